From an optimization exercise on the open Yosys and OpenROAD flow, aimed at small area and a short achievable clock period; shortcuts taken in it are not production practice. At most, simulation tests tie the RTL to the original design; equivalence was not proved. Runs are listed by start time; runs that overlapped did not see each other's results, and the first one shown may already differ from the original design. The series may have gaps, and a smaller design here may also do less where the tests do not look. Function not checked in runs 11, 12, 17 to 20, 27, 29 and 30: the RTL went through the layout flow alone. Power figures rest on the tool's default switching activity, not on a simulated workload.

$ cat flow/config.mk
export PLATFORM = sky130hd
export DESIGN_NAME = ALU_TOP
export DESIGN_NICKNAME = ALU_TOP
export VERILOG_FILES = /design/flow/design.v
export SDC_FILE = /design/flow/constraint.sdc
export NUM_CORES = 4
export LEC_CHECK = 0
export CAP_MARGIN = 20
export CORE_MARGIN = 2
export CORE_UTILIZATION = 40
export SLEW_MARGIN = 20
$ cat flow/design.v
module Decoder_Unit (
input wire [1:0] ALU_FUN,
output reg Arith_Enable, Logic_Enable, CMP_Enable, Shift_Enable
	);
always @(*) begin
Arith_Enable = 0;
Logic_Enable = 0;
CMP_Enable = 0;
Shift_Enable = 0;
	case (ALU_FUN)
		2'b00:begin
			Arith_Enable = 1;
		end
		2'b01:begin
			Logic_Enable = 1;
		end
		2'b10:begin
			CMP_Enable = 1;
		end
		2'b11:begin
			Shift_Enable = 1;
		end
	endcase
end
endmodule
module ARITHMETIC_UNIT #(parameter Arith_In_WIDTH = 16, Arith_Out_WIDTH = 32)(
input wire signed [Arith_In_WIDTH-1 : 0] A,
input wire signed [Arith_In_WIDTH-1 : 0] B,
input wire [1:0] ALU_FUN,
input wire CLK,
input wire RST,
input wire Arith_Enable,
output reg signed [Arith_Out_WIDTH-1 : 0] Arith_OUT,
output reg Arith_Flag
 	);
always @(posedge CLK or negedge RST) begin
if (!RST) begin
	Arith_OUT <= 32'b0;
	Arith_Flag <= 0;
end
else if (Arith_Enable) begin
		case (ALU_FUN)
			2'b00:begin
				Arith_OUT <= A+B;
				Arith_Flag <= 1;			
			end
			2'b01:begin
				Arith_OUT <= A-B;
				Arith_Flag <= 1;			
			end
			2'b10:begin
				Arith_OUT <= A*B;
				Arith_Flag <= 1;			
			end
			2'b11:begin
				if (B == 0) begin
					Arith_OUT <= 32'b0;
				end else begin
					Arith_OUT <= A/B;
				end
				Arith_Flag <= 1;			
			end
		endcase
end 
else begin
	Arith_OUT <= 32'b0;
	Arith_Flag <= 0;
end
end
endmodule
module LOGIC_UNIT #(parameter Logic_In_WIDTH = 16, Logic_Out_WIDTH = 16) (
input wire signed [Logic_In_WIDTH-1 : 0] A,
input wire signed [Logic_In_WIDTH-1 : 0] B,
input wire [1:0] ALU_FUN,
input wire CLK,
input wire RST,
input wire Logic_Enable,
output reg [Logic_Out_WIDTH-1 : 0] Logic_OUT,
output reg Logic_Flag
	);
always @(posedge CLK or negedge RST) begin
if (!RST) begin
	Logic_OUT <= 0;
	Logic_Flag <= 0;
end
else if (Logic_Enable) begin
		case (ALU_FUN)
			2'b00:begin
				Logic_OUT <= A&B;
				Logic_Flag <= 1;			
			end
			2'b01:begin
				Logic_OUT <= A|B;
				Logic_Flag <= 1;			
			end
			2'b10:begin
				Logic_OUT <= ~(A&B);
				Logic_Flag <= 1;			
			end
			2'b11:begin
				Logic_OUT <= ~(A|B);
				Logic_Flag <= 1;			
			end
		endcase
end 
else begin
	Logic_OUT <= 0;
	Logic_Flag <= 0;
end
end
endmodule
module CMP_UNIT #(parameter CMP_In_WIDTH = 16, CMP_Out_WIDTH = 2) (
input wire signed [CMP_In_WIDTH-1:0] A,
input wire signed [CMP_In_WIDTH-1:0] B,
input wire [1:0] ALU_FUN,
input wire CLK,
input wire RST,
input wire CMP_Enable,
output reg [CMP_Out_WIDTH-1:0] CMP_OUT,
output reg CMP_Flag
	);
always @(posedge CLK or negedge RST) begin
if (!RST) begin
	CMP_OUT <= 0;
	CMP_Flag <= 0;
end
else if (CMP_Enable) begin
		case (ALU_FUN)
			2'b00:begin
				CMP_Flag <= 1;
				CMP_OUT <= 0;	
			end
			2'b01:begin
				CMP_Flag <= 1;
				if (A == B) begin
					CMP_OUT <= 1;					
				end	else begin
					CMP_OUT <= 0;
				end			
			end
			2'b10:begin
				CMP_Flag <= 1;	
				if (A > B) begin
					CMP_OUT <= 2;					
				end	else begin
					CMP_OUT <= 0;
				end			
			end
			2'b11:begin
				CMP_Flag <= 1;
				if (A < B) begin
					CMP_OUT <= 3;					
				end	else begin
					CMP_OUT <= 0;
				end			
			end
		endcase
end 
else begin
	CMP_OUT <= 0;
	CMP_Flag <= 0;
end
end
endmodule 
module SHIFT_UNIT #(parameter Shift_In_WIDTH = 16, Shift_Out_WIDTH = 17)(
input wire signed [Shift_In_WIDTH-1:0] A,
input wire signed [Shift_In_WIDTH-1:0] B,
input wire [1:0] ALU_FUN,
input wire CLK,
input wire RST,
input wire Shift_Enable,
output reg [Shift_Out_WIDTH-1:0] Shift_OUT,
output reg Shift_Flag
 	);
always @(posedge CLK or negedge RST) begin
if (!RST) begin
	Shift_OUT <= 0;
	Shift_Flag <= 0;
end
else if (Shift_Enable) begin
		case (ALU_FUN)
			2'b00:begin
				Shift_OUT <= A >> 1;
				Shift_Flag <= 1;			
			end
			2'b01:begin
				Shift_OUT <= A << 1;
				Shift_Flag <= 1;			
			end
			2'b10:begin
				Shift_OUT <= B >> 1;
				Shift_Flag <= 1;			
			end
			2'b11:begin
				Shift_OUT <= B << 1;
				Shift_Flag <= 1;			
			end
		endcase
end 
else begin
	Shift_OUT <= 0;
	Shift_Flag <= 0;
end
end
endmodule
module ALU_TOP #(parameter Data_In_WIDTH = 16, Arith_Out_WIDTH = 32, Logic_Out_WIDTH = 16, CMP_Out_WIDTH = 2, Shift_Out_WIDTH = 17) (
input wire signed [Data_In_WIDTH-1 : 0] A,
input wire signed [Data_In_WIDTH-1 : 0] B,
input wire [3:0] ALU_FUNC,
input wire CLK,
input wire RST,
output wire signed [Arith_Out_WIDTH-1 : 0] Arith_OUT, 
output wire [Logic_Out_WIDTH-1 : 0] Logic_OUT,
output wire [CMP_Out_WIDTH-1 : 0] CMP_OUT,
output wire [Shift_Out_WIDTH-1 : 0] SHIFT_OUT,
output wire Arith_Flag, Logic_Flag, CMP_Flag, SHIFT_Flag 
	);
wire Arith_Enable, Logic_Enable, CMP_Enable, Shift_Enable;
Decoder_Unit Decoder(
.ALU_FUN(ALU_FUNC[3:2]),
.Arith_Enable(Arith_Enable),
.Logic_Enable(Logic_Enable),
.CMP_Enable(CMP_Enable),
.Shift_Enable(Shift_Enable)
	);
ARITHMETIC_UNIT #(.Arith_In_WIDTH(Data_In_WIDTH),.Arith_Out_WIDTH(Arith_Out_WIDTH)) Arith_unit(
.A(A),
.B(B),
.ALU_FUN(ALU_FUNC[1:0]),
.CLK(CLK),
.RST(RST),
.Arith_Enable(Arith_Enable),
.Arith_OUT(Arith_OUT),
.Arith_Flag(Arith_Flag)
	);
LOGIC_UNIT #(.Logic_In_WIDTH(Data_In_WIDTH),.Logic_Out_WIDTH(Logic_Out_WIDTH)) Logic_unit(
.A(A),
.B(B),
.ALU_FUN(ALU_FUNC[1:0]),
.CLK(CLK),
.RST(RST),
.Logic_Enable(Logic_Enable),
.Logic_OUT(Logic_OUT),
.Logic_Flag(Logic_Flag)
	);
CMP_UNIT #(.CMP_In_WIDTH(Data_In_WIDTH),.CMP_Out_WIDTH(CMP_Out_WIDTH)) CMP_unit(
.A(A),
.B(B),
.ALU_FUN(ALU_FUNC[1:0]),
.CLK(CLK),
.RST(RST),
.CMP_Enable(CMP_Enable),
.CMP_OUT(CMP_OUT),
.CMP_Flag(CMP_Flag)
	);
SHIFT_UNIT #(.Shift_In_WIDTH(Data_In_WIDTH),.Shift_Out_WIDTH(Shift_Out_WIDTH)) Shift_unit(
.A(A),
.B(B),
.ALU_FUN(ALU_FUNC[1:0]),
.CLK(CLK),
.RST(RST),
.Shift_Enable(Shift_Enable),
.Shift_OUT(SHIFT_OUT),
.Shift_Flag(SHIFT_Flag)
	);
endmodule
$ cat flow/constraint.sdc
create_clock -name core_clock -period 95.0 [get_ports {CLK}]
set_input_delay 19.0000 -clock core_clock [delete_from_list [all_inputs] [get_ports {CLK}]]
set_output_delay 19.0000 -clock core_clock [all_outputs]
set_load 0.01 [all_outputs]
$ cat flow/run.sh
#!/bin/bash
# synth_recipe.tcl (not shown) runs the flow's synth.tcl, then flattens the netlist and writes it again
# the make line also repeats each setting of config.mk as NAME=value (left out here)
make -C /OpenROAD-flow-scripts/flow DESIGN_CONFIG=/design/flow/config.mk WORK_HOME=/design/flow/orfs CLKGATE_MAP_FILE= SYNTH_SCRIPT=/design/flow/synth_recipe.tcl finish
==> flow_metrics.env, run 1 <==
export IMPL_antenna_found_initial=8
export IMPL_seq_area_frac_synth_pct=4.10
export IMPL_cts_hold_fix_buffers=0
export IMPL_hpwl_microns=142000
export IMPL_critPathMaxStageDelay_ns=1.01
export IMPL_dr_total_vias=46000
export IMPL_maxSlewViolCount=0
export IMPL_finish_utilization_pct=45.6
export IMPL_grt_pass1_wl_microns=267000
export IMPL_num_nets_final=7159
export IMPL_post_synth_num_cell_types=118
export IMPL_dr_pass1_iters=8
export IMPL_ios=109
export IMPL_synth_seq_cells=71
export IMPL_crit_fanout=27
export IMPL_area_growth_syn_to_layout_pct=12.7
export IMPL_cp_slowest_cell="clkdlybuf4s50_1"
export IMPL_hold_viol_final=0
export IMPL_hp_class="input port to async pin"
export IMPL_coreArea_sq_mm=0.107
export IMPL_drc=0
export IMPL_worstSetupStartpointType="input port"
export IMPL_period_minus_slack_ns=91.03
export IMPL_max_freq_mhz=11.0
export IMPL_cts_inserted_buffers=9
export IMPL_die_area_sq_mm=0.111
export IMPL_fillCellCount=11100
export IMPL_start_util_pct=40.4
export IMPL_synthFlopType="dfrtp_1"
export IMPL_drtIter0Drc=4583
export IMPL_layout_commonest_cell="ha_1"
export IMPL_worstPathArrival_ns=91.27
export IMPL_synth_async_reset_ratio_pct=100
export IMPL_clkTransAtPathRegs_ns=0.07
export IMPL_grt_max_degree=72
export IMPL_die_width_microns=333
export IMPL_track_usage_pct=31.0
export IMPL_drv_cap=0
export IMPL_layout_common_cells="ha_1, nand2_1, nor2_1, inv_1, a21oi_1"
export IMPL_status="finished clean"
export IMPL_post_drt_via_cell_ratio=6.05
export IMPL_cts_num_sinks=71
export IMPL_syn_instance_count=5864
export IMPL_synth_edf_count=0
export IMPL_die_y_microns=333
export IMPL_grt_pass1_vias=43100
export IMPL_netlist_area_sq_mm=0.0433
export IMPL_holdWs_ns=18.69
export IMPL_path_class="input port to register"
export IMPL_postRouteAntennaNets=0
export IMPL_port_buffers=108
export IMPL_finalInstanceArea_sq_mm=0.0488
export IMPL_critical_path_most_common_cell="ha_1"
export IMPL_drive_above_1_share_pct=8.77
export IMPL_multi_input_area_sq_mm=0.0401
export IMPL_fin_crit_sh_pct=95.8
export IMPL_endpoint_kind="register"
export IMPL_htree_num_levels=3
export IMPL_critPathLaunch="B[10]"
export IMPL_seq_area_sq_mm=0.00178
export IMPL_wl_per_cell_microns=23.3
export IMPL_yosysWarnings=5
export IMPL_row_count=120
export IMPL_worst_endpoint_required_ns=95.23
export IMPL_drt_total_wl_microns=178000
export IMPL_cts_buffer_depth=2
export IMPL_max_slew_margin_pct=15.1
export IMPL_gp_congestion=1.00
export IMPL_cts_tree="built"
export IMPL_setup_viol=0
export IMPL_syn_area_per_cell_sq_um=7.39
export IMPL_grt_overflow=0
export IMPL_tightestPinTransition_ns=1.26
export IMPL_placed_cell_area_sq_mm=0.0480
export IMPL_cts_root_buf="clkbuf_16"
## cells by family after synthesis
kind of cell / after synthesis / share of synthesized area [%]
simple gates: 2011 / 21.7
compound gates: 1637 / 25.2
fa+ha+maj: 926 / 31.3
buf+inv: 683 / 6.04
xor+xnor: 428 / 8.65
mux: 106 / 3.00
flops: 71 / 4.10
other cells: 2 / 0.0173
## metal layers
| layer | wire length [microns] | vias up | GRT usage [%] |
|---|---|---|---|
| met1 | 81600 | 22200 | 44.9 |
| met5 | 13 | - | 0 |
| li1 | - | 21500 | - |
| met4 | 6200 | 2 | 9.22 |
| met3 | 16400 | 303 | 5.51 |
| met2 | 73300 | 2015 | 46.4 |
## final timing paths
path	end
worst max-delay path	Arith_unit.Arith_OUT[24]
worst min-delay path	Shift_unit.Shift_OUT[13]
max in group asynchronous	Arith_unit.Arith_OUT[2]
min in group core_clock	Shift_unit.Shift_OUT[16]
## through the flow
step / worst slack [ns] / setup TNS (ns) / std cells
after floorplan: 4.93 / 0 / 6014
after global placement: -0.171 / -0.171 / 7569
after detailed placement: -0.911 / -3.64 / 7569
after CTS: 0.0176 / 0 / 7585
after global routing: -0.161 / -0.555 / 7604
final: 3.97 / 0 / 7604
## state kept, by name, summed over array words and instances, names as in the netlist
| signal | cells |
|---|---|
| Arith_unit.Arith_Flag | 1 |
| Arith_unit.Arith_OUT | 32 |
| CMP_unit.CMP_Flag | 1 |
| CMP_unit.CMP_OUT | 2 |
| Logic_unit.Logic_Flag | 1 |
| Logic_unit.Logic_OUT | 16 |
| Shift_unit.Shift_Flag | 1 |
| Shift_unit.Shift_OUT | 17 |
## Yosys cell counts (41+ instances only)
master    count  area, sq um
a211oi_1     63          473
a21o_1      179         1340
a21oi_1     416         2080
a31oi_1      74          463
and2_1       42          263
and3_1       52          325
clkbuf_1    139          522
dfrtp_1      71         1780
fa_1        264         5290
ha_1        662         8280
inv_1       471         1770
mux2_2       56          631
nand2_1     602         2260
nand2b_1     64          400
nand3_1     143          716
nand4_1      58          363
nor2_1      594         2230
nor2b_1      66          413
nor3_1      158          791
o211ai_1     55          413
o21a_1      122          916
o21ai_0     299         1500
o21bai_1     41          308
o31ai_1      58          435
or3_1        82          513
xnor2_1     298         2610
xor2_1      130         1140
## layout make-up
class                   count  share of cell area [%]
multi-input cells        5262                    82.1
repair buffers            367                    6.27
inverters                 484                    3.74
flip-flops and latches     71                    3.64
well taps                1403                    3.59
clock buffers               9                   0.461
clock inverters             7                   0.161
diodes                      1                 0.00512
## worst max-delay path: cells and delay by family
kind	cells	cell delay, ns
AOI/OAI and AO/OA	145	33.87
xor gates and xnor gates	2	0.40
adders and majority gates	31	9.49
buffers and inverters	27	6.68
muxes	8	2.38
and+or+nand+nor	88	19.29
## timing repair
item | in CTS | in global routing
setup endpoints to repair | 10 | 32
pin swaps | 0 | 16
setup buffers | 0 | 16
gates cloned | 0 | 2
gates resized for setup | 5 | 96
Power of run 1 is not shown: the default activity estimate is doubtful for this run.
==> run 2, diff against run 1 <==
==> flow/design.v (replaced) <==
module Decoder_Unit (
input wire [1:0] ALU_FUN,
output wire Arith_Enable, Logic_Enable, CMP_Enable, Shift_Enable
	);
assign Arith_Enable = (ALU_FUN == 2'b00);
assign Logic_Enable = (ALU_FUN == 2'b01);
assign CMP_Enable   = (ALU_FUN == 2'b10);
assign Shift_Enable = (ALU_FUN == 2'b11);
endmodule
module ALU_MUL (
  input  wire [15:0] A,
  input  wire [15:0] B,
  output wire [31:0] P
);
wire pp1;
wire pp2;
wire pp3;
wire pp4;
wire pp5;
wire pp6;
wire pp7;
wire pp8;
wire pp9;
wire pp10;
wire pp11;
wire pp12;
wire pp13;
wire pp14;
wire pp15;
wire pp16;
wire pp17;
wire pp18;
wire pp19;
wire pp20;
wire pp21;
wire pp22;
wire pp23;
wire pp24;
wire pp25;
wire pp26;
wire pp27;
wire pp28;
wire pp29;
wire pp30;
wire pp31;
wire pp32;
wire pp33;
wire pp34;
wire pp35;
wire pp36;
wire pp37;
wire pp38;
wire pp39;
wire pp40;
wire pp41;
wire pp42;
wire pp43;
wire pp44;
wire pp45;
wire pp46;
wire pp47;
wire pp48;
wire pp49;
wire pp50;
wire pp51;
wire pp52;
wire pp53;
wire pp54;
wire pp55;
wire pp56;
wire pp57;
wire pp58;
wire pp59;
wire pp60;
wire pp61;
wire pp62;
wire pp63;
wire pp64;
wire pp65;
wire pp66;
wire pp67;
wire pp68;
wire pp69;
wire pp70;
wire pp71;
wire pp72;
wire pp73;
wire pp74;
wire pp75;
wire pp76;
wire pp77;
wire pp78;
wire pp79;
wire pp80;
wire pp81;
wire pp82;
wire pp83;
wire pp84;
wire pp85;
wire pp86;
wire pp87;
wire pp88;
wire pp89;
wire pp90;
wire pp91;
wire pp92;
wire pp93;
wire pp94;
wire pp95;
wire pp96;
wire pp97;
wire pp98;
wire pp99;
wire pp100;
wire pp101;
wire pp102;
wire pp103;
wire pp104;
wire pp105;
wire pp106;
wire pp107;
wire pp108;
wire pp109;
wire pp110;
wire pp111;
wire pp112;
wire pp113;
wire pp114;
wire pp115;
wire pp116;
wire pp117;
wire pp118;
wire pp119;
wire pp120;
wire pp121;
wire pp122;
wire pp123;
wire pp124;
wire pp125;
wire pp126;
wire pp127;
wire pp128;
wire pp129;
wire pp130;
wire pp131;
wire pp132;
wire pp133;
wire pp134;
wire pp135;
wire pp136;
wire pp137;
wire pp138;
wire pp139;
wire pp140;
wire pp141;
wire pp142;
wire pp143;
wire pp144;
wire pp145;
wire pp146;
wire pp147;
wire pp148;
wire pp149;
wire pp150;
wire pp151;
wire pp152;
wire pp153;
wire pp154;
wire pp155;
wire pp156;
wire pp157;
wire pp158;
wire pp159;
wire pp160;
wire pp161;
wire pp162;
wire pp163;
wire pp164;
wire pp165;
wire pp166;
wire pp167;
wire pp168;
wire pp169;
wire pp170;
wire pp171;
wire pp172;
wire pp173;
wire pp174;
wire pp175;
wire pp176;
wire pp177;
wire pp178;
wire pp179;
wire pp180;
wire pp181;
wire pp182;
wire pp183;
wire pp184;
wire pp185;
wire pp186;
wire pp187;
wire pp188;
wire pp189;
wire pp190;
wire pp191;
wire pp192;
wire pp193;
wire pp194;
wire pp195;
wire pp196;
wire pp197;
wire pp198;
wire pp199;
wire pp200;
wire pp201;
wire pp202;
wire pp203;
wire pp204;
wire pp205;
wire pp206;
wire pp207;
wire pp208;
wire pp209;
wire pp210;
wire pp211;
wire pp212;
wire pp213;
wire pp214;
wire pp215;
wire pp216;
wire pp217;
wire pp218;
wire pp219;
wire pp220;
wire pp221;
wire pp222;
wire pp223;
wire pp224;
wire pp225;
wire pp226;
wire pp227;
wire pp228;
wire pp229;
wire pp230;
wire pp231;
wire pp232;
wire pp233;
wire pp234;
wire pp235;
wire pp236;
wire pp237;
wire pp238;
wire pp239;
wire pp240;
wire pp241;
wire pp242;
wire pp243;
wire pp244;
wire pp245;
wire pp246;
wire pp247;
wire pp248;
wire pp249;
wire pp250;
wire pp251;
wire pp252;
wire pp253;
wire pp254;
wire pp255;
wire pp256;
wire s257;
wire c258;
wire s259;
wire c260;
wire s261;
wire c262;
wire s263;
wire c264;
wire s265;
wire c266;
wire s267;
wire c268;
wire s269;
wire c270;
wire s271;
wire c272;
wire s273;
wire c274;
wire s275;
wire c276;
wire s277;
wire c278;
wire s279;
wire c280;
wire s281;
wire c282;
wire s283;
wire c284;
wire s285;
wire c286;
wire s287;
wire c288;
wire s289;
wire c290;
wire s291;
wire c292;
wire s293;
wire c294;
wire s295;
wire c296;
wire s297;
wire c298;
wire s299;
wire c300;
wire s301;
wire c302;
wire s303;
wire c304;
wire s305;
wire c306;
wire s307;
wire c308;
wire s309;
wire c310;
wire s311;
wire c312;
wire s313;
wire c314;
wire s315;
wire c316;
wire s317;
wire c318;
wire s319;
wire c320;
wire s321;
wire c322;
wire s323;
wire c324;
wire s325;
wire c326;
wire s327;
wire c328;
wire s329;
wire c330;
wire s331;
wire c332;
wire s333;
wire c334;
wire s335;
wire c336;
wire s337;
wire c338;
wire s339;
wire c340;
wire s341;
wire c342;
wire s343;
wire c344;
wire s345;
wire c346;
wire s347;
wire c348;
wire s349;
wire c350;
wire s351;
wire c352;
wire s353;
wire c354;
wire s355;
wire c356;
wire s357;
wire c358;
wire s359;
wire c360;
wire s361;
wire c362;
wire s363;
wire c364;
wire s365;
wire c366;
wire s367;
wire c368;
wire s369;
wire c370;
wire s371;
wire c372;
wire s373;
wire c374;
wire s375;
wire c376;
wire s377;
wire c378;
wire s379;
wire c380;
wire s381;
wire c382;
wire s383;
wire c384;
wire s385;
wire c386;
wire s387;
wire c388;
wire s389;
wire c390;
wire s391;
wire c392;
wire s393;
wire c394;
wire s395;
wire c396;
wire s397;
wire c398;
wire s399;
wire c400;
wire s401;
wire c402;
wire s403;
wire c404;
wire s405;
wire c406;
wire s407;
wire c408;
wire s409;
wire c410;
wire s411;
wire c412;
wire s413;
wire c414;
wire s415;
wire c416;
wire s417;
wire c418;
wire s419;
wire c420;
wire s421;
wire c422;
wire s423;
wire c424;
wire s425;
wire c426;
wire s427;
wire c428;
wire s429;
wire c430;
wire s431;
wire c432;
wire s433;
wire c434;
wire s435;
wire c436;
wire s437;
wire c438;
wire s439;
wire c440;
wire s441;
wire c442;
wire s443;
wire c444;
wire s445;
wire c446;
wire s447;
wire c448;
wire s449;
wire c450;
wire s451;
wire c452;
wire s453;
wire c454;
wire s455;
wire c456;
wire s457;
wire c458;
wire s459;
wire c460;
wire s461;
wire c462;
wire s463;
wire c464;
wire s465;
wire c466;
wire s467;
wire c468;
wire s469;
wire c470;
wire s471;
wire c472;
wire s473;
wire c474;
wire s475;
wire c476;
wire s477;
wire c478;
wire s479;
wire c480;
wire s481;
wire c482;
wire s483;
wire c484;
wire s485;
wire c486;
wire s487;
wire c488;
wire s489;
wire c490;
wire s491;
wire c492;
wire s493;
wire c494;
wire s495;
wire c496;
wire s497;
wire c498;
wire s499;
wire c500;
wire s501;
wire c502;
wire s503;
wire c504;
wire s505;
wire c506;
wire s507;
wire c508;
wire s509;
wire c510;
wire s511;
wire c512;
wire s513;
wire c514;
wire s515;
wire c516;
wire s517;
wire c518;
wire s519;
wire c520;
wire s521;
wire c522;
wire s523;
wire c524;
wire s525;
wire c526;
wire s527;
wire c528;
wire s529;
wire c530;
wire s531;
wire c532;
wire s533;
wire c534;
wire s535;
wire c536;
wire s537;
wire c538;
wire s539;
wire c540;
wire s541;
wire c542;
wire s543;
wire c544;
wire s545;
wire c546;
wire s547;
wire c548;
wire s549;
wire c550;
wire s551;
wire c552;
wire s553;
wire c554;
wire s555;
wire c556;
wire s557;
wire c558;
wire s559;
wire c560;
wire s561;
wire c562;
wire s563;
wire c564;
wire s565;
wire c566;
wire s567;
wire c568;
wire s569;
wire c570;
wire s571;
wire c572;
wire s573;
wire c574;
wire s575;
wire c576;
wire s577;
wire c578;
wire s579;
wire c580;
wire s581;
wire c582;
wire s583;
wire c584;
wire s585;
wire c586;
wire s587;
wire c588;
wire s589;
wire c590;
wire s591;
wire c592;
wire s593;
wire c594;
wire s595;
wire c596;
wire s597;
wire c598;
wire s599;
wire c600;
wire s601;
wire c602;
wire s603;
wire c604;
wire s605;
wire c606;
wire s607;
wire c608;
wire s609;
wire c610;
wire s611;
wire c612;
wire s613;
wire c614;
wire s615;
wire c616;
wire s617;
wire c618;
wire s619;
wire c620;
wire s621;
wire c622;
wire s623;
wire c624;
wire s625;
wire c626;
wire s627;
wire c628;
wire s629;
wire c630;
wire s631;
wire c632;
wire s633;
wire c634;
wire s635;
wire c636;
wire s637;
wire c638;
wire s639;
wire c640;
wire s641;
wire c642;
wire s643;
wire c644;
wire s645;
wire c646;
wire s647;
wire c648;
wire s649;
wire c650;
wire s651;
wire c652;
wire s653;
wire c654;
wire s655;
wire c656;
wire s657;
wire c658;
wire s659;
wire c660;
wire s661;
wire c662;
wire s663;
wire c664;
wire s665;
wire c666;
wire s667;
wire c668;
wire s669;
wire c670;
wire s671;
wire c672;
wire s673;
wire c674;
wire s675;
wire c676;
wire s677;
wire c678;
wire s679;
wire c680;
wire s681;
wire c682;
wire s683;
wire c684;
wire s685;
wire c686;
wire s687;
wire c688;
wire s689;
wire c690;
wire s691;
wire c692;
wire s693;
wire c694;
wire s695;
wire c696;
wire s697;
wire c698;
wire s699;
wire c700;
wire s701;
wire c702;
wire s703;
wire c704;
wire s705;
wire c706;
wire s707;
wire c708;
wire s709;
wire c710;
wire s711;
wire c712;
wire s713;
wire c714;
wire s715;
wire c716;
wire s717;
wire c718;
wire s719;
wire c720;
wire s721;
wire c722;
wire s723;
wire c724;
wire s725;
wire c726;
wire s727;
wire c728;
wire s729;
wire c730;
wire s731;
wire c732;
wire s733;
wire c734;
wire s735;
wire c736;
wire s737;
assign pp1 = A[0] & B[0];
assign pp2 = A[1] & B[0];
assign pp3 = A[2] & B[0];
assign pp4 = A[3] & B[0];
assign pp5 = A[4] & B[0];
assign pp6 = A[5] & B[0];
assign pp7 = A[6] & B[0];
assign pp8 = A[7] & B[0];
assign pp9 = A[8] & B[0];
assign pp10 = A[9] & B[0];
assign pp11 = A[10] & B[0];
assign pp12 = A[11] & B[0];
assign pp13 = A[12] & B[0];
assign pp14 = A[13] & B[0];
assign pp15 = A[14] & B[0];
assign pp16 = ~(A[15] & B[0]);
assign pp17 = A[0] & B[1];
assign pp18 = A[1] & B[1];
assign pp19 = A[2] & B[1];
assign pp20 = A[3] & B[1];
assign pp21 = A[4] & B[1];
assign pp22 = A[5] & B[1];
assign pp23 = A[6] & B[1];
assign pp24 = A[7] & B[1];
assign pp25 = A[8] & B[1];
assign pp26 = A[9] & B[1];
assign pp27 = A[10] & B[1];
assign pp28 = A[11] & B[1];
assign pp29 = A[12] & B[1];
assign pp30 = A[13] & B[1];
assign pp31 = A[14] & B[1];
assign pp32 = ~(A[15] & B[1]);
assign pp33 = A[0] & B[2];
assign pp34 = A[1] & B[2];
assign pp35 = A[2] & B[2];
assign pp36 = A[3] & B[2];
assign pp37 = A[4] & B[2];
assign pp38 = A[5] & B[2];
assign pp39 = A[6] & B[2];
assign pp40 = A[7] & B[2];
assign pp41 = A[8] & B[2];
assign pp42 = A[9] & B[2];
assign pp43 = A[10] & B[2];
assign pp44 = A[11] & B[2];
assign pp45 = A[12] & B[2];
assign pp46 = A[13] & B[2];
assign pp47 = A[14] & B[2];
assign pp48 = ~(A[15] & B[2]);
assign pp49 = A[0] & B[3];
assign pp50 = A[1] & B[3];
assign pp51 = A[2] & B[3];
assign pp52 = A[3] & B[3];
assign pp53 = A[4] & B[3];
assign pp54 = A[5] & B[3];
assign pp55 = A[6] & B[3];
assign pp56 = A[7] & B[3];
assign pp57 = A[8] & B[3];
assign pp58 = A[9] & B[3];
assign pp59 = A[10] & B[3];
assign pp60 = A[11] & B[3];
assign pp61 = A[12] & B[3];
assign pp62 = A[13] & B[3];
assign pp63 = A[14] & B[3];
assign pp64 = ~(A[15] & B[3]);
assign pp65 = A[0] & B[4];
assign pp66 = A[1] & B[4];
assign pp67 = A[2] & B[4];
assign pp68 = A[3] & B[4];
assign pp69 = A[4] & B[4];
assign pp70 = A[5] & B[4];
assign pp71 = A[6] & B[4];
assign pp72 = A[7] & B[4];
assign pp73 = A[8] & B[4];
assign pp74 = A[9] & B[4];
assign pp75 = A[10] & B[4];
assign pp76 = A[11] & B[4];
assign pp77 = A[12] & B[4];
assign pp78 = A[13] & B[4];
assign pp79 = A[14] & B[4];
assign pp80 = ~(A[15] & B[4]);
assign pp81 = A[0] & B[5];
assign pp82 = A[1] & B[5];
assign pp83 = A[2] & B[5];
assign pp84 = A[3] & B[5];
assign pp85 = A[4] & B[5];
assign pp86 = A[5] & B[5];
assign pp87 = A[6] & B[5];
assign pp88 = A[7] & B[5];
assign pp89 = A[8] & B[5];
assign pp90 = A[9] & B[5];
assign pp91 = A[10] & B[5];
assign pp92 = A[11] & B[5];
assign pp93 = A[12] & B[5];
assign pp94 = A[13] & B[5];
assign pp95 = A[14] & B[5];
assign pp96 = ~(A[15] & B[5]);
assign pp97 = A[0] & B[6];
assign pp98 = A[1] & B[6];
assign pp99 = A[2] & B[6];
assign pp100 = A[3] & B[6];
assign pp101 = A[4] & B[6];
assign pp102 = A[5] & B[6];
assign pp103 = A[6] & B[6];
assign pp104 = A[7] & B[6];
assign pp105 = A[8] & B[6];
assign pp106 = A[9] & B[6];
assign pp107 = A[10] & B[6];
assign pp108 = A[11] & B[6];
assign pp109 = A[12] & B[6];
assign pp110 = A[13] & B[6];
assign pp111 = A[14] & B[6];
assign pp112 = ~(A[15] & B[6]);
assign pp113 = A[0] & B[7];
assign pp114 = A[1] & B[7];
assign pp115 = A[2] & B[7];
assign pp116 = A[3] & B[7];
assign pp117 = A[4] & B[7];
assign pp118 = A[5] & B[7];
assign pp119 = A[6] & B[7];
assign pp120 = A[7] & B[7];
assign pp121 = A[8] & B[7];
assign pp122 = A[9] & B[7];
assign pp123 = A[10] & B[7];
assign pp124 = A[11] & B[7];
assign pp125 = A[12] & B[7];
assign pp126 = A[13] & B[7];
assign pp127 = A[14] & B[7];
assign pp128 = ~(A[15] & B[7]);
assign pp129 = A[0] & B[8];
assign pp130 = A[1] & B[8];
assign pp131 = A[2] & B[8];
assign pp132 = A[3] & B[8];
assign pp133 = A[4] & B[8];
assign pp134 = A[5] & B[8];
assign pp135 = A[6] & B[8];
assign pp136 = A[7] & B[8];
assign pp137 = A[8] & B[8];
assign pp138 = A[9] & B[8];
assign pp139 = A[10] & B[8];
assign pp140 = A[11] & B[8];
assign pp141 = A[12] & B[8];
assign pp142 = A[13] & B[8];
assign pp143 = A[14] & B[8];
assign pp144 = ~(A[15] & B[8]);
assign pp145 = A[0] & B[9];
assign pp146 = A[1] & B[9];
assign pp147 = A[2] & B[9];
assign pp148 = A[3] & B[9];
assign pp149 = A[4] & B[9];
assign pp150 = A[5] & B[9];
assign pp151 = A[6] & B[9];
assign pp152 = A[7] & B[9];
assign pp153 = A[8] & B[9];
assign pp154 = A[9] & B[9];
assign pp155 = A[10] & B[9];
assign pp156 = A[11] & B[9];
assign pp157 = A[12] & B[9];
assign pp158 = A[13] & B[9];
assign pp159 = A[14] & B[9];
assign pp160 = ~(A[15] & B[9]);
assign pp161 = A[0] & B[10];
assign pp162 = A[1] & B[10];
assign pp163 = A[2] & B[10];
assign pp164 = A[3] & B[10];
assign pp165 = A[4] & B[10];
assign pp166 = A[5] & B[10];
assign pp167 = A[6] & B[10];
assign pp168 = A[7] & B[10];
assign pp169 = A[8] & B[10];
assign pp170 = A[9] & B[10];
assign pp171 = A[10] & B[10];
assign pp172 = A[11] & B[10];
assign pp173 = A[12] & B[10];
assign pp174 = A[13] & B[10];
assign pp175 = A[14] & B[10];
assign pp176 = ~(A[15] & B[10]);
assign pp177 = A[0] & B[11];
assign pp178 = A[1] & B[11];
assign pp179 = A[2] & B[11];
assign pp180 = A[3] & B[11];
assign pp181 = A[4] & B[11];
assign pp182 = A[5] & B[11];
assign pp183 = A[6] & B[11];
assign pp184 = A[7] & B[11];
assign pp185 = A[8] & B[11];
assign pp186 = A[9] & B[11];
assign pp187 = A[10] & B[11];
assign pp188 = A[11] & B[11];
assign pp189 = A[12] & B[11];
assign pp190 = A[13] & B[11];
assign pp191 = A[14] & B[11];
assign pp192 = ~(A[15] & B[11]);
assign pp193 = A[0] & B[12];
assign pp194 = A[1] & B[12];
assign pp195 = A[2] & B[12];
assign pp196 = A[3] & B[12];
assign pp197 = A[4] & B[12];
assign pp198 = A[5] & B[12];
assign pp199 = A[6] & B[12];
assign pp200 = A[7] & B[12];
assign pp201 = A[8] & B[12];
assign pp202 = A[9] & B[12];
assign pp203 = A[10] & B[12];
assign pp204 = A[11] & B[12];
assign pp205 = A[12] & B[12];
assign pp206 = A[13] & B[12];
assign pp207 = A[14] & B[12];
assign pp208 = ~(A[15] & B[12]);
assign pp209 = A[0] & B[13];
assign pp210 = A[1] & B[13];
assign pp211 = A[2] & B[13];
assign pp212 = A[3] & B[13];
assign pp213 = A[4] & B[13];
assign pp214 = A[5] & B[13];
assign pp215 = A[6] & B[13];
assign pp216 = A[7] & B[13];
assign pp217 = A[8] & B[13];
assign pp218 = A[9] & B[13];
assign pp219 = A[10] & B[13];
assign pp220 = A[11] & B[13];
assign pp221 = A[12] & B[13];
assign pp222 = A[13] & B[13];
assign pp223 = A[14] & B[13];
assign pp224 = ~(A[15] & B[13]);
assign pp225 = A[0] & B[14];
assign pp226 = A[1] & B[14];
assign pp227 = A[2] & B[14];
assign pp228 = A[3] & B[14];
assign pp229 = A[4] & B[14];
assign pp230 = A[5] & B[14];
assign pp231 = A[6] & B[14];
assign pp232 = A[7] & B[14];
assign pp233 = A[8] & B[14];
assign pp234 = A[9] & B[14];
assign pp235 = A[10] & B[14];
assign pp236 = A[11] & B[14];
assign pp237 = A[12] & B[14];
assign pp238 = A[13] & B[14];
assign pp239 = A[14] & B[14];
assign pp240 = ~(A[15] & B[14]);
assign pp241 = ~(A[0] & B[15]);
assign pp242 = ~(A[1] & B[15]);
assign pp243 = ~(A[2] & B[15]);
assign pp244 = ~(A[3] & B[15]);
assign pp245 = ~(A[4] & B[15]);
assign pp246 = ~(A[5] & B[15]);
assign pp247 = ~(A[6] & B[15]);
assign pp248 = ~(A[7] & B[15]);
assign pp249 = ~(A[8] & B[15]);
assign pp250 = ~(A[9] & B[15]);
assign pp251 = ~(A[10] & B[15]);
assign pp252 = ~(A[11] & B[15]);
assign pp253 = ~(A[12] & B[15]);
assign pp254 = ~(A[13] & B[15]);
assign pp255 = ~(A[14] & B[15]);
assign pp256 = A[15] & B[15];
assign s257 = pp14 ^ pp29;
assign c258 = pp14 & pp29;
assign s259 = pp15 ^ pp30 ^ pp45;
assign c260 = (pp15 & pp30) | (pp45 & (pp15 ^ pp30));
assign s261 = pp60 ^ pp75;
assign c262 = pp60 & pp75;
assign s263 = pp16 ^ pp31 ^ pp46;
assign c264 = (pp16 & pp31) | (pp46 & (pp16 ^ pp31));
assign s265 = pp61 ^ pp76 ^ pp91;
assign c266 = (pp61 & pp76) | (pp91 & (pp61 ^ pp76));
assign s267 = pp106 ^ pp121;
assign c268 = pp106 & pp121;
assign s269 = pp32 ^ pp47 ^ pp62;
assign c270 = (pp32 & pp47) | (pp62 & (pp32 ^ pp47));
assign s271 = pp77 ^ pp92 ^ pp107;
assign c272 = (pp77 & pp92) | (pp107 & (pp77 ^ pp92));
assign s273 = pp122 ^ pp137 ^ pp152;
assign c274 = (pp122 & pp137) | (pp152 & (pp122 ^ pp137));
assign s275 = pp48 ^ pp63 ^ pp78;
assign c276 = (pp48 & pp63) | (pp78 & (pp48 ^ pp63));
assign s277 = pp93 ^ pp108 ^ pp123;
assign c278 = (pp93 & pp108) | (pp123 & (pp93 ^ pp108));
assign s279 = pp64 ^ pp79 ^ pp94;
assign c280 = (pp64 & pp79) | (pp94 & (pp64 ^ pp79));
assign s281 = pp10 ^ pp25;
assign c282 = pp10 & pp25;
assign s283 = pp11 ^ pp26 ^ pp41;
assign c284 = (pp11 & pp26) | (pp41 & (pp11 ^ pp26));
assign s285 = pp56 ^ pp71;
assign c286 = pp56 & pp71;
assign s287 = pp12 ^ pp27 ^ pp42;
assign c288 = (pp12 & pp27) | (pp42 & (pp12 ^ pp27));
assign s289 = pp57 ^ pp72 ^ pp87;
assign c290 = (pp57 & pp72) | (pp87 & (pp57 ^ pp72));
assign s291 = pp102 ^ pp117;
assign c292 = pp102 & pp117;
assign s293 = pp13 ^ pp28 ^ pp43;
assign c294 = (pp13 & pp28) | (pp43 & (pp13 ^ pp28));
assign s295 = pp58 ^ pp73 ^ pp88;
assign c296 = (pp58 & pp73) | (pp88 & (pp58 ^ pp73));
assign s297 = pp103 ^ pp118 ^ pp133;
assign c298 = (pp103 & pp118) | (pp133 & (pp103 ^ pp118));
assign s299 = pp148 ^ pp163;
assign c300 = pp148 & pp163;
assign s301 = s257 ^ pp44 ^ pp59;
assign c302 = (s257 & pp44) | (pp59 & (s257 ^ pp44));
assign s303 = pp74 ^ pp89 ^ pp104;
assign c304 = (pp74 & pp89) | (pp104 & (pp74 ^ pp89));
assign s305 = pp119 ^ pp134 ^ pp149;
assign c306 = (pp119 & pp134) | (pp149 & (pp119 ^ pp134));
assign s307 = pp164 ^ pp179 ^ pp194;
assign c308 = (pp164 & pp179) | (pp194 & (pp164 ^ pp179));
assign s309 = c258 ^ s259 ^ s261;
assign c310 = (c258 & s259) | (s261 & (c258 ^ s259));
assign s311 = pp90 ^ pp105 ^ pp120;
assign c312 = (pp90 & pp105) | (pp120 & (pp90 ^ pp105));
assign s313 = pp135 ^ pp150 ^ pp165;
assign c314 = (pp135 & pp150) | (pp165 & (pp135 ^ pp150));
assign s315 = pp180 ^ pp195 ^ pp210;
assign c316 = (pp180 & pp195) | (pp210 & (pp180 ^ pp195));
assign s317 = c260 ^ c262 ^ s263;
assign c318 = (c260 & c262) | (s263 & (c260 ^ c262));
assign s319 = s265 ^ s267 ^ pp136;
assign c320 = (s265 & s267) | (pp136 & (s265 ^ s267));
assign s321 = pp151 ^ pp166 ^ pp181;
assign c322 = (pp151 & pp166) | (pp181 & (pp151 ^ pp166));
assign s323 = pp196 ^ pp211 ^ pp226;
assign c324 = (pp196 & pp211) | (pp226 & (pp196 ^ pp211));
assign s325 = c264 ^ c266 ^ c268;
assign c326 = (c264 & c266) | (c268 & (c264 ^ c266));
assign s327 = s269 ^ s271 ^ s273;
assign c328 = (s269 & s271) | (s273 & (s269 ^ s271));
assign s329 = pp167 ^ pp182 ^ pp197;
assign c330 = (pp167 & pp182) | (pp197 & (pp167 ^ pp182));
assign s331 = pp212 ^ pp227 ^ pp242;
assign c332 = (pp212 & pp227) | (pp242 & (pp212 ^ pp227));
assign s333 = c270 ^ c272 ^ c274;
assign c334 = (c270 & c272) | (c274 & (c270 ^ c272));
assign s335 = s275 ^ s277 ^ pp138;
assign c336 = (s275 & s277) | (pp138 & (s275 ^ s277));
assign s337 = pp153 ^ pp168 ^ pp183;
assign c338 = (pp153 & pp168) | (pp183 & (pp153 ^ pp168));
assign s339 = pp198 ^ pp213 ^ pp228;
assign c340 = (pp198 & pp213) | (pp228 & (pp198 ^ pp213));
assign s341 = c276 ^ c278 ^ s279;
assign c342 = (c276 & c278) | (s279 & (c276 ^ c278));
assign s343 = pp109 ^ pp124 ^ pp139;
assign c344 = (pp109 & pp124) | (pp139 & (pp109 ^ pp124));
assign s345 = pp154 ^ pp169 ^ pp184;
assign c346 = (pp154 & pp169) | (pp184 & (pp154 ^ pp169));
assign s347 = pp199 ^ pp214 ^ pp229;
assign c348 = (pp199 & pp214) | (pp229 & (pp199 ^ pp214));
assign s349 = c280 ^ pp80 ^ pp95;
assign c350 = (c280 & pp80) | (pp95 & (c280 ^ pp80));
assign s351 = pp110 ^ pp125 ^ pp140;
assign c352 = (pp110 & pp125) | (pp140 & (pp110 ^ pp125));
assign s353 = pp155 ^ pp170 ^ pp185;
assign c354 = (pp155 & pp170) | (pp185 & (pp155 ^ pp170));
assign s355 = pp200 ^ pp215 ^ pp230;
assign c356 = (pp200 & pp215) | (pp230 & (pp200 ^ pp215));
assign s357 = pp96 ^ pp111 ^ pp126;
assign c358 = (pp96 & pp111) | (pp126 & (pp96 ^ pp111));
assign s359 = pp141 ^ pp156 ^ pp171;
assign c360 = (pp141 & pp156) | (pp171 & (pp141 ^ pp156));
assign s361 = pp186 ^ pp201 ^ pp216;
assign c362 = (pp186 & pp201) | (pp216 & (pp186 ^ pp201));
assign s363 = pp112 ^ pp127 ^ pp142;
assign c364 = (pp112 & pp127) | (pp142 & (pp112 ^ pp127));
assign s365 = pp157 ^ pp172 ^ pp187;
assign c366 = (pp157 & pp172) | (pp187 & (pp157 ^ pp172));
assign s367 = pp128 ^ pp143 ^ pp158;
assign c368 = (pp128 & pp143) | (pp158 & (pp128 ^ pp143));
assign s369 = pp7 ^ pp22;
assign c370 = pp7 & pp22;
assign s371 = pp8 ^ pp23 ^ pp38;
assign c372 = (pp8 & pp23) | (pp38 & (pp8 ^ pp23));
assign s373 = pp53 ^ pp68;
assign c374 = pp53 & pp68;
assign s375 = pp9 ^ pp24 ^ pp39;
assign c376 = (pp9 & pp24) | (pp39 & (pp9 ^ pp24));
assign s377 = pp54 ^ pp69 ^ pp84;
assign c378 = (pp54 & pp69) | (pp84 & (pp54 ^ pp69));
assign s379 = pp99 ^ pp114;
assign c380 = pp99 & pp114;
assign s381 = s281 ^ pp40 ^ pp55;
assign c382 = (s281 & pp40) | (pp55 & (s281 ^ pp40));
assign s383 = pp70 ^ pp85 ^ pp100;
assign c384 = (pp70 & pp85) | (pp100 & (pp70 ^ pp85));
assign s385 = pp115 ^ pp130 ^ pp145;
assign c386 = (pp115 & pp130) | (pp145 & (pp115 ^ pp130));
assign s387 = c282 ^ s283 ^ s285;
assign c388 = (c282 & s283) | (s285 & (c282 ^ s283));
assign s389 = pp86 ^ pp101 ^ pp116;
assign c390 = (pp86 & pp101) | (pp116 & (pp86 ^ pp101));
assign s391 = pp131 ^ pp146 ^ pp161;
assign c392 = (pp131 & pp146) | (pp161 & (pp131 ^ pp146));
assign s393 = c284 ^ c286 ^ s287;
assign c394 = (c284 & c286) | (s287 & (c284 ^ c286));
assign s395 = s289 ^ s291 ^ pp132;
assign c396 = (s289 & s291) | (pp132 & (s289 ^ s291));
assign s397 = pp147 ^ pp162 ^ pp177;
assign c398 = (pp147 & pp162) | (pp177 & (pp147 ^ pp162));
assign s399 = c288 ^ c290 ^ c292;
assign c400 = (c288 & c290) | (c292 & (c288 ^ c290));
assign s401 = s293 ^ s295 ^ s297;
assign c402 = (s293 & s295) | (s297 & (s293 ^ s295));
assign s403 = s299 ^ pp178 ^ pp193;
assign c404 = (s299 & pp178) | (pp193 & (s299 ^ pp178));
assign s405 = c294 ^ c296 ^ c298;
assign c406 = (c294 & c296) | (c298 & (c294 ^ c296));
assign s407 = c300 ^ s301 ^ s303;
assign c408 = (c300 & s301) | (s303 & (c300 ^ s301));
assign s409 = s305 ^ s307 ^ pp209;
assign c410 = (s305 & s307) | (pp209 & (s305 ^ s307));
assign s411 = c302 ^ c304 ^ c306;
assign c412 = (c302 & c304) | (c306 & (c302 ^ c304));
assign s413 = c308 ^ s309 ^ s311;
assign c414 = (c308 & s309) | (s311 & (c308 ^ s309));
assign s415 = s313 ^ s315 ^ pp225;
assign c416 = (s313 & s315) | (pp225 & (s313 ^ s315));
assign s417 = c310 ^ c312 ^ c314;
assign c418 = (c310 & c312) | (c314 & (c310 ^ c312));
assign s419 = c316 ^ s317 ^ s319;
assign c420 = (c316 & s317) | (s319 & (c316 ^ s317));
assign s421 = s321 ^ s323 ^ pp241;
assign c422 = (s321 & s323) | (pp241 & (s321 ^ s323));
assign s423 = c318 ^ c320 ^ c322;
assign c424 = (c318 & c320) | (c322 & (c318 ^ c320));
assign s425 = c324 ^ s325 ^ s327;
assign c426 = (c324 & s325) | (s327 & (c324 ^ s325));
assign s427 = ~(s329 ^ s331);
assign c428 = s329 | s331;
assign s429 = c326 ^ c328 ^ c330;
assign c430 = (c326 & c328) | (c330 & (c326 ^ c328));
assign s431 = c332 ^ s333 ^ s335;
assign c432 = (c332 & s333) | (s335 & (c332 ^ s333));
assign s433 = s337 ^ s339 ^ pp243;
assign c434 = (s337 & s339) | (pp243 & (s337 ^ s339));
assign s435 = c334 ^ c336 ^ c338;
assign c436 = (c334 & c336) | (c338 & (c334 ^ c336));
assign s437 = c340 ^ s341 ^ s343;
assign c438 = (c340 & s341) | (s343 & (c340 ^ s341));
assign s439 = s345 ^ s347 ^ pp244;
assign c440 = (s345 & s347) | (pp244 & (s345 ^ s347));
assign s441 = c342 ^ c344 ^ c346;
assign c442 = (c342 & c344) | (c346 & (c342 ^ c344));
assign s443 = c348 ^ s349 ^ s351;
assign c444 = (c348 & s349) | (s351 & (c348 ^ s349));
assign s445 = s353 ^ s355 ^ pp245;
assign c446 = (s353 & s355) | (pp245 & (s353 ^ s355));
assign s447 = c350 ^ c352 ^ c354;
assign c448 = (c350 & c352) | (c354 & (c350 ^ c352));
assign s449 = c356 ^ s357 ^ s359;
assign c450 = (c356 & s357) | (s359 & (c356 ^ s357));
assign s451 = s361 ^ pp231 ^ pp246;
assign c452 = (s361 & pp231) | (pp246 & (s361 ^ pp231));
assign s453 = c358 ^ c360 ^ c362;
assign c454 = (c358 & c360) | (c362 & (c358 ^ c360));
assign s455 = s363 ^ s365 ^ pp202;
assign c456 = (s363 & s365) | (pp202 & (s363 ^ s365));
assign s457 = pp217 ^ pp232 ^ pp247;
assign c458 = (pp217 & pp232) | (pp247 & (pp217 ^ pp232));
assign s459 = c364 ^ c366 ^ s367;
assign c460 = (c364 & c366) | (s367 & (c364 ^ c366));
assign s461 = pp173 ^ pp188 ^ pp203;
assign c462 = (pp173 & pp188) | (pp203 & (pp173 ^ pp188));
assign s463 = pp218 ^ pp233 ^ pp248;
assign c464 = (pp218 & pp233) | (pp248 & (pp218 ^ pp233));
assign s465 = c368 ^ pp144 ^ pp159;
assign c466 = (c368 & pp144) | (pp159 & (c368 ^ pp144));
assign s467 = pp174 ^ pp189 ^ pp204;
assign c468 = (pp174 & pp189) | (pp204 & (pp174 ^ pp189));
assign s469 = pp219 ^ pp234 ^ pp249;
assign c470 = (pp219 & pp234) | (pp249 & (pp219 ^ pp234));
assign s471 = pp160 ^ pp175 ^ pp190;
assign c472 = (pp160 & pp175) | (pp190 & (pp160 ^ pp175));
assign s473 = pp205 ^ pp220 ^ pp235;
assign c474 = (pp205 & pp220) | (pp235 & (pp205 ^ pp220));
assign s475 = pp176 ^ pp191 ^ pp206;
assign c476 = (pp176 & pp191) | (pp206 & (pp176 ^ pp191));
assign s477 = pp5 ^ pp20;
assign c478 = pp5 & pp20;
assign s479 = pp6 ^ pp21 ^ pp36;
assign c480 = (pp6 & pp21) | (pp36 & (pp6 ^ pp21));
assign s481 = pp51 ^ pp66;
assign c482 = pp51 & pp66;
assign s483 = s369 ^ pp37 ^ pp52;
assign c484 = (s369 & pp37) | (pp52 & (s369 ^ pp37));
assign s485 = pp67 ^ pp82 ^ pp97;
assign c486 = (pp67 & pp82) | (pp97 & (pp67 ^ pp82));
assign s487 = c370 ^ s371 ^ s373;
assign c488 = (c370 & s371) | (s373 & (c370 ^ s371));
assign s489 = pp83 ^ pp98 ^ pp113;
assign c490 = (pp83 & pp98) | (pp113 & (pp83 ^ pp98));
assign s491 = c372 ^ c374 ^ s375;
assign c492 = (c372 & c374) | (s375 & (c372 ^ c374));
assign s493 = s377 ^ s379 ^ pp129;
assign c494 = (s377 & s379) | (pp129 & (s377 ^ s379));
assign s495 = c376 ^ c378 ^ c380;
assign c496 = (c376 & c378) | (c380 & (c376 ^ c378));
assign s497 = s381 ^ s383 ^ s385;
assign c498 = (s381 & s383) | (s385 & (s381 ^ s383));
assign s499 = c382 ^ c384 ^ c386;
assign c500 = (c382 & c384) | (c386 & (c382 ^ c384));
assign s501 = s387 ^ s389 ^ s391;
assign c502 = (s387 & s389) | (s391 & (s387 ^ s389));
assign s503 = c388 ^ c390 ^ c392;
assign c504 = (c388 & c390) | (c392 & (c388 ^ c390));
assign s505 = s393 ^ s395 ^ s397;
assign c506 = (s393 & s395) | (s397 & (s393 ^ s395));
assign s507 = c394 ^ c396 ^ c398;
assign c508 = (c394 & c396) | (c398 & (c394 ^ c396));
assign s509 = s399 ^ s401 ^ s403;
assign c510 = (s399 & s401) | (s403 & (s399 ^ s401));
assign s511 = c400 ^ c402 ^ c404;
assign c512 = (c400 & c402) | (c404 & (c400 ^ c402));
assign s513 = s405 ^ s407 ^ s409;
assign c514 = (s405 & s407) | (s409 & (s405 ^ s407));
assign s515 = c406 ^ c408 ^ c410;
assign c516 = (c406 & c408) | (c410 & (c406 ^ c408));
assign s517 = s411 ^ s413 ^ s415;
assign c518 = (s411 & s413) | (s415 & (s411 ^ s413));
assign s519 = c412 ^ c414 ^ c416;
assign c520 = (c412 & c414) | (c416 & (c412 ^ c414));
assign s521 = s417 ^ s419 ^ s421;
assign c522 = (s417 & s419) | (s421 & (s417 ^ s419));
assign s523 = c418 ^ c420 ^ c422;
assign c524 = (c418 & c420) | (c422 & (c418 ^ c420));
assign s525 = s423 ^ s425 ^ s427;
assign c526 = (s423 & s425) | (s427 & (s423 ^ s425));
assign s527 = c424 ^ c426 ^ c428;
assign c528 = (c424 & c426) | (c428 & (c424 ^ c426));
assign s529 = s429 ^ s431 ^ s433;
assign c530 = (s429 & s431) | (s433 & (s429 ^ s431));
assign s531 = c430 ^ c432 ^ c434;
assign c532 = (c430 & c432) | (c434 & (c430 ^ c432));
assign s533 = s435 ^ s437 ^ s439;
assign c534 = (s435 & s437) | (s439 & (s435 ^ s437));
assign s535 = c436 ^ c438 ^ c440;
assign c536 = (c436 & c438) | (c440 & (c436 ^ c438));
assign s537 = s441 ^ s443 ^ s445;
assign c538 = (s441 & s443) | (s445 & (s441 ^ s443));
assign s539 = c442 ^ c444 ^ c446;
assign c540 = (c442 & c444) | (c446 & (c442 ^ c444));
assign s541 = s447 ^ s449 ^ s451;
assign c542 = (s447 & s449) | (s451 & (s447 ^ s449));
assign s543 = c448 ^ c450 ^ c452;
assign c544 = (c448 & c450) | (c452 & (c448 ^ c450));
assign s545 = s453 ^ s455 ^ s457;
assign c546 = (s453 & s455) | (s457 & (s453 ^ s455));
assign s547 = c454 ^ c456 ^ c458;
assign c548 = (c454 & c456) | (c458 & (c454 ^ c456));
assign s549 = s459 ^ s461 ^ s463;
assign c550 = (s459 & s461) | (s463 & (s459 ^ s461));
assign s551 = c460 ^ c462 ^ c464;
assign c552 = (c460 & c462) | (c464 & (c460 ^ c462));
assign s553 = s465 ^ s467 ^ s469;
assign c554 = (s465 & s467) | (s469 & (s465 ^ s467));
assign s555 = c466 ^ c468 ^ c470;
assign c556 = (c466 & c468) | (c470 & (c466 ^ c468));
assign s557 = s471 ^ s473 ^ pp250;
assign c558 = (s471 & s473) | (pp250 & (s471 ^ s473));
assign s559 = c472 ^ c474 ^ s475;
assign c560 = (c472 & c474) | (s475 & (c472 ^ c474));
assign s561 = pp221 ^ pp236 ^ pp251;
assign c562 = (pp221 & pp236) | (pp251 & (pp221 ^ pp236));
assign s563 = c476 ^ pp192 ^ pp207;
assign c564 = (c476 & pp192) | (pp207 & (c476 ^ pp192));
assign s565 = pp222 ^ pp237 ^ pp252;
assign c566 = (pp222 & pp237) | (pp252 & (pp222 ^ pp237));
assign s567 = pp208 ^ pp223 ^ pp238;
assign c568 = (pp208 & pp223) | (pp238 & (pp208 ^ pp223));
assign s569 = pp4 ^ pp19;
assign c570 = pp4 & pp19;
assign s571 = s477 ^ pp35 ^ pp50;
assign c572 = (s477 & pp35) | (pp50 & (s477 ^ pp35));
assign s573 = c478 ^ s479 ^ s481;
assign c574 = (c478 & s479) | (s481 & (c478 ^ s479));
assign s575 = c480 ^ c482 ^ s483;
assign c576 = (c480 & c482) | (s483 & (c480 ^ c482));
assign s577 = c484 ^ c486 ^ s487;
assign c578 = (c484 & c486) | (s487 & (c484 ^ c486));
assign s579 = c488 ^ c490 ^ s491;
assign c580 = (c488 & c490) | (s491 & (c488 ^ c490));
assign s581 = c492 ^ c494 ^ s495;
assign c582 = (c492 & c494) | (s495 & (c492 ^ c494));
assign s583 = c496 ^ c498 ^ s499;
assign c584 = (c496 & c498) | (s499 & (c496 ^ c498));
assign s585 = c500 ^ c502 ^ s503;
assign c586 = (c500 & c502) | (s503 & (c500 ^ c502));
assign s587 = c504 ^ c506 ^ s507;
assign c588 = (c504 & c506) | (s507 & (c504 ^ c506));
assign s589 = c508 ^ c510 ^ s511;
assign c590 = (c508 & c510) | (s511 & (c508 ^ c510));
assign s591 = c512 ^ c514 ^ s515;
assign c592 = (c512 & c514) | (s515 & (c512 ^ c514));
assign s593 = c516 ^ c518 ^ s519;
assign c594 = (c516 & c518) | (s519 & (c516 ^ c518));
assign s595 = c520 ^ c522 ^ s523;
assign c596 = (c520 & c522) | (s523 & (c520 ^ c522));
assign s597 = c524 ^ c526 ^ s527;
assign c598 = (c524 & c526) | (s527 & (c524 ^ c526));
assign s599 = c528 ^ c530 ^ s531;
assign c600 = (c528 & c530) | (s531 & (c528 ^ c530));
assign s601 = c532 ^ c534 ^ s535;
assign c602 = (c532 & c534) | (s535 & (c532 ^ c534));
assign s603 = c536 ^ c538 ^ s539;
assign c604 = (c536 & c538) | (s539 & (c536 ^ c538));
assign s605 = c540 ^ c542 ^ s543;
assign c606 = (c540 & c542) | (s543 & (c540 ^ c542));
assign s607 = c544 ^ c546 ^ s547;
assign c608 = (c544 & c546) | (s547 & (c544 ^ c546));
assign s609 = c548 ^ c550 ^ s551;
assign c610 = (c548 & c550) | (s551 & (c548 ^ c550));
assign s611 = c552 ^ c554 ^ s555;
assign c612 = (c552 & c554) | (s555 & (c552 ^ c554));
assign s613 = c556 ^ c558 ^ s559;
assign c614 = (c556 & c558) | (s559 & (c556 ^ c558));
assign s615 = c560 ^ c562 ^ s563;
assign c616 = (c560 & c562) | (s563 & (c560 ^ c562));
assign s617 = c564 ^ c566 ^ s567;
assign c618 = (c564 & c566) | (s567 & (c564 ^ c566));
assign s619 = c568 ^ pp224 ^ pp239;
assign c620 = (c568 & pp224) | (pp239 & (c568 ^ pp224));
assign s621 = pp3 ^ pp18;
assign c622 = pp3 & pp18;
assign s623 = s569 ^ pp34 ^ pp49;
assign c624 = (s569 & pp34) | (pp49 & (s569 ^ pp34));
assign s625 = c570 ^ s571 ^ pp65;
assign c626 = (c570 & s571) | (pp65 & (c570 ^ s571));
assign s627 = c572 ^ s573 ^ pp81;
assign c628 = (c572 & s573) | (pp81 & (c572 ^ s573));
assign s629 = c574 ^ s575 ^ s485;
assign c630 = (c574 & s575) | (s485 & (c574 ^ s575));
assign s631 = c576 ^ s577 ^ s489;
assign c632 = (c576 & s577) | (s489 & (c576 ^ s577));
assign s633 = c578 ^ s579 ^ s493;
assign c634 = (c578 & s579) | (s493 & (c578 ^ s579));
assign s635 = c580 ^ s581 ^ s497;
assign c636 = (c580 & s581) | (s497 & (c580 ^ s581));
assign s637 = c582 ^ s583 ^ s501;
assign c638 = (c582 & s583) | (s501 & (c582 ^ s583));
assign s639 = c584 ^ s585 ^ s505;
assign c640 = (c584 & s585) | (s505 & (c584 ^ s585));
assign s641 = c586 ^ s587 ^ s509;
assign c642 = (c586 & s587) | (s509 & (c586 ^ s587));
assign s643 = c588 ^ s589 ^ s513;
assign c644 = (c588 & s589) | (s513 & (c588 ^ s589));
assign s645 = c590 ^ s591 ^ s517;
assign c646 = (c590 & s591) | (s517 & (c590 ^ s591));
assign s647 = c592 ^ s593 ^ s521;
assign c648 = (c592 & s593) | (s521 & (c592 ^ s593));
assign s649 = c594 ^ s595 ^ s525;
assign c650 = (c594 & s595) | (s525 & (c594 ^ s595));
assign s651 = c596 ^ s597 ^ s529;
assign c652 = (c596 & s597) | (s529 & (c596 ^ s597));
assign s653 = c598 ^ s599 ^ s533;
assign c654 = (c598 & s599) | (s533 & (c598 ^ s599));
assign s655 = c600 ^ s601 ^ s537;
assign c656 = (c600 & s601) | (s537 & (c600 ^ s601));
assign s657 = c602 ^ s603 ^ s541;
assign c658 = (c602 & s603) | (s541 & (c602 ^ s603));
assign s659 = c604 ^ s605 ^ s545;
assign c660 = (c604 & s605) | (s545 & (c604 ^ s605));
assign s661 = c606 ^ s607 ^ s549;
assign c662 = (c606 & s607) | (s549 & (c606 ^ s607));
assign s663 = c608 ^ s609 ^ s553;
assign c664 = (c608 & s609) | (s553 & (c608 ^ s609));
assign s665 = c610 ^ s611 ^ s557;
assign c666 = (c610 & s611) | (s557 & (c610 ^ s611));
assign s667 = c612 ^ s613 ^ s561;
assign c668 = (c612 & s613) | (s561 & (c612 ^ s613));
assign s669 = c614 ^ s615 ^ s565;
assign c670 = (c614 & s615) | (s565 & (c614 ^ s615));
assign s671 = c616 ^ s617 ^ pp253;
assign c672 = (c616 & s617) | (pp253 & (c616 ^ s617));
assign s673 = c618 ^ s619 ^ pp254;
assign c674 = (c618 & s619) | (pp254 & (c618 ^ s619));
assign s675 = c620 ^ pp240 ^ pp255;
assign c676 = (c620 & pp240) | (pp255 & (c620 ^ pp240));
assign s677 = pp2 ^ pp17;
assign c678 = pp2 & pp17;
assign s679 = s621 ^ pp33 ^ c678;
assign c680 = (s621 & pp33) | (c678 & (s621 ^ pp33));
assign s681 = c622 ^ s623 ^ c680;
assign c682 = (c622 & s623) | (c680 & (c622 ^ s623));
assign s683 = c624 ^ s625 ^ c682;
assign c684 = (c624 & s625) | (c682 & (c624 ^ s625));
assign s685 = c626 ^ s627 ^ c684;
assign c686 = (c626 & s627) | (c684 & (c626 ^ s627));
assign s687 = c628 ^ s629 ^ c686;
assign c688 = (c628 & s629) | (c686 & (c628 ^ s629));
assign s689 = c630 ^ s631 ^ c688;
assign c690 = (c630 & s631) | (c688 & (c630 ^ s631));
assign s691 = c632 ^ s633 ^ c690;
assign c692 = (c632 & s633) | (c690 & (c632 ^ s633));
assign s693 = c634 ^ s635 ^ c692;
assign c694 = (c634 & s635) | (c692 & (c634 ^ s635));
assign s695 = c636 ^ s637 ^ c694;
assign c696 = (c636 & s637) | (c694 & (c636 ^ s637));
assign s697 = c638 ^ s639 ^ c696;
assign c698 = (c638 & s639) | (c696 & (c638 ^ s639));
assign s699 = c640 ^ s641 ^ c698;
assign c700 = (c640 & s641) | (c698 & (c640 ^ s641));
assign s701 = c642 ^ s643 ^ c700;
assign c702 = (c642 & s643) | (c700 & (c642 ^ s643));
assign s703 = c644 ^ s645 ^ c702;
assign c704 = (c644 & s645) | (c702 & (c644 ^ s645));
assign s705 = c646 ^ s647 ^ c704;
assign c706 = (c646 & s647) | (c704 & (c646 ^ s647));
assign s707 = c648 ^ s649 ^ c706;
assign c708 = (c648 & s649) | (c706 & (c648 ^ s649));
assign s709 = c650 ^ s651 ^ c708;
assign c710 = (c650 & s651) | (c708 & (c650 ^ s651));
assign s711 = c652 ^ s653 ^ c710;
assign c712 = (c652 & s653) | (c710 & (c652 ^ s653));
assign s713 = c654 ^ s655 ^ c712;
assign c714 = (c654 & s655) | (c712 & (c654 ^ s655));
assign s715 = c656 ^ s657 ^ c714;
assign c716 = (c656 & s657) | (c714 & (c656 ^ s657));
assign s717 = c658 ^ s659 ^ c716;
assign c718 = (c658 & s659) | (c716 & (c658 ^ s659));
assign s719 = c660 ^ s661 ^ c718;
assign c720 = (c660 & s661) | (c718 & (c660 ^ s661));
assign s721 = c662 ^ s663 ^ c720;
assign c722 = (c662 & s663) | (c720 & (c662 ^ s663));
assign s723 = c664 ^ s665 ^ c722;
assign c724 = (c664 & s665) | (c722 & (c664 ^ s665));
assign s725 = c666 ^ s667 ^ c724;
assign c726 = (c666 & s667) | (c724 & (c666 ^ s667));
assign s727 = c668 ^ s669 ^ c726;
assign c728 = (c668 & s669) | (c726 & (c668 ^ s669));
assign s729 = c670 ^ s671 ^ c728;
assign c730 = (c670 & s671) | (c728 & (c670 ^ s671));
assign s731 = c672 ^ s673 ^ c730;
assign c732 = (c672 & s673) | (c730 & (c672 ^ s673));
assign s733 = c674 ^ s675 ^ c732;
assign c734 = (c674 & s675) | (c732 & (c674 ^ s675));
assign s735 = c676 ^ pp256 ^ c734;
assign c736 = (c676 & pp256) | (c734 & (c676 ^ pp256));
assign s737 = 1'b1 ^ c736;
assign P = {s737, s735, s733, s731, s729, s727, s725, s723, s721, s719, s717, s715, s713, s711, s709, s707, s705, s703, s701, s699, s697, s695, s693, s691, s689, s687, s685, s683, s681, s679, s677, pp1};
endmodule
module ALU_DIV (
  input  wire [15:0] A,
  input  wire [15:0] B,
  output wire [16:0] Q    
);
wire sa = A[15];
wire sb = B[15];
wire [15:0] N;
assign N[0] = A[0];
assign N[1] = A[1] ^ (sa & (|A[0:0]));
assign N[2] = A[2] ^ (sa & (|A[1:0]));
assign N[3] = A[3] ^ (sa & (|A[2:0]));
assign N[4] = A[4] ^ (sa & (|A[3:0]));
assign N[5] = A[5] ^ (sa & (|A[4:0]));
assign N[6] = A[6] ^ (sa & (|A[5:0]));
assign N[7] = A[7] ^ (sa & (|A[6:0]));
assign N[8] = A[8] ^ (sa & (|A[7:0]));
assign N[9] = A[9] ^ (sa & (|A[8:0]));
assign N[10] = A[10] ^ (sa & (|A[9:0]));
assign N[11] = A[11] ^ (sa & (|A[10:0]));
assign N[12] = A[12] ^ (sa & (|A[11:0]));
assign N[13] = A[13] ^ (sa & (|A[12:0]));
assign N[14] = A[14] ^ (sa & (|A[13:0]));
assign N[15] = A[15] ^ (sa & (|A[14:0]));
wire ci = ~sb;
wire [15:0] Bx = B ^ {16{ci}};
wire [15:0] q;
wire [0:0] x15;
assign x15 = N[15];
wire [0:0] d15;
wire [1:0] c15;
assign c15[0] = ci;
assign d15[0] = x15[0] ^ Bx[0] ^ c15[0];
assign c15[1] = (x15[0] & Bx[0]) | (c15[0] & (x15[0] ^ Bx[0]));
assign q[15] = c15[1] & (&Bx[15:1]);
wire [0:0] r15 = q[15] ? d15 : x15;
wire [1:0] x14;
assign x14 = {r15, N[14]};
wire [1:0] d14;
wire [2:0] c14;
assign c14[0] = ci;
assign d14[0] = x14[0] ^ Bx[0] ^ c14[0];
assign c14[1] = (x14[0] & Bx[0]) | (c14[0] & (x14[0] ^ Bx[0]));
assign d14[1] = x14[1] ^ Bx[1] ^ c14[1];
assign c14[2] = (x14[1] & Bx[1]) | (c14[1] & (x14[1] ^ Bx[1]));
assign q[14] = c14[2] & (&Bx[15:2]);
wire [1:0] r14 = q[14] ? d14 : x14;
wire [2:0] x13;
assign x13 = {r14, N[13]};
wire [2:0] d13;
wire [3:0] c13;
assign c13[0] = ci;
assign d13[0] = x13[0] ^ Bx[0] ^ c13[0];
assign c13[1] = (x13[0] & Bx[0]) | (c13[0] & (x13[0] ^ Bx[0]));
assign d13[1] = x13[1] ^ Bx[1] ^ c13[1];
assign c13[2] = (x13[1] & Bx[1]) | (c13[1] & (x13[1] ^ Bx[1]));
assign d13[2] = x13[2] ^ Bx[2] ^ c13[2];
assign c13[3] = (x13[2] & Bx[2]) | (c13[2] & (x13[2] ^ Bx[2]));
assign q[13] = c13[3] & (&Bx[15:3]);
wire [2:0] r13 = q[13] ? d13 : x13;
wire [3:0] x12;
assign x12 = {r13, N[12]};
wire [3:0] d12;
wire [4:0] c12;
assign c12[0] = ci;
assign d12[0] = x12[0] ^ Bx[0] ^ c12[0];
assign c12[1] = (x12[0] & Bx[0]) | (c12[0] & (x12[0] ^ Bx[0]));
assign d12[1] = x12[1] ^ Bx[1] ^ c12[1];
assign c12[2] = (x12[1] & Bx[1]) | (c12[1] & (x12[1] ^ Bx[1]));
assign d12[2] = x12[2] ^ Bx[2] ^ c12[2];
assign c12[3] = (x12[2] & Bx[2]) | (c12[2] & (x12[2] ^ Bx[2]));
assign d12[3] = x12[3] ^ Bx[3] ^ c12[3];
assign c12[4] = (x12[3] & Bx[3]) | (c12[3] & (x12[3] ^ Bx[3]));
assign q[12] = c12[4] & (&Bx[15:4]);
wire [3:0] r12 = q[12] ? d12 : x12;
wire [4:0] x11;
assign x11 = {r12, N[11]};
wire [4:0] d11;
wire [5:0] c11;
assign c11[0] = ci;
assign d11[0] = x11[0] ^ Bx[0] ^ c11[0];
assign c11[1] = (x11[0] & Bx[0]) | (c11[0] & (x11[0] ^ Bx[0]));
assign d11[1] = x11[1] ^ Bx[1] ^ c11[1];
assign c11[2] = (x11[1] & Bx[1]) | (c11[1] & (x11[1] ^ Bx[1]));
assign d11[2] = x11[2] ^ Bx[2] ^ c11[2];
assign c11[3] = (x11[2] & Bx[2]) | (c11[2] & (x11[2] ^ Bx[2]));
assign d11[3] = x11[3] ^ Bx[3] ^ c11[3];
assign c11[4] = (x11[3] & Bx[3]) | (c11[3] & (x11[3] ^ Bx[3]));
assign d11[4] = x11[4] ^ Bx[4] ^ c11[4];
assign c11[5] = (x11[4] & Bx[4]) | (c11[4] & (x11[4] ^ Bx[4]));
assign q[11] = c11[5] & (&Bx[15:5]);
wire [4:0] r11 = q[11] ? d11 : x11;
wire [5:0] x10;
assign x10 = {r11, N[10]};
wire [5:0] d10;
wire [6:0] c10;
assign c10[0] = ci;
assign d10[0] = x10[0] ^ Bx[0] ^ c10[0];
assign c10[1] = (x10[0] & Bx[0]) | (c10[0] & (x10[0] ^ Bx[0]));
assign d10[1] = x10[1] ^ Bx[1] ^ c10[1];
assign c10[2] = (x10[1] & Bx[1]) | (c10[1] & (x10[1] ^ Bx[1]));
assign d10[2] = x10[2] ^ Bx[2] ^ c10[2];
assign c10[3] = (x10[2] & Bx[2]) | (c10[2] & (x10[2] ^ Bx[2]));
assign d10[3] = x10[3] ^ Bx[3] ^ c10[3];
assign c10[4] = (x10[3] & Bx[3]) | (c10[3] & (x10[3] ^ Bx[3]));
assign d10[4] = x10[4] ^ Bx[4] ^ c10[4];
assign c10[5] = (x10[4] & Bx[4]) | (c10[4] & (x10[4] ^ Bx[4]));
assign d10[5] = x10[5] ^ Bx[5] ^ c10[5];
assign c10[6] = (x10[5] & Bx[5]) | (c10[5] & (x10[5] ^ Bx[5]));
assign q[10] = c10[6] & (&Bx[15:6]);
wire [5:0] r10 = q[10] ? d10 : x10;
wire [6:0] x9;
assign x9 = {r10, N[9]};
wire [6:0] d9;
wire [7:0] c9;
assign c9[0] = ci;
assign d9[0] = x9[0] ^ Bx[0] ^ c9[0];
assign c9[1] = (x9[0] & Bx[0]) | (c9[0] & (x9[0] ^ Bx[0]));
assign d9[1] = x9[1] ^ Bx[1] ^ c9[1];
assign c9[2] = (x9[1] & Bx[1]) | (c9[1] & (x9[1] ^ Bx[1]));
assign d9[2] = x9[2] ^ Bx[2] ^ c9[2];
assign c9[3] = (x9[2] & Bx[2]) | (c9[2] & (x9[2] ^ Bx[2]));
assign d9[3] = x9[3] ^ Bx[3] ^ c9[3];
assign c9[4] = (x9[3] & Bx[3]) | (c9[3] & (x9[3] ^ Bx[3]));
assign d9[4] = x9[4] ^ Bx[4] ^ c9[4];
assign c9[5] = (x9[4] & Bx[4]) | (c9[4] & (x9[4] ^ Bx[4]));
assign d9[5] = x9[5] ^ Bx[5] ^ c9[5];
assign c9[6] = (x9[5] & Bx[5]) | (c9[5] & (x9[5] ^ Bx[5]));
assign d9[6] = x9[6] ^ Bx[6] ^ c9[6];
assign c9[7] = (x9[6] & Bx[6]) | (c9[6] & (x9[6] ^ Bx[6]));
assign q[9] = c9[7] & (&Bx[15:7]);
wire [6:0] r9 = q[9] ? d9 : x9;
wire [7:0] x8;
assign x8 = {r9, N[8]};
wire [7:0] d8;
wire [8:0] c8;
assign c8[0] = ci;
assign d8[0] = x8[0] ^ Bx[0] ^ c8[0];
assign c8[1] = (x8[0] & Bx[0]) | (c8[0] & (x8[0] ^ Bx[0]));
assign d8[1] = x8[1] ^ Bx[1] ^ c8[1];
assign c8[2] = (x8[1] & Bx[1]) | (c8[1] & (x8[1] ^ Bx[1]));
assign d8[2] = x8[2] ^ Bx[2] ^ c8[2];
assign c8[3] = (x8[2] & Bx[2]) | (c8[2] & (x8[2] ^ Bx[2]));
assign d8[3] = x8[3] ^ Bx[3] ^ c8[3];
assign c8[4] = (x8[3] & Bx[3]) | (c8[3] & (x8[3] ^ Bx[3]));
assign d8[4] = x8[4] ^ Bx[4] ^ c8[4];
assign c8[5] = (x8[4] & Bx[4]) | (c8[4] & (x8[4] ^ Bx[4]));
assign d8[5] = x8[5] ^ Bx[5] ^ c8[5];
assign c8[6] = (x8[5] & Bx[5]) | (c8[5] & (x8[5] ^ Bx[5]));
assign d8[6] = x8[6] ^ Bx[6] ^ c8[6];
assign c8[7] = (x8[6] & Bx[6]) | (c8[6] & (x8[6] ^ Bx[6]));
assign d8[7] = x8[7] ^ Bx[7] ^ c8[7];
assign c8[8] = (x8[7] & Bx[7]) | (c8[7] & (x8[7] ^ Bx[7]));
assign q[8] = c8[8] & (&Bx[15:8]);
wire [7:0] r8 = q[8] ? d8 : x8;
wire [8:0] x7;
assign x7 = {r8, N[7]};
wire [8:0] d7;
wire [9:0] c7;
assign c7[0] = ci;
assign d7[0] = x7[0] ^ Bx[0] ^ c7[0];
assign c7[1] = (x7[0] & Bx[0]) | (c7[0] & (x7[0] ^ Bx[0]));
assign d7[1] = x7[1] ^ Bx[1] ^ c7[1];
assign c7[2] = (x7[1] & Bx[1]) | (c7[1] & (x7[1] ^ Bx[1]));
assign d7[2] = x7[2] ^ Bx[2] ^ c7[2];
assign c7[3] = (x7[2] & Bx[2]) | (c7[2] & (x7[2] ^ Bx[2]));
assign d7[3] = x7[3] ^ Bx[3] ^ c7[3];
assign c7[4] = (x7[3] & Bx[3]) | (c7[3] & (x7[3] ^ Bx[3]));
assign d7[4] = x7[4] ^ Bx[4] ^ c7[4];
assign c7[5] = (x7[4] & Bx[4]) | (c7[4] & (x7[4] ^ Bx[4]));
assign d7[5] = x7[5] ^ Bx[5] ^ c7[5];
assign c7[6] = (x7[5] & Bx[5]) | (c7[5] & (x7[5] ^ Bx[5]));
assign d7[6] = x7[6] ^ Bx[6] ^ c7[6];
assign c7[7] = (x7[6] & Bx[6]) | (c7[6] & (x7[6] ^ Bx[6]));
assign d7[7] = x7[7] ^ Bx[7] ^ c7[7];
assign c7[8] = (x7[7] & Bx[7]) | (c7[7] & (x7[7] ^ Bx[7]));
assign d7[8] = x7[8] ^ Bx[8] ^ c7[8];
assign c7[9] = (x7[8] & Bx[8]) | (c7[8] & (x7[8] ^ Bx[8]));
assign q[7] = c7[9] & (&Bx[15:9]);
wire [8:0] r7 = q[7] ? d7 : x7;
wire [9:0] x6;
assign x6 = {r7, N[6]};
wire [9:0] d6;
wire [10:0] c6;
assign c6[0] = ci;
assign d6[0] = x6[0] ^ Bx[0] ^ c6[0];
assign c6[1] = (x6[0] & Bx[0]) | (c6[0] & (x6[0] ^ Bx[0]));
assign d6[1] = x6[1] ^ Bx[1] ^ c6[1];
assign c6[2] = (x6[1] & Bx[1]) | (c6[1] & (x6[1] ^ Bx[1]));
assign d6[2] = x6[2] ^ Bx[2] ^ c6[2];
assign c6[3] = (x6[2] & Bx[2]) | (c6[2] & (x6[2] ^ Bx[2]));
assign d6[3] = x6[3] ^ Bx[3] ^ c6[3];
assign c6[4] = (x6[3] & Bx[3]) | (c6[3] & (x6[3] ^ Bx[3]));
assign d6[4] = x6[4] ^ Bx[4] ^ c6[4];
assign c6[5] = (x6[4] & Bx[4]) | (c6[4] & (x6[4] ^ Bx[4]));
assign d6[5] = x6[5] ^ Bx[5] ^ c6[5];
assign c6[6] = (x6[5] & Bx[5]) | (c6[5] & (x6[5] ^ Bx[5]));
assign d6[6] = x6[6] ^ Bx[6] ^ c6[6];
assign c6[7] = (x6[6] & Bx[6]) | (c6[6] & (x6[6] ^ Bx[6]));
assign d6[7] = x6[7] ^ Bx[7] ^ c6[7];
assign c6[8] = (x6[7] & Bx[7]) | (c6[7] & (x6[7] ^ Bx[7]));
assign d6[8] = x6[8] ^ Bx[8] ^ c6[8];
assign c6[9] = (x6[8] & Bx[8]) | (c6[8] & (x6[8] ^ Bx[8]));
assign d6[9] = x6[9] ^ Bx[9] ^ c6[9];
assign c6[10] = (x6[9] & Bx[9]) | (c6[9] & (x6[9] ^ Bx[9]));
assign q[6] = c6[10] & (&Bx[15:10]);
wire [9:0] r6 = q[6] ? d6 : x6;
wire [10:0] x5;
assign x5 = {r6, N[5]};
wire [10:0] d5;
wire [11:0] c5;
assign c5[0] = ci;
assign d5[0] = x5[0] ^ Bx[0] ^ c5[0];
assign c5[1] = (x5[0] & Bx[0]) | (c5[0] & (x5[0] ^ Bx[0]));
assign d5[1] = x5[1] ^ Bx[1] ^ c5[1];
assign c5[2] = (x5[1] & Bx[1]) | (c5[1] & (x5[1] ^ Bx[1]));
assign d5[2] = x5[2] ^ Bx[2] ^ c5[2];
assign c5[3] = (x5[2] & Bx[2]) | (c5[2] & (x5[2] ^ Bx[2]));
assign d5[3] = x5[3] ^ Bx[3] ^ c5[3];
assign c5[4] = (x5[3] & Bx[3]) | (c5[3] & (x5[3] ^ Bx[3]));
assign d5[4] = x5[4] ^ Bx[4] ^ c5[4];
assign c5[5] = (x5[4] & Bx[4]) | (c5[4] & (x5[4] ^ Bx[4]));
assign d5[5] = x5[5] ^ Bx[5] ^ c5[5];
assign c5[6] = (x5[5] & Bx[5]) | (c5[5] & (x5[5] ^ Bx[5]));
assign d5[6] = x5[6] ^ Bx[6] ^ c5[6];
assign c5[7] = (x5[6] & Bx[6]) | (c5[6] & (x5[6] ^ Bx[6]));
assign d5[7] = x5[7] ^ Bx[7] ^ c5[7];
assign c5[8] = (x5[7] & Bx[7]) | (c5[7] & (x5[7] ^ Bx[7]));
assign d5[8] = x5[8] ^ Bx[8] ^ c5[8];
assign c5[9] = (x5[8] & Bx[8]) | (c5[8] & (x5[8] ^ Bx[8]));
assign d5[9] = x5[9] ^ Bx[9] ^ c5[9];
assign c5[10] = (x5[9] & Bx[9]) | (c5[9] & (x5[9] ^ Bx[9]));
assign d5[10] = x5[10] ^ Bx[10] ^ c5[10];
assign c5[11] = (x5[10] & Bx[10]) | (c5[10] & (x5[10] ^ Bx[10]));
assign q[5] = c5[11] & (&Bx[15:11]);
wire [10:0] r5 = q[5] ? d5 : x5;
wire [11:0] x4;
assign x4 = {r5, N[4]};
wire [11:0] d4;
wire [12:0] c4;
assign c4[0] = ci;
assign d4[0] = x4[0] ^ Bx[0] ^ c4[0];
assign c4[1] = (x4[0] & Bx[0]) | (c4[0] & (x4[0] ^ Bx[0]));
assign d4[1] = x4[1] ^ Bx[1] ^ c4[1];
assign c4[2] = (x4[1] & Bx[1]) | (c4[1] & (x4[1] ^ Bx[1]));
assign d4[2] = x4[2] ^ Bx[2] ^ c4[2];
assign c4[3] = (x4[2] & Bx[2]) | (c4[2] & (x4[2] ^ Bx[2]));
assign d4[3] = x4[3] ^ Bx[3] ^ c4[3];
assign c4[4] = (x4[3] & Bx[3]) | (c4[3] & (x4[3] ^ Bx[3]));
assign d4[4] = x4[4] ^ Bx[4] ^ c4[4];
assign c4[5] = (x4[4] & Bx[4]) | (c4[4] & (x4[4] ^ Bx[4]));
assign d4[5] = x4[5] ^ Bx[5] ^ c4[5];
assign c4[6] = (x4[5] & Bx[5]) | (c4[5] & (x4[5] ^ Bx[5]));
assign d4[6] = x4[6] ^ Bx[6] ^ c4[6];
assign c4[7] = (x4[6] & Bx[6]) | (c4[6] & (x4[6] ^ Bx[6]));
assign d4[7] = x4[7] ^ Bx[7] ^ c4[7];
assign c4[8] = (x4[7] & Bx[7]) | (c4[7] & (x4[7] ^ Bx[7]));
assign d4[8] = x4[8] ^ Bx[8] ^ c4[8];
assign c4[9] = (x4[8] & Bx[8]) | (c4[8] & (x4[8] ^ Bx[8]));
assign d4[9] = x4[9] ^ Bx[9] ^ c4[9];
assign c4[10] = (x4[9] & Bx[9]) | (c4[9] & (x4[9] ^ Bx[9]));
assign d4[10] = x4[10] ^ Bx[10] ^ c4[10];
assign c4[11] = (x4[10] & Bx[10]) | (c4[10] & (x4[10] ^ Bx[10]));
assign d4[11] = x4[11] ^ Bx[11] ^ c4[11];
assign c4[12] = (x4[11] & Bx[11]) | (c4[11] & (x4[11] ^ Bx[11]));
assign q[4] = c4[12] & (&Bx[15:12]);
wire [11:0] r4 = q[4] ? d4 : x4;
wire [12:0] x3;
assign x3 = {r4, N[3]};
wire [12:0] d3;
wire [13:0] c3;
assign c3[0] = ci;
assign d3[0] = x3[0] ^ Bx[0] ^ c3[0];
assign c3[1] = (x3[0] & Bx[0]) | (c3[0] & (x3[0] ^ Bx[0]));
assign d3[1] = x3[1] ^ Bx[1] ^ c3[1];
assign c3[2] = (x3[1] & Bx[1]) | (c3[1] & (x3[1] ^ Bx[1]));
assign d3[2] = x3[2] ^ Bx[2] ^ c3[2];
assign c3[3] = (x3[2] & Bx[2]) | (c3[2] & (x3[2] ^ Bx[2]));
assign d3[3] = x3[3] ^ Bx[3] ^ c3[3];
assign c3[4] = (x3[3] & Bx[3]) | (c3[3] & (x3[3] ^ Bx[3]));
assign d3[4] = x3[4] ^ Bx[4] ^ c3[4];
assign c3[5] = (x3[4] & Bx[4]) | (c3[4] & (x3[4] ^ Bx[4]));
assign d3[5] = x3[5] ^ Bx[5] ^ c3[5];
assign c3[6] = (x3[5] & Bx[5]) | (c3[5] & (x3[5] ^ Bx[5]));
assign d3[6] = x3[6] ^ Bx[6] ^ c3[6];
assign c3[7] = (x3[6] & Bx[6]) | (c3[6] & (x3[6] ^ Bx[6]));
assign d3[7] = x3[7] ^ Bx[7] ^ c3[7];
assign c3[8] = (x3[7] & Bx[7]) | (c3[7] & (x3[7] ^ Bx[7]));
assign d3[8] = x3[8] ^ Bx[8] ^ c3[8];
assign c3[9] = (x3[8] & Bx[8]) | (c3[8] & (x3[8] ^ Bx[8]));
assign d3[9] = x3[9] ^ Bx[9] ^ c3[9];
assign c3[10] = (x3[9] & Bx[9]) | (c3[9] & (x3[9] ^ Bx[9]));
assign d3[10] = x3[10] ^ Bx[10] ^ c3[10];
assign c3[11] = (x3[10] & Bx[10]) | (c3[10] & (x3[10] ^ Bx[10]));
assign d3[11] = x3[11] ^ Bx[11] ^ c3[11];
assign c3[12] = (x3[11] & Bx[11]) | (c3[11] & (x3[11] ^ Bx[11]));
assign d3[12] = x3[12] ^ Bx[12] ^ c3[12];
assign c3[13] = (x3[12] & Bx[12]) | (c3[12] & (x3[12] ^ Bx[12]));
assign q[3] = c3[13] & (&Bx[15:13]);
wire [12:0] r3 = q[3] ? d3 : x3;
wire [13:0] x2;
assign x2 = {r3, N[2]};
wire [13:0] d2;
wire [14:0] c2;
assign c2[0] = ci;
assign d2[0] = x2[0] ^ Bx[0] ^ c2[0];
assign c2[1] = (x2[0] & Bx[0]) | (c2[0] & (x2[0] ^ Bx[0]));
assign d2[1] = x2[1] ^ Bx[1] ^ c2[1];
assign c2[2] = (x2[1] & Bx[1]) | (c2[1] & (x2[1] ^ Bx[1]));
assign d2[2] = x2[2] ^ Bx[2] ^ c2[2];
assign c2[3] = (x2[2] & Bx[2]) | (c2[2] & (x2[2] ^ Bx[2]));
assign d2[3] = x2[3] ^ Bx[3] ^ c2[3];
assign c2[4] = (x2[3] & Bx[3]) | (c2[3] & (x2[3] ^ Bx[3]));
assign d2[4] = x2[4] ^ Bx[4] ^ c2[4];
assign c2[5] = (x2[4] & Bx[4]) | (c2[4] & (x2[4] ^ Bx[4]));
assign d2[5] = x2[5] ^ Bx[5] ^ c2[5];
assign c2[6] = (x2[5] & Bx[5]) | (c2[5] & (x2[5] ^ Bx[5]));
assign d2[6] = x2[6] ^ Bx[6] ^ c2[6];
assign c2[7] = (x2[6] & Bx[6]) | (c2[6] & (x2[6] ^ Bx[6]));
assign d2[7] = x2[7] ^ Bx[7] ^ c2[7];
assign c2[8] = (x2[7] & Bx[7]) | (c2[7] & (x2[7] ^ Bx[7]));
assign d2[8] = x2[8] ^ Bx[8] ^ c2[8];
assign c2[9] = (x2[8] & Bx[8]) | (c2[8] & (x2[8] ^ Bx[8]));
assign d2[9] = x2[9] ^ Bx[9] ^ c2[9];
assign c2[10] = (x2[9] & Bx[9]) | (c2[9] & (x2[9] ^ Bx[9]));
assign d2[10] = x2[10] ^ Bx[10] ^ c2[10];
assign c2[11] = (x2[10] & Bx[10]) | (c2[10] & (x2[10] ^ Bx[10]));
assign d2[11] = x2[11] ^ Bx[11] ^ c2[11];
assign c2[12] = (x2[11] & Bx[11]) | (c2[11] & (x2[11] ^ Bx[11]));
assign d2[12] = x2[12] ^ Bx[12] ^ c2[12];
assign c2[13] = (x2[12] & Bx[12]) | (c2[12] & (x2[12] ^ Bx[12]));
assign d2[13] = x2[13] ^ Bx[13] ^ c2[13];
assign c2[14] = (x2[13] & Bx[13]) | (c2[13] & (x2[13] ^ Bx[13]));
assign q[2] = c2[14] & (&Bx[15:14]);
wire [13:0] r2 = q[2] ? d2 : x2;
wire [14:0] x1;
assign x1 = {r2, N[1]};
wire [14:0] d1;
wire [15:0] c1;
assign c1[0] = ci;
assign d1[0] = x1[0] ^ Bx[0] ^ c1[0];
assign c1[1] = (x1[0] & Bx[0]) | (c1[0] & (x1[0] ^ Bx[0]));
assign d1[1] = x1[1] ^ Bx[1] ^ c1[1];
assign c1[2] = (x1[1] & Bx[1]) | (c1[1] & (x1[1] ^ Bx[1]));
assign d1[2] = x1[2] ^ Bx[2] ^ c1[2];
assign c1[3] = (x1[2] & Bx[2]) | (c1[2] & (x1[2] ^ Bx[2]));
assign d1[3] = x1[3] ^ Bx[3] ^ c1[3];
assign c1[4] = (x1[3] & Bx[3]) | (c1[3] & (x1[3] ^ Bx[3]));
assign d1[4] = x1[4] ^ Bx[4] ^ c1[4];
assign c1[5] = (x1[4] & Bx[4]) | (c1[4] & (x1[4] ^ Bx[4]));
assign d1[5] = x1[5] ^ Bx[5] ^ c1[5];
assign c1[6] = (x1[5] & Bx[5]) | (c1[5] & (x1[5] ^ Bx[5]));
assign d1[6] = x1[6] ^ Bx[6] ^ c1[6];
assign c1[7] = (x1[6] & Bx[6]) | (c1[6] & (x1[6] ^ Bx[6]));
assign d1[7] = x1[7] ^ Bx[7] ^ c1[7];
assign c1[8] = (x1[7] & Bx[7]) | (c1[7] & (x1[7] ^ Bx[7]));
assign d1[8] = x1[8] ^ Bx[8] ^ c1[8];
assign c1[9] = (x1[8] & Bx[8]) | (c1[8] & (x1[8] ^ Bx[8]));
assign d1[9] = x1[9] ^ Bx[9] ^ c1[9];
assign c1[10] = (x1[9] & Bx[9]) | (c1[9] & (x1[9] ^ Bx[9]));
assign d1[10] = x1[10] ^ Bx[10] ^ c1[10];
assign c1[11] = (x1[10] & Bx[10]) | (c1[10] & (x1[10] ^ Bx[10]));
assign d1[11] = x1[11] ^ Bx[11] ^ c1[11];
assign c1[12] = (x1[11] & Bx[11]) | (c1[11] & (x1[11] ^ Bx[11]));
assign d1[12] = x1[12] ^ Bx[12] ^ c1[12];
assign c1[13] = (x1[12] & Bx[12]) | (c1[12] & (x1[12] ^ Bx[12]));
assign d1[13] = x1[13] ^ Bx[13] ^ c1[13];
assign c1[14] = (x1[13] & Bx[13]) | (c1[13] & (x1[13] ^ Bx[13]));
assign d1[14] = x1[14] ^ Bx[14] ^ c1[14];
assign c1[15] = (x1[14] & Bx[14]) | (c1[14] & (x1[14] ^ Bx[14]));
assign q[1] = c1[15] & (&Bx[15:15]);
wire [14:0] r1 = q[1] ? d1 : x1;
wire [15:0] x0;
assign x0 = {r1, N[0]};
wire [15:0] d0;
wire [16:0] c0;
assign c0[0] = ci;
assign d0[0] = x0[0] ^ Bx[0] ^ c0[0];
assign c0[1] = (x0[0] & Bx[0]) | (c0[0] & (x0[0] ^ Bx[0]));
assign d0[1] = x0[1] ^ Bx[1] ^ c0[1];
assign c0[2] = (x0[1] & Bx[1]) | (c0[1] & (x0[1] ^ Bx[1]));
assign d0[2] = x0[2] ^ Bx[2] ^ c0[2];
assign c0[3] = (x0[2] & Bx[2]) | (c0[2] & (x0[2] ^ Bx[2]));
assign d0[3] = x0[3] ^ Bx[3] ^ c0[3];
assign c0[4] = (x0[3] & Bx[3]) | (c0[3] & (x0[3] ^ Bx[3]));
assign d0[4] = x0[4] ^ Bx[4] ^ c0[4];
assign c0[5] = (x0[4] & Bx[4]) | (c0[4] & (x0[4] ^ Bx[4]));
assign d0[5] = x0[5] ^ Bx[5] ^ c0[5];
assign c0[6] = (x0[5] & Bx[5]) | (c0[5] & (x0[5] ^ Bx[5]));
assign d0[6] = x0[6] ^ Bx[6] ^ c0[6];
assign c0[7] = (x0[6] & Bx[6]) | (c0[6] & (x0[6] ^ Bx[6]));
assign d0[7] = x0[7] ^ Bx[7] ^ c0[7];
assign c0[8] = (x0[7] & Bx[7]) | (c0[7] & (x0[7] ^ Bx[7]));
assign d0[8] = x0[8] ^ Bx[8] ^ c0[8];
assign c0[9] = (x0[8] & Bx[8]) | (c0[8] & (x0[8] ^ Bx[8]));
assign d0[9] = x0[9] ^ Bx[9] ^ c0[9];
assign c0[10] = (x0[9] & Bx[9]) | (c0[9] & (x0[9] ^ Bx[9]));
assign d0[10] = x0[10] ^ Bx[10] ^ c0[10];
assign c0[11] = (x0[10] & Bx[10]) | (c0[10] & (x0[10] ^ Bx[10]));
assign d0[11] = x0[11] ^ Bx[11] ^ c0[11];
assign c0[12] = (x0[11] & Bx[11]) | (c0[11] & (x0[11] ^ Bx[11]));
assign d0[12] = x0[12] ^ Bx[12] ^ c0[12];
assign c0[13] = (x0[12] & Bx[12]) | (c0[12] & (x0[12] ^ Bx[12]));
assign d0[13] = x0[13] ^ Bx[13] ^ c0[13];
assign c0[14] = (x0[13] & Bx[13]) | (c0[13] & (x0[13] ^ Bx[13]));
assign d0[14] = x0[14] ^ Bx[14] ^ c0[14];
assign c0[15] = (x0[14] & Bx[14]) | (c0[14] & (x0[14] ^ Bx[14]));
assign d0[15] = x0[15] ^ Bx[15] ^ c0[15];
assign c0[16] = (x0[15] & Bx[15]) | (c0[15] & (x0[15] ^ Bx[15]));
assign q[0] = c0[16];
wire sq = sa ^ sb;
wire bz = ~|B;
wire [16:0] qn;
assign qn[0] = q[0];
assign qn[1] = q[1] ^ (sq & (|q[0:0]));
assign qn[2] = q[2] ^ (sq & (|q[1:0]));
assign qn[3] = q[3] ^ (sq & (|q[2:0]));
assign qn[4] = q[4] ^ (sq & (|q[3:0]));
assign qn[5] = q[5] ^ (sq & (|q[4:0]));
assign qn[6] = q[6] ^ (sq & (|q[5:0]));
assign qn[7] = q[7] ^ (sq & (|q[6:0]));
assign qn[8] = q[8] ^ (sq & (|q[7:0]));
assign qn[9] = q[9] ^ (sq & (|q[8:0]));
assign qn[10] = q[10] ^ (sq & (|q[9:0]));
assign qn[11] = q[11] ^ (sq & (|q[10:0]));
assign qn[12] = q[12] ^ (sq & (|q[11:0]));
assign qn[13] = q[13] ^ (sq & (|q[12:0]));
assign qn[14] = q[14] ^ (sq & (|q[13:0]));
assign qn[15] = q[15] ^ (sq & (|q[14:0]));
assign qn[16] = sq & (|q);
assign Q = bz ? 17'd0 : qn;
endmodule
module ALU_ADDSUB (
  input  wire [15:0] A,
  input  wire [15:0] B,
  input  wire SUB,
  output wire [16:0] S    
);
wire [16:0] a = {A[15], A};
wire [16:0] b = {B[15], B} ^ {17{SUB}};
wire [17:0] c;
assign c[0] = SUB;
assign S[0] = a[0] ^ b[0] ^ c[0];
assign c[1] = (a[0] & b[0]) | (c[0] & (a[0] ^ b[0]));
assign S[1] = a[1] ^ b[1] ^ c[1];
assign c[2] = (a[1] & b[1]) | (c[1] & (a[1] ^ b[1]));
assign S[2] = a[2] ^ b[2] ^ c[2];
assign c[3] = (a[2] & b[2]) | (c[2] & (a[2] ^ b[2]));
assign S[3] = a[3] ^ b[3] ^ c[3];
assign c[4] = (a[3] & b[3]) | (c[3] & (a[3] ^ b[3]));
assign S[4] = a[4] ^ b[4] ^ c[4];
assign c[5] = (a[4] & b[4]) | (c[4] & (a[4] ^ b[4]));
assign S[5] = a[5] ^ b[5] ^ c[5];
assign c[6] = (a[5] & b[5]) | (c[5] & (a[5] ^ b[5]));
assign S[6] = a[6] ^ b[6] ^ c[6];
assign c[7] = (a[6] & b[6]) | (c[6] & (a[6] ^ b[6]));
assign S[7] = a[7] ^ b[7] ^ c[7];
assign c[8] = (a[7] & b[7]) | (c[7] & (a[7] ^ b[7]));
assign S[8] = a[8] ^ b[8] ^ c[8];
assign c[9] = (a[8] & b[8]) | (c[8] & (a[8] ^ b[8]));
assign S[9] = a[9] ^ b[9] ^ c[9];
assign c[10] = (a[9] & b[9]) | (c[9] & (a[9] ^ b[9]));
assign S[10] = a[10] ^ b[10] ^ c[10];
assign c[11] = (a[10] & b[10]) | (c[10] & (a[10] ^ b[10]));
assign S[11] = a[11] ^ b[11] ^ c[11];
assign c[12] = (a[11] & b[11]) | (c[11] & (a[11] ^ b[11]));
assign S[12] = a[12] ^ b[12] ^ c[12];
assign c[13] = (a[12] & b[12]) | (c[12] & (a[12] ^ b[12]));
assign S[13] = a[13] ^ b[13] ^ c[13];
assign c[14] = (a[13] & b[13]) | (c[13] & (a[13] ^ b[13]));
assign S[14] = a[14] ^ b[14] ^ c[14];
assign c[15] = (a[14] & b[14]) | (c[14] & (a[14] ^ b[14]));
assign S[15] = a[15] ^ b[15] ^ c[15];
assign c[16] = (a[15] & b[15]) | (c[15] & (a[15] ^ b[15]));
assign S[16] = a[16] ^ b[16] ^ c[16];
endmodule
module LOGIC_UNIT (
input wire [15:0] A,
input wire [15:0] B,
input wire [1:0] ALU_FUN,
output wire [15:0] Y
	);
assign Y = (ALU_FUN[0] ? (A | B) : (A & B)) ^ {16{ALU_FUN[1]}};
endmodule
module CMP_UNIT (
input wire [16:0] D,       
input wire [1:0] ALU_FUN,
output wire [1:0] Y
	);
wire eq = ~|D[15:0];
wire lt = D[16];
wire gt = ~lt & ~eq;
assign Y[1] = ALU_FUN[1] & (ALU_FUN[0] ? lt : gt);
assign Y[0] = ALU_FUN[0] & (ALU_FUN[1] ? lt : eq);
endmodule
module SHIFT_UNIT (
input wire [15:0] A,
input wire [15:0] B,
input wire [1:0] ALU_FUN,
output wire [16:0] Y
	);
wire [15:0] X = ALU_FUN[1] ? B : A;
assign Y = ALU_FUN[0] ? {X, 1'b0} : {1'b0, X[15], X[15:1]};
endmodule
module ALU_TOP (
input wire signed [15:0] A,
input wire signed [15:0] B,
input wire [3:0] ALU_FUNC,
input wire CLK,
input wire RST,
output reg signed [31:0] Arith_OUT,
output reg [15:0] Logic_OUT,
output reg [1:0] CMP_OUT,
output reg [16:0] SHIFT_OUT,
output reg Arith_Flag, Logic_Flag, CMP_Flag, SHIFT_Flag
	);
wire Arith_Enable, Logic_Enable, CMP_Enable, Shift_Enable;
Decoder_Unit Decoder (
.ALU_FUN(ALU_FUNC[3:2]),
.Arith_Enable(Arith_Enable),
.Logic_Enable(Logic_Enable),
.CMP_Enable(CMP_Enable),
.Shift_Enable(Shift_Enable)
	);
wire sub = ALU_FUNC[0] | ALU_FUNC[3];
wire [16:0] sum;
ALU_ADDSUB AddSub (.A(A), .B(B), .SUB(sub), .S(sum));
wire [31:0] prod;
ALU_MUL Mul (.A(A), .B(B), .P(prod));
wire [16:0] quo;
ALU_DIV Div (.A(A), .B(B), .Q(quo));
wire [31:0] arith = ALU_FUNC[1] ? (ALU_FUNC[0] ? {{15{quo[16]}}, quo} : prod)
                                : {{15{sum[16]}}, sum};
wire [15:0] logic_res;
LOGIC_UNIT Logic (.A(A), .B(B), .ALU_FUN(ALU_FUNC[1:0]), .Y(logic_res));
wire [1:0] cmp_res;
CMP_UNIT Cmp (.D(sum), .ALU_FUN(ALU_FUNC[1:0]), .Y(cmp_res));
wire [16:0] shift_res;
SHIFT_UNIT Shift (.A(A), .B(B), .ALU_FUN(ALU_FUNC[1:0]), .Y(shift_res));
always @(posedge CLK or negedge RST) begin
if (!RST) begin
	Arith_OUT <= 32'b0;
	Logic_OUT <= 16'b0;
	CMP_OUT <= 2'b0;
	SHIFT_OUT <= 17'b0;
	Arith_Flag <= 1'b0;
	Logic_Flag <= 1'b0;
	CMP_Flag <= 1'b0;
	SHIFT_Flag <= 1'b0;
end else begin
	Arith_OUT <= Arith_Enable ? arith : 32'b0;
	Logic_OUT <= Logic_Enable ? logic_res : 16'b0;
	CMP_OUT <= CMP_Enable ? cmp_res : 2'b0;
	SHIFT_OUT <= Shift_Enable ? shift_res : 17'b0;
	Arith_Flag <= Arith_Enable;
	Logic_Flag <= Logic_Enable;
	CMP_Flag <= CMP_Enable;
	SHIFT_Flag <= Shift_Enable;
end
end
endmodule
==> flow_metrics.env, run 2 <==
export IMPL_grt_pass1_wl_microns=88500
export IMPL_ios=109
export IMPL_worst_endpoint_required_ns=95.18
export IMPL_wl_per_cell_microns=23.9
export IMPL_post_synth_num_cell_types=85
export IMPL_setup_viol=0
export IMPL_synth_simple_gate_area_share_pct=19.4
export IMPL_synth_async_reset_ratio_pct=100
export IMPL_num_nets_final=2222
export IMPL_top_regs="Arith_OUT: 32 flops, SHIFT_OUT: 17 flops, Logic_OUT: 16 flops"
export IMPL_post_drt_via_cell_ratio=5.83
export IMPL_holdWs_ns=18.53
export IMPL_placed_cell_area_sq_mm=0.0182
export IMPL_setup_tns_ns=0
export IMPL_hp_class="input port to async pin"
export IMPL_synthTopCellsByArea="fa_1, dfrtp_1, and2_1"
export IMPL_coreArea_sq_mm=0.0409
export IMPL_cp_slowest_cell="or4b_2"
export IMPL_drc=0
export IMPL_antenna_found_initial=1
export IMPL_cts_root_buf="clkbuf_16"
export IMPL_synthFlopType="dfrtp_1"
export IMPL_seq_area_frac_synth_pct=10.7
export IMPL_grt_overflow=0
export IMPL_worst_ir_drop_vdd_uv=19.9
export IMPL_endpoint_kind="register"
export IMPL_synth_top_family_by_area="adder cells"
export IMPL_path_class="input port to register"
export IMPL_critPathLaunch="A[3]"
export IMPL_fillCellCount=3955
export IMPL_critPathMaxStageDelay_ns=0.84
export IMPL_max_freq_mhz=13.3
export IMPL_cts_tree="built"
export IMPL_fin_crit_sh_pct=79.0
export IMPL_synth_adder_area_share_pct=45.0
export IMPL_power_mw=0.353
export IMPL_n_antenna_cell=0
export IMPL_crit_fanout=25
export IMPL_cts_buffer_depth=2
export IMPL_cp_num_buf_inv=34
export IMPL_dr_total_vias=13600
export IMPL_period_minus_slack_ns=75.08
export IMPL_status="finished clean"
export IMPL_dp_cells=2326
export IMPL_critical_path_most_common_cell="fa_1"
export IMPL_post_cts_buffers=0
export IMPL_synth_edf_count=0
export IMPL_grt_pass1_vias=14600
export IMPL_drtIter0Drc=1317
export IMPL_yosys_top_cells_count="fa_1, nand2_1, inv_1"
export IMPL_largest_reg_flops=32
export IMPL_clkTransAtPathRegs_ns=0.07
export IMPL_htree_num_levels=3
export IMPL_p_leak_nw=8.03
export IMPL_drv_cap=0
export IMPL_synthMuxAreaShare_pct=4.19
export IMPL_dr_pass1_iters=6
export IMPL_p_per_area_mw_per_mm2=19.1
export IMPL_port_buffers=108
export IMPL_finalInstanceArea_sq_mm=0.0185
export IMPL_gp_congestion=0.969
export IMPL_track_usage_pct=26.6
export IMPL_worstPathArrival_ns=75.26
export IMPL_cts_num_sinks=71
export IMPL_synth_xor_area_share_pct=4.16
export IMPL_crit_family="adder cells"
export IMPL_synth_compound_area_share_pct=9.67
export IMPL_cts_hold_fix_buffers=0
export IMPL_die_y_microns=208
export IMPL_die_area_sq_mm=0.0432
export IMPL_drive_above_1_share_pct=7.68
export IMPL_place_ws_ns=20.14
export IMPL_syn_area_per_cell_sq_um=9.39
export IMPL_drt_total_wl_microns=55900
export IMPL_maxSlewViolCount=0
export IMPL_hpwl_microns=40400
export IMPL_syn_instance_count=1768
export IMPL_cts_resized=0
export IMPL_max_slew_margin_pct=30.6
export IMPL_synth_top_cell_area_share_pct=41.5
export IMPL_worstSetupStartpointType="input port"
export IMPL_layout_common_cells="fa_1, nand2_1, inv_1, and2_1"
export IMPL_synth_top_cell_by_area="fa_1"
export IMPL_rsz0062_at_grt="no"
export IMPL_final_cells=2342
export IMPL_top_register="Arith_OUT"
export IMPL_start_util_pct=40.6
export IMPL_hold_viol_final=0
export IMPL_die_width_microns=208
export IMPL_yosysMostFrequentCell="fa_1"
export IMPL_netlist_area_sq_mm=0.0166
export IMPL_layout_commonest_cell="fa_1"
export IMPL_finalWorstSetupSlack_ns=19.92
export IMPL_yosysWarnings=1
export IMPL_grt_max_degree=67
export IMPL_row_count=74
export IMPL_area_growth_syn_to_layout_pct=11.4
export IMPL_finish_utilization_pct=45.2
export IMPL_synth_seq_cells=71
export IMPL_postRouteAntennaNets=0
export IMPL_cts_inserted_buffers=9
export IMPL_tightestPinTransition_ns=1.04
[run 2: changes by cell type after synthesis, sizes merged, moves of 267 or more]
cell   previous run  this run
ha              662        35
o21ai           319        52
inv             472       160
nand2           604       231
a21oi           417        48
nor2            596       103
[run 2: how the worst max path moves through the flow]
stage | end | slack (ns) | depth (start not counted)
6_report | Arith_OUT[29] | 19.92 | 192
5_1_grt | Arith_OUT[23] | 17.14 | 192
4_1_cts | Arith_OUT[23] | 20.34 | 192
3_5_place_dp | Arith_OUT[23] | 20.14 | 192
3_3_place_gp | Arith_OUT[29] | 21.13 | 192
2_1_floorplan | Arith_OUT[21] | 23.38 | 197
[run 2: area by class of cell]
type                       count  area, sq um  share of cell area (%)
multi-input combinational   1402        13700                    74.1
sequential                    71         1780                    9.61
timing repair buffer         161         1450                    7.86
tap                          532          666                    3.60
inverter                     160          601                    3.25
clock buffer                   9          225                    1.22
clock inverter                 7         70.1                   0.379
[run 2: report_power, final]
group	switching [mW]	internal [mW]
Combinational	0.155	0.126
Sequential	0.00167	0.0343
Clock	0.0151	0.0204
Total	0.172	0.181
[run 2: metal layers]
| layer | wire, microns | vias up | share of wire [%] | track usage [%] |
|---|---|---|---|---|
| li1 | - | 5786 | - | - |
| met4 | 1710 | 0 | 3.1 | 7.80 |
| met2 | 26200 | 711 | 47 | 42.9 |
| met5 | 0 | - | 0 | 0 |
| met1 | 22900 | 7051 | 41 | 37.1 |
| met3 | 5090 | 98 | 9.1 | 4.46 |
[run 2: cells by family after synthesis]
logic type,after synthesis
adder cells (fa/ha/maj),393
flip-flops,71
AND/OR/NAND/NOR,646
buffers and inverters,295
AO/OA/AOI/OAI,235
XOR/XNOR,78
multiplexers,50
## Run 3: large edit since run 2, in outline
flow/design.v: 2051 -> 2893 lines; modules unchanged: 7
  ALU_DIV: edited, 432 -> 1274 lines, shown in part
==> module ALU_DIV, changes in run 3, first 57 of 1514 lines <==
@@ -29,8 +29,11 @@
 assign x15 = N[15];
 wire [0:0] d15;
+wire r15_s1;
+wire r15_c2;
+assign r15_s1 = x15[0] ^ Bx[0] ^ ci;
+assign r15_c2 = (x15[0] & Bx[0]) | (ci & (x15[0] ^ Bx[0]));
+assign d15[0] = r15_s1;
 wire [1:0] c15;
-assign c15[0] = ci;
-assign d15[0] = x15[0] ^ Bx[0] ^ c15[0];
-assign c15[1] = (x15[0] & Bx[0]) | (c15[0] & (x15[0] ^ Bx[0]));
+assign c15[1] = r15_c2;
 assign q[15] = c15[1] & (&Bx[15:1]);
 wire [0:0] r15 = q[15] ? d15 : x15;
@@ -38,10 +41,16 @@
 assign x14 = {r15, N[14]};
 wire [1:0] d14;
+wire r14_s1;
+wire r14_c2;
+wire r14_s3;
+wire r14_c4;
+assign r14_s1 = x14[0] ^ Bx[0] ^ ci;
+assign r14_c2 = (x14[0] & Bx[0]) | (ci & (x14[0] ^ Bx[0]));
+assign d14[0] = r14_s1;
+assign r14_s3 = x14[1] ^ Bx[1] ^ r14_c2;
+assign r14_c4 = (x14[1] & Bx[1]) | (r14_c2 & (x14[1] ^ Bx[1]));
+assign d14[1] = r14_s3;
 wire [2:0] c14;
-assign c14[0] = ci;
-assign d14[0] = x14[0] ^ Bx[0] ^ c14[0];
-assign c14[1] = (x14[0] & Bx[0]) | (c14[0] & (x14[0] ^ Bx[0]));
-assign d14[1] = x14[1] ^ Bx[1] ^ c14[1];
-assign c14[2] = (x14[1] & Bx[1]) | (c14[1] & (x14[1] ^ Bx[1]));
+assign c14[2] = r14_c4;
 assign q[14] = c14[2] & (&Bx[15:2]);
 wire [1:0] r14 = q[14] ? d14 : x14;
@@ -49,12 +58,21 @@
 assign x13 = {r14, N[13]};
 wire [2:0] d13;
+wire r13_s1;
+wire r13_c2;
+wire r13_s3;
+wire r13_c4;
+wire r13_s5;
+wire r13_c6;
+assign r13_s1 = x13[0] ^ Bx[0] ^ ci;
+assign r13_c2 = (x13[0] & Bx[0]) | (ci & (x13[0] ^ Bx[0]));
+assign d13[0] = r13_s1;
+assign r13_s3 = x13[1] ^ Bx[1] ^ r13_c2;
+assign r13_c4 = (x13[1] & Bx[1]) | (r13_c2 & (x13[1] ^ Bx[1]));
+assign d13[1] = r13_s3;
+assign r13_s5 = x13[2] ^ Bx[2] ^ r13_c4;
+assign r13_c6 = (x13[2] & Bx[2]) | (r13_c4 & (x13[2] ^ Bx[2]));
+assign d13[2] = r13_s5;
 wire [3:0] c13;
-assign c13[0] = ci;
--- a/flow/config.mk
+++ b/flow/config.mk
@@ -6,4 +6,5 @@
 export NUM_CORES = 4
 export LEC_CHECK = 0
+export ABC_AREA = 1
 export CAP_MARGIN = 20
 export CORE_MARGIN = 2
==> flow_metrics.env, run 3 <==
export IMPL_track_usage_pct=26.4
export IMPL_yosys_top_cells_count="nand2_1, inv_1, fa_1"
export IMPL_seq_area_sq_mm=0.00178
export IMPL_max_freq_mhz=18.6
export IMPL_grt_pass1_wl_microns=94300
export IMPL_synth_edf_count=0
export IMPL_area_growth_syn_to_layout_pct=11.1
export IMPL_post_cts_buffers=0
export IMPL_coreArea_sq_mm=0.0441
export IMPL_p_leak_nw=10.9
export IMPL_cts_hold_fix_buffers=0
export IMPL_dr_pass1_iters=5
export IMPL_die_y_microns=215
export IMPL_cts_inserted_buffers=9
export IMPL_max_slew_margin_pct=43.4
export IMPL_gp_congestion=0.912
export IMPL_clkTransAtPathRegs_ns=0.07
export IMPL_largest_reg_flops=32
export IMPL_synthMuxAreaShare_pct=0.336
export IMPL_die_area_sq_mm=0.0464
export IMPL_synthFlopType="dfrtp_1"
export IMPL_cp_slowest_cell="a21boi_2"
export IMPL_intPower_mw=0.196
export IMPL_htree_num_levels=3
export IMPL_pwr_share_clk_pct=8.7
export IMPL_drive_above_1_share_pct=7.31
export IMPL_critPathMaxStageDelay_ns=0.71
export IMPL_synth_compound_area_share_pct=9.33
export IMPL_p_per_area_mw_per_mm2=20.2
export IMPL_crit_fanout=20
export IMPL_syn_instance_count=2403
export IMPL_top_register="Arith_OUT"
export IMPL_wl_per_cell_microns=19.6
export IMPL_tightestPinTransition_ns=0.843
export IMPL_seq_area_frac_synth_pct=9.94
export IMPL_synth_simple_gate_area_share_pct=23.1
export IMPL_yosysMostFrequentCell="nand2_1"
export IMPL_hp_class="input port to async pin"
export IMPL_critical_path_most_common_cell="nand2_1"
export IMPL_drtIter0Drc=1171
export IMPL_synthTopCellsByArea="fa_1, nand2_1, dfrtp_1"
export IMPL_period_minus_slack_ns=53.66
export IMPL_post_synth_num_cell_types=56
export IMPL_fillCellCount=4530
export IMPL_synth_xor_area_share_pct=5.82
export IMPL_worst_ir_drop_vdd_uv=16.6
export IMPL_synth_top_family_by_area="adder cells"
export IMPL_netlist_area_sq_mm=0.0179
export IMPL_yosysWarnings=1
export IMPL_hpwl_microns=44900
export IMPL_cts_num_sinks=71
export IMPL_maxSlewViolCount=0
export IMPL_worstPathArrival_ns=53.86
export IMPL_grt_pass1_vias=16800
export IMPL_num_nets_final=2897
export IMPL_p_switching_mw=0.205
export IMPL_worst_endpoint_required_ns=95.20
export IMPL_swShare_pct=51.0
export IMPL_power_frac_comb_pct=82.3
export IMPL_synth_adder_area_share_pct=39.4
export IMPL_cts_tree="built"
export IMPL_cts_resized=0
export IMPL_status="finished clean"
export IMPL_top_regs="Arith_OUT: 32 flops, SHIFT_OUT: 17 flops, Logic_OUT: 16 flops"
export IMPL_layout_common_cells="nand2_1, inv_1, fa_1, a21oi_1, ha_1"
export IMPL_p_seq_share_pct=9.0
export IMPL_syn_area_per_cell_sq_um=7.44
export IMPL_rsz0062_at_grt="no"
export IMPL_ios=109
export IMPL_setup_tns_ns=0
export IMPL_port_buffers=108
export IMPL_start_util_pct=40.5
export IMPL_synth_async_reset_ratio_pct=100
export IMPL_crit_family="simple AND/OR/NAND/NOR gates"
export IMPL_endpoint_kind="register"
export IMPL_synth_seq_cells=71
export IMPL_multi_input_area_sq_mm=0.0140
export IMPL_drc=0
export IMPL_fin_crit_sh_pct=56.5
export IMPL_grt_overflow=0
export IMPL_drv_cap=0
export IMPL_setup_viol=0
export IMPL_postRouteAntennaNets=0
export IMPL_cts_buffer_depth=2
export IMPL_antenna_found_initial=1
export IMPL_die_width_microns=215
export IMPL_cp_num_buf_inv=34
export IMPL_grt_max_degree=72
export IMPL_layout_commonest_cell="nand2_1"
export IMPL_row_count=77
export IMPL_hold_viol_final=0
export IMPL_dp_cells=3038
export IMPL_cts_root_buf="clkbuf_16"
export IMPL_path_class="input port to register"
export IMPL_final_cells=3056
export IMPL_dr_total_vias=16000
export IMPL_synth_top_cell_by_area="fa_1"
export IMPL_synth_top_cell_area_share_pct=30.2
export IMPL_drt_total_wl_microns=59900
export IMPL_post_drt_via_cell_ratio=5.25
export IMPL_worstSetupStartpointType="input port"
-- run 3: changes by cell type in the layout (fill, tap and decap cells not counted), sizes merged, moves of 28 or more --
cell   previous run  this run
o21ai            52       123
a31oi            34         2
nand3            18        95
xor2             19        88
a21oi            48       133
ha               35       131
inv             162       424
fa              344       270
or2               7        35
and2            154         4
nand2           231       679
xnor2            59        29
-- run 3: kinds of logic after synthesis --
| logic type | Yosys count |
|---|---|
| AO/OA/AOI/OAI | 304 |
| XOR/XNOR | 117 |
| adder cells (fa/ha/maj) | 401 |
| buffers and inverters | 544 |
| flip-flops | 71 |
| multiplexers | 6 |
| AND/OR/NAND/NOR | 960 |
-- run 3: path summary, 6_finish.rpt --
check	from	to	slack, ns	cells after the start
worst max-delay path	B[9]	Arith_OUT[19]	41.34	219
worst min-delay path	RST	Arith_OUT[1]	18.63	1
max in group asynchronous	RST	CMP_OUT[1]	75.76	2
min in group core_clock	ALU_FUNC[1]	Logic_OUT[15]	19.24	3
-- run 3: metrics by stage --
stage,util [%],instance area [sq um],hold slack [ns],total power [mW],setup slack [ns]
2_1_floorplan,-,17900,18.70,0.270,46.86
3_3_place_gp,44.3,19500,19.22,0.360,42.29
3_5_place_dp,44.3,19500,19.22,0.367,41.24
4_1_cts,44.9,19800,18.85,0.404,41.48
5_1_grt,45.0,19900,18.66,0.448,37.60
6_report,45.0,19900,18.63,0.401,41.34
-- run 3: final cells by class --
class                      instances  area share [%]
multi-input combinational       1788            70.3
sequential                        71            8.95
inverter                         428            8.15
timing repair buffer             160            7.41
tap                              592            3.73
clock buffer                      11            1.27
clock inverter                     5           0.195
antenna                            1          0.0126
-- run 3: metal layers --
layer	part of all wire (%)	vias up	GRT usage, %	routed length, microns
met5	0	-	0	0
met4	5.2	0	12.4	3130
met3	6.2	180	3.14	3740
met2	49	636	46.2	29200
met1	40	7824	32.4	23800
li1	-	7406	-	-
-- run 3: power by group through the flow --
stage | Combinational (mW) | Sequential (mW) | Clock [mW]
after CTS | 0.332 | 0.0363 | 0.0355
final | 0.330 | 0.0361 | 0.0350
after global placement | 0.323 | 0.0369 | 0
after detailed placement | 0.330 | 0.0368 | 0
after floorplan | 0.233 | 0.0377 | 0
after global routing | 0.375 | 0.0364 | 0.0370
## Run 4: large edit since run 3, in outline
flow/design.v: 2893 -> 1811 lines; modules unchanged: 6
  ALU_MUL: edited, 1481 -> 1481 lines, shown in part
  ALU_DIV: edited, 1274 -> 192 lines
==> module ALU_MUL, changes in run 4, first 64 of 649 lines <==
@@ -741,272 +741,272 @@
 wire c736;
 wire s737;
-assign pp1 = A[0] & B[0];
-assign pp2 = A[1] & B[0];
-assign pp3 = A[2] & B[0];
-assign pp4 = A[3] & B[0];
-assign pp5 = A[4] & B[0];
-assign pp6 = A[5] & B[0];
-assign pp7 = A[6] & B[0];
-assign pp8 = A[7] & B[0];
-assign pp9 = A[8] & B[0];
-assign pp10 = A[9] & B[0];
-assign pp11 = A[10] & B[0];
-assign pp12 = A[11] & B[0];
-assign pp13 = A[12] & B[0];
-assign pp14 = A[13] & B[0];
-assign pp15 = A[14] & B[0];
-assign pp16 = ~(A[15] & B[0]);
-assign pp17 = A[0] & B[1];
-assign pp18 = A[1] & B[1];
-assign pp19 = A[2] & B[1];
-assign pp20 = A[3] & B[1];
-assign pp21 = A[4] & B[1];
-assign pp22 = A[5] & B[1];
-assign pp23 = A[6] & B[1];
-assign pp24 = A[7] & B[1];
-assign pp25 = A[8] & B[1];
-assign pp26 = A[9] & B[1];
-assign pp27 = A[10] & B[1];
-assign pp28 = A[11] & B[1];
-assign pp29 = A[12] & B[1];
-assign pp30 = A[13] & B[1];
-assign pp31 = A[14] & B[1];
-assign pp32 = ~(A[15] & B[1]);
-assign pp33 = A[0] & B[2];
-assign pp34 = A[1] & B[2];
-assign pp35 = A[2] & B[2];
-assign pp36 = A[3] & B[2];
-assign pp37 = A[4] & B[2];
-assign pp38 = A[5] & B[2];
-assign pp39 = A[6] & B[2];
-assign pp40 = A[7] & B[2];
-assign pp41 = A[8] & B[2];
-assign pp42 = A[9] & B[2];
-assign pp43 = A[10] & B[2];
-assign pp44 = A[11] & B[2];
-assign pp45 = A[12] & B[2];
-assign pp46 = A[13] & B[2];
-assign pp47 = A[14] & B[2];
-assign pp48 = ~(A[15] & B[2]);
-assign pp49 = A[0] & B[3];
-assign pp50 = A[1] & B[3];
-assign pp51 = A[2] & B[3];
-assign pp52 = A[3] & B[3];
-assign pp53 = A[4] & B[3];
-assign pp54 = A[5] & B[3];
-assign pp55 = A[6] & B[3];
-assign pp56 = A[7] & B[3];
-assign pp57 = A[8] & B[3];
-assign pp58 = A[9] & B[3];
-assign pp59 = A[10] & B[3];
-assign pp60 = A[11] & B[3];
-assign pp61 = A[12] & B[3];
==> module ALU_DIV as of run 4 <==
module ALU_DIV (
  input  wire [15:0] A,
  input  wire [15:0] B,
  output wire [16:0] Q    
);
wire sa = A[15];
wire sb = B[15];
wire [15:0] N;
assign N[0] = A[0];
assign N[1] = A[1] ^ (sa & (|A[0:0]));
assign N[2] = A[2] ^ (sa & (|A[1:0]));
assign N[3] = A[3] ^ (sa & (|A[2:0]));
assign N[4] = A[4] ^ (sa & (|A[3:0]));
assign N[5] = A[5] ^ (sa & (|A[4:0]));
assign N[6] = A[6] ^ (sa & (|A[5:0]));
assign N[7] = A[7] ^ (sa & (|A[6:0]));
assign N[8] = A[8] ^ (sa & (|A[7:0]));
assign N[9] = A[9] ^ (sa & (|A[8:0]));
assign N[10] = A[10] ^ (sa & (|A[9:0]));
assign N[11] = A[11] ^ (sa & (|A[10:0]));
assign N[12] = A[12] ^ (sa & (|A[11:0]));
assign N[13] = A[13] ^ (sa & (|A[12:0]));
assign N[14] = A[14] ^ (sa & (|A[13:0]));
assign N[15] = A[15] ^ (sa & (|A[14:0]));
wire ci = ~sb;
wire [15:0] Bx = B ^ {16{ci}};
wire [15:0] q;
wire [0:0] x15;
assign x15 = N[15];
wire [0:0] d15;
wire [1:0] c15;
wire [1:0] t15 = {1'b0, x15} + {1'b0, Bx[0:0]} + ci;
assign d15 = t15[0:0];
assign c15[1] = t15[1];
assign q[15] = c15[1] & (&Bx[15:1]);
wire [0:0] r15 = q[15] ? d15 : x15;
wire [1:0] x14;
assign x14 = {r15, N[14]};
wire [1:0] d14;
wire [2:0] c14;
wire [2:0] t14 = {1'b0, x14} + {1'b0, Bx[1:0]} + ci;
assign d14 = t14[1:0];
assign c14[2] = t14[2];
assign q[14] = c14[2] & (&Bx[15:2]);
wire [1:0] r14 = q[14] ? d14 : x14;
wire [2:0] x13;
assign x13 = {r14, N[13]};
wire [2:0] d13;
wire [3:0] c13;
wire [3:0] t13 = {1'b0, x13} + {1'b0, Bx[2:0]} + ci;
assign d13 = t13[2:0];
assign c13[3] = t13[3];
assign q[13] = c13[3] & (&Bx[15:3]);
wire [2:0] r13 = q[13] ? d13 : x13;
wire [3:0] x12;
assign x12 = {r13, N[12]};
wire [3:0] d12;
wire [4:0] c12;
wire [4:0] t12 = {1'b0, x12} + {1'b0, Bx[3:0]} + ci;
assign d12 = t12[3:0];
assign c12[4] = t12[4];
assign q[12] = c12[4] & (&Bx[15:4]);
wire [3:0] r12 = q[12] ? d12 : x12;
wire [4:0] x11;
assign x11 = {r12, N[11]};
wire [4:0] d11;
wire [5:0] c11;
wire [5:0] t11 = {1'b0, x11} + {1'b0, Bx[4:0]} + ci;
assign d11 = t11[4:0];
assign c11[5] = t11[5];
assign q[11] = c11[5] & (&Bx[15:5]);
wire [4:0] r11 = q[11] ? d11 : x11;
wire [5:0] x10;
assign x10 = {r11, N[10]};
wire [5:0] d10;
wire [6:0] c10;
wire [6:0] t10 = {1'b0, x10} + {1'b0, Bx[5:0]} + ci;
assign d10 = t10[5:0];
assign c10[6] = t10[6];
assign q[10] = c10[6] & (&Bx[15:6]);
wire [5:0] r10 = q[10] ? d10 : x10;
wire [6:0] x9;
assign x9 = {r10, N[9]};
wire [6:0] d9;
wire [7:0] c9;
wire [7:0] t9 = {1'b0, x9} + {1'b0, Bx[6:0]} + ci;
assign d9 = t9[6:0];
assign c9[7] = t9[7];
assign q[9] = c9[7] & (&Bx[15:7]);
wire [6:0] r9 = q[9] ? d9 : x9;
wire [7:0] x8;
assign x8 = {r9, N[8]};
wire [7:0] d8;
wire [8:0] c8;
wire [8:0] t8 = {1'b0, x8} + {1'b0, Bx[7:0]} + ci;
assign d8 = t8[7:0];
assign c8[8] = t8[8];
assign q[8] = c8[8] & (&Bx[15:8]);
wire [7:0] r8 = q[8] ? d8 : x8;
wire [8:0] x7;
assign x7 = {r8, N[7]};
wire [8:0] d7;
wire [9:0] c7;
wire [9:0] t7 = {1'b0, x7} + {1'b0, Bx[8:0]} + ci;
assign d7 = t7[8:0];
assign c7[9] = t7[9];
assign q[7] = c7[9] & (&Bx[15:9]);
wire [8:0] r7 = q[7] ? d7 : x7;
wire [9:0] x6;
assign x6 = {r7, N[6]};
wire [9:0] d6;
wire [10:0] c6;
wire [10:0] t6 = {1'b0, x6} + {1'b0, Bx[9:0]} + ci;
assign d6 = t6[9:0];
assign c6[10] = t6[10];
assign q[6] = c6[10] & (&Bx[15:10]);
wire [9:0] r6 = q[6] ? d6 : x6;
wire [10:0] x5;
assign x5 = {r6, N[5]};
wire [10:0] d5;
wire [11:0] c5;
wire [11:0] t5 = {1'b0, x5} + {1'b0, Bx[10:0]} + ci;
assign d5 = t5[10:0];
assign c5[11] = t5[11];
assign q[5] = c5[11] & (&Bx[15:11]);
wire [10:0] r5 = q[5] ? d5 : x5;
wire [11:0] x4;
assign x4 = {r5, N[4]};
wire [11:0] d4;
wire [12:0] c4;
wire [12:0] t4 = {1'b0, x4} + {1'b0, Bx[11:0]} + ci;
assign d4 = t4[11:0];
assign c4[12] = t4[12];
assign q[4] = c4[12] & (&Bx[15:12]);
wire [11:0] r4 = q[4] ? d4 : x4;
wire [12:0] x3;
assign x3 = {r4, N[3]};
wire [12:0] d3;
wire [13:0] c3;
wire [13:0] t3 = {1'b0, x3} + {1'b0, Bx[12:0]} + ci;
assign d3 = t3[12:0];
assign c3[13] = t3[13];
assign q[3] = c3[13] & (&Bx[15:13]);
wire [12:0] r3 = q[3] ? d3 : x3;
wire [13:0] x2;
assign x2 = {r3, N[2]};
wire [13:0] d2;
wire [14:0] c2;
wire [14:0] t2 = {1'b0, x2} + {1'b0, Bx[13:0]} + ci;
assign d2 = t2[13:0];
assign c2[14] = t2[14];
assign q[2] = c2[14] & (&Bx[15:14]);
wire [13:0] r2 = q[2] ? d2 : x2;
wire [14:0] x1;
assign x1 = {r2, N[1]};
wire [14:0] d1;
wire [15:0] c1;
wire [15:0] t1 = {1'b0, x1} + {1'b0, Bx[14:0]} + ci;
assign d1 = t1[14:0];
assign c1[15] = t1[15];
assign q[1] = c1[15] & (&Bx[15:15]);
wire [14:0] r1 = q[1] ? d1 : x1;
wire [15:0] x0;
assign x0 = {r1, N[0]};
wire [15:0] d0;
wire [16:0] c0;
wire [16:0] t0 = {1'b0, x0} + {1'b0, Bx[15:0]} + ci;
assign d0 = t0[15:0];
assign c0[16] = t0[16];
assign q[0] = c0[16];
wire sq = sa ^ sb;
wire bz = ~|B;
wire [16:0] qn;
assign qn[0] = q[0];
assign qn[1] = q[1] ^ (sq & (|q[0:0]));
assign qn[2] = q[2] ^ (sq & (|q[1:0]));
assign qn[3] = q[3] ^ (sq & (|q[2:0]));
assign qn[4] = q[4] ^ (sq & (|q[3:0]));
assign qn[5] = q[5] ^ (sq & (|q[4:0]));
assign qn[6] = q[6] ^ (sq & (|q[5:0]));
assign qn[7] = q[7] ^ (sq & (|q[6:0]));
assign qn[8] = q[8] ^ (sq & (|q[7:0]));
assign qn[9] = q[9] ^ (sq & (|q[8:0]));
assign qn[10] = q[10] ^ (sq & (|q[9:0]));
assign qn[11] = q[11] ^ (sq & (|q[10:0]));
assign qn[12] = q[12] ^ (sq & (|q[11:0]));
assign qn[13] = q[13] ^ (sq & (|q[12:0]));
assign qn[14] = q[14] ^ (sq & (|q[13:0]));
assign qn[15] = q[15] ^ (sq & (|q[14:0]));
assign qn[16] = sq & (|q);
assign Q = bz ? 17'd0 : qn;
endmodule
==> flow_metrics.env, run 4 <==
export IMPL_cts_resized=0
export IMPL_grt_pass1_wl_microns=92900
export IMPL_post_cts_buffers=0
export IMPL_cts_tree="built"
export IMPL_row_count=76
export IMPL_max_freq_mhz=19.5
export IMPL_endpoint_kind="register"
export IMPL_seq_area_frac_synth_pct=10.1
export IMPL_fillCellCount=4352
export IMPL_die_area_sq_mm=0.0457
export IMPL_p_leak_nw=10.0
export IMPL_synth_top_cell_area_share_pct=28.7
export IMPL_hp_class="input port to async pin"
export IMPL_finalWorstSetupSlack_ns=43.70
export IMPL_synth_seq_cells=71
export IMPL_wl_per_cell_microns=20.0
export IMPL_worst_ir_drop_vdd_uv=14.3
export IMPL_worstPathArrival_ns=51.51
export IMPL_yosysMostFrequentCell="nand2_1"
export IMPL_path_class="input port to register"
export IMPL_maxSlewViolCount=0
export IMPL_synthTopCellsByArea="fa_1, nand2_1, dfrtp_1"
export IMPL_p_switching_mw=0.210
export IMPL_die_width_microns=214
export IMPL_post_synth_num_cell_types=55
export IMPL_place_ws_ns=43.88
export IMPL_htree_num_levels=3
export IMPL_drive_above_1_share_pct=7.03
export IMPL_post_drt_via_cell_ratio=5.41
export IMPL_intPower_mw=0.190
export IMPL_crit_fanout=28
export IMPL_drc=0
export IMPL_grt_pass1_vias=16600
export IMPL_grt_max_degree=86
export IMPL_cp_slowest_cell="clkdlybuf4s50_1"
export IMPL_cts_root_buf="clkbuf_16"
export IMPL_top_layer="met5"
export IMPL_met1Wirelength_microns=24000
export IMPL_top_regs="Arith_OUT: 32 flops, SHIFT_OUT: 17 flops, Logic_OUT: 16 flops"
export IMPL_netlist_area_sq_mm=0.0176
export IMPL_critPathMaxStageDelay_ns=1.16
export IMPL_holdWs_ns=18.67
export IMPL_worstSetupStartpointType="input port"
export IMPL_synth_edf_count=0
export IMPL_fin_crit_sh_pct=54.0
export IMPL_grt_overflow=0
export IMPL_gp_congestion=0.957
export IMPL_critical_path_most_common_cell="nand2_1"
export IMPL_clkTransAtPathRegs_ns=0.08
export IMPL_coreArea_sq_mm=0.0433
export IMPL_dr_pass1_iters=6
export IMPL_cts_hold_fix_buffers=0
export IMPL_cts_buffer_depth=2
export IMPL_n_antenna_cell=0
export IMPL_postRouteAntennaNets=0
export IMPL_synthFlopType="dfrtp_1"
export IMPL_synth_async_reset_ratio_pct=100
export IMPL_status="finished clean"
export IMPL_die_y_microns=214
export IMPL_hpwl_microns=43900
export IMPL_start_util_pct=40.7
export IMPL_period_minus_slack_ns=51.30
export IMPL_cts_inserted_buffers=9
export IMPL_area_growth_syn_to_layout_pct=11.1
export IMPL_num_nets_final=2828
export IMPL_ios=109
export IMPL_cts_num_sinks=71
export IMPL_met3_length_microns=4440
export IMPL_drtIter0Drc=1088
export IMPL_drt_total_wl_microns=59700
export IMPL_setup_tns_ns=0
export IMPL_setup_viol=0
export IMPL_tightestPinTransition_ns=1.05
export IMPL_dr_total_vias=16200
export IMPL_swShare_pct=52.5
export IMPL_port_buffers=108
export IMPL_layout_commonest_cell="nand2_1"
export IMPL_p_per_area_mw_per_mm2=20.5
export IMPL_top_register="Arith_OUT"
export IMPL_power_frac_comb_pct=82.1
export IMPL_worst_endpoint_required_ns=95.21
export IMPL_yosys_top_cells_count="nand2_1, inv_1, fa_1"
export IMPL_hold_viol_final=0
export IMPL_layout_common_cells="nand2_1, inv_1, fa_1, a21oi_1, ha_1"
export IMPL_yosysWarnings=1
export IMPL_track_usage_pct=26.9
export IMPL_syn_area_per_cell_sq_um=7.52
export IMPL_antenna_found_initial=1
export IMPL_synth_top_cell_by_area="fa_1"
export IMPL_largest_reg_flops=32
export IMPL_rsz0062_at_grt="no"
export IMPL_p_seq_share_pct=8.9
export IMPL_wl_met2_microns=28600
export IMPL_drv_cap=0
export IMPL_max_slew_margin_pct=29.7
export IMPL_syn_instance_count=2343
export IMPL_pwr_share_clk_pct=9.0
==> run 4: cell count changes in the layout (fill, tap and decap cells not counted), sizes merged, moves of 17 or more <==
cell	change
a21oi	+22
or2	-25
nand2	-65
inv	-49
fa	-17
o21ai	+32
==> run 4: final cells by class <==
cell class	instances	area, sq um	area share (%)
Multi-Input combinational cell	1782	13900	71.2
Sequential cell	71	1780	9.08
Inverter	379	1420	7.27
Timing Repair Buffer	155	1420	7.23
Tap cell	585	732	3.74
Clock buffer	11	243	1.24
Clock inverter	5	40.0	0.205
==> run 4: metrics by stage <==
step / cell area [sq um] / std cells / utilization, % / total power [mW]
floorplan: 17600 / 2343 / - / 0.271
global placement: 19300 / 2972 / 44.6 / 0.360
detailed placement: 19300 / 2972 / 44.6 / 0.364
CTS: 19600 / 2988 / 45.2 / 0.402
global route: 19600 / 2988 / 45.2 / 0.449
finish: 19600 / 2988 / 45.2 / 0.401
==> run 4: final timing paths <==
| path | startpoint | end | slack (ns) | depth (start not counted) |
|---|---|---|---|---|
| max | B[1] | Arith_OUT[17] | 43.70 | 186 |
| min | RST | Arith_OUT[5] | 18.67 | 1 |
| max in group asynchronous | RST | Arith_OUT[11] | 75.83 | 1 |
| min in group core_clock | ALU_FUNC[2] | SHIFT_Flag | 19.33 | 3 |
==> run 4: layer usage <==
| layer | vias to the layer above | GRT usage, % |
|---|---|---|
| met5 | - | 0 |
| met4 | 2 | 11.0 |
| met3 | 174 | 3.78 |
| met2 | 729 | 46.1 |
| met1 | 7846 | 34.2 |
| li1 | 7421 | - |
==> run 4: cell families after synthesis <==
family	Yosys count	synth area share [%]
xor gates and xnor gates	133	6.91
DFF	71	10.1
AOI/OAI and AO/OA	377	12.3
muxes	1	0.0568
and+or+nand+nor	879	21.2
buffers and inverters	490	10.8
adders and majority gates	392	38.6
==> run 4: critical path, delay by kind of cell <==
kind / cells / cell delay [ns]
xor+xnor: 11 / 2.08
compound gates: 66 / 10.55
buf+inv: 21 / 4.30
simple gates: 73 / 10.04
fa+ha+maj: 15 / 5.39
==> run 4: power groups by stage <==
| stage | registers [mW] | clock network [mW] | logic, mW |
|---|---|---|---|
| 4_1_cts | 0.0358 | 0.0371 | 0.329 |
| 6_report | 0.0357 | 0.0361 | 0.329 |
| 3_3_place_gp | 0.0364 | 0 | 0.323 |
| 5_1_grt | 0.0360 | 0.0382 | 0.375 |
| 3_5_place_dp | 0.0363 | 0 | 0.328 |
| 2_1_floorplan | 0.0376 | 0 | 0.233 |
==> run 5, diff against run 4 <==
==> flow/flow/run.sh (new file) <==
#!/bin/bash
# The standard layout (standard.sh), with every port buffered by the smallest buffer cell
# instead of the one buffer_ports picks by default. Each tool's output lands in the ORFS logs
# under orfs/logs/; make's own output goes to standard_flow.log in this folder.
set -euo pipefail
bash standard.sh "BUFFER_PORTS_ARGS=-buffer_cell sky130_fd_sc_hd__buf_1" finish > standard_flow.log 2>&1
==> flow/standard.sh (new file) <==
#!/bin/bash
# synth_recipe.tcl (not shown) runs the flow's synth.tcl, then flattens the netlist and writes it again
# the make line also repeats each setting of config.mk as NAME=value (left out here)
make -C /OpenROAD-flow-scripts/flow DESIGN_CONFIG=/design/flow/config.mk WORK_HOME=/design/flow/orfs CLKGATE_MAP_FILE= SYNTH_SCRIPT=/design/flow/synth_recipe.tcl "${@:-finish}"
removed: flow/run.sh
==> flow_metrics.env, run 5 <==
export IMPL_status="finished clean"
export IMPL_synthFlopType="dfrtp_1"
export IMPL_port_buffers=108
export IMPL_worstSetupStartpointType="input port"
export IMPL_cp_num_buf_inv=24
export IMPL_intPower_mw=0.186
export IMPL_post_cts_buffers=0
export IMPL_largest_reg_flops=32
export IMPL_dr_total_vias=16100
export IMPL_swShare_pct=52.8
export IMPL_cts_hold_fix_buffers=0
export IMPL_setup_viol=0
export IMPL_max_freq_mhz=19.7
export IMPL_row_count=76
export IMPL_post_synth_num_cell_types=55
export IMPL_netlist_area_sq_mm=0.0176
export IMPL_cts_root_buf="clkbuf_16"
export IMPL_postRouteAntennaNets=0
export IMPL_holdWs_ns=18.92
export IMPL_ios=109
export IMPL_hp_class="input port to async pin"
export IMPL_num_nets_final=2833
export IMPL_yosysWarnings=1
export IMPL_worst_ir_drop_vdd_uv=15.0
export IMPL_cts_inserted_buffers=9
export IMPL_p_per_area_mw_per_mm2=20.8
export IMPL_track_usage_pct=26.9
export IMPL_synth_top_cell_by_area="fa_1"
export IMPL_p_seq_share_pct=9.2
export IMPL_critical_path_most_common_cell="nand2_1"
export IMPL_start_util_pct=40.7
export IMPL_layout_commonest_cell="nand2_1"
export IMPL_p_switching_mw=0.208
export IMPL_n_antenna_cell=0
export IMPL_yosysMostFrequentCell="nand2_1"
export IMPL_cts_resized=0
export IMPL_htree_num_levels=3
export IMPL_max_slew_margin_pct=31.0
export IMPL_drtIter0Drc=1144
export IMPL_layout_common_cells="nand2_1, inv_1, fa_1, a21oi_1, ha_1"
export IMPL_endpoint_kind="register"
export IMPL_grt_pass1_vias=16600
export IMPL_path_class="input port to register"
export IMPL_syn_instance_count=2343
export IMPL_drt_total_wl_microns=59600
export IMPL_synth_seq_cells=71
export IMPL_drc=0
export IMPL_period_minus_slack_ns=50.75
export IMPL_gp_congestion=0.963
export IMPL_top_regs="Arith_OUT: 32 flops, SHIFT_OUT: 17 flops, Logic_OUT: 16 flops"
export IMPL_drive_above_1_share_pct=7.27
export IMPL_top_register="Arith_OUT"
export IMPL_final_cells=2993
export IMPL_dr_pass1_iters=5
export IMPL_synth_top_cell_area_share_pct=28.7
export IMPL_coreArea_sq_mm=0.0433
export IMPL_cp_slowest_cell="clkinv_1"
export IMPL_dp_cells=2976
export IMPL_grt_pass1_wl_microns=93000
export IMPL_die_width_microns=214
export IMPL_wl_per_cell_microns=19.9
export IMPL_hpwl_microns=44000
export IMPL_antenna_found_initial=1
export IMPL_critPathMaxStageDelay_ns=0.56
export IMPL_worstPathArrival_ns=50.94
export IMPL_drv_cap=0
export IMPL_synth_edf_count=0
export IMPL_syn_area_per_cell_sq_um=7.52
export IMPL_seq_area_frac_synth_pct=10.1
export IMPL_yosys_top_cells_count="nand2_1, inv_1, fa_1"
export IMPL_grt_max_degree=72
export IMPL_synth_async_reset_ratio_pct=100
export IMPL_placed_cell_area_sq_mm=0.0187
export IMPL_synthTopCellsByArea="fa_1, nand2_1, dfrtp_1"
export IMPL_worst_endpoint_required_ns=95.20
export IMPL_area_growth_syn_to_layout_pct=7.78
export IMPL_die_y_microns=214
export IMPL_setup_tns_ns=0
export IMPL_fin_crit_sh_pct=53.4
export IMPL_finalInstanceArea_sq_mm=0.0190
export IMPL_crit_family="simple AND/OR/NAND/NOR gates"
export IMPL_die_area_sq_mm=0.0457
export IMPL_cts_tree="built"
export IMPL_cts_num_sinks=71
export IMPL_cts_buffer_depth=2
export IMPL_crit_fanout=30
export IMPL_fillCellCount=4415
export IMPL_hold_viol_final=0
export IMPL_power_frac_comb_pct=81.6
export IMPL_rsz0062_at_grt="no"
export IMPL_p_leak_nw=9.79
export IMPL_maxSlewViolCount=0
export IMPL_clkTransAtPathRegs_ns=0.07
export IMPL_post_drt_via_cell_ratio=5.37
export IMPL_pwr_share_clk_pct=9.2
export IMPL_grt_overflow=0
export IMPL_tightestPinTransition_ns=1.03
==> run 5: cell counts after synthesis <==
Identical to the previous run, type by type.
==> run 5: per-stage QoR <==
stage / worst slack [ns] / total power, mW / util (%)
after floorplan: 49.56 / 0.271 / -
after global placement: 45.35 / 0.352 / 43.2
after detailed placement: 44.19 / 0.359 / 43.2
after CTS: 44.48 / 0.397 / 43.9
after global routing: 40.47 / 0.441 / 43.9
final: 44.25 / 0.395 / 43.9
==> run 5: path summary, 6_finish.rpt <==
path                                  to  slack (ns)  cells past startpoint        start
setup / recovery           Arith_OUT[18]       44.25                    189        B[15]
hold / removal              Logic_OUT[7]       18.92                      2          RST
max in group asynchronous  Arith_OUT[19]       75.44                      2          RST
min in group core_clock       SHIFT_Flag       18.98                      3  ALU_FUNC[2]
==> run 5: power groups by stage <==
stage / sequential, mW / combinational [mW] / clock (mW)
final: 0.0363 / 0.322 / 0.0364
after global routing: 0.0364 / 0.366 / 0.0383
after CTS: 0.0364 / 0.324 / 0.0369
after detailed placement: 0.0369 / 0.322 / 0
after global placement: 0.0370 / 0.315 / 0
after floorplan: 0.0376 / 0.233 / 0
==> run 5: area by class of cell <==
class                      instances  area (sq um)  area share (%)
multi-input combinational       1782         13900            73.4
sequential                        71          1780            9.36
inverter                         379          1420            7.49
timing repair buffer             160           813            4.28
tap                              585           732            3.85
clock buffer                       9           225            1.19
clock inverter                     7          78.8           0.415
==> run 5: cell families (layout without fill, tap and decap cells) <==
logic type | after synthesis | count (layout) | share of synthesized area, %
AOI/OAI and AO/OA | 377 | 377 | 12.3
and+or+nand+nor | 879 | 879 | 21.2
adders and majority gates | 392 | 392 | 38.6
muxes | 1 | 1 | 0.0568
DFF | 71 | 71 | 10.1
buffers and inverters | 490 | 555 | 10.8
xor gates and xnor gates | 133 | 133 | 6.91
==> run 5: metal layers <==
metal | wire length, microns | GRT usage [%] | vias up
li1 | - | - | 7410
met1 | 24500 | 34.2 | 7893
met2 | 28800 | 46.4 | 621
met3 | 3800 | 3.25 | 158
met4 | 2490 | 11.4 | 2
met5 | 13 | 0 | -
==> run 6, diff against run 5 <==
--- a/flow/config.mk
+++ b/flow/config.mk
@@ -9,4 +9,4 @@
 export CAP_MARGIN = 20
 export CORE_MARGIN = 2
-export CORE_UTILIZATION = 40
+export CORE_UTILIZATION = 65
 export SLEW_MARGIN = 20
==> flow_metrics.env, run 6 <==
export IMPL_syn_area_per_cell_sq_um=7.52
export IMPL_area_growth_syn_to_layout_pct=5.79
export IMPL_postRouteAntennaNets=0
export IMPL_hp_class="input port to async pin"
export IMPL_finish_utilization_pct=69.5
export IMPL_dr_pass1_iters=5
export IMPL_antenna_found_initial=0
export IMPL_grt_max_degree=86
export IMPL_post_synth_num_cell_types=55
export IMPL_synth_compound_area_share_pct=12.3
export IMPL_tightestPinTransition_ns=0.987
export IMPL_synth_top_family_by_area="adder cells"
export IMPL_dr_total_vias=16300
export IMPL_cts_root_buf="clkbuf_16"
export IMPL_die_width_microns=169
export IMPL_grt_pass1_wl_microns=87500
export IMPL_synthTopCellsByArea="fa_1, nand2_1, dfrtp_1"
export IMPL_cts_inserted_buffers=9
export IMPL_path_class="input port to register"
export IMPL_final_cells=2746
export IMPL_rsz0062_at_grt="no"
export IMPL_power_mw=0.397
export IMPL_top_register="Arith_OUT"
export IMPL_num_nets_final=2830
export IMPL_synth_seq_cells=71
export IMPL_synth_top_cell_area_share_pct=28.7
export IMPL_seq_area_frac_synth_pct=10.1
export IMPL_worst_endpoint_required_ns=95.20
export IMPL_max_freq_mhz=19.7
export IMPL_cts_tree="built"
export IMPL_drv_cap=0
export IMPL_netlist_area_sq_mm=0.0176
export IMPL_cp_num_buf_inv=24
export IMPL_post_cts_buffers=0
export IMPL_die_y_microns=169
export IMPL_row_count=60
export IMPL_cts_hold_fix_buffers=0
export IMPL_drive_above_1_share_pct=7.15
export IMPL_cts_buffer_depth=2
export IMPL_top_regs="Arith_OUT: 32 flops, SHIFT_OUT: 17 flops, Logic_OUT: 16 flops"
export IMPL_syn_instance_count=2343
export IMPL_endpoint_kind="register"
export IMPL_crit_family="compound AO/OA/AOI/OAI gates"
export IMPL_coreArea_sq_mm=0.0268
export IMPL_status="finished clean"
export IMPL_worstPathArrival_ns=50.87
export IMPL_layout_commonest_cell="nand2_1"
export IMPL_synth_xor_area_share_pct=6.91
export IMPL_synth_adder_area_share_pct=38.6
export IMPL_critical_path_most_common_cell="nand2_1"
export IMPL_p_per_area_mw_per_mm2=21.3
export IMPL_worst_ir_drop_vdd_uv=47.2
export IMPL_wl_per_cell_microns=19.7
export IMPL_clkTransAtPathRegs_ns=0.07
export IMPL_htree_num_levels=3
export IMPL_setup_tns_ns=0
export IMPL_synth_top_cell_by_area="fa_1"
export IMPL_track_usage_pct=39.8
export IMPL_start_util_pct=65.7
export IMPL_port_buffers=108
export IMPL_n_antenna_cell=0
export IMPL_hpwl_microns=39700
export IMPL_synth_edf_count=0
export IMPL_cts_num_sinks=71
export IMPL_cp_slowest_cell="clkinv_1"
export IMPL_synthFlopType="dfrtp_1"
export IMPL_max_slew_margin_pct=34.2
export IMPL_crit_fanout=30
export IMPL_p_leak_nw=9.77
export IMPL_yosys_top_cells_count="nand2_1, inv_1, fa_1"
export IMPL_largest_reg_flops=32
export IMPL_hold_viol_final=0
export IMPL_layout_common_cells="nand2_1, inv_1, fa_1, a21oi_1, ha_1"
export IMPL_ios=109
export IMPL_setup_viol=0
export IMPL_dp_cells=2730
export IMPL_period_minus_slack_ns=50.67
export IMPL_yosysWarnings=1
export IMPL_fin_crit_sh_pct=53.3
export IMPL_synth_async_reset_ratio_pct=100
export IMPL_synthMuxAreaShare_pct=0.0568
export IMPL_cts_resized=0
export IMPL_synth_simple_gate_area_share_pct=21.2
export IMPL_holdWs_ns=18.80
export IMPL_grt_overflow=0
export IMPL_drtIter0Drc=1396
export IMPL_drt_total_wl_microns=54000
export IMPL_post_drt_via_cell_ratio=5.94
export IMPL_worstSetupStartpointType="input port"
export IMPL_grt_pass1_vias=16800
export IMPL_die_area_sq_mm=0.0284
export IMPL_drc=0
export IMPL_maxSlewViolCount=0
export IMPL_gp_congestion=0.940
export IMPL_critPathMaxStageDelay_ns=0.57
export IMPL_yosysMostFrequentCell="nand2_1"
-- run 6: area by class of cell --
cell class	count	area (sq um)
Multi-Input combinational cell	1782	13900
Timing Repair Buffer	157	782
Clock inverter	7	62.6
Sequential cell	71	1780
Inverter	379	1420
Tap cell	341	427
Clock buffer	9	225
Fill cell	2345	8160
-- run 6: worst max path at each step --
stage / from / cells past startpoint / slack [ns] / end
after floorplan: B[15] / 196 / 49.56 / Arith_OUT[29]
after global placement: B[15] / 189 / 45.81 / Arith_OUT[31]
after detailed placement: B[15] / 188 / 44.51 / Arith_OUT[19]
after CTS: B[15] / 188 / 44.76 / Arith_OUT[19]
after global routing: B[15] / 189 / 40.62 / Arith_OUT[16]
final: B[15] / 188 / 44.33 / Arith_OUT[17]
-- run 6: through the flow --
stage,instance area [sq um],setup slack [ns]
4_1_cts,18600,44.76
6_report,18600,44.33
2_1_floorplan,17600,49.56
3_3_place_gp,18300,45.81
3_5_place_dp,18300,44.51
5_1_grt,18600,40.62
-- run 6: cells by family (layout without fill, tap and decap cells) --
group / after synthesis / after routing
compound gates: 377 / 377
xor+xnor: 133 / 133
fa+ha+maj: 392 / 392
buf+inv: 490 / 552
flops: 71 / 71
mux: 1 / 1
simple gates: 879 / 879
-- run 6: metal layers --
| metal | vias up | global-route usage, % | part of all wire (%) |
|---|---|---|---|
| li1 | 7416 | - | - |
| met1 | 7845 | 51.1 | 39 |
| met2 | 844 | 65.4 | 47 |
| met3 | 216 | 6.97 | 9.2 |
| met4 | 0 | 20.3 | 5.2 |
| met5 | - | 0 | 0 |
-- run 6: power by group --
group / internal, mW / leakage, nW / total, mW / switching (mW)
clock network: 0.0183 / 0.139 / 0.0340 / 0.0158
logic: 0.134 / 8.68 / 0.328 / 0.194
registers: 0.0339 / 0.951 / 0.0355 / 0.00150
total: 0.186 / 9.77 / 0.397 / 0.212
==> run 7, diff against run 6 <==
==> flow/design.v (replaced) <==
module Decoder_Unit (
input wire [1:0] ALU_FUN,
output wire Arith_Enable, Logic_Enable, CMP_Enable, Shift_Enable
	);
assign Arith_Enable = (ALU_FUN == 2'b00);
assign Logic_Enable = (ALU_FUN == 2'b01);
assign CMP_Enable   = (ALU_FUN == 2'b10);
assign Shift_Enable = (ALU_FUN == 2'b11);
endmodule
module ALU_MUL (
  input  wire [15:0] A,
  input  wire [15:0] B,
  output wire [31:0] P
);
wire one1;
wire two2;
wire neg3;
wire pp4;
wire pp5;
wire pp6;
wire pp7;
wire pp8;
wire pp9;
wire pp10;
wire pp11;
wire pp12;
wire pp13;
wire pp14;
wire pp15;
wire pp16;
wire pp17;
wire pp18;
wire pp19;
wire pp20;
wire one21;
wire two22;
wire neg23;
wire pp24;
wire pp25;
wire pp26;
wire pp27;
wire pp28;
wire pp29;
wire pp30;
wire pp31;
wire pp32;
wire pp33;
wire pp34;
wire pp35;
wire pp36;
wire pp37;
wire pp38;
wire pp39;
wire pp40;
wire one41;
wire two42;
wire neg43;
wire pp44;
wire pp45;
wire pp46;
wire pp47;
wire pp48;
wire pp49;
wire pp50;
wire pp51;
wire pp52;
wire pp53;
wire pp54;
wire pp55;
wire pp56;
wire pp57;
wire pp58;
wire pp59;
wire pp60;
wire one61;
wire two62;
wire neg63;
wire pp64;
wire pp65;
wire pp66;
wire pp67;
wire pp68;
wire pp69;
wire pp70;
wire pp71;
wire pp72;
wire pp73;
wire pp74;
wire pp75;
wire pp76;
wire pp77;
wire pp78;
wire pp79;
wire pp80;
wire one81;
wire two82;
wire neg83;
wire pp84;
wire pp85;
wire pp86;
wire pp87;
wire pp88;
wire pp89;
wire pp90;
wire pp91;
wire pp92;
wire pp93;
wire pp94;
wire pp95;
wire pp96;
wire pp97;
wire pp98;
wire pp99;
wire pp100;
wire one101;
wire two102;
wire neg103;
wire pp104;
wire pp105;
wire pp106;
wire pp107;
wire pp108;
wire pp109;
wire pp110;
wire pp111;
wire pp112;
wire pp113;
wire pp114;
wire pp115;
wire pp116;
wire pp117;
wire pp118;
wire pp119;
wire pp120;
wire one121;
wire two122;
wire neg123;
wire pp124;
wire pp125;
wire pp126;
wire pp127;
wire pp128;
wire pp129;
wire pp130;
wire pp131;
wire pp132;
wire pp133;
wire pp134;
wire pp135;
wire pp136;
wire pp137;
wire pp138;
wire pp139;
wire pp140;
wire one141;
wire two142;
wire neg143;
wire pp144;
wire pp145;
wire pp146;
wire pp147;
wire pp148;
wire pp149;
wire pp150;
wire pp151;
wire pp152;
wire pp153;
wire pp154;
wire pp155;
wire pp156;
wire pp157;
wire pp158;
wire pp159;
wire pp160;
wire s161;
wire c162;
wire s163;
wire c164;
wire s165;
wire c166;
wire s167;
wire c168;
wire s169;
wire c170;
wire s171;
wire c172;
wire s173;
wire c174;
wire s175;
wire c176;
wire s177;
wire c178;
wire s179;
wire c180;
wire s181;
wire c182;
wire s183;
wire c184;
wire s185;
wire c186;
wire s187;
wire c188;
wire s189;
wire c190;
wire s191;
wire c192;
wire s193;
wire c194;
wire s195;
wire c196;
wire s197;
wire c198;
wire s199;
wire c200;
wire s201;
wire c202;
wire s203;
wire c204;
wire s205;
wire c206;
wire s207;
wire c208;
wire s209;
wire c210;
wire s211;
wire c212;
wire s213;
wire c214;
wire s215;
wire c216;
wire s217;
wire c218;
wire s219;
wire c220;
wire s221;
wire c222;
wire s223;
wire c224;
wire s225;
wire c226;
wire s227;
wire c228;
wire s229;
wire c230;
wire s231;
wire c232;
wire s233;
wire c234;
wire s235;
wire c236;
wire s237;
wire c238;
wire s239;
wire c240;
wire s241;
wire c242;
wire s243;
wire c244;
wire s245;
wire c246;
wire s247;
wire c248;
wire s249;
wire c250;
wire s251;
wire c252;
wire s253;
wire c254;
wire s255;
wire c256;
wire s257;
wire c258;
wire s259;
wire c260;
wire s261;
wire c262;
wire s263;
wire c264;
wire s265;
wire c266;
wire s267;
wire c268;
wire s269;
wire c270;
wire s271;
wire c272;
wire s273;
wire c274;
wire s275;
wire c276;
wire s277;
wire c278;
wire s279;
wire c280;
wire s281;
wire c282;
wire s283;
wire c284;
wire s285;
wire c286;
wire s287;
wire c288;
wire s289;
wire c290;
wire s291;
wire c292;
wire s293;
wire c294;
wire s295;
wire c296;
wire s297;
wire c298;
wire s299;
wire c300;
wire s301;
wire c302;
wire s303;
wire c304;
wire s305;
wire c306;
wire s307;
wire c308;
wire s309;
wire c310;
wire s311;
wire c312;
wire s313;
wire c314;
wire s315;
wire c316;
wire s317;
wire c318;
wire s319;
wire c320;
wire s321;
wire c322;
wire s323;
wire c324;
wire s325;
wire c326;
wire s327;
wire c328;
wire s329;
wire c330;
wire s331;
wire c332;
wire s333;
wire c334;
wire s335;
wire c336;
wire s337;
wire c338;
wire s339;
wire c340;
wire s341;
wire c342;
wire s343;
wire c344;
wire s345;
wire c346;
wire s347;
wire c348;
wire s349;
wire c350;
wire s351;
wire c352;
wire s353;
wire c354;
wire s355;
wire c356;
wire s357;
wire c358;
wire s359;
wire c360;
wire s361;
wire c362;
wire s363;
wire c364;
wire s365;
wire c366;
wire s367;
wire c368;
wire s369;
wire c370;
wire s371;
wire c372;
wire s373;
wire c374;
wire s375;
wire c376;
wire s377;
wire c378;
wire s379;
wire c380;
wire s381;
wire c382;
wire s383;
wire c384;
wire s385;
wire c386;
wire s387;
wire c388;
wire s389;
wire c390;
wire s391;
wire c392;
wire s393;
wire c394;
wire s395;
wire c396;
wire s397;
wire c398;
wire s399;
wire c400;
wire s401;
wire c402;
wire s403;
wire c404;
wire s405;
wire c406;
wire s407;
wire c408;
wire s409;
wire c410;
wire s411;
wire c412;
wire s413;
wire c414;
wire s415;
wire c416;
wire s417;
wire c418;
wire s419;
wire c420;
wire s421;
wire c422;
wire s423;
wire c424;
wire s425;
wire c426;
wire s427;
wire c428;
wire s429;
wire c430;
wire s431;
wire c432;
wire s433;
wire c434;
wire s435;
wire c436;
wire s437;
wire c438;
wire s439;
wire c440;
wire s441;
wire c442;
wire s443;
wire c444;
wire s445;
wire c446;
wire s447;
assign one1 = B[0] ^ 1'b0;
assign two2 = (B[1] & ~B[0] & ~1'b0) | (~B[1] & B[0] & 1'b0);
assign neg3 = B[1];
assign pp4 = ((one1 & A[0]) | (two2 & 1'b0)) ^ neg3;
assign pp5 = ((one1 & A[1]) | (two2 & A[0])) ^ neg3;
assign pp6 = ((one1 & A[2]) | (two2 & A[1])) ^ neg3;
assign pp7 = ((one1 & A[3]) | (two2 & A[2])) ^ neg3;
assign pp8 = ((one1 & A[4]) | (two2 & A[3])) ^ neg3;
assign pp9 = ((one1 & A[5]) | (two2 & A[4])) ^ neg3;
assign pp10 = ((one1 & A[6]) | (two2 & A[5])) ^ neg3;
assign pp11 = ((one1 & A[7]) | (two2 & A[6])) ^ neg3;
assign pp12 = ((one1 & A[8]) | (two2 & A[7])) ^ neg3;
assign pp13 = ((one1 & A[9]) | (two2 & A[8])) ^ neg3;
assign pp14 = ((one1 & A[10]) | (two2 & A[9])) ^ neg3;
assign pp15 = ((one1 & A[11]) | (two2 & A[10])) ^ neg3;
assign pp16 = ((one1 & A[12]) | (two2 & A[11])) ^ neg3;
assign pp17 = ((one1 & A[13]) | (two2 & A[12])) ^ neg3;
assign pp18 = ((one1 & A[14]) | (two2 & A[13])) ^ neg3;
assign pp19 = ((one1 & A[15]) | (two2 & A[14])) ^ neg3;
assign pp20 = ~(((one1 & A[15]) | (two2 & A[15])) ^ neg3);
assign one21 = B[2] ^ B[1];
assign two22 = (B[3] & ~B[2] & ~B[1]) | (~B[3] & B[2] & B[1]);
assign neg23 = B[3];
assign pp24 = ((one21 & A[0]) | (two22 & 1'b0)) ^ neg23;
assign pp25 = ((one21 & A[1]) | (two22 & A[0])) ^ neg23;
assign pp26 = ((one21 & A[2]) | (two22 & A[1])) ^ neg23;
assign pp27 = ((one21 & A[3]) | (two22 & A[2])) ^ neg23;
assign pp28 = ((one21 & A[4]) | (two22 & A[3])) ^ neg23;
assign pp29 = ((one21 & A[5]) | (two22 & A[4])) ^ neg23;
assign pp30 = ((one21 & A[6]) | (two22 & A[5])) ^ neg23;
assign pp31 = ((one21 & A[7]) | (two22 & A[6])) ^ neg23;
assign pp32 = ((one21 & A[8]) | (two22 & A[7])) ^ neg23;
assign pp33 = ((one21 & A[9]) | (two22 & A[8])) ^ neg23;
assign pp34 = ((one21 & A[10]) | (two22 & A[9])) ^ neg23;
assign pp35 = ((one21 & A[11]) | (two22 & A[10])) ^ neg23;
assign pp36 = ((one21 & A[12]) | (two22 & A[11])) ^ neg23;
assign pp37 = ((one21 & A[13]) | (two22 & A[12])) ^ neg23;
assign pp38 = ((one21 & A[14]) | (two22 & A[13])) ^ neg23;
assign pp39 = ((one21 & A[15]) | (two22 & A[14])) ^ neg23;
assign pp40 = ~(((one21 & A[15]) | (two22 & A[15])) ^ neg23);
assign one41 = B[4] ^ B[3];
assign two42 = (B[5] & ~B[4] & ~B[3]) | (~B[5] & B[4] & B[3]);
assign neg43 = B[5];
assign pp44 = ((one41 & A[0]) | (two42 & 1'b0)) ^ neg43;
assign pp45 = ((one41 & A[1]) | (two42 & A[0])) ^ neg43;
assign pp46 = ((one41 & A[2]) | (two42 & A[1])) ^ neg43;
assign pp47 = ((one41 & A[3]) | (two42 & A[2])) ^ neg43;
assign pp48 = ((one41 & A[4]) | (two42 & A[3])) ^ neg43;
assign pp49 = ((one41 & A[5]) | (two42 & A[4])) ^ neg43;
assign pp50 = ((one41 & A[6]) | (two42 & A[5])) ^ neg43;
assign pp51 = ((one41 & A[7]) | (two42 & A[6])) ^ neg43;
assign pp52 = ((one41 & A[8]) | (two42 & A[7])) ^ neg43;
assign pp53 = ((one41 & A[9]) | (two42 & A[8])) ^ neg43;
assign pp54 = ((one41 & A[10]) | (two42 & A[9])) ^ neg43;
assign pp55 = ((one41 & A[11]) | (two42 & A[10])) ^ neg43;
assign pp56 = ((one41 & A[12]) | (two42 & A[11])) ^ neg43;
assign pp57 = ((one41 & A[13]) | (two42 & A[12])) ^ neg43;
assign pp58 = ((one41 & A[14]) | (two42 & A[13])) ^ neg43;
assign pp59 = ((one41 & A[15]) | (two42 & A[14])) ^ neg43;
assign pp60 = ~(((one41 & A[15]) | (two42 & A[15])) ^ neg43);
assign one61 = B[6] ^ B[5];
assign two62 = (B[7] & ~B[6] & ~B[5]) | (~B[7] & B[6] & B[5]);
assign neg63 = B[7];
assign pp64 = ((one61 & A[0]) | (two62 & 1'b0)) ^ neg63;
assign pp65 = ((one61 & A[1]) | (two62 & A[0])) ^ neg63;
assign pp66 = ((one61 & A[2]) | (two62 & A[1])) ^ neg63;
assign pp67 = ((one61 & A[3]) | (two62 & A[2])) ^ neg63;
assign pp68 = ((one61 & A[4]) | (two62 & A[3])) ^ neg63;
assign pp69 = ((one61 & A[5]) | (two62 & A[4])) ^ neg63;
assign pp70 = ((one61 & A[6]) | (two62 & A[5])) ^ neg63;
assign pp71 = ((one61 & A[7]) | (two62 & A[6])) ^ neg63;
assign pp72 = ((one61 & A[8]) | (two62 & A[7])) ^ neg63;
assign pp73 = ((one61 & A[9]) | (two62 & A[8])) ^ neg63;
assign pp74 = ((one61 & A[10]) | (two62 & A[9])) ^ neg63;
assign pp75 = ((one61 & A[11]) | (two62 & A[10])) ^ neg63;
assign pp76 = ((one61 & A[12]) | (two62 & A[11])) ^ neg63;
assign pp77 = ((one61 & A[13]) | (two62 & A[12])) ^ neg63;
assign pp78 = ((one61 & A[14]) | (two62 & A[13])) ^ neg63;
assign pp79 = ((one61 & A[15]) | (two62 & A[14])) ^ neg63;
assign pp80 = ~(((one61 & A[15]) | (two62 & A[15])) ^ neg63);
assign one81 = B[8] ^ B[7];
assign two82 = (B[9] & ~B[8] & ~B[7]) | (~B[9] & B[8] & B[7]);
assign neg83 = B[9];
assign pp84 = ((one81 & A[0]) | (two82 & 1'b0)) ^ neg83;
assign pp85 = ((one81 & A[1]) | (two82 & A[0])) ^ neg83;
assign pp86 = ((one81 & A[2]) | (two82 & A[1])) ^ neg83;
assign pp87 = ((one81 & A[3]) | (two82 & A[2])) ^ neg83;
assign pp88 = ((one81 & A[4]) | (two82 & A[3])) ^ neg83;
assign pp89 = ((one81 & A[5]) | (two82 & A[4])) ^ neg83;
assign pp90 = ((one81 & A[6]) | (two82 & A[5])) ^ neg83;
assign pp91 = ((one81 & A[7]) | (two82 & A[6])) ^ neg83;
assign pp92 = ((one81 & A[8]) | (two82 & A[7])) ^ neg83;
assign pp93 = ((one81 & A[9]) | (two82 & A[8])) ^ neg83;
assign pp94 = ((one81 & A[10]) | (two82 & A[9])) ^ neg83;
assign pp95 = ((one81 & A[11]) | (two82 & A[10])) ^ neg83;
assign pp96 = ((one81 & A[12]) | (two82 & A[11])) ^ neg83;
assign pp97 = ((one81 & A[13]) | (two82 & A[12])) ^ neg83;
assign pp98 = ((one81 & A[14]) | (two82 & A[13])) ^ neg83;
assign pp99 = ((one81 & A[15]) | (two82 & A[14])) ^ neg83;
assign pp100 = ~(((one81 & A[15]) | (two82 & A[15])) ^ neg83);
assign one101 = B[10] ^ B[9];
assign two102 = (B[11] & ~B[10] & ~B[9]) | (~B[11] & B[10] & B[9]);
assign neg103 = B[11];
assign pp104 = ((one101 & A[0]) | (two102 & 1'b0)) ^ neg103;
assign pp105 = ((one101 & A[1]) | (two102 & A[0])) ^ neg103;
assign pp106 = ((one101 & A[2]) | (two102 & A[1])) ^ neg103;
assign pp107 = ((one101 & A[3]) | (two102 & A[2])) ^ neg103;
assign pp108 = ((one101 & A[4]) | (two102 & A[3])) ^ neg103;
assign pp109 = ((one101 & A[5]) | (two102 & A[4])) ^ neg103;
assign pp110 = ((one101 & A[6]) | (two102 & A[5])) ^ neg103;
assign pp111 = ((one101 & A[7]) | (two102 & A[6])) ^ neg103;
assign pp112 = ((one101 & A[8]) | (two102 & A[7])) ^ neg103;
assign pp113 = ((one101 & A[9]) | (two102 & A[8])) ^ neg103;
assign pp114 = ((one101 & A[10]) | (two102 & A[9])) ^ neg103;
assign pp115 = ((one101 & A[11]) | (two102 & A[10])) ^ neg103;
assign pp116 = ((one101 & A[12]) | (two102 & A[11])) ^ neg103;
assign pp117 = ((one101 & A[13]) | (two102 & A[12])) ^ neg103;
assign pp118 = ((one101 & A[14]) | (two102 & A[13])) ^ neg103;
assign pp119 = ((one101 & A[15]) | (two102 & A[14])) ^ neg103;
assign pp120 = ~(((one101 & A[15]) | (two102 & A[15])) ^ neg103);
assign one121 = B[12] ^ B[11];
assign two122 = (B[13] & ~B[12] & ~B[11]) | (~B[13] & B[12] & B[11]);
assign neg123 = B[13];
assign pp124 = ((one121 & A[0]) | (two122 & 1'b0)) ^ neg123;
assign pp125 = ((one121 & A[1]) | (two122 & A[0])) ^ neg123;
assign pp126 = ((one121 & A[2]) | (two122 & A[1])) ^ neg123;
assign pp127 = ((one121 & A[3]) | (two122 & A[2])) ^ neg123;
assign pp128 = ((one121 & A[4]) | (two122 & A[3])) ^ neg123;
assign pp129 = ((one121 & A[5]) | (two122 & A[4])) ^ neg123;
assign pp130 = ((one121 & A[6]) | (two122 & A[5])) ^ neg123;
assign pp131 = ((one121 & A[7]) | (two122 & A[6])) ^ neg123;
assign pp132 = ((one121 & A[8]) | (two122 & A[7])) ^ neg123;
assign pp133 = ((one121 & A[9]) | (two122 & A[8])) ^ neg123;
assign pp134 = ((one121 & A[10]) | (two122 & A[9])) ^ neg123;
assign pp135 = ((one121 & A[11]) | (two122 & A[10])) ^ neg123;
assign pp136 = ((one121 & A[12]) | (two122 & A[11])) ^ neg123;
assign pp137 = ((one121 & A[13]) | (two122 & A[12])) ^ neg123;
assign pp138 = ((one121 & A[14]) | (two122 & A[13])) ^ neg123;
assign pp139 = ((one121 & A[15]) | (two122 & A[14])) ^ neg123;
assign pp140 = ~(((one121 & A[15]) | (two122 & A[15])) ^ neg123);
assign one141 = B[14] ^ B[13];
assign two142 = (B[15] & ~B[14] & ~B[13]) | (~B[15] & B[14] & B[13]);
assign neg143 = B[15];
assign pp144 = ((one141 & A[0]) | (two142 & 1'b0)) ^ neg143;
assign pp145 = ((one141 & A[1]) | (two142 & A[0])) ^ neg143;
assign pp146 = ((one141 & A[2]) | (two142 & A[1])) ^ neg143;
assign pp147 = ((one141 & A[3]) | (two142 & A[2])) ^ neg143;
assign pp148 = ((one141 & A[4]) | (two142 & A[3])) ^ neg143;
assign pp149 = ((one141 & A[5]) | (two142 & A[4])) ^ neg143;
assign pp150 = ((one141 & A[6]) | (two142 & A[5])) ^ neg143;
assign pp151 = ((one141 & A[7]) | (two142 & A[6])) ^ neg143;
assign pp152 = ((one141 & A[8]) | (two142 & A[7])) ^ neg143;
assign pp153 = ((one141 & A[9]) | (two142 & A[8])) ^ neg143;
assign pp154 = ((one141 & A[10]) | (two142 & A[9])) ^ neg143;
assign pp155 = ((one141 & A[11]) | (two142 & A[10])) ^ neg143;
assign pp156 = ((one141 & A[12]) | (two142 & A[11])) ^ neg143;
assign pp157 = ((one141 & A[13]) | (two142 & A[12])) ^ neg143;
assign pp158 = ((one141 & A[14]) | (two142 & A[13])) ^ neg143;
assign pp159 = ((one141 & A[15]) | (two142 & A[14])) ^ neg143;
assign pp160 = ~(((one141 & A[15]) | (two142 & A[15])) ^ neg143);
assign s161 = pp14 ^ pp32;
assign c162 = pp14 & pp32;
assign s163 = pp15 ^ pp33;
assign c164 = pp15 & pp33;
assign s165 = pp16 ^ pp34 ^ pp52;
assign c166 = (pp16 & pp34) | (pp52 & (pp16 ^ pp34));
assign s167 = pp70 ^ pp88;
assign c168 = pp70 & pp88;
assign s169 = pp17 ^ pp35 ^ pp53;
assign c170 = (pp17 & pp35) | (pp53 & (pp17 ^ pp35));
assign s171 = pp71 ^ pp89;
assign c172 = pp71 & pp89;
assign s173 = pp18 ^ pp36 ^ pp54;
assign c174 = (pp18 & pp36) | (pp54 & (pp18 ^ pp36));
assign s175 = pp72 ^ pp90 ^ pp108;
assign c176 = (pp72 & pp90) | (pp108 & (pp72 ^ pp90));
assign s177 = pp126 ^ pp144;
assign c178 = pp126 & pp144;
assign s179 = pp19 ^ pp37 ^ pp55;
assign c180 = (pp19 & pp37) | (pp55 & (pp19 ^ pp37));
assign s181 = pp73 ^ pp91 ^ pp109;
assign c182 = (pp73 & pp91) | (pp109 & (pp73 ^ pp91));
assign s183 = pp127 ^ pp145;
assign c184 = pp127 & pp145;
assign s185 = pp20 ^ pp38 ^ pp56;
assign c186 = (pp20 & pp38) | (pp56 & (pp20 ^ pp38));
assign s187 = pp74 ^ pp92 ^ pp110;
assign c188 = (pp74 & pp92) | (pp110 & (pp74 ^ pp92));
assign s189 = ~(pp128 ^ pp146);
assign c190 = pp128 | pp146;
assign s191 = pp39 ^ pp57 ^ pp75;
assign c192 = (pp39 & pp57) | (pp75 & (pp39 ^ pp57));
assign s193 = pp93 ^ pp111 ^ pp129;
assign c194 = (pp93 & pp111) | (pp129 & (pp93 ^ pp111));
assign s195 = ~pp147;
assign c196 = pp147;
assign s197 = pp40 ^ pp58 ^ pp76;
assign c198 = (pp40 & pp58) | (pp76 & (pp40 ^ pp58));
assign s199 = pp94 ^ pp112 ^ pp130;
assign c200 = (pp94 & pp112) | (pp130 & (pp94 ^ pp112));
assign s201 = pp59 ^ pp77 ^ pp95;
assign c202 = (pp59 & pp77) | (pp95 & (pp59 ^ pp77));
assign s203 = pp113 ^ pp131;
assign c204 = pp113 & pp131;
assign s205 = pp60 ^ pp78 ^ pp96;
assign c206 = (pp60 & pp78) | (pp96 & (pp60 ^ pp78));
assign s207 = pp79 ^ pp97;
assign c208 = pp79 & pp97;
assign s209 = pp10 ^ pp28;
assign c210 = pp10 & pp28;
assign s211 = pp11 ^ pp29;
assign c212 = pp11 & pp29;
assign s213 = pp12 ^ pp30 ^ pp48;
assign c214 = (pp12 & pp30) | (pp48 & (pp12 ^ pp30));
assign s215 = pp66 ^ pp84;
assign c216 = pp66 & pp84;
assign s217 = pp13 ^ pp31 ^ pp49;
assign c218 = (pp13 & pp31) | (pp49 & (pp13 ^ pp31));
assign s219 = pp67 ^ pp85;
assign c220 = pp67 & pp85;
assign s221 = s161 ^ pp50 ^ pp68;
assign c222 = (s161 & pp50) | (pp68 & (s161 ^ pp50));
assign s223 = pp86 ^ pp104 ^ neg103;
assign c224 = (pp86 & pp104) | (neg103 & (pp86 ^ pp104));
assign s225 = c162 ^ s163 ^ pp51;
assign c226 = (c162 & s163) | (pp51 & (c162 ^ s163));
assign s227 = pp69 ^ pp87 ^ pp105;
assign c228 = (pp69 & pp87) | (pp105 & (pp69 ^ pp87));
assign s229 = c164 ^ s165 ^ s167;
assign c230 = (c164 & s165) | (s167 & (c164 ^ s165));
assign s231 = pp106 ^ pp124 ^ neg123;
assign c232 = (pp106 & pp124) | (neg123 & (pp106 ^ pp124));
assign s233 = c166 ^ c168 ^ s169;
assign c234 = (c166 & c168) | (s169 & (c166 ^ c168));
assign s235 = s171 ^ pp107 ^ pp125;
assign c236 = (s171 & pp107) | (pp125 & (s171 ^ pp107));
assign s237 = c170 ^ c172 ^ s173;
assign c238 = (c170 & c172) | (s173 & (c170 ^ c172));
assign s239 = s175 ^ s177 ^ neg143;
assign c240 = (s175 & s177) | (neg143 & (s175 ^ s177));
assign s241 = c174 ^ c176 ^ c178;
assign c242 = (c174 & c176) | (c178 & (c174 ^ c176));
assign s243 = s179 ^ s181 ^ s183;
assign c244 = (s179 & s181) | (s183 & (s179 ^ s181));
assign s245 = c180 ^ c182 ^ c184;
assign c246 = (c180 & c182) | (c184 & (c180 ^ c182));
assign s247 = s185 ^ s187 ^ s189;
assign c248 = (s185 & s187) | (s189 & (s185 ^ s187));
assign s249 = c186 ^ c188 ^ c190;
assign c250 = (c186 & c188) | (c190 & (c186 ^ c188));
assign s251 = s191 ^ s193 ^ s195;
assign c252 = (s191 & s193) | (s195 & (s191 ^ s193));
assign s253 = c192 ^ c194 ^ c196;
assign c254 = (c192 & c194) | (c196 & (c192 ^ c194));
assign s255 = s197 ^ s199 ^ pp148;
assign c256 = (s197 & s199) | (pp148 & (s197 ^ s199));
assign s257 = c198 ^ c200 ^ s201;
assign c258 = (c198 & c200) | (s201 & (c198 ^ c200));
assign s259 = ~(s203 ^ pp149);
assign c260 = s203 | pp149;
assign s261 = c202 ^ c204 ^ s205;
assign c262 = (c202 & c204) | (s205 & (c202 ^ c204));
assign s263 = pp114 ^ pp132 ^ pp150;
assign c264 = (pp114 & pp132) | (pp150 & (pp114 ^ pp132));
assign s265 = c206 ^ s207 ^ pp115;
assign c266 = (c206 & s207) | (pp115 & (c206 ^ s207));
assign s267 = ~(pp133 ^ pp151);
assign c268 = pp133 | pp151;
assign s269 = c208 ^ pp80 ^ pp98;
assign c270 = (c208 & pp80) | (pp98 & (c208 ^ pp80));
assign s271 = pp116 ^ pp134 ^ pp152;
assign c272 = (pp116 & pp134) | (pp152 & (pp116 ^ pp134));
assign s273 = pp99 ^ pp117 ^ pp135;
assign c274 = (pp99 & pp117) | (pp135 & (pp99 ^ pp117));
assign s275 = ~pp153;
assign c276 = pp153;
assign s277 = pp100 ^ pp118 ^ pp136;
assign c278 = (pp100 & pp118) | (pp136 & (pp100 ^ pp118));
assign s279 = pp119 ^ pp137;
assign c280 = pp119 & pp137;
assign s281 = pp8 ^ pp26;
assign c282 = pp8 & pp26;
assign s283 = pp9 ^ pp27;
assign c284 = pp9 & pp27;
assign s285 = s209 ^ pp46 ^ pp64;
assign c286 = (s209 & pp46) | (pp64 & (s209 ^ pp46));
assign s287 = c210 ^ s211 ^ pp47;
assign c288 = (c210 & s211) | (pp47 & (c210 ^ s211));
assign s289 = c212 ^ s213 ^ s215;
assign c290 = (c212 & s213) | (s215 & (c212 ^ s213));
assign s291 = c214 ^ c216 ^ s217;
assign c292 = (c214 & c216) | (s217 & (c214 ^ c216));
assign s293 = c218 ^ c220 ^ s221;
assign c294 = (c218 & c220) | (s221 & (c218 ^ c220));
assign s295 = c222 ^ c224 ^ s225;
assign c296 = (c222 & c224) | (s225 & (c222 ^ c224));
assign s297 = c226 ^ c228 ^ s229;
assign c298 = (c226 & c228) | (s229 & (c226 ^ c228));
assign s299 = c230 ^ c232 ^ s233;
assign c300 = (c230 & c232) | (s233 & (c230 ^ c232));
assign s301 = c234 ^ c236 ^ s237;
assign c302 = (c234 & c236) | (s237 & (c234 ^ c236));
assign s303 = c238 ^ c240 ^ s241;
assign c304 = (c238 & c240) | (s241 & (c238 ^ c240));
assign s305 = c242 ^ c244 ^ s245;
assign c306 = (c242 & c244) | (s245 & (c242 ^ c244));
assign s307 = c246 ^ c248 ^ s249;
assign c308 = (c246 & c248) | (s249 & (c246 ^ c248));
assign s309 = c250 ^ c252 ^ s253;
assign c310 = (c250 & c252) | (s253 & (c250 ^ c252));
assign s311 = c254 ^ c256 ^ s257;
assign c312 = (c254 & c256) | (s257 & (c254 ^ c256));
assign s313 = c258 ^ c260 ^ s261;
assign c314 = (c258 & c260) | (s261 & (c258 ^ c260));
assign s315 = c262 ^ c264 ^ s265;
assign c316 = (c262 & c264) | (s265 & (c262 ^ c264));
assign s317 = c266 ^ c268 ^ s269;
assign c318 = (c266 & c268) | (s269 & (c266 ^ c268));
assign s319 = c270 ^ c272 ^ s273;
assign c320 = (c270 & c272) | (s273 & (c270 ^ c272));
assign s321 = c274 ^ c276 ^ s277;
assign c322 = (c274 & c276) | (s277 & (c274 ^ c276));
assign s323 = c278 ^ s279 ^ pp155;
assign c324 = (c278 & s279) | (pp155 & (c278 ^ s279));
assign s325 = c280 ^ pp120 ^ pp138;
assign c326 = (c280 & pp120) | (pp138 & (c280 ^ pp120));
assign s327 = pp139 ^ pp157;
assign c328 = pp139 & pp157;
assign s329 = pp6 ^ pp24;
assign c330 = pp6 & pp24;
assign s331 = pp7 ^ pp25;
assign c332 = pp7 & pp25;
assign s333 = s281 ^ pp44 ^ neg43;
assign c334 = (s281 & pp44) | (neg43 & (s281 ^ pp44));
assign s335 = c282 ^ s283 ^ pp45;
assign c336 = (c282 & s283) | (pp45 & (c282 ^ s283));
assign s337 = c284 ^ s285 ^ neg63;
assign c338 = (c284 & s285) | (neg63 & (c284 ^ s285));
assign s339 = c286 ^ s287 ^ pp65;
assign c340 = (c286 & s287) | (pp65 & (c286 ^ s287));
assign s341 = c288 ^ s289 ^ neg83;
assign c342 = (c288 & s289) | (neg83 & (c288 ^ s289));
assign s343 = c290 ^ s291 ^ s219;
assign c344 = (c290 & s291) | (s219 & (c290 ^ s291));
assign s345 = c292 ^ s293 ^ s223;
assign c346 = (c292 & s293) | (s223 & (c292 ^ s293));
assign s347 = c294 ^ s295 ^ s227;
assign c348 = (c294 & s295) | (s227 & (c294 ^ s295));
assign s349 = c296 ^ s297 ^ s231;
assign c350 = (c296 & s297) | (s231 & (c296 ^ s297));
assign s351 = c298 ^ s299 ^ s235;
assign c352 = (c298 & s299) | (s235 & (c298 ^ s299));
assign s353 = c300 ^ s301 ^ s239;
assign c354 = (c300 & s301) | (s239 & (c300 ^ s301));
assign s355 = c302 ^ s303 ^ s243;
assign c356 = (c302 & s303) | (s243 & (c302 ^ s303));
assign s357 = c304 ^ s305 ^ s247;
assign c358 = (c304 & s305) | (s247 & (c304 ^ s305));
assign s359 = c306 ^ s307 ^ s251;
assign c360 = (c306 & s307) | (s251 & (c306 ^ s307));
assign s361 = c308 ^ s309 ^ s255;
assign c362 = (c308 & s309) | (s255 & (c308 ^ s309));
assign s363 = c310 ^ s311 ^ s259;
assign c364 = (c310 & s311) | (s259 & (c310 ^ s311));
assign s365 = c312 ^ s313 ^ s263;
assign c366 = (c312 & s313) | (s263 & (c312 ^ s313));
assign s367 = c314 ^ s315 ^ s267;
assign c368 = (c314 & s315) | (s267 & (c314 ^ s315));
assign s369 = c316 ^ s317 ^ s271;
assign c370 = (c316 & s317) | (s271 & (c316 ^ s317));
assign s371 = c318 ^ s319 ^ s275;
assign c372 = (c318 & s319) | (s275 & (c318 ^ s319));
assign s373 = c320 ^ s321 ^ pp154;
assign c374 = (c320 & s321) | (pp154 & (c320 ^ s321));
assign s375 = ~(c322 ^ s323);
assign c376 = c322 | s323;
assign s377 = c324 ^ s325 ^ pp156;
assign c378 = (c324 & s325) | (pp156 & (c324 ^ s325));
assign s379 = ~(c326 ^ s327);
assign c380 = c326 | s327;
assign s381 = c328 ^ pp140 ^ pp158;
assign c382 = (c328 & pp140) | (pp158 & (c328 ^ pp140));
assign s383 = ~pp159;
assign c384 = pp159;
assign s385 = pp4 ^ neg3;
assign c386 = pp4 & neg3;
assign s387 = pp5 ^ c386;
assign c388 = pp5 & c386;
assign s389 = s329 ^ neg23 ^ c388;
assign c390 = (s329 & neg23) | (c388 & (s329 ^ neg23));
assign s391 = c330 ^ s331 ^ c390;
assign c392 = (c330 & s331) | (c390 & (c330 ^ s331));
assign s393 = c332 ^ s333 ^ c392;
assign c394 = (c332 & s333) | (c392 & (c332 ^ s333));
assign s395 = c334 ^ s335 ^ c394;
assign c396 = (c334 & s335) | (c394 & (c334 ^ s335));
assign s397 = c336 ^ s337 ^ c396;
assign c398 = (c336 & s337) | (c396 & (c336 ^ s337));
assign s399 = c338 ^ s339 ^ c398;
assign c400 = (c338 & s339) | (c398 & (c338 ^ s339));
assign s401 = c340 ^ s341 ^ c400;
assign c402 = (c340 & s341) | (c400 & (c340 ^ s341));
assign s403 = c342 ^ s343 ^ c402;
assign c404 = (c342 & s343) | (c402 & (c342 ^ s343));
assign s405 = c344 ^ s345 ^ c404;
assign c406 = (c344 & s345) | (c404 & (c344 ^ s345));
assign s407 = c346 ^ s347 ^ c406;
assign c408 = (c346 & s347) | (c406 & (c346 ^ s347));
assign s409 = c348 ^ s349 ^ c408;
assign c410 = (c348 & s349) | (c408 & (c348 ^ s349));
assign s411 = c350 ^ s351 ^ c410;
assign c412 = (c350 & s351) | (c410 & (c350 ^ s351));
assign s413 = c352 ^ s353 ^ c412;
assign c414 = (c352 & s353) | (c412 & (c352 ^ s353));
assign s415 = c354 ^ s355 ^ c414;
assign c416 = (c354 & s355) | (c414 & (c354 ^ s355));
assign s417 = c356 ^ s357 ^ c416;
assign c418 = (c356 & s357) | (c416 & (c356 ^ s357));
assign s419 = c358 ^ s359 ^ c418;
assign c420 = (c358 & s359) | (c418 & (c358 ^ s359));
assign s421 = c360 ^ s361 ^ c420;
assign c422 = (c360 & s361) | (c420 & (c360 ^ s361));
assign s423 = c362 ^ s363 ^ c422;
assign c424 = (c362 & s363) | (c422 & (c362 ^ s363));
assign s425 = c364 ^ s365 ^ c424;
assign c426 = (c364 & s365) | (c424 & (c364 ^ s365));
assign s427 = c366 ^ s367 ^ c426;
assign c428 = (c366 & s367) | (c426 & (c366 ^ s367));
assign s429 = c368 ^ s369 ^ c428;
assign c430 = (c368 & s369) | (c428 & (c368 ^ s369));
assign s431 = c370 ^ s371 ^ c430;
assign c432 = (c370 & s371) | (c430 & (c370 ^ s371));
assign s433 = c372 ^ s373 ^ c432;
assign c434 = (c372 & s373) | (c432 & (c372 ^ s373));
assign s435 = c374 ^ s375 ^ c434;
assign c436 = (c374 & s375) | (c434 & (c374 ^ s375));
assign s437 = c376 ^ s377 ^ c436;
assign c438 = (c376 & s377) | (c436 & (c376 ^ s377));
assign s439 = c378 ^ s379 ^ c438;
assign c440 = (c378 & s379) | (c438 & (c378 ^ s379));
assign s441 = c380 ^ s381 ^ c440;
assign c442 = (c380 & s381) | (c440 & (c380 ^ s381));
assign s443 = c382 ^ s383 ^ c442;
assign c444 = (c382 & s383) | (c442 & (c382 ^ s383));
assign s445 = c384 ^ pp160 ^ c444;
assign c446 = (c384 & pp160) | (c444 & (c384 ^ pp160));
assign s447 = 1'b1 ^ c446;
assign P = {s447, s445, s443, s441, s439, s437, s435, s433, s431, s429, s427, s425, s423, s421, s419, s417, s415, s413, s411, s409, s407, s405, s403, s401, s399, s397, s395, s393, s391, s389, s387, s385};
endmodule
module ALU_DIV (
  input  wire [15:0] A,
  input  wire [15:0] B,
  output wire [16:0] Q    
);
wire sa = A[15];
wire sb = B[15];
wire [15:0] N;
assign N[0] = A[0];
assign N[1] = A[1] ^ (sa & (|A[0:0]));
assign N[2] = A[2] ^ (sa & (|A[1:0]));
assign N[3] = A[3] ^ (sa & (|A[2:0]));
assign N[4] = A[4] ^ (sa & (|A[3:0]));
assign N[5] = A[5] ^ (sa & (|A[4:0]));
assign N[6] = A[6] ^ (sa & (|A[5:0]));
assign N[7] = A[7] ^ (sa & (|A[6:0]));
assign N[8] = A[8] ^ (sa & (|A[7:0]));
assign N[9] = A[9] ^ (sa & (|A[8:0]));
assign N[10] = A[10] ^ (sa & (|A[9:0]));
assign N[11] = A[11] ^ (sa & (|A[10:0]));
assign N[12] = A[12] ^ (sa & (|A[11:0]));
assign N[13] = A[13] ^ (sa & (|A[12:0]));
assign N[14] = A[14] ^ (sa & (|A[13:0]));
assign N[15] = A[15] ^ (sa & (|A[14:0]));
wire ci = ~sb;
wire [15:0] Bx = B ^ {16{ci}};
wire [15:0] q;
wire [0:0] x15;
assign x15 = N[15];
wire [0:0] d15;
wire [1:0] c15;
wire [1:0] t15 = {1'b0, x15} + {1'b0, Bx[0:0]} + ci;
assign d15 = t15[0:0];
assign c15[1] = t15[1];
assign q[15] = c15[1] & (&Bx[15:1]);
wire [0:0] r15 = q[15] ? d15 : x15;
wire [1:0] x14;
assign x14 = {r15, N[14]};
wire [1:0] d14;
wire [2:0] c14;
wire [2:0] t14 = {1'b0, x14} + {1'b0, Bx[1:0]} + ci;
assign d14 = t14[1:0];
assign c14[2] = t14[2];
assign q[14] = c14[2] & (&Bx[15:2]);
wire [1:0] r14 = q[14] ? d14 : x14;
wire [2:0] x13;
assign x13 = {r14, N[13]};
wire [2:0] d13;
wire [3:0] c13;
wire [3:0] t13 = {1'b0, x13} + {1'b0, Bx[2:0]} + ci;
assign d13 = t13[2:0];
assign c13[3] = t13[3];
assign q[13] = c13[3] & (&Bx[15:3]);
wire [2:0] r13 = q[13] ? d13 : x13;
wire [3:0] x12;
assign x12 = {r13, N[12]};
wire [3:0] d12;
wire [4:0] c12;
wire [4:0] t12 = {1'b0, x12} + {1'b0, Bx[3:0]} + ci;
assign d12 = t12[3:0];
assign c12[4] = t12[4];
assign q[12] = c12[4] & (&Bx[15:4]);
wire [3:0] r12 = q[12] ? d12 : x12;
wire [4:0] x11;
assign x11 = {r12, N[11]};
wire [4:0] d11;
wire [5:0] c11;
wire [5:0] t11 = {1'b0, x11} + {1'b0, Bx[4:0]} + ci;
assign d11 = t11[4:0];
assign c11[5] = t11[5];
assign q[11] = c11[5] & (&Bx[15:5]);
wire [4:0] r11 = q[11] ? d11 : x11;
wire [5:0] x10;
assign x10 = {r11, N[10]};
wire [5:0] d10;
wire [6:0] c10;
wire [6:0] t10 = {1'b0, x10} + {1'b0, Bx[5:0]} + ci;
assign d10 = t10[5:0];
assign c10[6] = t10[6];
assign q[10] = c10[6] & (&Bx[15:6]);
wire [5:0] r10 = q[10] ? d10 : x10;
wire [6:0] x9;
assign x9 = {r10, N[9]};
wire [6:0] d9;
wire [7:0] c9;
wire [7:0] t9 = {1'b0, x9} + {1'b0, Bx[6:0]} + ci;
assign d9 = t9[6:0];
assign c9[7] = t9[7];
assign q[9] = c9[7] & (&Bx[15:7]);
wire [6:0] r9 = q[9] ? d9 : x9;
wire [7:0] x8;
assign x8 = {r9, N[8]};
wire [7:0] d8;
wire [8:0] c8;
wire [8:0] t8 = {1'b0, x8} + {1'b0, Bx[7:0]} + ci;
assign d8 = t8[7:0];
assign c8[8] = t8[8];
assign q[8] = c8[8] & (&Bx[15:8]);
wire [7:0] r8 = q[8] ? d8 : x8;
wire [8:0] x7;
assign x7 = {r8, N[7]};
wire [8:0] d7;
wire [9:0] c7;
wire [9:0] t7 = {1'b0, x7} + {1'b0, Bx[8:0]} + ci;
assign d7 = t7[8:0];
assign c7[9] = t7[9];
assign q[7] = c7[9] & (&Bx[15:9]);
wire [8:0] r7 = q[7] ? d7 : x7;
wire [9:0] x6;
assign x6 = {r7, N[6]};
wire [9:0] d6;
wire [10:0] c6;
wire [10:0] t6 = {1'b0, x6} + {1'b0, Bx[9:0]} + ci;
assign d6 = t6[9:0];
assign c6[10] = t6[10];
assign q[6] = c6[10] & (&Bx[15:10]);
wire [9:0] r6 = q[6] ? d6 : x6;
wire [10:0] x5;
assign x5 = {r6, N[5]};
wire [10:0] d5;
wire [11:0] c5;
wire [11:0] t5 = {1'b0, x5} + {1'b0, Bx[10:0]} + ci;
assign d5 = t5[10:0];
assign c5[11] = t5[11];
assign q[5] = c5[11] & (&Bx[15:11]);
wire [10:0] r5 = q[5] ? d5 : x5;
wire [11:0] x4;
assign x4 = {r5, N[4]};
wire [11:0] d4;
wire [12:0] c4;
wire [12:0] t4 = {1'b0, x4} + {1'b0, Bx[11:0]} + ci;
assign d4 = t4[11:0];
assign c4[12] = t4[12];
assign q[4] = c4[12] & (&Bx[15:12]);
wire [11:0] r4 = q[4] ? d4 : x4;
wire [12:0] x3;
assign x3 = {r4, N[3]};
wire [12:0] d3;
wire [13:0] c3;
wire [13:0] t3 = {1'b0, x3} + {1'b0, Bx[12:0]} + ci;
assign d3 = t3[12:0];
assign c3[13] = t3[13];
assign q[3] = c3[13] & (&Bx[15:13]);
wire [12:0] r3 = q[3] ? d3 : x3;
wire [13:0] x2;
assign x2 = {r3, N[2]};
wire [13:0] d2;
wire [14:0] c2;
wire [14:0] t2 = {1'b0, x2} + {1'b0, Bx[13:0]} + ci;
assign d2 = t2[13:0];
assign c2[14] = t2[14];
assign q[2] = c2[14] & (&Bx[15:14]);
wire [13:0] r2 = q[2] ? d2 : x2;
wire [14:0] x1;
assign x1 = {r2, N[1]};
wire [14:0] d1;
wire [15:0] c1;
wire [15:0] t1 = {1'b0, x1} + {1'b0, Bx[14:0]} + ci;
assign d1 = t1[14:0];
assign c1[15] = t1[15];
assign q[1] = c1[15] & (&Bx[15:15]);
wire [14:0] r1 = q[1] ? d1 : x1;
wire [15:0] x0;
assign x0 = {r1, N[0]};
wire [15:0] d0;
wire [16:0] c0;
wire [16:0] t0 = {1'b0, x0} + {1'b0, Bx[15:0]} + ci;
assign d0 = t0[15:0];
assign c0[16] = t0[16];
assign q[0] = c0[16];
wire sq = sa ^ sb;
wire [16:0] qn;
assign qn[0] = q[0];
assign qn[1] = q[1] ^ (sq & (|q[0:0]));
assign qn[2] = q[2] ^ (sq & (|q[1:0]));
assign qn[3] = q[3] ^ (sq & (|q[2:0]));
assign qn[4] = q[4] ^ (sq & (|q[3:0]));
assign qn[5] = q[5] ^ (sq & (|q[4:0]));
assign qn[6] = q[6] ^ (sq & (|q[5:0]));
assign qn[7] = q[7] ^ (sq & (|q[6:0]));
assign qn[8] = q[8] ^ (sq & (|q[7:0]));
assign qn[9] = q[9] ^ (sq & (|q[8:0]));
assign qn[10] = q[10] ^ (sq & (|q[9:0]));
assign qn[11] = q[11] ^ (sq & (|q[10:0]));
assign qn[12] = q[12] ^ (sq & (|q[11:0]));
assign qn[13] = q[13] ^ (sq & (|q[12:0]));
assign qn[14] = q[14] ^ (sq & (|q[13:0]));
assign qn[15] = q[15] ^ (sq & (|q[14:0]));
assign qn[16] = sq & (|q);
assign Q = qn;
endmodule
module ALU_ADDSUB (
  input  wire [15:0] A,
  input  wire [15:0] B,
  input  wire SUB,
  output wire [16:0] S    
);
wire [16:0] a = {A[15], A};
wire [16:0] b = {B[15], B} ^ {17{SUB}};
wire [17:0] c;
assign c[0] = SUB;
assign S[0] = a[0] ^ b[0] ^ c[0];
assign c[1] = (a[0] & b[0]) | (c[0] & (a[0] ^ b[0]));
assign S[1] = a[1] ^ b[1] ^ c[1];
assign c[2] = (a[1] & b[1]) | (c[1] & (a[1] ^ b[1]));
assign S[2] = a[2] ^ b[2] ^ c[2];
assign c[3] = (a[2] & b[2]) | (c[2] & (a[2] ^ b[2]));
assign S[3] = a[3] ^ b[3] ^ c[3];
assign c[4] = (a[3] & b[3]) | (c[3] & (a[3] ^ b[3]));
assign S[4] = a[4] ^ b[4] ^ c[4];
assign c[5] = (a[4] & b[4]) | (c[4] & (a[4] ^ b[4]));
assign S[5] = a[5] ^ b[5] ^ c[5];
assign c[6] = (a[5] & b[5]) | (c[5] & (a[5] ^ b[5]));
assign S[6] = a[6] ^ b[6] ^ c[6];
assign c[7] = (a[6] & b[6]) | (c[6] & (a[6] ^ b[6]));
assign S[7] = a[7] ^ b[7] ^ c[7];
assign c[8] = (a[7] & b[7]) | (c[7] & (a[7] ^ b[7]));
assign S[8] = a[8] ^ b[8] ^ c[8];
assign c[9] = (a[8] & b[8]) | (c[8] & (a[8] ^ b[8]));
assign S[9] = a[9] ^ b[9] ^ c[9];
assign c[10] = (a[9] & b[9]) | (c[9] & (a[9] ^ b[9]));
assign S[10] = a[10] ^ b[10] ^ c[10];
assign c[11] = (a[10] & b[10]) | (c[10] & (a[10] ^ b[10]));
assign S[11] = a[11] ^ b[11] ^ c[11];
assign c[12] = (a[11] & b[11]) | (c[11] & (a[11] ^ b[11]));
assign S[12] = a[12] ^ b[12] ^ c[12];
assign c[13] = (a[12] & b[12]) | (c[12] & (a[12] ^ b[12]));
assign S[13] = a[13] ^ b[13] ^ c[13];
assign c[14] = (a[13] & b[13]) | (c[13] & (a[13] ^ b[13]));
assign S[14] = a[14] ^ b[14] ^ c[14];
assign c[15] = (a[14] & b[14]) | (c[14] & (a[14] ^ b[14]));
assign S[15] = a[15] ^ b[15] ^ c[15];
assign c[16] = (a[15] & b[15]) | (c[15] & (a[15] ^ b[15]));
assign S[16] = a[16] ^ b[16] ^ c[16];
endmodule
module LOGIC_UNIT (
input wire [15:0] A,
input wire [15:0] B,
input wire [1:0] ALU_FUN,
output wire [15:0] Y
	);
assign Y = (ALU_FUN[0] ? (A | B) : (A & B)) ^ {16{ALU_FUN[1]}};
endmodule
module CMP_UNIT (
input wire [16:0] D,       
input wire [1:0] ALU_FUN,
output wire [1:0] Y
	);
wire eq = ~|D[15:0];
wire lt = D[16];
wire gt = ~lt & ~eq;
assign Y[1] = ALU_FUN[1] & (ALU_FUN[0] ? lt : gt);
assign Y[0] = ALU_FUN[0] & (ALU_FUN[1] ? lt : eq);
endmodule
module SHIFT_UNIT (
input wire [15:0] A,
input wire [15:0] B,
input wire [1:0] ALU_FUN,
output wire [16:0] Y
	);
wire [15:0] X = ALU_FUN[1] ? B : A;
assign Y = ALU_FUN[0] ? {X, 1'b0} : {1'b0, X[15], X[15:1]};
endmodule
module ALU_TOP (
input wire signed [15:0] A,
input wire signed [15:0] B,
input wire [3:0] ALU_FUNC,
input wire CLK,
input wire RST,
output reg signed [31:0] Arith_OUT,
output reg [15:0] Logic_OUT,
output reg [1:0] CMP_OUT,
output reg [16:0] SHIFT_OUT,
output reg Arith_Flag, Logic_Flag, CMP_Flag, SHIFT_Flag
	);
wire Arith_Enable, Logic_Enable, CMP_Enable, Shift_Enable;
Decoder_Unit Decoder (
.ALU_FUN(ALU_FUNC[3:2]),
.Arith_Enable(Arith_Enable),
.Logic_Enable(Logic_Enable),
.CMP_Enable(CMP_Enable),
.Shift_Enable(Shift_Enable)
	);
wire sub = ALU_FUNC[0] | ALU_FUNC[3];
wire [16:0] sum;
ALU_ADDSUB AddSub (.A(A), .B(B), .SUB(sub), .S(sum));
wire [31:0] prod;
ALU_MUL Mul (.A(A), .B(B), .P(prod));
wire [16:0] quo;
ALU_DIV Div (.A(A), .B(B), .Q(quo));
wire div_ok = |B;
wire sel_add = Arith_Enable & ~ALU_FUNC[1];
wire sel_mul = Arith_Enable & ALU_FUNC[1] & ~ALU_FUNC[0];
wire sel_div = Arith_Enable & ALU_FUNC[1] & ALU_FUNC[0] & div_ok;
wire [31:0] arith = ({32{sel_add}} & {{15{sum[16]}}, sum})
                  | ({32{sel_mul}} & prod)
                  | ({32{sel_div}} & {{15{quo[16]}}, quo});
wire [15:0] logic_res;
LOGIC_UNIT Logic (.A(A), .B(B), .ALU_FUN(ALU_FUNC[1:0]), .Y(logic_res));
wire [1:0] cmp_res;
CMP_UNIT Cmp (.D(sum), .ALU_FUN(ALU_FUNC[1:0]), .Y(cmp_res));
wire [16:0] shift_res;
SHIFT_UNIT Shift (.A(A), .B(B), .ALU_FUN(ALU_FUNC[1:0]), .Y(shift_res));
always @(posedge CLK or negedge RST) begin
if (!RST) begin
	Arith_OUT <= 32'b0;
	Logic_OUT <= 16'b0;
	CMP_OUT <= 2'b0;
	SHIFT_OUT <= 17'b0;
	Arith_Flag <= 1'b0;
	Logic_Flag <= 1'b0;
	CMP_Flag <= 1'b0;
	SHIFT_Flag <= 1'b0;
end else begin
	Arith_OUT <= arith;
	Logic_OUT <= Logic_Enable ? logic_res : 16'b0;
	CMP_OUT <= CMP_Enable ? cmp_res : 2'b0;
	SHIFT_OUT <= Shift_Enable ? shift_res : 17'b0;
	Arith_Flag <= Arith_Enable;
	Logic_Flag <= Logic_Enable;
	CMP_Flag <= CMP_Enable;
	SHIFT_Flag <= Shift_Enable;
end
end
endmodule
--- a/flow/config.mk
+++ b/flow/config.mk
@@ -9,4 +9,4 @@
 export CAP_MARGIN = 20
 export CORE_MARGIN = 2
-export CORE_UTILIZATION = 65
+export CORE_UTILIZATION = 40
 export SLEW_MARGIN = 20
==> flow_metrics.env, run 7 <==
export IMPL_layout_commonest_cell="nand2_1"
export IMPL_cp_slowest_cell="buf_4"
export IMPL_area_growth_syn_to_layout_pct=7.24
export IMPL_die_y_microns=206
export IMPL_ios=109
export IMPL_cts_resized=0
export IMPL_worst_ir_drop_vdd_uv=31.8
export IMPL_tightestPinTransition_ns=1.13
export IMPL_critPathLaunch="B[15]"
export IMPL_synthFlopType="dfrtp_1"
export IMPL_cts_num_sinks=71
export IMPL_coreArea_sq_mm=0.0400
export IMPL_top_regs="Arith_OUT: 32 flops, SHIFT_OUT: 17 flops, Logic_OUT: 16 flops"
export IMPL_netlist_area_sq_mm=0.0163
export IMPL_dr_pass1_iters=8
export IMPL_period_minus_slack_ns=50.88
export IMPL_synthTopCellsByArea="fa_1, xor2_1, ha_1"
export IMPL_synthMuxAreaShare_pct=0.0614
export IMPL_die_width_microns=206
export IMPL_track_usage_pct=26.5
export IMPL_synth_top_cell_by_area="fa_1"
export IMPL_synth_async_reset_ratio_pct=100
export IMPL_wl_per_cell_microns=20.4
export IMPL_antenna_found_initial=0
export IMPL_worst_endpoint_required_ns=95.20
export IMPL_hpwl_microns=41700
export IMPL_largest_reg_flops=32
export IMPL_status="finished clean"
export IMPL_max_freq_mhz=19.7
export IMPL_fin_crit_sh_pct=53.6
export IMPL_num_nets_final=2511
export IMPL_drc=0
export IMPL_finalInstanceArea_sq_mm=0.0175
export IMPL_synth_seq_cells=71
export IMPL_cts_inserted_buffers=9
export IMPL_worstSetupStartpointType="input port"
export IMPL_critical_path_most_common_cell="nand2_1"
export IMPL_cts_hold_fix_buffers=0
export IMPL_port_buffers=108
export IMPL_holdWs_ns=18.91
export IMPL_synth_adder_area_share_pct=28.8
export IMPL_syn_area_per_cell_sq_um=7.64
export IMPL_grt_pass1_wl_microns=85900
export IMPL_post_cts_buffers=0
export IMPL_clkTransAtPathRegs_ns=0.08
export IMPL_yosysMostFrequentCell="nand2_1"
export IMPL_start_util_pct=40.8
export IMPL_dp_cells=2696
export IMPL_p_leak_nw=8.67
export IMPL_synth_xor_area_share_pct=15.0
export IMPL_synth_simple_gate_area_share_pct=18.4
export IMPL_p_per_area_mw_per_mm2=22.0
export IMPL_synth_edf_count=0
export IMPL_grt_overflow=0
export IMPL_setup_tns_ns=0
export IMPL_drv_cap=0
export IMPL_dr_total_vias=15200
export IMPL_final_cells=2711
export IMPL_hp_class="input port to async pin"
export IMPL_synth_top_family_by_area="adder cells"
export IMPL_syn_instance_count=2134
export IMPL_gp_congestion=0.924
export IMPL_top_register="Arith_OUT"
export IMPL_crit_fanout=29
export IMPL_n_antenna_cell=0
export IMPL_yosysWarnings=1
export IMPL_seq_area_frac_synth_pct=10.9
export IMPL_post_drt_via_cell_ratio=5.61
export IMPL_drive_above_1_share_pct=8.46
export IMPL_rsz0062_at_grt="no"
export IMPL_htree_num_levels=3
export IMPL_drt_total_wl_microns=55400
export IMPL_drtIter0Drc=1449
export IMPL_maxSlewViolCount=0
export IMPL_synth_top_cell_area_share_pct=17.3
export IMPL_cp_endpoint="Arith_OUT[16]"
export IMPL_row_count=73
export IMPL_die_area_sq_mm=0.0424
export IMPL_fillCellCount=4082
export IMPL_hold_viol_final=0
export IMPL_setup_viol=0
export IMPL_max_slew_margin_pct=24.8
export IMPL_placed_cell_area_sq_mm=0.0172
export IMPL_postRouteAntennaNets=0
export IMPL_post_synth_num_cell_types=60
export IMPL_path_class="input port to register"
export IMPL_layout_common_cells="nand2_1, inv_1, xor2_1, ha_1, fa_1"
export IMPL_cts_tree="built"
export IMPL_grt_max_degree=72
export IMPL_endpoint_kind="register"
export IMPL_grt_pass1_vias=15500
export IMPL_worstPathArrival_ns=51.08
export IMPL_cts_buffer_depth=2
export IMPL_synth_compound_area_share_pct=18.3
export IMPL_place_ws_ns=44.14
export IMPL_critPathMaxStageDelay_ns=0.47
export IMPL_finalWorstSetupSlack_ns=44.12
export IMPL_yosys_top_cells_count="nand2_1, inv_1, xor2_1"
export IMPL_cts_root_buf="clkbuf_16"
==> run 7: cell count changes after synthesis, moves of 11 or more <==
| cell | delta |
|---|---|
| o21ai_1 | +15 |
| xor2_1 | +128 |
| o22ai_1 | +119 |
| fa_1 | -112 |
| a21oi_1 | -14 |
| nor2_1 | -28 |
| o21ai_2 | +11 |
| nand3_2 | +11 |
| o21ai_0 | -14 |
| inv_1 | -142 |
| nand2_1 | -212 |
| ha_1 | +11 |
==> run 7: how the worst min path moves through the flow <==
stage / startpoint / to / slack, ns / cells after the start
after floorplan: RST / Arith_Flag / 18.70 / 0
after CTS: RST / SHIFT_OUT[11] / 18.92 / 2
after detailed placement: ALU_FUNC[2] / Arith_Flag / 19.32 / 2
after global placement: RST / SHIFT_OUT[13] / 19.31 / 2
final: RST / SHIFT_OUT[11] / 18.91 / 2
after global routing: ALU_FUNC[2] / Arith_Flag / 18.97 / 2
==> run 7: layer usage <==
layer	routed length [microns]	GRT usage, %	share of wire [%]	vias to the layer above
li1	-	-	-	7184
met5	0	0	0	-
met3	3750	4.13	6.8	159
met2	26200	44.1	47	583
met1	22900	33.7	41	7295
met4	2460	12.1	4.4	0
==> run 7: critical path: cells and delay by family <==
family	cells	cell delay (ns)
and+or+nand+nor	63	8.95
buffers and inverters	24	3.79
adders and majority gates	16	5.75
xor gates and xnor gates	7	1.39
AOI/OAI and AO/OA	72	12.08
==> run 7: cell families after synthesis <==
kind of cell               after synthesis
and+or+nand+nor                        652
AOI/OAI and AO/OA                      497
xor gates and xnor gates               270
DFF                                     71
adders and majority gates              291
buffers and inverters                  352
muxes                                    1
==> run 7: power breakdown <==
part	total (mW)	switching, mW	internal (mW)	leakage [nW]
Sequential	0.0360	0.00151	0.0345	0.954
Clock	0.0370	0.0168	0.0202	0.141
Combinational	0.312	0.183	0.129	7.57
==> run 7: layout make-up <==
| type | count | area (sq um) | share of cell area [%] |
|---|---|---|---|
| inverter | 244 | 916 | 5.24 |
| clock buffer | 9 | 225 | 1.29 |
| clock inverter | 6 | 61.3 | 0.351 |
| tap | 525 | 657 | 3.76 |
| multi-input combinational | 1711 | 13200 | 75.2 |
| timing repair buffer | 145 | 693 | 3.96 |
| sequential | 71 | 1780 | 10.2 |
==> run 7: through the flow <==
stage	total power [mW]	utilization, %
detailed placement	0.350	43.0
CTS	0.389	43.7
finish	0.385	43.7
global route	0.431	43.7
global placement	0.344	43.0
floorplan	0.263	-
==> run 8, diff against run 7 <==
==> flow/flow/run.sh (replaced) <==
#!/bin/bash
# The standard layout (standard.sh) with two changes:
#  - synthesis is the standard synthesis with ABC's mapping script replaced by
#    flow/abc.script (flow/synth.tcl); the registers are the standard synthesis's;
#  - every port is buffered by the smallest buffer cell instead of the one buffer_ports
#    picks by default.
# Each tool's output lands in the ORFS logs under orfs/logs/; make's own output goes to
# standard_flow.log in this folder.
set -euo pipefail
bash standard.sh "SYNTH_SCRIPT=$PWD/flow/synth.tcl" \
  "BUFFER_PORTS_ARGS=-buffer_cell sky130_fd_sc_hd__buf_1" finish > standard_flow.log 2>&1
==> flow/flow/abc.script (new file) <==
strash
dch
map -B 0.9
topo
stime -c
==> flow/flow/synth.tcl (new file) <==
# The standard synthesis (synth_recipe.tcl in the work folder), with ABC's mapping script
# replaced by flow/abc.script. Only the combinational mapping changes; the registers are the
# standard synthesis's.
set my_flow_dir [file dirname [file normalize [info script]]]
proc abc {args} {
  set i [lsearch -exact $args -script]
  if {$i >= 0} { lset args [expr {$i + 1}] [file join $::my_flow_dir abc.script] }
  yosys abc {*}$args
}
source [file join [file dirname $my_flow_dir] synth_recipe.tcl]
==> flow_metrics.env, run 8 <==
export IMPL_critical_path_most_common_cell="nand2_1"
export IMPL_max_slew_margin_pct=31.7
export IMPL_grt_max_degree=72
export IMPL_layout_common_cells="nand2_1, clkinv_1, xor2_1, o21ai_0, ha_1"
export IMPL_clkTransAtPathRegs_ns=0.07
export IMPL_path_class="input port to register"
export IMPL_grt_pass1_wl_microns=83900
export IMPL_max_freq_mhz=18.5
export IMPL_synth_async_reset_ratio_pct=100
export IMPL_synthFlopType="dfrtp_1"
export IMPL_grt_pass1_vias=15400
export IMPL_htree_num_levels=3
export IMPL_finish_utilization_pct=45.1
export IMPL_top_regs="Arith_OUT: 32 flops, SHIFT_OUT: 17 flops, Logic_OUT: 16 flops"
export IMPL_tightestPinTransition_ns=1.02
export IMPL_yosysMostFrequentCell="nand2_1"
export IMPL_critPathMaxStageDelay_ns=0.63
export IMPL_die_y_microns=200
export IMPL_maxSlewViolCount=0
export IMPL_p_per_area_mw_per_mm2=22.1
export IMPL_cts_hold_fix_buffers=0
export IMPL_placed_cell_area_sq_mm=0.0166
export IMPL_setup_tns_ns=0
export IMPL_die_width_microns=200
export IMPL_place_ws_ns=41.09
export IMPL_endpoint_kind="register"
export IMPL_cts_resized=0
export IMPL_netlist_area_sq_mm=0.0153
export IMPL_postRouteAntennaNets=0
export IMPL_gp_congestion=0.915
export IMPL_post_drt_via_cell_ratio=5.64
export IMPL_synth_seq_cells=71
export IMPL_status="finished clean"
export IMPL_coreArea_sq_mm=0.0377
export IMPL_start_util_pct=40.7
export IMPL_ios=109
export IMPL_worst_endpoint_required_ns=95.19
export IMPL_synthTopCellsByArea="fa_1, xor2_1, ha_1"
export IMPL_track_usage_pct=27.3
export IMPL_row_count=71
export IMPL_drv_cap=0
export IMPL_hpwl_microns=39600
export IMPL_n_antenna_cell=0
export IMPL_yosysWarnings=1
export IMPL_p_leak_nw=7.48
export IMPL_cts_num_sinks=71
export IMPL_setup_viol=0
export IMPL_layout_commonest_cell="nand2_1"
export IMPL_seq_area_frac_synth_pct=11.6
export IMPL_post_cts_buffers=0
export IMPL_fillCellCount=3827
export IMPL_crit_fanout=29
export IMPL_dr_pass1_iters=5
export IMPL_dr_total_vias=15200
export IMPL_area_growth_syn_to_layout_pct=10.8
export IMPL_worst_ir_drop_vdd_uv=35.7
export IMPL_syn_area_per_cell_sq_um=7.56
export IMPL_finalWorstSetupSlack_ns=40.91
export IMPL_cp_slowest_cell="nand3_1"
export IMPL_hp_class="input port to async pin"
export IMPL_num_nets_final=2508
export IMPL_antenna_found_initial=0
export IMPL_drt_total_wl_microns=53000
export IMPL_synth_edf_count=0
export IMPL_cts_tree="built"
export IMPL_rsz0062_at_grt="no"
export IMPL_synth_top_cell_area_share_pct=18.4
export IMPL_period_minus_slack_ns=54.09
export IMPL_yosys_top_cells_count="nand2_1, clkinv_1, xor2_1"
export IMPL_port_buffers=108
export IMPL_cts_inserted_buffers=9
export IMPL_fin_crit_sh_pct=56.9
export IMPL_largest_reg_flops=32
export IMPL_syn_instance_count=2026
export IMPL_grt_overflow=0
export IMPL_post_synth_num_cell_types=32
export IMPL_drive_above_1_share_pct=4.08
export IMPL_drc=0
export IMPL_worstSetupStartpointType="input port"
export IMPL_worstPathArrival_ns=54.28
export IMPL_die_area_sq_mm=0.0399
export IMPL_synth_top_cell_by_area="fa_1"
export IMPL_cts_buffer_depth=2
export IMPL_top_register="Arith_OUT"
export IMPL_hold_viol_final=0
export IMPL_cts_root_buf="clkbuf_16"
export IMPL_finalInstanceArea_sq_mm=0.0170
export IMPL_drtIter0Drc=1166
export IMPL_wl_per_cell_microns=19.7
run 8: cell count changes after synthesis, moves of 45 or more:
cell,delta
clkinv_1,+237
clkbuf_1,-55
o21ai_1,-45
inv_1,-225
o21ai_0,+74
run 8: critical path: cells and delay by family:
family                   cells  cell delay [ns]
AO/OA/AOI/OAI               73            13.63
AND/OR/NAND/NOR             61             9.83
adder cells (fa/ha/maj)     15             5.61
buffers and inverters       23             4.51
XOR/XNOR                     7             1.56
run 8: how the worst max path moves through the flow:
stage                     startpoint             to  cells past startpoint
after floorplan                B[15]  Arith_OUT[10]                    180
after global placement         B[15]  Arith_OUT[27]                    179
after detailed placement       B[15]  Arith_OUT[31]                    179
after CTS                      B[15]  Arith_OUT[31]                    179
after global routing           B[13]  Arith_OUT[31]                    179
final                          B[13]  Arith_OUT[31]                    179
run 8: through the flow:
step / total power, mW / cells / hold WS (ns)
final: 0.376 / 2695 / 18.90
after global routing: 0.426 / 2695 / 18.95
after CTS: 0.380 / 2695 / 18.95
after detailed placement: 0.336 / 2679 / 19.31
after global placement: 0.334 / 2679 / 19.31
after floorplan: 0.251 / 2026 / 18.70
run 8: area by class of cell:
| class | count | area (sq um) | area share [%] |
|---|---|---|---|
| Inverter | 244 | 916 | 5.40 |
| Timing Repair Buffer | 142 | 669 | 3.94 |
| Tap cell | 511 | 639 | 3.77 |
| Sequential cell | 71 | 1780 | 10.5 |
| Clock buffer | 10 | 239 | 1.41 |
| Multi-Input combinational cell | 1711 | 12600 | 74.5 |
| Clock inverter | 6 | 92.6 | 0.545 |
run 8: kinds of logic (layout without fill, tap and decap cells):
| logic type | Yosys count | after routing | share of synthesized area [%] |
|---|---|---|---|
| DFF | 71 | 71 | 11.6 |
| buffers and inverters | 244 | 402 | 5.98 |
| and+or+nand+nor | 652 | 652 | 17.7 |
| adders and majority gates | 291 | 291 | 30.7 |
| muxes | 1 | 1 | 0.0653 |
| xor gates and xnor gates | 270 | 270 | 15.4 |
| AOI/OAI and AO/OA | 497 | 497 | 18.5 |
run 8: routing by layer:
layer / global-route usage, % / vias to the layer above / wire [microns]
met3: 3.16 / 138 / 3440
met2: 47.6 / 613 / 25800
li1: - / 7187 / -
met1: 34.1 / 7269 / 21600
met4: 11.0 / 0 / 2120
met5: 0 / - / 0
run 8: power breakdown:
group	internal (mW)	switching, mW
clock	0.0239	0.0165
combinational	0.125	0.174
sequential	0.0345	0.00186
==> run 9, diff against run 8 <==
==> flow/flow/abc.script (replaced) <==
strash
dch
map -a
topo
stime -c
==> flow_metrics.env, run 9 <==
export IMPL_cts_tree="built"
export IMPL_rsz0062_at_grt="no"
export IMPL_synth_async_reset_ratio_pct=100
export IMPL_top_register="Arith_OUT"
export IMPL_maxSlewViolCount=0
export IMPL_clkTransAtPathRegs_ns=0.06
export IMPL_hp_class="input port to async pin"
export IMPL_seq_area_frac_synth_pct=12.0
export IMPL_grt_max_degree=72
export IMPL_drv_cap=0
export IMPL_layout_commonest_cell="nand2_1"
export IMPL_worst_endpoint_required_ns=95.22
export IMPL_grt_overflow=0
export IMPL_largest_reg_flops=32
export IMPL_synth_top_cell_area_share_pct=19.1
export IMPL_top_regs="Arith_OUT: 32 flops, SHIFT_OUT: 17 flops, Logic_OUT: 16 flops"
export IMPL_p_per_area_mw_per_mm2=22.9
export IMPL_cts_root_buf="clkbuf_16"
export IMPL_coreArea_sq_mm=0.0365
export IMPL_track_usage_pct=26.8
export IMPL_synth_simple_gate_area_share_pct=13.1
export IMPL_htree_num_levels=3
export IMPL_syn_area_per_cell_sq_um=7.81
export IMPL_yosys_top_cells_count="nand2_1, xor2_1, clkinv_1"
export IMPL_drive_above_1_share_pct=4.65
export IMPL_die_area_sq_mm=0.0385
export IMPL_wl_per_cell_microns=20.1
export IMPL_place_ws_ns=39.39
export IMPL_max_freq_mhz=17.9
export IMPL_die_y_microns=196
export IMPL_gp_congestion=0.908
export IMPL_post_drt_via_cell_ratio=5.77
export IMPL_postRouteAntennaNets=0
export IMPL_num_nets_final=2388
export IMPL_grt_pass1_wl_microns=80500
export IMPL_cts_num_sinks=71
export IMPL_cts_inserted_buffers=9
export IMPL_hpwl_microns=38100
export IMPL_synthMuxAreaShare_pct=0.144
export IMPL_port_buffers=108
export IMPL_status="finished clean"
export IMPL_syn_instance_count=1893
export IMPL_post_cts_buffers=0
export IMPL_synthTopCellsByArea="fa_1, xor2_1, ha_1"
export IMPL_die_width_microns=196
export IMPL_drc=0
export IMPL_ios=109
export IMPL_dr_pass1_iters=6
export IMPL_netlist_area_sq_mm=0.0148
export IMPL_synthFlopType="dfrtp_1"
export IMPL_path_class="input port to register"
export IMPL_period_minus_slack_ns=55.91
export IMPL_cp_slowest_cell="clkinv_1"
export IMPL_fin_crit_sh_pct=58.9
export IMPL_setup_tns_ns=0
export IMPL_setup_viol=0
export IMPL_endpoint_kind="register"
export IMPL_hold_viol_final=0
export IMPL_synth_top_family_by_area="adder cells"
export IMPL_tightestPinTransition_ns=1.02
export IMPL_cts_hold_fix_buffers=0
export IMPL_post_synth_num_cell_types=35
export IMPL_synth_edf_count=0
export IMPL_yosysWarnings=1
export IMPL_antenna_found_initial=1
export IMPL_start_util_pct=40.5
export IMPL_worstSetupStartpointType="input port"
export IMPL_drtIter0Drc=1081
export IMPL_synth_adder_area_share_pct=31.8
export IMPL_cts_buffer_depth=2
export IMPL_row_count=70
export IMPL_synth_xor_area_share_pct=15.7
export IMPL_yosysMostFrequentCell="nand2_1"
export IMPL_max_slew_margin_pct=32.0
export IMPL_p_leak_nw=7.11
export IMPL_worstPathArrival_ns=56.13
export IMPL_drt_total_wl_microns=51000
export IMPL_critical_path_most_common_cell="nand2_1"
export IMPL_synth_seq_cells=71
export IMPL_crit_fanout=28
export IMPL_worst_ir_drop_vdd_uv=34.3
export IMPL_synth_compound_area_share_pct=21.7
export IMPL_layout_common_cells="nand2_1, xor2_1, clkinv_1, a21oi_1, o21ai_0"
export IMPL_finalWorstSetupSlack_ns=39.09
export IMPL_cts_resized=0
export IMPL_critPathMaxStageDelay_ns=1.01
export IMPL_synth_top_cell_by_area="fa_1"
export IMPL_area_growth_syn_to_layout_pct=11.2
export IMPL_grt_pass1_vias=14700
export IMPL_dr_total_vias=14600
[run 9: critical path: cells and delay by family]
family	cells	cell delay (ns)
fa+ha+maj	16	6.08
compound gates	72	12.13
xor+xnor	11	2.21
buf+inv	22	5.74
simple gates	71	10.85
[run 9: where the power goes]
part / switching, mW / total, mW / internal (mW)
sequential: 0.00224 / 0.0368 / 0.0346
combinational: 0.178 / 0.305 / 0.127
clock: 0.0159 / 0.0342 / 0.0183
[run 9: metrics by stage]
stage                     instance area, sq um  util, %  cells  total power [mW]  hold slack [ns]
after CTS                                16400     45.0   2532             0.379            18.91
after global routing                     16400     45.0   2532             0.420            18.97
after global placement                   16100     44.2   2516             0.338            19.26
after floorplan                          14800        -   1893             0.252            18.70
after detailed placement                 16100     44.2   2516             0.343            19.27
final                                    16400     45.0   2533             0.376            18.88
[run 9: area by class of cell]
type / instances / area (sq um)
Inverter: 218 / 818
Sequential cell: 71 / 1780
Antenna cell: 1 / 2.50
Tap cell: 468 / 586
Multi-Input combinational cell: 1604 / 12200
Clock inverter: 7 / 62.6
Fill cell: 3713 / 20100
Timing Repair Buffer: 155 / 771
Clock buffer: 9 / 225
[run 9: cells by family (layout without fill, tap and decap cells)]
kind of cell / count (synthesis) / after routing
AO/OA/AOI/OAI: 563 / 563
XOR/XNOR: 265 / 265
adder cells (fa/ha/maj): 291 / 291
buffers and inverters: 218 / 389
flip-flops: 71 / 71
multiplexers: 2 / 2
other: 0 / 1
AND/OR/NAND/NOR: 483 / 483
[run 9: routing by layer]
layer	vias to the layer above	routed length (microns)	GRT usage (%)	share of wire, %
met3	147	3350	3.80	6.6
li1	6865	-	-	-
met1	7030	21400	34.8	42
met4	0	2350	11.5	4.6
met2	580	23800	44.5	47
met5	-	0	0	0
[run 9: final timing paths]
check                       startpoint             to  slack, ns
setup / recovery                 B[15]  Arith_OUT[30]      39.09
hold / removal                     RST  Arith_OUT[22]      18.88
max in group asynchronous          RST  Arith_OUT[12]      75.48
min in group core_clock    ALU_FUNC[2]     SHIFT_Flag      18.92
==> run 10, diff against run 9 <==
==> flow/flow/run.sh (replaced) <==
#!/bin/bash
# The standard layout (standard.sh), with every port buffered by the smallest buffer cell
# instead of the one buffer_ports picks by default. Each tool's output lands in the ORFS logs
# under orfs/logs/; make's own output goes to standard_flow.log in this folder.
set -euo pipefail
bash standard.sh "BUFFER_PORTS_ARGS=-buffer_cell sky130_fd_sc_hd__buf_1" finish > standard_flow.log 2>&1
--- a/flow/config.mk
+++ b/flow/config.mk
@@ -6,5 +6,4 @@
 export NUM_CORES = 4
 export LEC_CHECK = 0
-export ABC_AREA = 1
 export CAP_MARGIN = 20
 export CORE_MARGIN = 2
removed: flow/flow/abc.script
removed: flow/flow/synth.tcl
==> flow_metrics.env, run 10 <==
export IMPL_cts_hold_fix_buffers=0
export IMPL_yosysMostFrequentCell="nor2_1"
export IMPL_hold_viol_final=0
export IMPL_area_growth_syn_to_layout_pct=6.82
export IMPL_seq_area_frac_synth_pct=9.54
export IMPL_finalWorstSetupSlack_ns=42.20
export IMPL_hp_class="input port to async pin"
export IMPL_p_per_area_mw_per_mm2=21.2
export IMPL_worstPathArrival_ns=53.01
export IMPL_num_nets_final=2721
export IMPL_finalInstanceArea_sq_mm=0.0199
export IMPL_p_leak_nw=8.41
export IMPL_ios=109
export IMPL_cts_inserted_buffers=9
export IMPL_post_drt_via_cell_ratio=6.27
export IMPL_status="finished clean"
export IMPL_grt_overflow=0
export IMPL_worstSetupStartpointType="input port"
export IMPL_wl_met2_microns=32700
export IMPL_wl_per_cell_microns=23.8
export IMPL_maxSlewViolCount=0
export IMPL_largest_reg_flops=32
export IMPL_pwr_share_clk_pct=8.8
export IMPL_dp_cells=2988
export IMPL_met1Wirelength_microns=28600
export IMPL_syn_area_per_cell_sq_um=7.72
export IMPL_post_cts_buffers=0
export IMPL_drtIter0Drc=1867
export IMPL_tightestPinTransition_ns=1.13
export IMPL_layout_common_cells="nor2_1, nand2_1, a21oi_1, ha_1, fa_1"
export IMPL_drt_total_wl_microns=71500
export IMPL_grt_pass1_wl_microns=111000
export IMPL_synth_top_cell_by_area="fa_1"
export IMPL_cts_num_sinks=71
export IMPL_grt_pass1_vias=18900
export IMPL_port_buffers=108
export IMPL_n_antenna_cell=0
export IMPL_drc=0
export IMPL_synth_async_reset_ratio_pct=100
export IMPL_synth_seq_cells=71
export IMPL_place_ws_ns=42.27
export IMPL_met3_length_microns=6360
export IMPL_antenna_found_initial=1
export IMPL_drv_cap=0
export IMPL_postRouteAntennaNets=0
export IMPL_cts_tree="built"
export IMPL_gp_congestion=0.933
export IMPL_max_slew_margin_pct=24.3
export IMPL_critPathMaxStageDelay_ns=0.74
export IMPL_cts_root_buf="clkbuf_16"
export IMPL_worst_endpoint_required_ns=95.21
export IMPL_crit_fanout=43
export IMPL_die_area_sq_mm=0.0483
export IMPL_yosys_top_cells_count="nor2_1, nand2_1, clkbuf_1"
export IMPL_critical_path_most_common_cell="ha_1"
export IMPL_power_mw=0.421
export IMPL_top_register="Arith_OUT"
export IMPL_die_y_microns=220
export IMPL_hpwl_microns=51000
export IMPL_endpoint_kind="register"
export IMPL_final_cells=3004
export IMPL_dr_pass1_iters=6
export IMPL_holdWs_ns=18.87
export IMPL_synth_edf_count=0
export IMPL_drive_above_1_share_pct=8.76
export IMPL_track_usage_pct=29.9
export IMPL_swShare_pct=52.7
export IMPL_p_seq_share_pct=8.8
export IMPL_top_layer="met4"
export IMPL_netlist_area_sq_mm=0.0186
export IMPL_coreArea_sq_mm=0.0463
export IMPL_max_freq_mhz=18.9
export IMPL_worst_ir_drop_vdd_uv=19.6
export IMPL_syn_instance_count=2413
export IMPL_power_frac_comb_pct=82.4
export IMPL_top_regs="Arith_OUT: 32 flops, SHIFT_OUT: 17 flops, Logic_OUT: 16 flops"
export IMPL_synth_top_cell_area_share_pct=15.2
export IMPL_placed_cell_area_sq_mm=0.0196
export IMPL_dr_total_vias=18800
export IMPL_finish_utilization_pct=43.0
export IMPL_clkTransAtPathRegs_ns=0.08
export IMPL_setup_viol=0
export IMPL_cts_buffer_depth=2
export IMPL_p_switching_mw=0.222
export IMPL_intPower_mw=0.199
export IMPL_post_synth_num_cell_types=89
export IMPL_fin_crit_sh_pct=55.6
export IMPL_row_count=79
export IMPL_start_util_pct=40.3
export IMPL_grt_max_degree=72
export IMPL_htree_num_levels=3
export IMPL_period_minus_slack_ns=52.80
export IMPL_path_class="input port to register"
export IMPL_setup_tns_ns=0
export IMPL_die_width_microns=220
export IMPL_cp_slowest_cell="ha_1"
export IMPL_synthTopCellsByArea="fa_1, ha_1, dfrtp_1"
export IMPL_yosysWarnings=1
export IMPL_rsz0062_at_grt="no"
export IMPL_layout_commonest_cell="nor2_1"
export IMPL_cts_resized=0
export IMPL_synthFlopType="dfrtp_1"
==> run 10: cell count changes in the layout (fill, tap and decap cells not counted), sizes merged, moves of 32 or more <==
cell and change:
mux2 +37, clkinv -207, o21ai -41, nor2 +152
o22ai -63, xnor2 +92, nor3 +39, maj3 +32
xor2 -170, a221oi +73, a211oi +33, nand2 -68
inv +111
==> run 10: cells by family after synthesis <==
| group | after synthesis | share of synthesized area [%] |
|---|---|---|
| mux | 66 | 4.56 |
| flops | 71 | 9.54 |
| fa+ha+maj | 323 | 26.9 |
| compound gates | 712 | 25.7 |
| buf+inv | 333 | 6.85 |
| simple gates | 721 | 17.6 |
| xor+xnor | 187 | 8.79 |
==> run 10: path summary, 6_finish.rpt <==
kind | start | end | slack, ns | cells after the start
max in group asynchronous | RST | SHIFT_OUT[8] | 75.49 | 2
setup / recovery | B[15] | Arith_OUT[29] | 42.20 | 126
hold / removal | RST | CMP_Flag | 18.87 | 2
min in group core_clock | ALU_FUNC[3] | CMP_Flag | 19.04 | 3
==> run 10: per-layer routing <==
metal  track usage [%]  up-vias
met5                 0        -
met4              16.4        0
met3              4.57      205
met2              48.7      972
met1              37.9     9085
li1                  -     8575
==> run 10: power groups by stage <==
stage / registers, mW / clock network [mW] / logic [mW]
after floorplan: 0.0393 / 0 / 0.219
after global placement: 0.0380 / 0 / 0.335
after detailed placement: 0.0377 / 0 / 0.340
after CTS: 0.0373 / 0.0370 / 0.343
after global routing: 0.0376 / 0.0384 / 0.376
final: 0.0372 / 0.0370 / 0.347
==> run 10: layout make-up <==
class	instances	area [sq um]
fillers	4744	26400
multi-input cells	2009	15600
flip-flops and latches	71	1780
repair buffers	179	972
well taps	607	759
inverters	122	458
clock buffers	11	243
clock inverters	5	57.6
==> run 10: worst max-delay path: cells and delay by family <==
family	cells	cell delay (ns)
AOI/OAI and AO/OA	64	17.03
and+or+nand+nor	30	6.53
adders and majority gates	16	5.84
muxes	5	2.00
buffers and inverters	7	1.58
xor gates and xnor gates	4	0.87
--- run 11: outline of the changes from run 10 ---
flow/design.v: 1235 -> 2317 lines; modules unchanged: 7
  ALU_DIV: edited, 191 -> 1273 lines, shown in part
==> module ALU_DIV, changes in run 11, first 60 of 1274 lines <==
@@ -29,8 +29,11 @@
 assign x15 = N[15];
 wire [0:0] d15;
+wire r15_s1;
+wire r15_c2;
+assign r15_s1 = x15[0] ^ Bx[0] ^ ci;
+assign r15_c2 = (x15[0] & Bx[0]) | (ci & (x15[0] ^ Bx[0]));
+assign d15[0] = r15_s1;
 wire [1:0] c15;
-wire [1:0] t15 = {1'b0, x15} + {1'b0, Bx[0:0]} + ci;
-assign d15 = t15[0:0];
-assign c15[1] = t15[1];
+assign c15[1] = r15_c2;
 assign q[15] = c15[1] & (&Bx[15:1]);
 wire [0:0] r15 = q[15] ? d15 : x15;
@@ -38,8 +41,16 @@
 assign x14 = {r15, N[14]};
 wire [1:0] d14;
+wire r14_s1;
+wire r14_c2;
+wire r14_s3;
+wire r14_c4;
+assign r14_s1 = x14[0] ^ Bx[0] ^ ci;
+assign r14_c2 = (x14[0] & Bx[0]) | (ci & (x14[0] ^ Bx[0]));
+assign d14[0] = r14_s1;
+assign r14_s3 = x14[1] ^ Bx[1] ^ r14_c2;
+assign r14_c4 = (x14[1] & Bx[1]) | (r14_c2 & (x14[1] ^ Bx[1]));
+assign d14[1] = r14_s3;
 wire [2:0] c14;
-wire [2:0] t14 = {1'b0, x14} + {1'b0, Bx[1:0]} + ci;
-assign d14 = t14[1:0];
-assign c14[2] = t14[2];
+assign c14[2] = r14_c4;
 assign q[14] = c14[2] & (&Bx[15:2]);
 wire [1:0] r14 = q[14] ? d14 : x14;
@@ -47,8 +58,21 @@
 assign x13 = {r14, N[13]};
 wire [2:0] d13;
+wire r13_s1;
+wire r13_c2;
+wire r13_s3;
+wire r13_c4;
+wire r13_s5;
+wire r13_c6;
+assign r13_s1 = x13[0] ^ Bx[0] ^ ci;
+assign r13_c2 = (x13[0] & Bx[0]) | (ci & (x13[0] ^ Bx[0]));
+assign d13[0] = r13_s1;
+assign r13_s3 = x13[1] ^ Bx[1] ^ r13_c2;
+assign r13_c4 = (x13[1] & Bx[1]) | (r13_c2 & (x13[1] ^ Bx[1]));
+assign d13[1] = r13_s3;
+assign r13_s5 = x13[2] ^ Bx[2] ^ r13_c4;
+assign r13_c6 = (x13[2] & Bx[2]) | (r13_c4 & (x13[2] ^ Bx[2]));
+assign d13[2] = r13_s5;
 wire [3:0] c13;
-wire [3:0] t13 = {1'b0, x13} + {1'b0, Bx[2:0]} + ci;
-assign d13 = t13[2:0];
-assign c13[3] = t13[3];
+assign c13[3] = r13_c6;
 assign q[13] = c13[3] & (&Bx[15:3]);
 wire [2:0] r13 = q[13] ? d13 : x13;
--- a/flow/config.mk
+++ b/flow/config.mk
@@ -6,4 +6,5 @@
 export NUM_CORES = 4
 export LEC_CHECK = 0
+export ABC_AREA = 1
 export CAP_MARGIN = 20
 export CORE_MARGIN = 2
==> flow_metrics.env, run 11 <==
export IMPL_status="finished clean"
export IMPL_fin_crit_sh_pct=56.8
export IMPL_netlist_area_sq_mm=0.0167
export IMPL_crit_family="simple AND/OR/NAND/NOR gates"
export IMPL_yosysWarnings=1
export IMPL_setup_tns_ns=0
export IMPL_dp_cells=2761
export IMPL_grt_pass1_wl_microns=86300
export IMPL_synthFlopType="dfrtp_1"
export IMPL_yosys_top_cells_count="nand2_1, inv_1, xor2_1"
export IMPL_hpwl_microns=41200
export IMPL_dr_pass1_iters=7
export IMPL_cp_slowest_cell="nand2_1"
export IMPL_crit_fanout=33
export IMPL_max_freq_mhz=18.5
export IMPL_start_util_pct=40.7
export IMPL_hold_viol_final=0
export IMPL_critPathMaxStageDelay_ns=0.56
export IMPL_grt_overflow=0
export IMPL_swShare_pct=52.4
export IMPL_track_usage_pct=25.5
export IMPL_p_per_area_mw_per_mm2=21.6
export IMPL_die_y_microns=208
export IMPL_cp_depth=211
export IMPL_die_width_microns=208
export IMPL_seq_area_frac_synth_pct=10.6
export IMPL_coreArea_sq_mm=0.0410
export IMPL_largest_reg_flops=32
export IMPL_num_nets_final=2578
export IMPL_post_synth_num_cell_types=66
export IMPL_drc=0
export IMPL_critical_path_most_common_cell="nand2_1"
export IMPL_finalInstanceArea_sq_mm=0.0178
export IMPL_grt_pass1_vias=15500
export IMPL_final_cells=2778
export IMPL_intPower_mw=0.183
export IMPL_p_seq_share_pct=9.5
export IMPL_yosysMostFrequentCell="nand2_1"
export IMPL_port_buffers=108
export IMPL_worstPathArrival_ns=54.20
export IMPL_gp_congestion=0.888
export IMPL_p_leak_nw=8.89
export IMPL_cts_buffer_depth=2
export IMPL_cts_root_buf="clkbuf_16"
export IMPL_die_area_sq_mm=0.0434
export IMPL_synth_seq_cells=71
export IMPL_drtIter0Drc=1347
export IMPL_cts_resized=0
export IMPL_area_growth_syn_to_layout_pct=6.59
export IMPL_postRouteAntennaNets=0
export IMPL_worst_ir_drop_vdd_uv=26.6
export IMPL_worstSetupStartpointType="input port"
export IMPL_syn_area_per_cell_sq_um=7.62
export IMPL_syn_instance_count=2192
export IMPL_layout_common_cells="nand2_1, inv_1, xor2_1, fa_1, ha_1"
export IMPL_row_count=74
export IMPL_pwr_share_clk_pct=9.2
export IMPL_worst_endpoint_required_ns=95.20
export IMPL_placed_cell_area_sq_mm=0.0175
export IMPL_rsz0062_at_grt="no"
export IMPL_clkTransAtPathRegs_ns=0.06
export IMPL_post_cts_buffers=0
export IMPL_fillCellCount=4252
export IMPL_dr_total_vias=15300
export IMPL_synth_edf_count=0
export IMPL_grt_max_degree=72
export IMPL_tightestPinTransition_ns=1.13
export IMPL_layout_commonest_cell="nand2_1"
export IMPL_hp_class="input port to async pin"
export IMPL_top_register="Arith_OUT"
export IMPL_ios=109
export IMPL_cts_num_sinks=71
export IMPL_synthTopCellsByArea="fa_1, xor2_1, dfrtp_1"
export IMPL_finalWorstSetupSlack_ns=41.00
export IMPL_p_switching_mw=0.201
export IMPL_htree_num_levels=3
export IMPL_power_frac_comb_pct=81.3
export IMPL_synth_async_reset_ratio_pct=100
export IMPL_wl_per_cell_microns=19.8
export IMPL_max_slew_margin_pct=24.2
export IMPL_endpoint_kind="register"
export IMPL_synth_top_cell_by_area="fa_1"
export IMPL_drive_above_1_share_pct=9.49
export IMPL_cp_num_buf_inv=33
export IMPL_place_ws_ns=40.85
export IMPL_antenna_found_initial=1
export IMPL_synth_top_cell_area_share_pct=18.9
export IMPL_setup_viol=0
export IMPL_post_drt_via_cell_ratio=5.50
export IMPL_top_regs="Arith_OUT: 32 flops, SHIFT_OUT: 17 flops, Logic_OUT: 16 flops"
export IMPL_drv_cap=0
export IMPL_maxSlewViolCount=0
export IMPL_period_minus_slack_ns=54.00
export IMPL_cts_inserted_buffers=9
export IMPL_path_class="input port to register"
export IMPL_cts_tree="built"
export IMPL_drt_total_wl_microns=55000
export IMPL_cts_hold_fix_buffers=0
[run 11: changes by cell type in the layout (fill, tap and decap cells not counted), moves of 32 or more]
cell      change
a211oi_1     -32
a21oi_1      -83
a221oi_1     -73
inv_1       +158
mux2_2       -37
nand2_1     +203
nand3_1      +50
nor2_1      -177
nor3_1       -39
o22ai_1      +64
xnor2_1     -101
xor2_1      +165
[run 11: power by group through the flow]
stage	logic, mW	registers [mW]	clock network (mW)
floorplan	0.231	0.0387	0
global placement	0.305	0.0371	0
detailed placement	0.310	0.0371	0
CTS	0.313	0.0365	0.0358
global route	0.359	0.0369	0.0370
finish	0.312	0.0365	0.0353
[run 11: how the worst max path moves through the flow]
stage | start | endpoint | slack [ns]
after floorplan | B[15] | Arith_OUT[21] | 45.95
after global placement | B[15] | Arith_OUT[18] | 42.00
after detailed placement | B[15] | Arith_OUT[19] | 40.85
after CTS | B[15] | Arith_OUT[19] | 41.10
after global routing | B[15] | Arith_OUT[17] | 37.39
final | B[15] | Arith_OUT[19] | 41.00
[run 11: kinds of logic after synthesis]
| group | Yosys count | synth area share, % |
|---|---|---|
| AND/OR/NAND/NOR | 744 | 21.2 |
| AO/OA/AOI/OAI | 413 | 14.4 |
| buffers and inverters | 403 | 10.2 |
| adder cells (fa/ha/maj) | 303 | 29.8 |
| XOR/XNOR | 253 | 13.5 |
| flip-flops | 71 | 10.6 |
| multiplexers | 5 | 0.300 |
[run 11: metrics by stage]
step           power [mW]  utilization, %  hold slack, ns
6_report            0.383            43.4           18.89
5_1_grt             0.433            43.4           18.96
4_1_cts             0.386            43.4           18.92
3_5_place_dp        0.347            42.6           19.30
3_3_place_gp        0.342            42.6           19.28
2_1_floorplan       0.270               -           18.70
[run 11: metal layers]
metal	track usage, %	share of wire [%]
met1	32.7	42
met3	3.56	6.6
met4	9.45	3.2
met2	43.5	48
met5	0	0
[run 11: area by class of cell]
type                       count  area (sq um)  area share (%)
timing repair buffer         149           724            4.07
sequential                    71          1780            9.99
tap                          532           666            3.74
inverter                     291          1100            6.17
clock buffer                   9           225            1.27
clock inverter                 6          70.1           0.394
antenna                        2          5.00          0.0281
multi-input combinational   1718         13200            74.3
## Run 12: large edit since run 11, in outline
flow/design.v: 2317 -> 1692 lines; modules unchanged: 7
  ALU_DIV: edited, 1273 -> 648 lines, shown in part
==> module ALU_DIV, changes in run 12, first 60 of 1713 lines <==
@@ -41,16 +41,12 @@
 assign x14 = {r15, N[14]};
 wire [1:0] d14;
-wire r14_s1;
-wire r14_c2;
-wire r14_s3;
-wire r14_c4;
-assign r14_s1 = x14[0] ^ Bx[0] ^ ci;
-assign r14_c2 = (x14[0] & Bx[0]) | (ci & (x14[0] ^ Bx[0]));
-assign d14[0] = r14_s1;
-assign r14_s3 = x14[1] ^ Bx[1] ^ r14_c2;
-assign r14_c4 = (x14[1] & Bx[1]) | (r14_c2 & (x14[1] ^ Bx[1]));
-assign d14[1] = r14_s3;
 wire [2:0] c14;
-assign c14[2] = r14_c4;
+wire [1:0] p14 = x14 ^ Bx[1:0];
+wire [1:0] g14 = x14 & Bx[1:0];
+wire k14_g0 = g14[0] | (p14[0] & ci);
+wire k14_1G = g14[1] | (p14[1] & k14_g0);
+assign d14[0] = p14[0] ^ ci;
+assign d14[1] = p14[1] ^ k14_g0;
+assign c14[2] = k14_1G;
 assign q[14] = c14[2] & (&Bx[15:2]);
 wire [1:0] r14 = q[14] ? d14 : x14;
@@ -58,21 +54,14 @@
 assign x13 = {r14, N[13]};
 wire [2:0] d13;
-wire r13_s1;
-wire r13_c2;
-wire r13_s3;
-wire r13_c4;
-wire r13_s5;
-wire r13_c6;
-assign r13_s1 = x13[0] ^ Bx[0] ^ ci;
-assign r13_c2 = (x13[0] & Bx[0]) | (ci & (x13[0] ^ Bx[0]));
-assign d13[0] = r13_s1;
-assign r13_s3 = x13[1] ^ Bx[1] ^ r13_c2;
-assign r13_c4 = (x13[1] & Bx[1]) | (r13_c2 & (x13[1] ^ Bx[1]));
-assign d13[1] = r13_s3;
-assign r13_s5 = x13[2] ^ Bx[2] ^ r13_c4;
-assign r13_c6 = (x13[2] & Bx[2]) | (r13_c4 & (x13[2] ^ Bx[2]));
-assign d13[2] = r13_s5;
 wire [3:0] c13;
-assign c13[3] = r13_c6;
+wire [2:0] p13 = x13 ^ Bx[2:0];
+wire [2:0] g13 = x13 & Bx[2:0];
+wire k13_g0 = g13[0] | (p13[0] & ci);
+wire k13_1G = g13[1] | (p13[1] & k13_g0);
+wire k13_2G = g13[2] | (p13[2] & k13_1G);
+assign d13[0] = p13[0] ^ ci;
+assign d13[1] = p13[1] ^ k13_g0;
+assign d13[2] = p13[2] ^ k13_1G;
+assign c13[3] = k13_2G;
 assign q[13] = c13[3] & (&Bx[15:3]);
 wire [2:0] r13 = q[13] ? d13 : x13;
@@ -80,32 +69,18 @@
 assign x12 = {r13, N[12]};
 wire [3:0] d12;
-wire r12_s1;
-wire r12_c2;
==> flow_metrics.env, run 12 <==
export IMPL_seq_area_frac_synth_pct=11.4
export IMPL_holdWs_ns=18.81
export IMPL_max_freq_mhz=18.7
export IMPL_seq_area_sq_mm=0.00178
export IMPL_period_minus_slack_ns=53.58
export IMPL_synth_edf_count=0
export IMPL_die_y_microns=201
export IMPL_final_cells=2583
export IMPL_setup_viol=0
export IMPL_cts_num_sinks=71
export IMPL_postRouteAntennaNets=0
export IMPL_fin_crit_sh_pct=56.4
export IMPL_cts_resized=0
export IMPL_start_util_pct=40.4
export IMPL_p_per_area_mw_per_mm2=21.9
export IMPL_cts_inserted_buffers=9
export IMPL_drtIter0Drc=1023
export IMPL_critical_path_most_common_cell="nand2_1"
export IMPL_num_nets_final=2404
export IMPL_intPower_mw=0.179
export IMPL_dp_cells=2566
export IMPL_grt_busiest_layer="met2"
export IMPL_gp_congestion=0.925
export IMPL_worst_endpoint_required_ns=95.25
export IMPL_p_switching_mw=0.190
export IMPL_wl_per_cell_microns=20.3
export IMPL_clkTransAtPathRegs_ns=0.07
export IMPL_setup_tns_ns=0
export IMPL_syn_area_per_cell_sq_um=7.78
export IMPL_maxSlewViolCount=0
export IMPL_track_usage_pct=26.1
export IMPL_row_count=72
export IMPL_layout_commonest_cell="nand2_1"
export IMPL_critPathMaxStageDelay_ns=0.77
export IMPL_yosys_top_cells_count="nand2_1, inv_1, xor2_1"
export IMPL_port_buffers=108
export IMPL_grt_pass1_vias=14600
export IMPL_die_area_sq_mm=0.0405
export IMPL_coreArea_sq_mm=0.0386
export IMPL_drt_total_wl_microns=52400
export IMPL_synth_top_cell_by_area="fa_1"
export IMPL_cts_buffer_depth=2
export IMPL_status="finished clean"
export IMPL_yosysMostFrequentCell="nand2_1"
export IMPL_antenna_found_initial=0
export IMPL_drive_above_1_share_pct=8.43
export IMPL_path_class="input port to register"
export IMPL_multi_input_area_sq_mm=0.0125
export IMPL_cts_root_buf="clkbuf_16"
export IMPL_hpwl_microns=39300
export IMPL_die_width_microns=201
export IMPL_p_leak_nw=8.26
export IMPL_syn_instance_count=2003
export IMPL_area_growth_syn_to_layout_pct=7.97
export IMPL_worstPathArrival_ns=53.83
export IMPL_synth_async_reset_ratio_pct=100
export IMPL_synth_seq_cells=71
export IMPL_power_frac_comb_pct=80.1
export IMPL_post_cts_buffers=0
export IMPL_fillCellCount=3925
export IMPL_grt_overflow=0
export IMPL_grt_use_met1_pct=33.3
export IMPL_worstSetupStartpointType="input port"
export IMPL_cts_hold_fix_buffers=0
export IMPL_p_seq_share_pct=9.9
export IMPL_rsz0062_at_grt="no"
export IMPL_yosysWarnings=1
export IMPL_htree_num_levels=3
export IMPL_largest_reg_flops=32
export IMPL_endpoint_kind="register"
export IMPL_grt_use_met3_pct=3.30
export IMPL_drv_cap=0
export IMPL_swShare_pct=51.5
export IMPL_cp_slowest_cell="nor2_2"
export IMPL_hp_class="input port to async pin"
export IMPL_dr_total_vias=14500
export IMPL_dr_pass1_iters=5
export IMPL_synthTopCellsByArea="fa_1, dfrtp_1, ha_1"
export IMPL_ios=109
export IMPL_grtUsageMet2_pct=44.4
export IMPL_max_slew_margin_pct=31.3
export IMPL_tightestPinTransition_ns=1.03
export IMPL_synth_top_cell_area_share_pct=22.1
export IMPL_post_synth_num_cell_types=55
export IMPL_crit_fanout=29
export IMPL_pwr_share_clk_pct=10.0
export IMPL_layout_common_cells="nand2_1, inv_1, xor2_1, fa_1, ha_1"
export IMPL_grt_max_degree=72
export IMPL_cts_tree="built"
export IMPL_hold_viol_final=0
export IMPL_top_register="Arith_OUT"
export IMPL_netlist_area_sq_mm=0.0156
export IMPL_synthFlopType="dfrtp_1"
export IMPL_grt_pass1_wl_microns=82300
export IMPL_top_regs="Arith_OUT: 32 flops, SHIFT_OUT: 17 flops, Logic_OUT: 16 flops"
export IMPL_drc=0
export IMPL_power_mw=0.368
export IMPL_post_drt_via_cell_ratio=5.59
export IMPL_worst_ir_drop_vdd_uv=41.1
==> run 12: cell families after synthesis <==
family | Yosys count | synth area share, %
compound gates | 403 | 15.5
flops | 71 | 11.4
fa+ha+maj | 306 | 32.9
xor+xnor | 226 | 12.7
mux | 2 | 0.129
simple gates | 657 | 18.8
buf+inv | 338 | 8.58
==> run 12: final timing paths <==
check | to | slack, ns | cells past startpoint | from
max in group asynchronous | Logic_OUT[3] | 75.54 | 1 | RST
setup / recovery | Arith_OUT[17] | 41.42 | 193 | B[15]
min in group core_clock | CMP_Flag | 18.93 | 2 | ALU_FUNC[2]
hold / removal | SHIFT_OUT[12] | 18.81 | 1 | RST
==> run 12: final cells by class <==
| type | instances | area share [%] |
|---|---|---|
| multi-input cells | 1594 | 74.2 |
| flip-flops and latches | 71 | 10.6 |
| inverters | 235 | 5.27 |
| repair buffers | 149 | 4.41 |
| well taps | 518 | 3.85 |
| clock buffers | 9 | 1.34 |
| clock inverters | 6 | 0.372 |
| diodes | 1 | 0.0149 |
==> run 12: routing by layer <==
metal  wire length [microns]  up-vias
li1                        -     6677
met1                   21400     7020
met2                   25600      621
met3                    3310      133
met4                    2100        0
met5                       0        -
==> run 12: critical path: cells and delay by family <==
| kind | cells | cell delay (ns) |
|---|---|---|
| AOI/OAI and AO/OA | 52 | 9.74 |
| and+or+nand+nor | 94 | 12.77 |
| buffers and inverters | 19 | 3.23 |
| xor gates and xnor gates | 9 | 1.71 |
| adders and majority gates | 19 | 7.28 |
==> run 12: power by group through the flow <==
stage	combinational [mW]	clock (mW)	sequential, mW
detailed placement	0.298	0	0.0369
floorplan	0.216	0	0.0386
global route	0.340	0.0384	0.0367
finish	0.295	0.0369	0.0364
global placement	0.294	0	0.0370
CTS	0.299	0.0372	0.0365
==> run 12: stage by stage <==
| step | instance area, sq um | util (%) | worst slack (ns) |
|---|---|---|---|
| after floorplan | 15600 | - | 47.87 |
| after global placement | 16500 | 42.8 | 42.57 |
| after detailed placement | 16500 | 42.8 | 41.36 |
| after CTS | 16800 | 43.5 | 41.68 |
| after global routing | 16800 | 43.6 | 37.93 |
| final | 16800 | 43.6 | 41.42 |
==> run 13, diff against run 12 <==
==> flow/design.v: back to that of run 7 <==
==> flow/flow/run.sh (replaced) <==
#!/bin/bash
# The standard layout (standard.sh) with three changes:
#  - synthesis is the standard synthesis with ABC's mapping script replaced by
#    flow/abc.script (flow/synth.tcl); the registers are the standard synthesis's;
#  - every port is buffered by the smallest buffer cell instead of the one buffer_ports
#    picks by default;
#  - repair_timing aims for 49 ns of setup slack (SETUP_SLACK_MARGIN) instead of 0, so the
#    resizer upsizes the critical path; the clock and constraints stay the design's.
# Each tool's output lands in the ORFS logs under orfs/logs/; make's own output goes to
# standard_flow.log in this folder.
set -euo pipefail
bash standard.sh "SYNTH_SCRIPT=$PWD/flow/synth.tcl" \
  "BUFFER_PORTS_ARGS=-buffer_cell sky130_fd_sc_hd__buf_1" \
  SETUP_SLACK_MARGIN=49 finish > standard_flow.log 2>&1
==> flow/flow/abc.script (new file) <==
strash
dch
map -a
topo
stime -c
==> flow/flow/synth.tcl (new file) <==
# The standard synthesis (synth_recipe.tcl in the work folder), with ABC's mapping script
# replaced by flow/abc.script. Only the combinational mapping changes; the registers are the
# standard synthesis's.
set my_flow_dir [file dirname [file normalize [info script]]]
proc abc {args} {
  set i [lsearch -exact $args -script]
  if {$i >= 0} { lset args [expr {$i + 1}] [file join $::my_flow_dir abc.script] }
  yosys abc {*}$args
}
source [file join [file dirname $my_flow_dir] synth_recipe.tcl]
==> flow_metrics.env, run 13 <==
export IMPL_post_synth_num_cell_types=35
export IMPL_top_register="Arith_OUT"
export IMPL_layout_commonest_cell="nand2_1"
export IMPL_row_count=70
export IMPL_track_usage_pct=28.6
export IMPL_die_y_microns=196
export IMPL_finalWorstSetupSlack_ns=49.76
export IMPL_max_freq_mhz=22.1
export IMPL_crit_fanout=10
export IMPL_status="finished clean"
export IMPL_place_ws_ns=44.16
export IMPL_cts_root_buf="clkbuf_16"
export IMPL_dr_pass1_iters=7
export IMPL_cts_hold_fix_buffers=0
export IMPL_grt_pass1_wl_microns=85400
export IMPL_worst_endpoint_required_ns=95.21
export IMPL_drt_total_wl_microns=56700
export IMPL_synth_async_reset_ratio_pct=100
export IMPL_holdWs_ns=18.89
export IMPL_area_growth_syn_to_layout_pct=32.5
export IMPL_fillCellCount=3394
export IMPL_hpwl_microns=38600
export IMPL_critPathLaunch="B[8]"
export IMPL_setup_viol=0
export IMPL_drtIter0Drc=981
export IMPL_hp_class="input port to async pin"
export IMPL_wl_per_cell_microns=20.8
export IMPL_p_per_area_mw_per_mm2=22.2
export IMPL_die_area_sq_mm=0.0385
export IMPL_synth_top_cell_by_area="fa_1"
export IMPL_gp_congestion=0.912
export IMPL_cp_num_buf_inv=22
export IMPL_critical_path_most_common_cell="a21oi_2"
export IMPL_crit_family="compound AO/OA/AOI/OAI gates"
export IMPL_grt_max_degree=72
export IMPL_cts_num_sinks=71
export IMPL_coreArea_sq_mm=0.0365
export IMPL_seq_area_frac_synth_pct=12.0
export IMPL_clkTransAtPathRegs_ns=0.07
export IMPL_yosysMostFrequentCell="nand2_1"
export IMPL_final_cells=2728
export IMPL_cp_slowest_cell="buf_1"
export IMPL_dr_total_vias=15800
export IMPL_endpoint_kind="register"
export IMPL_path_class="input port to register"
export IMPL_layout_common_cells="nand2_1, xor2_1, buf_4, clkinv_1, a21oi_1"
export IMPL_synth_edf_count=0
export IMPL_num_nets_final=2584
export IMPL_htree_num_levels=3
export IMPL_port_buffers=108
export IMPL_syn_area_per_cell_sq_um=7.81
export IMPL_drv_cap=0
export IMPL_start_util_pct=40.5
export IMPL_synthFlopType="dfrtp_1"
export IMPL_postRouteAntennaNets=0
export IMPL_worstSetupStartpointType="input port"
export IMPL_synth_seq_cells=71
export IMPL_max_slew_margin_pct=35.6
export IMPL_antenna_found_initial=0
export IMPL_syn_instance_count=1893
export IMPL_dp_cells=2515
export IMPL_synth_top_cell_area_share_pct=19.1
export IMPL_yosys_top_cells_count="nand2_1, xor2_1, clkinv_1"
export IMPL_drive_above_1_share_pct=23.9
export IMPL_grt_overflow=0
export IMPL_largest_reg_flops=32
export IMPL_period_minus_slack_ns=45.24
export IMPL_maxSlewViolCount=0
export IMPL_critPathMaxStageDelay_ns=0.48
export IMPL_cts_tree="built"
export IMPL_drc=0
export IMPL_synthTopCellsByArea="fa_1, xor2_1, ha_1"
export IMPL_yosysWarnings=1
export IMPL_worstPathArrival_ns=45.45
export IMPL_worst_ir_drop_vdd_uv=32.2
export IMPL_top_regs="Arith_OUT: 32 flops, SHIFT_OUT: 17 flops, Logic_OUT: 16 flops"
export IMPL_hold_viol_final=0
export IMPL_netlist_area_sq_mm=0.0148
export IMPL_p_leak_nw=8.60
export IMPL_grt_pass1_vias=15600
export IMPL_n_antenna_cell=0
export IMPL_post_drt_via_cell_ratio=5.78
export IMPL_die_width_microns=196
export IMPL_ios=109
export IMPL_tightestPinTransition_ns=0.965
export IMPL_cts_inserted_buffers=9
export IMPL_fin_crit_sh_pct=47.6
export IMPL_rsz0062_at_grt="yes"
export IMPL_cts_buffer_depth=2
export IMPL_setup_tns_ns=0
-- run 13: cell types whose count changed in the layout (fill, tap and decap cells not counted), sizes merged, moves of 65 or more --
cell and delta:
nand2 -142, buf +186, clkinv +181, a21oi +109, nand3 -65, inv -198
-- run 13: layout make-up --
| type | instances | area, sq um | area share, % |
|---|---|---|---|
| Inverter | 218 | 911 | 4.65 |
| Timing Repair Buffer | 344 | 2370 | 12.1 |
| Multi-Input combinational cell | 1609 | 13600 | 69.5 |
| Clock buffer | 9 | 225 | 1.15 |
| Tap cell | 468 | 586 | 2.99 |
| Clock inverter | 7 | 103 | 0.524 |
| Timing Repair inverter | 2 | 10.0 | 0.0511 |
| Sequential cell | 71 | 1780 | 9.07 |
-- run 13: cell families (layout without fill, tap and decap cells) --
group,after synthesis,count (layout),share of synthesized area [%]
buf+inv,218,580,5.53
fa+ha+maj,291,291,31.8
mux,2,2,0.144
xor+xnor,265,265,15.7
simple gates,483,488,13.1
flops,71,71,12.0
compound gates,563,563,21.7
-- run 13: path summary, 6_finish.rpt --
check / end / slack [ns] / depth (start not counted)
worst max-delay path: Arith_OUT[10] / 49.76 / 189
worst min-delay path: Arith_OUT[22] / 18.89 / 2
max in group asynchronous: Arith_OUT[2] / 75.47 / 2
min in group core_clock: SHIFT_Flag / 18.92 / 3
-- run 13: metal layers --
metal | global-route usage [%] | vias to the layer above | routed length (microns)
li1 | - | 7262 | -
met1 | 35.1 | 7591 | 22000
met2 | 48.8 | 718 | 27400
met3 | 5.19 | 208 | 4250
met4 | 12.7 | 0 | 3080
met5 | 0 | - | 0
-- run 13: through the flow --
| step | power (mW) | instance area (sq um) | util, % |
|---|---|---|---|
| 3_3_place_gp | 0.335 | 16300 | 44.7 |
| 2_1_floorplan | 0.255 | 15000 | - |
| 4_1_cts | 0.403 | 18000 | 49.3 |
| 5_1_grt | 0.481 | 19600 | 53.6 |
| 6_report | 0.436 | 19600 | 53.6 |
| 3_5_place_dp | 0.341 | 16300 | 44.7 |
-- run 13: repair_timing --
| item | in CTS | in global routing |
|---|---|---|
| gates cloned | 7 | 2 |
| setup buffers | 112 | 76 |
| pin swaps | 56 | 146 |
| gates resized for setup | 103 | 255 |
| setup endpoints to repair | 32 | 32 |
-- run 13: report_power, final --
group	switching, mW	internal [mW]
logic	0.201	0.159
registers	0.00228	0.0346
clock network	0.0156	0.0234
total	0.219	0.217
==> run 14, diff against run 13 <==
==> flow/flow/run.sh (replaced) <==
#!/bin/bash
# The standard layout (standard.sh) with two changes:
#  - every port is buffered by the smallest buffer cell instead of the one buffer_ports
#    picks by default;
#  - repair_timing aims for 47 ns of setup slack (SETUP_SLACK_MARGIN) instead of 0, so the
#    resizer upsizes the critical path; the clock and constraints stay the design's.
# Each tool's output lands in the ORFS logs under orfs/logs/; make's own output goes to
# standard_flow.log in this folder.
set -euo pipefail
bash standard.sh "BUFFER_PORTS_ARGS=-buffer_cell sky130_fd_sc_hd__buf_1" \
  SETUP_SLACK_MARGIN=47 finish > standard_flow.log 2>&1
removed: flow/flow/abc.script
removed: flow/flow/synth.tcl
==> flow_metrics.env, run 14 <==
export IMPL_hold_viol_final=0
export IMPL_setup_tns_ns=0
export IMPL_syn_area_per_cell_sq_um=7.64
export IMPL_synth_top_cell_by_area="fa_1"
export IMPL_top_register="Arith_OUT"
export IMPL_hpwl_microns=41700
export IMPL_cts_tree="built"
export IMPL_synthFlopType="dfrtp_1"
export IMPL_coreArea_sq_mm=0.0400
export IMPL_hp_class="input port to async pin"
export IMPL_ios=109
export IMPL_largest_reg_flops=32
export IMPL_synth_top_cell_area_share_pct=17.3
export IMPL_tightestPinTransition_ns=1.04
export IMPL_htree_num_levels=3
export IMPL_cts_hold_fix_buffers=0
export IMPL_cts_root_buf="clkbuf_16"
export IMPL_post_drt_via_cell_ratio=5.63
export IMPL_p_seq_share_pct=9.0
export IMPL_clkTransAtPathRegs_ns=0.08
export IMPL_drt_total_wl_microns=57200
export IMPL_die_y_microns=206
export IMPL_status="finished clean"
export IMPL_synth_async_reset_ratio_pct=100
export IMPL_critical_path_most_common_cell="nand2_1"
export IMPL_p_switching_mw=0.210
export IMPL_intPower_mw=0.191
export IMPL_p_per_area_mw_per_mm2=21.8
export IMPL_gp_congestion=0.924
export IMPL_grtUsageMet2_pct=44.5
export IMPL_worst_endpoint_required_ns=95.24
export IMPL_grt_use_met3_pct=4.12
export IMPL_swShare_pct=52.4
export IMPL_area_growth_syn_to_layout_pct=12.8
export IMPL_start_util_pct=40.8
export IMPL_rsz0062_at_grt="no"
export IMPL_holdWs_ns=18.91
export IMPL_fin_crit_sh_pct=48.6
export IMPL_grt_pass1_wl_microns=86900
export IMPL_synthTopCellsByArea="fa_1, xor2_1, ha_1"
export IMPL_synth_seq_cells=71
export IMPL_num_nets_final=2569
export IMPL_track_usage_pct=26.8
export IMPL_grt_max_degree=72
export IMPL_row_count=73
export IMPL_yosysMostFrequentCell="nand2_1"
export IMPL_grt_use_met1_pct=34.2
export IMPL_drv_cap=0
export IMPL_cts_num_sinks=71
export IMPL_finish_utilization_pct=46.0
export IMPL_seq_area_frac_synth_pct=10.9
export IMPL_max_slew_margin_pct=30.3
export IMPL_syn_instance_count=2134
export IMPL_layout_commonest_cell="nand2_1"
export IMPL_port_buffers=108
export IMPL_period_minus_slack_ns=46.13
export IMPL_cts_buffer_depth=2
export IMPL_drive_above_1_share_pct=13.8
export IMPL_post_synth_num_cell_types=60
export IMPL_worst_ir_drop_vdd_uv=31.8
export IMPL_layout_common_cells="nand2_1, inv_1, xor2_1, ha_1, fa_1"
export IMPL_drtIter0Drc=1531
export IMPL_drc=0
export IMPL_n_antenna_cell=0
export IMPL_cp_slowest_cell="fa_1"
export IMPL_crit_fanout=15
export IMPL_critPathMaxStageDelay_ns=0.44
export IMPL_worstPathArrival_ns=46.37
export IMPL_pwr_share_clk_pct=9.3
export IMPL_max_freq_mhz=21.7
export IMPL_dr_total_vias=15600
export IMPL_power_mw=0.401
export IMPL_power_frac_comb_pct=81.7
export IMPL_cts_inserted_buffers=9
export IMPL_p_leak_nw=9.08
export IMPL_endpoint_kind="register"
export IMPL_wl_per_cell_microns=20.6
export IMPL_worstSetupStartpointType="input port"
export IMPL_maxSlewViolCount=0
export IMPL_top_regs="Arith_OUT: 32 flops, SHIFT_OUT: 17 flops, Logic_OUT: 16 flops"
export IMPL_grt_pass1_vias=15700
export IMPL_postRouteAntennaNets=0
export IMPL_yosys_top_cells_count="nand2_1, inv_1, xor2_1"
export IMPL_grt_busiest_layer="met2"
export IMPL_grt_overflow=0
export IMPL_dr_pass1_iters=6
export IMPL_die_area_sq_mm=0.0424
export IMPL_cp_num_buf_inv=30
export IMPL_die_width_microns=206
export IMPL_netlist_area_sq_mm=0.0163
export IMPL_setup_viol=0
export IMPL_synth_edf_count=0
export IMPL_cp_depth=186
export IMPL_antenna_found_initial=0
export IMPL_crit_family="compound AO/OA/AOI/OAI gates"
export IMPL_path_class="input port to register"
export IMPL_yosysWarnings=1
==> run 14: worst paths after layout <==
| check | slack, ns | to | start |
|---|---|---|---|
| max in group asynchronous | 75.42 | Arith_OUT[14] | RST |
| hold / removal | 18.91 | SHIFT_OUT[11] | RST |
| setup / recovery | 48.87 | Arith_OUT[14] | B[15] |
| min in group core_clock | 18.94 | Arith_Flag | ALU_FUNC[2] |
==> run 14: cell families (layout without fill, tap and decap cells) <==
family	count (synthesis)	in the layout	share of synthesized area, %
multiplexers	1	1	0.0614
flip-flops	71	71	10.9
adder cells (fa/ha/maj)	291	291	28.8
AND/OR/NAND/NOR	652	659	18.4
buffers and inverters	352	455	8.52
XOR/XNOR	270	270	15.0
AO/OA/AOI/OAI	497	497	18.3
==> run 14: metrics by stage <==
step	cell area (sq um)	instances	worst slack [ns]
final	18400	2769	48.87
after global routing	18400	2769	46.78
after CTS	17600	2717	47.01
after detailed placement	17200	2696	44.14
after global placement	17200	2696	45.33
after floorplan	16300	2134	49.81
==> run 14: layout make-up <==
| type | count | area (sq um) |
|---|---|---|
| Clock buffer | 9 | 225 |
| Fill cell | 4000 | 21600 |
| Sequential cell | 71 | 1780 |
| Multi-Input combinational cell | 1718 | 13600 |
| Tap cell | 525 | 657 |
| Timing Repair Buffer | 195 | 1130 |
| Timing Repair inverter | 1 | 7.51 |
| Clock inverter | 6 | 61.3 |
| Inverter | 244 | 931 |
==> run 14: repair_timing <==
| item | 4_1_cts | 5_1_grt |
|---|---|---|
| cloned | 3 | 6 |
| pin swaps | 2 | 30 |
| setup endpoints to repair | 32 | 32 |
| resized for setup | 25 | 81 |
| buffers inserted | 3 | 46 |
| hold endpoints to repair | 0 | 0 |
==> run 14: routing by layer <==
| metal | part of all wire [%] | vias to the layer above |
|---|---|---|
| li1 | - | 7306 |
| met1 | 41 | 7499 |
| met2 | 48 | 628 |
| met3 | 7.1 | 147 |
| met4 | 4.4 | 0 |
| met5 | 0 | - |
==> run 14: power by group through the flow <==
stage | sequential (mW) | clock, mW | combinational, mW
2_1_floorplan | 0.0385 | 0 | 0.224
4_1_cts | 0.0361 | 0.0376 | 0.319
3_3_place_gp | 0.0366 | 0 | 0.308
3_5_place_dp | 0.0366 | 0 | 0.314
6_report | 0.0361 | 0.0371 | 0.327
5_1_grt | 0.0364 | 0.0384 | 0.371
==> run 15, diff against run 14 <==
==> flow/flow/run.sh (replaced) <==
#!/bin/bash
# The standard layout (standard.sh) with two changes:
#  - every port is buffered by the smallest buffer cell instead of the one buffer_ports
#    picks by default;
#  - repair_timing aims for 42 ns of setup slack (SETUP_SLACK_MARGIN) instead of 0, so the
#    resizer upsizes the critical path; the clock and constraints stay the design's.
# Each tool's output lands in the ORFS logs under orfs/logs/; make's own output goes to
# standard_flow.log in this folder.
set -euo pipefail
bash standard.sh "BUFFER_PORTS_ARGS=-buffer_cell sky130_fd_sc_hd__buf_1" \
  SETUP_SLACK_MARGIN=42 finish > standard_flow.log 2>&1
==> flow_metrics.env, run 15 <==
export IMPL_status="finished clean"
export IMPL_endpoint_kind="register"
export IMPL_max_slew_margin_pct=21.3
export IMPL_critPathLaunch="B[15]"
export IMPL_crit_fanout=27
export IMPL_worst_endpoint_required_ns=95.20
export IMPL_cts_hold_fix_buffers=0
export IMPL_grt_pass1_vias=15500
export IMPL_yosys_top_cells_count="nand2_1, inv_1, xor2_1"
export IMPL_grt_overflow=0
export IMPL_layout_common_cells="nand2_1, inv_1, xor2_1, ha_1, fa_1"
export IMPL_setup_viol=0
export IMPL_worst_ir_drop_vdd_uv=31.8
export IMPL_drive_above_1_share_pct=8.73
export IMPL_postRouteAntennaNets=0
export IMPL_rsz0062_at_grt="no"
export IMPL_syn_area_per_cell_sq_um=7.64
export IMPL_area_growth_syn_to_layout_pct=7.45
export IMPL_cts_root_buf="clkbuf_16"
export IMPL_cts_buffer_depth=2
export IMPL_top_register="Arith_OUT"
export IMPL_grt_pass1_wl_microns=85900
export IMPL_gp_congestion=0.924
export IMPL_synth_xor_area_share_pct=15.0
export IMPL_hold_viol_final=0
export IMPL_drv_cap=0
export IMPL_synthTopCellsByArea="fa_1, xor2_1, ha_1"
export IMPL_htree_num_levels=3
export IMPL_post_cts_buffers=0
export IMPL_post_synth_num_cell_types=60
export IMPL_start_util_pct=40.8
export IMPL_n_antenna_cell=0
export IMPL_worstSetupStartpointType="input port"
export IMPL_cts_inserted_buffers=9
export IMPL_synth_top_family_by_area="adder cells"
export IMPL_drtIter0Drc=1387
export IMPL_critical_path_most_common_cell="nand2_1"
export IMPL_multi_input_area_sq_mm=0.0132
export IMPL_synth_adder_area_share_pct=28.8
export IMPL_synthFlopType="dfrtp_1"
export IMPL_port_buffers=108
export IMPL_dr_total_vias=15200
export IMPL_hp_class="input port to async pin"
export IMPL_netlist_area_sq_mm=0.0163
export IMPL_post_drt_via_cell_ratio=5.61
export IMPL_synth_simple_gate_area_share_pct=18.4
export IMPL_fillCellCount=4083
export IMPL_synth_top_cell_by_area="fa_1"
export IMPL_worstPathArrival_ns=50.03
export IMPL_die_y_microns=206
export IMPL_fin_crit_sh_pct=52.5
export IMPL_holdWs_ns=18.91
export IMPL_wl_per_cell_microns=20.5
export IMPL_clkTransAtPathRegs_ns=0.08
export IMPL_place_ws_ns=44.14
export IMPL_row_count=73
export IMPL_drc=0
export IMPL_synth_top_cell_area_share_pct=17.3
export IMPL_path_class="input port to register"
export IMPL_p_leak_nw=8.67
export IMPL_p_per_area_mw_per_mm2=21.9
export IMPL_yosysMostFrequentCell="nand2_1"
export IMPL_syn_instance_count=2134
export IMPL_cts_num_sinks=71
export IMPL_max_freq_mhz=20.1
export IMPL_die_width_microns=206
export IMPL_tightestPinTransition_ns=1.18
export IMPL_critPathMaxStageDelay_ns=0.47
export IMPL_cts_tree="built"
export IMPL_cp_slowest_cell="fa_1"
export IMPL_largest_reg_flops=32
export IMPL_coreArea_sq_mm=0.0400
export IMPL_top_regs="Arith_OUT: 32 flops, SHIFT_OUT: 17 flops, Logic_OUT: 16 flops"
export IMPL_grt_max_degree=72
export IMPL_setup_tns_ns=0
export IMPL_seq_area_sq_mm=0.00178
export IMPL_die_area_sq_mm=0.0424
export IMPL_dr_pass1_iters=8
export IMPL_num_nets_final=2512
export IMPL_ios=109
export IMPL_synth_edf_count=0
export IMPL_antenna_found_initial=0
export IMPL_period_minus_slack_ns=49.83
export IMPL_maxSlewViolCount=0
export IMPL_synth_compound_area_share_pct=18.3
export IMPL_yosysWarnings=1
export IMPL_drt_total_wl_microns=55500
export IMPL_synth_seq_cells=71
export IMPL_layout_commonest_cell="nand2_1"
export IMPL_finish_utilization_pct=43.8
export IMPL_synth_async_reset_ratio_pct=100
export IMPL_hpwl_microns=41700
export IMPL_track_usage_pct=26.5
export IMPL_synthMuxAreaShare_pct=0.0614
export IMPL_finalWorstSetupSlack_ns=45.17
export IMPL_seq_area_frac_synth_pct=10.9
export IMPL_cp_endpoint="Arith_OUT[16]"
[run 15: cell counts after synthesis]
Identical to the previous run, type by type.
[run 15: metal layers]
| metal | GRT usage (%) | wire length (microns) | vias up | share of wire [%] |
|---|---|---|---|---|
| met5 | 0 | 0 | - | 0 |
| met4 | 12.1 | 2460 | 0 | 4.4 |
| met3 | 4.13 | 3820 | 149 | 6.9 |
| met2 | 44.1 | 26300 | 580 | 47 |
| met1 | 33.7 | 23000 | 7295 | 41 |
| li1 | - | - | 7186 | - |
[run 15: final cells by class]
type / instances / share of cell area (%)
Multi-Input combinational cell: 1711 / 75.2
Sequential cell: 71 / 10.1
Inverter: 244 / 5.27
Timing Repair Buffer: 145 / 3.98
Tap cell: 525 / 3.75
Clock buffer: 9 / 1.29
Clock inverter: 6 / 0.350
Timing Repair inverter: 1 / 0.0286
[run 15: repair_timing]
action / CTS / global route
gates resized for setup: 0 / 7
setup endpoints to repair: 0 / 32
hold endpoints to repair: 0 / 0
[run 15: critical path: cells and delay by family]
kind	cells	cell delay, ns
and+or+nand+nor	64	8.44
adders and majority gates	16	5.77
xor gates and xnor gates	8	1.56
AOI/OAI and AO/OA	70	11.77
buffers and inverters	24	3.36
[run 15: worst min-delay path by stage]
stage               cells after the start        start       endpoint
floorplan                               0          RST     Arith_Flag
global placement                        2          RST  SHIFT_OUT[13]
detailed placement                      2  ALU_FUNC[2]     Arith_Flag
CTS                                     2          RST  SHIFT_OUT[11]
global route                            2  ALU_FUNC[2]     Arith_Flag
finish                                  2          RST  SHIFT_OUT[11]
[run 15: cells by family after synthesis]
kind of cell | Yosys count
XOR/XNOR | 270
adder cells (fa/ha/maj) | 291
multiplexers | 1
AO/OA/AOI/OAI | 497
flip-flops | 71
AND/OR/NAND/NOR | 652
buffers and inverters | 352
[run 15: report_power, final]
group	switching (mW)	internal, mW
registers	0.00151	0.0345
clock network	0.0167	0.0202
logic	0.183	0.129
total	0.201	0.184
[run 15: stage by stage]
stage | std cells | area [sq um] | power [mW]
after floorplan | 2134 | 16300 | 0.263
after global placement | 2696 | 17200 | 0.344
after detailed placement | 2696 | 17200 | 0.350
after CTS | 2711 | 17500 | 0.389
after global routing | 2712 | 17500 | 0.432
final | 2712 | 17500 | 0.385
==> run 16, diff against run 15 <==
==> flow/flow/run.sh (replaced) <==
#!/bin/bash
# The standard layout (standard.sh) with two changes:
#  - every port is buffered by the smallest buffer cell instead of the one buffer_ports
#    picks by default;
#  - repair_timing aims for 45 ns of setup slack (SETUP_SLACK_MARGIN) instead of 0, so the
#    resizer upsizes the critical path; the clock and constraints stay the design's.
# Each tool's output lands in the ORFS logs under orfs/logs/; make's own output goes to
# standard_flow.log in this folder.
set -euo pipefail
bash standard.sh "BUFFER_PORTS_ARGS=-buffer_cell sky130_fd_sc_hd__buf_1" \
  SETUP_SLACK_MARGIN=45 finish > standard_flow.log 2>&1
==> flow_metrics.env, run 16 <==
export IMPL_cts_tree="built"
export IMPL_layout_commonest_cell="nand2_1"
export IMPL_maxSlewViolCount=0
export IMPL_place_ws_ns=44.14
export IMPL_max_slew_margin_pct=8.52
export IMPL_port_buffers=108
export IMPL_synth_top_cell_area_share_pct=17.3
export IMPL_postRouteAntennaNets=0
export IMPL_top_register="Arith_OUT"
export IMPL_cts_buffer_depth=2
export IMPL_placed_cell_area_sq_mm=0.0172
export IMPL_die_area_sq_mm=0.0424
export IMPL_wl_per_cell_microns=20.6
export IMPL_setup_viol=0
export IMPL_coreArea_sq_mm=0.0400
export IMPL_worstSetupStartpointType="input port"
export IMPL_ios=109
export IMPL_path_class="input port to register"
export IMPL_yosysMostFrequentCell="nand2_1"
export IMPL_cp_slowest_cell="clkinvlp_2"
export IMPL_drive_above_1_share_pct=10.2
export IMPL_area_growth_syn_to_layout_pct=9.14
export IMPL_power_mw=0.391
export IMPL_dr_total_vias=15300
export IMPL_p_per_area_mw_per_mm2=22.0
export IMPL_htree_num_levels=3
export IMPL_critPathMaxStageDelay_ns=0.53
export IMPL_synth_async_reset_ratio_pct=100
export IMPL_drc=0
export IMPL_track_usage_pct=26.5
export IMPL_hpwl_microns=41700
export IMPL_netlist_area_sq_mm=0.0163
export IMPL_synth_edf_count=0
export IMPL_grt_overflow=0
export IMPL_yosys_top_cells_count="nand2_1, inv_1, xor2_1"
export IMPL_drt_total_wl_microns=56200
export IMPL_drv_cap=0
export IMPL_dr_pass1_iters=6
export IMPL_syn_instance_count=2134
export IMPL_grt_pass1_wl_microns=86100
export IMPL_grt_max_degree=72
export IMPL_finalWorstSetupSlack_ns=47.56
export IMPL_synthTopCellsByArea="fa_1, xor2_1, ha_1"
export IMPL_synth_top_cell_by_area="fa_1"
export IMPL_die_y_microns=206
export IMPL_max_freq_mhz=21.1
export IMPL_critical_path_most_common_cell="nand2_1"
export IMPL_cp_num_buf_inv=24
export IMPL_row_count=73
export IMPL_num_nets_final=2525
export IMPL_post_synth_num_cell_types=60
export IMPL_antenna_found_initial=0
export IMPL_final_cells=2726
export IMPL_finish_utilization_pct=44.5
export IMPL_layout_common_cells="nand2_1, inv_1, xor2_1, ha_1, fa_1"
export IMPL_hold_viol_final=0
export IMPL_synth_seq_cells=71
export IMPL_tightestPinTransition_ns=1.37
export IMPL_top_regs="Arith_OUT: 32 flops, SHIFT_OUT: 17 flops, Logic_OUT: 16 flops"
export IMPL_worst_ir_drop_vdd_uv=31.8
export IMPL_period_minus_slack_ns=47.44
export IMPL_rsz0062_at_grt="no"
export IMPL_hp_class="input port to async pin"
export IMPL_cts_root_buf="clkbuf_16"
export IMPL_holdWs_ns=18.91
export IMPL_post_drt_via_cell_ratio=5.63
export IMPL_worst_endpoint_required_ns=95.20
export IMPL_status="finished clean"
export IMPL_worstPathArrival_ns=47.64
export IMPL_dp_cells=2696
export IMPL_seq_area_frac_synth_pct=10.9
export IMPL_endpoint_kind="register"
export IMPL_grt_pass1_vias=15500
export IMPL_setup_tns_ns=0
export IMPL_crit_family="compound AO/OA/AOI/OAI gates"
export IMPL_finalInstanceArea_sq_mm=0.0178
export IMPL_start_util_pct=40.8
export IMPL_drtIter0Drc=1451
export IMPL_fin_crit_sh_pct=49.9
export IMPL_largest_reg_flops=32
export IMPL_synthFlopType="dfrtp_1"
export IMPL_p_leak_nw=8.84
export IMPL_yosysWarnings=1
export IMPL_clkTransAtPathRegs_ns=0.08
export IMPL_gp_congestion=0.924
export IMPL_crit_fanout=19
export IMPL_cts_num_sinks=71
export IMPL_syn_area_per_cell_sq_um=7.64
export IMPL_cts_inserted_buffers=9
export IMPL_die_width_microns=206
==> run 16: cell counts after synthesis <==
Identical to the previous run, type by type.
==> run 16: power breakdown <==
group          internal, mW  switching [mW]
Clock                0.0202          0.0168
Sequential           0.0345         0.00152
Combinational         0.131           0.186
==> run 16: final timing paths <==
path	from	to	slack, ns	depth (start not counted)
worst min-delay path	RST	SHIFT_OUT[11]	18.91	2
worst max-delay path	B[15]	Arith_OUT[16]	47.56	179
max in group asynchronous	RST	Arith_OUT[14]	75.42	2
min in group core_clock	ALU_FUNC[2]	Arith_Flag	18.94	2
==> run 16: per-layer routing <==
layer	global-route usage (%)	vias up	wire (microns)
li1	-	7215	-
met1	33.8	7351	23000
met2	44.1	635	26700
met3	4.15	147	4030
met4	12.1	0	2420
met5	0	-	0
==> run 16: cells by family (layout without fill, tap and decap cells) <==
logic type,after synthesis,count (layout),share of synthesized area [%]
flip-flops,71,71,10.9
other,0,1,0
adder cells (fa/ha/maj),291,291,28.8
AO/OA/AOI/OAI,497,497,18.3
XOR/XNOR,270,270,15.0
buffers and inverters,352,415,8.52
multiplexers,1,1,0.0614
AND/OR/NAND/NOR,652,655,18.4
==> run 16: area by class of cell <==
| cell class | instances | area, sq um |
|---|---|---|
| fillers | 4061 | 22200 |
| multi-input cells | 1714 | 13300 |
| flip-flops and latches | 71 | 1780 |
| inverters | 244 | 928 |
| repair buffers | 155 | 811 |
| well taps | 525 | 657 |
| clock buffers | 9 | 225 |
| clock inverters | 6 | 61.3 |
| repair inverters | 1 | 5.00 |
| diodes | 1 | 2.50 |
==> run 16: repair_timing <==
action,4_1_cts,5_1_grt
buffers inserted,0,9
pin swaps,0,5
cloned,1,4
hold buffers,0,0
gates resized for setup,5,41
setup endpoints to repair,32,32
==> run 17, diff against run 16 <==
==> flow/design.v: back to that of run 12 <==
==> flow_metrics.env, run 17 <==
export IMPL_max_slew_margin_pct=32.7
export IMPL_port_buffers=108
export IMPL_finalInstanceArea_sq_mm=0.0174
export IMPL_ios=109
export IMPL_synth_async_reset_ratio_pct=100
export IMPL_area_growth_syn_to_layout_pct=11.4
export IMPL_postRouteAntennaNets=0
export IMPL_syn_area_per_cell_sq_um=7.78
export IMPL_drt_total_wl_microns=53500
export IMPL_post_synth_num_cell_types=55
export IMPL_synth_seq_cells=71
export IMPL_setup_viol=0
export IMPL_dr_total_vias=14700
export IMPL_path_class="input port to register"
export IMPL_post_drt_via_cell_ratio=5.62
export IMPL_top_regs="Arith_OUT: 32 flops, SHIFT_OUT: 17 flops, Logic_OUT: 16 flops"
export IMPL_cts_hold_fix_buffers=0
export IMPL_drc=0
export IMPL_syn_instance_count=2003
export IMPL_maxSlewViolCount=0
export IMPL_grt_pass1_vias=14700
export IMPL_cts_tree="built"
export IMPL_rsz0062_at_grt="no"
export IMPL_finalWorstSetupSlack_ns=47.07
export IMPL_holdWs_ns=18.81
export IMPL_endpoint_kind="register"
export IMPL_yosys_top_cells_count="nand2_1, inv_1, xor2_1"
export IMPL_setup_tns_ns=0
export IMPL_hp_class="input port to async pin"
export IMPL_dp_cells=2566
export IMPL_cp_slowest_cell="fa_1"
export IMPL_drive_above_1_share_pct=12.1
export IMPL_p_leak_nw=8.46
export IMPL_crit_fanout=19
export IMPL_start_util_pct=40.4
export IMPL_grt_pass1_wl_microns=83000
export IMPL_layout_common_cells="nand2_1, inv_1, xor2_1, fa_1"
export IMPL_drv_cap=0
export IMPL_drtIter0Drc=1083
export IMPL_tightestPinTransition_ns=1.01
export IMPL_synthFlopType="dfrtp_1"
export IMPL_grt_max_degree=72
export IMPL_fin_crit_sh_pct=50.5
export IMPL_final_cells=2611
export IMPL_p_per_area_mw_per_mm2=21.9
export IMPL_yosysMostFrequentCell="nand2_1"
export IMPL_placed_cell_area_sq_mm=0.0165
export IMPL_die_y_microns=201
export IMPL_layout_commonest_cell="nand2_1"
export IMPL_worstPathArrival_ns=48.24
export IMPL_seq_area_frac_synth_pct=11.4
export IMPL_die_area_sq_mm=0.0405
export IMPL_track_usage_pct=26.3
export IMPL_critPathMaxStageDelay_ns=0.46
export IMPL_num_nets_final=2432
export IMPL_max_freq_mhz=20.9
export IMPL_grt_overflow=0
export IMPL_cts_root_buf="clkbuf_16"
export IMPL_power_mw=0.380
export IMPL_wl_per_cell_microns=20.5
export IMPL_top_register="Arith_OUT"
export IMPL_clkTransAtPathRegs_ns=0.06
export IMPL_synth_top_cell_by_area="fa_1"
export IMPL_critical_path_most_common_cell="nand2_1"
export IMPL_cts_inserted_buffers=9
export IMPL_place_ws_ns=41.36
export IMPL_coreArea_sq_mm=0.0386
export IMPL_htree_num_levels=3
export IMPL_antenna_found_initial=0
export IMPL_period_minus_slack_ns=47.93
export IMPL_finish_utilization_pct=45.0
export IMPL_cts_buffer_depth=2
export IMPL_cts_num_sinks=71
export IMPL_synth_top_cell_area_share_pct=22.1
export IMPL_die_width_microns=201
export IMPL_yosysWarnings=1
export IMPL_worstSetupStartpointType="input port"
export IMPL_worst_endpoint_required_ns=95.31
export IMPL_netlist_area_sq_mm=0.0156
export IMPL_largest_reg_flops=32
export IMPL_row_count=72
export IMPL_status="finished clean"
export IMPL_hpwl_microns=39300
export IMPL_hold_viol_final=0
export IMPL_synth_edf_count=0
export IMPL_worst_ir_drop_vdd_uv=41.1
export IMPL_gp_congestion=0.925
export IMPL_synthTopCellsByArea="fa_1, dfrtp_1, ha_1"
export IMPL_dr_pass1_iters=5
export IMPL_fillCellCount=3882
==> run 17: cell types whose count changed after synthesis, sizes merged, moves of 8 or more <==
| cell | change |
|---|---|
| xnor2 | -8 |
| nand3 | -17 |
| ha | -16 |
| a21o | +10 |
| inv | -11 |
| fa | +31 |
| buf | -9 |
| nor2 | -8 |
| nand2 | +36 |
| a21oi | -64 |
| o21ai | -19 |
| xor2 | -36 |
| o21bai | -23 |
==> run 17: kinds of logic after synthesis <==
logic type	count (synthesis)	synth area share, %
AND/OR/NAND/NOR	657	18.8
AO/OA/AOI/OAI	403	15.5
buffers and inverters	338	8.58
adder cells (fa/ha/maj)	306	32.9
XOR/XNOR	226	12.7
flip-flops	71	11.4
multiplexers	2	0.129
==> run 17: worst max-delay path: cells and delay by family <==
kind                     cells  cell delay, ns
buffers and inverters       17            2.15
XOR/XNOR                     9            1.62
adder cells (fa/ha/maj)     18            6.81
AND/OR/NAND/NOR             98            9.88
AO/OA/AOI/OAI               56            8.76
==> run 17: repair_timing <==
item	in CTS	in global routing
cloned	2	3
pin swaps	4	13
endpoints found under the setup margin	32	32
resized for setup	20	79
setup buffers	9	14
==> run 17: worst max path at each step <==
stage	startpoint	to	slack, ns	cells after the start
floorplan	B[15]	Arith_OUT[21]	47.87	200
global placement	B[15]	Arith_OUT[18]	42.57	191
detailed placement	B[15]	Arith_OUT[16]	41.36	194
CTS	B[15]	Arith_OUT[16]	45.01	195
global route	A[7]	Arith_OUT[10]	44.91	202
finish	A[6]	Arith_OUT[30]	47.07	198
==> run 17: power breakdown <==
| part | switching [mW] | internal [mW] |
|---|---|---|
| Sequential | 0.00185 | 0.0346 |
| Combinational | 0.176 | 0.131 |
| Clock | 0.0169 | 0.0202 |
==> run 17: cell type report <==
| cell class | count | area (sq um) | area share, % |
|---|---|---|---|
| clock buffers | 9 | 225 | 1.30 |
| repair inverters | 1 | 5.00 | 0.0288 |
| repair buffers | 172 | 971 | 5.59 |
| flip-flops and latches | 71 | 1780 | 10.2 |
| well taps | 518 | 648 | 3.73 |
| multi-input cells | 1598 | 12800 | 73.5 |
| clock inverters | 6 | 62.6 | 0.360 |
| inverters | 235 | 917 | 5.28 |
| diodes | 1 | 2.50 | 0.0144 |
==> run 17: layer usage <==
layer	routed length (microns)	global-route usage, %	vias to the layer above
met1	21600	33.4	7163
li1	-	-	6741
met4	2240	12.2	0
met5	0	0	-
met3	3540	3.40	147
met2	26100	44.6	627
==> run 18, diff against run 17 <==
==> flow/flow/run.sh (replaced) <==
#!/bin/bash
# The standard layout (standard.sh) with two changes:
#  - every port is buffered by the smallest buffer cell instead of the one buffer_ports
#    picks by default;
#  - repair_timing aims for 47 ns of setup slack (SETUP_SLACK_MARGIN) instead of 0, so the
#    resizer upsizes the critical path; the clock and constraints stay the design's.
# Each tool's output lands in the ORFS logs under orfs/logs/; make's own output goes to
# standard_flow.log in this folder.
set -euo pipefail
bash standard.sh "BUFFER_PORTS_ARGS=-buffer_cell sky130_fd_sc_hd__buf_1" \
  SETUP_SLACK_MARGIN=47 finish > standard_flow.log 2>&1
==> flow_metrics.env, run 18 <==
export IMPL_status="finished clean"
export IMPL_start_util_pct=40.4
export IMPL_synth_top_cell_area_share_pct=22.1
export IMPL_ios=109
export IMPL_yosys_top_cells_count="nand2_1, inv_1, xor2_1"
export IMPL_area_growth_syn_to_layout_pct=17.6
export IMPL_netlist_area_sq_mm=0.0156
export IMPL_syn_instance_count=2003
export IMPL_grt_overflow=0
export IMPL_worstSetupStartpointType="input port"
export IMPL_p_leak_nw=8.87
export IMPL_n_antenna_cell=0
export IMPL_largest_reg_flops=32
export IMPL_synth_async_reset_ratio_pct=100
export IMPL_drt_total_wl_microns=55100
export IMPL_drv_cap=0
export IMPL_wl_per_cell_microns=20.5
export IMPL_grt_max_degree=72
export IMPL_hold_viol_final=0
export IMPL_drtIter0Drc=1068
export IMPL_layout_common_cells="nand2_1, inv_1, xor2_1, fa_1, o22ai_1"
export IMPL_layout_commonest_cell="nand2_1"
export IMPL_antenna_found_initial=0
export IMPL_worst_ir_drop_vdd_uv=41.4
export IMPL_grt_pass1_wl_microns=83900
export IMPL_top_regs="Arith_OUT: 32 flops, SHIFT_OUT: 17 flops, Logic_OUT: 16 flops"
export IMPL_path_class="input port to register"
export IMPL_coreArea_sq_mm=0.0386
export IMPL_htree_num_levels=3
export IMPL_yosysWarnings=1
export IMPL_synth_top_cell_by_area="fa_1"
export IMPL_synth_edf_count=0
export IMPL_cp_endpoint="Arith_OUT[4]"
export IMPL_yosysMostFrequentCell="nand2_1"
export IMPL_setup_viol=0
export IMPL_top_register="Arith_OUT"
export IMPL_seq_area_frac_synth_pct=11.4
export IMPL_clkTransAtPathRegs_ns=0.08
export IMPL_post_synth_num_cell_types=55
export IMPL_hp_class="input port to async pin"
export IMPL_cts_buffer_depth=2
export IMPL_die_width_microns=201
export IMPL_rsz0062_at_grt="no"
export IMPL_die_area_sq_mm=0.0405
export IMPL_max_freq_mhz=21.5
export IMPL_synthTopCellsByArea="fa_1, dfrtp_1, ha_1"
export IMPL_power_mw=0.391
export IMPL_cts_tree="built"
export IMPL_fin_crit_sh_pct=49.0
export IMPL_worst_endpoint_required_ns=95.24
export IMPL_final_cells=2685
export IMPL_syn_area_per_cell_sq_um=7.78
export IMPL_cts_root_buf="clkbuf_16"
export IMPL_p_per_area_mw_per_mm2=21.3
export IMPL_synth_seq_cells=71
export IMPL_dr_pass1_iters=7
export IMPL_drc=0
export IMPL_cp_slowest_cell="fa_2"
export IMPL_crit_fanout=10
export IMPL_tightestPinTransition_ns=1.02
export IMPL_max_slew_margin_pct=31.9
export IMPL_row_count=72
export IMPL_cts_num_sinks=71
export IMPL_critPathMaxStageDelay_ns=0.42
export IMPL_worstPathArrival_ns=46.83
export IMPL_fillCellCount=3784
export IMPL_maxSlewViolCount=0
export IMPL_cts_inserted_buffers=9
export IMPL_critPathLaunch="A[0]"
export IMPL_num_nets_final=2507
export IMPL_post_drt_via_cell_ratio=5.62
export IMPL_track_usage_pct=26.6
export IMPL_postRouteAntennaNets=0
export IMPL_port_buffers=108
export IMPL_dp_cells=2566
export IMPL_synthFlopType="dfrtp_1"
export IMPL_hpwl_microns=39300
export IMPL_endpoint_kind="register"
export IMPL_die_y_microns=201
export IMPL_period_minus_slack_ns=46.59
export IMPL_critical_path_most_common_cell="nand2_1"
export IMPL_dr_total_vias=15100
export IMPL_gp_congestion=0.925
export IMPL_drive_above_1_share_pct=18.0
export IMPL_setup_tns_ns=0
export IMPL_grt_pass1_vias=14900
run 18: cell families after synthesis:
family                   count (synthesis)  synth area share, %
XOR/XNOR                               226                 12.7
buffers and inverters                  338                 8.58
adder cells (fa/ha/maj)                306                 32.9
AO/OA/AOI/OAI                          403                 15.5
flip-flops                              71                 11.4
AND/OR/NAND/NOR                        657                 18.8
multiplexers                             2                0.129
run 18: how the worst min path moves through the flow:
stage                     startpoint       endpoint  depth (start not counted)
after CTS                        RST   Arith_OUT[1]                          1
after global routing             RST  SHIFT_OUT[16]                          1
after floorplan                  RST     Arith_Flag                          0
final                            RST  SHIFT_OUT[12]                          1
after global placement           RST  SHIFT_OUT[14]                          1
after detailed placement         RST  SHIFT_OUT[14]                          1
run 18: report_power, final:
| group | switching, mW | internal (mW) |
|---|---|---|
| clock | 0.0168 | 0.0202 |
| sequential | 0.00183 | 0.0346 |
| combinational | 0.180 | 0.137 |
| total | 0.199 | 0.192 |
run 18: layer usage:
metal	vias up	part of all wire, %	global-route usage, %
met1	7325	39	33.6
met3	152	7.4	3.56
met4	0	4.7	12.6
met5	-	0	0
li1	6893	-	-
met2	712	49	45.0
run 18: critical path, delay by kind of cell:
kind / cells / cell delay (ns)
AOI/OAI and AO/OA: 56 / 9.00
xor gates and xnor gates: 9 / 1.77
adders and majority gates: 18 / 6.05
buffers and inverters: 15 / 1.72
and+or+nand+nor: 97 / 9.18
run 18: layout make-up:
| type | count | area (sq um) | area share, % |
|---|---|---|---|
| Timing Repair inverter | 1 | 5.00 | 0.0273 |
| Inverter | 235 | 963 | 5.26 |
| Timing Repair Buffer | 245 | 1580 | 8.63 |
| Clock inverter | 6 | 62.6 | 0.341 |
| Sequential cell | 71 | 1780 | 9.69 |
| Multi-Input combinational cell | 1600 | 13100 | 71.3 |
| Clock buffer | 9 | 225 | 1.23 |
| Tap cell | 518 | 648 | 3.54 |
run 18: timing repair:
item,4_1_cts,5_1_grt
cloned,4,4
buffers inserted,19,76
endpoints found under the setup margin,32,32
pin swaps,11,55
hold endpoints to repair,0,0
hold buffers,0,0
resized for setup,67,128
run 18: metrics by stage:
| step | hold slack [ns] | setup WS [ns] | instance area [sq um] | utilization (%) |
|---|---|---|---|---|
| 2_1_floorplan | 18.70 | 47.87 | 15600 | - |
| 3_3_place_gp | 19.28 | 42.57 | 16500 | 42.8 |
| 3_5_place_dp | 19.30 | 41.36 | 16500 | 42.8 |
| 4_1_cts | 18.91 | 47.01 | 17200 | 44.6 |
| 5_1_grt | 18.89 | 46.74 | 18300 | 47.5 |
| 6_report | 18.81 | 48.41 | 18300 | 47.5 |
==> run 19, diff against run 18 <==
==> flow/flow/run.sh (replaced) <==
#!/bin/bash
# The standard layout (standard.sh) with three changes:
#  - synthesis is the standard synthesis with ABC's mapping script replaced by
#    flow/abc.script (flow/synth.tcl); the registers are the standard synthesis's;
#  - every port is buffered by the smallest buffer cell instead of the one buffer_ports
#    picks by default;
#  - repair_timing aims for 44 ns of setup slack (SETUP_SLACK_MARGIN) instead of 0, so the
#    resizer upsizes the critical path; the clock and constraints stay the design's.
# Each tool's output lands in the ORFS logs under orfs/logs/; make's own output goes to
# standard_flow.log in this folder.
set -euo pipefail
bash standard.sh "SYNTH_SCRIPT=$PWD/flow/synth.tcl" \
  "BUFFER_PORTS_ARGS=-buffer_cell sky130_fd_sc_hd__buf_1" \
  SETUP_SLACK_MARGIN=44 finish > standard_flow.log 2>&1
==> flow/flow/abc.script (new file) <==
strash
dch
map -a
topo
stime -c
==> flow/flow/synth.tcl (new file) <==
# The standard synthesis (synth_recipe.tcl in the work folder), with ABC's mapping script
# replaced by flow/abc.script. Only the combinational mapping changes; the registers are the
# standard synthesis's.
set my_flow_dir [file dirname [file normalize [info script]]]
proc abc {args} {
  set i [lsearch -exact $args -script]
  if {$i >= 0} { lset args [expr {$i + 1}] [file join $::my_flow_dir abc.script] }
  yosys abc {*}$args
}
source [file join [file dirname $my_flow_dir] synth_recipe.tcl]
==> flow_metrics.env, run 19 <==
export IMPL_yosysMostFrequentCell="nand2_1"
export IMPL_postRouteAntennaNets=0
export IMPL_placed_cell_area_sq_mm=0.0158
export IMPL_yosysWarnings=1
export IMPL_n_antenna_cell=0
export IMPL_grt_pass1_vias=14000
export IMPL_grt_max_degree=64
export IMPL_dr_total_vias=14300
export IMPL_syn_instance_count=1751
export IMPL_endpoint_kind="register"
export IMPL_setup_tns_ns=0
export IMPL_max_freq_mhz=20.2
export IMPL_port_buffers=108
export IMPL_synth_top_cell_area_share_pct=24.0
export IMPL_crit_family="compound AO/OA/AOI/OAI gates"
export IMPL_hp_class="input port to async pin"
export IMPL_layout_commonest_cell="nand2_1"
export IMPL_tightestPinTransition_ns=1.01
export IMPL_htree_num_levels=3
export IMPL_cp_depth=207
export IMPL_cp_slowest_cell="a2111oi_4"
export IMPL_top_register="Arith_OUT"
export IMPL_worstSetupStartpointType="input port"
export IMPL_die_area_sq_mm=0.0374
export IMPL_drv_cap=0
export IMPL_drc=0
export IMPL_synth_top_cell_by_area="fa_1"
export IMPL_post_synth_num_cell_types=34
export IMPL_worstPathArrival_ns=49.78
export IMPL_maxSlewViolCount=0
export IMPL_gp_congestion=0.925
export IMPL_synth_async_reset_ratio_pct=100
export IMPL_num_nets_final=2360
export IMPL_crit_fanout=9
export IMPL_grt_pass1_wl_microns=77800
export IMPL_row_count=69
export IMPL_synth_edf_count=0
export IMPL_coreArea_sq_mm=0.0355
export IMPL_die_width_microns=193
export IMPL_setup_viol=0
export IMPL_critical_path_most_common_cell="nand2_1"
export IMPL_p_leak_nw=7.75
export IMPL_rsz0062_at_grt="no"
export IMPL_worst_ir_drop_vdd_uv=32.2
export IMPL_yosys_top_cells_count="nand2_1, clkinv_1, xor2_1"
export IMPL_p_per_area_mw_per_mm2=21.4
export IMPL_period_minus_slack_ns=49.51
export IMPL_status="finished clean"
export IMPL_cts_num_sinks=71
export IMPL_synth_seq_cells=71
export IMPL_hpwl_microns=36500
export IMPL_critPathMaxStageDelay_ns=0.41
export IMPL_hold_viol_final=0
export IMPL_top_regs="Arith_OUT: 32 flops, SHIFT_OUT: 17 flops, Logic_OUT: 16 flops"
export IMPL_track_usage_pct=26.6
export IMPL_netlist_area_sq_mm=0.0143
export IMPL_dr_pass1_iters=7
export IMPL_syn_area_per_cell_sq_um=8.19
export IMPL_max_slew_margin_pct=32.0
export IMPL_drt_total_wl_microns=51400
export IMPL_largest_reg_flops=32
export IMPL_wl_per_cell_microns=20.7
export IMPL_worst_endpoint_required_ns=95.28
export IMPL_synthTopCellsByArea="fa_1, xor2_1, dfrtp_1"
export IMPL_grt_overflow=0
export IMPL_ios=109
export IMPL_synthFlopType="dfrtp_1"
export IMPL_cp_num_buf_inv=26
export IMPL_area_growth_syn_to_layout_pct=24.2
export IMPL_fin_crit_sh_pct=52.1
export IMPL_cts_root_buf="clkbuf_16"
export IMPL_antenna_found_initial=0
export IMPL_cts_inserted_buffers=9
export IMPL_layout_common_cells="nand2_1, xor2_1, clkinv_1, fa_1, o22ai_1"
export IMPL_drtIter0Drc=1156
export IMPL_drive_above_1_share_pct=19.0
export IMPL_post_drt_via_cell_ratio=5.76
export IMPL_finalInstanceArea_sq_mm=0.0178
export IMPL_seq_area_frac_synth_pct=12.4
export IMPL_finish_utilization_pct=50.2
export IMPL_cts_tree="built"
export IMPL_start_util_pct=40.4
export IMPL_die_y_microns=193
export IMPL_path_class="input port to register"
export IMPL_cts_buffer_depth=2
export IMPL_clkTransAtPathRegs_ns=0.09
## run 19: cell types whose count changed after synthesis, sizes merged, moves of 10 or more
cell and change:
a21oi +25, clkbuf -61, xnor2 -10, o21a +14, nand2 -134, xor2 +12, buf -42, inv -226
clkinv +196, a31oi +10, nor2 +37, nand3 -80
## run 19: logic make-up after synthesis
group                    Yosys count  synth area share [%]
XOR/XNOR                         228                  13.9
multiplexers                       6                 0.436
flip-flops                        71                  12.4
AND/OR/NAND/NOR                  473                  13.1
buffers and inverters            205                  5.36
adder cells (fa/ha/maj)          306                  35.7
AO/OA/AOI/OAI                    462                  19.1
## run 19: worst max-delay path by stage
stage	from	to	slack [ns]
2_1_floorplan	A[2]	Arith_OUT[29]	44.01
3_3_place_gp	B[15]	Arith_OUT[30]	39.56
3_5_place_dp	B[15]	Arith_OUT[30]	38.36
4_1_cts	B[15]	Arith_OUT[30]	44.00
5_1_grt	A[0]	Arith_OUT[16]	43.51
6_report	A[0]	Arith_OUT[16]	45.49
## run 19: layer usage
| layer | vias to the layer above | GRT usage, % | wire, microns |
|---|---|---|---|
| li1 | 6498 | - | - |
| met2 | 657 | 44.0 | 24900 |
| met5 | - | 0 | 0 |
| met4 | 0 | 12.6 | 2380 |
| met1 | 6985 | 34.6 | 20800 |
| met3 | 160 | 3.47 | 3330 |
## run 19: through the flow
stage | instances | hold WS [ns] | power [mW] | setup WS [ns]
floorplan | 1751 | 18.70 | 0.239 | 44.01
global placement | 2360 | 18.97 | 0.311 | 39.56
detailed placement | 2360 | 18.97 | 0.315 | 38.36
CTS | 2411 | 18.56 | 0.365 | 44.00
global route | 2482 | 18.58 | 0.427 | 43.51
finish | 2482 | 18.55 | 0.382 | 45.49
## run 19: final cells by class
class / instances / area [sq um]
sequential: 71 / 1780
clock buffer: 9 / 225
multi-input combinational: 1482 / 12800
timing repair buffer: 246 / 1560
inverter: 205 / 840
fill: 3393 / 17700
clock inverter: 7 / 73.8
timing repair inverter: 1 / 5.00
tap: 461 / 577
## run 19: power by group
| part | internal, mW | leakage (nW) | total [mW] | switching (mW) |
|---|---|---|---|---|
| sequential | 0.0345 | 0.954 | 0.0361 | 0.00158 |
| clock | 0.0186 | 0.148 | 0.0369 | 0.0182 |
| combinational | 0.136 | 6.65 | 0.309 | 0.173 |
## run 19: timing repair
item	4_1_cts	5_1_grt
pin swaps	24	103
gates cloned	5	5
endpoints found under the setup margin	32	32
hold buffers	0	0
gates resized for setup	93	154
setup buffers	30	66
==> run 20, diff against run 19 <==
--- a/flow/design.v
+++ b/flow/design.v
@@ -986,11 +986,11 @@
 wire k12_2G = g12[3] | (p12[3] & g12[2]);
 wire k12_2P = p12[3] & p12[2];
-wire k12_3G = g12[2] | (p12[2] & k12_1G);
-wire k12_4G = k12_2G | (k12_2P & k12_1G);
+wire k12_3G = k12_2G | (k12_2P & k12_1G);
+wire k12_4G = g12[2] | (p12[2] & k12_1G);
 assign d12[0] = p12[0] ^ ci;
 assign d12[1] = p12[1] ^ k12_g0;
 assign d12[2] = p12[2] ^ k12_1G;
-assign d12[3] = p12[3] ^ k12_3G;
-assign c12[4] = k12_4G;
+assign d12[3] = p12[3] ^ k12_4G;
+assign c12[4] = k12_3G;
 assign q[12] = c12[4] & (&Bx[15:4]);
 wire [3:0] r12 = q[12] ? d12 : x12;
@@ -1005,12 +1005,12 @@
 wire k11_2G = g11[3] | (p11[3] & g11[2]);
 wire k11_2P = p11[3] & p11[2];
-wire k11_3G = g11[2] | (p11[2] & k11_1G);
-wire k11_4G = k11_2G | (k11_2P & k11_1G);
-wire k11_5G = g11[4] | (p11[4] & k11_4G);
+wire k11_3G = k11_2G | (k11_2P & k11_1G);
+wire k11_4G = g11[2] | (p11[2] & k11_1G);
+wire k11_5G = g11[4] | (p11[4] & k11_3G);
 assign d11[0] = p11[0] ^ ci;
 assign d11[1] = p11[1] ^ k11_g0;
 assign d11[2] = p11[2] ^ k11_1G;
-assign d11[3] = p11[3] ^ k11_3G;
-assign d11[4] = p11[4] ^ k11_4G;
+assign d11[3] = p11[3] ^ k11_4G;
+assign d11[4] = p11[4] ^ k11_3G;
 assign c11[5] = k11_5G;
 assign q[11] = c11[5] & (&Bx[15:5]);
@@ -1028,15 +1028,15 @@
 wire k10_3G = g10[5] | (p10[5] & g10[4]);
 wire k10_3P = p10[5] & p10[4];
-wire k10_4G = g10[2] | (p10[2] & k10_1G);
-wire k10_5G = k10_2G | (k10_2P & k10_1G);
-wire k10_6G = g10[4] | (p10[4] & k10_5G);
-wire k10_7G = k10_3G | (k10_3P & k10_5G);
+wire k10_4G = k10_2G | (k10_2P & k10_1G);
+wire k10_5G = k10_3G | (k10_3P & k10_4G);
+wire k10_6G = g10[2] | (p10[2] & k10_1G);
+wire k10_7G = g10[4] | (p10[4] & k10_4G);
 assign d10[0] = p10[0] ^ ci;
 assign d10[1] = p10[1] ^ k10_g0;
 assign d10[2] = p10[2] ^ k10_1G;
-assign d10[3] = p10[3] ^ k10_4G;
-assign d10[4] = p10[4] ^ k10_5G;
-assign d10[5] = p10[5] ^ k10_6G;
-assign c10[6] = k10_7G;
+assign d10[3] = p10[3] ^ k10_6G;
+assign d10[4] = p10[4] ^ k10_4G;
+assign d10[5] = p10[5] ^ k10_7G;
+assign c10[6] = k10_5G;
 assign q[10] = c10[6] & (&Bx[15:6]);
 wire [5:0] r10 = q[10] ? d10 : x10;
@@ -1053,19 +1053,17 @@
 wire k9_3G = g9[5] | (p9[5] & g9[4]);
 wire k9_3P = p9[5] & p9[4];
-wire k9_4G = g9[2] | (p9[2] & k9_1G);
-wire k9_5G = k9_2G | (k9_2P & k9_1G);
-wire k9_6G = g9[6] | (p9[6] & k9_3G);
-wire k9_6P = p9[6] & k9_3P;
-wire k9_7G = g9[4] | (p9[4] & k9_5G);
-wire k9_8G = k9_3G | (k9_3P & k9_5G);
-wire k9_9G = k9_6G | (k9_6P & k9_5G);
+wire k9_4G = k9_2G | (k9_2P & k9_1G);
+wire k9_5G = k9_3G | (k9_3P & k9_4G);
+wire k9_6G = g9[2] | (p9[2] & k9_1G);
+wire k9_7G = g9[4] | (p9[4] & k9_4G);
+wire k9_8G = g9[6] | (p9[6] & k9_5G);
 assign d9[0] = p9[0] ^ ci;
 assign d9[1] = p9[1] ^ k9_g0;
 assign d9[2] = p9[2] ^ k9_1G;
-assign d9[3] = p9[3] ^ k9_4G;
-assign d9[4] = p9[4] ^ k9_5G;
+assign d9[3] = p9[3] ^ k9_6G;
+assign d9[4] = p9[4] ^ k9_4G;
 assign d9[5] = p9[5] ^ k9_7G;
-assign d9[6] = p9[6] ^ k9_8G;
-assign c9[7] = k9_9G;
+assign d9[6] = p9[6] ^ k9_5G;
+assign c9[7] = k9_8G;
 assign q[9] = c9[7] & (&Bx[15:7]);
 wire [6:0] r9 = q[9] ? d9 : x9;
@@ -1084,23 +1082,21 @@
 wire k8_4G = g8[7] | (p8[7] & g8[6]);
 wire k8_4P = p8[7] & p8[6];
-wire k8_5G = g8[2] | (p8[2] & k8_1G);
-wire k8_6G = k8_2G | (k8_2P & k8_1G);
-wire k8_7G = g8[6] | (p8[6] & k8_3G);
-wire k8_7P = p8[6] & k8_3P;
-wire k8_8G = k8_4G | (k8_4P & k8_3G);
-wire k8_8P = k8_4P & k8_3P;
-wire k8_9G = g8[4] | (p8[4] & k8_6G);
-wire k8_10G = k8_3G | (k8_3P & k8_6G);
-wire k8_11G = k8_7G | (k8_7P & k8_6G);
-wire k8_12G = k8_8G | (k8_8P & k8_6G);
+wire k8_5G = k8_2G | (k8_2P & k8_1G);
+wire k8_6G = k8_4G | (k8_4P & k8_3G);
+wire k8_6P = k8_4P & k8_3P;
+wire k8_7G = k8_6G | (k8_6P & k8_5G);
+wire k8_8G = k8_3G | (k8_3P & k8_5G);
+wire k8_9G = g8[2] | (p8[2] & k8_1G);
+wire k8_10G = g8[4] | (p8[4] & k8_5G);
+wire k8_11G = g8[6] | (p8[6] & k8_8G);
 assign d8[0] = p8[0] ^ ci;
 assign d8[1] = p8[1] ^ k8_g0;
 assign d8[2] = p8[2] ^ k8_1G;
-assign d8[3] = p8[3] ^ k8_5G;
-assign d8[4] = p8[4] ^ k8_6G;
-assign d8[5] = p8[5] ^ k8_9G;
-assign d8[6] = p8[6] ^ k8_10G;
+assign d8[3] = p8[3] ^ k8_9G;
+assign d8[4] = p8[4] ^ k8_5G;
+assign d8[5] = p8[5] ^ k8_10G;
+assign d8[6] = p8[6] ^ k8_8G;
 assign d8[7] = p8[7] ^ k8_11G;
-assign c8[8] = k8_12G;
+assign c8[8] = k8_7G;
 assign q[8] = c8[8] & (&Bx[15:8]);
 wire [7:0] r8 = q[8] ? d8 : x8;
@@ -1119,25 +1115,23 @@
 wire k7_4G = g7[7] | (p7[7] & g7[6]);
 wire k7_4P = p7[7] & p7[6];
-wire k7_5G = g7[2] | (p7[2] & k7_1G);
-wire k7_6G = k7_2G | (k7_2P & k7_1G);
-wire k7_7G = g7[6] | (p7[6] & k7_3G);
-wire k7_7P = p7[6] & k7_3P;
-wire k7_8G = k7_4G | (k7_4P & k7_3G);
-wire k7_8P = k7_4P & k7_3P;
-wire k7_9G = g7[4] | (p7[4] & k7_6G);
-wire k7_10G = k7_3G | (k7_3P & k7_6G);
-wire k7_11G = k7_7G | (k7_7P & k7_6G);
-wire k7_12G = k7_8G | (k7_8P & k7_6G);
-wire k7_13G = g7[8] | (p7[8] & k7_12G);
+wire k7_5G = k7_2G | (k7_2P & k7_1G);
+wire k7_6G = k7_4G | (k7_4P & k7_3G);
+wire k7_6P = k7_4P & k7_3P;
+wire k7_7G = k7_6G | (k7_6P & k7_5G);
+wire k7_8G = k7_3G | (k7_3P & k7_5G);
+wire k7_9G = g7[2] | (p7[2] & k7_1G);
+wire k7_10G = g7[4] | (p7[4] & k7_5G);
+wire k7_11G = g7[6] | (p7[6] & k7_8G);
+wire k7_12G = g7[8] | (p7[8] & k7_7G);
 assign d7[0] = p7[0] ^ ci;
 assign d7[1] = p7[1] ^ k7_g0;
 assign d7[2] = p7[2] ^ k7_1G;
-assign d7[3] = p7[3] ^ k7_5G;
-assign d7[4] = p7[4] ^ k7_6G;
-assign d7[5] = p7[5] ^ k7_9G;
-assign d7[6] = p7[6] ^ k7_10G;
+assign d7[3] = p7[3] ^ k7_9G;
+assign d7[4] = p7[4] ^ k7_5G;
+assign d7[5] = p7[5] ^ k7_10G;
+assign d7[6] = p7[6] ^ k7_8G;
 assign d7[7] = p7[7] ^ k7_11G;
-assign d7[8] = p7[8] ^ k7_12G;
-assign c7[9] = k7_13G;
+assign d7[8] = p7[8] ^ k7_7G;
+assign c7[9] = k7_12G;
 assign q[7] = c7[9] & (&Bx[15:9]);
 wire [8:0] r7 = q[7] ? d7 : x7;
@@ -1158,27 +1152,25 @@
 wire k6_5G = g6[9] | (p6[9] & g6[8]);
 wire k6_5P = p6[9] & p6[8];
-wire k6_6G = g6[2] | (p6[2] & k6_1G);
-wire k6_7G = k6_2G | (k6_2P & k6_1G);
-wire k6_8G = g6[6] | (p6[6] & k6_3G);
-wire k6_8P = p6[6] & k6_3P;
-wire k6_9G = k6_4G | (k6_4P & k6_3G);
-wire k6_9P = k6_4P & k6_3P;
-wire k6_10G = g6[4] | (p6[4] & k6_7G);
-wire k6_11G = k6_3G | (k6_3P & k6_7G);
-wire k6_12G = k6_8G | (k6_8P & k6_7G);
-wire k6_13G = k6_9G | (k6_9P & k6_7G);
-wire k6_14G = g6[8] | (p6[8] & k6_13G);
-wire k6_15G = k6_5G | (k6_5P & k6_13G);
+wire k6_6G = k6_2G | (k6_2P & k6_1G);
+wire k6_7G = k6_4G | (k6_4P & k6_3G);
+wire k6_7P = k6_4P & k6_3P;
+wire k6_8G = k6_7G | (k6_7P & k6_6G);
+wire k6_9G = k6_3G | (k6_3P & k6_6G);
+wire k6_10G = k6_5G | (k6_5P & k6_8G);
+wire k6_11G = g6[2] | (p6[2] & k6_1G);
+wire k6_12G = g6[4] | (p6[4] & k6_6G);
+wire k6_13G = g6[6] | (p6[6] & k6_9G);
+wire k6_14G = g6[8] | (p6[8] & k6_8G);
 assign d6[0] = p6[0] ^ ci;
 assign d6[1] = p6[1] ^ k6_g0;
 assign d6[2] = p6[2] ^ k6_1G;
-assign d6[3] = p6[3] ^ k6_6G;
-assign d6[4] = p6[4] ^ k6_7G;
-assign d6[5] = p6[5] ^ k6_10G;
-assign d6[6] = p6[6] ^ k6_11G;
-assign d6[7] = p6[7] ^ k6_12G;
-assign d6[8] = p6[8] ^ k6_13G;
+assign d6[3] = p6[3] ^ k6_11G;
+assign d6[4] = p6[4] ^ k6_6G;
+assign d6[5] = p6[5] ^ k6_12G;
+assign d6[6] = p6[6] ^ k6_9G;
+assign d6[7] = p6[7] ^ k6_13G;
+assign d6[8] = p6[8] ^ k6_8G;
 assign d6[9] = p6[9] ^ k6_14G;
-assign c6[10] = k6_15G;
+assign c6[10] = k6_10G;
 assign q[6] = c6[10] & (&Bx[15:10]);
 wire [9:0] r6 = q[6] ? d6 : x6;
@@ -1199,31 +1191,27 @@
 wire k5_5G = g5[9] | (p5[9] & g5[8]);
 wire k5_5P = p5[9] & p5[8];
-wire k5_6G = g5[2] | (p5[2] & k5_1G);
-wire k5_7G = k5_2G | (k5_2P & k5_1G);
-wire k5_8G = g5[6] | (p5[6] & k5_3G);
-wire k5_8P = p5[6] & k5_3P;
-wire k5_9G = k5_4G | (k5_4P & k5_3G);
-wire k5_9P = k5_4P & k5_3P;
-wire k5_10G = g5[10] | (p5[10] & k5_5G);
-wire k5_10P = p5[10] & k5_5P;
-wire k5_11G = g5[4] | (p5[4] & k5_7G);
-wire k5_12G = k5_3G | (k5_3P & k5_7G);
-wire k5_13G = k5_8G | (k5_8P & k5_7G);
-wire k5_14G = k5_9G | (k5_9P & k5_7G);
-wire k5_15G = g5[8] | (p5[8] & k5_14G);
-wire k5_16G = k5_5G | (k5_5P & k5_14G);
-wire k5_17G = k5_10G | (k5_10P & k5_14G);
+wire k5_6G = k5_2G | (k5_2P & k5_1G);
+wire k5_7G = k5_4G | (k5_4P & k5_3G);
+wire k5_7P = k5_4P & k5_3P;
+wire k5_8G = k5_7G | (k5_7P & k5_6G);
+wire k5_9G = k5_3G | (k5_3P & k5_6G);
+wire k5_10G = k5_5G | (k5_5P & k5_8G);
+wire k5_11G = g5[2] | (p5[2] & k5_1G);
+wire k5_12G = g5[4] | (p5[4] & k5_6G);
+wire k5_13G = g5[6] | (p5[6] & k5_9G);
+wire k5_14G = g5[8] | (p5[8] & k5_8G);
+wire k5_15G = g5[10] | (p5[10] & k5_10G);
 assign d5[0] = p5[0] ^ ci;
 assign d5[1] = p5[1] ^ k5_g0;
 assign d5[2] = p5[2] ^ k5_1G;
-assign d5[3] = p5[3] ^ k5_6G;
-assign d5[4] = p5[4] ^ k5_7G;
-assign d5[5] = p5[5] ^ k5_11G;
-assign d5[6] = p5[6] ^ k5_12G;
+assign d5[3] = p5[3] ^ k5_11G;
+assign d5[4] = p5[4] ^ k5_6G;
+assign d5[5] = p5[5] ^ k5_12G;
+assign d5[6] = p5[6] ^ k5_9G;
 assign d5[7] = p5[7] ^ k5_13G;
-assign d5[8] = p5[8] ^ k5_14G;
-assign d5[9] = p5[9] ^ k5_15G;
-assign d5[10] = p5[10] ^ k5_16G;
-assign c5[11] = k5_17G;
+assign d5[8] = p5[8] ^ k5_8G;
+assign d5[9] = p5[9] ^ k5_14G;
+assign d5[10] = p5[10] ^ k5_10G;
+assign c5[11] = k5_15G;
 assign q[5] = c5[11] & (&Bx[15:11]);
 wire [10:0] r5 = q[5] ? d5 : x5;
@@ -1246,35 +1234,31 @@
 wire k4_6G = g4[11] | (p4[11] & g4[10]);
 wire k4_6P = p4[11] & p4[10];
-wire k4_7G = g4[2] | (p4[2] & k4_1G);
-wire k4_8G = k4_2G | (k4_2P & k4_1G);
-wire k4_9G = g4[6] | (p4[6] & k4_3G);
-wire k4_9P = p4[6] & k4_3P;
-wire k4_10G = k4_4G | (k4_4P & k4_3G);
-wire k4_10P = k4_4P & k4_3P;
-wire k4_11G = g4[10] | (p4[10] & k4_5G);
-wire k4_11P = p4[10] & k4_5P;
-wire k4_12G = k4_6G | (k4_6P & k4_5G);
-wire k4_12P = k4_6P & k4_5P;
-wire k4_13G = g4[4] | (p4[4] & k4_8G);
-wire k4_14G = k4_3G | (k4_3P & k4_8G);
-wire k4_15G = k4_9G | (k4_9P & k4_8G);
-wire k4_16G = k4_10G | (k4_10P & k4_8G);
-wire k4_17G = g4[8] | (p4[8] & k4_16G);
-wire k4_18G = k4_5G | (k4_5P & k4_16G);
-wire k4_19G = k4_11G | (k4_11P & k4_16G);
-wire k4_20G = k4_12G | (k4_12P & k4_16G);
+wire k4_7G = k4_2G | (k4_2P & k4_1G);
+wire k4_8G = k4_4G | (k4_4P & k4_3G);
+wire k4_8P = k4_4P & k4_3P;
+wire k4_9G = k4_6G | (k4_6P & k4_5G);
+wire k4_9P = k4_6P & k4_5P;
+wire k4_10G = k4_8G | (k4_8P & k4_7G);
+wire k4_11G = k4_9G | (k4_9P & k4_10G);
+wire k4_12G = k4_3G | (k4_3P & k4_7G);
+wire k4_13G = k4_5G | (k4_5P & k4_10G);
+wire k4_14G = g4[2] | (p4[2] & k4_1G);
+wire k4_15G = g4[4] | (p4[4] & k4_7G);
+wire k4_16G = g4[6] | (p4[6] & k4_12G);
+wire k4_17G = g4[8] | (p4[8] & k4_10G);
+wire k4_18G = g4[10] | (p4[10] & k4_13G);
 assign d4[0] = p4[0] ^ ci;
 assign d4[1] = p4[1] ^ k4_g0;
 assign d4[2] = p4[2] ^ k4_1G;
-assign d4[3] = p4[3] ^ k4_7G;
-assign d4[4] = p4[4] ^ k4_8G;
-assign d4[5] = p4[5] ^ k4_13G;
-assign d4[6] = p4[6] ^ k4_14G;
-assign d4[7] = p4[7] ^ k4_15G;
-assign d4[8] = p4[8] ^ k4_16G;
+assign d4[3] = p4[3] ^ k4_14G;
+assign d4[4] = p4[4] ^ k4_7G;
+assign d4[5] = p4[5] ^ k4_15G;
+assign d4[6] = p4[6] ^ k4_12G;
+assign d4[7] = p4[7] ^ k4_16G;
+assign d4[8] = p4[8] ^ k4_10G;
 assign d4[9] = p4[9] ^ k4_17G;
-assign d4[10] = p4[10] ^ k4_18G;
-assign d4[11] = p4[11] ^ k4_19G;
-assign c4[12] = k4_20G;
+assign d4[10] = p4[10] ^ k4_13G;
+assign d4[11] = p4[11] ^ k4_18G;
+assign c4[12] = k4_11G;
 assign q[4] = c4[12] & (&Bx[15:12]);
 wire [11:0] r4 = q[4] ? d4 : x4;
@@ -1297,39 +1281,33 @@
 wire k3_6G = g3[11] | (p3[11] & g3[10]);
 wire k3_6P = p3[11] & p3[10];
-wire k3_7G = g3[2] | (p3[2] & k3_1G);
-wire k3_8G = k3_2G | (k3_2P & k3_1G);
-wire k3_9G = g3[6] | (p3[6] & k3_3G);
-wire k3_9P = p3[6] & k3_3P;
-wire k3_10G = k3_4G | (k3_4P & k3_3G);
-wire k3_10P = k3_4P & k3_3P;
-wire k3_11G = g3[10] | (p3[10] & k3_5G);
-wire k3_11P = p3[10] & k3_5P;
-wire k3_12G = k3_6G | (k3_6P & k3_5G);
-wire k3_12P = k3_6P & k3_5P;
-wire k3_13G = g3[4] | (p3[4] & k3_8G);
-wire k3_14G = k3_3G | (k3_3P & k3_8G);
-wire k3_15G = k3_9G | (k3_9P & k3_8G);
-wire k3_16G = k3_10G | (k3_10P & k3_8G);
-wire k3_17G = g3[12] | (p3[12] & k3_12G);
-wire k3_17P = p3[12] & k3_12P;
-wire k3_18G = g3[8] | (p3[8] & k3_16G);
-wire k3_19G = k3_5G | (k3_5P & k3_16G);
-wire k3_20G = k3_11G | (k3_11P & k3_16G);
-wire k3_21G = k3_12G | (k3_12P & k3_16G);
-wire k3_22G = k3_17G | (k3_17P & k3_16G);
+wire k3_7G = k3_2G | (k3_2P & k3_1G);
+wire k3_8G = k3_4G | (k3_4P & k3_3G);
+wire k3_8P = k3_4P & k3_3P;
+wire k3_9G = k3_6G | (k3_6P & k3_5G);
+wire k3_9P = k3_6P & k3_5P;
+wire k3_10G = k3_8G | (k3_8P & k3_7G);
+wire k3_11G = k3_9G | (k3_9P & k3_10G);
+wire k3_12G = k3_3G | (k3_3P & k3_7G);
+wire k3_13G = k3_5G | (k3_5P & k3_10G);
+wire k3_14G = g3[2] | (p3[2] & k3_1G);
+wire k3_15G = g3[4] | (p3[4] & k3_7G);
+wire k3_16G = g3[6] | (p3[6] & k3_12G);
+wire k3_17G = g3[8] | (p3[8] & k3_10G);
+wire k3_18G = g3[10] | (p3[10] & k3_13G);
+wire k3_19G = g3[12] | (p3[12] & k3_11G);
 assign d3[0] = p3[0] ^ ci;
 assign d3[1] = p3[1] ^ k3_g0;
 assign d3[2] = p3[2] ^ k3_1G;
-assign d3[3] = p3[3] ^ k3_7G;
-assign d3[4] = p3[4] ^ k3_8G;
-assign d3[5] = p3[5] ^ k3_13G;
-assign d3[6] = p3[6] ^ k3_14G;
-assign d3[7] = p3[7] ^ k3_15G;
-assign d3[8] = p3[8] ^ k3_16G;
-assign d3[9] = p3[9] ^ k3_18G;
-assign d3[10] = p3[10] ^ k3_19G;
-assign d3[11] = p3[11] ^ k3_20G;
-assign d3[12] = p3[12] ^ k3_21G;
-assign c3[13] = k3_22G;
+assign d3[3] = p3[3] ^ k3_14G;
+assign d3[4] = p3[4] ^ k3_7G;
+assign d3[5] = p3[5] ^ k3_15G;
+assign d3[6] = p3[6] ^ k3_12G;
+assign d3[7] = p3[7] ^ k3_16G;
+assign d3[8] = p3[8] ^ k3_10G;
+assign d3[9] = p3[9] ^ k3_17G;
+assign d3[10] = p3[10] ^ k3_13G;
+assign d3[11] = p3[11] ^ k3_18G;
+assign d3[12] = p3[12] ^ k3_11G;
+assign c3[13] = k3_19G;
 assign q[3] = c3[13] & (&Bx[15:13]);
 wire [12:0] r3 = q[3] ? d3 : x3;
@@ -1354,43 +1332,35 @@
 wire k2_7G = g2[13] | (p2[13] & g2[12]);
 wire k2_7P = p2[13] & p2[12];
-wire k2_8G = g2[2] | (p2[2] & k2_1G);
-wire k2_9G = k2_2G | (k2_2P & k2_1G);
-wire k2_10G = g2[6] | (p2[6] & k2_3G);
-wire k2_10P = p2[6] & k2_3P;
-wire k2_11G = k2_4G | (k2_4P & k2_3G);
-wire k2_11P = k2_4P & k2_3P;
-wire k2_12G = g2[10] | (p2[10] & k2_5G);
-wire k2_12P = p2[10] & k2_5P;
-wire k2_13G = k2_6G | (k2_6P & k2_5G);
-wire k2_13P = k2_6P & k2_5P;
-wire k2_14G = g2[4] | (p2[4] & k2_9G);
-wire k2_15G = k2_3G | (k2_3P & k2_9G);
-wire k2_16G = k2_10G | (k2_10P & k2_9G);
-wire k2_17G = k2_11G | (k2_11P & k2_9G);
-wire k2_18G = g2[12] | (p2[12] & k2_13G);
-wire k2_18P = p2[12] & k2_13P;
-wire k2_19G = k2_7G | (k2_7P & k2_13G);
-wire k2_19P = k2_7P & k2_13P;
-wire k2_20G = g2[8] | (p2[8] & k2_17G);
-wire k2_21G = k2_5G | (k2_5P & k2_17G);
-wire k2_22G = k2_12G | (k2_12P & k2_17G);
-wire k2_23G = k2_13G | (k2_13P & k2_17G);
-wire k2_24G = k2_18G | (k2_18P & k2_17G);
-wire k2_25G = k2_19G | (k2_19P & k2_17G);
+wire k2_8G = k2_2G | (k2_2P & k2_1G);
+wire k2_9G = k2_4G | (k2_4P & k2_3G);
+wire k2_9P = k2_4P & k2_3P;
+wire k2_10G = k2_6G | (k2_6P & k2_5G);
+wire k2_10P = k2_6P & k2_5P;
+wire k2_11G = k2_9G | (k2_9P & k2_8G);
+wire k2_12G = k2_10G | (k2_10P & k2_11G);
+wire k2_13G = k2_3G | (k2_3P & k2_8G);
+wire k2_14G = k2_5G | (k2_5P & k2_11G);
+wire k2_15G = k2_7G | (k2_7P & k2_12G);
+wire k2_16G = g2[2] | (p2[2] & k2_1G);
+wire k2_17G = g2[4] | (p2[4] & k2_8G);
+wire k2_18G = g2[6] | (p2[6] & k2_13G);
+wire k2_19G = g2[8] | (p2[8] & k2_11G);
+wire k2_20G = g2[10] | (p2[10] & k2_14G);
+wire k2_21G = g2[12] | (p2[12] & k2_12G);
 assign d2[0] = p2[0] ^ ci;
 assign d2[1] = p2[1] ^ k2_g0;
 assign d2[2] = p2[2] ^ k2_1G;
-assign d2[3] = p2[3] ^ k2_8G;
-assign d2[4] = p2[4] ^ k2_9G;
-assign d2[5] = p2[5] ^ k2_14G;
-assign d2[6] = p2[6] ^ k2_15G;
-assign d2[7] = p2[7] ^ k2_16G;
-assign d2[8] = p2[8] ^ k2_17G;
-assign d2[9] = p2[9] ^ k2_20G;
-assign d2[10] = p2[10] ^ k2_21G;
-assign d2[11] = p2[11] ^ k2_22G;
-assign d2[12] = p2[12] ^ k2_23G;
-assign d2[13] = p2[13] ^ k2_24G;
-assign c2[14] = k2_25G;
+assign d2[3] = p2[3] ^ k2_16G;
+assign d2[4] = p2[4] ^ k2_8G;
+assign d2[5] = p2[5] ^ k2_17G;
+assign d2[6] = p2[6] ^ k2_13G;
+assign d2[7] = p2[7] ^ k2_18G;
+assign d2[8] = p2[8] ^ k2_11G;
+assign d2[9] = p2[9] ^ k2_19G;
+assign d2[10] = p2[10] ^ k2_14G;
+assign d2[11] = p2[11] ^ k2_20G;
+assign d2[12] = p2[12] ^ k2_12G;
+assign d2[13] = p2[13] ^ k2_21G;
+assign c2[14] = k2_15G;
 assign q[2] = c2[14] & (&Bx[15:14]);
 wire [13:0] r2 = q[2] ? d2 : x2;
@@ -1415,49 +1385,37 @@
 wire k1_7G = g1[13] | (p1[13] & g1[12]);
 wire k1_7P = p1[13] & p1[12];
-wire k1_8G = g1[2] | (p1[2] & k1_1G);
-wire k1_9G = k1_2G | (k1_2P & k1_1G);
-wire k1_10G = g1[6] | (p1[6] & k1_3G);
-wire k1_10P = p1[6] & k1_3P;
-wire k1_11G = k1_4G | (k1_4P & k1_3G);
-wire k1_11P = k1_4P & k1_3P;
-wire k1_12G = g1[10] | (p1[10] & k1_5G);
-wire k1_12P = p1[10] & k1_5P;
-wire k1_13G = k1_6G | (k1_6P & k1_5G);
-wire k1_13P = k1_6P & k1_5P;
-wire k1_14G = g1[14] | (p1[14] & k1_7G);
-wire k1_14P = p1[14] & k1_7P;
-wire k1_15G = g1[4] | (p1[4] & k1_9G);
-wire k1_16G = k1_3G | (k1_3P & k1_9G);
-wire k1_17G = k1_10G | (k1_10P & k1_9G);
-wire k1_18G = k1_11G | (k1_11P & k1_9G);
-wire k1_19G = g1[12] | (p1[12] & k1_13G);
-wire k1_19P = p1[12] & k1_13P;
-wire k1_20G = k1_7G | (k1_7P & k1_13G);
-wire k1_20P = k1_7P & k1_13P;
-wire k1_21G = k1_14G | (k1_14P & k1_13G);
-wire k1_21P = k1_14P & k1_13P;
-wire k1_22G = g1[8] | (p1[8] & k1_18G);
-wire k1_23G = k1_5G | (k1_5P & k1_18G);
-wire k1_24G = k1_12G | (k1_12P & k1_18G);
-wire k1_25G = k1_13G | (k1_13P & k1_18G);
-wire k1_26G = k1_19G | (k1_19P & k1_18G);
-wire k1_27G = k1_20G | (k1_20P & k1_18G);
-wire k1_28G = k1_21G | (k1_21P & k1_18G);
+wire k1_8G = k1_2G | (k1_2P & k1_1G);
+wire k1_9G = k1_4G | (k1_4P & k1_3G);
+wire k1_9P = k1_4P & k1_3P;
+wire k1_10G = k1_6G | (k1_6P & k1_5G);
+wire k1_10P = k1_6P & k1_5P;
+wire k1_11G = k1_9G | (k1_9P & k1_8G);
+wire k1_12G = k1_10G | (k1_10P & k1_11G);
+wire k1_13G = k1_3G | (k1_3P & k1_8G);
+wire k1_14G = k1_5G | (k1_5P & k1_11G);
+wire k1_15G = k1_7G | (k1_7P & k1_12G);
+wire k1_16G = g1[2] | (p1[2] & k1_1G);
+wire k1_17G = g1[4] | (p1[4] & k1_8G);
+wire k1_18G = g1[6] | (p1[6] & k1_13G);
+wire k1_19G = g1[8] | (p1[8] & k1_11G);
+wire k1_20G = g1[10] | (p1[10] & k1_14G);
+wire k1_21G = g1[12] | (p1[12] & k1_12G);
+wire k1_22G = g1[14] | (p1[14] & k1_15G);
 assign d1[0] = p1[0] ^ ci;
 assign d1[1] = p1[1] ^ k1_g0;
 assign d1[2] = p1[2] ^ k1_1G;
-assign d1[3] = p1[3] ^ k1_8G;
-assign d1[4] = p1[4] ^ k1_9G;
-assign d1[5] = p1[5] ^ k1_15G;
-assign d1[6] = p1[6] ^ k1_16G;
-assign d1[7] = p1[7] ^ k1_17G;
-assign d1[8] = p1[8] ^ k1_18G;
-assign d1[9] = p1[9] ^ k1_22G;
-assign d1[10] = p1[10] ^ k1_23G;
-assign d1[11] = p1[11] ^ k1_24G;
-assign d1[12] = p1[12] ^ k1_25G;
-assign d1[13] = p1[13] ^ k1_26G;
-assign d1[14] = p1[14] ^ k1_27G;
-assign c1[15] = k1_28G;
+assign d1[3] = p1[3] ^ k1_16G;
+assign d1[4] = p1[4] ^ k1_8G;
+assign d1[5] = p1[5] ^ k1_17G;
+assign d1[6] = p1[6] ^ k1_13G;
+assign d1[7] = p1[7] ^ k1_18G;
+assign d1[8] = p1[8] ^ k1_11G;
+assign d1[9] = p1[9] ^ k1_19G;
+assign d1[10] = p1[10] ^ k1_14G;
+assign d1[11] = p1[11] ^ k1_20G;
+assign d1[12] = p1[12] ^ k1_12G;
+assign d1[13] = p1[13] ^ k1_21G;
+assign d1[14] = p1[14] ^ k1_15G;
+assign c1[15] = k1_22G;
 assign q[1] = c1[15] & (&Bx[15:15]);
 wire [14:0] r1 = q[1] ? d1 : x1;
@@ -1484,55 +1442,43 @@
 wire k0_8G = g0[15] | (p0[15] & g0[14]);
 wire k0_8P = p0[15] & p0[14];
-wire k0_9G = g0[2] | (p0[2] & k0_1G);
-wire k0_10G = k0_2G | (k0_2P & k0_1G);
-wire k0_11G = g0[6] | (p0[6] & k0_3G);
-wire k0_11P = p0[6] & k0_3P;
-wire k0_12G = k0_4G | (k0_4P & k0_3G);
-wire k0_12P = k0_4P & k0_3P;
-wire k0_13G = g0[10] | (p0[10] & k0_5G);
-wire k0_13P = p0[10] & k0_5P;
-wire k0_14G = k0_6G | (k0_6P & k0_5G);
-wire k0_14P = k0_6P & k0_5P;
-wire k0_15G = g0[14] | (p0[14] & k0_7G);
-wire k0_15P = p0[14] & k0_7P;
-wire k0_16G = k0_8G | (k0_8P & k0_7G);
-wire k0_16P = k0_8P & k0_7P;
-wire k0_17G = g0[4] | (p0[4] & k0_10G);
-wire k0_18G = k0_3G | (k0_3P & k0_10G);
-wire k0_19G = k0_11G | (k0_11P & k0_10G);
-wire k0_20G = k0_12G | (k0_12P & k0_10G);
-wire k0_21G = g0[12] | (p0[12] & k0_14G);
-wire k0_21P = p0[12] & k0_14P;
-wire k0_22G = k0_7G | (k0_7P & k0_14G);
-wire k0_22P = k0_7P & k0_14P;
-wire k0_23G = k0_15G | (k0_15P & k0_14G);
-wire k0_23P = k0_15P & k0_14P;
-wire k0_24G = k0_16G | (k0_16P & k0_14G);
-wire k0_24P = k0_16P & k0_14P;
-wire k0_25G = g0[8] | (p0[8] & k0_20G);
-wire k0_26G = k0_5G | (k0_5P & k0_20G);
-wire k0_27G = k0_13G | (k0_13P & k0_20G);
-wire k0_28G = k0_14G | (k0_14P & k0_20G);
-wire k0_29G = k0_21G | (k0_21P & k0_20G);
-wire k0_30G = k0_22G | (k0_22P & k0_20G);
-wire k0_31G = k0_23G | (k0_23P & k0_20G);
-wire k0_32G = k0_24G | (k0_24P & k0_20G);
+wire k0_9G = k0_2G | (k0_2P & k0_1G);
+wire k0_10G = k0_4G | (k0_4P & k0_3G);
+wire k0_10P = k0_4P & k0_3P;
+wire k0_11G = k0_6G | (k0_6P & k0_5G);
+wire k0_11P = k0_6P & k0_5P;
+wire k0_12G = k0_8G | (k0_8P & k0_7G);
+wire k0_12P = k0_8P & k0_7P;
+wire k0_13G = k0_10G | (k0_10P & k0_9G);
+wire k0_14G = k0_12G | (k0_12P & k0_11G);
+wire k0_14P = k0_12P & k0_11P;
+wire k0_15G = k0_14G | (k0_14P & k0_13G);
+wire k0_16G = k0_11G | (k0_11P & k0_13G);
+wire k0_17G = k0_3G | (k0_3P & k0_9G);
+wire k0_18G = k0_5G | (k0_5P & k0_13G);
+wire k0_19G = k0_7G | (k0_7P & k0_16G);
+wire k0_20G = g0[2] | (p0[2] & k0_1G);
+wire k0_21G = g0[4] | (p0[4] & k0_9G);
+wire k0_22G = g0[6] | (p0[6] & k0_17G);
+wire k0_23G = g0[8] | (p0[8] & k0_13G);
+wire k0_24G = g0[10] | (p0[10] & k0_18G);
+wire k0_25G = g0[12] | (p0[12] & k0_16G);
+wire k0_26G = g0[14] | (p0[14] & k0_19G);
 assign d0[0] = p0[0] ^ ci;
 assign d0[1] = p0[1] ^ k0_g0;
 assign d0[2] = p0[2] ^ k0_1G;
-assign d0[3] = p0[3] ^ k0_9G;
-assign d0[4] = p0[4] ^ k0_10G;
-assign d0[5] = p0[5] ^ k0_17G;
-assign d0[6] = p0[6] ^ k0_18G;
-assign d0[7] = p0[7] ^ k0_19G;
-assign d0[8] = p0[8] ^ k0_20G;
-assign d0[9] = p0[9] ^ k0_25G;
-assign d0[10] = p0[10] ^ k0_26G;
-assign d0[11] = p0[11] ^ k0_27G;
-assign d0[12] = p0[12] ^ k0_28G;
-assign d0[13] = p0[13] ^ k0_29G;
-assign d0[14] = p0[14] ^ k0_30G;
-assign d0[15] = p0[15] ^ k0_31G;
-assign c0[16] = k0_32G;
+assign d0[3] = p0[3] ^ k0_20G;
+assign d0[4] = p0[4] ^ k0_9G;
+assign d0[5] = p0[5] ^ k0_21G;
+assign d0[6] = p0[6] ^ k0_17G;
+assign d0[7] = p0[7] ^ k0_22G;
+assign d0[8] = p0[8] ^ k0_13G;
+assign d0[9] = p0[9] ^ k0_23G;
+assign d0[10] = p0[10] ^ k0_18G;
+assign d0[11] = p0[11] ^ k0_24G;
+assign d0[12] = p0[12] ^ k0_16G;
+assign d0[13] = p0[13] ^ k0_25G;
+assign d0[14] = p0[14] ^ k0_19G;
+assign d0[15] = p0[15] ^ k0_26G;
+assign c0[16] = k0_15G;
 assign q[0] = c0[16];
 wire sq = sa ^ sb;
==> flow/flow/run.sh (replaced) <==
#!/bin/bash
# The standard layout (standard.sh) with two changes:
#  - every port is buffered by the smallest buffer cell instead of the one buffer_ports
#    picks by default;
#  - repair_timing aims for 45 ns of setup slack (SETUP_SLACK_MARGIN) instead of 0, so the
#    resizer upsizes the critical path; the clock and constraints stay the design's.
# Each tool's output lands in the ORFS logs under orfs/logs/; make's own output goes to
# standard_flow.log in this folder.
set -euo pipefail
bash standard.sh "BUFFER_PORTS_ARGS=-buffer_cell sky130_fd_sc_hd__buf_1" \
  SETUP_SLACK_MARGIN=45 finish > standard_flow.log 2>&1
removed: flow/flow/abc.script
removed: flow/flow/synth.tcl
==> flow_metrics.env, run 20 <==
export IMPL_status="finished clean"
export IMPL_top_register="Arith_OUT"
export IMPL_max_slew_margin_pct=33.0
export IMPL_crit_family="compound AO/OA/AOI/OAI gates"
export IMPL_cts_root_buf="clkbuf_16"
export IMPL_critical_path_most_common_cell="nand2_1"
export IMPL_path_class="input port to register"
export IMPL_endpoint_kind="register"
export IMPL_worst_ir_drop_vdd_uv=16.8
export IMPL_cts_tree="built"
export IMPL_critPathMaxStageDelay_ns=0.45
export IMPL_p_switching_mw=0.204
export IMPL_dp_cells=2561
export IMPL_synthFlopType="dfrtp_1"
export IMPL_holdWs_ns=18.90
export IMPL_drc=0
export IMPL_coreArea_sq_mm=0.0395
export IMPL_hold_viol_final=0
export IMPL_cp_num_buf_inv=30
export IMPL_wl_per_cell_microns=20.9
export IMPL_rsz0062_at_grt="no"
export IMPL_intPower_mw=0.193
export IMPL_htree_num_levels=3
export IMPL_worst_endpoint_required_ns=95.19
export IMPL_antenna_found_initial=0
export IMPL_clkTransAtPathRegs_ns=0.07
export IMPL_maxSlewViolCount=0
export IMPL_post_drt_via_cell_ratio=5.62
export IMPL_hpwl_microns=40600
export IMPL_grt_pass1_wl_microns=83800
export IMPL_cts_hold_fix_buffers=0
export IMPL_row_count=73
export IMPL_syn_instance_count=1997
export IMPL_yosysMostFrequentCell="nand2_1"
export IMPL_drv_cap=0
export IMPL_grt_pass1_vias=14700
export IMPL_yosys_top_cells_count="nand2_1, inv_1, xor2_1"
export IMPL_synthTopCellsByArea="fa_1, xor2_1, dfrtp_1"
export IMPL_worstSetupStartpointType="input port"
export IMPL_drt_total_wl_microns=55800
export IMPL_largest_reg_flops=32
export IMPL_pwr_share_clk_pct=9.4
export IMPL_synth_top_cell_area_share_pct=23.8
export IMPL_power_mw=0.397
export IMPL_syn_area_per_cell_sq_um=8.01
export IMPL_synth_seq_cells=71
export IMPL_cts_num_sinks=71
export IMPL_yosysWarnings=1
export IMPL_ios=109
export IMPL_period_minus_slack_ns=48.07
export IMPL_area_growth_syn_to_layout_pct=16.0
export IMPL_die_area_sq_mm=0.0416
export IMPL_synth_top_cell_by_area="fa_1"
export IMPL_gp_congestion=0.904
export IMPL_p_seq_share_pct=9.1
export IMPL_num_nets_final=2495
export IMPL_dr_pass1_iters=7
export IMPL_layout_common_cells="nand2_1, xor2_1, inv_1, fa_1, o22ai_1"
export IMPL_setup_viol=0
export IMPL_die_y_microns=204
export IMPL_worstPathArrival_ns=48.26
export IMPL_netlist_area_sq_mm=0.0160
export IMPL_synth_async_reset_ratio_pct=100
export IMPL_seq_area_frac_synth_pct=11.1
export IMPL_dr_total_vias=15000
export IMPL_postRouteAntennaNets=0
export IMPL_crit_fanout=20
export IMPL_track_usage_pct=26.3
export IMPL_finish_utilization_pct=46.9
export IMPL_hp_class="input port to async pin"
export IMPL_fin_crit_sh_pct=50.6
export IMPL_power_frac_comb_pct=81.5
export IMPL_cts_buffer_depth=2
export IMPL_setup_tns_ns=0
export IMPL_swShare_pct=51.4
export IMPL_synth_edf_count=0
export IMPL_drive_above_1_share_pct=17.7
export IMPL_cts_inserted_buffers=9
export IMPL_p_leak_nw=8.96
export IMPL_top_regs="Arith_OUT: 32 flops, SHIFT_OUT: 17 flops, Logic_OUT: 16 flops"
export IMPL_post_synth_num_cell_types=58
export IMPL_drtIter0Drc=1503
export IMPL_tightestPinTransition_ns=1.00
export IMPL_start_util_pct=40.4
export IMPL_port_buffers=108
export IMPL_layout_commonest_cell="nand2_1"
export IMPL_max_freq_mhz=20.8
export IMPL_n_antenna_cell=0
export IMPL_cp_slowest_cell="fa_1"
export IMPL_grt_overflow=0
export IMPL_p_per_area_mw_per_mm2=21.4
export IMPL_die_width_microns=204
export IMPL_final_cells=2667
export IMPL_grt_max_degree=72
## run 20: cell count changes after synthesis, sizes merged, moves of 8 or more
cell    previous run  this run
nor2             118        94
nor3              13         5
buf                0        44
xnor2             25        13
or2               10        24
inv                0       249
a21oi             92        60
fa               172       190
nand3             16        92
clkinv           205         6
clkbuf             0        64
o21a              16         0
nand2            301       381
## run 20: path summary, 6_finish.rpt
check	start	endpoint	slack (ns)	cells after the start
worst max-delay path	A[8]	Arith_OUT[20]	46.93	183
worst min-delay path	RST	Logic_Flag	18.90	2
max in group asynchronous	RST	Arith_OUT[27]	75.44	2
min in group core_clock	ALU_FUNC[2]	SHIFT_Flag	18.94	3
## run 20: metrics by stage
step / setup WS [ns] / area [sq um]
floorplan: 47.42 / 16000
global placement: 42.07 / 16900
detailed placement: 40.87 / 16900
CTS: 45.03 / 17400
global route: 44.73 / 18500
finish: 46.93 / 18500
## run 20: cells by family (layout without fill, tap and decap cells)
logic type                 after synthesis  after routing  share of synthesized area [%]
DFF                                     71             71                           11.1
xor gates and xnor gates               221            221                           12.3
and+or+nand+nor                        612            614                           18.2
muxes                                    2              2                          0.125
AOI/OAI and AO/OA                      408            408                           15.4
buffers and inverters                  363            506                           8.95
adders and majority gates              320            320                           34.0
## run 20: layer usage
layer | vias up | part of all wire [%] | GRT usage, %
met5 | - | 0 | 0
met4 | 0 | 3.3 | 9.44
met3 | 131 | 6.6 | 2.39
met2 | 669 | 49 | 44.8
met1 | 7381 | 41 | 34.7
li1 | 6808 | - | -
## run 20: what timing repair did
item / in CTS / in global routing
pin swaps: 6 / 31
gates resized for setup: 26 / 130
gates cloned: 0 / 4
hold endpoints to repair: 0 / 0
buffers inserted: 17 / 69
endpoints found under the setup margin: 32 / 32
## run 20: power by group through the flow
stage / sequential (mW) / clock [mW] / combinational [mW]
3_3_place_gp: 0.0369 / 0 / 0.293
5_1_grt: 0.0366 / 0.0390 / 0.369
3_5_place_dp: 0.0368 / 0 / 0.301
2_1_floorplan: 0.0386 / 0 / 0.217
6_report: 0.0362 / 0.0373 / 0.324
4_1_cts: 0.0363 / 0.0376 / 0.306
## run 20: area by class of cell
class | instances | area [sq um]
fill | 3885 | 21000
multi-input combinational | 1565 | 13200
sequential | 71 | 1780
timing repair buffer | 235 | 1530
inverter | 255 | 1040
tap | 525 | 657
clock buffer | 9 | 225
clock inverter | 7 | 83.8
==> run 21, diff against run 20 <==
==> flow/design.v: back to that of run 7 <==
==> flow/flow/run.sh (replaced) <==
#!/bin/bash
# The standard layout (standard.sh) with three changes:
#  - synthesis is the standard synthesis with ABC's mapping script replaced by
#    flow/abc.script (flow/synth.tcl); the registers are the standard synthesis's;
#  - every port is buffered by the smallest buffer cell instead of the one buffer_ports
#    picks by default;
#  - repair_timing aims for 46 ns of setup slack (SETUP_SLACK_MARGIN) instead of 0, so the
#    resizer upsizes the critical path; the clock and constraints stay the design's.
# Each tool's output lands in the ORFS logs under orfs/logs/; make's own output goes to
# standard_flow.log in this folder.
set -euo pipefail
bash standard.sh "SYNTH_SCRIPT=$PWD/flow/synth.tcl" \
  "BUFFER_PORTS_ARGS=-buffer_cell sky130_fd_sc_hd__buf_1" \
  SETUP_SLACK_MARGIN=46 finish > standard_flow.log 2>&1
==> flow/flow/abc.script (new file) <==
strash
dch
map -a
topo
stime -c
==> flow/flow/synth.tcl (new file) <==
# The standard synthesis (synth_recipe.tcl in the work folder), with ABC's mapping script
# replaced by flow/abc.script. Only the combinational mapping changes; the registers are the
# standard synthesis's.
set my_flow_dir [file dirname [file normalize [info script]]]
proc abc {args} {
  set i [lsearch -exact $args -script]
  if {$i >= 0} { lset args [expr {$i + 1}] [file join $::my_flow_dir abc.script] }
  yosys abc {*}$args
}
source [file join [file dirname $my_flow_dir] synth_recipe.tcl]
==> flow_metrics.env, run 21 <==
export IMPL_status="finished clean"
export IMPL_critPathLaunch="B[15]"
export IMPL_syn_area_per_cell_sq_um=7.81
export IMPL_cts_num_sinks=71
export IMPL_synthFlopType="dfrtp_1"
export IMPL_wl_per_cell_microns=20.5
export IMPL_track_usage_pct=27.3
export IMPL_num_nets_final=2451
export IMPL_dr_total_vias=14900
export IMPL_die_width_microns=196
export IMPL_drive_above_1_share_pct=12.3
export IMPL_netlist_area_sq_mm=0.0148
export IMPL_yosysWarnings=1
export IMPL_top_regs="Arith_OUT: 32 flops, SHIFT_OUT: 17 flops, Logic_OUT: 16 flops"
export IMPL_synthTopCellsByArea="fa_1, xor2_1, ha_1"
export IMPL_rsz0062_at_grt="no"
export IMPL_die_area_sq_mm=0.0385
export IMPL_pwr_share_clk_pct=8.9
export IMPL_layout_common_cells="nand2_1, xor2_1, clkinv_1, a21oi_1, o21ai_0"
export IMPL_synth_top_cell_by_area="fa_1"
export IMPL_swShare_pct=51.6
export IMPL_cp_num_buf_inv=23
export IMPL_postRouteAntennaNets=0
export IMPL_drv_cap=0
export IMPL_p_leak_nw=7.62
export IMPL_coreArea_sq_mm=0.0365
export IMPL_worst_endpoint_required_ns=95.22
export IMPL_cts_buffer_depth=2
export IMPL_synth_async_reset_ratio_pct=100
export IMPL_finalInstanceArea_sq_mm=0.0175
export IMPL_dp_cells=2514
export IMPL_place_ws_ns=39.73
export IMPL_drc=0
export IMPL_post_drt_via_cell_ratio=5.74
export IMPL_clkTransAtPathRegs_ns=0.07
export IMPL_drtIter0Drc=1079
export IMPL_dr_pass1_iters=5
export IMPL_maxSlewViolCount=0
export IMPL_intPower_mw=0.188
export IMPL_cp_slowest_cell="o31ai_1"
export IMPL_ios=109
export IMPL_hp_class="input port to async pin"
export IMPL_synth_adder_area_share_pct=31.8
export IMPL_grt_pass1_wl_microns=81900
export IMPL_synth_top_family_by_area="adder cells"
export IMPL_synth_simple_gate_area_share_pct=13.1
export IMPL_grt_overflow=0
export IMPL_setup_viol=0
export IMPL_cts_root_buf="clkbuf_16"
export IMPL_largest_reg_flops=32
export IMPL_area_growth_syn_to_layout_pct=18.2
export IMPL_tightestPinTransition_ns=0.946
export IMPL_crit_family="compound AO/OA/AOI/OAI gates"
export IMPL_post_synth_num_cell_types=35
export IMPL_p_switching_mw=0.201
export IMPL_port_buffers=108
export IMPL_worst_ir_drop_vdd_uv=43.2
export IMPL_n_antenna_cell=0
export IMPL_synth_compound_area_share_pct=21.7
export IMPL_path_class="input port to register"
export IMPL_yosys_top_cells_count="nand2_1, xor2_1, clkinv_1"
export IMPL_yosysMostFrequentCell="nand2_1"
export IMPL_cp_depth=182
export IMPL_antenna_found_initial=0
export IMPL_synth_seq_cells=71
export IMPL_worstPathArrival_ns=47.16
export IMPL_hold_viol_final=0
export IMPL_synth_edf_count=0
export IMPL_critical_path_most_common_cell="a21oi_1"
export IMPL_grt_pass1_vias=14800
export IMPL_crit_fanout=16
export IMPL_max_slew_margin_pct=36.9
export IMPL_start_util_pct=40.5
export IMPL_setup_tns_ns=0
export IMPL_cts_hold_fix_buffers=0
export IMPL_critPathMaxStageDelay_ns=0.70
export IMPL_cts_inserted_buffers=9
export IMPL_fin_crit_sh_pct=49.4
export IMPL_die_y_microns=196
export IMPL_synth_xor_area_share_pct=15.7
export IMPL_power_frac_comb_pct=81.6
export IMPL_final_cells=2595
export IMPL_htree_num_levels=3
export IMPL_seq_area_frac_synth_pct=12.0
export IMPL_worstSetupStartpointType="input port"
export IMPL_endpoint_kind="register"
export IMPL_synth_top_cell_area_share_pct=19.1
export IMPL_top_register="Arith_OUT"
export IMPL_cts_tree="built"
export IMPL_gp_congestion=0.928
export IMPL_max_freq_mhz=21.3
export IMPL_p_seq_share_pct=9.5
export IMPL_p_per_area_mw_per_mm2=22.2
export IMPL_finalWorstSetupSlack_ns=48.06
export IMPL_grt_max_degree=72
export IMPL_layout_commonest_cell="nand2_1"
export IMPL_syn_instance_count=1893
export IMPL_synthMuxAreaShare_pct=0.144
export IMPL_drt_total_wl_microns=53200
export IMPL_placed_cell_area_sq_mm=0.0162
export IMPL_period_minus_slack_ns=46.94
export IMPL_hpwl_microns=38500
export IMPL_row_count=70
run 21: cell count changes in the layout (fill, tap and decap cells not counted), sizes merged, moves of 20 or more:
cell	change
fa	-49
inv	-233
clkinv	+208
nand3	-61
xnor2	+28
a21oi	+116
nor2	+35
o21ai	+31
ha	+20
nand2	-92
run 21: path summary, 6_finish.rpt:
path,slack [ns],end
min in group core_clock,18.91,SHIFT_Flag
max in group asynchronous,75.49,Logic_OUT[14]
max,48.06,Arith_OUT[10]
min,18.88,Arith_OUT[20]
run 21: cell families after synthesis:
kind of cell	count (synthesis)
AO/OA/AOI/OAI	563
adder cells (fa/ha/maj)	291
buffers and inverters	218
flip-flops	71
AND/OR/NAND/NOR	483
multiplexers	2
XOR/XNOR	265
run 21: cell type report:
cell class | instances | area, sq um
Inverter | 218 | 852
Fill cell | 3628 | 19000
Tap cell | 468 | 586
Multi-Input combinational cell | 1607 | 12700
Sequential cell | 71 | 1780
Clock inverter | 7 | 62.6
Timing Repair Buffer | 214 | 1280
Timing Repair inverter | 1 | 5.00
Clock buffer | 9 | 225
run 21: power by group through the flow:
stage / clock network [mW] / registers [mW] / logic (mW)
final: 0.0345 / 0.0369 / 0.317
after global placement: 0 / 0.0373 / 0.296
after CTS: 0.0348 / 0.0368 / 0.306
after floorplan: 0 / 0.0386 / 0.214
after global routing: 0.0359 / 0.0371 / 0.360
after detailed placement: 0 / 0.0373 / 0.299
run 21: routing by layer:
metal,vias to the layer above,wire length [microns],track usage (%)
met5,-,0,0
met4,0,2500,12.4
met3,143,3510,3.95
met2,591,25400,46.0
met1,7196,21700,34.6
li1,6978,-,-
run 21: stage by stage:
step	utilization, %	hold WS, ns	power, mW
6_report	47.9	18.88	0.389
5_1_grt	47.9	18.93	0.433
4_1_cts	45.9	18.91	0.378
3_5_place_dp	44.2	19.27	0.337
3_3_place_gp	44.2	19.26	0.334
2_1_floorplan	-	18.70	0.253
run 21: timing repair:
item	CTS	global route
pin swaps	6	34
buffers inserted	11	49
setup endpoints to repair	32	32
resized for setup	61	89
endpoints found under the hold margin	0	0
gates cloned	2	3
==> run 22, diff against run 21 <==
--- a/flow/flow/run.sh
+++ b/flow/flow/run.sh
@@ -5,5 +5,5 @@
 #  - every port is buffered by the smallest buffer cell instead of the one buffer_ports
 #    picks by default;
-#  - repair_timing aims for 46 ns of setup slack (SETUP_SLACK_MARGIN) instead of 0, so the
+#  - repair_timing aims for 41 ns of setup slack (SETUP_SLACK_MARGIN) instead of 0, so the
 #    resizer upsizes the critical path; the clock and constraints stay the design's.
 # Each tool's output lands in the ORFS logs under orfs/logs/; make's own output goes to
@@ -12,3 +12,3 @@
 bash standard.sh "SYNTH_SCRIPT=$PWD/flow/synth.tcl" \
   "BUFFER_PORTS_ARGS=-buffer_cell sky130_fd_sc_hd__buf_1" \
-  SETUP_SLACK_MARGIN=46 finish > standard_flow.log 2>&1
+  SETUP_SLACK_MARGIN=41 finish > standard_flow.log 2>&1
==> flow_metrics.env, run 22 <==
export IMPL_status="finished clean"
export IMPL_p_leak_nw=7.21
export IMPL_drc=0
export IMPL_critPathMaxStageDelay_ns=0.48
export IMPL_largest_reg_flops=32
export IMPL_synth_async_reset_ratio_pct=100
export IMPL_hp_class="input port to async pin"
export IMPL_top_register="Arith_OUT"
export IMPL_critical_path_most_common_cell="a21oi_1"
export IMPL_seq_area_frac_synth_pct=12.0
export IMPL_tightestPinTransition_ns=0.945
export IMPL_grt_busiest_layer="met2"
export IMPL_grt_use_met3_pct=3.80
export IMPL_yosysWarnings=1
export IMPL_rsz0062_at_grt="no"
export IMPL_cts_tree="built"
export IMPL_cts_root_buf="clkbuf_16"
export IMPL_post_drt_via_cell_ratio=5.74
export IMPL_period_minus_slack_ns=50.60
export IMPL_layout_commonest_cell="nand2_1"
export IMPL_grtUsageMet2_pct=44.5
export IMPL_coreArea_sq_mm=0.0365
export IMPL_dr_pass1_iters=5
export IMPL_cp_slowest_cell="fa_1"
export IMPL_clkTransAtPathRegs_ns=0.06
export IMPL_netlist_area_sq_mm=0.0148
export IMPL_drt_total_wl_microns=51100
export IMPL_worst_endpoint_required_ns=95.22
export IMPL_syn_instance_count=1893
export IMPL_dr_total_vias=14600
export IMPL_finish_utilization_pct=45.5
export IMPL_htree_num_levels=3
export IMPL_cts_inserted_buffers=9
export IMPL_layout_common_cells="nand2_1, xor2_1, clkinv_1, a21oi_1, o21ai_0"
export IMPL_worstSetupStartpointType="input port"
export IMPL_antenna_found_initial=1
export IMPL_cts_hold_fix_buffers=0
export IMPL_crit_fanout=28
export IMPL_port_buffers=108
export IMPL_row_count=70
export IMPL_yosys_top_cells_count="nand2_1, xor2_1, clkinv_1"
export IMPL_grt_use_met1_pct=34.8
export IMPL_grt_max_degree=72
export IMPL_hpwl_microns=38100
export IMPL_path_class="input port to register"
export IMPL_fin_crit_sh_pct=53.3
export IMPL_cts_num_sinks=71
export IMPL_gp_congestion=0.908
export IMPL_synth_edf_count=0
export IMPL_endpoint_kind="register"
export IMPL_synthTopCellsByArea="fa_1, xor2_1, ha_1"
export IMPL_worst_ir_drop_vdd_uv=34.4
export IMPL_die_area_sq_mm=0.0385
export IMPL_grt_pass1_wl_microns=80500
export IMPL_synthFlopType="dfrtp_1"
export IMPL_cts_buffer_depth=2
export IMPL_die_width_microns=196
export IMPL_postRouteAntennaNets=0
export IMPL_hold_viol_final=0
export IMPL_grt_pass1_vias=14700
export IMPL_ios=109
export IMPL_worstPathArrival_ns=50.82
export IMPL_drive_above_1_share_pct=6.24
export IMPL_p_per_area_mw_per_mm2=22.7
export IMPL_post_synth_num_cell_types=35
export IMPL_synth_top_cell_area_share_pct=19.1
export IMPL_area_growth_syn_to_layout_pct=12.4
export IMPL_track_usage_pct=26.8
export IMPL_synth_seq_cells=71
export IMPL_critPathLaunch="B[15]"
export IMPL_holdWs_ns=18.88
export IMPL_top_regs="Arith_OUT: 32 flops, SHIFT_OUT: 17 flops, Logic_OUT: 16 flops"
export IMPL_max_slew_margin_pct=37.0
export IMPL_place_ws_ns=39.39
export IMPL_die_y_microns=196
export IMPL_drtIter0Drc=965
export IMPL_wl_per_cell_microns=20.2
export IMPL_num_nets_final=2391
export IMPL_syn_area_per_cell_sq_um=7.81
export IMPL_finalWorstSetupSlack_ns=44.40
export IMPL_synth_top_cell_by_area="fa_1"
export IMPL_yosysMostFrequentCell="nand2_1"
export IMPL_drv_cap=0
export IMPL_grt_overflow=0
export IMPL_setup_viol=0
export IMPL_maxSlewViolCount=0
export IMPL_setup_tns_ns=0
export IMPL_max_freq_mhz=19.8
export IMPL_start_util_pct=40.5
[run 22: cell count changes in the layout (fill, tap and decap cells not counted), sizes merged, moves of 2 or more]
cell      delta
nor2         -2
buf         -55
clkinvlp     +4
clkinv       -4
[run 22: final cells by class]
class / count / area [sq um]
multi-input cells: 1604 / 12300
diodes: 1 / 2.50
clock buffers: 9 / 225
fillers: 3699 / 19900
well taps: 468 / 586
inverters: 218 / 843
flip-flops and latches: 71 / 1780
clock inverters: 7 / 62.6
repair buffers: 158 / 810
[run 22: through the flow]
stage / instances / cell area [sq um] / power, mW
final: 2536 / 16600 / 0.378
after global routing: 2535 / 16600 / 0.423
after CTS: 2532 / 16400 / 0.379
after detailed placement: 2516 / 16100 / 0.343
after global placement: 2516 / 16100 / 0.338
after floorplan: 1893 / 14800 / 0.252
[run 22: report_power, final]
| part | internal, mW | switching [mW] | total, mW |
|---|---|---|---|
| registers | 0.0346 | 0.00225 | 0.0368 |
| clock network | 0.0183 | 0.0158 | 0.0340 |
| logic | 0.128 | 0.179 | 0.307 |
[run 22: final timing paths]
path | depth (start not counted) | endpoint
max | 193 | Arith_OUT[30]
max in group asynchronous | 2 | Arith_OUT[12]
min in group core_clock | 3 | SHIFT_Flag
min | 2 | Arith_OUT[22]
[run 22: cell families (layout without fill, tap and decap cells)]
logic type | Yosys count | in the layout | share of synthesized area, %
buf+inv | 218 | 392 | 5.53
other cells | 0 | 1 | 0
compound gates | 563 | 563 | 21.7
simple gates | 483 | 483 | 13.1
fa+ha+maj | 291 | 291 | 31.8
flops | 71 | 71 | 12.0
mux | 2 | 2 | 0.144
xor+xnor | 265 | 265 | 15.7
[run 22: timing repair]
item | CTS | global route
gates resized for setup | 4 | 48
setup endpoints to repair | 29 | 32
buffers inserted | 0 | 3
pin swaps | 0 | 1
[run 22: layer usage]
metal,vias up,wire length [microns],part of all wire (%)
met1,7015,21400,42
met2,538,24200,47
met4,0,2210,4.3
met3,138,3320,6.5
li1,6861,-,-
met5,-,0,0
[run 22: worst max-delay path, delay by kind of cell]
family | cells | cell delay [ns]
AOI/OAI and AO/OA | 69 | 11.27
adders and majority gates | 16 | 5.26
xor gates and xnor gates | 14 | 2.59
and+or+nand+nor | 73 | 9.55
buffers and inverters | 21 | 3.07
==> run 23, diff against run 22 <==
--- a/flow/flow/run.sh
+++ b/flow/flow/run.sh
@@ -5,5 +5,5 @@
 #  - every port is buffered by the smallest buffer cell instead of the one buffer_ports
 #    picks by default;
-#  - repair_timing aims for 41 ns of setup slack (SETUP_SLACK_MARGIN) instead of 0, so the
+#  - repair_timing aims for 44 ns of setup slack (SETUP_SLACK_MARGIN) instead of 0, so the
 #    resizer upsizes the critical path; the clock and constraints stay the design's.
 # Each tool's output lands in the ORFS logs under orfs/logs/; make's own output goes to
@@ -12,3 +12,3 @@
 bash standard.sh "SYNTH_SCRIPT=$PWD/flow/synth.tcl" \
   "BUFFER_PORTS_ARGS=-buffer_cell sky130_fd_sc_hd__buf_1" \
-  SETUP_SLACK_MARGIN=41 finish > standard_flow.log 2>&1
+  SETUP_SLACK_MARGIN=44 finish > standard_flow.log 2>&1
==> flow_metrics.env, run 23 <==
export IMPL_yosysMostFrequentCell="nand2_1"
export IMPL_synth_seq_cells=71
export IMPL_setup_tns_ns=0
export IMPL_cts_tree="built"
export IMPL_hpwl_microns=38100
export IMPL_p_switching_mw=0.199
export IMPL_dr_total_vias=14700
export IMPL_p_per_area_mw_per_mm2=22.5
export IMPL_syn_area_per_cell_sq_um=7.81
export IMPL_cts_buffer_depth=2
export IMPL_critPathLaunch="B[15]"
export IMPL_critical_path_most_common_cell="a21oi_1"
export IMPL_pwr_share_clk_pct=8.9
export IMPL_layout_common_cells="nand2_1, xor2_1, clkinv_1, a21oi_1, o21ai_0"
export IMPL_fin_crit_sh_pct=50.8
export IMPL_top_regs="Arith_OUT: 32 flops, SHIFT_OUT: 17 flops, Logic_OUT: 16 flops"
export IMPL_die_area_sq_mm=0.0385
export IMPL_endpoint_kind="register"
export IMPL_synth_top_cell_area_share_pct=19.1
export IMPL_max_freq_mhz=20.7
export IMPL_cts_inserted_buffers=9
export IMPL_max_slew_margin_pct=37.0
export IMPL_worst_ir_drop_vdd_uv=34.5
export IMPL_dr_pass1_iters=6
export IMPL_cp_slowest_cell="fa_1"
export IMPL_maxSlewViolCount=0
export IMPL_start_util_pct=40.5
export IMPL_seq_area_frac_synth_pct=12.0
export IMPL_period_minus_slack_ns=48.30
export IMPL_worst_endpoint_required_ns=95.22
export IMPL_fillCellCount=3675
export IMPL_hold_viol_final=0
export IMPL_yosysWarnings=1
export IMPL_path_class="input port to register"
export IMPL_synth_top_cell_by_area="fa_1"
export IMPL_finish_utilization_pct=46.4
export IMPL_port_buffers=108
export IMPL_gp_congestion=0.908
export IMPL_die_width_microns=196
export IMPL_die_y_microns=196
export IMPL_post_synth_num_cell_types=35
export IMPL_drc=0
export IMPL_synth_edf_count=0
export IMPL_power_mw=0.382
export IMPL_track_usage_pct=26.8
export IMPL_grt_pass1_vias=14800
export IMPL_area_growth_syn_to_layout_pct=14.6
export IMPL_netlist_area_sq_mm=0.0148
export IMPL_rsz0062_at_grt="no"
export IMPL_worstSetupStartpointType="input port"
export IMPL_postRouteAntennaNets=0
export IMPL_antenna_found_initial=1
export IMPL_synth_async_reset_ratio_pct=100
export IMPL_synthFlopType="dfrtp_1"
export IMPL_post_drt_via_cell_ratio=5.75
export IMPL_p_leak_nw=7.38
export IMPL_hp_class="input port to async pin"
export IMPL_row_count=70
export IMPL_swShare_pct=52.1
export IMPL_power_frac_comb_pct=81.4
export IMPL_grt_pass1_wl_microns=80700
export IMPL_ios=109
export IMPL_p_seq_share_pct=9.6
export IMPL_wl_per_cell_microns=20.2
export IMPL_coreArea_sq_mm=0.0365
export IMPL_cp_endpoint="Arith_OUT[30]"
export IMPL_layout_commonest_cell="nand2_1"
export IMPL_syn_instance_count=1893
export IMPL_intPower_mw=0.183
export IMPL_drive_above_1_share_pct=8.68
export IMPL_tightestPinTransition_ns=0.945
export IMPL_yosys_top_cells_count="nand2_1, xor2_1, clkinv_1"
export IMPL_htree_num_levels=3
export IMPL_grt_overflow=0
export IMPL_top_register="Arith_OUT"
export IMPL_crit_fanout=27
export IMPL_critPathMaxStageDelay_ns=0.48
export IMPL_finalWorstSetupSlack_ns=46.70
export IMPL_worstPathArrival_ns=48.52
export IMPL_drtIter0Drc=990
export IMPL_drt_total_wl_microns=51500
export IMPL_drv_cap=0
export IMPL_place_ws_ns=39.39
export IMPL_status="finished clean"
export IMPL_synthTopCellsByArea="fa_1, xor2_1, ha_1"
export IMPL_clkTransAtPathRegs_ns=0.06
export IMPL_grt_max_degree=72
export IMPL_largest_reg_flops=32
export IMPL_num_nets_final=2409
export IMPL_cts_root_buf="clkbuf_16"
export IMPL_cts_num_sinks=71
export IMPL_setup_viol=0
-- run 23: cell type report --
type                    instances  area (sq um)  share of cell area (%)
repair buffers                174           943                    5.57
inverters                     218           857                    5.06
flip-flops and latches         71          1780                    10.5
multi-input cells            1605         12500                    73.7
well taps                     468           586                    3.46
diodes                          1          2.50                  0.0148
clock buffers                   9           225                    1.33
clock inverters                 7          62.6                   0.369
repair inverters                1          5.00                  0.0295
-- run 23: worst min path at each step --
stage                      from       endpoint  slack, ns  depth (start not counted)
finish                      RST  Arith_OUT[22]      18.89                          2
global route                RST  Arith_OUT[22]      18.97                          2
CTS                 ALU_FUNC[2]     SHIFT_Flag      18.91                          3
detailed placement  ALU_FUNC[2]     SHIFT_Flag      19.27                          3
global placement    ALU_FUNC[2]     SHIFT_Flag      19.26                          3
floorplan                   RST     Arith_Flag      18.70                          0
-- run 23: layer usage --
layer / vias to the layer above / GRT usage, % / share of wire (%) / wire length [microns]
met5: - / 0 / 0 / 0
met1: 7029 / 34.8 / 41 / 21200
li1: 6890 / - / - / -
met3: 164 / 3.83 / 7.0 / 3610
met4: 0 / 11.5 / 4.8 / 2460
met2: 602 / 44.6 / 47 / 24200
-- run 23: repair_timing --
| action | in CTS | in global routing |
|---|---|---|
| gates cloned | 0 | 2 |
| pin swaps | 0 | 12 |
| setup buffers | 0 | 19 |
| setup endpoints to repair | 32 | 32 |
| endpoints found under the hold margin | 0 | 0 |
| resized for setup | 38 | 64 |
| hold buffers | 0 | 0 |
-- run 23: cell families after synthesis --
logic type / share of synthesized area (%)
and+or+nand+nor: 13.1
muxes: 0.144
DFF: 12.0
buffers and inverters: 5.53
AOI/OAI and AO/OA: 21.7
adders and majority gates: 31.8
xor gates and xnor gates: 15.7
-- run 23: power by group through the flow --
stage | logic, mW | registers, mW | clock network (mW)
after floorplan | 0.214 | 0.0386 | 0
after global placement | 0.301 | 0.0373 | 0
after detailed placement | 0.305 | 0.0373 | 0
after CTS | 0.308 | 0.0368 | 0.0345
after global routing | 0.354 | 0.0370 | 0.0357
final | 0.311 | 0.0368 | 0.0341
-- run 23: metrics by stage --
step / cells / hold slack, ns / area (sq um)
6_report: 2554 / 18.89 / 16900
5_1_grt: 2553 / 18.97 / 16900
4_1_cts: 2532 / 18.91 / 16600
3_5_place_dp: 2516 / 19.27 / 16100
3_3_place_gp: 2516 / 19.26 / 16100
2_1_floorplan: 1893 / 18.70 / 14800
-- run 23: critical path, delay by kind of cell --
kind	cells	cell delay [ns]
AO/OA/AOI/OAI	72	11.52
AND/OR/NAND/NOR	72	8.07
adder cells (fa/ha/maj)	16	5.52
buffers and inverters	21	2.59
XOR/XNOR	11	1.71
==> run 24, diff against run 23 <==
==> flow/flow/abc.script (replaced) <==
strash
dch
map -B 0.9
topo
stime -c
==> flow_metrics.env, run 24 <==
export IMPL_status="finished clean"
export IMPL_seq_area_sq_mm=0.00178
export IMPL_track_usage_pct=27.3
export IMPL_max_slew_margin_pct=33.2
export IMPL_fin_crit_sh_pct=51.0
export IMPL_ios=109
export IMPL_intPower_mw=0.188
export IMPL_worstSetupStartpointType="input port"
export IMPL_die_y_microns=200
export IMPL_fillCellCount=3791
export IMPL_drc=0
export IMPL_hold_viol_final=0
export IMPL_die_area_sq_mm=0.0399
export IMPL_setup_tns_ns=0
export IMPL_multi_input_area_sq_mm=0.0130
export IMPL_period_minus_slack_ns=48.44
export IMPL_pwr_share_clk_pct=10.5
export IMPL_layout_commonest_cell="nand2_1"
export IMPL_placed_cell_area_sq_mm=0.0166
export IMPL_largest_reg_flops=32
export IMPL_clkTransAtPathRegs_ns=0.07
export IMPL_synth_top_cell_area_share_pct=18.4
export IMPL_yosysMostFrequentCell="nand2_1"
export IMPL_syn_instance_count=2026
export IMPL_netlist_area_sq_mm=0.0153
export IMPL_row_count=71
export IMPL_start_util_pct=40.7
export IMPL_coreArea_sq_mm=0.0377
export IMPL_grt_overflow=0
export IMPL_finalWorstSetupSlack_ns=46.56
export IMPL_synth_top_cell_by_area="fa_1"
export IMPL_critical_path_most_common_cell="nand2_1"
export IMPL_synth_seq_cells=71
export IMPL_cp_slowest_cell="fa_1"
export IMPL_postRouteAntennaNets=0
export IMPL_worst_endpoint_required_ns=95.21
export IMPL_dr_pass1_iters=5
export IMPL_tightestPinTransition_ns=1.00
export IMPL_top_register="Arith_OUT"
export IMPL_grt_pass1_wl_microns=83900
export IMPL_synth_edf_count=0
export IMPL_gp_congestion=0.915
export IMPL_cts_root_buf="clkbuf_16"
export IMPL_critPathMaxStageDelay_ns=0.47
export IMPL_cts_tree="built"
export IMPL_max_freq_mhz=20.6
export IMPL_hpwl_microns=39600
export IMPL_grt_max_degree=72
export IMPL_area_growth_syn_to_layout_pct=13.7
export IMPL_p_per_area_mw_per_mm2=22.2
export IMPL_path_class="input port to register"
export IMPL_port_buffers=108
export IMPL_drive_above_1_share_pct=7.23
export IMPL_grt_pass1_vias=15400
export IMPL_htree_num_levels=3
export IMPL_post_synth_num_cell_types=32
export IMPL_worstPathArrival_ns=48.64
export IMPL_yosys_top_cells_count="nand2_1, clkinv_1, xor2_1"
export IMPL_rsz0062_at_grt="no"
export IMPL_post_drt_via_cell_ratio=5.70
export IMPL_synth_async_reset_ratio_pct=100
export IMPL_n_antenna_cell=0
export IMPL_seq_area_frac_synth_pct=11.6
export IMPL_swShare_pct=51.6
export IMPL_die_width_microns=200
export IMPL_p_seq_share_pct=9.4
export IMPL_maxSlewViolCount=0
export IMPL_synthTopCellsByArea="fa_1, xor2_1, ha_1"
export IMPL_worst_ir_drop_vdd_uv=35.2
export IMPL_drv_cap=0
export IMPL_yosysWarnings=1
export IMPL_layout_common_cells="nand2_1, clkinv_1, xor2_1, o21ai_0, ha_1"
export IMPL_top_regs="Arith_OUT: 32 flops, SHIFT_OUT: 17 flops, Logic_OUT: 16 flops"
export IMPL_endpoint_kind="register"
export IMPL_crit_fanout=27
export IMPL_p_switching_mw=0.200
export IMPL_antenna_found_initial=0
export IMPL_drtIter0Drc=1175
export IMPL_drt_total_wl_microns=54000
export IMPL_finalInstanceArea_sq_mm=0.0174
export IMPL_num_nets_final=2522
export IMPL_cts_buffer_depth=2
export IMPL_p_leak_nw=7.66
export IMPL_dr_total_vias=15500
export IMPL_cts_num_sinks=71
export IMPL_cts_inserted_buffers=9
export IMPL_synthFlopType="dfrtp_1"
export IMPL_place_ws_ns=41.09
export IMPL_hp_class="input port to async pin"
export IMPL_power_frac_comb_pct=80.1
export IMPL_wl_per_cell_microns=19.9
export IMPL_syn_area_per_cell_sq_um=7.56
export IMPL_cts_hold_fix_buffers=0
export IMPL_setup_viol=0
## run 24: cell families after synthesis
family / after synthesis / share of synthesized area (%)
simple gates: 652 / 17.7
xor+xnor: 270 / 15.4
flops: 71 / 11.6
buf+inv: 244 / 5.98
mux: 1 / 0.0653
fa+ha+maj: 291 / 30.7
compound gates: 497 / 18.5
## run 24: path summary, 6_finish.rpt
| kind | start | to | slack, ns | cells after the start |
|---|---|---|---|---|
| worst max-delay path | B[15] | Arith_OUT[31] | 46.56 | 187 |
| worst min-delay path | RST | Arith_OUT[19] | 18.89 | 2 |
| max in group asynchronous | RST | Arith_OUT[5] | 75.44 | 2 |
| min in group core_clock | ALU_FUNC[2] | CMP_Flag | 18.95 | 4 |
## run 24: metrics by stage
| step | util (%) | total power, mW | hold WS (ns) | std cells |
|---|---|---|---|---|
| 2_1_floorplan | - | 0.251 | 18.70 | 2026 |
| 3_3_place_gp | 44.2 | 0.334 | 19.31 | 2679 |
| 3_5_place_dp | 44.2 | 0.336 | 19.31 | 2679 |
| 4_1_cts | 45.2 | 0.382 | 18.95 | 2695 |
| 5_1_grt | 46.2 | 0.437 | 18.95 | 2709 |
| 6_report | 46.2 | 0.387 | 18.89 | 2709 |
## run 24: timing repair
action / in CTS / in global routing
gates cloned: 0 / 4
setup endpoints to repair: 32 / 32
resized for setup: 20 / 78
pin swaps: 0 / 9
endpoints found under the hold margin: 0 / 0
setup buffers: 0 / 10
## run 24: worst max-delay path: cells and delay by family
kind	cells	cell delay (ns)
adders and majority gates	16	5.92
xor gates and xnor gates	9	1.75
AOI/OAI and AO/OA	72	11.44
and+or+nand+nor	66	7.55
buffers and inverters	24	2.89
## run 24: metal layers
| metal | track usage, % | up-vias | part of all wire [%] |
|---|---|---|---|
| met1 | 34.1 | 7456 | 40 |
| met5 | 0 | - | 0 |
| met4 | 10.9 | 0 | 4.0 |
| li1 | - | 7216 | - |
| met2 | 47.7 | 649 | 49 |
| met3 | 3.19 | 132 | 6.6 |
## run 24: layout make-up
type	count	share of cell area, %
clock buffer	10	1.37
clock inverter	6	0.532
sequential	71	10.2
multi-input combinational	1715	74.4
tap	511	3.67
inverter	244	5.47
timing repair buffer	152	4.37
## run 24: power by group through the flow
stage	combinational [mW]	clock [mW]	sequential [mW]
4_1_cts	0.304	0.0409	0.0365
5_1_grt	0.359	0.0420	0.0367
3_5_place_dp	0.299	0	0.0371
6_report	0.311	0.0405	0.0364
2_1_floorplan	0.212	0	0.0385
3_3_place_gp	0.297	0	0.0370
==> run 25, diff against run 24 <==
==> flow/flow/abc.script (replaced) <==
strash
&get -n
&st
&dch
&nf
&put
topo
stime -c
==> flow_metrics.env, run 25 <==
export IMPL_status="finished clean"
export IMPL_syn_area_per_cell_sq_um=9.04
export IMPL_seq_area_frac_synth_pct=11.7
export IMPL_hold_viol_final=0
export IMPL_grt_max_degree=72
export IMPL_synth_top_cell_area_share_pct=18.6
export IMPL_layout_common_cells="xnor2_1, nand2_1, ha_1, fa_1, a21oi_1"
export IMPL_drv_cap=0
export IMPL_postRouteAntennaNets=0
export IMPL_largest_reg_flops=32
export IMPL_synthTopCellsByArea="fa_1, xnor2_1, ha_1"
export IMPL_fillCellCount=3704
export IMPL_finish_utilization_pct=46.2
export IMPL_netlist_area_sq_mm=0.0151
export IMPL_row_count=71
export IMPL_drtIter0Drc=1156
export IMPL_n_antenna_cell=0
export IMPL_gp_congestion=0.898
export IMPL_synthFlopType="dfrtp_1"
export IMPL_cts_buffer_depth=2
export IMPL_p_leak_nw=6.98
export IMPL_dr_pass1_iters=6
export IMPL_worstSetupStartpointType="input port"
export IMPL_start_util_pct=40.4
export IMPL_drc=0
export IMPL_cts_num_sinks=71
export IMPL_antenna_found_initial=0
export IMPL_max_slew_margin_pct=37.3
export IMPL_synth_top_cell_by_area="fa_1"
export IMPL_num_nets_final=2196
export IMPL_worst_endpoint_required_ns=95.14
export IMPL_grt_pass1_vias=14100
export IMPL_place_ws_ns=39.47
export IMPL_yosys_top_cells_count="xnor2_1, ha_1, nand2_1"
export IMPL_synth_seq_cells=71
export IMPL_p_per_area_mw_per_mm2=22.9
export IMPL_cts_inserted_buffers=9
export IMPL_setup_tns_ns=0
export IMPL_synth_edf_count=0
export IMPL_path_class="input port to register"
export IMPL_area_growth_syn_to_layout_pct=14.4
export IMPL_syn_instance_count=1676
export IMPL_yosysWarnings=1
export IMPL_layout_commonest_cell="xnor2_1"
export IMPL_die_width_microns=199
export IMPL_drt_total_wl_microns=50200
export IMPL_yosysMostFrequentCell="xnor2_1"
export IMPL_max_freq_mhz=20.5
export IMPL_port_buffers=108
export IMPL_ios=109
export IMPL_cp_slowest_cell="fa_1"
export IMPL_grt_overflow=0
export IMPL_tightestPinTransition_ns=0.938
export IMPL_post_synth_num_cell_types=49
export IMPL_cts_tree="built"
export IMPL_rsz0062_at_grt="no"
export IMPL_hpwl_microns=36100
export IMPL_setup_viol=0
export IMPL_grt_pass1_wl_microns=79100
export IMPL_synth_async_reset_ratio_pct=100
export IMPL_drive_above_1_share_pct=7.75
export IMPL_clkTransAtPathRegs_ns=0.06
export IMPL_die_area_sq_mm=0.0394
export IMPL_post_drt_via_cell_ratio=5.86
export IMPL_worst_ir_drop_vdd_uv=19.4
export IMPL_track_usage_pct=25.7
export IMPL_fin_crit_sh_pct=51.3
export IMPL_hp_class="input port to async pin"
export IMPL_endpoint_kind="register"
export IMPL_crit_fanout=21
export IMPL_critical_path_most_common_cell="a21oi_1"
export IMPL_critPathMaxStageDelay_ns=0.45
export IMPL_die_y_microns=199
export IMPL_finalWorstSetupSlack_ns=46.26
export IMPL_dr_total_vias=14000
export IMPL_period_minus_slack_ns=48.74
export IMPL_coreArea_sq_mm=0.0375
export IMPL_top_regs="Arith_OUT: 32 flops, SHIFT_OUT: 17 flops, Logic_OUT: 16 flops"
export IMPL_top_register="Arith_OUT"
export IMPL_worstPathArrival_ns=48.88
export IMPL_htree_num_levels=3
export IMPL_cts_hold_fix_buffers=0
export IMPL_maxSlewViolCount=0
export IMPL_wl_per_cell_microns=21.1
export IMPL_cts_root_buf="clkbuf_16"
[run 25: cell types whose count changed after synthesis, sizes merged, moves of 21 or more]
cell / change
a21o: +21
a22oi: +115
clkinv: -135
mux2: +70
mux2i: +23
nand2: -250
nand3: -97
o21ai: -76
o22ai: -119
xnor2: +184
xor2: -150
[run 25: worst paths after layout]
check / cells after the start / end / startpoint / slack, ns
setup / recovery: 147 / Arith_OUT[7] / B[15] / 46.26
hold / removal: 1 / Arith_OUT[19] / RST / 18.78
max in group asynchronous: 1 / Arith_OUT[3] / RST / 75.61
min in group core_clock: 2 / CMP_Flag / ALU_FUNC[2] / 19.05
[run 25: worst max-delay path, delay by kind of cell]
| family | cells | cell delay [ns] |
|---|---|---|
| adders and majority gates | 16 | 5.78 |
| AOI/OAI and AO/OA | 71 | 12.66 |
| xor gates and xnor gates | 3 | 0.55 |
| muxes | 12 | 3.99 |
| and+or+nand+nor | 36 | 5.17 |
| buffers and inverters | 9 | 1.64 |
[run 25: report_power, final]
part | internal (mW) | total (mW) | switching (mW)
logic | 0.144 | 0.327 | 0.183
clock network | 0.0183 | 0.0339 | 0.0156
registers | 0.0346 | 0.0363 | 0.00162
total | 0.197 | 0.397 | 0.200
[run 25: routing by layer]
layer	share of wire [%]	routed length, microns	vias to the layer above	global-route usage (%)
met3	7.8	3930	106	3.46
met2	46	22900	598	41.8
li1	-	-	6416	-
met1	43	21800	6843	35.4
met4	3.0	1520	0	7.90
met5	0	0	-	0
[run 25: kinds of logic (layout without fill, tap and decap cells)]
family / count (synthesis) / count (layout) / synth area share (%)
compound gates: 478 / 478 / 19.9
simple gates: 316 / 316 / 9.37
fa+ha+maj: 304 / 304 / 31.9
xor+xnor: 304 / 304 / 17.6
buf+inv: 109 / 305 / 2.70
mux: 94 / 94 / 6.79
flops: 71 / 71 / 11.7
[run 25: layout make-up]
cell class	instances	area [sq um]	area share, %
multi-input cells	1496	13200	76.2
flip-flops and latches	71	1780	10.3
repair buffers	180	1010	5.83
well taps	511	639	3.69
inverters	109	414	2.39
clock buffers	9	225	1.30
clock inverters	7	62.6	0.361
[run 25: repair_timing]
| action | CTS | global route |
|---|---|---|
| buffers inserted | 11 | 8 |
| gates resized for setup | 19 | 46 |
| setup endpoints to repair | 32 | 32 |
| cloned | 0 | 2 |
| pin swaps | 4 | 11 |
[run 25: per-stage QoR]
| step | hold slack (ns) | total power, mW | instances | cell area (sq um) |
|---|---|---|---|---|
| floorplan | 18.70 | 0.256 | 1676 | 15100 |
| global placement | 19.23 | 0.348 | 2346 | 16600 |
| detailed placement | 19.24 | 0.354 | 2346 | 16600 |
| CTS | 18.88 | 0.393 | 2373 | 17100 |
| global route | 18.86 | 0.436 | 2383 | 17300 |
| finish | 18.78 | 0.397 | 2383 | 17300 |
==> run 26, diff against run 25 <==
==> flow/flow/abc.script (replaced) <==
strash
dch
map -a
topo
stime -c
--- a/flow/config.mk
+++ b/flow/config.mk
@@ -9,4 +9,4 @@
 export CAP_MARGIN = 20
 export CORE_MARGIN = 2
-export CORE_UTILIZATION = 40
+export CORE_UTILIZATION = 60
 export SLEW_MARGIN = 20
==> flow_metrics.env, run 26 <==
export IMPL_multi_input_area_sq_mm=0.0125
export IMPL_path_class="input port to register"
export IMPL_die_y_microns=161
export IMPL_cts_buffer_depth=2
export IMPL_cts_inserted_buffers=9
export IMPL_pwr_share_clk_pct=9.4
export IMPL_cts_num_sinks=71
export IMPL_drv_cap=0
export IMPL_critPathMaxStageDelay_ns=0.67
export IMPL_power_frac_comb_pct=81.5
export IMPL_top_register="Arith_OUT"
export IMPL_grt_overflow=0
export IMPL_tightestPinTransition_ns=0.998
export IMPL_yosysMostFrequentCell="nand2_1"
export IMPL_top_regs="Arith_OUT: 32 flops, SHIFT_OUT: 17 flops, Logic_OUT: 16 flops"
export IMPL_crit_fanout=26
export IMPL_coreArea_sq_mm=0.0242
export IMPL_cp_slowest_cell="clkinv_1"
export IMPL_netlist_area_sq_mm=0.0148
export IMPL_swShare_pct=51.9
export IMPL_worstSetupStartpointType="input port"
export IMPL_holdWs_ns=18.84
export IMPL_drive_above_1_share_pct=8.67
export IMPL_largest_reg_flops=32
export IMPL_row_count=57
export IMPL_grt_pass1_vias=14600
export IMPL_max_freq_mhz=20.5
export IMPL_syn_area_per_cell_sq_um=7.81
export IMPL_fin_crit_sh_pct=51.4
export IMPL_grt_pass1_wl_microns=77200
export IMPL_num_nets_final=2411
export IMPL_cts_tree="built"
export IMPL_synthFlopType="dfrtp_1"
export IMPL_p_leak_nw=7.39
export IMPL_yosysWarnings=1
export IMPL_intPower_mw=0.191
export IMPL_wl_per_cell_microns=20.8
export IMPL_dr_pass1_iters=8
export IMPL_worst_ir_drop_vdd_uv=38.4
export IMPL_ios=109
export IMPL_layout_commonest_cell="nand2_1"
export IMPL_port_buffers=108
export IMPL_worst_endpoint_required_ns=95.23
export IMPL_worstPathArrival_ns=49.05
export IMPL_seq_area_sq_mm=0.00178
export IMPL_setup_tns_ns=0
export IMPL_gp_congestion=0.935
export IMPL_dr_total_vias=15100
export IMPL_post_synth_num_cell_types=35
export IMPL_die_area_sq_mm=0.0259
export IMPL_antenna_found_initial=0
export IMPL_drtIter0Drc=1398
export IMPL_synth_edf_count=0
export IMPL_yosys_top_cells_count="nand2_1, xor2_1, clkinv_1"
export IMPL_cts_root_buf="clkbuf_16"
export IMPL_drt_total_wl_microns=50200
export IMPL_area_growth_syn_to_layout_pct=13.7
export IMPL_hold_viol_final=0
export IMPL_drc=0
export IMPL_start_util_pct=61.0
export IMPL_p_per_area_mw_per_mm2=23.7
export IMPL_seq_area_frac_synth_pct=12.0
export IMPL_die_width_microns=161
export IMPL_synth_top_cell_by_area="fa_1"
export IMPL_layout_common_cells="nand2_1, xor2_1, clkinv_1, a21oi_1, o21ai_0"
export IMPL_synth_async_reset_ratio_pct=100
export IMPL_post_drt_via_cell_ratio=6.27
export IMPL_max_slew_margin_pct=33.4
export IMPL_rsz0062_at_grt="no"
export IMPL_syn_instance_count=1893
export IMPL_fillCellCount=2100
export IMPL_grt_max_degree=72
export IMPL_track_usage_pct=37.9
export IMPL_setup_viol=0
export IMPL_p_switching_mw=0.207
export IMPL_postRouteAntennaNets=0
export IMPL_synthTopCellsByArea="fa_1, xor2_1, ha_1"
export IMPL_htree_num_levels=3
export IMPL_status="finished clean"
export IMPL_synth_seq_cells=71
export IMPL_synth_top_cell_area_share_pct=19.1
export IMPL_hpwl_microns=36400
export IMPL_hp_class="input port to async pin"
export IMPL_maxSlewViolCount=0
export IMPL_endpoint_kind="register"
export IMPL_power_mw=0.398
export IMPL_clkTransAtPathRegs_ns=0.07
export IMPL_period_minus_slack_ns=48.82
export IMPL_p_seq_share_pct=9.1
export IMPL_n_antenna_cell=0
[run 26: area by class of cell]
class	count	share of cell area, %
Timing Repair inverter	1	0.0298
Clock inverter	6	0.446
Clock buffer	10	1.42
Multi-Input combinational cell	1607	74.4
Inverter	218	5.10
Tap cell	324	2.41
Timing Repair Buffer	174	5.62
Sequential cell	71	10.6
[run 26: repair_timing]
| item | in CTS | in global routing |
|---|---|---|
| endpoints found under the setup margin | 32 | 32 |
| pin swaps | 1 | 15 |
| buffers inserted | 3 | 17 |
| gates resized for setup | 38 | 69 |
| hold buffers | 0 | 0 |
| gates cloned | 0 | 6 |
[run 26: logic make-up (layout without fill, tap and decap cells)]
kind of cell	after synthesis	in the layout	synth area share, %
AO/OA/AOI/OAI	563	563	21.7
XOR/XNOR	265	265	15.7
adder cells (fa/ha/maj)	291	291	31.8
buffers and inverters	218	409	5.53
flip-flops	71	71	12.0
multiplexers	2	2	0.144
AND/OR/NAND/NOR	483	486	13.1
[run 26: worst max path at each step]
stage	startpoint	endpoint	cells after the start
6_report	B[2]	Arith_OUT[17]	185
5_1_grt	B[15]	Arith_OUT[29]	194
4_1_cts	B[15]	Arith_OUT[30]	193
2_1_floorplan	B[15]	Arith_OUT[29]	181
3_5_place_dp	B[15]	Arith_OUT[30]	193
3_3_place_gp	B[15]	Arith_OUT[30]	192
[run 26: stage by stage]
| step | cells | cell area, sq um | setup slack [ns] | utilization, % |
|---|---|---|---|---|
| after floorplan | 1893 | 14800 | 44.87 | - |
| after global placement | 2369 | 15900 | 41.20 | 65.7 |
| after detailed placement | 2369 | 15900 | 39.73 | 65.7 |
| after CTS | 2388 | 16400 | 44.01 | 67.6 |
| after global routing | 2411 | 16800 | 43.73 | 69.3 |
| final | 2411 | 16800 | 46.18 | 69.3 |
[run 26: power by group through the flow]
stage	sequential (mW)	combinational, mW	clock, mW
3_5_place_dp	0.0367	0.312	0
4_1_cts	0.0362	0.317	0.0374
6_report	0.0362	0.324	0.0372
2_1_floorplan	0.0386	0.214	0
5_1_grt	0.0365	0.363	0.0382
3_3_place_gp	0.0367	0.307	0
[run 26: layer usage]
metal / GRT usage [%] / part of all wire, %
met1: 49.0 / 39
met2: 63.0 / 47
met3: 4.75 / 8.1
met4: 19.2 / 5.9
met5: 0 / 0
[run 26: critical path, delay by kind of cell]
| family | cells | cell delay [ns] |
|---|---|---|
| compound gates | 69 | 10.75 |
| simple gates | 69 | 8.39 |
| fa+ha+maj | 15 | 5.35 |
| buf+inv | 19 | 3.23 |
| xor+xnor | 13 | 2.22 |
==> run 27, diff against run 26 <==
--- a/flow/design.v
+++ b/flow/design.v
@@ -1080,23 +1080,26 @@
 assign q[0] = c0[16];
 wire sq = sa ^ sb;
-wire [16:0] qn;
-assign qn[0] = q[0];
-assign qn[1] = q[1] ^ (sq & (|q[0:0]));
-assign qn[2] = q[2] ^ (sq & (|q[1:0]));
-assign qn[3] = q[3] ^ (sq & (|q[2:0]));
-assign qn[4] = q[4] ^ (sq & (|q[3:0]));
-assign qn[5] = q[5] ^ (sq & (|q[4:0]));
-assign qn[6] = q[6] ^ (sq & (|q[5:0]));
-assign qn[7] = q[7] ^ (sq & (|q[6:0]));
-assign qn[8] = q[8] ^ (sq & (|q[7:0]));
-assign qn[9] = q[9] ^ (sq & (|q[8:0]));
-assign qn[10] = q[10] ^ (sq & (|q[9:0]));
-assign qn[11] = q[11] ^ (sq & (|q[10:0]));
-assign qn[12] = q[12] ^ (sq & (|q[11:0]));
-assign qn[13] = q[13] ^ (sq & (|q[12:0]));
-assign qn[14] = q[14] ^ (sq & (|q[13:0]));
-assign qn[15] = q[15] ^ (sq & (|q[14:0]));
-assign qn[16] = sq & (|q);
-assign Q = qn;
+wire [15:0] qh = {1'b0, q[15:1]};
+wire [15:0] qneg;
+assign qneg[0] = qh[0];
+assign qneg[1] = qh[1] ^ (|qh[0:0]);
+assign qneg[2] = qh[2] ^ (|qh[1:0]);
+assign qneg[3] = qh[3] ^ (|qh[2:0]);
+assign qneg[4] = qh[4] ^ (|qh[3:0]);
+assign qneg[5] = qh[5] ^ (|qh[4:0]);
+assign qneg[6] = qh[6] ^ (|qh[5:0]);
+assign qneg[7] = qh[7] ^ (|qh[6:0]);
+assign qneg[8] = qh[8] ^ (|qh[7:0]);
+assign qneg[9] = qh[9] ^ (|qh[8:0]);
+assign qneg[10] = qh[10] ^ (|qh[9:0]);
+assign qneg[11] = qh[11] ^ (|qh[10:0]);
+assign qneg[12] = qh[12] ^ (|qh[11:0]);
+assign qneg[13] = qh[13] ^ (|qh[12:0]);
+assign qneg[14] = qh[14] ^ (|qh[13:0]);
+assign qneg[15] = qh[15] ^ (|qh[14:0]);
+wire [15:0] h0 = sq ? qneg : qh;
+wire [15:0] h1 = qh ^ {16{sq}};
+assign Q[16:1] = q[0] ? h1 : h0;
+assign Q[0] = q[0];
 endmodule
 module ALU_ADDSUB (
--- a/flow/config.mk
+++ b/flow/config.mk
@@ -9,4 +9,4 @@
 export CAP_MARGIN = 20
 export CORE_MARGIN = 2
-export CORE_UTILIZATION = 60
+export CORE_UTILIZATION = 40
 export SLEW_MARGIN = 20
==> flow_metrics.env, run 27 <==
export IMPL_max_freq_mhz=20.8
export IMPL_die_y_microns=198
export IMPL_tightestPinTransition_ns=0.966
export IMPL_htree_num_levels=3
export IMPL_worstPathArrival_ns=48.32
export IMPL_placed_cell_area_sq_mm=0.0163
export IMPL_port_buffers=108
export IMPL_track_usage_pct=27.3
export IMPL_num_nets_final=2451
export IMPL_synth_top_cell_area_share_pct=18.8
export IMPL_drive_above_1_share_pct=6.92
export IMPL_cts_buffer_depth=2
export IMPL_worst_endpoint_required_ns=95.22
export IMPL_rsz0062_at_grt="no"
export IMPL_max_slew_margin_pct=35.6
export IMPL_yosys_top_cells_count="nand2_1, xor2_1, clkinv_1"
export IMPL_crit_fanout=26
export IMPL_critPathLaunch="B[15]"
export IMPL_cp_slowest_cell="a2111oi_1"
export IMPL_maxSlewViolCount=0
export IMPL_setup_viol=0
export IMPL_area_growth_syn_to_layout_pct=13.9
export IMPL_drv_cap=0
export IMPL_hpwl_microns=39200
export IMPL_row_count=70
export IMPL_status="finished clean"
export IMPL_synthTopCellsByArea="fa_1, xor2_1, ha_1"
export IMPL_setup_tns_ns=0
export IMPL_endpoint_kind="register"
export IMPL_worstSetupStartpointType="input port"
export IMPL_p_per_area_mw_per_mm2=23.7
export IMPL_largest_reg_flops=32
export IMPL_cts_inserted_buffers=9
export IMPL_synth_async_reset_ratio_pct=100
export IMPL_dr_pass1_iters=6
export IMPL_synth_top_cell_by_area="fa_1"
export IMPL_drtIter0Drc=1532
export IMPL_syn_area_per_cell_sq_um=7.75
export IMPL_finalInstanceArea_sq_mm=0.0171
export IMPL_die_width_microns=198
export IMPL_top_register="Arith_OUT"
export IMPL_path_class="input port to register"
export IMPL_grt_use_met3_pct=3.33
export IMPL_seq_area_frac_synth_pct=11.9
export IMPL_synth_edf_count=0
export IMPL_layout_common_cells="nand2_1, xor2_1, clkinv_1, a21oi_1, o21ai_0"
export IMPL_grt_busiest_layer="met2"
export IMPL_grt_use_met1_pct=36.2
export IMPL_worst_ir_drop_vdd_uv=37.2
export IMPL_p_leak_nw=7.44
export IMPL_grt_pass1_wl_microns=82400
export IMPL_dr_total_vias=15000
export IMPL_drt_total_wl_microns=52800
export IMPL_die_area_sq_mm=0.0390
export IMPL_antenna_found_initial=0
export IMPL_synth_seq_cells=71
export IMPL_drc=0
export IMPL_top_regs="Arith_OUT: 32 flops, SHIFT_OUT: 17 flops, Logic_OUT: 16 flops"
export IMPL_grt_overflow=0
export IMPL_fillCellCount=3711
export IMPL_cts_tree="built"
export IMPL_synthFlopType="dfrtp_1"
export IMPL_period_minus_slack_ns=48.10
export IMPL_critPathMaxStageDelay_ns=0.60
export IMPL_gp_congestion=0.916
export IMPL_clkTransAtPathRegs_ns=0.06
export IMPL_grt_max_degree=72
export IMPL_fin_crit_sh_pct=50.6
export IMPL_netlist_area_sq_mm=0.0150
export IMPL_yosysMostFrequentCell="nand2_1"
export IMPL_wl_per_cell_microns=20.4
export IMPL_grtUsageMet2_pct=46.1
export IMPL_layout_commonest_cell="nand2_1"
export IMPL_syn_instance_count=1933
export IMPL_grt_pass1_vias=14700
export IMPL_cts_num_sinks=71
export IMPL_yosysWarnings=1
export IMPL_ios=109
export IMPL_post_synth_num_cell_types=36
export IMPL_holdWs_ns=18.88
export IMPL_cts_root_buf="clkbuf_16"
export IMPL_post_drt_via_cell_ratio=5.78
export IMPL_coreArea_sq_mm=0.0368
export IMPL_hp_class="input port to async pin"
export IMPL_hold_viol_final=0
export IMPL_postRouteAntennaNets=0
export IMPL_start_util_pct=40.7
[run 27: timing repair]
item                                   CTS  global route
pin swaps                                0             9
endpoints found under the hold margin    0             0
setup endpoints to repair               32            32
resized for setup                       16            57
hold buffers                             0             0
gates cloned                             0             2
buffers inserted                         0            20
[run 27: worst paths after layout]
kind | endpoint | depth (start not counted) | slack, ns
max | Arith_OUT[29] | 174 | 46.90
min | Arith_OUT[21] | 2 | 18.88
max in group asynchronous | Logic_OUT[0] | 2 | 75.46
min in group core_clock | Logic_Flag | 3 | 18.91
[run 27: worst max-delay path: cells and delay by family]
family | cells | cell delay, ns
and+or+nand+nor | 68 | 8.67
buffers and inverters | 18 | 2.74
xor gates and xnor gates | 7 | 1.03
AOI/OAI and AO/OA | 65 | 10.65
adders and majority gates | 16 | 6.12
[run 27: layer usage]
metal | wire length (microns) | vias up | share of wire, %
met1 | 22200 | 7222 | 42
met3 | 3560 | 109 | 6.7
met4 | 1660 | 0 | 3.1
met2 | 25400 | 622 | 48
met5 | 0 | - | 0
li1 | - | 7023 | -
[run 27: area by class of cell]
type / count / area, sq um / area share [%]
antenna: 1 / 2.50 / 0.0147
clock buffer: 12 / 246 / 1.44
clock inverter: 4 / 77.6 / 0.455
inverter: 218 / 842 / 4.93
multi-input combinational: 1646 / 12600 / 73.9
sequential: 71 / 1780 / 10.4
tap: 468 / 586 / 3.43
timing repair buffer: 172 / 916 / 5.37
[run 27: cells by family after synthesis]
logic type	after synthesis	synth area share, %
and+or+nand+nor	528	14.2
xor gates and xnor gates	272	15.9
AOI/OAI and AO/OA	547	20.8
muxes	2	0.142
DFF	71	11.9
buffers and inverters	218	5.46
adders and majority gates	295	31.7
[run 27: metrics by stage]
step                      cells  setup WS (ns)  utilization [%]  total power, mW
after floorplan            1933          45.86                -            0.259
after global placement     2553          42.82             44.4            0.353
after detailed placement   2553          41.53             44.4            0.356
after CTS                  2569          44.05             45.4            0.397
after global routing       2591          43.90             46.4            0.448
final                      2592          46.90             46.4            0.404
[run 27: where the power goes]
part | leakage [nW] | switching [mW] | internal (mW)
clock | 0.157 | 0.0146 | 0.0239
sequential | 0.954 | 0.00246 | 0.0348
combinational | 6.33 | 0.193 | 0.136
==> run 28, diff against run 27 <==
--- a/flow/design.v
+++ b/flow/design.v
@@ -1080,26 +1080,23 @@
 assign q[0] = c0[16];
 wire sq = sa ^ sb;
-wire [15:0] qh = {1'b0, q[15:1]};
-wire [15:0] qneg;
-assign qneg[0] = qh[0];
-assign qneg[1] = qh[1] ^ (|qh[0:0]);
-assign qneg[2] = qh[2] ^ (|qh[1:0]);
-assign qneg[3] = qh[3] ^ (|qh[2:0]);
-assign qneg[4] = qh[4] ^ (|qh[3:0]);
-assign qneg[5] = qh[5] ^ (|qh[4:0]);
-assign qneg[6] = qh[6] ^ (|qh[5:0]);
-assign qneg[7] = qh[7] ^ (|qh[6:0]);
-assign qneg[8] = qh[8] ^ (|qh[7:0]);
-assign qneg[9] = qh[9] ^ (|qh[8:0]);
-assign qneg[10] = qh[10] ^ (|qh[9:0]);
-assign qneg[11] = qh[11] ^ (|qh[10:0]);
-assign qneg[12] = qh[12] ^ (|qh[11:0]);
-assign qneg[13] = qh[13] ^ (|qh[12:0]);
-assign qneg[14] = qh[14] ^ (|qh[13:0]);
-assign qneg[15] = qh[15] ^ (|qh[14:0]);
-wire [15:0] h0 = sq ? qneg : qh;
-wire [15:0] h1 = qh ^ {16{sq}};
-assign Q[16:1] = q[0] ? h1 : h0;
-assign Q[0] = q[0];
+wire [16:0] qn;
+assign qn[0] = q[0];
+assign qn[1] = q[1] ^ (sq & (|q[0:0]));
+assign qn[2] = q[2] ^ (sq & (|q[1:0]));
+assign qn[3] = q[3] ^ (sq & (|q[2:0]));
+assign qn[4] = q[4] ^ (sq & (|q[3:0]));
+assign qn[5] = q[5] ^ (sq & (|q[4:0]));
+assign qn[6] = q[6] ^ (sq & (|q[5:0]));
+assign qn[7] = q[7] ^ (sq & (|q[6:0]));
+assign qn[8] = q[8] ^ (sq & (|q[7:0]));
+assign qn[9] = q[9] ^ (sq & (|q[8:0]));
+assign qn[10] = q[10] ^ (sq & (|q[9:0]));
+assign qn[11] = q[11] ^ (sq & (|q[10:0]));
+assign qn[12] = q[12] ^ (sq & (|q[11:0]));
+assign qn[13] = q[13] ^ (sq & (|q[12:0]));
+assign qn[14] = q[14] ^ (sq & (|q[13:0]));
+assign qn[15] = q[15] ^ (sq & (|q[14:0]));
+assign qn[16] = sq & (|q);
+assign Q = qn;
 endmodule
 module ALU_ADDSUB (
==> flow/flow/abc.script (replaced) <==
strash
dch
map -a
topo
stime -c
buffer -c
==> flow_metrics.env, run 28 <==
export IMPL_status="finished clean"
export IMPL_dp_cells=2572
export IMPL_critPathMaxStageDelay_ns=0.49
export IMPL_worst_ir_drop_vdd_uv=25.5
export IMPL_synth_edf_count=0
export IMPL_coreArea_sq_mm=0.0399
export IMPL_syn_area_per_cell_sq_um=8.14
export IMPL_cp_num_buf_inv=22
export IMPL_layout_commonest_cell="nand2_1"
export IMPL_rsz0062_at_grt="no"
export IMPL_p_per_area_mw_per_mm2=23.1
export IMPL_cp_endpoint="Arith_OUT[29]"
export IMPL_cts_inserted_buffers=9
export IMPL_fin_crit_sh_pct=50.8
export IMPL_htree_num_levels=3
export IMPL_worstSetupStartpointType="input port"
export IMPL_crit_fanout=27
export IMPL_track_usage_pct=25.0
export IMPL_dr_total_vias=14600
export IMPL_synth_top_cell_area_share_pct=17.4
export IMPL_cts_root_buf="clkbuf_16"
export IMPL_antenna_found_initial=1
export IMPL_post_synth_num_cell_types=47
export IMPL_critPathLaunch="B[15]"
export IMPL_synthFlopType="dfrtp_1"
export IMPL_grt_pass1_vias=14600
export IMPL_power_mw=0.392
export IMPL_final_cells=2610
export IMPL_max_slew_margin_pct=36.8
export IMPL_die_y_microns=206
export IMPL_die_area_sq_mm=0.0422
export IMPL_drtIter0Drc=1265
export IMPL_setup_tns_ns=0
export IMPL_synth_top_cell_by_area="fa_1"
export IMPL_seq_area_sq_mm=0.00178
export IMPL_grt_max_degree=64
export IMPL_hp_class="input port to async pin"
export IMPL_p_leak_nw=8.12
export IMPL_yosysMostFrequentCell="nand2_1"
export IMPL_drt_total_wl_microns=52900
export IMPL_largest_reg_flops=32
export IMPL_dr_pass1_iters=5
export IMPL_synth_async_reset_ratio_pct=100
export IMPL_post_drt_via_cell_ratio=5.58
export IMPL_area_growth_syn_to_layout_pct=4.68
export IMPL_layout_common_cells="nand2_1, xor2_1, inv_1, a21oi_1, o21ai_0"
export IMPL_wl_per_cell_microns=20.3
export IMPL_grt_pass1_wl_microns=81200
export IMPL_worstPathArrival_ns=48.46
export IMPL_period_minus_slack_ns=48.23
export IMPL_gp_congestion=0.880
export IMPL_yosysWarnings=1
export IMPL_maxSlewViolCount=0
export IMPL_multi_input_area_sq_mm=0.0125
export IMPL_max_freq_mhz=20.7
export IMPL_cp_depth=192
export IMPL_die_width_microns=206
export IMPL_row_count=73
export IMPL_top_register="Arith_OUT"
export IMPL_hold_viol_final=0
export IMPL_netlist_area_sq_mm=0.0162
export IMPL_holdWs_ns=18.57
export IMPL_yosys_top_cells_count="nand2_1, xor2_1, inv_1"
export IMPL_cts_tree="built"
export IMPL_top_regs="Arith_OUT: 32 flops, SHIFT_OUT: 17 flops, Logic_OUT: 16 flops"
export IMPL_cts_num_sinks=71
export IMPL_finish_utilization_pct=42.6
export IMPL_finalInstanceArea_sq_mm=0.0170
export IMPL_port_buffers=108
export IMPL_crit_family="compound AO/OA/AOI/OAI gates"
export IMPL_place_ws_ns=42.09
export IMPL_setup_viol=0
export IMPL_drive_above_1_share_pct=8.25
export IMPL_synth_seq_cells=71
export IMPL_critical_path_most_common_cell="a21oi_1"
export IMPL_grt_overflow=0
export IMPL_num_nets_final=2408
export IMPL_cts_hold_fix_buffers=0
export IMPL_hpwl_microns=39700
export IMPL_fillCellCount=4134
export IMPL_finalWorstSetupSlack_ns=46.77
export IMPL_seq_area_frac_synth_pct=10.9
export IMPL_syn_instance_count=1995
export IMPL_cp_slowest_cell="fa_1"
export IMPL_postRouteAntennaNets=0
export IMPL_endpoint_kind="register"
export IMPL_tightestPinTransition_ns=0.947
export IMPL_start_util_pct=40.7
export IMPL_drc=0
export IMPL_worst_endpoint_required_ns=95.23
export IMPL_path_class="input port to register"
export IMPL_clkTransAtPathRegs_ns=0.07
export IMPL_cts_buffer_depth=2
export IMPL_drv_cap=0
export IMPL_placed_cell_area_sq_mm=0.0162
export IMPL_ios=109
export IMPL_synthTopCellsByArea="fa_1, xor2_1, ha_1"
run 28: per-layer routing:
layer / part of all wire (%) / vias to the layer above / global-route usage, % / routed length, microns
met2: 47 / 625 / 41.3 / 25000
met4: 3.4 / 0 / 8.76 / 1810
met5: 0 / - / 0 / 0
met3: 7.8 / 114 / 3.34 / 4100
met1: 42 / 6971 / 33.4 / 22000
li1: - / 6865 / - / -
run 28: cell families (layout without fill, tap and decap cells):
family / count (synthesis) / after routing / share of synthesized area, %
other: 0 / 1 / 0
buffers and inverters: 320 / 408 / 13.9
AND/OR/NAND/NOR: 483 / 484 / 12.0
multiplexers: 2 / 2 / 0.131
adder cells (fa/ha/maj): 291 / 291 / 28.9
AO/OA/AOI/OAI: 563 / 563 / 19.7
flip-flops: 71 / 71 / 10.9
XOR/XNOR: 265 / 265 / 14.3
run 28: layout make-up:
cell class / count / area share [%]
Sequential cell: 71 / 10.4
Clock inverter: 7 / 0.640
Multi-Input combinational cell: 1605 / 73.3
Tap cell: 525 / 3.86
Inverter: 218 / 4.89
Antenna cell: 1 / 0.0147
Timing Repair Buffer: 174 / 5.56
Clock buffer: 9 / 1.32
run 28: power breakdown:
group          leakage [nW]  internal, mW  switching (mW)
Clock                 0.164        0.0237          0.0166
Combinational          7.01         0.131           0.184
Sequential            0.954        0.0346         0.00250
run 28: worst min path at each step:
stage | from | endpoint | slack (ns) | cells after the start
finish | RST | Arith_OUT[2] | 18.57 | 1
global placement | RST | Arith_OUT[2] | 18.95 | 1
floorplan | RST | Arith_Flag | 18.70 | 0
CTS | RST | Arith_OUT[2] | 18.57 | 1
global route | RST | Arith_OUT[2] | 18.58 | 1
detailed placement | RST | Arith_OUT[2] | 18.95 | 1
run 28: what timing repair did:
action / 4_1_cts / 5_1_grt
cloned: 0 / 1
setup buffers: 1 / 19
resized for setup: 18 / 68
pin swaps: 0 / 7
setup endpoints to repair: 32 / 32
==> run 29, diff against run 28 <==
--- a/flow/design.v
+++ b/flow/design.v
@@ -1080,23 +1080,26 @@
 assign q[0] = c0[16];
 wire sq = sa ^ sb;
-wire [16:0] qn;
-assign qn[0] = q[0];
-assign qn[1] = q[1] ^ (sq & (|q[0:0]));
-assign qn[2] = q[2] ^ (sq & (|q[1:0]));
-assign qn[3] = q[3] ^ (sq & (|q[2:0]));
-assign qn[4] = q[4] ^ (sq & (|q[3:0]));
-assign qn[5] = q[5] ^ (sq & (|q[4:0]));
-assign qn[6] = q[6] ^ (sq & (|q[5:0]));
-assign qn[7] = q[7] ^ (sq & (|q[6:0]));
-assign qn[8] = q[8] ^ (sq & (|q[7:0]));
-assign qn[9] = q[9] ^ (sq & (|q[8:0]));
-assign qn[10] = q[10] ^ (sq & (|q[9:0]));
-assign qn[11] = q[11] ^ (sq & (|q[10:0]));
-assign qn[12] = q[12] ^ (sq & (|q[11:0]));
-assign qn[13] = q[13] ^ (sq & (|q[12:0]));
-assign qn[14] = q[14] ^ (sq & (|q[13:0]));
-assign qn[15] = q[15] ^ (sq & (|q[14:0]));
-assign qn[16] = sq & (|q);
-assign Q = qn;
+wire [15:0] qh = {1'b0, q[15:1]};
+wire [15:0] qneg;
+assign qneg[0] = qh[0];
+assign qneg[1] = qh[1] ^ (|qh[0:0]);
+assign qneg[2] = qh[2] ^ (|qh[1:0]);
+assign qneg[3] = qh[3] ^ (|qh[2:0]);
+assign qneg[4] = qh[4] ^ (|qh[3:0]);
+assign qneg[5] = qh[5] ^ (|qh[4:0]);
+assign qneg[6] = qh[6] ^ (|qh[5:0]);
+assign qneg[7] = qh[7] ^ (|qh[6:0]);
+assign qneg[8] = qh[8] ^ (|qh[7:0]);
+assign qneg[9] = qh[9] ^ (|qh[8:0]);
+assign qneg[10] = qh[10] ^ (|qh[9:0]);
+assign qneg[11] = qh[11] ^ (|qh[10:0]);
+assign qneg[12] = qh[12] ^ (|qh[11:0]);
+assign qneg[13] = qh[13] ^ (|qh[12:0]);
+assign qneg[14] = qh[14] ^ (|qh[13:0]);
+assign qneg[15] = qh[15] ^ (|qh[14:0]);
+wire [15:0] h0 = sq ? qneg : qh;
+wire [15:0] h1 = qh ^ {16{sq}};
+assign Q[16:1] = q[0] ? h1 : h0;
+assign Q[0] = q[0];
 endmodule
 module ALU_ADDSUB (
--- a/flow/flow/run.sh
+++ b/flow/flow/run.sh
@@ -5,5 +5,5 @@
 #  - every port is buffered by the smallest buffer cell instead of the one buffer_ports
 #    picks by default;
-#  - repair_timing aims for 44 ns of setup slack (SETUP_SLACK_MARGIN) instead of 0, so the
+#  - repair_timing aims for 46 ns of setup slack (SETUP_SLACK_MARGIN) instead of 0, so the
 #    resizer upsizes the critical path; the clock and constraints stay the design's.
 # Each tool's output lands in the ORFS logs under orfs/logs/; make's own output goes to
@@ -12,3 +12,3 @@
 bash standard.sh "SYNTH_SCRIPT=$PWD/flow/synth.tcl" \
   "BUFFER_PORTS_ARGS=-buffer_cell sky130_fd_sc_hd__buf_1" \
-  SETUP_SLACK_MARGIN=44 finish > standard_flow.log 2>&1
+  SETUP_SLACK_MARGIN=46 finish > standard_flow.log 2>&1
==> flow/flow/abc.script (replaced) <==
strash
dch
map -a
topo
stime -c
==> flow_metrics.env, run 29 <==
export IMPL_cp_slowest_cell="nor4_4"
export IMPL_placed_cell_area_sq_mm=0.0163
export IMPL_clkTransAtPathRegs_ns=0.07
export IMPL_finish_utilization_pct=48.0
export IMPL_fillCellCount=3637
export IMPL_coreArea_sq_mm=0.0368
export IMPL_worst_endpoint_required_ns=95.23
export IMPL_p_seq_share_pct=8.8
export IMPL_critPathLaunch="A[2]"
export IMPL_row_count=70
export IMPL_antenna_found_initial=1
export IMPL_p_leak_nw=7.73
export IMPL_area_growth_syn_to_layout_pct=17.7
export IMPL_worst_ir_drop_vdd_uv=67.1
export IMPL_drc=0
export IMPL_grt_overflow=0
export IMPL_port_buffers=108
export IMPL_hold_viol_final=0
export IMPL_top_register="Arith_OUT"
export IMPL_hpwl_microns=39000
export IMPL_met1Wirelength_microns=22200
export IMPL_syn_instance_count=1933
export IMPL_cp_endpoint="Arith_OUT[30]"
export IMPL_yosysMostFrequentCell="nand2_1"
export IMPL_p_per_area_mw_per_mm2=23.8
export IMPL_synthTopCellsByArea="fa_1, xor2_1, ha_1"
export IMPL_yosysWarnings=1
export IMPL_hp_class="input port to async pin"
export IMPL_layout_commonest_cell="nand2_1"
export IMPL_synth_edf_count=0
export IMPL_ios=109
export IMPL_largest_reg_flops=32
export IMPL_setup_tns_ns=0
export IMPL_path_class="input port to register"
export IMPL_grt_pass1_vias=15000
export IMPL_pwr_share_clk_pct=10.0
export IMPL_dr_total_vias=15300
export IMPL_critPathMaxStageDelay_ns=0.46
export IMPL_swShare_pct=51.3
export IMPL_cts_buffer_depth=2
export IMPL_synth_seq_cells=71
export IMPL_cp_depth=182
export IMPL_drtIter0Drc=1242
export IMPL_endpoint_kind="register"
export IMPL_track_usage_pct=27.5
export IMPL_synth_top_cell_area_share_pct=18.8
export IMPL_cp_num_buf_inv=12
export IMPL_tightestPinTransition_ns=0.976
export IMPL_wl_per_cell_microns=20.7
export IMPL_max_slew_margin_pct=34.9
export IMPL_cts_num_sinks=71
export IMPL_die_area_sq_mm=0.0390
export IMPL_synthFlopType="dfrtp_1"
export IMPL_synth_top_cell_by_area="fa_1"
export IMPL_die_y_microns=198
export IMPL_syn_area_per_cell_sq_um=7.75
export IMPL_intPower_mw=0.204
export IMPL_top_layer="met4"
export IMPL_rsz0062_at_grt="no"
export IMPL_crit_fanout=15
export IMPL_post_synth_num_cell_types=36
export IMPL_cts_inserted_buffers=9
export IMPL_top_regs="Arith_OUT: 32 flops, SHIFT_OUT: 17 flops, Logic_OUT: 16 flops"
export IMPL_drv_cap=0
export IMPL_cts_hold_fix_buffers=0
export IMPL_period_minus_slack_ns=46.99
export IMPL_power_frac_comb_pct=81.2
export IMPL_die_width_microns=198
export IMPL_netlist_area_sq_mm=0.0150
export IMPL_cts_tree="built"
export IMPL_post_drt_via_cell_ratio=5.81
export IMPL_maxSlewViolCount=0
export IMPL_gp_congestion=0.914
export IMPL_htree_num_levels=3
export IMPL_start_util_pct=40.7
export IMPL_yosys_top_cells_count="nand2_1, xor2_1, clkinv_1"
export IMPL_p_switching_mw=0.215
export IMPL_finalInstanceArea_sq_mm=0.0176
export IMPL_max_freq_mhz=21.3
export IMPL_drt_total_wl_microns=54300
export IMPL_synth_async_reset_ratio_pct=100
export IMPL_fin_crit_sh_pct=49.5
export IMPL_setup_viol=0
export IMPL_wl_met2_microns=25800
export IMPL_seq_area_frac_synth_pct=11.9
export IMPL_worstPathArrival_ns=47.21
export IMPL_met3_length_microns=4100
export IMPL_drive_above_1_share_pct=11.0
export IMPL_dr_pass1_iters=5
export IMPL_postRouteAntennaNets=0
export IMPL_crit_family="compound AO/OA/AOI/OAI gates"
export IMPL_grt_max_degree=72
export IMPL_status="finished clean"
export IMPL_num_nets_final=2484
export IMPL_worstSetupStartpointType="input port"
export IMPL_grt_pass1_wl_microns=82900
export IMPL_layout_common_cells="nand2_1, xor2_1, clkinv_1, a21oi_1, ha_1"
export IMPL_cts_root_buf="clkbuf_16"
[run 29: cell type report]
class / count / area [sq um] / area share [%]
Antenna cell: 1 / 2.50 / 0.0142
Clock buffer: 9 / 225 / 1.28
Clock inverter: 7 / 128 / 0.723
Inverter: 218 / 872 / 4.94
Multi-Input combinational cell: 1647 / 12900 / 73.1
Sequential cell: 71 / 1780 / 10.1
Tap cell: 468 / 586 / 3.32
Timing Repair Buffer: 204 / 1160 / 6.58
[run 29: power by group through the flow]
stage                     clock network [mW]  registers (mW)  logic (mW)
after floorplan                            0          0.0388       0.220
after global placement                     0          0.0375       0.312
after detailed placement                   0          0.0374       0.315
after CTS                             0.0425          0.0369       0.322
after global routing                  0.0437          0.0371       0.385
final                                 0.0420          0.0369       0.341
[run 29: logic make-up (layout without fill, tap and decap cells)]
kind of cell	count (synthesis)	in the layout	synth area share, %
xor+xnor	272	272	15.9
simple gates	528	531	14.2
flops	71	71	11.9
mux	2	2	0.142
fa+ha+maj	295	295	31.7
buf+inv	218	438	5.46
compound gates	547	547	20.8
other cells	0	1	0
[run 29: worst min path at each step]
stage | startpoint | to | slack, ns | depth (start not counted)
floorplan | RST | Arith_Flag | 18.70 | 0
global placement | RST | Arith_OUT[22] | 19.25 | 1
detailed placement | RST | Arith_OUT[22] | 19.26 | 1
CTS | RST | Arith_OUT[22] | 18.88 | 1
global route | RST | Arith_OUT[23] | 18.88 | 1
finish | RST | Arith_OUT[22] | 18.78 | 1
[run 29: metrics by stage]
| stage | hold slack [ns] | std cells | total power [mW] | setup slack [ns] |
|---|---|---|---|---|
| 2_1_floorplan | 18.70 | 1933 | 0.259 | 46.23 |
| 3_5_place_dp | 19.26 | 2551 | 0.352 | 41.05 |
| 6_report | 18.78 | 2625 | 0.420 | 48.02 |
| 3_3_place_gp | 19.25 | 2551 | 0.350 | 42.27 |
| 4_1_cts | 18.88 | 2573 | 0.401 | 46.03 |
| 5_1_grt | 18.88 | 2625 | 0.466 | 45.70 |
[run 29: metal layers]
metal	GRT usage, %	vias up
met5	0	-
met4	10.2	0
met3	3.98	165
met2	46.9	705
met1	35.2	7293
li1	-	7089
[run 29: what timing repair did]
item | 4_1_cts | 5_1_grt
endpoints found under the setup margin | 32 | 32
pin swaps | 3 | 46
setup buffers | 5 | 48
gates resized for setup | 47 | 110
cloned | 1 | 3
==> run 30, diff against run 29 <==
--- a/flow/flow/run.sh
+++ b/flow/flow/run.sh
@@ -5,5 +5,5 @@
 #  - every port is buffered by the smallest buffer cell instead of the one buffer_ports
 #    picks by default;
-#  - repair_timing aims for 46 ns of setup slack (SETUP_SLACK_MARGIN) instead of 0, so the
+#  - repair_timing aims for 44 ns of setup slack (SETUP_SLACK_MARGIN) instead of 0, so the
 #    resizer upsizes the critical path; the clock and constraints stay the design's.
 # Each tool's output lands in the ORFS logs under orfs/logs/; make's own output goes to
@@ -12,3 +12,3 @@
 bash standard.sh "SYNTH_SCRIPT=$PWD/flow/synth.tcl" \
   "BUFFER_PORTS_ARGS=-buffer_cell sky130_fd_sc_hd__buf_1" \
-  SETUP_SLACK_MARGIN=46 finish > standard_flow.log 2>&1
+  SETUP_SLACK_MARGIN=44 finish > standard_flow.log 2>&1
==> flow/flow/abc.script (replaced) <==
strash
dch
map -a
topo
stime -c
buffer -c
==> flow_metrics.env, run 30 <==
export IMPL_status="finished clean"
export IMPL_grt_max_degree=72
export IMPL_die_area_sq_mm=0.0427
export IMPL_max_slew_margin_pct=35.3
export IMPL_yosys_top_cells_count="nand2_1, xor2_1, inv_1"
export IMPL_max_freq_mhz=20.6
export IMPL_layout_common_cells="nand2_1, xor2_1, inv_1, a21oi_1, ha_1"
export IMPL_coreArea_sq_mm=0.0406
export IMPL_wl_per_cell_microns=19.6
export IMPL_netlist_area_sq_mm=0.0164
export IMPL_crit_fanout=17
export IMPL_grt_pass1_vias=14900
export IMPL_p_per_area_mw_per_mm2=23.7
export IMPL_setup_viol=0
export IMPL_postRouteAntennaNets=0
export IMPL_cts_inserted_buffers=9
export IMPL_n_antenna_cell=0
export IMPL_largest_reg_flops=32
export IMPL_num_nets_final=2453
export IMPL_endpoint_kind="register"
export IMPL_post_drt_via_cell_ratio=5.66
export IMPL_setup_tns_ns=0
export IMPL_drv_cap=0
export IMPL_synth_top_cell_by_area="fa_1"
export IMPL_start_util_pct=40.4
export IMPL_gp_congestion=0.909
export IMPL_synth_async_reset_ratio_pct=100
export IMPL_worstPathArrival_ns=48.73
export IMPL_hp_class="input port to async pin"
export IMPL_dr_pass1_iters=6
export IMPL_synthFlopType="dfrtp_1"
export IMPL_worst_endpoint_required_ns=95.24
export IMPL_clkTransAtPathRegs_ns=0.07
export IMPL_cts_hold_fix_buffers=0
export IMPL_track_usage_pct=24.4
export IMPL_rsz0062_at_grt="no"
export IMPL_worstSetupStartpointType="input port"
export IMPL_area_growth_syn_to_layout_pct=4.11
export IMPL_syn_area_per_cell_sq_um=8.07
export IMPL_seq_area_frac_synth_pct=10.8
export IMPL_hpwl_microns=38900
export IMPL_post_synth_num_cell_types=50
export IMPL_top_register="Arith_OUT"
export IMPL_drtIter0Drc=1497
export IMPL_tightestPinTransition_ns=0.971
export IMPL_drt_total_wl_microns=52100
export IMPL_fin_crit_sh_pct=51.0
export IMPL_layout_commonest_cell="nand2_1"
export IMPL_htree_num_levels=3
export IMPL_power_mw=0.405
export IMPL_period_minus_slack_ns=48.49
export IMPL_yosysWarnings=1
export IMPL_final_cells=2657
export IMPL_maxSlewViolCount=0
export IMPL_hold_viol_final=0
export IMPL_top_regs="Arith_OUT: 32 flops, SHIFT_OUT: 17 flops, Logic_OUT: 16 flops"
export IMPL_worst_ir_drop_vdd_uv=31.6
export IMPL_die_y_microns=207
export IMPL_synth_seq_cells=71
export IMPL_dp_cells=2611
export IMPL_cts_buffer_depth=2
export IMPL_cts_root_buf="clkbuf_16"
export IMPL_p_leak_nw=8.13
export IMPL_cts_num_sinks=71
export IMPL_die_width_microns=207
export IMPL_drive_above_1_share_pct=7.01
export IMPL_critPathMaxStageDelay_ns=0.58
export IMPL_cts_tree="built"
export IMPL_antenna_found_initial=0
export IMPL_grt_overflow=0
export IMPL_grt_pass1_wl_microns=81300
export IMPL_row_count=74
export IMPL_synthTopCellsByArea="fa_1, xor2_1, ha_1"
export IMPL_synth_top_cell_area_share_pct=17.2
export IMPL_drc=0
export IMPL_ios=109
export IMPL_dr_total_vias=15000
export IMPL_synth_edf_count=0
export IMPL_path_class="input port to register"
export IMPL_port_buffers=108
export IMPL_fillCellCount=4154
export IMPL_syn_instance_count=2035
export IMPL_cp_slowest_cell="a2111oi_1"
export IMPL_yosysMostFrequentCell="nand2_1"
[run 30: cell count changes in the layout (fill, tap and decap cells not counted), moves of 6 or more]
cell	change
inv_1	+196
clkinv_1	-187
buf_4	-33
a21oi_1	+9
a21oi_2	-9
o21ai_2	-7
xor2_1	+7
xor2_2	-7
clkinv_2	-6
clkinvlp_4	+6
nand2_1	+6
o21ai_0	+6
[run 30: cell type report]
cell class | instances | area, sq um | area share [%]
multi-input combinational | 1647 | 12600 | 73.7
sequential | 71 | 1780 | 10.4
timing repair buffer | 171 | 902 | 5.27
inverter | 218 | 845 | 4.94
tap | 532 | 666 | 3.89
clock buffer | 10 | 239 | 1.40
clock inverter | 6 | 52.6 | 0.307
timing repair inverter | 2 | 10.0 | 0.0585
[run 30: path summary, 6_finish.rpt]
path	start	endpoint	slack, ns
max	A[2]	Arith_OUT[30]	46.51
max in group asynchronous	RST	Arith_OUT[1]	75.46
min in group core_clock	ALU_FUNC[2]	CMP_Flag	18.92
min	RST	Arith_OUT[16]	18.83
[run 30: cell families (layout without fill, tap and decap cells)]
group                    after synthesis  in the layout  synth area share (%)
buffers and inverters                320            407                  13.7
XOR/XNOR                             272            272                  14.5
multiplexers                           2              2                 0.129
AO/OA/AOI/OAI                        547            547                  19.0
adder cells (fa/ha/maj)              295            295                  28.9
flip-flops                            71             71                  10.8
AND/OR/NAND/NOR                      528            531                  13.0
[run 30: metal layers]
metal	vias up	wire length (microns)	global-route usage, %
met4	0	1630	8.37
met1	7308	22500	32.9
met5	-	0	0
li1	7000	-	-
met2	613	24400	40.8
met3	110	3550	2.75
[run 30: power by group]
part / switching, mW / internal [mW]
registers: 0.00292 / 0.0347
clock network: 0.0165 / 0.0189
logic: 0.194 / 0.138
total: 0.213 / 0.191
[run 30: worst max-delay path: cells and delay by family]
family	cells	cell delay, ns
compound gates	65	10.65
simple gates	69	9.74
xor+xnor	10	1.79
buf+inv	13	1.91
fa+ha+maj	15	5.58
[run 30: timing repair]
| item | CTS | global route |
|---|---|---|
| resized for setup | 12 | 51 |
| cloned | 1 | 4 |
| pin swaps | 1 | 12 |
| buffers inserted | 2 | 23 |
| setup endpoints to repair | 32 | 32 |
[run 30: stage by stage]
stage	hold WS (ns)	area, sq um	utilization, %	setup slack [ns]
detailed placement	19.29	16400	40.3	42.03
global route	18.94	17100	42.1	43.89
global placement	19.29	16400	40.3	43.73
CTS	18.92	16700	41.2	44.14
finish	18.83	17100	42.1	46.51
floorplan	18.70	16400	-	48.09

-- static timing again, ports no longer ideal --
Ports are ideal in the flow. The routed layouts listed here were re-timed in OpenROAD. Step 1: set_driving_cell puts a clkbuf_16 on CLK and a buf_2 on each other input, an assumption about the parent block. Step 2, shift: input delay + t, output delay - t, t = (earliest + latest rising clock arrival at the registers) / 2. This alone moves slack from input paths to output paths. Three values: ideal, step 1, step 2; two values: the first two.
| run | shift t [ns] | setup WS [ns] | clock arrival spread, ns | cell pins on the clock port's net |
|---|---|---|---|---|
| run 1 | 0.429 | 3.967 / 3.991 / 3.562 | 0.014 / 0.013 | 1 |
| run 2 | 0.388 | 19.922 / 19.934 / 19.547 | 0.017 / 0.017 | 1 |
| run 3 | 0.393 | 41.342 / 41.355 / 40.962 | 0.015 / 0.015 | 1 |
| run 4 | 0.426 | 43.702 / 43.721 / 43.295 | 0.026 / 0.025 | 1 |
| run 5 | 0.395 | 44.253 / 44.271 / 43.877 | 0.023 / 0.023 | 1 |
| run 6 | 0.397 | 44.332 / 44.357 / 43.961 | 0.009 / 0.009 | 1 |
| run 7 | 0.421 | 44.122 / 44.149 / 43.728 | 0.023 / 0.024 | 1 |
| run 8 | 0.408 | 40.911 / 40.939 / 40.531 | 0.015 / 0.015 | 1 |
| run 9 | 0.395 | 39.085 / 39.103 / 38.708 | 0.015 / 0.015 | 1 |
| run 10 | 0.414 | 42.200 / 42.215 / 41.801 | 0.025 / 0.024 | 1 |
| run 11 | 0.406 | 41.002 / 41.027 / 40.621 | 0.014 / 0.013 | 1 |
| run 12 | 0.421 | 41.424 / 41.438 / 41.017 | 0.017 / 0.018 | 1 |
| run 13 | 0.396 | 49.762 / 49.753 / 49.357 | 0.009 / 0.009 | 1 |
| run 14 | 0.425 | 48.871 / 48.899 / 48.474 | 0.023 / 0.022 | 1 |
| run 15 | 0.421 | 45.169 / 45.196 / 44.774 | 0.024 / 0.023 | 1 |
| run 16 | 0.422 | 47.558 / 47.568 / 47.146 | 0.026 / 0.026 | 1 |
| run 17 | 0.419 | 47.070 / 47.082 / 46.662 | 0.018 / 0.019 | 1 |
| run 18 | 0.419 | 48.410 / 48.440 / 48.021 | 0.016 / 0.016 | 1 |
| run 19 | 0.426 | 45.493 / 45.507 / 45.081 | 0.023 / 0.024 | 1 |
| run 20 | 0.405 | 46.934 / 46.958 / 46.553 | 0.014 / 0.013 | 1 |
| run 21 | 0.396 | 48.059 / 47.945 / 47.549 | 0.015 / 0.016 | 1 |
| run 22 | 0.394 | 44.395 / 44.383 / 43.990 | 0.017 / 0.017 | 1 |
| run 23 | 0.394 | 46.699 / 46.684 / 46.291 | 0.017 / 0.017 | 1 |
| run 24 | 0.407 | 46.563 / 46.589 / 46.182 | 0.015 / 0.016 | 1 |
| run 25 | 0.387 | 46.258 / 46.268 / 45.882 | 0.018 / 0.019 | 1 |
| run 26 | 0.397 | 46.180 / 46.151 / 45.754 | 0.011 / 0.011 | 1 |
| run 27 | 0.392 | 46.899 / 46.923 / 46.531 | 0.016 / 0.016 | 1 |
| run 28 | 0.399 | 46.775 / 46.795 / 46.396 | 0.010 / 0.010 | 1 |
| run 29 | 0.394 | 48.015 / 48.002 / 47.609 | 0.012 / 0.011 | 1 |
| run 30 | 0.406 | 46.512 / 46.539 / 46.133 | 0.014 / 0.014 | 1 |
After both steps setup and hold are still met in every run listed. The setup slack of run 21, which loses most, moves by -0.114 ns with the drivers and by -0.510 ns with both steps.
